Context: an optimization exercise on an open-source flow, tuned for small area, a short achievable clock period and few clock cycles per item. The choices shown serve that exercise and are no tape-out recipe. Function was checked by simulation only, so behaviour that the tests miss may differ from the original. Order is by start time. A run may have started before the one above it ended, and the first run may already hold edits. The series may have gaps, and a smaller design here may also do less where the tests do not look.

$ cat design.v
module RSA #(
    parameter WIDTH = 16,
    parameter K = 4
)(
    input clk,
    input reset,
    input [WIDTH-1:0] Data,
    input [5:0] Key,
    input [WIDTH-1:0] N,
    output [WIDTH-1:0] Result,
    output Done
);
    localparam G = 16 / K;            
    localparam CW = (G > 8) ? 4 : (G > 4) ? 3 : (G > 2) ? 2 : 1;
    reg [15:0] Dr, Nr;
    reg [5:0]  Kr;
    always @(posedge clk) begin
        Dr <= Data;
        Nr <= N;
        Kr <= Key;
    end
    reg [15:0] R;           
    reg [16:0] P;           
    reg [CW-1:0] cnt;       
    reg [2:0] j;            
    reg mul;                
    reg first;              
    reg done;
    wire last = (G == 1) ? 1'b1 : (cnt == G - 1);
    wire [15:0] A = mul ? ((Kr == 6'd0) ? 16'd1 : Dr) : R;
    wire [15:0] Aw = A << (cnt * K);      
    wire [16:0] Nx  = {1'b0, Nr};
    wire [16:0] BmN = {1'b0, R} - Nx;
    wire [16:0] Ps [0:K];
    assign Ps[0] = P;
    genvar i;
    generate
        for (i = 0; i < K; i = i + 1) begin : st
            wire s  = Ps[i][16];
            wire [16:0] T = {Ps[i][15:0], 1'b0} + (s ? Nx : ~Nx) + {16'd0, ~s};
            wire [16:0] c2 = Aw[15 - i] ? (T[16] ? {1'b0, R} : BmN) : 17'd0;
            assign Ps[i+1] = T + c2;
        end
    endgenerate
    wire [16:0] Pk = Ps[K];
    wire [15:0] Rn = Pk[16] ? (Pk[15:0] + Nr) : Pk[15:0];
    wire [2:0] msb = Kr[5] ? 3'd5 : Kr[4] ? 3'd4 : Kr[3] ? 3'd3 :
                     Kr[2] ? 3'd2 : Kr[1] ? 3'd1 : 3'd0;
    wire [2:0] je = first ? msb : j;
    always @(posedge clk) begin
        if (reset) begin
            P <= 17'd0;
            cnt <= 0;
            R <= 16'd1;
            mul <= 1'b1;
            first <= 1'b1;
            done <= 1'b0;
            j <= 3'd0;
        end else begin
            P <= last ? 17'd0 : Pk;
            cnt <= last ? 0 : cnt + 1'b1;
            if (last && !done) begin
                R <= Rn;
                first <= 1'b0;
                if (mul) begin
                    if (je == 3'd0) done <= 1'b1;
                    else begin
                        j <= je - 3'd1;
                        mul <= 1'b0;
                    end
                end else begin
                    if (Kr[j]) mul <= 1'b1;
                    else if (j == 3'd0) done <= 1'b1;
                    else j <= j - 3'd1;
                end
            end
        end
    end
    assign Result = R;
    assign Done = done;
endmodule
$ cat run.sh
#!/bin/bash
# synth_recipe.tcl (not shown) runs the flow's synth.tcl, then flattens the netlist and writes it again
# the make line also repeats each setting of config.mk as NAME=value (left out here)
make -C /OpenROAD-flow-scripts/flow DESIGN_CONFIG=/design/flow/config.mk WORK_HOME=/design/flow/orfs CLKGATE_MAP_FILE= SYNTH_SCRIPT=/design/flow/synth_recipe.tcl finish
$ cat config.mk
export PLATFORM = sky130hd
export DESIGN_NAME = RSA
export DESIGN_NICKNAME = RSA
export VERILOG_FILES = /design/flow/design.v
export SDC_FILE = /design/flow/constraint.sdc
export NUM_CORES = 4
export LEC_CHECK = 0
export ABC_CLOCK_PERIOD_IN_PS = 25000
export CAP_MARGIN = 20
export CORE_MARGIN = 2
export CORE_UTILIZATION = 40
export PLACE_DENSITY = 0.6
export SLEW_MARGIN = 20
$ cat constraint.sdc
create_clock -name core_clock -period 145.0 [get_ports {clk}]
set_input_delay 29.0000 -clock core_clock [delete_from_list [all_inputs] [get_ports {clk}]]
set_output_delay 29.0000 -clock core_clock [all_outputs]
set_load 0.01 [all_outputs]
==> results of run 1 <==
[per-stage QoR]
step	area [um^2]	worst slack, ns	cells	hold WS (ns)
finish	12600	114.39	1879	0.531
detailed placement	12200	114.61	1864	0.520
CTS	12600	114.41	1879	0.537
floorplan	11300	115.16	1473	0.493
global route	12600	114.37	1879	0.578
global placement	12200	114.62	1864	0.519
[per-layer routing]
| layer | share of wire [%] | global-route usage, % | vias up |
|---|---|---|---|
| met4 | 2.9 | 8.73 | 2 |
| met5 | 0.035 | 0 | - |
| li1 | - | - | 5299 |
| met1 | 46 | 34.4 | 5058 |
| met2 | 46 | 41.6 | 353 |
| met3 | 5.5 | 2.27 | 61 |
[cells in the final DEF, fill, tap and decap left out, drive strengths merged, types with 12 or more instances in the layout]
cell	instances
o21a	29
o21bai	27
a311oi	12
a21o	40
nand2b	17
nor2	142
xnor2	148
a31oi	13
nand3	23
dfxtp	79
a21oi	139
buf	12
inv	88
nor2b	24
o21ai	79
mux2i	35
ha	162
nand2	117
xor2	34
and3	13
nor3	28
a211oi	18
clkdlybuf4s50	56
[layout make-up]
type,instances,area [um^2]
fillers,2823,15300
repair buffers,68,651
well taps,378,473
inverters,87,327
clock inverters,5,81.3
clock buffers,10,239
multi-input cells,1252,9210
flip-flops and latches,79,1580
[state kept, by name, indices dropped and copies added (netlist names)]
| signal | count |
|---|---|
| first | 1 |
| Dr | 16 |
| done | 1 |
| Kr | 6 |
| P | 17 |
| R | 16 |
| mul | 1 |
| Nr | 16 |
| cnt | 2 |
| j | 3 |
[cells by family after synthesis]
group,share of synthesized area [%]
AOI/OAI and AO/OA,24.4
and+or+nand+nor,17.8
xor gates and xnor gates,14.6
adders and majority gates,19.6
buffers and inverters,4.90
DFF,13.9
muxes,4.68
[worst paths after layout]
path,start,endpoint,slack [ns],cells after the start
worst min-delay path,done$_SDFFE_PP0P_,done$_SDFFE_PP0P_,0.53,2
worst max-delay path,R[12]$_SDFFE_PP0P_,Result[12],114.39,1
worst min register to register,done$_SDFFE_PP0P_,done$_SDFFE_PP0P_,0.53,2
worst max register to register,P[16]$_SDFF_PP0_,R[15]$_SDFFE_PP0P_,117.49,102
==> results.toml, run 1 <==
[placement]
numPortBuffers = 56
gp_congestion = 0.941
post-dp-hpwl_mm = 30.0

[run_status]
status = "timing/DRC/antenna clean"

[sta]
hold_viol = 0
finalClockSkew_ns = 0.0117
setup_tns_ns = 0
slew_viol_final = 0
setup_violations = 0
finalCritPeriodShare_pct = 21.1
rsz0062_at_grt = "no"
timing.fmax_mhz = 32.7
finalCriticalPeriod_ns = 30.61
worst_slew_margin_rel_pct = 28.0
worstMarginPinSlew_ns = 1.08

[critical_path]
crit_slowest_cell = "dfxtp_1"
worstSetupEndpointType = "output port"
cp-start-kind = "flip-flop"
critical-path-top-delay-family = "flip-flops"
crit_type = "flip-flop to output port"
path_cells = "clkdlybuf4s50_1"
worstPathRequired_ns = 116.00
cp_num_buf_inv = 1
critPathMaxStageDelay_ns = 0.63
cp_max_fo = 8
cp.arrival_ns = 1.61

[cts]
root_buffer = "clkbuf_16"
clk_pin_slew_ns = 0.06
hold_buffers = 0
cts_max_level = 3
clk_latency_ns = 0.35
cts_tree = "done"
cts.sinks = 79
postCtsSetupBuffers = 0
cts_resized = 0
cts_buffer_depth = 2
numCtsBuffers = 9

[floorplanning]
die_area_um2 = 29700
fp.dieW_um = 172
die_h_um = 172
initial_core_util_pct = 40.7
rows = 61
pin_count = 57
core_area_um2 = 27900

[grt]
grt_max_degree = 28
grt_remaining_overflow = 0
grt_usage_pct = 25.2
grt_pass1_wl_mm = 57.0
grt_pass1_vias = 10100
antenna_found_initial = 1

[final_layout]
nNetsFinal = 1709
antenna_cells = 0
fin_util_pct = 45.1
layout-drive-gt1-share_pct = 4.20
area_delta_synth_final_pct = 10.8

[worst_hold_path]
hold_path_class = "flip-flop to flip-flop"

[yosys]
synth.most_common_cell = "ha_1"
synth_top_area_share_pct = 17.9
yosysUniqueCellTypes = 79
async_flop_share_pct = 0
synth_seq_cells = 79
avgSynthCellArea_um2 = 7.70
synth_edf_count = 0
yosysWarningCount = 1
ys_seq_area_share_pct = 13.9
ys_top_cells_by_count = "162 x ha_1, 148 x xnor2_1, 142 x nor2_1"
yosys.area.top_type = "ha_1"
synth.cell_area_um2 = 11300
synthFlopType = "dfxtp_1"
synthCells = 1473
synthTopCellsByArea = "ha_1 18%, dfxtp_1 14%, xnor2_1 11%"

[route]
routed_via_density = 5.73
wl_per_cell_um = 19.7
route.detailed.drc = 0
via_count = 10800
drt_wl_total_mm = 37.0
first_iter_violations = 969
ant_nets = 0
firstDrtPassIters = 6

[run]
maxCapViolations = 0
Testbench counts, summed over its fixed seeds: cycles 34,968, ops 1,200.
Power of run 1 is left out: the tool's default activity adds up to more than one toggle a clock period on the data nets, which glitch-free logic cannot reach.
==> inputs of run 2 (changes only) <==
==> design.v (replaced) <==
module RSA #(
    parameter WIDTH = 16
)(
    input clk,
    input reset,
    input [WIDTH-1:0] Data,
    input [5:0] Key,
    input [WIDTH-1:0] N,
    output [WIDTH-1:0] Result,
    output Done
);
    reg [15:0] Dr, Nr;
    reg [5:0]  Kr;
    always @(posedge clk) begin
        Dr <= Data;
        Nr <= N;
        Kr <= Key;
    end
    reg [15:0] R;           
    reg [2:0] j;            
    reg mul;                
    reg first;              
    reg done;
    wire [3:0] s = Nr[15] ? 4'd0 : Nr[14] ? 4'd1 : Nr[13] ? 4'd2 : Nr[12] ? 4'd3 :
                   Nr[11] ? 4'd4 : Nr[10] ? 4'd5 : Nr[9]  ? 4'd6 : Nr[8]  ? 4'd7 :
                   Nr[7]  ? 4'd8 : Nr[6]  ? 4'd9 : Nr[5]  ? 4'd10 : Nr[4] ? 4'd11 :
                   Nr[3]  ? 4'd12 : Nr[2] ? 4'd13 : Nr[1]  ? 4'd14 : 4'd15;
    wire [15:0] Nn = Nr << s;       
    wire [15:0] Bn = R << s;        
    wire [15:0] A = mul ? ((Kr == 6'd0) ? 16'd1 : Dr) : R;
    wire [33:0] pp0 = {34{A[0]}} & ({18'd0, Bn} << 0);
    wire [33:0] pp1 = {34{A[1]}} & ({18'd0, Bn} << 1);
    wire [33:0] pp2 = {34{A[2]}} & ({18'd0, Bn} << 2);
    wire [33:0] pp3 = {34{A[3]}} & ({18'd0, Bn} << 3);
    wire [33:0] pp4 = {34{A[4]}} & ({18'd0, Bn} << 4);
    wire [33:0] pp5 = {34{A[5]}} & ({18'd0, Bn} << 5);
    wire [33:0] pp6 = {34{A[6]}} & ({18'd0, Bn} << 6);
    wire [33:0] pp7 = {34{A[7]}} & ({18'd0, Bn} << 7);
    wire [33:0] pp8 = {34{A[8]}} & ({18'd0, Bn} << 8);
    wire [33:0] pp9 = {34{A[9]}} & ({18'd0, Bn} << 9);
    wire [33:0] pp10 = {34{A[10]}} & ({18'd0, Bn} << 10);
    wire [33:0] pp11 = {34{A[11]}} & ({18'd0, Bn} << 11);
    wire [33:0] pp12 = {34{A[12]}} & ({18'd0, Bn} << 12);
    wire [33:0] pp13 = {34{A[13]}} & ({18'd0, Bn} << 13);
    wire [33:0] pp14 = {34{A[14]}} & ({18'd0, Bn} << 14);
    wire [33:0] pp15 = {34{A[15]}} & ({18'd0, Bn} << 15);
    wire [33:0] ms0 = pp0 ^ pp1 ^ pp2;
    wire [33:0] mc0m = (pp0 & pp1) | (pp0 & pp2) | (pp1 & pp2);
    wire [33:0] mc0 = {mc0m[32:0], 1'b0};
    wire [33:0] ms1 = pp3 ^ pp4 ^ pp5;
    wire [33:0] mc1m = (pp3 & pp4) | (pp3 & pp5) | (pp4 & pp5);
    wire [33:0] mc1 = {mc1m[32:0], 1'b0};
    wire [33:0] ms2 = pp6 ^ pp7 ^ pp8;
    wire [33:0] mc2m = (pp6 & pp7) | (pp6 & pp8) | (pp7 & pp8);
    wire [33:0] mc2 = {mc2m[32:0], 1'b0};
    wire [33:0] ms3 = pp9 ^ pp10 ^ pp11;
    wire [33:0] mc3m = (pp9 & pp10) | (pp9 & pp11) | (pp10 & pp11);
    wire [33:0] mc3 = {mc3m[32:0], 1'b0};
    wire [33:0] ms4 = pp12 ^ pp13 ^ pp14;
    wire [33:0] mc4m = (pp12 & pp13) | (pp12 & pp14) | (pp13 & pp14);
    wire [33:0] mc4 = {mc4m[32:0], 1'b0};
    wire [33:0] ms5 = ms0 ^ mc0 ^ ms1;
    wire [33:0] mc5m = (ms0 & mc0) | (ms0 & ms1) | (mc0 & ms1);
    wire [33:0] mc5 = {mc5m[32:0], 1'b0};
    wire [33:0] ms6 = mc1 ^ ms2 ^ mc2;
    wire [33:0] mc6m = (mc1 & ms2) | (mc1 & mc2) | (ms2 & mc2);
    wire [33:0] mc6 = {mc6m[32:0], 1'b0};
    wire [33:0] ms7 = ms3 ^ mc3 ^ ms4;
    wire [33:0] mc7m = (ms3 & mc3) | (ms3 & ms4) | (mc3 & ms4);
    wire [33:0] mc7 = {mc7m[32:0], 1'b0};
    wire [33:0] ms8 = ms5 ^ mc5 ^ ms6;
    wire [33:0] mc8m = (ms5 & mc5) | (ms5 & ms6) | (mc5 & ms6);
    wire [33:0] mc8 = {mc8m[32:0], 1'b0};
    wire [33:0] ms9 = mc6 ^ ms7 ^ mc7;
    wire [33:0] mc9m = (mc6 & ms7) | (mc6 & mc7) | (ms7 & mc7);
    wire [33:0] mc9 = {mc9m[32:0], 1'b0};
    wire [33:0] ms10 = ms8 ^ mc8 ^ ms9;
    wire [33:0] mc10m = (ms8 & mc8) | (ms8 & ms9) | (mc8 & ms9);
    wire [33:0] mc10 = {mc10m[32:0], 1'b0};
    wire [33:0] ms11 = mc9 ^ mc4 ^ pp15;
    wire [33:0] mc11m = (mc9 & mc4) | (mc9 & pp15) | (mc4 & pp15);
    wire [33:0] mc11 = {mc11m[32:0], 1'b0};
    wire [33:0] ms12 = ms10 ^ mc10 ^ ms11;
    wire [33:0] mc12m = (ms10 & mc10) | (ms10 & ms11) | (mc10 & ms11);
    wire [33:0] mc12 = {mc12m[32:0], 1'b0};
    wire [33:0] ms13 = ms12 ^ mc12 ^ mc11;
    wire [33:0] mc13m = (ms12 & mc12) | (ms12 & mc11) | (mc12 & mc11);
    wire [33:0] mc13 = {mc13m[32:0], 1'b0};
    wire [33:0] S16 = ms13;
    wire [33:0] C16 = mc13;
    wire [4:0] tH = S16[33:29] + C16[33:29];
    wire [4:0] H16 = tH;
    wire [28:0] SL16 = S16[28:0];
    wire [28:0] CL16 = C16[28:0];
    wire n14 = Nn[14];
    wire qp15 = ~H16[4];                                
    wire qm15 = H16[4] & ~(H16[3] & H16[2] & H16[1]);   
    wire [13:0] d15 = qp15 ? ~Nn[13:0] : qm15 ? Nn[13:0] : 14'd0;
    wire [13:0] a15 = SL16[28:15];
    wire [13:0] b15 = CL16[28:15];
    wire [13:0] fs15 = a15 ^ b15 ^ d15;
    wire [13:0] fc15 = (a15 & b15) | (a15 & d15) | (b15 & d15);
    wire [4:0] dh15 = qp15 ? (n14 ? 5'b11000 : 5'b11010) : qm15 ? (n14 ? 5'b00110 : 5'b00100) : 5'd0;
    wire s13p15 = a15[13] ^ b15[13] ^ ~Nn[13];
    wire c13p15 = (a15[13] & b15[13]) | (a15[13] & ~Nn[13]) | (b15[13] & ~Nn[13]);
    wire c12p15 = (a15[12] & b15[12]) | (a15[12] & ~Nn[12]) | (b15[12] & ~Nn[12]);
    wire [4:0] Hp15 = {H16[3:0], 1'b0} + (n14 ? 5'b11000 : 5'b11010) + {4'd0, s13p15} + {4'd0, c12p15} + {3'd0, c13p15, 1'b0};
    wire s13m15 = a15[13] ^ b15[13] ^ Nn[13];
    wire c13m15 = (a15[13] & b15[13]) | (a15[13] & Nn[13]) | (b15[13] & Nn[13]);
    wire c12m15 = (a15[12] & b15[12]) | (a15[12] & Nn[12]) | (b15[12] & Nn[12]);
    wire [4:0] Hm15 = {H16[3:0], 1'b0} + (n14 ? 5'b00110 : 5'b00100) + {4'd0, s13m15} + {4'd0, c12m15} + {3'd0, c13m15, 1'b0};
    wire s13z15 = a15[13] ^ b15[13] ^ 1'b0;
    wire c13z15 = (a15[13] & b15[13]) | (a15[13] & 1'b0) | (b15[13] & 1'b0);
    wire c12z15 = (a15[12] & b15[12]) | (a15[12] & 1'b0) | (b15[12] & 1'b0);
    wire [4:0] Hz15 = {H16[3:0], 1'b0} + 5'd0 + {4'd0, s13z15} + {4'd0, c12z15} + {3'd0, c13z15, 1'b0};
    wire [4:0] H15 = qp15 ? Hp15 : qm15 ? Hm15 : Hz15;
    wire [27:0] SL15 = {fs15[12:0], SL16[14:0]};
    wire [27:0] CL15 = {fc15[11:0], qp15, CL16[14:0]};
    wire qp14 = ~H15[4];                                
    wire qm14 = H15[4] & ~(H15[3] & H15[2] & H15[1]);   
    wire [13:0] d14 = qp14 ? ~Nn[13:0] : qm14 ? Nn[13:0] : 14'd0;
    wire [13:0] a14 = SL15[27:14];
    wire [13:0] b14 = CL15[27:14];
    wire [13:0] fs14 = a14 ^ b14 ^ d14;
    wire [13:0] fc14 = (a14 & b14) | (a14 & d14) | (b14 & d14);
    wire [4:0] dh14 = qp14 ? (n14 ? 5'b11000 : 5'b11010) : qm14 ? (n14 ? 5'b00110 : 5'b00100) : 5'd0;
    wire s13p14 = a14[13] ^ b14[13] ^ ~Nn[13];
    wire c13p14 = (a14[13] & b14[13]) | (a14[13] & ~Nn[13]) | (b14[13] & ~Nn[13]);
    wire c12p14 = (a14[12] & b14[12]) | (a14[12] & ~Nn[12]) | (b14[12] & ~Nn[12]);
    wire [4:0] Hp14 = {H15[3:0], 1'b0} + (n14 ? 5'b11000 : 5'b11010) + {4'd0, s13p14} + {4'd0, c12p14} + {3'd0, c13p14, 1'b0};
    wire s13m14 = a14[13] ^ b14[13] ^ Nn[13];
    wire c13m14 = (a14[13] & b14[13]) | (a14[13] & Nn[13]) | (b14[13] & Nn[13]);
    wire c12m14 = (a14[12] & b14[12]) | (a14[12] & Nn[12]) | (b14[12] & Nn[12]);
    wire [4:0] Hm14 = {H15[3:0], 1'b0} + (n14 ? 5'b00110 : 5'b00100) + {4'd0, s13m14} + {4'd0, c12m14} + {3'd0, c13m14, 1'b0};
    wire s13z14 = a14[13] ^ b14[13] ^ 1'b0;
    wire c13z14 = (a14[13] & b14[13]) | (a14[13] & 1'b0) | (b14[13] & 1'b0);
    wire c12z14 = (a14[12] & b14[12]) | (a14[12] & 1'b0) | (b14[12] & 1'b0);
    wire [4:0] Hz14 = {H15[3:0], 1'b0} + 5'd0 + {4'd0, s13z14} + {4'd0, c12z14} + {3'd0, c13z14, 1'b0};
    wire [4:0] H14 = qp14 ? Hp14 : qm14 ? Hm14 : Hz14;
    wire [26:0] SL14 = {fs14[12:0], SL15[13:0]};
    wire [26:0] CL14 = {fc14[11:0], qp14, CL15[13:0]};
    wire qp13 = ~H14[4];                                
    wire qm13 = H14[4] & ~(H14[3] & H14[2] & H14[1]);   
    wire [13:0] d13 = qp13 ? ~Nn[13:0] : qm13 ? Nn[13:0] : 14'd0;
    wire [13:0] a13 = SL14[26:13];
    wire [13:0] b13 = CL14[26:13];
    wire [13:0] fs13 = a13 ^ b13 ^ d13;
    wire [13:0] fc13 = (a13 & b13) | (a13 & d13) | (b13 & d13);
    wire [4:0] dh13 = qp13 ? (n14 ? 5'b11000 : 5'b11010) : qm13 ? (n14 ? 5'b00110 : 5'b00100) : 5'd0;
    wire s13p13 = a13[13] ^ b13[13] ^ ~Nn[13];
    wire c13p13 = (a13[13] & b13[13]) | (a13[13] & ~Nn[13]) | (b13[13] & ~Nn[13]);
    wire c12p13 = (a13[12] & b13[12]) | (a13[12] & ~Nn[12]) | (b13[12] & ~Nn[12]);
    wire [4:0] Hp13 = {H14[3:0], 1'b0} + (n14 ? 5'b11000 : 5'b11010) + {4'd0, s13p13} + {4'd0, c12p13} + {3'd0, c13p13, 1'b0};
    wire s13m13 = a13[13] ^ b13[13] ^ Nn[13];
    wire c13m13 = (a13[13] & b13[13]) | (a13[13] & Nn[13]) | (b13[13] & Nn[13]);
    wire c12m13 = (a13[12] & b13[12]) | (a13[12] & Nn[12]) | (b13[12] & Nn[12]);
    wire [4:0] Hm13 = {H14[3:0], 1'b0} + (n14 ? 5'b00110 : 5'b00100) + {4'd0, s13m13} + {4'd0, c12m13} + {3'd0, c13m13, 1'b0};
    wire s13z13 = a13[13] ^ b13[13] ^ 1'b0;
    wire c13z13 = (a13[13] & b13[13]) | (a13[13] & 1'b0) | (b13[13] & 1'b0);
    wire c12z13 = (a13[12] & b13[12]) | (a13[12] & 1'b0) | (b13[12] & 1'b0);
    wire [4:0] Hz13 = {H14[3:0], 1'b0} + 5'd0 + {4'd0, s13z13} + {4'd0, c12z13} + {3'd0, c13z13, 1'b0};
    wire [4:0] H13 = qp13 ? Hp13 : qm13 ? Hm13 : Hz13;
    wire [25:0] SL13 = {fs13[12:0], SL14[12:0]};
    wire [25:0] CL13 = {fc13[11:0], qp13, CL14[12:0]};
    wire qp12 = ~H13[4];                                
    wire qm12 = H13[4] & ~(H13[3] & H13[2] & H13[1]);   
    wire [13:0] d12 = qp12 ? ~Nn[13:0] : qm12 ? Nn[13:0] : 14'd0;
    wire [13:0] a12 = SL13[25:12];
    wire [13:0] b12 = CL13[25:12];
    wire [13:0] fs12 = a12 ^ b12 ^ d12;
    wire [13:0] fc12 = (a12 & b12) | (a12 & d12) | (b12 & d12);
    wire [4:0] dh12 = qp12 ? (n14 ? 5'b11000 : 5'b11010) : qm12 ? (n14 ? 5'b00110 : 5'b00100) : 5'd0;
    wire s13p12 = a12[13] ^ b12[13] ^ ~Nn[13];
    wire c13p12 = (a12[13] & b12[13]) | (a12[13] & ~Nn[13]) | (b12[13] & ~Nn[13]);
    wire c12p12 = (a12[12] & b12[12]) | (a12[12] & ~Nn[12]) | (b12[12] & ~Nn[12]);
    wire [4:0] Hp12 = {H13[3:0], 1'b0} + (n14 ? 5'b11000 : 5'b11010) + {4'd0, s13p12} + {4'd0, c12p12} + {3'd0, c13p12, 1'b0};
    wire s13m12 = a12[13] ^ b12[13] ^ Nn[13];
    wire c13m12 = (a12[13] & b12[13]) | (a12[13] & Nn[13]) | (b12[13] & Nn[13]);
    wire c12m12 = (a12[12] & b12[12]) | (a12[12] & Nn[12]) | (b12[12] & Nn[12]);
    wire [4:0] Hm12 = {H13[3:0], 1'b0} + (n14 ? 5'b00110 : 5'b00100) + {4'd0, s13m12} + {4'd0, c12m12} + {3'd0, c13m12, 1'b0};
    wire s13z12 = a12[13] ^ b12[13] ^ 1'b0;
    wire c13z12 = (a12[13] & b12[13]) | (a12[13] & 1'b0) | (b12[13] & 1'b0);
    wire c12z12 = (a12[12] & b12[12]) | (a12[12] & 1'b0) | (b12[12] & 1'b0);
    wire [4:0] Hz12 = {H13[3:0], 1'b0} + 5'd0 + {4'd0, s13z12} + {4'd0, c12z12} + {3'd0, c13z12, 1'b0};
    wire [4:0] H12 = qp12 ? Hp12 : qm12 ? Hm12 : Hz12;
    wire [24:0] SL12 = {fs12[12:0], SL13[11:0]};
    wire [24:0] CL12 = {fc12[11:0], qp12, CL13[11:0]};
    wire qp11 = ~H12[4];                                
    wire qm11 = H12[4] & ~(H12[3] & H12[2] & H12[1]);   
    wire [13:0] d11 = qp11 ? ~Nn[13:0] : qm11 ? Nn[13:0] : 14'd0;
    wire [13:0] a11 = SL12[24:11];
    wire [13:0] b11 = CL12[24:11];
    wire [13:0] fs11 = a11 ^ b11 ^ d11;
    wire [13:0] fc11 = (a11 & b11) | (a11 & d11) | (b11 & d11);
    wire [4:0] dh11 = qp11 ? (n14 ? 5'b11000 : 5'b11010) : qm11 ? (n14 ? 5'b00110 : 5'b00100) : 5'd0;
    wire s13p11 = a11[13] ^ b11[13] ^ ~Nn[13];
    wire c13p11 = (a11[13] & b11[13]) | (a11[13] & ~Nn[13]) | (b11[13] & ~Nn[13]);
    wire c12p11 = (a11[12] & b11[12]) | (a11[12] & ~Nn[12]) | (b11[12] & ~Nn[12]);
    wire [4:0] Hp11 = {H12[3:0], 1'b0} + (n14 ? 5'b11000 : 5'b11010) + {4'd0, s13p11} + {4'd0, c12p11} + {3'd0, c13p11, 1'b0};
    wire s13m11 = a11[13] ^ b11[13] ^ Nn[13];
    wire c13m11 = (a11[13] & b11[13]) | (a11[13] & Nn[13]) | (b11[13] & Nn[13]);
    wire c12m11 = (a11[12] & b11[12]) | (a11[12] & Nn[12]) | (b11[12] & Nn[12]);
    wire [4:0] Hm11 = {H12[3:0], 1'b0} + (n14 ? 5'b00110 : 5'b00100) + {4'd0, s13m11} + {4'd0, c12m11} + {3'd0, c13m11, 1'b0};
    wire s13z11 = a11[13] ^ b11[13] ^ 1'b0;
    wire c13z11 = (a11[13] & b11[13]) | (a11[13] & 1'b0) | (b11[13] & 1'b0);
    wire c12z11 = (a11[12] & b11[12]) | (a11[12] & 1'b0) | (b11[12] & 1'b0);
    wire [4:0] Hz11 = {H12[3:0], 1'b0} + 5'd0 + {4'd0, s13z11} + {4'd0, c12z11} + {3'd0, c13z11, 1'b0};
    wire [4:0] H11 = qp11 ? Hp11 : qm11 ? Hm11 : Hz11;
    wire [23:0] SL11 = {fs11[12:0], SL12[10:0]};
    wire [23:0] CL11 = {fc11[11:0], qp11, CL12[10:0]};
    wire qp10 = ~H11[4];                                
    wire qm10 = H11[4] & ~(H11[3] & H11[2] & H11[1]);   
    wire [13:0] d10 = qp10 ? ~Nn[13:0] : qm10 ? Nn[13:0] : 14'd0;
    wire [13:0] a10 = SL11[23:10];
    wire [13:0] b10 = CL11[23:10];
    wire [13:0] fs10 = a10 ^ b10 ^ d10;
    wire [13:0] fc10 = (a10 & b10) | (a10 & d10) | (b10 & d10);
    wire [4:0] dh10 = qp10 ? (n14 ? 5'b11000 : 5'b11010) : qm10 ? (n14 ? 5'b00110 : 5'b00100) : 5'd0;
    wire s13p10 = a10[13] ^ b10[13] ^ ~Nn[13];
    wire c13p10 = (a10[13] & b10[13]) | (a10[13] & ~Nn[13]) | (b10[13] & ~Nn[13]);
    wire c12p10 = (a10[12] & b10[12]) | (a10[12] & ~Nn[12]) | (b10[12] & ~Nn[12]);
    wire [4:0] Hp10 = {H11[3:0], 1'b0} + (n14 ? 5'b11000 : 5'b11010) + {4'd0, s13p10} + {4'd0, c12p10} + {3'd0, c13p10, 1'b0};
    wire s13m10 = a10[13] ^ b10[13] ^ Nn[13];
    wire c13m10 = (a10[13] & b10[13]) | (a10[13] & Nn[13]) | (b10[13] & Nn[13]);
    wire c12m10 = (a10[12] & b10[12]) | (a10[12] & Nn[12]) | (b10[12] & Nn[12]);
    wire [4:0] Hm10 = {H11[3:0], 1'b0} + (n14 ? 5'b00110 : 5'b00100) + {4'd0, s13m10} + {4'd0, c12m10} + {3'd0, c13m10, 1'b0};
    wire s13z10 = a10[13] ^ b10[13] ^ 1'b0;
    wire c13z10 = (a10[13] & b10[13]) | (a10[13] & 1'b0) | (b10[13] & 1'b0);
    wire c12z10 = (a10[12] & b10[12]) | (a10[12] & 1'b0) | (b10[12] & 1'b0);
    wire [4:0] Hz10 = {H11[3:0], 1'b0} + 5'd0 + {4'd0, s13z10} + {4'd0, c12z10} + {3'd0, c13z10, 1'b0};
    wire [4:0] H10 = qp10 ? Hp10 : qm10 ? Hm10 : Hz10;
    wire [22:0] SL10 = {fs10[12:0], SL11[9:0]};
    wire [22:0] CL10 = {fc10[11:0], qp10, CL11[9:0]};
    wire qp9 = ~H10[4];                                
    wire qm9 = H10[4] & ~(H10[3] & H10[2] & H10[1]);   
    wire [13:0] d9 = qp9 ? ~Nn[13:0] : qm9 ? Nn[13:0] : 14'd0;
    wire [13:0] a9 = SL10[22:9];
    wire [13:0] b9 = CL10[22:9];
    wire [13:0] fs9 = a9 ^ b9 ^ d9;
    wire [13:0] fc9 = (a9 & b9) | (a9 & d9) | (b9 & d9);
    wire [4:0] dh9 = qp9 ? (n14 ? 5'b11000 : 5'b11010) : qm9 ? (n14 ? 5'b00110 : 5'b00100) : 5'd0;
    wire s13p9 = a9[13] ^ b9[13] ^ ~Nn[13];
    wire c13p9 = (a9[13] & b9[13]) | (a9[13] & ~Nn[13]) | (b9[13] & ~Nn[13]);
    wire c12p9 = (a9[12] & b9[12]) | (a9[12] & ~Nn[12]) | (b9[12] & ~Nn[12]);
    wire [4:0] Hp9 = {H10[3:0], 1'b0} + (n14 ? 5'b11000 : 5'b11010) + {4'd0, s13p9} + {4'd0, c12p9} + {3'd0, c13p9, 1'b0};
    wire s13m9 = a9[13] ^ b9[13] ^ Nn[13];
    wire c13m9 = (a9[13] & b9[13]) | (a9[13] & Nn[13]) | (b9[13] & Nn[13]);
    wire c12m9 = (a9[12] & b9[12]) | (a9[12] & Nn[12]) | (b9[12] & Nn[12]);
    wire [4:0] Hm9 = {H10[3:0], 1'b0} + (n14 ? 5'b00110 : 5'b00100) + {4'd0, s13m9} + {4'd0, c12m9} + {3'd0, c13m9, 1'b0};
    wire s13z9 = a9[13] ^ b9[13] ^ 1'b0;
    wire c13z9 = (a9[13] & b9[13]) | (a9[13] & 1'b0) | (b9[13] & 1'b0);
    wire c12z9 = (a9[12] & b9[12]) | (a9[12] & 1'b0) | (b9[12] & 1'b0);
    wire [4:0] Hz9 = {H10[3:0], 1'b0} + 5'd0 + {4'd0, s13z9} + {4'd0, c12z9} + {3'd0, c13z9, 1'b0};
    wire [4:0] H9 = qp9 ? Hp9 : qm9 ? Hm9 : Hz9;
    wire [21:0] SL9 = {fs9[12:0], SL10[8:0]};
    wire [21:0] CL9 = {fc9[11:0], qp9, CL10[8:0]};
    wire qp8 = ~H9[4];                                
    wire qm8 = H9[4] & ~(H9[3] & H9[2] & H9[1]);   
    wire [13:0] d8 = qp8 ? ~Nn[13:0] : qm8 ? Nn[13:0] : 14'd0;
    wire [13:0] a8 = SL9[21:8];
    wire [13:0] b8 = CL9[21:8];
    wire [13:0] fs8 = a8 ^ b8 ^ d8;
    wire [13:0] fc8 = (a8 & b8) | (a8 & d8) | (b8 & d8);
    wire [4:0] dh8 = qp8 ? (n14 ? 5'b11000 : 5'b11010) : qm8 ? (n14 ? 5'b00110 : 5'b00100) : 5'd0;
    wire s13p8 = a8[13] ^ b8[13] ^ ~Nn[13];
    wire c13p8 = (a8[13] & b8[13]) | (a8[13] & ~Nn[13]) | (b8[13] & ~Nn[13]);
    wire c12p8 = (a8[12] & b8[12]) | (a8[12] & ~Nn[12]) | (b8[12] & ~Nn[12]);
    wire [4:0] Hp8 = {H9[3:0], 1'b0} + (n14 ? 5'b11000 : 5'b11010) + {4'd0, s13p8} + {4'd0, c12p8} + {3'd0, c13p8, 1'b0};
    wire s13m8 = a8[13] ^ b8[13] ^ Nn[13];
    wire c13m8 = (a8[13] & b8[13]) | (a8[13] & Nn[13]) | (b8[13] & Nn[13]);
    wire c12m8 = (a8[12] & b8[12]) | (a8[12] & Nn[12]) | (b8[12] & Nn[12]);
    wire [4:0] Hm8 = {H9[3:0], 1'b0} + (n14 ? 5'b00110 : 5'b00100) + {4'd0, s13m8} + {4'd0, c12m8} + {3'd0, c13m8, 1'b0};
    wire s13z8 = a8[13] ^ b8[13] ^ 1'b0;
    wire c13z8 = (a8[13] & b8[13]) | (a8[13] & 1'b0) | (b8[13] & 1'b0);
    wire c12z8 = (a8[12] & b8[12]) | (a8[12] & 1'b0) | (b8[12] & 1'b0);
    wire [4:0] Hz8 = {H9[3:0], 1'b0} + 5'd0 + {4'd0, s13z8} + {4'd0, c12z8} + {3'd0, c13z8, 1'b0};
    wire [4:0] H8 = qp8 ? Hp8 : qm8 ? Hm8 : Hz8;
    wire [20:0] SL8 = {fs8[12:0], SL9[7:0]};
    wire [20:0] CL8 = {fc8[11:0], qp8, CL9[7:0]};
    wire qp7 = ~H8[4];                                
    wire qm7 = H8[4] & ~(H8[3] & H8[2] & H8[1]);   
    wire [13:0] d7 = qp7 ? ~Nn[13:0] : qm7 ? Nn[13:0] : 14'd0;
    wire [13:0] a7 = SL8[20:7];
    wire [13:0] b7 = CL8[20:7];
    wire [13:0] fs7 = a7 ^ b7 ^ d7;
    wire [13:0] fc7 = (a7 & b7) | (a7 & d7) | (b7 & d7);
    wire [4:0] dh7 = qp7 ? (n14 ? 5'b11000 : 5'b11010) : qm7 ? (n14 ? 5'b00110 : 5'b00100) : 5'd0;
    wire s13p7 = a7[13] ^ b7[13] ^ ~Nn[13];
    wire c13p7 = (a7[13] & b7[13]) | (a7[13] & ~Nn[13]) | (b7[13] & ~Nn[13]);
    wire c12p7 = (a7[12] & b7[12]) | (a7[12] & ~Nn[12]) | (b7[12] & ~Nn[12]);
    wire [4:0] Hp7 = {H8[3:0], 1'b0} + (n14 ? 5'b11000 : 5'b11010) + {4'd0, s13p7} + {4'd0, c12p7} + {3'd0, c13p7, 1'b0};
    wire s13m7 = a7[13] ^ b7[13] ^ Nn[13];
    wire c13m7 = (a7[13] & b7[13]) | (a7[13] & Nn[13]) | (b7[13] & Nn[13]);
    wire c12m7 = (a7[12] & b7[12]) | (a7[12] & Nn[12]) | (b7[12] & Nn[12]);
    wire [4:0] Hm7 = {H8[3:0], 1'b0} + (n14 ? 5'b00110 : 5'b00100) + {4'd0, s13m7} + {4'd0, c12m7} + {3'd0, c13m7, 1'b0};
    wire s13z7 = a7[13] ^ b7[13] ^ 1'b0;
    wire c13z7 = (a7[13] & b7[13]) | (a7[13] & 1'b0) | (b7[13] & 1'b0);
    wire c12z7 = (a7[12] & b7[12]) | (a7[12] & 1'b0) | (b7[12] & 1'b0);
    wire [4:0] Hz7 = {H8[3:0], 1'b0} + 5'd0 + {4'd0, s13z7} + {4'd0, c12z7} + {3'd0, c13z7, 1'b0};
    wire [4:0] H7 = qp7 ? Hp7 : qm7 ? Hm7 : Hz7;
    wire [19:0] SL7 = {fs7[12:0], SL8[6:0]};
    wire [19:0] CL7 = {fc7[11:0], qp7, CL8[6:0]};
    wire qp6 = ~H7[4];                                
    wire qm6 = H7[4] & ~(H7[3] & H7[2] & H7[1]);   
    wire [13:0] d6 = qp6 ? ~Nn[13:0] : qm6 ? Nn[13:0] : 14'd0;
    wire [13:0] a6 = SL7[19:6];
    wire [13:0] b6 = CL7[19:6];
    wire [13:0] fs6 = a6 ^ b6 ^ d6;
    wire [13:0] fc6 = (a6 & b6) | (a6 & d6) | (b6 & d6);
    wire [4:0] dh6 = qp6 ? (n14 ? 5'b11000 : 5'b11010) : qm6 ? (n14 ? 5'b00110 : 5'b00100) : 5'd0;
    wire s13p6 = a6[13] ^ b6[13] ^ ~Nn[13];
    wire c13p6 = (a6[13] & b6[13]) | (a6[13] & ~Nn[13]) | (b6[13] & ~Nn[13]);
    wire c12p6 = (a6[12] & b6[12]) | (a6[12] & ~Nn[12]) | (b6[12] & ~Nn[12]);
    wire [4:0] Hp6 = {H7[3:0], 1'b0} + (n14 ? 5'b11000 : 5'b11010) + {4'd0, s13p6} + {4'd0, c12p6} + {3'd0, c13p6, 1'b0};
    wire s13m6 = a6[13] ^ b6[13] ^ Nn[13];
    wire c13m6 = (a6[13] & b6[13]) | (a6[13] & Nn[13]) | (b6[13] & Nn[13]);
    wire c12m6 = (a6[12] & b6[12]) | (a6[12] & Nn[12]) | (b6[12] & Nn[12]);
    wire [4:0] Hm6 = {H7[3:0], 1'b0} + (n14 ? 5'b00110 : 5'b00100) + {4'd0, s13m6} + {4'd0, c12m6} + {3'd0, c13m6, 1'b0};
    wire s13z6 = a6[13] ^ b6[13] ^ 1'b0;
    wire c13z6 = (a6[13] & b6[13]) | (a6[13] & 1'b0) | (b6[13] & 1'b0);
    wire c12z6 = (a6[12] & b6[12]) | (a6[12] & 1'b0) | (b6[12] & 1'b0);
    wire [4:0] Hz6 = {H7[3:0], 1'b0} + 5'd0 + {4'd0, s13z6} + {4'd0, c12z6} + {3'd0, c13z6, 1'b0};
    wire [4:0] H6 = qp6 ? Hp6 : qm6 ? Hm6 : Hz6;
    wire [18:0] SL6 = {fs6[12:0], SL7[5:0]};
    wire [18:0] CL6 = {fc6[11:0], qp6, CL7[5:0]};
    wire qp5 = ~H6[4];                                
    wire qm5 = H6[4] & ~(H6[3] & H6[2] & H6[1]);   
    wire [13:0] d5 = qp5 ? ~Nn[13:0] : qm5 ? Nn[13:0] : 14'd0;
    wire [13:0] a5 = SL6[18:5];
    wire [13:0] b5 = CL6[18:5];
    wire [13:0] fs5 = a5 ^ b5 ^ d5;
    wire [13:0] fc5 = (a5 & b5) | (a5 & d5) | (b5 & d5);
    wire [4:0] dh5 = qp5 ? (n14 ? 5'b11000 : 5'b11010) : qm5 ? (n14 ? 5'b00110 : 5'b00100) : 5'd0;
    wire s13p5 = a5[13] ^ b5[13] ^ ~Nn[13];
    wire c13p5 = (a5[13] & b5[13]) | (a5[13] & ~Nn[13]) | (b5[13] & ~Nn[13]);
    wire c12p5 = (a5[12] & b5[12]) | (a5[12] & ~Nn[12]) | (b5[12] & ~Nn[12]);
    wire [4:0] Hp5 = {H6[3:0], 1'b0} + (n14 ? 5'b11000 : 5'b11010) + {4'd0, s13p5} + {4'd0, c12p5} + {3'd0, c13p5, 1'b0};
    wire s13m5 = a5[13] ^ b5[13] ^ Nn[13];
    wire c13m5 = (a5[13] & b5[13]) | (a5[13] & Nn[13]) | (b5[13] & Nn[13]);
    wire c12m5 = (a5[12] & b5[12]) | (a5[12] & Nn[12]) | (b5[12] & Nn[12]);
    wire [4:0] Hm5 = {H6[3:0], 1'b0} + (n14 ? 5'b00110 : 5'b00100) + {4'd0, s13m5} + {4'd0, c12m5} + {3'd0, c13m5, 1'b0};
    wire s13z5 = a5[13] ^ b5[13] ^ 1'b0;
    wire c13z5 = (a5[13] & b5[13]) | (a5[13] & 1'b0) | (b5[13] & 1'b0);
    wire c12z5 = (a5[12] & b5[12]) | (a5[12] & 1'b0) | (b5[12] & 1'b0);
    wire [4:0] Hz5 = {H6[3:0], 1'b0} + 5'd0 + {4'd0, s13z5} + {4'd0, c12z5} + {3'd0, c13z5, 1'b0};
    wire [4:0] H5 = qp5 ? Hp5 : qm5 ? Hm5 : Hz5;
    wire [17:0] SL5 = {fs5[12:0], SL6[4:0]};
    wire [17:0] CL5 = {fc5[11:0], qp5, CL6[4:0]};
    wire qp4 = ~H5[4];                                
    wire qm4 = H5[4] & ~(H5[3] & H5[2] & H5[1]);   
    wire [13:0] d4 = qp4 ? ~Nn[13:0] : qm4 ? Nn[13:0] : 14'd0;
    wire [13:0] a4 = SL5[17:4];
    wire [13:0] b4 = CL5[17:4];
    wire [13:0] fs4 = a4 ^ b4 ^ d4;
    wire [13:0] fc4 = (a4 & b4) | (a4 & d4) | (b4 & d4);
    wire [4:0] dh4 = qp4 ? (n14 ? 5'b11000 : 5'b11010) : qm4 ? (n14 ? 5'b00110 : 5'b00100) : 5'd0;
    wire s13p4 = a4[13] ^ b4[13] ^ ~Nn[13];
    wire c13p4 = (a4[13] & b4[13]) | (a4[13] & ~Nn[13]) | (b4[13] & ~Nn[13]);
    wire c12p4 = (a4[12] & b4[12]) | (a4[12] & ~Nn[12]) | (b4[12] & ~Nn[12]);
    wire [4:0] Hp4 = {H5[3:0], 1'b0} + (n14 ? 5'b11000 : 5'b11010) + {4'd0, s13p4} + {4'd0, c12p4} + {3'd0, c13p4, 1'b0};
    wire s13m4 = a4[13] ^ b4[13] ^ Nn[13];
    wire c13m4 = (a4[13] & b4[13]) | (a4[13] & Nn[13]) | (b4[13] & Nn[13]);
    wire c12m4 = (a4[12] & b4[12]) | (a4[12] & Nn[12]) | (b4[12] & Nn[12]);
    wire [4:0] Hm4 = {H5[3:0], 1'b0} + (n14 ? 5'b00110 : 5'b00100) + {4'd0, s13m4} + {4'd0, c12m4} + {3'd0, c13m4, 1'b0};
    wire s13z4 = a4[13] ^ b4[13] ^ 1'b0;
    wire c13z4 = (a4[13] & b4[13]) | (a4[13] & 1'b0) | (b4[13] & 1'b0);
    wire c12z4 = (a4[12] & b4[12]) | (a4[12] & 1'b0) | (b4[12] & 1'b0);
    wire [4:0] Hz4 = {H5[3:0], 1'b0} + 5'd0 + {4'd0, s13z4} + {4'd0, c12z4} + {3'd0, c13z4, 1'b0};
    wire [4:0] H4 = qp4 ? Hp4 : qm4 ? Hm4 : Hz4;
    wire [16:0] SL4 = {fs4[12:0], SL5[3:0]};
    wire [16:0] CL4 = {fc4[11:0], qp4, CL5[3:0]};
    wire qp3 = ~H4[4];                                
    wire qm3 = H4[4] & ~(H4[3] & H4[2] & H4[1]);   
    wire [13:0] d3 = qp3 ? ~Nn[13:0] : qm3 ? Nn[13:0] : 14'd0;
    wire [13:0] a3 = SL4[16:3];
    wire [13:0] b3 = CL4[16:3];
    wire [13:0] fs3 = a3 ^ b3 ^ d3;
    wire [13:0] fc3 = (a3 & b3) | (a3 & d3) | (b3 & d3);
    wire [4:0] dh3 = qp3 ? (n14 ? 5'b11000 : 5'b11010) : qm3 ? (n14 ? 5'b00110 : 5'b00100) : 5'd0;
    wire s13p3 = a3[13] ^ b3[13] ^ ~Nn[13];
    wire c13p3 = (a3[13] & b3[13]) | (a3[13] & ~Nn[13]) | (b3[13] & ~Nn[13]);
    wire c12p3 = (a3[12] & b3[12]) | (a3[12] & ~Nn[12]) | (b3[12] & ~Nn[12]);
    wire [4:0] Hp3 = {H4[3:0], 1'b0} + (n14 ? 5'b11000 : 5'b11010) + {4'd0, s13p3} + {4'd0, c12p3} + {3'd0, c13p3, 1'b0};
    wire s13m3 = a3[13] ^ b3[13] ^ Nn[13];
    wire c13m3 = (a3[13] & b3[13]) | (a3[13] & Nn[13]) | (b3[13] & Nn[13]);
    wire c12m3 = (a3[12] & b3[12]) | (a3[12] & Nn[12]) | (b3[12] & Nn[12]);
    wire [4:0] Hm3 = {H4[3:0], 1'b0} + (n14 ? 5'b00110 : 5'b00100) + {4'd0, s13m3} + {4'd0, c12m3} + {3'd0, c13m3, 1'b0};
    wire s13z3 = a3[13] ^ b3[13] ^ 1'b0;
    wire c13z3 = (a3[13] & b3[13]) | (a3[13] & 1'b0) | (b3[13] & 1'b0);
    wire c12z3 = (a3[12] & b3[12]) | (a3[12] & 1'b0) | (b3[12] & 1'b0);
    wire [4:0] Hz3 = {H4[3:0], 1'b0} + 5'd0 + {4'd0, s13z3} + {4'd0, c12z3} + {3'd0, c13z3, 1'b0};
    wire [4:0] H3 = qp3 ? Hp3 : qm3 ? Hm3 : Hz3;
    wire [15:0] SL3 = {fs3[12:0], SL4[2:0]};
    wire [15:0] CL3 = {fc3[11:0], qp3, CL4[2:0]};
    wire qp2 = ~H3[4];                                
    wire qm2 = H3[4] & ~(H3[3] & H3[2] & H3[1]);   
    wire [13:0] d2 = qp2 ? ~Nn[13:0] : qm2 ? Nn[13:0] : 14'd0;
    wire [13:0] a2 = SL3[15:2];
    wire [13:0] b2 = CL3[15:2];
    wire [13:0] fs2 = a2 ^ b2 ^ d2;
    wire [13:0] fc2 = (a2 & b2) | (a2 & d2) | (b2 & d2);
    wire [4:0] dh2 = qp2 ? (n14 ? 5'b11000 : 5'b11010) : qm2 ? (n14 ? 5'b00110 : 5'b00100) : 5'd0;
    wire s13p2 = a2[13] ^ b2[13] ^ ~Nn[13];
    wire c13p2 = (a2[13] & b2[13]) | (a2[13] & ~Nn[13]) | (b2[13] & ~Nn[13]);
    wire c12p2 = (a2[12] & b2[12]) | (a2[12] & ~Nn[12]) | (b2[12] & ~Nn[12]);
    wire [4:0] Hp2 = {H3[3:0], 1'b0} + (n14 ? 5'b11000 : 5'b11010) + {4'd0, s13p2} + {4'd0, c12p2} + {3'd0, c13p2, 1'b0};
    wire s13m2 = a2[13] ^ b2[13] ^ Nn[13];
    wire c13m2 = (a2[13] & b2[13]) | (a2[13] & Nn[13]) | (b2[13] & Nn[13]);
    wire c12m2 = (a2[12] & b2[12]) | (a2[12] & Nn[12]) | (b2[12] & Nn[12]);
    wire [4:0] Hm2 = {H3[3:0], 1'b0} + (n14 ? 5'b00110 : 5'b00100) + {4'd0, s13m2} + {4'd0, c12m2} + {3'd0, c13m2, 1'b0};
    wire s13z2 = a2[13] ^ b2[13] ^ 1'b0;
    wire c13z2 = (a2[13] & b2[13]) | (a2[13] & 1'b0) | (b2[13] & 1'b0);
    wire c12z2 = (a2[12] & b2[12]) | (a2[12] & 1'b0) | (b2[12] & 1'b0);
    wire [4:0] Hz2 = {H3[3:0], 1'b0} + 5'd0 + {4'd0, s13z2} + {4'd0, c12z2} + {3'd0, c13z2, 1'b0};
    wire [4:0] H2 = qp2 ? Hp2 : qm2 ? Hm2 : Hz2;
    wire [14:0] SL2 = {fs2[12:0], SL3[1:0]};
    wire [14:0] CL2 = {fc2[11:0], qp2, CL3[1:0]};
    wire qp1 = ~H2[4];                                
    wire qm1 = H2[4] & ~(H2[3] & H2[2] & H2[1]);   
    wire [13:0] d1 = qp1 ? ~Nn[13:0] : qm1 ? Nn[13:0] : 14'd0;
    wire [13:0] a1 = SL2[14:1];
    wire [13:0] b1 = CL2[14:1];
    wire [13:0] fs1 = a1 ^ b1 ^ d1;
    wire [13:0] fc1 = (a1 & b1) | (a1 & d1) | (b1 & d1);
    wire [4:0] dh1 = qp1 ? (n14 ? 5'b11000 : 5'b11010) : qm1 ? (n14 ? 5'b00110 : 5'b00100) : 5'd0;
    wire s13p1 = a1[13] ^ b1[13] ^ ~Nn[13];
    wire c13p1 = (a1[13] & b1[13]) | (a1[13] & ~Nn[13]) | (b1[13] & ~Nn[13]);
    wire c12p1 = (a1[12] & b1[12]) | (a1[12] & ~Nn[12]) | (b1[12] & ~Nn[12]);
    wire [4:0] Hp1 = {H2[3:0], 1'b0} + (n14 ? 5'b11000 : 5'b11010) + {4'd0, s13p1} + {4'd0, c12p1} + {3'd0, c13p1, 1'b0};
    wire s13m1 = a1[13] ^ b1[13] ^ Nn[13];
    wire c13m1 = (a1[13] & b1[13]) | (a1[13] & Nn[13]) | (b1[13] & Nn[13]);
    wire c12m1 = (a1[12] & b1[12]) | (a1[12] & Nn[12]) | (b1[12] & Nn[12]);
    wire [4:0] Hm1 = {H2[3:0], 1'b0} + (n14 ? 5'b00110 : 5'b00100) + {4'd0, s13m1} + {4'd0, c12m1} + {3'd0, c13m1, 1'b0};
    wire s13z1 = a1[13] ^ b1[13] ^ 1'b0;
    wire c13z1 = (a1[13] & b1[13]) | (a1[13] & 1'b0) | (b1[13] & 1'b0);
    wire c12z1 = (a1[12] & b1[12]) | (a1[12] & 1'b0) | (b1[12] & 1'b0);
    wire [4:0] Hz1 = {H2[3:0], 1'b0} + 5'd0 + {4'd0, s13z1} + {4'd0, c12z1} + {3'd0, c13z1, 1'b0};
    wire [4:0] H1 = qp1 ? Hp1 : qm1 ? Hm1 : Hz1;
    wire [13:0] SL1 = {fs1[12:0], SL2[0:0]};
    wire [13:0] CL1 = {fc1[11:0], qp1, CL2[0:0]};
    wire qp0 = ~H1[4];                                
    wire qm0 = H1[4] & ~(H1[3] & H1[2] & H1[1]);   
    wire [13:0] d0 = qp0 ? ~Nn[13:0] : qm0 ? Nn[13:0] : 14'd0;
    wire [13:0] a0 = SL1[13:0];
    wire [13:0] b0 = CL1[13:0];
    wire [13:0] fs0 = a0 ^ b0 ^ d0;
    wire [13:0] fc0 = (a0 & b0) | (a0 & d0) | (b0 & d0);
    wire [4:0] dh0 = qp0 ? (n14 ? 5'b11000 : 5'b11010) : qm0 ? (n14 ? 5'b00110 : 5'b00100) : 5'd0;
    wire s13p0 = a0[13] ^ b0[13] ^ ~Nn[13];
    wire c13p0 = (a0[13] & b0[13]) | (a0[13] & ~Nn[13]) | (b0[13] & ~Nn[13]);
    wire c12p0 = (a0[12] & b0[12]) | (a0[12] & ~Nn[12]) | (b0[12] & ~Nn[12]);
    wire [4:0] Hp0 = {H1[3:0], 1'b0} + (n14 ? 5'b11000 : 5'b11010) + {4'd0, s13p0} + {4'd0, c12p0} + {3'd0, c13p0, 1'b0};
    wire s13m0 = a0[13] ^ b0[13] ^ Nn[13];
    wire c13m0 = (a0[13] & b0[13]) | (a0[13] & Nn[13]) | (b0[13] & Nn[13]);
    wire c12m0 = (a0[12] & b0[12]) | (a0[12] & Nn[12]) | (b0[12] & Nn[12]);
    wire [4:0] Hm0 = {H1[3:0], 1'b0} + (n14 ? 5'b00110 : 5'b00100) + {4'd0, s13m0} + {4'd0, c12m0} + {3'd0, c13m0, 1'b0};
    wire s13z0 = a0[13] ^ b0[13] ^ 1'b0;
    wire c13z0 = (a0[13] & b0[13]) | (a0[13] & 1'b0) | (b0[13] & 1'b0);
    wire c12z0 = (a0[12] & b0[12]) | (a0[12] & 1'b0) | (b0[12] & 1'b0);
    wire [4:0] Hz0 = {H1[3:0], 1'b0} + 5'd0 + {4'd0, s13z0} + {4'd0, c12z0} + {3'd0, c13z0, 1'b0};
    wire [4:0] H0 = qp0 ? Hp0 : qm0 ? Hm0 : Hz0;
    wire [12:0] SL0 = {fs0[12:0]};
    wire [12:0] CL0 = {fc0[11:0], qp0};
    wire [18:0] r1 = {H0[4], H0, 13'd0} + {6'd0, SL0} + {6'd0, CL0};
    wire [18:0] r2 = {H0[4], H0, 13'd0} + {6'd0, SL0} + {6'd0, CL0} + {3'b000, Nn};
    wire [15:0] rc = r1[18] ? r2[15:0] : r1[15:0];
    wire [15:0] Rn = rc >> s;
    wire [2:0] msb = Kr[5] ? 3'd5 : Kr[4] ? 3'd4 : Kr[3] ? 3'd3 :
                     Kr[2] ? 3'd2 : Kr[1] ? 3'd1 : 3'd0;
    wire [2:0] je = first ? msb : j;
    always @(posedge clk) begin
        if (reset) begin
            R <= 16'd1;
            mul <= 1'b1;
            first <= 1'b1;
            done <= 1'b0;
            j <= 3'd0;
        end else if (!done) begin
            R <= Rn;
            first <= 1'b0;
            if (mul) begin
                if (je == 3'd0) done <= 1'b1;
                else begin
                    j <= je - 3'd1;
                    mul <= 1'b0;
                end
            end else begin
                if (Kr[j]) mul <= 1'b1;
                else if (j == 3'd0) done <= 1'b1;
                else j <= j - 3'd1;
            end
        end
    end
    assign Result = R;
    assign Done = done;
endmodule
--- a/config.mk
+++ b/config.mk
@@ -7,3 +7,2 @@
 export LEC_CHECK = 0
-export ABC_CLOCK_PERIOD_IN_PS = 25000
 export CAP_MARGIN = 20
==> run 2 against run 1 <==
Area after synthesis increased by 150%. Sequential share of layout area decreased by 8.6 points. Global-route usage decreased by 4.2 points. Still clean.
==> results.toml, run 2 <==
[final_layout]
top_regs = "Dr x16, Nr x16, R x16"
area_delta_synth_final_pct = 6.67
fill_cells = 7039
layout_common_cells = "547 x inv_1, 496 x fa_1, 449 x nor2_1, 275 x ha_1, 269 x a21oi_1"
nNetsFinal = 4209
antenna_cells = 0
mostFrequentLayoutCell = "inv_1"
layout-drive-gt1-share_pct = 6.14

[sta]
finalCritPeriodShare_pct = 28.7
finalClockSkew_ns = 0.0133
worstMarginPinSlew_ns = 1.01
setup_tns_ns = 0
finalCriticalPeriod_ns = 41.60
setup_violations = 0
worst_slew_margin_rel_pct = 32.1
slew_viol_final = 0
hold_viol = 0
timing.fmax_mhz = 24.0
rsz0062_at_grt = "no"

[yosys]
yosysWarningCount = 1
synth-simple-area-share_pct = 14.8
synth.area.mux_share_pct = 4.13
synth_seq_cells = 60
synth-compound-area-share_pct = 16.3
synthTopCellsByArea = "fa_1 35%, ha_1 12%, inv_1 7.2%"
synth.cell_area_um2 = 28300
synthCells = 3439
async_flop_share_pct = 0
yosysUniqueCellTypes = 117
synthFlopType = "dfxtp_1"
synthAdderAreaFrac_pct = 47.2
synth_edf_count = 0
synth_top_area_share_pct = 35.0
synth.most_common_cell = "inv_1"
synth_xor_area_share_pct = 3.50
ys_top_cells_by_count = "547 x inv_1, 496 x fa_1, 452 x nor2_1"
ys_seq_area_share_pct = 4.24
avgSynthCellArea_um2 = 8.24
synth_top_family_by_area = "adder cells"
yosys.area.top_type = "fa_1"

[cts]
root_buffer = "clkbuf_16"
postCtsSetupBuffers = 0
cts_buffer_depth = 2
numCtsBuffers = 9
cts_max_level = 3
hold_buffers = 0
clk_pin_slew_ns = 0.06
cts_tree = "done"
cts_resized = 0
cts.sinks = 60
clk_latency_ns = 0.33

[route]
wl_per_cell_um = 17.2
first_iter_violations = 1674
routed_via_density = 5.26
via_count = 22800
drt_wl_total_mm = 74.8
ant_nets = 0
route.detailed.drc = 0
firstDrtPassIters = 5

[critical_path]
crit_slowest_cell = "fa_1"
critPathMaxStageDelay_ns = 0.58
crit_type = "flip-flop to flip-flop"
worstSetupEndpointType = "flip-flop"
cp.arrival_ns = 41.77
startpoint = "Nr[2]$_DFF_P_"
cp-start-kind = "flip-flop"
cp_max_fo = 51
reg2reg_from = "Nr[2]$_DFF_P_"
worstPathRequired_ns = 145.16
reg2reg_slack_ns = 103.40
r2r_cells = 173
cpMostUsedCell = "fa_1"
r2r_end = "R[0]$_SDFFE_PP1N_"

[placement]
post-dp-hpwl_mm = 61.8
gp_congestion = 0.901
numPortBuffers = 56

[grt]
grt_pass1_wl_mm = 126
grt_pass1_vias = 23300
antenna_found_initial = 0
grt_usage_pct = 21.0
grt_max_degree = 52
grt_remaining_overflow = 0

[floorplanning]
core_area_um2 = 70000
die_area_um2 = 73000
pin_count = 57
fp.dieW_um = 270
initial_core_util_pct = 40.5
rows = 97
die_h_um = 270

[worst_hold_path]
min-delay-start = "j[0]$_SDFFE_PP0P_"
holdPathStages = 2
hold_path_class = "flip-flop to flip-flop"
hold_end = "j[0]$_SDFFE_PP0P_"

[run]
maxCapViolations = 0

[run_status]
status = "timing/DRC/antenna clean"
## run 2: area by class of cell
cell class	instances	area, um^2	share of cell area (%)
Clock buffer	9	225	0.745
Clock inverter	7	98.8	0.327
Inverter	563	2120	7.00
Multi-Input combinational cell	2652	24400	80.8
Sequential cell	60	1200	3.97
Tap cell	940	1180	3.89
Timing Repair Buffer	112	981	3.25
## run 2: worst max-delay path by stage
stage          cells after the start  slack, ns                 to
6_report                         173     103.40  R[0]$_SDFFE_PP1N_
5_1_grt                          173     100.13  R[0]$_SDFFE_PP1N_
4_1_cts                          173     103.51  R[0]$_SDFFE_PP1N_
3_5_place_dp                     174     103.58  R[0]$_SDFFE_PP1N_
3_3_place_gp                     173     103.98  R[0]$_SDFFE_PP1N_
2_1_floorplan                    168     107.64  R[6]$_SDFFE_PP0N_
## run 2: critical path: cells and delay by family (launching register included)
family	cells	cell delay, ns
muxes	4	1.18
buffers and inverters	23	2.56
adders and majority gates	50	19.24
AOI/OAI and AO/OA	55	10.10
xor gates and xnor gates	6	1.95
DFF	1	0.39
and+or+nand+nor	35	5.97
## run 2: per-stage QoR
step,setup slack [ns],util [%],std cells,hold WS (ns),instance area [um^2]
after floorplan,107.64,-,3439,0.504,28300
after global placement,103.98,42.7,4327,0.553,29900
after detailed placement,103.58,42.7,4327,0.565,29900
after CTS,103.51,43.2,4343,0.569,30200
after global routing,100.13,43.2,4343,0.597,30200
final,103.40,43.2,4343,0.568,30200
## run 2: cell families after synthesis
| kind of cell | after synthesis |
|---|---|
| AOI/OAI and AO/OA | 723 |
| DFF | 60 |
| muxes | 101 |
| adders and majority gates | 771 |
| and+or+nand+nor | 948 |
| buffers and inverters | 727 |
| xor gates and xnor gates | 109 |
## run 2: per-layer routing
layer  wire length (um)  global-route usage [%]  vias to the layer above
met3               2780                    1.08                       60
li1                   -                       -                    11100
met5                  0                       0                        -
met4               1820                    4.81                        0
met1              35500                    30.3                    11200
met2              34700                    34.7                      514
Testbench counts for the RTL of run 2, summed over its fixed seeds: cycles 9,642, ops 1,200.
Power of run 2 is left out for the same reason.
==> inputs of run 3 (changes only) <==
==> design.v (replaced) <==
module RSA #(
    parameter WIDTH = 16
)(
    input clk,
    input reset,
    input [WIDTH-1:0] Data,
    input [5:0] Key,
    input [WIDTH-1:0] N,
    output [WIDTH-1:0] Result,
    output Done
);
    reg [15:0] Dr, Nr;
    reg [5:0]  Kr;
    always @(posedge clk) begin
        Dr <= Data;
        Nr <= N;
        Kr <= Key;
    end
    reg [15:0] R;           
    reg [2:0] j;            
    reg mul;                
    reg first;              
    reg done;
    wire [3:0] s = Nr[15] ? 4'd0 : Nr[14] ? 4'd1 : Nr[13] ? 4'd2 : Nr[12] ? 4'd3 :
                   Nr[11] ? 4'd4 : Nr[10] ? 4'd5 : Nr[9]  ? 4'd6 : Nr[8]  ? 4'd7 :
                   Nr[7]  ? 4'd8 : Nr[6]  ? 4'd9 : Nr[5]  ? 4'd10 : Nr[4] ? 4'd11 :
                   Nr[3]  ? 4'd12 : Nr[2] ? 4'd13 : Nr[1]  ? 4'd14 : 4'd15;
    wire [15:0] Nn = Nr << s;       
    wire [15:0] Bn = R << s;        
    wire [15:0] A = mul ? ((Kr == 6'd0) ? 16'd1 : Dr) : R;
    wire [33:0] pp0 = {34{A[0]}} & ({18'd0, Bn} << 0);
    wire [33:0] pp1 = {34{A[1]}} & ({18'd0, Bn} << 1);
    wire [33:0] pp2 = {34{A[2]}} & ({18'd0, Bn} << 2);
    wire [33:0] pp3 = {34{A[3]}} & ({18'd0, Bn} << 3);
    wire [33:0] pp4 = {34{A[4]}} & ({18'd0, Bn} << 4);
    wire [33:0] pp5 = {34{A[5]}} & ({18'd0, Bn} << 5);
    wire [33:0] pp6 = {34{A[6]}} & ({18'd0, Bn} << 6);
    wire [33:0] pp7 = {34{A[7]}} & ({18'd0, Bn} << 7);
    wire [33:0] pp8 = {34{A[8]}} & ({18'd0, Bn} << 8);
    wire [33:0] pp9 = {34{A[9]}} & ({18'd0, Bn} << 9);
    wire [33:0] pp10 = {34{A[10]}} & ({18'd0, Bn} << 10);
    wire [33:0] pp11 = {34{A[11]}} & ({18'd0, Bn} << 11);
    wire [33:0] pp12 = {34{A[12]}} & ({18'd0, Bn} << 12);
    wire [33:0] pp13 = {34{A[13]}} & ({18'd0, Bn} << 13);
    wire [33:0] pp14 = {34{A[14]}} & ({18'd0, Bn} << 14);
    wire [33:0] pp15 = {34{A[15]}} & ({18'd0, Bn} << 15);
    wire [33:0] ms0 = pp0 ^ pp1 ^ pp2;
    wire [33:0] mc0m = (pp0 & pp1) | (pp0 & pp2) | (pp1 & pp2);
    wire [33:0] mc0 = {mc0m[32:0], 1'b0};
    wire [33:0] ms1 = pp3 ^ pp4 ^ pp5;
    wire [33:0] mc1m = (pp3 & pp4) | (pp3 & pp5) | (pp4 & pp5);
    wire [33:0] mc1 = {mc1m[32:0], 1'b0};
    wire [33:0] ms2 = pp6 ^ pp7 ^ pp8;
    wire [33:0] mc2m = (pp6 & pp7) | (pp6 & pp8) | (pp7 & pp8);
    wire [33:0] mc2 = {mc2m[32:0], 1'b0};
    wire [33:0] ms3 = pp9 ^ pp10 ^ pp11;
    wire [33:0] mc3m = (pp9 & pp10) | (pp9 & pp11) | (pp10 & pp11);
    wire [33:0] mc3 = {mc3m[32:0], 1'b0};
    wire [33:0] ms4 = pp12 ^ pp13 ^ pp14;
    wire [33:0] mc4m = (pp12 & pp13) | (pp12 & pp14) | (pp13 & pp14);
    wire [33:0] mc4 = {mc4m[32:0], 1'b0};
    wire [33:0] ms5 = ms0 ^ mc0 ^ ms1;
    wire [33:0] mc5m = (ms0 & mc0) | (ms0 & ms1) | (mc0 & ms1);
    wire [33:0] mc5 = {mc5m[32:0], 1'b0};
    wire [33:0] ms6 = mc1 ^ ms2 ^ mc2;
    wire [33:0] mc6m = (mc1 & ms2) | (mc1 & mc2) | (ms2 & mc2);
    wire [33:0] mc6 = {mc6m[32:0], 1'b0};
    wire [33:0] ms7 = ms3 ^ mc3 ^ ms4;
    wire [33:0] mc7m = (ms3 & mc3) | (ms3 & ms4) | (mc3 & ms4);
    wire [33:0] mc7 = {mc7m[32:0], 1'b0};
    wire [33:0] ms8 = ms5 ^ mc5 ^ ms6;
    wire [33:0] mc8m = (ms5 & mc5) | (ms5 & ms6) | (mc5 & ms6);
    wire [33:0] mc8 = {mc8m[32:0], 1'b0};
    wire [33:0] ms9 = mc6 ^ ms7 ^ mc7;
    wire [33:0] mc9m = (mc6 & ms7) | (mc6 & mc7) | (ms7 & mc7);
    wire [33:0] mc9 = {mc9m[32:0], 1'b0};
    wire [33:0] ms10 = ms8 ^ mc8 ^ ms9;
    wire [33:0] mc10m = (ms8 & mc8) | (ms8 & ms9) | (mc8 & ms9);
    wire [33:0] mc10 = {mc10m[32:0], 1'b0};
    wire [33:0] ms11 = mc9 ^ mc4 ^ pp15;
    wire [33:0] mc11m = (mc9 & mc4) | (mc9 & pp15) | (mc4 & pp15);
    wire [33:0] mc11 = {mc11m[32:0], 1'b0};
    wire [33:0] ms12 = ms10 ^ mc10 ^ ms11;
    wire [33:0] mc12m = (ms10 & mc10) | (ms10 & ms11) | (mc10 & ms11);
    wire [33:0] mc12 = {mc12m[32:0], 1'b0};
    wire [33:0] ms13 = ms12 ^ mc12 ^ mc11;
    wire [33:0] mc13m = (ms12 & mc12) | (ms12 & mc11) | (mc12 & mc11);
    wire [33:0] mc13 = {mc13m[32:0], 1'b0};
    wire [33:0] S16 = ms13;
    wire [33:0] C16 = mc13;
    wire [4:0] tH = S16[33:29] + C16[33:29];
    wire [4:0] H16 = tH;
    wire [28:0] SL16 = S16[28:0];
    wire [28:0] CL16 = C16[28:0];
    wire n14 = Nn[14];
    wire qp15 = ~H16[4];                                
    wire qm15 = H16[4] & ~(H16[3] & H16[2] & H16[1]);   
    wire [13:0] d15 = qp15 ? ~Nn[13:0] : qm15 ? Nn[13:0] : 14'd0;
    wire [13:0] a15 = SL16[28:15];
    wire [13:0] b15 = CL16[28:15];
    wire [13:0] fs15 = a15 ^ b15 ^ d15;
    wire [13:0] fc15 = (a15 & b15) | (a15 & d15) | (b15 & d15);
    wire [4:0] dh15 = qp15 ? (n14 ? 5'b11000 : 5'b11010) : qm15 ? (n14 ? 5'b00110 : 5'b00100) : 5'd0;
    wire [4:0] H15 = {H16[3:0], 1'b0} + dh15 + {4'd0, fs15[13]} + {4'd0, fc15[12]} + {3'd0, fc15[13], 1'b0};
    wire [27:0] SL15 = {fs15[12:0], SL16[14:0]};
    wire [27:0] CL15 = {fc15[11:0], qp15, CL16[14:0]};
    wire qp14 = ~H15[4];                                
    wire qm14 = H15[4] & ~(H15[3] & H15[2] & H15[1]);   
    wire [13:0] d14 = qp14 ? ~Nn[13:0] : qm14 ? Nn[13:0] : 14'd0;
    wire [13:0] a14 = SL15[27:14];
    wire [13:0] b14 = CL15[27:14];
    wire [13:0] fs14 = a14 ^ b14 ^ d14;
    wire [13:0] fc14 = (a14 & b14) | (a14 & d14) | (b14 & d14);
    wire [4:0] dh14 = qp14 ? (n14 ? 5'b11000 : 5'b11010) : qm14 ? (n14 ? 5'b00110 : 5'b00100) : 5'd0;
    wire [4:0] H14 = {H15[3:0], 1'b0} + dh14 + {4'd0, fs14[13]} + {4'd0, fc14[12]} + {3'd0, fc14[13], 1'b0};
    wire [26:0] SL14 = {fs14[12:0], SL15[13:0]};
    wire [26:0] CL14 = {fc14[11:0], qp14, CL15[13:0]};
    wire qp13 = ~H14[4];                                
    wire qm13 = H14[4] & ~(H14[3] & H14[2] & H14[1]);   
    wire [13:0] d13 = qp13 ? ~Nn[13:0] : qm13 ? Nn[13:0] : 14'd0;
    wire [13:0] a13 = SL14[26:13];
    wire [13:0] b13 = CL14[26:13];
    wire [13:0] fs13 = a13 ^ b13 ^ d13;
    wire [13:0] fc13 = (a13 & b13) | (a13 & d13) | (b13 & d13);
    wire [4:0] dh13 = qp13 ? (n14 ? 5'b11000 : 5'b11010) : qm13 ? (n14 ? 5'b00110 : 5'b00100) : 5'd0;
    wire [4:0] H13 = {H14[3:0], 1'b0} + dh13 + {4'd0, fs13[13]} + {4'd0, fc13[12]} + {3'd0, fc13[13], 1'b0};
    wire [25:0] SL13 = {fs13[12:0], SL14[12:0]};
    wire [25:0] CL13 = {fc13[11:0], qp13, CL14[12:0]};
    wire qp12 = ~H13[4];                                
    wire qm12 = H13[4] & ~(H13[3] & H13[2] & H13[1]);   
    wire [13:0] d12 = qp12 ? ~Nn[13:0] : qm12 ? Nn[13:0] : 14'd0;
    wire [13:0] a12 = SL13[25:12];
    wire [13:0] b12 = CL13[25:12];
    wire [13:0] fs12 = a12 ^ b12 ^ d12;
    wire [13:0] fc12 = (a12 & b12) | (a12 & d12) | (b12 & d12);
    wire [4:0] dh12 = qp12 ? (n14 ? 5'b11000 : 5'b11010) : qm12 ? (n14 ? 5'b00110 : 5'b00100) : 5'd0;
    wire [4:0] H12 = {H13[3:0], 1'b0} + dh12 + {4'd0, fs12[13]} + {4'd0, fc12[12]} + {3'd0, fc12[13], 1'b0};
    wire [24:0] SL12 = {fs12[12:0], SL13[11:0]};
    wire [24:0] CL12 = {fc12[11:0], qp12, CL13[11:0]};
    wire qp11 = ~H12[4];                                
    wire qm11 = H12[4] & ~(H12[3] & H12[2] & H12[1]);   
    wire [13:0] d11 = qp11 ? ~Nn[13:0] : qm11 ? Nn[13:0] : 14'd0;
    wire [13:0] a11 = SL12[24:11];
    wire [13:0] b11 = CL12[24:11];
    wire [13:0] fs11 = a11 ^ b11 ^ d11;
    wire [13:0] fc11 = (a11 & b11) | (a11 & d11) | (b11 & d11);
    wire [4:0] dh11 = qp11 ? (n14 ? 5'b11000 : 5'b11010) : qm11 ? (n14 ? 5'b00110 : 5'b00100) : 5'd0;
    wire [4:0] H11 = {H12[3:0], 1'b0} + dh11 + {4'd0, fs11[13]} + {4'd0, fc11[12]} + {3'd0, fc11[13], 1'b0};
    wire [23:0] SL11 = {fs11[12:0], SL12[10:0]};
    wire [23:0] CL11 = {fc11[11:0], qp11, CL12[10:0]};
    wire qp10 = ~H11[4];                                
    wire qm10 = H11[4] & ~(H11[3] & H11[2] & H11[1]);   
    wire [13:0] d10 = qp10 ? ~Nn[13:0] : qm10 ? Nn[13:0] : 14'd0;
    wire [13:0] a10 = SL11[23:10];
    wire [13:0] b10 = CL11[23:10];
    wire [13:0] fs10 = a10 ^ b10 ^ d10;
    wire [13:0] fc10 = (a10 & b10) | (a10 & d10) | (b10 & d10);
    wire [4:0] dh10 = qp10 ? (n14 ? 5'b11000 : 5'b11010) : qm10 ? (n14 ? 5'b00110 : 5'b00100) : 5'd0;
    wire [4:0] H10 = {H11[3:0], 1'b0} + dh10 + {4'd0, fs10[13]} + {4'd0, fc10[12]} + {3'd0, fc10[13], 1'b0};
    wire [22:0] SL10 = {fs10[12:0], SL11[9:0]};
    wire [22:0] CL10 = {fc10[11:0], qp10, CL11[9:0]};
    wire qp9 = ~H10[4];                                
    wire qm9 = H10[4] & ~(H10[3] & H10[2] & H10[1]);   
    wire [13:0] d9 = qp9 ? ~Nn[13:0] : qm9 ? Nn[13:0] : 14'd0;
    wire [13:0] a9 = SL10[22:9];
    wire [13:0] b9 = CL10[22:9];
    wire [13:0] fs9 = a9 ^ b9 ^ d9;
    wire [13:0] fc9 = (a9 & b9) | (a9 & d9) | (b9 & d9);
    wire [4:0] dh9 = qp9 ? (n14 ? 5'b11000 : 5'b11010) : qm9 ? (n14 ? 5'b00110 : 5'b00100) : 5'd0;
    wire [4:0] H9 = {H10[3:0], 1'b0} + dh9 + {4'd0, fs9[13]} + {4'd0, fc9[12]} + {3'd0, fc9[13], 1'b0};
    wire [21:0] SL9 = {fs9[12:0], SL10[8:0]};
    wire [21:0] CL9 = {fc9[11:0], qp9, CL10[8:0]};
    wire qp8 = ~H9[4];                                
    wire qm8 = H9[4] & ~(H9[3] & H9[2] & H9[1]);   
    wire [13:0] d8 = qp8 ? ~Nn[13:0] : qm8 ? Nn[13:0] : 14'd0;
    wire [13:0] a8 = SL9[21:8];
    wire [13:0] b8 = CL9[21:8];
    wire [13:0] fs8 = a8 ^ b8 ^ d8;
    wire [13:0] fc8 = (a8 & b8) | (a8 & d8) | (b8 & d8);
    wire [4:0] dh8 = qp8 ? (n14 ? 5'b11000 : 5'b11010) : qm8 ? (n14 ? 5'b00110 : 5'b00100) : 5'd0;
    wire [4:0] H8 = {H9[3:0], 1'b0} + dh8 + {4'd0, fs8[13]} + {4'd0, fc8[12]} + {3'd0, fc8[13], 1'b0};
    wire [20:0] SL8 = {fs8[12:0], SL9[7:0]};
    wire [20:0] CL8 = {fc8[11:0], qp8, CL9[7:0]};
    wire qp7 = ~H8[4];                                
    wire qm7 = H8[4] & ~(H8[3] & H8[2] & H8[1]);   
    wire [13:0] d7 = qp7 ? ~Nn[13:0] : qm7 ? Nn[13:0] : 14'd0;
    wire [13:0] a7 = SL8[20:7];
    wire [13:0] b7 = CL8[20:7];
    wire [13:0] fs7 = a7 ^ b7 ^ d7;
    wire [13:0] fc7 = (a7 & b7) | (a7 & d7) | (b7 & d7);
    wire [4:0] dh7 = qp7 ? (n14 ? 5'b11000 : 5'b11010) : qm7 ? (n14 ? 5'b00110 : 5'b00100) : 5'd0;
    wire [4:0] H7 = {H8[3:0], 1'b0} + dh7 + {4'd0, fs7[13]} + {4'd0, fc7[12]} + {3'd0, fc7[13], 1'b0};
    wire [19:0] SL7 = {fs7[12:0], SL8[6:0]};
    wire [19:0] CL7 = {fc7[11:0], qp7, CL8[6:0]};
    wire qp6 = ~H7[4];                                
    wire qm6 = H7[4] & ~(H7[3] & H7[2] & H7[1]);   
    wire [13:0] d6 = qp6 ? ~Nn[13:0] : qm6 ? Nn[13:0] : 14'd0;
    wire [13:0] a6 = SL7[19:6];
    wire [13:0] b6 = CL7[19:6];
    wire [13:0] fs6 = a6 ^ b6 ^ d6;
    wire [13:0] fc6 = (a6 & b6) | (a6 & d6) | (b6 & d6);
    wire [4:0] dh6 = qp6 ? (n14 ? 5'b11000 : 5'b11010) : qm6 ? (n14 ? 5'b00110 : 5'b00100) : 5'd0;
    wire [4:0] H6 = {H7[3:0], 1'b0} + dh6 + {4'd0, fs6[13]} + {4'd0, fc6[12]} + {3'd0, fc6[13], 1'b0};
    wire [18:0] SL6 = {fs6[12:0], SL7[5:0]};
    wire [18:0] CL6 = {fc6[11:0], qp6, CL7[5:0]};
    wire qp5 = ~H6[4];                                
    wire qm5 = H6[4] & ~(H6[3] & H6[2] & H6[1]);   
    wire [13:0] d5 = qp5 ? ~Nn[13:0] : qm5 ? Nn[13:0] : 14'd0;
    wire [13:0] a5 = SL6[18:5];
    wire [13:0] b5 = CL6[18:5];
    wire [13:0] fs5 = a5 ^ b5 ^ d5;
    wire [13:0] fc5 = (a5 & b5) | (a5 & d5) | (b5 & d5);
    wire [4:0] dh5 = qp5 ? (n14 ? 5'b11000 : 5'b11010) : qm5 ? (n14 ? 5'b00110 : 5'b00100) : 5'd0;
    wire [4:0] H5 = {H6[3:0], 1'b0} + dh5 + {4'd0, fs5[13]} + {4'd0, fc5[12]} + {3'd0, fc5[13], 1'b0};
    wire [17:0] SL5 = {fs5[12:0], SL6[4:0]};
    wire [17:0] CL5 = {fc5[11:0], qp5, CL6[4:0]};
    wire qp4 = ~H5[4];                                
    wire qm4 = H5[4] & ~(H5[3] & H5[2] & H5[1]);   
    wire [13:0] d4 = qp4 ? ~Nn[13:0] : qm4 ? Nn[13:0] : 14'd0;
    wire [13:0] a4 = SL5[17:4];
    wire [13:0] b4 = CL5[17:4];
    wire [13:0] fs4 = a4 ^ b4 ^ d4;
    wire [13:0] fc4 = (a4 & b4) | (a4 & d4) | (b4 & d4);
    wire [4:0] dh4 = qp4 ? (n14 ? 5'b11000 : 5'b11010) : qm4 ? (n14 ? 5'b00110 : 5'b00100) : 5'd0;
    wire [4:0] H4 = {H5[3:0], 1'b0} + dh4 + {4'd0, fs4[13]} + {4'd0, fc4[12]} + {3'd0, fc4[13], 1'b0};
    wire [16:0] SL4 = {fs4[12:0], SL5[3:0]};
    wire [16:0] CL4 = {fc4[11:0], qp4, CL5[3:0]};
    wire qp3 = ~H4[4];                                
    wire qm3 = H4[4] & ~(H4[3] & H4[2] & H4[1]);   
    wire [13:0] d3 = qp3 ? ~Nn[13:0] : qm3 ? Nn[13:0] : 14'd0;
    wire [13:0] a3 = SL4[16:3];
    wire [13:0] b3 = CL4[16:3];
    wire [13:0] fs3 = a3 ^ b3 ^ d3;
    wire [13:0] fc3 = (a3 & b3) | (a3 & d3) | (b3 & d3);
    wire [4:0] dh3 = qp3 ? (n14 ? 5'b11000 : 5'b11010) : qm3 ? (n14 ? 5'b00110 : 5'b00100) : 5'd0;
    wire [4:0] H3 = {H4[3:0], 1'b0} + dh3 + {4'd0, fs3[13]} + {4'd0, fc3[12]} + {3'd0, fc3[13], 1'b0};
    wire [15:0] SL3 = {fs3[12:0], SL4[2:0]};
    wire [15:0] CL3 = {fc3[11:0], qp3, CL4[2:0]};
    wire qp2 = ~H3[4];                                
    wire qm2 = H3[4] & ~(H3[3] & H3[2] & H3[1]);   
    wire [13:0] d2 = qp2 ? ~Nn[13:0] : qm2 ? Nn[13:0] : 14'd0;
    wire [13:0] a2 = SL3[15:2];
    wire [13:0] b2 = CL3[15:2];
    wire [13:0] fs2 = a2 ^ b2 ^ d2;
    wire [13:0] fc2 = (a2 & b2) | (a2 & d2) | (b2 & d2);
    wire [4:0] dh2 = qp2 ? (n14 ? 5'b11000 : 5'b11010) : qm2 ? (n14 ? 5'b00110 : 5'b00100) : 5'd0;
    wire [4:0] H2 = {H3[3:0], 1'b0} + dh2 + {4'd0, fs2[13]} + {4'd0, fc2[12]} + {3'd0, fc2[13], 1'b0};
    wire [14:0] SL2 = {fs2[12:0], SL3[1:0]};
    wire [14:0] CL2 = {fc2[11:0], qp2, CL3[1:0]};
    wire qp1 = ~H2[4];                                
    wire qm1 = H2[4] & ~(H2[3] & H2[2] & H2[1]);   
    wire [13:0] d1 = qp1 ? ~Nn[13:0] : qm1 ? Nn[13:0] : 14'd0;
    wire [13:0] a1 = SL2[14:1];
    wire [13:0] b1 = CL2[14:1];
    wire [13:0] fs1 = a1 ^ b1 ^ d1;
    wire [13:0] fc1 = (a1 & b1) | (a1 & d1) | (b1 & d1);
    wire [4:0] dh1 = qp1 ? (n14 ? 5'b11000 : 5'b11010) : qm1 ? (n14 ? 5'b00110 : 5'b00100) : 5'd0;
    wire [4:0] H1 = {H2[3:0], 1'b0} + dh1 + {4'd0, fs1[13]} + {4'd0, fc1[12]} + {3'd0, fc1[13], 1'b0};
    wire [13:0] SL1 = {fs1[12:0], SL2[0:0]};
    wire [13:0] CL1 = {fc1[11:0], qp1, CL2[0:0]};
    wire qp0 = ~H1[4];                                
    wire qm0 = H1[4] & ~(H1[3] & H1[2] & H1[1]);   
    wire [13:0] d0 = qp0 ? ~Nn[13:0] : qm0 ? Nn[13:0] : 14'd0;
    wire [13:0] a0 = SL1[13:0];
    wire [13:0] b0 = CL1[13:0];
    wire [13:0] fs0 = a0 ^ b0 ^ d0;
    wire [13:0] fc0 = (a0 & b0) | (a0 & d0) | (b0 & d0);
    wire [4:0] dh0 = qp0 ? (n14 ? 5'b11000 : 5'b11010) : qm0 ? (n14 ? 5'b00110 : 5'b00100) : 5'd0;
    wire [4:0] H0 = {H1[3:0], 1'b0} + dh0 + {4'd0, fs0[13]} + {4'd0, fc0[12]} + {3'd0, fc0[13], 1'b0};
    wire [12:0] SL0 = {fs0[12:0]};
    wire [12:0] CL0 = {fc0[11:0], qp0};
    wire [18:0] r1 = {H0[4], H0, 13'd0} + {6'd0, SL0} + {6'd0, CL0};
    wire [18:0] r2 = {H0[4], H0, 13'd0} + {6'd0, SL0} + {6'd0, CL0} + {3'b000, Nn};
    wire [15:0] rc = r1[18] ? r2[15:0] : r1[15:0];
    wire [15:0] Rn = rc >> s;
    wire [2:0] msb = Kr[5] ? 3'd5 : Kr[4] ? 3'd4 : Kr[3] ? 3'd3 :
                     Kr[2] ? 3'd2 : Kr[1] ? 3'd1 : 3'd0;
    wire [2:0] je = first ? msb : j;
    always @(posedge clk) begin
        if (reset) begin
            R <= 16'd1;
            mul <= 1'b1;
            first <= 1'b1;
            done <= 1'b0;
            j <= 3'd0;
        end else if (!done) begin
            R <= Rn;
            first <= 1'b0;
            if (mul) begin
                if (je == 3'd0) done <= 1'b1;
                else begin
                    j <= je - 3'd1;
                    mul <= 1'b0;
                end
            end else begin
                if (Kr[j]) mul <= 1'b1;
                else if (j == 3'd0) done <= 1'b1;
                else j <= j - 3'd1;
            end
        end
    end
    assign Result = R;
    assign Done = done;
endmodule
==> flow/run.sh (new file) <==
#!/bin/bash
# The standard layout, except that synthesis leaves adders to ABC instead of
# extracting full/half adder cells first (ADDER_MAP_FILE empty): ABC then sees
# whole paths and maps them much faster.  Registers are unchanged.
set -euo pipefail
bash standard.sh ADDER_MAP_FILE= finish > flow_make.log 2>&1
==> standard.sh (new file) <==
#!/bin/bash
# synth_recipe.tcl (not shown) runs the flow's synth.tcl, then flattens the netlist and writes it again
# the make line also repeats each setting of config.mk as NAME=value (left out here)
make -C /OpenROAD-flow-scripts/flow DESIGN_CONFIG=/design/flow/config.mk WORK_HOME=/design/flow/orfs CLKGATE_MAP_FILE= SYNTH_SCRIPT=/design/flow/synth_recipe.tcl "${@:-finish}"
--- a/config.mk
+++ b/config.mk
@@ -7,2 +7,3 @@
 export LEC_CHECK = 0
+export ABC_AREA = 1
 export CAP_MARGIN = 20
removed: run.sh
==> run 3 against run 2 <==
Critical path depth is 171 lower. Clock skew down 0.0061 ns. Fmax increased by 37%. First-iteration DRC count increased by 22%. Area after synthesis is 3.6% higher. Worst setup slack gained 11 ns. Highest routed layer unchanged. Worst hold slack worse by 0.063 ns. Global-route usage increased by 1.0 points. Utilization fell by 1.4 points.
==> results.toml, run 3 <==
[critical_path]
critPathMaxStageDelay_ns = 0.58
critical-path-top-delay-family = "buffers and inverters"
path_cells = "buf_4, clkdlybuf4s50_1"
cp_num_buf_inv = 2
cp.arrival_ns = 1.48
cp-start-kind = "flip-flop"
worstSetupEndpointType = "output port"
crit_slowest_cell = "clkdlybuf4s50_1"
crit_type = "flip-flop to output port"
cp_max_fo = 20
worstPathRequired_ns = 116.00

[yosys]
synth.cell_area_um2 = 29400
synth.area.mux_share_pct = 0.136
synth-compound-area-share_pct = 14.6
synthFlopType = "dfxtp_1"
synth_top_area_share_pct = 23.8
async_flop_share_pct = 0
synth-simple-area-share_pct = 51.8
synthCells = 5710
synth_top_family_by_area = "simple AND/OR/NAND/NOR gates"
avgSynthCellArea_um2 = 5.14
synthTopCellsByArea = "nand2_1 24%, inv_1 11%, nor2_1 8.0%"
ys_top_cells_by_count = "1858 x nand2_1, 863 x inv_1, 628 x nor2_1"
synth_xor_area_share_pct = 12.8
synth.most_common_cell = "nand2_1"
yosysUniqueCellTypes = 81
synth_edf_count = 0
yosysWarningCount = 1
ys_seq_area_share_pct = 4.09
synthAdderAreaFrac_pct = 0.0682
synth_seq_cells = 60
yosys.area.top_type = "nand2_1"

[sta]
setup_ws_ns = 114.52
finalCritPeriodShare_pct = 21.0
worst_slew_margin_rel_pct = 23.8
rsz0062_at_grt = "no"
timing.fmax_mhz = 32.8
setup_violations = 0
worstMarginPinSlew_ns = 1.13
slew_viol_final = 0
finalCriticalPeriod_ns = 30.48
finalClockSkew_ns = 0.00719
hold_viol = 0
setup_tns_ns = 0

[route]
firstDrtPassIters = 6
via_count = 31900
ant_nets = 0
wl_per_cell_um = 12.7
routed_via_density = 4.81
drt_wl_total_mm = 84.4
first_iter_violations = 2050
route.detailed.drc = 0

[final_layout]
register_area_um2 = 1200
area_delta_synth_final_pct = 3.47
postLayoutCellArea_um2 = 30400
layout_common_cells = "1858 x nand2_1, 863 x inv_1, 628 x nor2_1, 384 x o21ai_0, 330 x nand3_1"
layout-drive-gt1-share_pct = 11.8
fill_cells = 8177
nNetsFinal = 5711
antenna_cells = 0
multi_input_area_um2 = 23300
top_regs = "Dr x16, Nr x16, R x16"
fin_util_pct = 41.7
mostFrequentLayoutCell = "nand2_1"

[grt]
grt_pass1_wl_mm = 138
grt_max_degree = 58
grt_remaining_overflow = 0
antenna_found_initial = 0
grt_pass1_vias = 27900
grt_usage_pct = 22.0

[floorplanning]
die_area_um2 = 75600
die_h_um = 275
pin_count = 57
core_area_um2 = 72800
initial_core_util_pct = 40.3
rows = 99
fp.dieW_um = 275

[cts]
clk_latency_ns = 0.34
root_buffer = "clkbuf_16"
cts_tree = "done"
clk_pin_slew_ns = 0.06
postCtsSetupBuffers = 0
hold_buffers = 0
cts_max_level = 3
cts_buffer_depth = 2
numCtsBuffers = 9
cts_resized = 0
cts.sinks = 60

[placement]
post-dp-hpwl_mm = 68.8
place_area_um2 = 30100
numPortBuffers = 56
gp_congestion = 0.902
place_ws_ns = 114.50

[run]
maxCapViolations = 0

[worst_hold_path]
hold_path_class = "flip-flop to flip-flop"

[run_status]
status = "timing/DRC/antenna clean"
## run 3: metrics by stage
| stage | hold WS (ns) | std cells |
|---|---|---|
| CTS | 0.501 | 6635 |
| global route | 0.524 | 6635 |
| finish | 0.505 | 6635 |
| global placement | 0.497 | 6619 |
| detailed placement | 0.490 | 6619 |
| floorplan | 0.469 | 5710 |
## run 3: final timing paths
check | startpoint | end | slack [ns] | cells past startpoint
worst max-delay path | done$_SDFF_PP0_ | Done | 114.52 | 2
worst min-delay path | j[1]$_SDFFE_PP0P_ | j[1]$_SDFFE_PP0P_ | 0.51 | 2
worst max register to register | Nr[2]$_DFF_P_ | R[2]$_SDFFE_PP0N_ | 117.69 | 211
worst min register to register | j[1]$_SDFFE_PP0P_ | j[1]$_SDFFE_PP0P_ | 0.51 | 2
## run 3: layer usage
metal | vias to the layer above | GRT usage, % | routed length (um)
li1 | 17500 | - | -
met1 | 13700 | 30.6 | 41300
met2 | 618 | 37.3 | 37600
met3 | 105 | 1.18 | 3540
met4 | 0 | 4.95 | 1970
met5 | - | 0 | 0
## run 3: worst reg2reg max path, delay by kind of cell (launching register included)
| kind | cells | cell delay [ns] |
|---|---|---|
| DFF | 1 | 0.34 |
| and+or+nand+nor | 157 | 18.43 |
| buffers and inverters | 22 | 3.40 |
| xor gates and xnor gates | 2 | 0.58 |
| AOI/OAI and AO/OA | 30 | 4.41 |
## run 3: final cells by class
| type | count | share of cell area [%] |
|---|---|---|
| flip-flops and latches | 60 | 3.95 |
| multi-input cells | 4574 | 76.8 |
| clock buffers | 11 | 0.766 |
| well taps | 959 | 3.95 |
| clock inverters | 5 | 0.128 |
| inverters | 934 | 11.7 |
| repair buffers | 92 | 2.73 |
## run 3: cells by family (layout without fill, tap and decap cells)
group           count (synthesis)  in the layout
compound gates                768            768
xor+xnor                      416            416
fa+ha+maj                       2              2
buf+inv                      1076           1042
flops                          60             60
mux                             4              4
simple gates                 3384           3384
Testbench counts for the RTL of run 3, summed over its fixed seeds: cycles 9,642, ops 1,200.
Power of run 3 is left out for the same reason.
==> inputs of run 4 (changes only) <==
--- a/design.v
+++ b/design.v
@@ -28,4 +28,10 @@
     wire [15:0] Nn = Nr << s;       
-    wire [15:0] Bn = R << s;        
-    wire [15:0] A = mul ? ((Kr == 6'd0) ? 16'd1 : Dr) : R;
+    wire [2:0] msb = Kr[5] ? 3'd5 : Kr[4] ? 3'd4 : Kr[3] ? 3'd3 :
+                     Kr[2] ? 3'd2 : Kr[1] ? 3'd1 : 3'd0;
+    wire skip = first & (Dr < Nr) & (Kr[5:1] != 5'd0);
+    wire me = first ? ~skip : mul;
+    wire [2:0] je = first ? (skip ? msb - 3'd1 : msb) : j;
+    wire [15:0] A = (me | first) ? ((Kr == 6'd0) ? 16'd1 : Dr) : R;
+    wire [15:0] Bsrc = first ? (skip ? Dr : 16'd1) : R;
+    wire [15:0] Bn = Bsrc << s;     
     wire [33:0] pp0 = {34{A[0]}} & ({18'd0, Bn} << 0);
@@ -275,8 +281,4 @@
     wire [15:0] Rn = rc >> s;
-    wire [2:0] msb = Kr[5] ? 3'd5 : Kr[4] ? 3'd4 : Kr[3] ? 3'd3 :
-                     Kr[2] ? 3'd2 : Kr[1] ? 3'd1 : 3'd0;
-    wire [2:0] je = first ? msb : j;
     always @(posedge clk) begin
         if (reset) begin
-            R <= 16'd1;
             mul <= 1'b1;
@@ -286,5 +288,4 @@
         end else if (!done) begin
-            R <= Rn;
             first <= 1'b0;
-            if (mul) begin
+            if (me) begin
                 if (je == 3'd0) done <= 1'b1;
@@ -295,5 +296,10 @@
             end else begin
-                if (Kr[j]) mul <= 1'b1;
-                else if (j == 3'd0) done <= 1'b1;
-                else j <= j - 3'd1;
+                if (Kr[je]) begin
+                    mul <= 1'b1;
+                    j <= je;
+                end else if (je == 3'd0) done <= 1'b1;
+                else begin
+                    j <= je - 3'd1;
+                    mul <= 1'b0;
+                end
             end
@@ -301,2 +307,5 @@
     end
+    always @(posedge clk) begin
+        if (!done) R <= Rn;
+    end
     assign Result = R;
==> flow/run.sh (replaced) <==
#!/bin/bash
# The standard layout with two synthesis changes, registers unchanged:
#  - adders are left to ABC instead of being extracted into full/half adder
#    cells first (ADDER_MAP_FILE empty), so ABC sees and maps whole paths;
#  - ABC's area script (flow/abc_area.script) buffers and downsizes but does
#    not upsize.
# ORFS's scripts are copied here so that only that one script differs.
set -euo pipefail
rm -rf scripts_abc
cp -r "$FLOW_HOME/scripts" scripts_abc
cp flow/abc_area.script scripts_abc/abc_area.script
bash standard.sh ADDER_MAP_FILE= SCRIPTS_DIR="$PWD/scripts_abc" finish > flow_make.log 2>&1
==> flow/abc_area.script (new file) <==
strash
dch
map -B 0.9
topo
stime -c
buffer -c
dnsize -c
==> run 4 against run 3 <==
Still clean on timing, DRC and antenna. Synthesized cell count up 1.5%. Worst setup slack worse by 3.3 ns. Area after synthesis down 7.3%. Critical endpoint is now R[5]$_DFFE_PN_.
==> results.toml, run 4 <==
[run_status]
status = "timing/DRC/antenna clean"

[cts]
clk_pin_slew_ns = 0.05
cts.sinks = 60
cts_max_level = 3
cts_buffer_depth = 2
hold_buffers = 0
numCtsBuffers = 9
cts_resized = 0
clk_latency_ns = 0.32
root_buffer = "clkbuf_16"
cts_tree = "done"
postCtsSetupBuffers = 0

[final_layout]
postLayoutCellArea_um2 = 29100
layout-drive-gt1-share_pct = 3.53
nNetsFinal = 5815
layout_common_cells = "2170 x nand2_1, 922 x inv_1, 685 x nor2_1, 512 x o21ai_0, 417 x nand3_1"
stdcell_count = 6654
mostFrequentLayoutCell = "nand2_1"
area_delta_synth_final_pct = 6.74
top_regs = "Dr x16, Nr x16, R x16"

[critical_path]
critical-path-top-delay-family = "simple AND/OR/NAND/NOR gates"
r2r_cells = 220
cpMostUsedCell = "nand2_1"
cp_num_buf_inv = 24
cp.arrival_ns = 33.83
worstSetupEndpointType = "flip-flop"
cp_max_fo = 51
crit_slowest_cell = "and2_0"
critPathMaxStageDelay_ns = 0.62
crit_type = "flip-flop to flip-flop"
r2r_end = "R[5]$_DFFE_PN_"
reg2reg_from = "Nr[2]$_DFF_P_"
worstPathRequired_ns = 145.06
cp-start-kind = "flip-flop"
reg2reg_slack_ns = 111.23

[route]
ant_nets = 0
via_count = 33000
first_iter_violations = 2502
route.detailed.drc = 0
wl_per_cell_um = 13.6
routed_via_density = 4.96
firstDrtPassIters = 6
drt_wl_total_mm = 90.7

[grt]
grt_remaining_overflow = 0
grt_max_degree = 60
grt_usage_pct = 25.3
grt_pass1_wl_mm = 147
grt_pass1_vias = 29300
antenna_found_initial = 1

[floorplanning]
die_h_um = 265
initial_core_util_pct = 40.5
core_area_um2 = 67300
rows = 95
die_area_um2 = 70200
pin_count = 57
fp.dieW_um = 265

[worst_hold_path]
hold_end = "mul$_SDFFE_PP1N_"
holdPathStages = 2
hold_path_class = "flip-flop to flip-flop"
min-delay-start = "mul$_SDFFE_PP1N_"

[yosys]
ys_top_cells_by_count = "2170 x nand2_1, 922 x inv_1, 686 x nor2_1"
synth_edf_count = 16
yosysUniqueCellTypes = 45
synth.most_common_cell = "nand2_1"
synthCells = 5796
avgSynthCellArea_um2 = 4.70
synth.cell_area_um2 = 27200
synth_top_area_share_pct = 29.9
synthFlopType = "dfxtp_1"
synth_seq_cells = 60
ys_seq_area_share_pct = 5.00
yosysWarningCount = 1
async_flop_share_pct = 0
yosys.area.top_type = "nand2_1"
synthTopCellsByArea = "nand2_1 30%, inv_1 13%, o21ai_0 9.6%"

[sta]
slew_viol_final = 0
setup_violations = 0
rsz0062_at_grt = "no"
setup_tns_ns = 0
worst_slew_margin_rel_pct = 36.7
timing.fmax_mhz = 29.6
finalCritPeriodShare_pct = 23.3
hold_viol = 0
setup_ws_ns = 111.23
finalCriticalPeriod_ns = 33.77
worstMarginPinSlew_ns = 0.948
finalClockSkew_ns = 0.00714

[placement]
dp_cells = 6637
post-dp-hpwl_mm = 72.7
place_ws_ns = 111.60
place_area_um2 = 28800
gp_congestion = 0.955
numPortBuffers = 56

[run]
maxCapViolations = 0
-- run 4: cell types whose count changed after synthesis, moves of 59 or more --
cell / previous run / this run
nand3_2: 90 / 0
nand3_1: 330 / 417
inv_1: 863 / 922
nand2_2: 195 / 1
nand2_1: 1858 / 2170
clkbuf_1: 44 / 109
o21ai_0: 387 / 520
-- run 4: cell type report --
| cell class | count | area [um^2] |
|---|---|---|
| fillers | 7767 | 38200 |
| multi-input cells | 4665 | 21900 |
| inverters | 927 | 3480 |
| flip-flops and latches | 60 | 1360 |
| well taps | 873 | 1090 |
| repair buffers | 112 | 981 |
| clock buffers | 9 | 225 |
| clock inverters | 7 | 57.6 |
| diodes | 1 | 2.50 |
-- run 4: per-stage QoR --
stage,hold slack [ns],utilization [%]
finish,0.494,43.2
global route,0.508,43.2
global placement,0.504,42.8
CTS,0.503,43.2
floorplan,0.447,-
detailed placement,0.496,42.8
-- run 4: layer usage --
| metal | GRT usage [%] | share of wire [%] |
|---|---|---|
| met3 | 2.25 | 5.7 |
| met4 | 10.1 | 4.2 |
| met5 | 0 | 0 |
| met1 | 33.5 | 47 |
| met2 | 42.3 | 43 |
-- run 4: logic make-up (layout without fill, tap and decap cells) --
kind of cell / Yosys count / after routing / synth area share [%]
flip-flops: 60 / 60 / 5.00
buffers and inverters: 1071 / 1055 / 14.8
AO/OA/AOI/OAI: 786 / 786 / 15.3
XOR/XNOR: 422 / 422 / 13.6
adder cells (fa/ha/maj): 1 / 1 / 0.0368
other: 0 / 1 / 0
AND/OR/NAND/NOR: 3456 / 3456 / 51.2
-- run 4: worst max-delay path by stage --
stage / from / endpoint / slack, ns / depth (start not counted)
after floorplan: R[11]$_SDFFCE_PP0N_ / Result[11] / 115.58 / 0
after global placement: Nr[15]$_DFF_P_ / R[5]$_DFFE_PN_ / 112.89 / 220
after detailed placement: Nr[15]$_DFF_P_ / R[5]$_DFFE_PN_ / 111.60 / 218
after CTS: Nr[15]$_DFF_P_ / R[5]$_DFFE_PN_ / 111.52 / 220
after global routing: Nr[2]$_DFF_P_ / R[5]$_DFFE_PN_ / 106.08 / 222
final: Nr[2]$_DFF_P_ / R[5]$_DFFE_PN_ / 111.23 / 220
-- run 4: tightest hold or removal path: cells and delay by family (launching register included) --
kind                   cells  cell delay, ns
DFF                        1            0.29
AOI/OAI and AO/OA          1            0.08
buffers and inverters      1            0.07
Testbench counts for the RTL of run 4, summed over its fixed seeds: cycles 9,070, ops 1,200.
Power of run 4 is left out for the same reason.
==> inputs of run 5 (changes only) <==
--- a/design.v
+++ b/design.v
@@ -19,2 +19,3 @@
     reg [15:0] R;           
+    reg [15:0] Rs;          
     reg [2:0] j;            
@@ -28,2 +29,15 @@
     wire [15:0] Nn = Nr << s;       
+    wire [15:0] lead;
+    genvar g;
+    generate
+        for (g = 0; g < 16; g = g + 1) begin : ld
+            if (g == 15) begin : t
+                assign lead[g] = Nr[g];
+            end else begin : o
+                assign lead[g] = Nr[g] & ~(|Nr[15:g+1]);
+            end
+        end
+    endgenerate
+    wire [15:0] p2s = {lead[0], lead[1], lead[2], lead[3], lead[4], lead[5], lead[6], lead[7],
+                       lead[8], lead[9], lead[10], lead[11], lead[12], lead[13], lead[14], lead[15]};
     wire [2:0] msb = Kr[5] ? 3'd5 : Kr[4] ? 3'd4 : Kr[3] ? 3'd3 :
@@ -33,5 +47,5 @@
     wire [2:0] je = first ? (skip ? msb - 3'd1 : msb) : j;
+    wire [15:0] Ds = Dr << s;
+    wire [15:0] Bn = first ? (skip ? Ds : p2s) : Rs;
     wire [15:0] A = (me | first) ? ((Kr == 6'd0) ? 16'd1 : Dr) : R;
-    wire [15:0] Bsrc = first ? (skip ? Dr : 16'd1) : R;
-    wire [15:0] Bn = Bsrc << s;     
     wire [33:0] pp0 = {34{A[0]}} & ({18'd0, Bn} << 0);
@@ -109,3 +123,15 @@
     wire [4:0] dh15 = qp15 ? (n14 ? 5'b11000 : 5'b11010) : qm15 ? (n14 ? 5'b00110 : 5'b00100) : 5'd0;
-    wire [4:0] H15 = {H16[3:0], 1'b0} + dh15 + {4'd0, fs15[13]} + {4'd0, fc15[12]} + {3'd0, fc15[13], 1'b0};
+    wire s13p15 = a15[13] ^ b15[13] ^ ~Nn[13];
+    wire c13p15 = (a15[13] & b15[13]) | (a15[13] & ~Nn[13]) | (b15[13] & ~Nn[13]);
+    wire c12p15 = (a15[12] & b15[12]) | (a15[12] & ~Nn[12]) | (b15[12] & ~Nn[12]);
+    wire [4:0] Hp15 = {H16[3:0], 1'b0} + (n14 ? 5'b11000 : 5'b11010) + {4'd0, s13p15} + {4'd0, c12p15} + {3'd0, c13p15, 1'b0};
+    wire s13m15 = a15[13] ^ b15[13] ^ Nn[13];
+    wire c13m15 = (a15[13] & b15[13]) | (a15[13] & Nn[13]) | (b15[13] & Nn[13]);
+    wire c12m15 = (a15[12] & b15[12]) | (a15[12] & Nn[12]) | (b15[12] & Nn[12]);
+    wire [4:0] Hm15 = {H16[3:0], 1'b0} + (n14 ? 5'b00110 : 5'b00100) + {4'd0, s13m15} + {4'd0, c12m15} + {3'd0, c13m15, 1'b0};
+    wire s13z15 = a15[13] ^ b15[13] ^ 1'b0;
+    wire c13z15 = (a15[13] & b15[13]) | (a15[13] & 1'b0) | (b15[13] & 1'b0);
+    wire c12z15 = (a15[12] & b15[12]) | (a15[12] & 1'b0) | (b15[12] & 1'b0);
+    wire [4:0] Hz15 = {H16[3:0], 1'b0} + 5'd0 + {4'd0, s13z15} + {4'd0, c12z15} + {3'd0, c13z15, 1'b0};
+    wire [4:0] H15 = qp15 ? Hp15 : qm15 ? Hm15 : Hz15;
     wire [27:0] SL15 = {fs15[12:0], SL16[14:0]};
@@ -120,3 +146,15 @@
     wire [4:0] dh14 = qp14 ? (n14 ? 5'b11000 : 5'b11010) : qm14 ? (n14 ? 5'b00110 : 5'b00100) : 5'd0;
-    wire [4:0] H14 = {H15[3:0], 1'b0} + dh14 + {4'd0, fs14[13]} + {4'd0, fc14[12]} + {3'd0, fc14[13], 1'b0};
+    wire s13p14 = a14[13] ^ b14[13] ^ ~Nn[13];
+    wire c13p14 = (a14[13] & b14[13]) | (a14[13] & ~Nn[13]) | (b14[13] & ~Nn[13]);
+    wire c12p14 = (a14[12] & b14[12]) | (a14[12] & ~Nn[12]) | (b14[12] & ~Nn[12]);
+    wire [4:0] Hp14 = {H15[3:0], 1'b0} + (n14 ? 5'b11000 : 5'b11010) + {4'd0, s13p14} + {4'd0, c12p14} + {3'd0, c13p14, 1'b0};
+    wire s13m14 = a14[13] ^ b14[13] ^ Nn[13];
+    wire c13m14 = (a14[13] & b14[13]) | (a14[13] & Nn[13]) | (b14[13] & Nn[13]);
+    wire c12m14 = (a14[12] & b14[12]) | (a14[12] & Nn[12]) | (b14[12] & Nn[12]);
+    wire [4:0] Hm14 = {H15[3:0], 1'b0} + (n14 ? 5'b00110 : 5'b00100) + {4'd0, s13m14} + {4'd0, c12m14} + {3'd0, c13m14, 1'b0};
+    wire s13z14 = a14[13] ^ b14[13] ^ 1'b0;
+    wire c13z14 = (a14[13] & b14[13]) | (a14[13] & 1'b0) | (b14[13] & 1'b0);
+    wire c12z14 = (a14[12] & b14[12]) | (a14[12] & 1'b0) | (b14[12] & 1'b0);
+    wire [4:0] Hz14 = {H15[3:0], 1'b0} + 5'd0 + {4'd0, s13z14} + {4'd0, c12z14} + {3'd0, c13z14, 1'b0};
+    wire [4:0] H14 = qp14 ? Hp14 : qm14 ? Hm14 : Hz14;
     wire [26:0] SL14 = {fs14[12:0], SL15[13:0]};
@@ -131,3 +169,15 @@
     wire [4:0] dh13 = qp13 ? (n14 ? 5'b11000 : 5'b11010) : qm13 ? (n14 ? 5'b00110 : 5'b00100) : 5'd0;
-    wire [4:0] H13 = {H14[3:0], 1'b0} + dh13 + {4'd0, fs13[13]} + {4'd0, fc13[12]} + {3'd0, fc13[13], 1'b0};
+    wire s13p13 = a13[13] ^ b13[13] ^ ~Nn[13];
+    wire c13p13 = (a13[13] & b13[13]) | (a13[13] & ~Nn[13]) | (b13[13] & ~Nn[13]);
+    wire c12p13 = (a13[12] & b13[12]) | (a13[12] & ~Nn[12]) | (b13[12] & ~Nn[12]);
+    wire [4:0] Hp13 = {H14[3:0], 1'b0} + (n14 ? 5'b11000 : 5'b11010) + {4'd0, s13p13} + {4'd0, c12p13} + {3'd0, c13p13, 1'b0};
+    wire s13m13 = a13[13] ^ b13[13] ^ Nn[13];
+    wire c13m13 = (a13[13] & b13[13]) | (a13[13] & Nn[13]) | (b13[13] & Nn[13]);
+    wire c12m13 = (a13[12] & b13[12]) | (a13[12] & Nn[12]) | (b13[12] & Nn[12]);
+    wire [4:0] Hm13 = {H14[3:0], 1'b0} + (n14 ? 5'b00110 : 5'b00100) + {4'd0, s13m13} + {4'd0, c12m13} + {3'd0, c13m13, 1'b0};
+    wire s13z13 = a13[13] ^ b13[13] ^ 1'b0;
+    wire c13z13 = (a13[13] & b13[13]) | (a13[13] & 1'b0) | (b13[13] & 1'b0);
+    wire c12z13 = (a13[12] & b13[12]) | (a13[12] & 1'b0) | (b13[12] & 1'b0);
+    wire [4:0] Hz13 = {H14[3:0], 1'b0} + 5'd0 + {4'd0, s13z13} + {4'd0, c12z13} + {3'd0, c13z13, 1'b0};
+    wire [4:0] H13 = qp13 ? Hp13 : qm13 ? Hm13 : Hz13;
     wire [25:0] SL13 = {fs13[12:0], SL14[12:0]};
@@ -142,3 +192,15 @@
     wire [4:0] dh12 = qp12 ? (n14 ? 5'b11000 : 5'b11010) : qm12 ? (n14 ? 5'b00110 : 5'b00100) : 5'd0;
-    wire [4:0] H12 = {H13[3:0], 1'b0} + dh12 + {4'd0, fs12[13]} + {4'd0, fc12[12]} + {3'd0, fc12[13], 1'b0};
+    wire s13p12 = a12[13] ^ b12[13] ^ ~Nn[13];
+    wire c13p12 = (a12[13] & b12[13]) | (a12[13] & ~Nn[13]) | (b12[13] & ~Nn[13]);
+    wire c12p12 = (a12[12] & b12[12]) | (a12[12] & ~Nn[12]) | (b12[12] & ~Nn[12]);
+    wire [4:0] Hp12 = {H13[3:0], 1'b0} + (n14 ? 5'b11000 : 5'b11010) + {4'd0, s13p12} + {4'd0, c12p12} + {3'd0, c13p12, 1'b0};
+    wire s13m12 = a12[13] ^ b12[13] ^ Nn[13];
+    wire c13m12 = (a12[13] & b12[13]) | (a12[13] & Nn[13]) | (b12[13] & Nn[13]);
+    wire c12m12 = (a12[12] & b12[12]) | (a12[12] & Nn[12]) | (b12[12] & Nn[12]);
+    wire [4:0] Hm12 = {H13[3:0], 1'b0} + (n14 ? 5'b00110 : 5'b00100) + {4'd0, s13m12} + {4'd0, c12m12} + {3'd0, c13m12, 1'b0};
+    wire s13z12 = a12[13] ^ b12[13] ^ 1'b0;
+    wire c13z12 = (a12[13] & b12[13]) | (a12[13] & 1'b0) | (b12[13] & 1'b0);
+    wire c12z12 = (a12[12] & b12[12]) | (a12[12] & 1'b0) | (b12[12] & 1'b0);
+    wire [4:0] Hz12 = {H13[3:0], 1'b0} + 5'd0 + {4'd0, s13z12} + {4'd0, c12z12} + {3'd0, c13z12, 1'b0};
+    wire [4:0] H12 = qp12 ? Hp12 : qm12 ? Hm12 : Hz12;
     wire [24:0] SL12 = {fs12[12:0], SL13[11:0]};
@@ -153,3 +215,15 @@
     wire [4:0] dh11 = qp11 ? (n14 ? 5'b11000 : 5'b11010) : qm11 ? (n14 ? 5'b00110 : 5'b00100) : 5'd0;
-    wire [4:0] H11 = {H12[3:0], 1'b0} + dh11 + {4'd0, fs11[13]} + {4'd0, fc11[12]} + {3'd0, fc11[13], 1'b0};
+    wire s13p11 = a11[13] ^ b11[13] ^ ~Nn[13];
+    wire c13p11 = (a11[13] & b11[13]) | (a11[13] & ~Nn[13]) | (b11[13] & ~Nn[13]);
+    wire c12p11 = (a11[12] & b11[12]) | (a11[12] & ~Nn[12]) | (b11[12] & ~Nn[12]);
+    wire [4:0] Hp11 = {H12[3:0], 1'b0} + (n14 ? 5'b11000 : 5'b11010) + {4'd0, s13p11} + {4'd0, c12p11} + {3'd0, c13p11, 1'b0};
+    wire s13m11 = a11[13] ^ b11[13] ^ Nn[13];
+    wire c13m11 = (a11[13] & b11[13]) | (a11[13] & Nn[13]) | (b11[13] & Nn[13]);
+    wire c12m11 = (a11[12] & b11[12]) | (a11[12] & Nn[12]) | (b11[12] & Nn[12]);
+    wire [4:0] Hm11 = {H12[3:0], 1'b0} + (n14 ? 5'b00110 : 5'b00100) + {4'd0, s13m11} + {4'd0, c12m11} + {3'd0, c13m11, 1'b0};
+    wire s13z11 = a11[13] ^ b11[13] ^ 1'b0;
+    wire c13z11 = (a11[13] & b11[13]) | (a11[13] & 1'b0) | (b11[13] & 1'b0);
+    wire c12z11 = (a11[12] & b11[12]) | (a11[12] & 1'b0) | (b11[12] & 1'b0);
+    wire [4:0] Hz11 = {H12[3:0], 1'b0} + 5'd0 + {4'd0, s13z11} + {4'd0, c12z11} + {3'd0, c13z11, 1'b0};
+    wire [4:0] H11 = qp11 ? Hp11 : qm11 ? Hm11 : Hz11;
     wire [23:0] SL11 = {fs11[12:0], SL12[10:0]};
@@ -164,3 +238,15 @@
     wire [4:0] dh10 = qp10 ? (n14 ? 5'b11000 : 5'b11010) : qm10 ? (n14 ? 5'b00110 : 5'b00100) : 5'd0;
-    wire [4:0] H10 = {H11[3:0], 1'b0} + dh10 + {4'd0, fs10[13]} + {4'd0, fc10[12]} + {3'd0, fc10[13], 1'b0};
+    wire s13p10 = a10[13] ^ b10[13] ^ ~Nn[13];
+    wire c13p10 = (a10[13] & b10[13]) | (a10[13] & ~Nn[13]) | (b10[13] & ~Nn[13]);
+    wire c12p10 = (a10[12] & b10[12]) | (a10[12] & ~Nn[12]) | (b10[12] & ~Nn[12]);
+    wire [4:0] Hp10 = {H11[3:0], 1'b0} + (n14 ? 5'b11000 : 5'b11010) + {4'd0, s13p10} + {4'd0, c12p10} + {3'd0, c13p10, 1'b0};
+    wire s13m10 = a10[13] ^ b10[13] ^ Nn[13];
+    wire c13m10 = (a10[13] & b10[13]) | (a10[13] & Nn[13]) | (b10[13] & Nn[13]);
+    wire c12m10 = (a10[12] & b10[12]) | (a10[12] & Nn[12]) | (b10[12] & Nn[12]);
+    wire [4:0] Hm10 = {H11[3:0], 1'b0} + (n14 ? 5'b00110 : 5'b00100) + {4'd0, s13m10} + {4'd0, c12m10} + {3'd0, c13m10, 1'b0};
+    wire s13z10 = a10[13] ^ b10[13] ^ 1'b0;
+    wire c13z10 = (a10[13] & b10[13]) | (a10[13] & 1'b0) | (b10[13] & 1'b0);
+    wire c12z10 = (a10[12] & b10[12]) | (a10[12] & 1'b0) | (b10[12] & 1'b0);
+    wire [4:0] Hz10 = {H11[3:0], 1'b0} + 5'd0 + {4'd0, s13z10} + {4'd0, c12z10} + {3'd0, c13z10, 1'b0};
+    wire [4:0] H10 = qp10 ? Hp10 : qm10 ? Hm10 : Hz10;
     wire [22:0] SL10 = {fs10[12:0], SL11[9:0]};
@@ -175,3 +261,15 @@
     wire [4:0] dh9 = qp9 ? (n14 ? 5'b11000 : 5'b11010) : qm9 ? (n14 ? 5'b00110 : 5'b00100) : 5'd0;
-    wire [4:0] H9 = {H10[3:0], 1'b0} + dh9 + {4'd0, fs9[13]} + {4'd0, fc9[12]} + {3'd0, fc9[13], 1'b0};
+    wire s13p9 = a9[13] ^ b9[13] ^ ~Nn[13];
+    wire c13p9 = (a9[13] & b9[13]) | (a9[13] & ~Nn[13]) | (b9[13] & ~Nn[13]);
+    wire c12p9 = (a9[12] & b9[12]) | (a9[12] & ~Nn[12]) | (b9[12] & ~Nn[12]);
+    wire [4:0] Hp9 = {H10[3:0], 1'b0} + (n14 ? 5'b11000 : 5'b11010) + {4'd0, s13p9} + {4'd0, c12p9} + {3'd0, c13p9, 1'b0};
+    wire s13m9 = a9[13] ^ b9[13] ^ Nn[13];
+    wire c13m9 = (a9[13] & b9[13]) | (a9[13] & Nn[13]) | (b9[13] & Nn[13]);
+    wire c12m9 = (a9[12] & b9[12]) | (a9[12] & Nn[12]) | (b9[12] & Nn[12]);
+    wire [4:0] Hm9 = {H10[3:0], 1'b0} + (n14 ? 5'b00110 : 5'b00100) + {4'd0, s13m9} + {4'd0, c12m9} + {3'd0, c13m9, 1'b0};
+    wire s13z9 = a9[13] ^ b9[13] ^ 1'b0;
+    wire c13z9 = (a9[13] & b9[13]) | (a9[13] & 1'b0) | (b9[13] & 1'b0);
+    wire c12z9 = (a9[12] & b9[12]) | (a9[12] & 1'b0) | (b9[12] & 1'b0);
+    wire [4:0] Hz9 = {H10[3:0], 1'b0} + 5'd0 + {4'd0, s13z9} + {4'd0, c12z9} + {3'd0, c13z9, 1'b0};
+    wire [4:0] H9 = qp9 ? Hp9 : qm9 ? Hm9 : Hz9;
     wire [21:0] SL9 = {fs9[12:0], SL10[8:0]};
@@ -186,3 +284,15 @@
     wire [4:0] dh8 = qp8 ? (n14 ? 5'b11000 : 5'b11010) : qm8 ? (n14 ? 5'b00110 : 5'b00100) : 5'd0;
-    wire [4:0] H8 = {H9[3:0], 1'b0} + dh8 + {4'd0, fs8[13]} + {4'd0, fc8[12]} + {3'd0, fc8[13], 1'b0};
+    wire s13p8 = a8[13] ^ b8[13] ^ ~Nn[13];
+    wire c13p8 = (a8[13] & b8[13]) | (a8[13] & ~Nn[13]) | (b8[13] & ~Nn[13]);
+    wire c12p8 = (a8[12] & b8[12]) | (a8[12] & ~Nn[12]) | (b8[12] & ~Nn[12]);
+    wire [4:0] Hp8 = {H9[3:0], 1'b0} + (n14 ? 5'b11000 : 5'b11010) + {4'd0, s13p8} + {4'd0, c12p8} + {3'd0, c13p8, 1'b0};
+    wire s13m8 = a8[13] ^ b8[13] ^ Nn[13];
+    wire c13m8 = (a8[13] & b8[13]) | (a8[13] & Nn[13]) | (b8[13] & Nn[13]);
+    wire c12m8 = (a8[12] & b8[12]) | (a8[12] & Nn[12]) | (b8[12] & Nn[12]);
+    wire [4:0] Hm8 = {H9[3:0], 1'b0} + (n14 ? 5'b00110 : 5'b00100) + {4'd0, s13m8} + {4'd0, c12m8} + {3'd0, c13m8, 1'b0};
+    wire s13z8 = a8[13] ^ b8[13] ^ 1'b0;
+    wire c13z8 = (a8[13] & b8[13]) | (a8[13] & 1'b0) | (b8[13] & 1'b0);
+    wire c12z8 = (a8[12] & b8[12]) | (a8[12] & 1'b0) | (b8[12] & 1'b0);
+    wire [4:0] Hz8 = {H9[3:0], 1'b0} + 5'd0 + {4'd0, s13z8} + {4'd0, c12z8} + {3'd0, c13z8, 1'b0};
+    wire [4:0] H8 = qp8 ? Hp8 : qm8 ? Hm8 : Hz8;
     wire [20:0] SL8 = {fs8[12:0], SL9[7:0]};
@@ -197,3 +307,15 @@
     wire [4:0] dh7 = qp7 ? (n14 ? 5'b11000 : 5'b11010) : qm7 ? (n14 ? 5'b00110 : 5'b00100) : 5'd0;
-    wire [4:0] H7 = {H8[3:0], 1'b0} + dh7 + {4'd0, fs7[13]} + {4'd0, fc7[12]} + {3'd0, fc7[13], 1'b0};
+    wire s13p7 = a7[13] ^ b7[13] ^ ~Nn[13];
+    wire c13p7 = (a7[13] & b7[13]) | (a7[13] & ~Nn[13]) | (b7[13] & ~Nn[13]);
+    wire c12p7 = (a7[12] & b7[12]) | (a7[12] & ~Nn[12]) | (b7[12] & ~Nn[12]);
+    wire [4:0] Hp7 = {H8[3:0], 1'b0} + (n14 ? 5'b11000 : 5'b11010) + {4'd0, s13p7} + {4'd0, c12p7} + {3'd0, c13p7, 1'b0};
+    wire s13m7 = a7[13] ^ b7[13] ^ Nn[13];
+    wire c13m7 = (a7[13] & b7[13]) | (a7[13] & Nn[13]) | (b7[13] & Nn[13]);
+    wire c12m7 = (a7[12] & b7[12]) | (a7[12] & Nn[12]) | (b7[12] & Nn[12]);
+    wire [4:0] Hm7 = {H8[3:0], 1'b0} + (n14 ? 5'b00110 : 5'b00100) + {4'd0, s13m7} + {4'd0, c12m7} + {3'd0, c13m7, 1'b0};
+    wire s13z7 = a7[13] ^ b7[13] ^ 1'b0;
+    wire c13z7 = (a7[13] & b7[13]) | (a7[13] & 1'b0) | (b7[13] & 1'b0);
+    wire c12z7 = (a7[12] & b7[12]) | (a7[12] & 1'b0) | (b7[12] & 1'b0);
+    wire [4:0] Hz7 = {H8[3:0], 1'b0} + 5'd0 + {4'd0, s13z7} + {4'd0, c12z7} + {3'd0, c13z7, 1'b0};
+    wire [4:0] H7 = qp7 ? Hp7 : qm7 ? Hm7 : Hz7;
     wire [19:0] SL7 = {fs7[12:0], SL8[6:0]};
@@ -208,3 +330,15 @@
     wire [4:0] dh6 = qp6 ? (n14 ? 5'b11000 : 5'b11010) : qm6 ? (n14 ? 5'b00110 : 5'b00100) : 5'd0;
-    wire [4:0] H6 = {H7[3:0], 1'b0} + dh6 + {4'd0, fs6[13]} + {4'd0, fc6[12]} + {3'd0, fc6[13], 1'b0};
+    wire s13p6 = a6[13] ^ b6[13] ^ ~Nn[13];
+    wire c13p6 = (a6[13] & b6[13]) | (a6[13] & ~Nn[13]) | (b6[13] & ~Nn[13]);
+    wire c12p6 = (a6[12] & b6[12]) | (a6[12] & ~Nn[12]) | (b6[12] & ~Nn[12]);
+    wire [4:0] Hp6 = {H7[3:0], 1'b0} + (n14 ? 5'b11000 : 5'b11010) + {4'd0, s13p6} + {4'd0, c12p6} + {3'd0, c13p6, 1'b0};
+    wire s13m6 = a6[13] ^ b6[13] ^ Nn[13];
+    wire c13m6 = (a6[13] & b6[13]) | (a6[13] & Nn[13]) | (b6[13] & Nn[13]);
+    wire c12m6 = (a6[12] & b6[12]) | (a6[12] & Nn[12]) | (b6[12] & Nn[12]);
+    wire [4:0] Hm6 = {H7[3:0], 1'b0} + (n14 ? 5'b00110 : 5'b00100) + {4'd0, s13m6} + {4'd0, c12m6} + {3'd0, c13m6, 1'b0};
+    wire s13z6 = a6[13] ^ b6[13] ^ 1'b0;
+    wire c13z6 = (a6[13] & b6[13]) | (a6[13] & 1'b0) | (b6[13] & 1'b0);
+    wire c12z6 = (a6[12] & b6[12]) | (a6[12] & 1'b0) | (b6[12] & 1'b0);
+    wire [4:0] Hz6 = {H7[3:0], 1'b0} + 5'd0 + {4'd0, s13z6} + {4'd0, c12z6} + {3'd0, c13z6, 1'b0};
+    wire [4:0] H6 = qp6 ? Hp6 : qm6 ? Hm6 : Hz6;
     wire [18:0] SL6 = {fs6[12:0], SL7[5:0]};
@@ -219,3 +353,15 @@
     wire [4:0] dh5 = qp5 ? (n14 ? 5'b11000 : 5'b11010) : qm5 ? (n14 ? 5'b00110 : 5'b00100) : 5'd0;
-    wire [4:0] H5 = {H6[3:0], 1'b0} + dh5 + {4'd0, fs5[13]} + {4'd0, fc5[12]} + {3'd0, fc5[13], 1'b0};
+    wire s13p5 = a5[13] ^ b5[13] ^ ~Nn[13];
+    wire c13p5 = (a5[13] & b5[13]) | (a5[13] & ~Nn[13]) | (b5[13] & ~Nn[13]);
+    wire c12p5 = (a5[12] & b5[12]) | (a5[12] & ~Nn[12]) | (b5[12] & ~Nn[12]);
+    wire [4:0] Hp5 = {H6[3:0], 1'b0} + (n14 ? 5'b11000 : 5'b11010) + {4'd0, s13p5} + {4'd0, c12p5} + {3'd0, c13p5, 1'b0};
+    wire s13m5 = a5[13] ^ b5[13] ^ Nn[13];
+    wire c13m5 = (a5[13] & b5[13]) | (a5[13] & Nn[13]) | (b5[13] & Nn[13]);
+    wire c12m5 = (a5[12] & b5[12]) | (a5[12] & Nn[12]) | (b5[12] & Nn[12]);
+    wire [4:0] Hm5 = {H6[3:0], 1'b0} + (n14 ? 5'b00110 : 5'b00100) + {4'd0, s13m5} + {4'd0, c12m5} + {3'd0, c13m5, 1'b0};
+    wire s13z5 = a5[13] ^ b5[13] ^ 1'b0;
+    wire c13z5 = (a5[13] & b5[13]) | (a5[13] & 1'b0) | (b5[13] & 1'b0);
+    wire c12z5 = (a5[12] & b5[12]) | (a5[12] & 1'b0) | (b5[12] & 1'b0);
+    wire [4:0] Hz5 = {H6[3:0], 1'b0} + 5'd0 + {4'd0, s13z5} + {4'd0, c12z5} + {3'd0, c13z5, 1'b0};
+    wire [4:0] H5 = qp5 ? Hp5 : qm5 ? Hm5 : Hz5;
     wire [17:0] SL5 = {fs5[12:0], SL6[4:0]};
@@ -230,3 +376,15 @@
     wire [4:0] dh4 = qp4 ? (n14 ? 5'b11000 : 5'b11010) : qm4 ? (n14 ? 5'b00110 : 5'b00100) : 5'd0;
-    wire [4:0] H4 = {H5[3:0], 1'b0} + dh4 + {4'd0, fs4[13]} + {4'd0, fc4[12]} + {3'd0, fc4[13], 1'b0};
+    wire s13p4 = a4[13] ^ b4[13] ^ ~Nn[13];
+    wire c13p4 = (a4[13] & b4[13]) | (a4[13] & ~Nn[13]) | (b4[13] & ~Nn[13]);
+    wire c12p4 = (a4[12] & b4[12]) | (a4[12] & ~Nn[12]) | (b4[12] & ~Nn[12]);
+    wire [4:0] Hp4 = {H5[3:0], 1'b0} + (n14 ? 5'b11000 : 5'b11010) + {4'd0, s13p4} + {4'd0, c12p4} + {3'd0, c13p4, 1'b0};
+    wire s13m4 = a4[13] ^ b4[13] ^ Nn[13];
+    wire c13m4 = (a4[13] & b4[13]) | (a4[13] & Nn[13]) | (b4[13] & Nn[13]);
+    wire c12m4 = (a4[12] & b4[12]) | (a4[12] & Nn[12]) | (b4[12] & Nn[12]);
+    wire [4:0] Hm4 = {H5[3:0], 1'b0} + (n14 ? 5'b00110 : 5'b00100) + {4'd0, s13m4} + {4'd0, c12m4} + {3'd0, c13m4, 1'b0};
+    wire s13z4 = a4[13] ^ b4[13] ^ 1'b0;
+    wire c13z4 = (a4[13] & b4[13]) | (a4[13] & 1'b0) | (b4[13] & 1'b0);
+    wire c12z4 = (a4[12] & b4[12]) | (a4[12] & 1'b0) | (b4[12] & 1'b0);
+    wire [4:0] Hz4 = {H5[3:0], 1'b0} + 5'd0 + {4'd0, s13z4} + {4'd0, c12z4} + {3'd0, c13z4, 1'b0};
+    wire [4:0] H4 = qp4 ? Hp4 : qm4 ? Hm4 : Hz4;
     wire [16:0] SL4 = {fs4[12:0], SL5[3:0]};
@@ -241,3 +399,15 @@
     wire [4:0] dh3 = qp3 ? (n14 ? 5'b11000 : 5'b11010) : qm3 ? (n14 ? 5'b00110 : 5'b00100) : 5'd0;
-    wire [4:0] H3 = {H4[3:0], 1'b0} + dh3 + {4'd0, fs3[13]} + {4'd0, fc3[12]} + {3'd0, fc3[13], 1'b0};
+    wire s13p3 = a3[13] ^ b3[13] ^ ~Nn[13];
+    wire c13p3 = (a3[13] & b3[13]) | (a3[13] & ~Nn[13]) | (b3[13] & ~Nn[13]);
+    wire c12p3 = (a3[12] & b3[12]) | (a3[12] & ~Nn[12]) | (b3[12] & ~Nn[12]);
+    wire [4:0] Hp3 = {H4[3:0], 1'b0} + (n14 ? 5'b11000 : 5'b11010) + {4'd0, s13p3} + {4'd0, c12p3} + {3'd0, c13p3, 1'b0};
+    wire s13m3 = a3[13] ^ b3[13] ^ Nn[13];
+    wire c13m3 = (a3[13] & b3[13]) | (a3[13] & Nn[13]) | (b3[13] & Nn[13]);
+    wire c12m3 = (a3[12] & b3[12]) | (a3[12] & Nn[12]) | (b3[12] & Nn[12]);
+    wire [4:0] Hm3 = {H4[3:0], 1'b0} + (n14 ? 5'b00110 : 5'b00100) + {4'd0, s13m3} + {4'd0, c12m3} + {3'd0, c13m3, 1'b0};
+    wire s13z3 = a3[13] ^ b3[13] ^ 1'b0;
+    wire c13z3 = (a3[13] & b3[13]) | (a3[13] & 1'b0) | (b3[13] & 1'b0);
+    wire c12z3 = (a3[12] & b3[12]) | (a3[12] & 1'b0) | (b3[12] & 1'b0);
+    wire [4:0] Hz3 = {H4[3:0], 1'b0} + 5'd0 + {4'd0, s13z3} + {4'd0, c12z3} + {3'd0, c13z3, 1'b0};
+    wire [4:0] H3 = qp3 ? Hp3 : qm3 ? Hm3 : Hz3;
     wire [15:0] SL3 = {fs3[12:0], SL4[2:0]};
@@ -252,3 +422,15 @@
     wire [4:0] dh2 = qp2 ? (n14 ? 5'b11000 : 5'b11010) : qm2 ? (n14 ? 5'b00110 : 5'b00100) : 5'd0;
-    wire [4:0] H2 = {H3[3:0], 1'b0} + dh2 + {4'd0, fs2[13]} + {4'd0, fc2[12]} + {3'd0, fc2[13], 1'b0};
+    wire s13p2 = a2[13] ^ b2[13] ^ ~Nn[13];
+    wire c13p2 = (a2[13] & b2[13]) | (a2[13] & ~Nn[13]) | (b2[13] & ~Nn[13]);
+    wire c12p2 = (a2[12] & b2[12]) | (a2[12] & ~Nn[12]) | (b2[12] & ~Nn[12]);
+    wire [4:0] Hp2 = {H3[3:0], 1'b0} + (n14 ? 5'b11000 : 5'b11010) + {4'd0, s13p2} + {4'd0, c12p2} + {3'd0, c13p2, 1'b0};
+    wire s13m2 = a2[13] ^ b2[13] ^ Nn[13];
+    wire c13m2 = (a2[13] & b2[13]) | (a2[13] & Nn[13]) | (b2[13] & Nn[13]);
+    wire c12m2 = (a2[12] & b2[12]) | (a2[12] & Nn[12]) | (b2[12] & Nn[12]);
+    wire [4:0] Hm2 = {H3[3:0], 1'b0} + (n14 ? 5'b00110 : 5'b00100) + {4'd0, s13m2} + {4'd0, c12m2} + {3'd0, c13m2, 1'b0};
+    wire s13z2 = a2[13] ^ b2[13] ^ 1'b0;
+    wire c13z2 = (a2[13] & b2[13]) | (a2[13] & 1'b0) | (b2[13] & 1'b0);
+    wire c12z2 = (a2[12] & b2[12]) | (a2[12] & 1'b0) | (b2[12] & 1'b0);
+    wire [4:0] Hz2 = {H3[3:0], 1'b0} + 5'd0 + {4'd0, s13z2} + {4'd0, c12z2} + {3'd0, c13z2, 1'b0};
+    wire [4:0] H2 = qp2 ? Hp2 : qm2 ? Hm2 : Hz2;
     wire [14:0] SL2 = {fs2[12:0], SL3[1:0]};
@@ -263,3 +445,15 @@
     wire [4:0] dh1 = qp1 ? (n14 ? 5'b11000 : 5'b11010) : qm1 ? (n14 ? 5'b00110 : 5'b00100) : 5'd0;
-    wire [4:0] H1 = {H2[3:0], 1'b0} + dh1 + {4'd0, fs1[13]} + {4'd0, fc1[12]} + {3'd0, fc1[13], 1'b0};
+    wire s13p1 = a1[13] ^ b1[13] ^ ~Nn[13];
+    wire c13p1 = (a1[13] & b1[13]) | (a1[13] & ~Nn[13]) | (b1[13] & ~Nn[13]);
+    wire c12p1 = (a1[12] & b1[12]) | (a1[12] & ~Nn[12]) | (b1[12] & ~Nn[12]);
+    wire [4:0] Hp1 = {H2[3:0], 1'b0} + (n14 ? 5'b11000 : 5'b11010) + {4'd0, s13p1} + {4'd0, c12p1} + {3'd0, c13p1, 1'b0};
+    wire s13m1 = a1[13] ^ b1[13] ^ Nn[13];
+    wire c13m1 = (a1[13] & b1[13]) | (a1[13] & Nn[13]) | (b1[13] & Nn[13]);
+    wire c12m1 = (a1[12] & b1[12]) | (a1[12] & Nn[12]) | (b1[12] & Nn[12]);
+    wire [4:0] Hm1 = {H2[3:0], 1'b0} + (n14 ? 5'b00110 : 5'b00100) + {4'd0, s13m1} + {4'd0, c12m1} + {3'd0, c13m1, 1'b0};
+    wire s13z1 = a1[13] ^ b1[13] ^ 1'b0;
+    wire c13z1 = (a1[13] & b1[13]) | (a1[13] & 1'b0) | (b1[13] & 1'b0);
+    wire c12z1 = (a1[12] & b1[12]) | (a1[12] & 1'b0) | (b1[12] & 1'b0);
+    wire [4:0] Hz1 = {H2[3:0], 1'b0} + 5'd0 + {4'd0, s13z1} + {4'd0, c12z1} + {3'd0, c13z1, 1'b0};
+    wire [4:0] H1 = qp1 ? Hp1 : qm1 ? Hm1 : Hz1;
     wire [13:0] SL1 = {fs1[12:0], SL2[0:0]};
@@ -274,3 +468,15 @@
     wire [4:0] dh0 = qp0 ? (n14 ? 5'b11000 : 5'b11010) : qm0 ? (n14 ? 5'b00110 : 5'b00100) : 5'd0;
-    wire [4:0] H0 = {H1[3:0], 1'b0} + dh0 + {4'd0, fs0[13]} + {4'd0, fc0[12]} + {3'd0, fc0[13], 1'b0};
+    wire s13p0 = a0[13] ^ b0[13] ^ ~Nn[13];
+    wire c13p0 = (a0[13] & b0[13]) | (a0[13] & ~Nn[13]) | (b0[13] & ~Nn[13]);
+    wire c12p0 = (a0[12] & b0[12]) | (a0[12] & ~Nn[12]) | (b0[12] & ~Nn[12]);
+    wire [4:0] Hp0 = {H1[3:0], 1'b0} + (n14 ? 5'b11000 : 5'b11010) + {4'd0, s13p0} + {4'd0, c12p0} + {3'd0, c13p0, 1'b0};
+    wire s13m0 = a0[13] ^ b0[13] ^ Nn[13];
+    wire c13m0 = (a0[13] & b0[13]) | (a0[13] & Nn[13]) | (b0[13] & Nn[13]);
+    wire c12m0 = (a0[12] & b0[12]) | (a0[12] & Nn[12]) | (b0[12] & Nn[12]);
+    wire [4:0] Hm0 = {H1[3:0], 1'b0} + (n14 ? 5'b00110 : 5'b00100) + {4'd0, s13m0} + {4'd0, c12m0} + {3'd0, c13m0, 1'b0};
+    wire s13z0 = a0[13] ^ b0[13] ^ 1'b0;
+    wire c13z0 = (a0[13] & b0[13]) | (a0[13] & 1'b0) | (b0[13] & 1'b0);
+    wire c12z0 = (a0[12] & b0[12]) | (a0[12] & 1'b0) | (b0[12] & 1'b0);
+    wire [4:0] Hz0 = {H1[3:0], 1'b0} + 5'd0 + {4'd0, s13z0} + {4'd0, c12z0} + {3'd0, c13z0, 1'b0};
+    wire [4:0] H0 = qp0 ? Hp0 : qm0 ? Hm0 : Hz0;
     wire [12:0] SL0 = {fs0[12:0]};
@@ -308,3 +514,6 @@
     always @(posedge clk) begin
-        if (!done) R <= Rn;
+        if (!done) begin
+            R <= Rn;
+            Rs <= rc;
+        end
     end
==> run.sh (new file) <==
#!/bin/bash
# synth_recipe.tcl (not shown) runs the flow's synth.tcl, then flattens the netlist and writes it again
# the make line also repeats each setting of config.mk as NAME=value (left out here)
make -C /OpenROAD-flow-scripts/flow DESIGN_CONFIG=/design/flow/config.mk WORK_HOME=/design/flow/orfs CLKGATE_MAP_FILE= SYNTH_SCRIPT=/design/flow/synth_recipe.tcl finish
removed: flow/run.sh
removed: flow/abc_area.script
removed: standard.sh
==> run 5 against run 4 <==
Non-clock buffer count decreased by 7. Final cell count down 27%. Fmax shrank 10%. Die area up 7.6%. Area after synthesis rose by 7.8%. Critical path depth decreased by 43. Clock skew about the same. Count of clock-buffer cells in the layout grew 3. Synthesized cell count shrank 32%. Critical path type unchanged.
==> results.toml, run 5 <==
[yosys]
synth.cell_area_um2 = 29300
ys_top_cells_by_count = "884 x nand2_1, 736 x inv_1, 496 x fa_1"
synthTopCellsByArea = "fa_1 34%, ha_1 12%, nand2_1 11%"
synth_seq_cells = 76
synth.most_common_cell = "nand2_1"
yosysUniqueCellTypes = 54
synth_edf_count = 32
synth_top_area_share_pct = 33.8
avgSynthCellArea_um2 = 7.47
yosys.area.top_type = "fa_1"
synthFlopType = "dfxtp_1"
yosysWarningCount = 1
async_flop_share_pct = 0
synthCells = 3927
ys_seq_area_share_pct = 6.28

[critical_path]
startpoint = "Nr[4]$_DFF_P_"
cp.arrival_ns = 37.82
reg2reg_from = "Nr[4]$_DFF_P_"
cp_max_fo = 51
cpMostUsedCell = "fa_1"
cp-start-kind = "flip-flop"
crit_slowest_cell = "fa_1"
worstSetupEndpointType = "flip-flop"
critPathMaxStageDelay_ns = 0.56
crit_path_end = "R[2]$_DFFE_PN_"
reg2reg_slack_ns = 107.29
r2r_end = "R[2]$_DFFE_PN_"
worstPathRequired_ns = 145.10
crit_type = "flip-flop to flip-flop"
r2r_cells = 177

[final_layout]
mostFrequentLayoutCell = "nand2_1"
layout_common_cells = "883 x nand2_1, 736 x inv_1, 496 x fa_1, 333 x o21ai_0, 292 x ha_1"
nNetsFinal = 4743
layout-drive-gt1-share_pct = 5.44
area_delta_synth_final_pct = 6.33

[grt]
grt_pass1_wl_mm = 134
antenna_found_initial = 0
grt_max_degree = 52
grt_pass1_vias = 25100
grt_usage_pct = 22.1
grt_remaining_overflow = 0

[route]
wl_per_cell_um = 16.5
routed_via_density = 5.09
first_iter_violations = 1639
drt_wl_total_mm = 80.7
route.detailed.drc = 0
firstDrtPassIters = 5
via_count = 24900
ant_nets = 0

[floorplanning]
rows = 99
core_area_um2 = 72800
fp.dieW_um = 275
die_area_um2 = 75600
die_h_um = 275
pin_count = 57
initial_core_util_pct = 40.3

[cts]
cts_buffer_depth = 2
cts_max_level = 3
cts_tree = "done"
clk_latency_ns = 0.35
cts_resized = 0
root_buffer = "clkbuf_16"
postCtsSetupBuffers = 0
clk_pin_slew_ns = 0.06
cts.sinks = 76
hold_buffers = 0
numCtsBuffers = 9

[sta]
worst_slew_margin_rel_pct = 28.4
finalCriticalPeriod_ns = 37.72
slew_viol_final = 0
hold_viol = 0
setup_violations = 0
finalCritPeriodShare_pct = 26.0
rsz0062_at_grt = "no"
finalClockSkew_ns = 0.00758
setup_tns_ns = 0
worstMarginPinSlew_ns = 1.06
timing.fmax_mhz = 26.5

[placement]
numPortBuffers = 56
post-dp-hpwl_mm = 68.2
gp_congestion = 0.932

[worst_hold_path]
min-delay-start = "mul$_SDFFE_PP1N_"
hold_path_class = "flip-flop to flip-flop"

[run]
maxCapViolations = 0

[run_status]
status = "timing/DRC/antenna clean"
[run 5: cell type report]
| type | count | area, um^2 |
|---|---|---|
| inverter | 779 | 2920 |
| multi-input combinational | 2944 | 24100 |
| clock inverter | 3 | 15.0 |
| antenna | 1 | 2.50 |
| tap | 959 | 1200 |
| timing repair buffer | 105 | 928 |
| clock buffer | 12 | 236 |
| sequential | 76 | 1840 |
| fill | 7539 | 41600 |
[run 5: per-layer routing]
| layer | GRT usage (%) | up-vias | share of wire [%] |
|---|---|---|---|
| met5 | 0 | - | 0 |
| met4 | 5.69 | 0 | 2.7 |
| met2 | 36.7 | 666 | 46 |
| li1 | - | 12200 | - |
| met3 | 2.31 | 111 | 5.5 |
| met1 | 30.8 | 11900 | 46 |
[run 5: worst max-delay path: cells and delay by family, from the launching register on]
kind	cells	cell delay, ns
compound gates	26	3.89
flops	1	0.35
simple gates	63	8.18
fa+ha+maj	56	21.25
buf+inv	27	2.94
xor+xnor	5	0.80
[run 5: worst min-delay path by stage]
stage / depth (start not counted) / slack, ns / to
finish: 2 / 0.49 / mul$_SDFFE_PP1N_
floorplan: 2 / 0.45 / mul$_SDFFE_PP1N_
global placement: 2 / 0.47 / mul$_SDFFE_PP1N_
detailed placement: 2 / 0.48 / mul$_SDFFE_PP1N_
CTS: 2 / 0.49 / mul$_SDFFE_PP1N_
global route: 2 / 0.53 / mul$_SDFFE_PP1N_
[run 5: cells by family (layout without fill, tap and decap cells)]
| family | after synthesis | count (layout) | synth area share, % |
|---|---|---|---|
| fa+ha+maj | 788 | 788 | 46.3 |
| simple gates | 1566 | 1566 | 23.7 |
| buf+inv | 907 | 899 | 11.9 |
| flops | 76 | 76 | 6.28 |
| other cells | 0 | 1 | 0 |
| mux | 8 | 8 | 0.273 |
| xor+xnor | 66 | 66 | 1.97 |
| compound gates | 516 | 516 | 9.67 |
[run 5: per-stage QoR]
stage,hold slack (ns),util (%),area [um^2],worst slack (ns),cells
detailed placement,0.475,42.5,31000,107.23,4863
finish,0.492,42.8,31200,107.29,4879
CTS,0.487,42.8,31200,107.16,4878
floorplan,0.449,-,29300,110.90,3927
global route,0.532,42.8,31200,103.91,4878
global placement,0.474,42.5,31000,107.58,4863
Testbench counts for the RTL of run 5, summed over its fixed seeds: cycles 9,070, ops 1,200.
Power of run 5 is left out for the same reason.
==> inputs of run 6 (changes only) <==
==> flow/run.sh (new file) <==
#!/bin/bash
# The standard layout (standard synthesis, same constraints), with one change:
# ORFS's repair_timing steps aim for a setup slack of 113 ns instead of 0, so
# that gate sizing and buffering shorten the internal register-to-register
# paths, which the 145 ns clock alone never asks for.  Logic is unchanged.
set -euo pipefail
bash standard.sh SETUP_SLACK_MARGIN=113 finish > flow_make.log 2>&1
==> standard.sh (new file) <==
#!/bin/bash
# synth_recipe.tcl (not shown) runs the flow's synth.tcl, then flattens the netlist and writes it again
# the make line also repeats each setting of config.mk as NAME=value (left out here)
make -C /OpenROAD-flow-scripts/flow DESIGN_CONFIG=/design/flow/config.mk WORK_HOME=/design/flow/orfs CLKGATE_MAP_FILE= SYNTH_SCRIPT=/design/flow/synth_recipe.tcl "${@:-finish}"
removed: run.sh
==> run 6 against run 5 <==
Largest cell class unchanged. Cell area grew 12%. Die area stayed put. Critical endpoint unchanged. Count of clock-buffer cells in the layout shrank 2. Highest routed layer unchanged. Register-to-register slack better by 6.4 ns. Fmax grew 20%. Critical path depth unchanged. Synthesized cell count is the same. Clock skew barely moved. Global-route usage up 0.82 points. Area after synthesis did not move. Flip-flop and latch count did not move.
==> results.toml, run 6 <==
[route]
firstDrtPassIters = 5
drt_wl_total_mm = 85.9
wl_per_cell_um = 16.8
first_iter_violations = 1812
route.detailed.drc = 0
ant_nets = 0
via_count = 26100
routed_via_density = 5.12

[floorplanning]
fp.dieW_um = 275
rows = 99
core_area_um2 = 72800
die_area_um2 = 75600
die_h_um = 275
pin_count = 57
initial_core_util_pct = 40.3

[yosys]
yosys.area.top_type = "fa_1"
synth.cell_area_um2 = 29300
avgSynthCellArea_um2 = 7.47
synth_seq_cells = 76
ys_seq_area_share_pct = 6.28
ys_top_cells_by_count = "884 x nand2_1, 736 x inv_1, 496 x fa_1"
synth.most_common_cell = "nand2_1"
synth_edf_count = 32
yosysWarningCount = 1
synthTopCellsByArea = "fa_1 34%, ha_1 12%, nand2_1 11%"
yosysUniqueCellTypes = 54
synth_top_area_share_pct = 33.8
synthFlopType = "dfxtp_1"
synthCells = 3927
async_flop_share_pct = 0

[worst_hold_path]
hold_path_class = "flip-flop to flip-flop"
holdPathStages = 2
hold_end = "mul$_SDFFE_PP1N_"
min-delay-start = "mul$_SDFFE_PP1N_"

[grt]
grt_pass1_wl_mm = 139
grt_pass1_vias = 26000
grt_max_degree = 51
grt_remaining_overflow = 0
antenna_found_initial = 0
grt_usage_pct = 22.9

[critical_path]
critical-path-top-delay-family = "adder cells"
cp-start-kind = "flip-flop"
cpMostUsedCell = "fa_2"
worstPathRequired_ns = 145.10
worstSetupEndpointType = "flip-flop"
reg2reg_slack_ns = 113.66
reg2reg_from = "Nr[2]$_DFF_P_"
r2r_end = "R[2]$_DFFE_PN_"
crit_type = "flip-flop to flip-flop"
cp_num_buf_inv = 26
crit_slowest_cell = "fa_1"
r2r_cells = 177
cp_max_fo = 6
cp.arrival_ns = 31.44
critPathMaxStageDelay_ns = 0.54

[sta]
setup_violations = 0
hold_viol = 0
rsz0062_at_grt = "yes"
worstMarginPinSlew_ns = 1.05
finalCriticalPeriod_ns = 31.34
finalCritPeriodShare_pct = 21.6
slew_viol_final = 0
finalClockSkew_ns = 0.00734
timing.fmax_mhz = 31.9
setup_tns_ns = 0
worst_slew_margin_rel_pct = 28.9

[final_layout]
mostFrequentLayoutCell = "nand2_1"
fill_cells = 7135
layout-drive-gt1-share_pct = 20.0
postLayoutCellArea_um2 = 35100
antenna_cells = 0
area_delta_synth_final_pct = 19.6
layout_common_cells = "818 x nand2_1, 680 x inv_1, 432 x fa_1, 266 x o21ai_0, 254 x buf_4"
nNetsFinal = 4964
stdcell_count = 5100

[cts]
numCtsBuffers = 9
cts.sinks = 76
cts_buffer_depth = 2
clk_latency_ns = 0.35
cts_max_level = 3
root_buffer = "clkbuf_16"
clk_pin_slew_ns = 0.06
cts_tree = "done"

[placement]
post-dp-hpwl_mm = 67.5
gp_congestion = 0.955
dp_cells = 4861
place_area_um2 = 31100
numPortBuffers = 56

[run_status]
status = "timing/DRC/antenna clean"

[run]
maxCapViolations = 0
-- run 6: cell counts after synthesis --
Identical to the previous run, type by type.
-- run 6: final cells by class --
class,count,area [um^2],share of cell area (%)
Timing Repair Buffer,324,2760,7.85
Inverter,779,2980,8.48
Multi-Input combinational cell,2946,26000,74.0
Clock inverter,6,103,0.292
Tap cell,959,1200,3.42
Sequential cell,76,1860,5.29
Clock buffer,10,229,0.652
-- run 6: worst register-to-register path: cells and delay by family (launching register included) --
family / cells / cell delay (ns)
buf+inv: 26 / 1.91
xor+xnor: 7 / 1.13
compound gates: 26 / 3.05
flops: 1 / 0.36
fa+ha+maj: 55 / 18.91
simple gates: 63 / 5.81
-- run 6: layer usage --
| metal | GRT usage (%) | wire [um] |
|---|---|---|
| met1 | 32.2 | 38700 |
| met2 | 38.6 | 40600 |
| met3 | 1.32 | 4230 |
| met4 | 5.87 | 2340 |
| met5 | 0 | 0 |
-- run 6: worst max-delay path by stage --
stage          slack (ns)     startpoint        endpoint  cells after the start
2_1_floorplan      113.03  Nr[4]$_DFF_P_  R[2]$_DFFE_PN_                    184
3_3_place_gp       108.59  Nr[1]$_DFF_P_  R[2]$_DFFE_PN_                    179
3_5_place_dp       108.49  Nr[1]$_DFF_P_  R[2]$_DFFE_PN_                    178
4_1_cts            113.00  Nr[2]$_DFF_P_  R[7]$_DFFE_PN_                    184
5_1_grt            112.31  Nr[2]$_DFF_P_  R[2]$_DFFE_PN_                    177
6_report           113.66  Nr[2]$_DFF_P_  R[2]$_DFFE_PN_                    177
-- run 6: what timing repair did --
action	4_1_cts	5_1_grt
pin swaps	113	222
resized for setup	263	276
endpoints found under the setup margin	32	32
cloned	4	3
buffers inserted	128	88
hold buffers	0	0
-- run 6: logic make-up (layout without fill, tap and decap cells) --
family	Yosys count	count (layout)	share of synthesized area [%]
flops	76	76	6.28
simple gates	1566	1568	23.7
fa+ha+maj	788	788	46.3
buf+inv	907	1119	11.9
mux	8	8	0.273
xor+xnor	66	66	1.97
compound gates	516	516	9.67
-- run 6: per-stage QoR --
step / utilization (%) / hold slack, ns / setup slack, ns
4_1_cts: 45.9 / 0.492 / 113.00
6_report: 48.2 / 0.485 / 113.66
3_5_place_dp: 42.6 / 0.480 / 108.49
2_1_floorplan: - / 0.449 / 113.03
5_1_grt: 48.2 / 0.535 / 112.31
3_3_place_gp: 42.6 / 0.473 / 108.59
Power of run 6 is left out for the same reason.
==> inputs of run 7 (changes only) <==
==> design.v: back to that of run 4 <==
==> flow/run.sh (replaced) <==
#!/bin/bash
# The standard layout, except that synthesis leaves adders to ABC instead of
# extracting full/half adder cells first (ADDER_MAP_FILE empty): ABC then sees
# whole paths and maps them much faster.  Registers are unchanged.
set -euo pipefail
bash standard.sh ADDER_MAP_FILE= finish > flow_make.log 2>&1
==> run 7 against run 6 <==
Utilization down 6.4 points. Highest routed layer unchanged. Fmax rose by 3.3%. Flip-flop and latch count is 16 lower. Still clean on timing, DRC and antenna.
==> results.toml, run 7 <==
[grt]
grt_remaining_overflow = 0
antenna_found_initial = 0
grt_usage_pct = 22.3
grt_pass1_wl_mm = 145
grt_max_degree = 60
grt_pass1_vias = 29900

[yosys]
synthCells = 5796
synth.most_common_cell = "nand2_1"
yosys.area.top_type = "nand2_1"
avgSynthCellArea_um2 = 5.21
yosysUniqueCellTypes = 78
synth.cell_area_um2 = 30200
synthTopCellsByArea = "nand2_1 24%, inv_1 10%, nor2_1 7.9%"
ys_seq_area_share_pct = 4.50
synth_seq_cells = 60
synth_top_area_share_pct = 24.1
async_flop_share_pct = 0
synth_edf_count = 16
synthFlopType = "dfxtp_1"
yosysWarningCount = 1
ys_top_cells_by_count = "1939 x nand2_1, 838 x inv_1, 634 x nor2_1"

[cts]
postCtsSetupBuffers = 0
cts_tree = "done"
cts_buffer_depth = 2
cts.sinks = 60
clk_latency_ns = 0.33
numCtsBuffers = 9
cts_resized = 0
hold_buffers = 0
root_buffer = "clkbuf_16"
cts_max_level = 3
clk_pin_slew_ns = 0.05

[route]
drt_wl_total_mm = 87.5
firstDrtPassIters = 5
via_count = 32700
wl_per_cell_um = 13.0
ant_nets = 0
first_iter_violations = 2109
routed_via_density = 4.86
route.detailed.drc = 0

[worst_hold_path]
hold_end = "mul$_SDFFE_PP1N_"
holdPathStages = 2
hold_path_class = "flip-flop to flip-flop"
min-delay-start = "mul$_SDFFE_PP1N_"

[critical_path]
cp-start-kind = "flip-flop"
reg2reg_slack_ns = 116.91
r2r_end = "R[5]$_DFFE_PN_"
critical-path-top-delay-family = "buffers and inverters"
cp.arrival_ns = 1.33
worstPathRequired_ns = 116.00
reg2reg_from = "Nr[15]$_DFF_P_"
r2r_cells = 214
cp_num_buf_inv = 1
worstSetupEndpointType = "output port"
crit_type = "flip-flop to output port"
path_depth = 1
critPathMaxStageDelay_ns = 0.59
crit_slowest_cell = "clkdlybuf4s50_1"
path_cells = "clkdlybuf4s50_1"
cp_max_fo = 3

[floorplanning]
pin_count = 57
die_h_um = 279
rows = 100
die_area_um2 = 77800
core_area_um2 = 74600
fp.dieW_um = 279
initial_core_util_pct = 40.5

[sta]
slew_viol_final = 0
finalClockSkew_ns = 0.00585
timing.fmax_mhz = 33.0
setup_tns_ns = 0
worstMarginPinSlew_ns = 1.04
hold_viol = 0
finalCritPeriodShare_pct = 20.9
rsz0062_at_grt = "no"
setup_violations = 0
worst_slew_margin_rel_pct = 30.5
finalCriticalPeriod_ns = 30.33

[final_layout]
mostFrequentLayoutCell = "nand2_1"
top_regs = "Dr x16, Nr x16, R x16"
layout_common_cells = "1939 x nand2_1, 838 x inv_1, 633 x nor2_1, 423 x o21ai_0, 311 x nand3_1"
fin_util_pct = 41.8
area_delta_synth_final_pct = 3.10
layout-drive-gt1-share_pct = 12.3
nNetsFinal = 5796

[placement]
gp_congestion = 0.964
numPortBuffers = 56
post-dp-hpwl_mm = 70.9

[run_status]
status = "timing/DRC/antenna clean"

[run]
maxCapViolations = 0
## run 7: worst max-delay path by stage
stage	slack, ns	endpoint	start
after global placement	115.02	Result[12]	R[12]$_SDFFCE_PP0N_
final	114.67	Result[12]	R[12]$_SDFFCE_PP0N_
after floorplan	115.55	Result[12]	R[12]$_SDFFCE_PP0N_
after detailed placement	115.01	Result[12]	R[12]$_SDFFCE_PP0N_
after global routing	113.17	R[9]$_SDFFCE_PP0N_	Nr[15]$_DFF_P_
after CTS	114.66	Result[12]	R[12]$_SDFFCE_PP0N_
## run 7: layout make-up
| class | count | area, um^2 |
|---|---|---|
| timing repair buffer | 93 | 846 |
| fill | 8328 | 43400 |
| multi-input combinational | 4665 | 23900 |
| clock buffer | 12 | 268 |
| tap | 969 | 1210 |
| clock inverter | 4 | 45.0 |
| sequential | 60 | 1360 |
| inverter | 927 | 3570 |
| antenna | 1 | 2.50 |
## run 7: metal layers
layer | global-route usage, % | vias to the layer above | wire length (um)
li1 | - | 17800 | -
met1 | 29.7 | 14200 | 42200
met3 | 1.09 | 103 | 3250
met2 | 39.3 | 613 | 39900
met5 | 0 | - | 0
met4 | 5.67 | 0 | 2170
## run 7: logic make-up (layout without fill, tap and decap cells)
kind of cell	Yosys count	in the layout	synth area share, %
and+or+nand+nor	3456	3456	51.6
buffers and inverters	1071	1036	16.7
AOI/OAI and AO/OA	786	786	14.7
xor gates and xnor gates	422	422	12.5
DFF	60	60	4.50
adders and majority gates	1	1	0.0331
other	0	1	0
## run 7: metrics by stage
step           cells  area (um^2)  hold slack (ns)  setup WS, ns
2_1_floorplan   5796        30200            0.502        115.55
6_report        6731        31200            0.535        114.67
3_5_place_dp    6713        30800            0.528        115.01
3_3_place_gp    6713        30800            0.532        115.02
4_1_cts         6729        31100            0.535        114.66
5_1_grt         6730        31200            0.577        113.17
Testbench counts for the RTL of run 7, summed over its fixed seeds: cycles 9,070, ops 1,200.
Power of run 7 is left out for the same reason.
==> inputs of run 8 (changes only) <==
==> design.v (replaced) <==
module HSTEP (
    input [4:0] H,
    input a12,
    input b12,
    input a13,
    input b13,
    input [2:0] Nt,
    output [4:0] Hn,
    output qp,
    output qm,
    output s12
);
    assign qp = ~H[4];                           
    assign qm = H[4] & ~(H[3] & H[2] & H[1]);    
    wire d12 = qp ? ~Nt[0] : qm ? Nt[0] : 1'b0;
    wire d13 = qp ? ~Nt[1] : qm ? Nt[1] : 1'b0;
    assign s12 = a12 ^ b12 ^ d12;
    wire c12 = (a12 & b12) | (a12 & d12) | (b12 & d12);
    wire s13 = a13 ^ b13 ^ d13;
    wire c13 = (a13 & b13) | (a13 & d13) | (b13 & d13);
    wire [4:0] dh = qp ? (Nt[2] ? 5'b11000 : 5'b11010) : qm ? (Nt[2] ? 5'b00110 : 5'b00100) : 5'd0;
    assign Hn = {H[3:0], 1'b0} + dh + {4'd0, s13} + {4'd0, c12} + {3'd0, c13, 1'b0};
endmodule
module FIXUP (
    input [4:0] H,
    input [12:0] S,
    input [12:0] C,
    input [15:0] Nn,
    output [15:0] rc
);
    wire [18:0] r1 = {H[4], H, 13'd0} + {6'd0, S} + {6'd0, C};
    wire [18:0] r2 = {H[4], H, 13'd0} + {6'd0, S} + {6'd0, C} + {3'b000, Nn};
    assign rc = r1[18] ? r2[15:0] : r1[15:0];
endmodule
module RSA #(
    parameter WIDTH = 16
)(
    input clk,
    input reset,
    input [WIDTH-1:0] Data,
    input [5:0] Key,
    input [WIDTH-1:0] N,
    output [WIDTH-1:0] Result,
    output Done
);
    reg [15:0] Dr, Nr;
    reg [5:0]  Kr;
    always @(posedge clk) begin
        Dr <= Data;
        Nr <= N;
        Kr <= Key;
    end
    reg [15:0] R;           
    reg [2:0] j;            
    reg mul;                
    reg first;              
    reg done;
    wire [3:0] s = Nr[15] ? 4'd0 : Nr[14] ? 4'd1 : Nr[13] ? 4'd2 : Nr[12] ? 4'd3 :
                   Nr[11] ? 4'd4 : Nr[10] ? 4'd5 : Nr[9]  ? 4'd6 : Nr[8]  ? 4'd7 :
                   Nr[7]  ? 4'd8 : Nr[6]  ? 4'd9 : Nr[5]  ? 4'd10 : Nr[4] ? 4'd11 :
                   Nr[3]  ? 4'd12 : Nr[2] ? 4'd13 : Nr[1]  ? 4'd14 : 4'd15;
    wire [15:0] Nn = Nr << s;       
    wire [2:0] msb = Kr[5] ? 3'd5 : Kr[4] ? 3'd4 : Kr[3] ? 3'd3 :
                     Kr[2] ? 3'd2 : Kr[1] ? 3'd1 : 3'd0;
    wire skip = first & (Dr < Nr) & (Kr[5:1] != 5'd0);
    wire me = first ? ~skip : mul;
    wire [2:0] je = first ? (skip ? msb - 3'd1 : msb) : j;
    wire [15:0] A = (me | first) ? ((Kr == 6'd0) ? 16'd1 : Dr) : R;
    wire [15:0] Bsrc = first ? (skip ? Dr : 16'd1) : R;
    wire [15:0] Bn = Bsrc << s;     
    wire [33:0] pp0 = {34{A[0]}} & ({18'd0, Bn} << 0);
    wire [33:0] pp1 = {34{A[1]}} & ({18'd0, Bn} << 1);
    wire [33:0] pp2 = {34{A[2]}} & ({18'd0, Bn} << 2);
    wire [33:0] pp3 = {34{A[3]}} & ({18'd0, Bn} << 3);
    wire [33:0] pp4 = {34{A[4]}} & ({18'd0, Bn} << 4);
    wire [33:0] pp5 = {34{A[5]}} & ({18'd0, Bn} << 5);
    wire [33:0] pp6 = {34{A[6]}} & ({18'd0, Bn} << 6);
    wire [33:0] pp7 = {34{A[7]}} & ({18'd0, Bn} << 7);
    wire [33:0] pp8 = {34{A[8]}} & ({18'd0, Bn} << 8);
    wire [33:0] pp9 = {34{A[9]}} & ({18'd0, Bn} << 9);
    wire [33:0] pp10 = {34{A[10]}} & ({18'd0, Bn} << 10);
    wire [33:0] pp11 = {34{A[11]}} & ({18'd0, Bn} << 11);
    wire [33:0] pp12 = {34{A[12]}} & ({18'd0, Bn} << 12);
    wire [33:0] pp13 = {34{A[13]}} & ({18'd0, Bn} << 13);
    wire [33:0] pp14 = {34{A[14]}} & ({18'd0, Bn} << 14);
    wire [33:0] pp15 = {34{A[15]}} & ({18'd0, Bn} << 15);
    wire [33:0] ms0 = pp0 ^ pp1 ^ pp2;
    wire [33:0] mc0m = (pp0 & pp1) | (pp0 & pp2) | (pp1 & pp2);
    wire [33:0] mc0 = {mc0m[32:0], 1'b0};
    wire [33:0] ms1 = pp3 ^ pp4 ^ pp5;
    wire [33:0] mc1m = (pp3 & pp4) | (pp3 & pp5) | (pp4 & pp5);
    wire [33:0] mc1 = {mc1m[32:0], 1'b0};
    wire [33:0] ms2 = pp6 ^ pp7 ^ pp8;
    wire [33:0] mc2m = (pp6 & pp7) | (pp6 & pp8) | (pp7 & pp8);
    wire [33:0] mc2 = {mc2m[32:0], 1'b0};
    wire [33:0] ms3 = pp9 ^ pp10 ^ pp11;
    wire [33:0] mc3m = (pp9 & pp10) | (pp9 & pp11) | (pp10 & pp11);
    wire [33:0] mc3 = {mc3m[32:0], 1'b0};
    wire [33:0] ms4 = pp12 ^ pp13 ^ pp14;
    wire [33:0] mc4m = (pp12 & pp13) | (pp12 & pp14) | (pp13 & pp14);
    wire [33:0] mc4 = {mc4m[32:0], 1'b0};
    wire [33:0] ms5 = ms0 ^ mc0 ^ ms1;
    wire [33:0] mc5m = (ms0 & mc0) | (ms0 & ms1) | (mc0 & ms1);
    wire [33:0] mc5 = {mc5m[32:0], 1'b0};
    wire [33:0] ms6 = mc1 ^ ms2 ^ mc2;
    wire [33:0] mc6m = (mc1 & ms2) | (mc1 & mc2) | (ms2 & mc2);
    wire [33:0] mc6 = {mc6m[32:0], 1'b0};
    wire [33:0] ms7 = ms3 ^ mc3 ^ ms4;
    wire [33:0] mc7m = (ms3 & mc3) | (ms3 & ms4) | (mc3 & ms4);
    wire [33:0] mc7 = {mc7m[32:0], 1'b0};
    wire [33:0] ms8 = ms5 ^ mc5 ^ ms6;
    wire [33:0] mc8m = (ms5 & mc5) | (ms5 & ms6) | (mc5 & ms6);
    wire [33:0] mc8 = {mc8m[32:0], 1'b0};
    wire [33:0] ms9 = mc6 ^ ms7 ^ mc7;
    wire [33:0] mc9m = (mc6 & ms7) | (mc6 & mc7) | (ms7 & mc7);
    wire [33:0] mc9 = {mc9m[32:0], 1'b0};
    wire [33:0] ms10 = ms8 ^ mc8 ^ ms9;
    wire [33:0] mc10m = (ms8 & mc8) | (ms8 & ms9) | (mc8 & ms9);
    wire [33:0] mc10 = {mc10m[32:0], 1'b0};
    wire [33:0] ms11 = mc9 ^ mc4 ^ pp15;
    wire [33:0] mc11m = (mc9 & mc4) | (mc9 & pp15) | (mc4 & pp15);
    wire [33:0] mc11 = {mc11m[32:0], 1'b0};
    wire [33:0] ms12 = ms10 ^ mc10 ^ ms11;
    wire [33:0] mc12m = (ms10 & mc10) | (ms10 & ms11) | (mc10 & ms11);
    wire [33:0] mc12 = {mc12m[32:0], 1'b0};
    wire [33:0] ms13 = ms12 ^ mc12 ^ mc11;
    wire [33:0] mc13m = (ms12 & mc12) | (ms12 & mc11) | (mc12 & mc11);
    wire [33:0] mc13 = {mc13m[32:0], 1'b0};
    wire [33:0] S16 = ms13;
    wire [33:0] C16 = mc13;
    wire [4:0] tH = S16[33:29] + C16[33:29];
    wire [4:0] H16 = tH;
    wire [28:0] SL16 = S16[28:0];
    wire [28:0] CL16 = C16[28:0];
    wire qp15, qm15, ts15;
    wire [4:0] H15;
    HSTEP h15 (.H(H16), .a12(SL16[27]), .b12(CL16[27]), .a13(SL16[28]), .b13(CL16[28]),
               .Nt(Nn[14:12]), .Hn(H15), .qp(qp15), .qm(qm15), .s12(ts15));
    wire [11:0] d15 = qp15 ? ~Nn[11:0] : qm15 ? Nn[11:0] : 12'd0;
    wire [11:0] a15 = SL16[26:15];
    wire [11:0] b15 = CL16[26:15];
    wire [11:0] fs15 = a15 ^ b15 ^ d15;
    wire [11:0] fc15 = (a15 & b15) | (a15 & d15) | (b15 & d15);
    wire [27:0] SL15 = {ts15, fs15, SL16[14:0]};
    wire [27:0] CL15 = {fc15, qp15, CL16[14:0]};
    wire qp14, qm14, ts14;
    wire [4:0] H14;
    HSTEP h14 (.H(H15), .a12(SL15[26]), .b12(CL15[26]), .a13(SL15[27]), .b13(CL15[27]),
               .Nt(Nn[14:12]), .Hn(H14), .qp(qp14), .qm(qm14), .s12(ts14));
    wire [11:0] d14 = qp14 ? ~Nn[11:0] : qm14 ? Nn[11:0] : 12'd0;
    wire [11:0] a14 = SL15[25:14];
    wire [11:0] b14 = CL15[25:14];
    wire [11:0] fs14 = a14 ^ b14 ^ d14;
    wire [11:0] fc14 = (a14 & b14) | (a14 & d14) | (b14 & d14);
    wire [26:0] SL14 = {ts14, fs14, SL15[13:0]};
    wire [26:0] CL14 = {fc14, qp14, CL15[13:0]};
    wire qp13, qm13, ts13;
    wire [4:0] H13;
    HSTEP h13 (.H(H14), .a12(SL14[25]), .b12(CL14[25]), .a13(SL14[26]), .b13(CL14[26]),
               .Nt(Nn[14:12]), .Hn(H13), .qp(qp13), .qm(qm13), .s12(ts13));
    wire [11:0] d13 = qp13 ? ~Nn[11:0] : qm13 ? Nn[11:0] : 12'd0;
    wire [11:0] a13 = SL14[24:13];
    wire [11:0] b13 = CL14[24:13];
    wire [11:0] fs13 = a13 ^ b13 ^ d13;
    wire [11:0] fc13 = (a13 & b13) | (a13 & d13) | (b13 & d13);
    wire [25:0] SL13 = {ts13, fs13, SL14[12:0]};
    wire [25:0] CL13 = {fc13, qp13, CL14[12:0]};
    wire qp12, qm12, ts12;
    wire [4:0] H12;
    HSTEP h12 (.H(H13), .a12(SL13[24]), .b12(CL13[24]), .a13(SL13[25]), .b13(CL13[25]),
               .Nt(Nn[14:12]), .Hn(H12), .qp(qp12), .qm(qm12), .s12(ts12));
    wire [11:0] d12 = qp12 ? ~Nn[11:0] : qm12 ? Nn[11:0] : 12'd0;
    wire [11:0] a12 = SL13[23:12];
    wire [11:0] b12 = CL13[23:12];
    wire [11:0] fs12 = a12 ^ b12 ^ d12;
    wire [11:0] fc12 = (a12 & b12) | (a12 & d12) | (b12 & d12);
    wire [24:0] SL12 = {ts12, fs12, SL13[11:0]};
    wire [24:0] CL12 = {fc12, qp12, CL13[11:0]};
    wire qp11, qm11, ts11;
    wire [4:0] H11;
    HSTEP h11 (.H(H12), .a12(SL12[23]), .b12(CL12[23]), .a13(SL12[24]), .b13(CL12[24]),
               .Nt(Nn[14:12]), .Hn(H11), .qp(qp11), .qm(qm11), .s12(ts11));
    wire [11:0] d11 = qp11 ? ~Nn[11:0] : qm11 ? Nn[11:0] : 12'd0;
    wire [11:0] a11 = SL12[22:11];
    wire [11:0] b11 = CL12[22:11];
    wire [11:0] fs11 = a11 ^ b11 ^ d11;
    wire [11:0] fc11 = (a11 & b11) | (a11 & d11) | (b11 & d11);
    wire [23:0] SL11 = {ts11, fs11, SL12[10:0]};
    wire [23:0] CL11 = {fc11, qp11, CL12[10:0]};
    wire qp10, qm10, ts10;
    wire [4:0] H10;
    HSTEP h10 (.H(H11), .a12(SL11[22]), .b12(CL11[22]), .a13(SL11[23]), .b13(CL11[23]),
               .Nt(Nn[14:12]), .Hn(H10), .qp(qp10), .qm(qm10), .s12(ts10));
    wire [11:0] d10 = qp10 ? ~Nn[11:0] : qm10 ? Nn[11:0] : 12'd0;
    wire [11:0] a10 = SL11[21:10];
    wire [11:0] b10 = CL11[21:10];
    wire [11:0] fs10 = a10 ^ b10 ^ d10;
    wire [11:0] fc10 = (a10 & b10) | (a10 & d10) | (b10 & d10);
    wire [22:0] SL10 = {ts10, fs10, SL11[9:0]};
    wire [22:0] CL10 = {fc10, qp10, CL11[9:0]};
    wire qp9, qm9, ts9;
    wire [4:0] H9;
    HSTEP h9 (.H(H10), .a12(SL10[21]), .b12(CL10[21]), .a13(SL10[22]), .b13(CL10[22]),
               .Nt(Nn[14:12]), .Hn(H9), .qp(qp9), .qm(qm9), .s12(ts9));
    wire [11:0] d9 = qp9 ? ~Nn[11:0] : qm9 ? Nn[11:0] : 12'd0;
    wire [11:0] a9 = SL10[20:9];
    wire [11:0] b9 = CL10[20:9];
    wire [11:0] fs9 = a9 ^ b9 ^ d9;
    wire [11:0] fc9 = (a9 & b9) | (a9 & d9) | (b9 & d9);
    wire [21:0] SL9 = {ts9, fs9, SL10[8:0]};
    wire [21:0] CL9 = {fc9, qp9, CL10[8:0]};
    wire qp8, qm8, ts8;
    wire [4:0] H8;
    HSTEP h8 (.H(H9), .a12(SL9[20]), .b12(CL9[20]), .a13(SL9[21]), .b13(CL9[21]),
               .Nt(Nn[14:12]), .Hn(H8), .qp(qp8), .qm(qm8), .s12(ts8));
    wire [11:0] d8 = qp8 ? ~Nn[11:0] : qm8 ? Nn[11:0] : 12'd0;
    wire [11:0] a8 = SL9[19:8];
    wire [11:0] b8 = CL9[19:8];
    wire [11:0] fs8 = a8 ^ b8 ^ d8;
    wire [11:0] fc8 = (a8 & b8) | (a8 & d8) | (b8 & d8);
    wire [20:0] SL8 = {ts8, fs8, SL9[7:0]};
    wire [20:0] CL8 = {fc8, qp8, CL9[7:0]};
    wire qp7, qm7, ts7;
    wire [4:0] H7;
    HSTEP h7 (.H(H8), .a12(SL8[19]), .b12(CL8[19]), .a13(SL8[20]), .b13(CL8[20]),
               .Nt(Nn[14:12]), .Hn(H7), .qp(qp7), .qm(qm7), .s12(ts7));
    wire [11:0] d7 = qp7 ? ~Nn[11:0] : qm7 ? Nn[11:0] : 12'd0;
    wire [11:0] a7 = SL8[18:7];
    wire [11:0] b7 = CL8[18:7];
    wire [11:0] fs7 = a7 ^ b7 ^ d7;
    wire [11:0] fc7 = (a7 & b7) | (a7 & d7) | (b7 & d7);
    wire [19:0] SL7 = {ts7, fs7, SL8[6:0]};
    wire [19:0] CL7 = {fc7, qp7, CL8[6:0]};
    wire qp6, qm6, ts6;
    wire [4:0] H6;
    HSTEP h6 (.H(H7), .a12(SL7[18]), .b12(CL7[18]), .a13(SL7[19]), .b13(CL7[19]),
               .Nt(Nn[14:12]), .Hn(H6), .qp(qp6), .qm(qm6), .s12(ts6));
    wire [11:0] d6 = qp6 ? ~Nn[11:0] : qm6 ? Nn[11:0] : 12'd0;
    wire [11:0] a6 = SL7[17:6];
    wire [11:0] b6 = CL7[17:6];
    wire [11:0] fs6 = a6 ^ b6 ^ d6;
    wire [11:0] fc6 = (a6 & b6) | (a6 & d6) | (b6 & d6);
    wire [18:0] SL6 = {ts6, fs6, SL7[5:0]};
    wire [18:0] CL6 = {fc6, qp6, CL7[5:0]};
    wire qp5, qm5, ts5;
    wire [4:0] H5;
    HSTEP h5 (.H(H6), .a12(SL6[17]), .b12(CL6[17]), .a13(SL6[18]), .b13(CL6[18]),
               .Nt(Nn[14:12]), .Hn(H5), .qp(qp5), .qm(qm5), .s12(ts5));
    wire [11:0] d5 = qp5 ? ~Nn[11:0] : qm5 ? Nn[11:0] : 12'd0;
    wire [11:0] a5 = SL6[16:5];
    wire [11:0] b5 = CL6[16:5];
    wire [11:0] fs5 = a5 ^ b5 ^ d5;
    wire [11:0] fc5 = (a5 & b5) | (a5 & d5) | (b5 & d5);
    wire [17:0] SL5 = {ts5, fs5, SL6[4:0]};
    wire [17:0] CL5 = {fc5, qp5, CL6[4:0]};
    wire qp4, qm4, ts4;
    wire [4:0] H4;
    HSTEP h4 (.H(H5), .a12(SL5[16]), .b12(CL5[16]), .a13(SL5[17]), .b13(CL5[17]),
               .Nt(Nn[14:12]), .Hn(H4), .qp(qp4), .qm(qm4), .s12(ts4));
    wire [11:0] d4 = qp4 ? ~Nn[11:0] : qm4 ? Nn[11:0] : 12'd0;
    wire [11:0] a4 = SL5[15:4];
    wire [11:0] b4 = CL5[15:4];
    wire [11:0] fs4 = a4 ^ b4 ^ d4;
    wire [11:0] fc4 = (a4 & b4) | (a4 & d4) | (b4 & d4);
    wire [16:0] SL4 = {ts4, fs4, SL5[3:0]};
    wire [16:0] CL4 = {fc4, qp4, CL5[3:0]};
    wire qp3, qm3, ts3;
    wire [4:0] H3;
    HSTEP h3 (.H(H4), .a12(SL4[15]), .b12(CL4[15]), .a13(SL4[16]), .b13(CL4[16]),
               .Nt(Nn[14:12]), .Hn(H3), .qp(qp3), .qm(qm3), .s12(ts3));
    wire [11:0] d3 = qp3 ? ~Nn[11:0] : qm3 ? Nn[11:0] : 12'd0;
    wire [11:0] a3 = SL4[14:3];
    wire [11:0] b3 = CL4[14:3];
    wire [11:0] fs3 = a3 ^ b3 ^ d3;
    wire [11:0] fc3 = (a3 & b3) | (a3 & d3) | (b3 & d3);
    wire [15:0] SL3 = {ts3, fs3, SL4[2:0]};
    wire [15:0] CL3 = {fc3, qp3, CL4[2:0]};
    wire qp2, qm2, ts2;
    wire [4:0] H2;
    HSTEP h2 (.H(H3), .a12(SL3[14]), .b12(CL3[14]), .a13(SL3[15]), .b13(CL3[15]),
               .Nt(Nn[14:12]), .Hn(H2), .qp(qp2), .qm(qm2), .s12(ts2));
    wire [11:0] d2 = qp2 ? ~Nn[11:0] : qm2 ? Nn[11:0] : 12'd0;
    wire [11:0] a2 = SL3[13:2];
    wire [11:0] b2 = CL3[13:2];
    wire [11:0] fs2 = a2 ^ b2 ^ d2;
    wire [11:0] fc2 = (a2 & b2) | (a2 & d2) | (b2 & d2);
    wire [14:0] SL2 = {ts2, fs2, SL3[1:0]};
    wire [14:0] CL2 = {fc2, qp2, CL3[1:0]};
    wire qp1, qm1, ts1;
    wire [4:0] H1;
    HSTEP h1 (.H(H2), .a12(SL2[13]), .b12(CL2[13]), .a13(SL2[14]), .b13(CL2[14]),
               .Nt(Nn[14:12]), .Hn(H1), .qp(qp1), .qm(qm1), .s12(ts1));
    wire [11:0] d1 = qp1 ? ~Nn[11:0] : qm1 ? Nn[11:0] : 12'd0;
    wire [11:0] a1 = SL2[12:1];
    wire [11:0] b1 = CL2[12:1];
    wire [11:0] fs1 = a1 ^ b1 ^ d1;
    wire [11:0] fc1 = (a1 & b1) | (a1 & d1) | (b1 & d1);
    wire [13:0] SL1 = {ts1, fs1, SL2[0:0]};
    wire [13:0] CL1 = {fc1, qp1, CL2[0:0]};
    wire qp0, qm0, ts0;
    wire [4:0] H0;
    HSTEP h0 (.H(H1), .a12(SL1[12]), .b12(CL1[12]), .a13(SL1[13]), .b13(CL1[13]),
               .Nt(Nn[14:12]), .Hn(H0), .qp(qp0), .qm(qm0), .s12(ts0));
    wire [11:0] d0 = qp0 ? ~Nn[11:0] : qm0 ? Nn[11:0] : 12'd0;
    wire [11:0] a0 = SL1[11:0];
    wire [11:0] b0 = CL1[11:0];
    wire [11:0] fs0 = a0 ^ b0 ^ d0;
    wire [11:0] fc0 = (a0 & b0) | (a0 & d0) | (b0 & d0);
    wire [12:0] SL0 = {ts0, fs0};
    wire [12:0] CL0 = {fc0, qp0};
    wire [15:0] rc;
    FIXUP fx (.H(H0), .S(SL0), .C(CL0), .Nn(Nn), .rc(rc));
    wire [15:0] Rn = rc >> s;
    always @(posedge clk) begin
        if (reset) begin
            mul <= 1'b1;
            first <= 1'b1;
            done <= 1'b0;
            j <= 3'd0;
        end else if (!done) begin
            first <= 1'b0;
            if (me) begin
                if (je == 3'd0) done <= 1'b1;
                else begin
                    j <= je - 3'd1;
                    mul <= 1'b0;
                end
            end else begin
                if (Kr[je]) begin
                    mul <= 1'b1;
                    j <= je;
                end else if (je == 3'd0) done <= 1'b1;
                else begin
                    j <= je - 3'd1;
                    mul <= 1'b0;
                end
            end
        end
    end
    always @(posedge clk) begin
        if (!done) R <= Rn;
    end
    assign Result = R;
    assign Done = done;
endmodule
==> flow/run.sh (replaced) <==
#!/bin/bash
# The standard layout with two changes; registers and constraints unchanged.
#  - Synthesis (hierarchical, as config.mk sets) extracts full/half adder cells
#    only in the top module RSA.  The small SRT-step and fix-up modules
#    (HSTEP, FIXUP in BRam.v) are left to ABC, which maps their short loop
#    much faster than a chain of adder cells.
#  - ORFS's repair_timing steps aim for a setup slack of 115 ns instead of 0,
#    so that sizing and buffering also work on the paths inside the design.
# ORFS's scripts are copied here so that only that one synthesis line differs.
set -euo pipefail
rm -rf scripts_sel
cp -r "$FLOW_HOME/scripts" scripts_sel
sed -i 's/^  extract_fa {\*}\[dont_use_extract_fa_args\]$/  extract_fa {*}[dont_use_extract_fa_args] RSA/' scripts_sel/synth.tcl
grep -q '^  extract_fa {\*}\[dont_use_extract_fa_args\] RSA$' scripts_sel/synth.tcl
bash standard.sh SCRIPTS_DIR="$PWD/scripts_sel" SETUP_SLACK_MARGIN=115 finish > flow_make.log 2>&1
--- a/config.mk
+++ b/config.mk
@@ -13 +13,2 @@
 export SLEW_MARGIN = 20
+export SYNTH_HIERARCHICAL = 1
==> run 8 against run 7 <==
Still clean. Die area fell by 12%. Global-route usage rose by 1.3 points. Critical path depth did not move. Via count fell by 26%. First-iteration DRC count fell by 15%. Count of clock-buffer cells in the layout fell by 3. Worst setup slack improved by 0.31 ns. Non-clock buffer count rose by 33. Register-to-register slack improved by 0.66 ns. Area after synthesis fell by 12%. Worst hold slack improved by 0.013 ns. Routed wire length fell by 8.2%.
==> results.toml, run 8 <==
[critical_path]
cp_num_buf_inv = 1
crit_type = "flip-flop to output port"
worstSetupEndpointType = "output port"
cp_max_fo = 3
path_cells = "buf_2"
worstPathRequired_ns = 116.00
cp-start-kind = "flip-flop"
critPathMaxStageDelay_ns = 0.50
cp.arrival_ns = 1.02
critical-path-top-delay-family = "flip-flops"
crit_slowest_cell = "edfxtp_1"

[cts]
clk_latency_ns = 0.34
cts_max_level = 3
cts.sinks = 60
cts_buffer_depth = 2
numCtsBuffers = 9
hold_buffers = 0
root_buffer = "clkbuf_16"
clk_pin_slew_ns = 0.06
cts_tree = "done"

[grt]
grt_remaining_overflow = 0
grt_pass1_wl_mm = 128
antenna_found_initial = 1
grt_max_degree = 64
grt_usage_pct = 23.6
grt_pass1_vias = 23400

[run]
maxCapViolations = 0

[floorplanning]
initial_core_util_pct = 40.4
fp.dieW_um = 261
core_area_um2 = 65600
rows = 94
pin_count = 57
die_h_um = 261
die_area_um2 = 68300

[final_layout]
mostFrequentLayoutCell = "nand2_1"
nNetsFinal = 4407
postLayoutCellArea_um2 = 28800
area_delta_synth_final_pct = 8.60
fill_cells = 6947
layout-drive-gt1-share_pct = 16.3
top_regs = "Dr x16, Nr x16, R x16"
fin_util_pct = 43.9
antenna_cells = 0
layout_common_cells = "959 x nand2_1, 590 x inv_1, 385 x fa_1, 363 x nand3_1, 284 x nor2_1"

[yosys]
synthCells = 3879
synth.cell_area_um2 = 26500
yosys.area.top_type = "fa_1"
synth_top_area_share_pct = 29.2
synthFlopType = "dfxtp_1"
synth.most_common_cell = "nand2_1"
yosysUniqueCellTypes = 53
synth_seq_cells = 60
async_flop_share_pct = 0
synth_edf_count = 16
avgSynthCellArea_um2 = 6.83
ys_top_cells_by_count = "1008 x nand2_1, 605 x inv_1, 386 x fa_1"
synthTopCellsByArea = "fa_1 29%, nand2_1 14%, inv_1 8.6%"
ys_seq_area_share_pct = 5.14
yosysWarningCount = 7

[placement]
place_area_um2 = 27700
numPortBuffers = 56
gp_congestion = 0.960
post-dp-hpwl_mm = 64.3

[route]
wl_per_cell_um = 16.9
drt_wl_total_mm = 80.4
via_count = 24400
first_iter_violations = 1799
route.detailed.drc = 0
firstDrtPassIters = 6
ant_nets = 0
routed_via_density = 5.11

[sta]
worstMarginPinSlew_ns = 1.04
worst_slew_margin_rel_pct = 30.3
rsz0062_at_grt = "yes"
slew_viol_final = 0
hold_viol = 0
setup_tns_ns = 0
finalCritPeriodShare_pct = 20.7
finalClockSkew_ns = 0.00682
finalCriticalPeriod_ns = 30.02
setup_violations = 0
timing.fmax_mhz = 33.3

[worst_hold_path]
hold_path_class = "flip-flop to flip-flop"

[run_status]
status = "timing/DRC/antenna clean"
==> run 8: cell count changes after synthesis, moves of 77 or more <==
| cell | previous run | this run |
|---|---|---|
| nand2_1 | 1939 | 1008 |
| fa_1 | 0 | 386 |
| nor2_1 | 634 | 290 |
| inv_1 | 838 | 605 |
| o21ai_0 | 431 | 230 |
| xor2_1 | 259 | 71 |
| a21oi_1 | 151 | 36 |
| xnor2_1 | 154 | 39 |
| ha_1 | 0 | 80 |
| or2_2 | 101 | 24 |
==> run 8: modules after synthesis (local to each module, per instance) <==
module  flops+latches  cells inside  area (um^2)
HSTEP               0            66          387
FIXUP               0           487         2250
RSA                60          2336        18100
==> run 8: logic make-up (layout without fill, tap and decap cells) <==
logic type      Yosys count  count (layout)  share of synthesized area, %
buf+inv                 778             802                          12.1
mux                       1               1                        0.0378
flops                    60              60                          5.14
fa+ha+maj               466             466                          32.9
compound gates          389             390                          8.00
other cells               1               1                        0.0141
simple gates           2074            2076                          38.1
xor+xnor                110             110                          3.63
==> run 8: final timing paths <==
kind / end / slack, ns / start / depth (start not counted)
worst min-delay path: done$_SDFF_PP0_ / 0.55 / done$_SDFF_PP0_ / 2
worst min register to register: done$_SDFF_PP0_ / 0.55 / done$_SDFF_PP0_ / 2
worst max register to register: R[3]$_DFFE_PN_ / 117.57 / first$_SDFFE_PP1N_ / 186
worst max-delay path: Result[10] / 114.98 / R[10]$_SDFFCE_PP0N_ / 1
==> run 8: metal layers <==
metal | share of wire (%) | vias to the layer above | routed length (um) | GRT usage, %
li1 | - | 12000 | - | -
met1 | 43 | 11400 | 34600 | 31.6
met2 | 48 | 788 | 38800 | 41.0
met3 | 6.1 | 127 | 4900 | 2.28
met4 | 2.6 | 0 | 2130 | 5.49
met5 | 0 | - | 0 | 0
==> run 8: what timing repair did <==
item / in CTS / in global routing
setup buffers: 17 / 19
gates resized for setup: 91 / 157
pin swaps: 2 / 13
cloned: 1 / 2
setup endpoints to repair: 33 / 22
==> run 8: area by class of cell <==
cell class	count	area (um^2)	area share, %
well taps	864	1080	3.76
multi-input cells	3044	22500	78.2
inverters	660	2520	8.77
repair buffers	126	1020	3.55
flip-flops and latches	60	1370	4.76
clock inverters	7	60.1	0.209
clock buffers	9	225	0.782
==> run 8: stage by stage <==
step | std cells | hold slack (ns) | setup slack (ns)
after floorplan | 3879 | 0.471 | 115.58
after global placement | 4715 | 0.496 | 112.56
after detailed placement | 4715 | 0.507 | 112.43
after CTS | 4749 | 0.536 | 114.98
after global routing | 4770 | 0.576 | 114.83
final | 4770 | 0.548 | 114.98
Testbench counts for the RTL of run 8, summed over its fixed seeds: cycles 9,070, ops 1,200.
Power of run 8 is left out for the same reason.
==> inputs of run 9 (changes only) <==
==> flow/run.sh (replaced) <==
#!/bin/bash
# The standard layout (standard synthesis, hierarchical as config.mk sets, same
# constraints), with one change: ORFS's repair_timing steps aim for a setup
# slack of 115 ns instead of 0, so that gate sizing and buffering also shorten
# the paths inside the design, which the 145 ns clock alone never asks for.
set -euo pipefail
bash standard.sh SETUP_SLACK_MARGIN=115 finish > flow_make.log 2>&1
==> run 9 against run 8 <==
Count of clock-buffer cells in the layout did not move. Largest cell class unchanged. Highest routed layer unchanged. First-iteration DRC count down 19%. Register-to-register slack worse by 8.7 ns. Via count decreased by 6.9%. Flip-flop and latch count unchanged.
==> results.toml, run 9 <==
[yosys]
synth.area.mux_share_pct = 0.0403
synthTopCellsByArea = "fa_1 36%, nand2_1 12%, ha_1 10%"
synth_edf_count = 16
synthFlopType = "dfxtp_1"
synth_top_family_by_area = "adder cells"
synth_top_area_share_pct = 36.5
yosysUniqueCellTypes = 52
synth-compound-area-share_pct = 7.53
yosysWarningCount = 7
async_flop_share_pct = 0
synthAdderAreaFrac_pct = 46.9
synth_seq_cells = 60
synth.most_common_cell = "nand2_1"
ys_seq_area_share_pct = 5.49
synth.cell_area_um2 = 24800
synth_xor_area_share_pct = 1.27
ys_top_cells_by_count = "812 x nand2_1, 624 x inv_1, 452 x fa_1"
synth-simple-area-share_pct = 26.4
avgSynthCellArea_um2 = 7.31
synthCells = 3396
yosys.area.top_type = "fa_1"

[route]
ant_nets = 0
wl_per_cell_um = 17.5
first_iter_violations = 1449
route.detailed.drc = 0
drt_wl_total_mm = 76.3
firstDrtPassIters = 6
routed_via_density = 5.19
via_count = 22700

[grt]
grt_use_met2_pct = 41.6
grt_max_degree = 49
grt_pass1_vias = 23100
top_usage_layer = "met2"
grt_pass1_wl_mm = 124
grt_usage_pct = 24.4
met3_usage_pct = 3.41
antenna_found_initial = 0
grt_remaining_overflow = 0
use_met1_pct = 32.4

[floorplanning]
core_area_um2 = 61500
pin_count = 57
fp.dieW_um = 253
rows = 91
die_h_um = 253
die_area_um2 = 64000
initial_core_util_pct = 40.4

[final_layout]
fill_cells = 5995
mostFrequentLayoutCell = "nand2_1"
layout-drive-gt1-share_pct = 21.8
top_regs = "Dr x16, Nr x16, R x16"
antenna_cells = 0
nNetsFinal = 4268
area_delta_synth_final_pct = 20.6
stdcell_count = 4364
layout_common_cells = "702 x nand2_1, 576 x inv_1, 409 x fa_1, 269 x nor2_1, 254 x nand3_1"

[sta]
finalCritPeriodShare_pct = 24.9
slew_viol_final = 0
rsz0062_at_grt = "yes"
timing.fmax_mhz = 27.7
finalClockSkew_ns = 0.00842
finalCriticalPeriod_ns = 36.15
setup_violations = 0
worstMarginPinSlew_ns = 1.16
setup_tns_ns = 0
hold_viol = 0
worst_slew_margin_rel_pct = 22.6

[critical_path]
cp.arrival_ns = 36.22
worstPathRequired_ns = 145.07
path_depth = 210
r2r_end = "R[5]$_DFFE_PN_"
cpMostUsedCell = "fa_2"
critPathMaxStageDelay_ns = 0.47
cp_max_fo = 7
crit_type = "flip-flop to flip-flop"
reg2reg_slack_ns = 108.85
critical-path-top-delay-family = "adder cells"
crit_slowest_cell = "fa_1"
cp_num_buf_inv = 30
crit_path_end = "R[5]$_DFFE_PN_"
startpoint = "Nr[5]$_DFF_P_"
reg2reg_from = "Nr[5]$_DFF_P_"
worstSetupEndpointType = "flip-flop"
r2r_cells = 210
cp-start-kind = "flip-flop"

[cts]
cts_max_level = 3
cts_tree = "done"
clk_latency_ns = 0.34
clk_pin_slew_ns = 0.06
numCtsBuffers = 9
cts.sinks = 60
hold_buffers = 0
root_buffer = "clkbuf_16"
cts_buffer_depth = 2

[placement]
dp_cells = 4177
post-dp-hpwl_mm = 58.2
gp_congestion = 0.898
numPortBuffers = 56

[run]
maxCapViolations = 0

[worst_hold_path]
holdPathStages = 2
hold_path_class = "flip-flop to flip-flop"

[run_status]
status = "timing/DRC/antenna clean"
run 9: cell count changes after synthesis, moves of 32 or more:
cell	delta
o21ai_1	-40
fa_1	+66
nand2_1	-196
nand2_4	-32
nand3_1	-76
nand3_2	-51
xor2_1	-44
ha_1	+127
nand2_2	-109
run 9: routing by layer:
layer  vias up  routed length (um)
met1     10900               31900
met5         -                   0
li1      10800                   -
met2       783               37000
met4         0                2240
met3       145                5230
run 9: worst min path at each step:
stage | from | to | slack, ns
after floorplan | mul$_SDFFE_PP1N_ | mul$_SDFFE_PP1N_ | 0.47
after global placement | mul$_SDFFE_PP1N_ | mul$_SDFFE_PP1N_ | 0.50
after detailed placement | mul$_SDFFE_PP1N_ | mul$_SDFFE_PP1N_ | 0.51
after CTS | mul$_SDFFE_PP1N_ | mul$_SDFFE_PP1N_ | 0.56
after global routing | mul$_SDFFE_PP1N_ | mul$_SDFFE_PP1N_ | 0.57
final | mul$_SDFFE_PP1N_ | mul$_SDFFE_PP1N_ | 0.55
run 9: cell families after synthesis:
group / after synthesis
buffers and inverters: 769
xor gates and xnor gates: 36
other: 1
AOI/OAI and AO/OA: 342
and+or+nand+nor: 1528
adders and majority gates: 659
muxes: 1
DFF: 60
run 9: timing repair:
item | in CTS | in global routing
setup buffers | 130 | 35
pin swaps | 122 | 128
gates cloned | 5 | 1
endpoints found under the setup margin | 33 | 33
gates resized for setup | 321 | 193
run 9: per-stage QoR:
step / hold slack, ns / cell area [um^2] / worst slack [ns] / util [%]
after floorplan: 0.471 / 25400 / 109.22 / -
final: 0.551 / 29900 / 108.85 / 48.7
after CTS: 0.563 / 28900 / 108.95 / 47.1
after global routing: 0.569 / 29900 / 107.21 / 48.7
after detailed placement: 0.511 / 26600 / 106.37 / 43.3
after global placement: 0.504 / 26600 / 106.89 / 43.3
run 9: cell type report:
cell class	instances	area, um^2	share of cell area (%)
repair buffers	259	2290	7.64
clock buffers	9	225	0.753
inverters	666	2570	8.57
well taps	790	988	3.30
multi-input cells	2573	22400	74.8
clock inverters	7	81.3	0.272
flip-flops and latches	60	1410	4.71
run 9: worst min-delay path, stage by stage, from the launching register on:
cell,delay (ns)
dfxtp_1,0.30
inv_1,0.08
o211ai_1,0.11
run 9: Yosys stat by module, one instance, submodules excluded:
module  area (um^2)  flip-flops and latches  cells
RSA           18100                      60   2336
FIXUP          1880                       0    340
HSTEP           304                       0     45
Power of run 9 is left out for the same reason.
==> inputs of run 10 (changes only) <==
==> design.v (replaced) <==
module HSTEP (
    input [4:0] H,
    input s,
    input c,
    input c2,
    input [1:0] Nt,
    output [4:0] Hn,
    output qp,
    output qm
);
    assign qp = ~H[4];                           
    assign qm = H[4] & ~(H[3] & H[2] & H[1]);    
    wire [4:0] k = qp ? {3'b110, ~Nt} : qm ? {3'b001, Nt} : 5'd0;
    assign Hn = {H[3:0], 1'b0} + k + {4'd0, s} + {4'd0, c} + {3'd0, c2, 1'b0};
endmodule
module FIXUP (
    input [4:0] H,
    input [12:0] S,
    input [13:0] C,
    input [15:0] Nn,
    output [15:0] rc
);
    wire [18:0] r1 = {H[4], H, 13'd0} + {6'd0, S} + {5'd0, C};
    wire [18:0] r2 = {H[4], H, 13'd0} + {6'd0, S} + {5'd0, C} + {3'b000, Nn};
    assign rc = r1[18] ? r2[15:0] : r1[15:0];
endmodule
module RSA #(
    parameter WIDTH = 16
)(
    input clk,
    input reset,
    input [WIDTH-1:0] Data,
    input [5:0] Key,
    input [WIDTH-1:0] N,
    output [WIDTH-1:0] Result,
    output Done
);
    reg [15:0] Dr, Nr;
    reg [5:0]  Kr;
    always @(posedge clk) begin
        Dr <= Data;
        Nr <= N;
        Kr <= Key;
    end
    reg [15:0] R;           
    reg [2:0] j;            
    reg mul;                
    reg first;              
    reg done;
    wire [3:0] s = Nr[15] ? 4'd0 : Nr[14] ? 4'd1 : Nr[13] ? 4'd2 : Nr[12] ? 4'd3 :
                   Nr[11] ? 4'd4 : Nr[10] ? 4'd5 : Nr[9]  ? 4'd6 : Nr[8]  ? 4'd7 :
                   Nr[7]  ? 4'd8 : Nr[6]  ? 4'd9 : Nr[5]  ? 4'd10 : Nr[4] ? 4'd11 :
                   Nr[3]  ? 4'd12 : Nr[2] ? 4'd13 : Nr[1]  ? 4'd14 : 4'd15;
    wire [15:0] Nn = Nr << s;       
    wire [2:0] msb = Kr[5] ? 3'd5 : Kr[4] ? 3'd4 : Kr[3] ? 3'd3 :
                     Kr[2] ? 3'd2 : Kr[1] ? 3'd1 : 3'd0;
    wire skip = first & (Dr < Nr) & (Kr[5:1] != 5'd0);
    wire me = first ? ~skip : mul;
    wire [2:0] je = first ? (skip ? msb - 3'd1 : msb) : j;
    wire [15:0] A = (me | first) ? ((Kr == 6'd0) ? 16'd1 : Dr) : R;
    wire [15:0] Bsrc = first ? (skip ? Dr : 16'd1) : R;
    wire [15:0] Bn = Bsrc << s;     
    wire [33:0] pp0 = {34{A[0]}} & ({18'd0, Bn} << 0);
    wire [33:0] pp1 = {34{A[1]}} & ({18'd0, Bn} << 1);
    wire [33:0] pp2 = {34{A[2]}} & ({18'd0, Bn} << 2);
    wire [33:0] pp3 = {34{A[3]}} & ({18'd0, Bn} << 3);
    wire [33:0] pp4 = {34{A[4]}} & ({18'd0, Bn} << 4);
    wire [33:0] pp5 = {34{A[5]}} & ({18'd0, Bn} << 5);
    wire [33:0] pp6 = {34{A[6]}} & ({18'd0, Bn} << 6);
    wire [33:0] pp7 = {34{A[7]}} & ({18'd0, Bn} << 7);
    wire [33:0] pp8 = {34{A[8]}} & ({18'd0, Bn} << 8);
    wire [33:0] pp9 = {34{A[9]}} & ({18'd0, Bn} << 9);
    wire [33:0] pp10 = {34{A[10]}} & ({18'd0, Bn} << 10);
    wire [33:0] pp11 = {34{A[11]}} & ({18'd0, Bn} << 11);
    wire [33:0] pp12 = {34{A[12]}} & ({18'd0, Bn} << 12);
    wire [33:0] pp13 = {34{A[13]}} & ({18'd0, Bn} << 13);
    wire [33:0] pp14 = {34{A[14]}} & ({18'd0, Bn} << 14);
    wire [33:0] pp15 = {34{A[15]}} & ({18'd0, Bn} << 15);
    wire [33:0] ms0 = pp0 ^ pp1 ^ pp2;
    wire [33:0] mc0m = (pp0 & pp1) | (pp0 & pp2) | (pp1 & pp2);
    wire [33:0] mc0 = {mc0m[32:0], 1'b0};
    wire [33:0] ms1 = pp3 ^ pp4 ^ pp5;
    wire [33:0] mc1m = (pp3 & pp4) | (pp3 & pp5) | (pp4 & pp5);
    wire [33:0] mc1 = {mc1m[32:0], 1'b0};
    wire [33:0] ms2 = pp6 ^ pp7 ^ pp8;
    wire [33:0] mc2m = (pp6 & pp7) | (pp6 & pp8) | (pp7 & pp8);
    wire [33:0] mc2 = {mc2m[32:0], 1'b0};
    wire [33:0] ms3 = pp9 ^ pp10 ^ pp11;
    wire [33:0] mc3m = (pp9 & pp10) | (pp9 & pp11) | (pp10 & pp11);
    wire [33:0] mc3 = {mc3m[32:0], 1'b0};
    wire [33:0] ms4 = pp12 ^ pp13 ^ pp14;
    wire [33:0] mc4m = (pp12 & pp13) | (pp12 & pp14) | (pp13 & pp14);
    wire [33:0] mc4 = {mc4m[32:0], 1'b0};
    wire [33:0] ms5 = ms0 ^ mc0 ^ ms1;
    wire [33:0] mc5m = (ms0 & mc0) | (ms0 & ms1) | (mc0 & ms1);
    wire [33:0] mc5 = {mc5m[32:0], 1'b0};
    wire [33:0] ms6 = mc1 ^ ms2 ^ mc2;
    wire [33:0] mc6m = (mc1 & ms2) | (mc1 & mc2) | (ms2 & mc2);
    wire [33:0] mc6 = {mc6m[32:0], 1'b0};
    wire [33:0] ms7 = ms3 ^ mc3 ^ ms4;
    wire [33:0] mc7m = (ms3 & mc3) | (ms3 & ms4) | (mc3 & ms4);
    wire [33:0] mc7 = {mc7m[32:0], 1'b0};
    wire [33:0] ms8 = ms5 ^ mc5 ^ ms6;
    wire [33:0] mc8m = (ms5 & mc5) | (ms5 & ms6) | (mc5 & ms6);
    wire [33:0] mc8 = {mc8m[32:0], 1'b0};
    wire [33:0] ms9 = mc6 ^ ms7 ^ mc7;
    wire [33:0] mc9m = (mc6 & ms7) | (mc6 & mc7) | (ms7 & mc7);
    wire [33:0] mc9 = {mc9m[32:0], 1'b0};
    wire [33:0] ms10 = ms8 ^ mc8 ^ ms9;
    wire [33:0] mc10m = (ms8 & mc8) | (ms8 & ms9) | (mc8 & ms9);
    wire [33:0] mc10 = {mc10m[32:0], 1'b0};
    wire [33:0] ms11 = mc9 ^ mc4 ^ pp15;
    wire [33:0] mc11m = (mc9 & mc4) | (mc9 & pp15) | (mc4 & pp15);
    wire [33:0] mc11 = {mc11m[32:0], 1'b0};
    wire [33:0] ms12 = ms10 ^ mc10 ^ ms11;
    wire [33:0] mc12m = (ms10 & mc10) | (ms10 & ms11) | (mc10 & ms11);
    wire [33:0] mc12 = {mc12m[32:0], 1'b0};
    wire [33:0] ms13 = ms12 ^ mc12 ^ mc11;
    wire [33:0] mc13m = (ms12 & mc12) | (ms12 & mc11) | (mc12 & mc11);
    wire [33:0] mc13 = {mc13m[32:0], 1'b0};
    wire [33:0] S16 = ms13;
    wire [33:0] C16 = mc13;
    wire [4:0] tH = S16[33:29] + C16[33:29];
    wire [4:0] H16 = tH;
    wire [28:0] SL16 = S16[28:0];
    wire [29:0] CL16 = {1'b0, C16[28:0]};
    wire qp15, qm15;
    wire [4:0] H15;
    HSTEP h15 (.H(H16), .s(SL16[28]), .c(CL16[28]), .c2(CL16[29]),
               .Nt(Nn[14:13]), .Hn(H15), .qp(qp15), .qm(qm15));
    wire [12:0] d15 = qp15 ? ~Nn[12:0] : qm15 ? Nn[12:0] : 13'd0;
    wire [12:0] a15 = SL16[27:15];
    wire [12:0] b15 = CL16[27:15];
    wire [12:0] fs15 = a15 ^ b15 ^ d15;
    wire [12:0] fc15 = (a15 & b15) | (a15 & d15) | (b15 & d15);
    wire [27:0] SL15 = {fs15, SL16[14:0]};
    wire [28:0] CL15 = {fc15, qp15, CL16[14:0]};
    wire qp14, qm14;
    wire [4:0] H14;
    HSTEP h14 (.H(H15), .s(SL15[27]), .c(CL15[27]), .c2(CL15[28]),
               .Nt(Nn[14:13]), .Hn(H14), .qp(qp14), .qm(qm14));
    wire [12:0] d14 = qp14 ? ~Nn[12:0] : qm14 ? Nn[12:0] : 13'd0;
    wire [12:0] a14 = SL15[26:14];
    wire [12:0] b14 = CL15[26:14];
    wire [12:0] fs14 = a14 ^ b14 ^ d14;
    wire [12:0] fc14 = (a14 & b14) | (a14 & d14) | (b14 & d14);
    wire [26:0] SL14 = {fs14, SL15[13:0]};
    wire [27:0] CL14 = {fc14, qp14, CL15[13:0]};
    wire qp13, qm13;
    wire [4:0] H13;
    HSTEP h13 (.H(H14), .s(SL14[26]), .c(CL14[26]), .c2(CL14[27]),
               .Nt(Nn[14:13]), .Hn(H13), .qp(qp13), .qm(qm13));
    wire [12:0] d13 = qp13 ? ~Nn[12:0] : qm13 ? Nn[12:0] : 13'd0;
    wire [12:0] a13 = SL14[25:13];
    wire [12:0] b13 = CL14[25:13];
    wire [12:0] fs13 = a13 ^ b13 ^ d13;
    wire [12:0] fc13 = (a13 & b13) | (a13 & d13) | (b13 & d13);
    wire [25:0] SL13 = {fs13, SL14[12:0]};
    wire [26:0] CL13 = {fc13, qp13, CL14[12:0]};
    wire qp12, qm12;
    wire [4:0] H12;
    HSTEP h12 (.H(H13), .s(SL13[25]), .c(CL13[25]), .c2(CL13[26]),
               .Nt(Nn[14:13]), .Hn(H12), .qp(qp12), .qm(qm12));
    wire [12:0] d12 = qp12 ? ~Nn[12:0] : qm12 ? Nn[12:0] : 13'd0;
    wire [12:0] a12 = SL13[24:12];
    wire [12:0] b12 = CL13[24:12];
    wire [12:0] fs12 = a12 ^ b12 ^ d12;
    wire [12:0] fc12 = (a12 & b12) | (a12 & d12) | (b12 & d12);
    wire [24:0] SL12 = {fs12, SL13[11:0]};
    wire [25:0] CL12 = {fc12, qp12, CL13[11:0]};
    wire qp11, qm11;
    wire [4:0] H11;
    HSTEP h11 (.H(H12), .s(SL12[24]), .c(CL12[24]), .c2(CL12[25]),
               .Nt(Nn[14:13]), .Hn(H11), .qp(qp11), .qm(qm11));
    wire [12:0] d11 = qp11 ? ~Nn[12:0] : qm11 ? Nn[12:0] : 13'd0;
    wire [12:0] a11 = SL12[23:11];
    wire [12:0] b11 = CL12[23:11];
    wire [12:0] fs11 = a11 ^ b11 ^ d11;
    wire [12:0] fc11 = (a11 & b11) | (a11 & d11) | (b11 & d11);
    wire [23:0] SL11 = {fs11, SL12[10:0]};
    wire [24:0] CL11 = {fc11, qp11, CL12[10:0]};
    wire qp10, qm10;
    wire [4:0] H10;
    HSTEP h10 (.H(H11), .s(SL11[23]), .c(CL11[23]), .c2(CL11[24]),
               .Nt(Nn[14:13]), .Hn(H10), .qp(qp10), .qm(qm10));
    wire [12:0] d10 = qp10 ? ~Nn[12:0] : qm10 ? Nn[12:0] : 13'd0;
    wire [12:0] a10 = SL11[22:10];
    wire [12:0] b10 = CL11[22:10];
    wire [12:0] fs10 = a10 ^ b10 ^ d10;
    wire [12:0] fc10 = (a10 & b10) | (a10 & d10) | (b10 & d10);
    wire [22:0] SL10 = {fs10, SL11[9:0]};
    wire [23:0] CL10 = {fc10, qp10, CL11[9:0]};
    wire qp9, qm9;
    wire [4:0] H9;
    HSTEP h9 (.H(H10), .s(SL10[22]), .c(CL10[22]), .c2(CL10[23]),
               .Nt(Nn[14:13]), .Hn(H9), .qp(qp9), .qm(qm9));
    wire [12:0] d9 = qp9 ? ~Nn[12:0] : qm9 ? Nn[12:0] : 13'd0;
    wire [12:0] a9 = SL10[21:9];
    wire [12:0] b9 = CL10[21:9];
    wire [12:0] fs9 = a9 ^ b9 ^ d9;
    wire [12:0] fc9 = (a9 & b9) | (a9 & d9) | (b9 & d9);
    wire [21:0] SL9 = {fs9, SL10[8:0]};
    wire [22:0] CL9 = {fc9, qp9, CL10[8:0]};
    wire qp8, qm8;
    wire [4:0] H8;
    HSTEP h8 (.H(H9), .s(SL9[21]), .c(CL9[21]), .c2(CL9[22]),
               .Nt(Nn[14:13]), .Hn(H8), .qp(qp8), .qm(qm8));
    wire [12:0] d8 = qp8 ? ~Nn[12:0] : qm8 ? Nn[12:0] : 13'd0;
    wire [12:0] a8 = SL9[20:8];
    wire [12:0] b8 = CL9[20:8];
    wire [12:0] fs8 = a8 ^ b8 ^ d8;
    wire [12:0] fc8 = (a8 & b8) | (a8 & d8) | (b8 & d8);
    wire [20:0] SL8 = {fs8, SL9[7:0]};
    wire [21:0] CL8 = {fc8, qp8, CL9[7:0]};
    wire qp7, qm7;
    wire [4:0] H7;
    HSTEP h7 (.H(H8), .s(SL8[20]), .c(CL8[20]), .c2(CL8[21]),
               .Nt(Nn[14:13]), .Hn(H7), .qp(qp7), .qm(qm7));
    wire [12:0] d7 = qp7 ? ~Nn[12:0] : qm7 ? Nn[12:0] : 13'd0;
    wire [12:0] a7 = SL8[19:7];
    wire [12:0] b7 = CL8[19:7];
    wire [12:0] fs7 = a7 ^ b7 ^ d7;
    wire [12:0] fc7 = (a7 & b7) | (a7 & d7) | (b7 & d7);
    wire [19:0] SL7 = {fs7, SL8[6:0]};
    wire [20:0] CL7 = {fc7, qp7, CL8[6:0]};
    wire qp6, qm6;
    wire [4:0] H6;
    HSTEP h6 (.H(H7), .s(SL7[19]), .c(CL7[19]), .c2(CL7[20]),
               .Nt(Nn[14:13]), .Hn(H6), .qp(qp6), .qm(qm6));
    wire [12:0] d6 = qp6 ? ~Nn[12:0] : qm6 ? Nn[12:0] : 13'd0;
    wire [12:0] a6 = SL7[18:6];
    wire [12:0] b6 = CL7[18:6];
    wire [12:0] fs6 = a6 ^ b6 ^ d6;
    wire [12:0] fc6 = (a6 & b6) | (a6 & d6) | (b6 & d6);
    wire [18:0] SL6 = {fs6, SL7[5:0]};
    wire [19:0] CL6 = {fc6, qp6, CL7[5:0]};
    wire qp5, qm5;
    wire [4:0] H5;
    HSTEP h5 (.H(H6), .s(SL6[18]), .c(CL6[18]), .c2(CL6[19]),
               .Nt(Nn[14:13]), .Hn(H5), .qp(qp5), .qm(qm5));
    wire [12:0] d5 = qp5 ? ~Nn[12:0] : qm5 ? Nn[12:0] : 13'd0;
    wire [12:0] a5 = SL6[17:5];
    wire [12:0] b5 = CL6[17:5];
    wire [12:0] fs5 = a5 ^ b5 ^ d5;
    wire [12:0] fc5 = (a5 & b5) | (a5 & d5) | (b5 & d5);
    wire [17:0] SL5 = {fs5, SL6[4:0]};
    wire [18:0] CL5 = {fc5, qp5, CL6[4:0]};
    wire qp4, qm4;
    wire [4:0] H4;
    HSTEP h4 (.H(H5), .s(SL5[17]), .c(CL5[17]), .c2(CL5[18]),
               .Nt(Nn[14:13]), .Hn(H4), .qp(qp4), .qm(qm4));
    wire [12:0] d4 = qp4 ? ~Nn[12:0] : qm4 ? Nn[12:0] : 13'd0;
    wire [12:0] a4 = SL5[16:4];
    wire [12:0] b4 = CL5[16:4];
    wire [12:0] fs4 = a4 ^ b4 ^ d4;
    wire [12:0] fc4 = (a4 & b4) | (a4 & d4) | (b4 & d4);
    wire [16:0] SL4 = {fs4, SL5[3:0]};
    wire [17:0] CL4 = {fc4, qp4, CL5[3:0]};
    wire qp3, qm3;
    wire [4:0] H3;
    HSTEP h3 (.H(H4), .s(SL4[16]), .c(CL4[16]), .c2(CL4[17]),
               .Nt(Nn[14:13]), .Hn(H3), .qp(qp3), .qm(qm3));
    wire [12:0] d3 = qp3 ? ~Nn[12:0] : qm3 ? Nn[12:0] : 13'd0;
    wire [12:0] a3 = SL4[15:3];
    wire [12:0] b3 = CL4[15:3];
    wire [12:0] fs3 = a3 ^ b3 ^ d3;
    wire [12:0] fc3 = (a3 & b3) | (a3 & d3) | (b3 & d3);
    wire [15:0] SL3 = {fs3, SL4[2:0]};
    wire [16:0] CL3 = {fc3, qp3, CL4[2:0]};
    wire qp2, qm2;
    wire [4:0] H2;
    HSTEP h2 (.H(H3), .s(SL3[15]), .c(CL3[15]), .c2(CL3[16]),
               .Nt(Nn[14:13]), .Hn(H2), .qp(qp2), .qm(qm2));
    wire [12:0] d2 = qp2 ? ~Nn[12:0] : qm2 ? Nn[12:0] : 13'd0;
    wire [12:0] a2 = SL3[14:2];
    wire [12:0] b2 = CL3[14:2];
    wire [12:0] fs2 = a2 ^ b2 ^ d2;
    wire [12:0] fc2 = (a2 & b2) | (a2 & d2) | (b2 & d2);
    wire [14:0] SL2 = {fs2, SL3[1:0]};
    wire [15:0] CL2 = {fc2, qp2, CL3[1:0]};
    wire qp1, qm1;
    wire [4:0] H1;
    HSTEP h1 (.H(H2), .s(SL2[14]), .c(CL2[14]), .c2(CL2[15]),
               .Nt(Nn[14:13]), .Hn(H1), .qp(qp1), .qm(qm1));
    wire [12:0] d1 = qp1 ? ~Nn[12:0] : qm1 ? Nn[12:0] : 13'd0;
    wire [12:0] a1 = SL2[13:1];
    wire [12:0] b1 = CL2[13:1];
    wire [12:0] fs1 = a1 ^ b1 ^ d1;
    wire [12:0] fc1 = (a1 & b1) | (a1 & d1) | (b1 & d1);
    wire [13:0] SL1 = {fs1, SL2[0:0]};
    wire [14:0] CL1 = {fc1, qp1, CL2[0:0]};
    wire qp0, qm0;
    wire [4:0] H0;
    HSTEP h0 (.H(H1), .s(SL1[13]), .c(CL1[13]), .c2(CL1[14]),
               .Nt(Nn[14:13]), .Hn(H0), .qp(qp0), .qm(qm0));
    wire [12:0] d0 = qp0 ? ~Nn[12:0] : qm0 ? Nn[12:0] : 13'd0;
    wire [12:0] a0 = SL1[12:0];
    wire [12:0] b0 = CL1[12:0];
    wire [12:0] fs0 = a0 ^ b0 ^ d0;
    wire [12:0] fc0 = (a0 & b0) | (a0 & d0) | (b0 & d0);
    wire [12:0] SL0 = {fs0};
    wire [13:0] CL0 = {fc0, qp0};
    wire [15:0] rc;
    FIXUP fx (.H(H0), .S(SL0), .C(CL0), .Nn(Nn), .rc(rc));
    wire [15:0] Rn = rc >> s;
    always @(posedge clk) begin
        if (reset) begin
            mul <= 1'b1;
            first <= 1'b1;
            done <= 1'b0;
            j <= 3'd0;
        end else if (!done) begin
            first <= 1'b0;
            if (me) begin
                if (je == 3'd0) done <= 1'b1;
                else begin
                    j <= je - 3'd1;
                    mul <= 1'b0;
                end
            end else begin
                if (Kr[je]) begin
                    mul <= 1'b1;
                    j <= je;
                end else if (je == 3'd0) done <= 1'b1;
                else begin
                    j <= je - 3'd1;
                    mul <= 1'b0;
                end
            end
        end
    end
    always @(posedge clk) begin
        if (!done) R <= Rn;
    end
    assign Result = R;
    assign Done = done;
endmodule
==> flow/run.sh (replaced) <==
#!/bin/bash
# The standard layout with two changes; registers and constraints unchanged.
#  - Synthesis (hierarchical, as config.mk sets) extracts full/half adder cells
#    only in the top module RSA.  The small SRT-step and fix-up modules
#    (HSTEP, FIXUP in BRam.v) are left to ABC, which maps their short loop
#    much faster than a chain of adder cells.
#  - ORFS's repair_timing steps aim for a setup slack of 115 ns instead of 0,
#    so that sizing and buffering also work on the paths inside the design.
# ORFS's scripts are copied here so that only that one synthesis line differs.
set -euo pipefail
rm -rf scripts_sel
cp -r "$FLOW_HOME/scripts" scripts_sel
sed -i 's/^  extract_fa {\*}\[dont_use_extract_fa_args\]$/  extract_fa {*}[dont_use_extract_fa_args] RSA/' scripts_sel/synth.tcl
grep -q '^  extract_fa {\*}\[dont_use_extract_fa_args\] RSA$' scripts_sel/synth.tcl
bash standard.sh SCRIPTS_DIR="$PWD/scripts_sel" SETUP_SLACK_MARGIN=115 finish > flow_make.log 2>&1
==> run 10 against run 9 <==
Fmax increased by 21%. First-iteration DRC count increased by 25%. Final cell count increased by 8.0%. Highest routed layer unchanged. Critical path depth decreased by 209. Via count increased by 5.8%. Cell area decreased by 5.4%.
==> results.toml, run 10 <==
[sta]
hold_viol = 0
slew_viol_final = 0
worst_slew_margin_rel_pct = 24.8
timing.fmax_mhz = 33.3
finalCriticalPeriod_ns = 29.99
setup_violations = 0
finalClockSkew_ns = 0.00740
rsz0062_at_grt = "no"
finalCritPeriodShare_pct = 20.7
setup_tns_ns = 0
worstMarginPinSlew_ns = 1.12

[final_layout]
register_area_um2 = 1360
mostFrequentLayoutCell = "nand2_1"
area_delta_synth_final_pct = 6.13
layout-drive-gt1-share_pct = 14.2
antenna_cells = 0
fin_util_pct = 43.0
nNetsFinal = 4367
multi_input_area_um2 = 22100
fill_cells = 6951
layout_common_cells = "919 x nand2_1, 570 x inv_1, 476 x nand3_1, 402 x fa_1, 295 x nor2_1"
top_regs = "Dr x16, Nr x16, R x16"

[critical_path]
cp.arrival_ns = 0.99
crit_slowest_cell = "edfxtp_1"
crit_type = "flip-flop to output port"
cp_max_fo = 2
cp-start-kind = "flip-flop"
cp_num_buf_inv = 1
critPathMaxStageDelay_ns = 0.41
critical-path-top-delay-family = "flip-flops"
worstPathRequired_ns = 116.00
worstSetupEndpointType = "output port"
path_cells = "clkdlybuf4s15_2"

[cts]
numCtsBuffers = 9
clk_pin_slew_ns = 0.06
cts_buffer_depth = 2
hold_buffers = 0
cts_tree = "done"
cts.sinks = 60
root_buffer = "clkbuf_16"
clk_latency_ns = 0.34
cts_max_level = 3

[route]
via_count = 24000
wl_per_cell_um = 16.3
drt_wl_total_mm = 77.1
routed_via_density = 5.09
route.detailed.drc = 0
first_iter_violations = 1808
firstDrtPassIters = 5
ant_nets = 0

[yosys]
synth_top_area_share_pct = 30.2
synthFlopType = "dfxtp_1"
avgSynthCellArea_um2 = 6.91
synth_edf_count = 16
ys_top_cells_by_count = "943 x nand2_1, 586 x inv_1, 478 x nand3_1"
yosysUniqueCellTypes = 56
async_flop_share_pct = 0
synth_seq_cells = 60
ys_seq_area_share_pct = 5.10
synthTopCellsByArea = "fa_1 30%, nand2_1 13%, nand3_1 9.0%"
synth.cell_area_um2 = 26700
synthCells = 3857
yosys.area.top_type = "fa_1"
yosysWarningCount = 7
synth.most_common_cell = "nand2_1"

[grt]
use_met1_pct = 31.7
grt_pass1_wl_mm = 127
grt_use_met2_pct = 36.5
met3_usage_pct = 2.46
grt_max_degree = 68
antenna_found_initial = 0
top_usage_layer = "met2"
grt_pass1_vias = 23500
grt_remaining_overflow = 0
grt_usage_pct = 22.5

[floorplanning]
die_h_um = 262
pin_count = 57
rows = 94
die_area_um2 = 68800
initial_core_util_pct = 40.5
fp.dieW_um = 262
core_area_um2 = 65900

[run]
maxCapViolations = 0

[run_status]
status = "timing/DRC/antenna clean"

[worst_hold_path]
hold_path_class = "flip-flop to flip-flop"

[placement]
gp_congestion = 0.904
post-dp-hpwl_mm = 61.7
numPortBuffers = 56
## run 10: kinds of logic (layout without fill, tap and decap cells)
logic type	after synthesis	count (layout)	share of synthesized area, %
AND/OR/NAND/NOR	2084	2085	37.8
buffers and inverters	801	791	12.7
adder cells (fa/ha/maj)	482	482	33.9
AO/OA/AOI/OAI	335	335	6.91
XOR/XNOR	94	94	3.54
flip-flops	60	60	5.10
other	1	3	0.0141
## run 10: timing repair
item / 4_1_cts / 5_1_grt
resized for setup: 37 / 84
gates cloned: 0 / 1
endpoints found under the hold margin: 0 / 0
setup buffers: 6 / 24
pin swaps: 0 / 2
setup endpoints to repair: 17 / 30
## run 10: path summary, 6_finish.rpt
check	startpoint	to	slack, ns	depth (start not counted)
setup / recovery	R[14]$_SDFFCE_PP0N_	Result[14]	115.01	1
hold / removal	mul$_SDFFE_PP1N_	mul$_SDFFE_PP1N_	0.50	2
setup reg to reg	Nr[2]$_DFF_P_	R[0]$_DFFE_PN_	117.95	161
hold reg to reg	mul$_SDFFE_PP1N_	mul$_SDFFE_PP1N_	0.50	2
## run 10: worst min-delay path: stages, from the launching register on
cell     delay, ns
dfxtp_1       0.31
o21ai_0       0.07
nand3_1       0.07
## run 10: modules after synthesis (local to each module, per instance)
module | copies in the design | cells
RSA | 1 | 2469
FIXUP | 1 | 492
HSTEP | 16 | 56
## run 10: area by class of cell
| type | instances | share of cell area, % |
|---|---|---|
| Sequential cell | 60 | 4.81 |
| Timing Repair Buffer | 114 | 3.30 |
| Tap cell | 864 | 3.82 |
| Clock inverter | 7 | 0.203 |
| Inverter | 661 | 8.99 |
| Multi-Input combinational cell | 2999 | 78.1 |
| Clock buffer | 9 | 0.796 |
## run 10: metrics by stage
step                      instances  cell area (um^2)  worst slack (ns)  hold slack [ns]
after global placement         4667             27700            115.01            0.498
after floorplan                3859             26700            115.58            0.467
after detailed placement       4667             27700            115.02            0.499
after global routing           4714             28300            114.99            0.553
final                          4714             28300            115.01            0.504
after CTS                      4689             28000            114.89            0.510
## run 10: layer usage
layer,share of wire [%],routed length (um)
met1,45,34900
met2,46,35400
met4,3.0,2290
met5,0,0
met3,5.8,4460
Testbench counts for the RTL of run 10, summed over its fixed seeds: cycles 9,070, ops 1,200.
Power of run 10 is left out for the same reason.
==> inputs of run 11 (changes only) <==
==> flow/run.sh (replaced) <==
#!/bin/bash
# The standard layout (standard synthesis, hierarchical as config.mk sets, same
# constraints), with one change: ORFS's repair_timing steps aim for a setup
# slack of 115 ns instead of 0, so that gate sizing and buffering also shorten
# the paths inside the design, which the 145 ns clock alone never asks for.
set -euo pipefail
bash standard.sh SETUP_SLACK_MARGIN=115 finish > flow_make.log 2>&1
==> run 11 against run 10 <==
Still clean on timing, DRC and antenna. Final cell count fell by 3.5%. Synthesized cell count fell by 8.9%. Clock skew about the same. Worst hold slack improved by 0.0099 ns. Non-clock buffer count grew 172. Fmax is 8.7% lower. Count of clock-buffer cells in the layout is the same. Sequential share of layout area is 0.15 points lower. Worst setup slack got worse by 2.9 ns. Register-to-register slack got worse by 5.8 ns. Area after synthesis shrank 5.3%.
==> results.toml, run 11 <==
[placement]
gp_congestion = 0.953
dp_cells = 4323
numPortBuffers = 56
post-dp-hpwl_mm = 58.6

[critical_path]
critPathMaxStageDelay_ns = 0.56
worstSetupEndpointType = "flip-flop"
reg2reg_slack_ns = 112.15
cpMostUsedCell = "nand2_2"
cp.arrival_ns = 32.94
critical-path-top-delay-family = "adder cells"
reg2reg_from = "Nr[11]$_DFF_P_"
worstPathRequired_ns = 145.09
cp_num_buf_inv = 46
r2r_cells = 210
r2r_end = "R[2]$_DFFE_PN_"
crit_type = "flip-flop to flip-flop"
cp_max_fo = 8
crit_slowest_cell = "fa_1"
cp-start-kind = "flip-flop"

[yosys]
synthCells = 3515
synth.cell_area_um2 = 25300
yosysWarningCount = 7
synth_seq_cells = 60
avgSynthCellArea_um2 = 7.19
synth_edf_count = 16
synthTopCellsByArea = "fa_1 36%, nand2_1 14%, inv_1 9.8%"
synth.most_common_cell = "nand2_1"
yosysUniqueCellTypes = 54
yosys.area.top_type = "fa_1"
synth_top_area_share_pct = 35.8
ys_top_cells_by_count = "945 x nand2_1, 660 x inv_1, 452 x fa_1"
synthFlopType = "dfxtp_1"
async_flop_share_pct = 0
ys_seq_area_share_pct = 5.39

[route]
first_iter_violations = 1684
routed_via_density = 5.12
ant_nets = 0
wl_per_cell_um = 17.0
wl_met1_mm = 33.9
dr_wl_met2_mm = 36.0
drt_wl_total_mm = 77.5
via_count = 23300
dr_wl_met3_mm = 4.34
route.detailed.drc = 0
routed.top_layer = "met4"
firstDrtPassIters = 8

[cts]
cts_buffer_depth = 2
cts_max_level = 3
numCtsBuffers = 9
cts_tree = "done"
root_buffer = "clkbuf_16"
hold_buffers = 0
clk_latency_ns = 0.33
cts.sinks = 60
clk_pin_slew_ns = 0.06

[worst_hold_path]
hold_end = "mul$_SDFFE_PP1N_"
holdPathStages = 2
hold_path_class = "flip-flop to flip-flop"
min-delay-start = "mul$_SDFFE_PP1N_"

[final_layout]
layout-drive-gt1-share_pct = 22.4
nNetsFinal = 4381
top_regs = "Dr x16, Nr x16, R x16"
stdcell_count = 4548
area_delta_synth_final_pct = 19.5
fill_cells = 6237
antenna_cells = 0
layout_common_cells = "808 x nand2_1, 598 x inv_1, 429 x fa_1, 322 x nand3_1, 228 x nor2_1"
mostFrequentLayoutCell = "nand2_1"

[sta]
finalClockSkew_ns = 0.00780
timing.fmax_mhz = 30.4
setup_tns_ns = 0
finalCritPeriodShare_pct = 22.7
slew_viol_final = 0
rsz0062_at_grt = "yes"
hold_viol = 0
worstMarginPinSlew_ns = 1.12
setup_violations = 0
worst_slew_margin_rel_pct = 24.4
finalCriticalPeriod_ns = 32.85

[floorplanning]
die_area_um2 = 65200
fp.dieW_um = 255
initial_core_util_pct = 40.3
rows = 92
die_h_um = 255
pin_count = 57
core_area_um2 = 62700

[grt]
grt_max_degree = 57
grt_remaining_overflow = 0
grt_usage_pct = 24.3
grt_pass1_wl_mm = 125
grt_pass1_vias = 23400
antenna_found_initial = 0

[run_status]
status = "timing/DRC/antenna clean"

[run]
maxCapViolations = 0
run 11: cell families (layout without fill, tap and decap cells):
kind of cell    Yosys count  after routing  share of synthesized area (%)
simple gates           1676           1678                           28.8
buf+inv                 809            989                           13.1
fa+ha+maj               644            644                           45.3
compound gates          287            287                           6.10
flops                    60             60                           5.39
xor+xnor                 38             38                           1.32
other cells               1              6                         0.0148
run 11: area by class of cell:
class / instances / area (um^2) / area share [%]
multi-input combinational: 2653 / 22500 / 74.4
inverter: 686 / 2610 / 8.66
timing repair buffer: 286 / 2320 / 7.68
sequential: 60 / 1410 / 4.66
tap: 846 / 1060 / 3.51
clock buffer: 9 / 225 / 0.746
clock inverter: 7 / 98.8 / 0.327
timing repair inverter: 1 / 7.51 / 0.0249
run 11: per-module statistics from Yosys (local to each module, per instance):
module,times used,flops+latches,cells inside
HSTEP,16,0,44
RSA,1,60,2469
FIXUP,1,0,342
run 11: worst max path at each step:
stage,start,endpoint,slack (ns),depth (start not counted)
after floorplan,Nr[11]$_DFF_P_,R[0]$_DFFE_PN_,113.39,211
after global placement,Nr[4]$_DFF_P_,R[0]$_DFFE_PN_,111.26,214
after detailed placement,Nr[12]$_DFF_P_,R[4]$_DFFE_PN_,110.66,209
after CTS,Nr[11]$_DFF_P_,R[4]$_DFFE_PN_,112.29,211
after global routing,Nr[15]$_DFF_P_,R[9]$_SDFFCE_PP0N_,110.27,214
final,Nr[11]$_DFF_P_,R[2]$_DFFE_PN_,112.15,210
run 11: metrics by stage:
step	util, %	hold slack (ns)	setup WS [ns]	instance area (um^2)
after floorplan	-	0.467	113.39	25700
after CTS	46.6	0.519	112.29	29200
final	48.1	0.514	112.15	30200
after global placement	42.7	0.495	111.26	26800
after global routing	48.1	0.529	110.27	30200
after detailed placement	42.7	0.511	110.66	26800
run 11: timing repair:
item	in CTS	in global routing
cloned	3	0
endpoints found under the setup margin	33	31
resized for setup	293	194
pin swaps	156	114
buffers inserted	165	41
run 11: routing by layer:
| metal | global-route usage, % | vias up |
|---|---|---|
| met5 | 0 | - |
| met4 | 8.27 | 0 |
| met3 | 2.02 | 150 |
| met2 | 39.9 | 769 |
| met1 | 33.7 | 11300 |
| li1 | - | 11100 |
run 11: worst min-delay path, cell delays in order (launching register included):
cell and delay, ns:
dfxtp_1 0.31, o21ai_0 0.07, nand3_1 0.08
Power of run 11 is left out for the same reason.
==> inputs of run 12 (changes only) <==
==> design.v: back to that of run 8 <==
==> flow/run.sh (replaced) <==
#!/bin/bash
# The standard layout with three changes; registers and constraints unchanged.
#  - Synthesis (hierarchical, as config.mk sets) extracts full/half adder cells
#    only in the top module RSA.  The small SRT-step and fix-up modules
#    (HSTEP, FIXUP in BRam.v) are left to ABC, which maps their short loop
#    much faster than a chain of adder cells.
#  - ABC's area script (flow/abc_area.script) buffers and downsizes but does
#    not upsize; the layout's timing repair sizes up only where needed.
#  - ORFS's repair_timing steps aim for a setup slack of 115 ns instead of 0,
#    so that sizing and buffering also work on the paths inside the design.
# ORFS's scripts are copied here so that only those two synthesis files differ.
set -euo pipefail
rm -rf scripts_sel
cp -r "$FLOW_HOME/scripts" scripts_sel
sed -i 's/^  extract_fa {\*}\[dont_use_extract_fa_args\]$/  extract_fa {*}[dont_use_extract_fa_args] RSA/' scripts_sel/synth.tcl
grep -q '^  extract_fa {\*}\[dont_use_extract_fa_args\] RSA$' scripts_sel/synth.tcl
cp flow/abc_area.script scripts_sel/abc_area.script
bash standard.sh SCRIPTS_DIR="$PWD/scripts_sel" SETUP_SLACK_MARGIN=115 finish > flow_make.log 2>&1
==> flow/abc_area.script (new file) <==
strash
dch
map -B 0.9
topo
stime -c
buffer -c
dnsize -c
==> run 12 against run 11 <==
First-iteration DRC count is 21% higher. Fmax grew 9.5%. Register-to-register slack improved by 4.7 ns. Synthesized cell count increased by 10%. Largest cell class unchanged.
==> results.toml, run 12 <==
[yosys]
synth.most_common_cell = "nand2_1"
ys_top_cells_by_count = "1206 x nand2_1, 637 x inv_1, 442 x nand3_1"
synth_top_area_share_pct = 31.4
yosys.area.top_type = "fa_1"
yosysUniqueCellTypes = 34
avgSynthCellArea_um2 = 6.35
synthCells = 3879
ys_seq_area_share_pct = 5.53
yosysWarningCount = 7
synthFlopType = "dfxtp_1"
async_flop_share_pct = 0
synth_seq_cells = 60
synthTopCellsByArea = "fa_1 31%, nand2_1 18%, inv_1 9.7%"
synth_edf_count = 16
synth.cell_area_um2 = 24600

[floorplanning]
core_area_um2 = 60600
rows = 90
die_area_um2 = 63600
fp.dieW_um = 252
pin_count = 57
initial_core_util_pct = 40.6
die_h_um = 252

[critical_path]
worstSetupEndpointType = "output port"
crit_slowest_cell = "edfxtp_1"
critPathMaxStageDelay_ns = 0.48
cp-start-kind = "flip-flop"
crit_type = "flip-flop to output port"
cp.arrival_ns = 1.00
cp_max_fo = 2
worstPathRequired_ns = 116.00
cp_num_buf_inv = 1
path_cells = "buf_2"
critical-path-top-delay-family = "flip-flops"

[grt]
grt_max_degree = 67
grt_pass1_vias = 23200
antenna_found_initial = 0
grt_pass1_wl_mm = 123
grt_usage_pct = 24.0
grt_remaining_overflow = 0

[route]
firstDrtPassIters = 8
routed_via_density = 5.18
wl_per_cell_um = 16.4
first_iter_violations = 2044
route.detailed.drc = 0
via_count = 24600
drt_wl_total_mm = 77.7
ant_nets = 0

[cts]
clk_latency_ns = 0.33
cts_max_level = 3
clk_pin_slew_ns = 0.05
cts.sinks = 60
numCtsBuffers = 9
root_buffer = "clkbuf_16"
cts_tree = "done"
cts_buffer_depth = 2

[sta]
finalClockSkew_ns = 0.00348
worstMarginPinSlew_ns = 1.20
setup_tns_ns = 0
setup_violations = 0
finalCriticalPeriod_ns = 30.00
slew_viol_final = 0
timing.fmax_mhz = 33.3
finalCritPeriodShare_pct = 20.7
hold_viol = 0
rsz0062_at_grt = "yes"
worst_slew_margin_rel_pct = 19.5
hold_slack_ns = 0.549

[run]
maxCapViolations = 0

[final_layout]
fin_util_pct = 47.9
layout_common_cells = "1024 x nand2_1, 610 x inv_1, 379 x fa_1, 362 x nand3_1, 274 x nor2_1"
antenna_cells = 0
mostFrequentLayoutCell = "nand2_1"
top_regs = "Dr x16, Nr x16, R x16"
layout-drive-gt1-share_pct = 16.8
area_delta_synth_final_pct = 17.9
nNetsFinal = 4470

[worst_hold_path]
hold_path_class = "flip-flop to flip-flop"

[run_status]
status = "timing/DRC/antenna clean"

[placement]
numPortBuffers = 56
post-dp-hpwl_mm = 59.6
gp_congestion = 0.935
==> run 12: cell types whose count changed after synthesis, moves of 21 or more <==
cell and delta:
or2_2 +33, nand2_2 -29, nand3_1 +87, buf_2 -37
fa_1 -66, ha_1 -112, nand2_1 +261, a21oi_1 -21
inv_1 -23, o21ai_0 +138, clkbuf_1 +66, nor2_1 +82
nand4_1 +22, xor2_1 +59
==> run 12: stage by stage <==
step	cells	worst slack (ns)	cell area (um^2)
4_1_cts	4684	114.99	26700
6_report	4751	115.00	29000
3_5_place_dp	4642	112.26	26100
3_3_place_gp	4642	112.47	26100
2_1_floorplan	3879	115.58	24600
5_1_grt	4751	114.48	29000
==> run 12: timing repair <==
| item | in CTS | in global routing |
|---|---|---|
| gates resized for setup | 140 | 540 |
| hold buffers | 0 | 0 |
| setup buffers | 25 | 63 |
| setup endpoints to repair | 33 | 22 |
| pin swaps | 6 | 120 |
| cloned | 1 | 4 |
==> run 12: area by class of cell <==
type,instances,area (um^2)
fill,6174,31600
multi-input combinational,3043,22300
inverter,660,2540
timing repair buffer,190,1560
sequential,60,1390
tap,782,978
clock buffer,11,254
clock inverter,5,57.6
==> run 12: final timing paths <==
| path | from | end | slack [ns] | depth (start not counted) |
|---|---|---|---|---|
| worst max-delay path | R[8]$_SDFFCE_PP0N_ | Result[8] | 115.00 | 1 |
| worst max register to register | Nr[3]$_DFF_P_ | R[9]$_SDFFCE_PP0N_ | 116.90 | 243 |
| worst min register to register | done$_SDFF_PP0_ | done$_SDFF_PP0_ | 0.55 | 2 |
| worst min-delay path | done$_SDFF_PP0_ | done$_SDFF_PP0_ | 0.55 | 2 |
==> run 12: kinds of logic (layout without fill, tap and decap cells) <==
group / after synthesis / after routing / share of synthesized area [%]
flops: 60 / 60 / 5.53
xor+xnor: 110 / 110 / 3.91
compound gates: 389 / 389 / 8.23
fa+ha+maj: 466 / 466 / 35.4
other cells: 1 / 1 / 0.0152
mux: 1 / 1 / 0.0407
simple gates: 2074 / 2076 / 34.9
buf+inv: 778 / 866 / 11.9
==> run 12: per-module statistics from Yosys (local to each module, per instance) <==
| module | flops+latches | area [um^2] | cells inside | times used |
|---|---|---|---|---|
| RSA | 60 | 17700 | 2336 | 1 |
| FIXUP | 0 | 2070 | 487 | 1 |
| HSTEP | 0 | 303 | 66 | 16 |
==> run 12: per-layer routing <==
metal / global-route usage [%] / routed length [um] / share of wire [%]
met3: 2.85 / 5370 / 6.9
met2: 39.9 / 36600 / 47
met4: 5.82 / 2040 / 2.6
met1: 33.2 / 33700 / 43
met5: 0 / 0 / 0
Testbench counts for the RTL of run 12, summed over its fixed seeds: cycles 9,070, ops 1,200.
Power of run 12 is left out for the same reason.
==> inputs of run 13 (changes only) <==
==> design.v: back to that of run 10 <==
==> flow/run.sh (replaced) <==
#!/bin/bash
# The standard layout with two changes; registers and constraints unchanged.
#  - Synthesis (hierarchical, as config.mk sets) extracts full/half adder cells
#    only in the top module RSA.  The small SRT-step and fix-up modules
#    (HSTEP, FIXUP in BRam.v) are left to ABC, which maps their short loop
#    much faster than a chain of adder cells.
#  - ORFS's repair_timing steps aim for a setup slack of 115 ns instead of 0,
#    so that sizing and buffering also work on the paths inside the design.
# ORFS's scripts are copied here so that only that one synthesis line differs.
set -euo pipefail
rm -rf scripts_sel
cp -r "$FLOW_HOME/scripts" scripts_sel
sed -i 's/^  extract_fa {\*}\[dont_use_extract_fa_args\]$/  extract_fa {*}[dont_use_extract_fa_args] RSA/' scripts_sel/synth.tcl
grep -q '^  extract_fa {\*}\[dont_use_extract_fa_args\] RSA$' scripts_sel/synth.tcl
bash standard.sh SCRIPTS_DIR="$PWD/scripts_sel" SETUP_SLACK_MARGIN=115 finish > flow_make.log 2>&1
--- a/config.mk
+++ b/config.mk
@@ -10,4 +10,4 @@
 export CORE_MARGIN = 2
-export CORE_UTILIZATION = 40
-export PLACE_DENSITY = 0.6
+export CORE_UTILIZATION = 60
+export PLACE_DENSITY = 0.75
 export SLEW_MARGIN = 20
removed: flow/abc_area.script
==> run 13 against run 12 <==
Still clean. Worst hold slack got worse by 0.032 ns. Critical path depth unchanged. Flip-flop and latch count unchanged. Register-to-register slack improved by 0.53 ns. Die area decreased by 27%. Non-clock buffer count decreased by 82. Synthesized cell count decreased by 0.57%. Cell area decreased by 3.7%. Routed wire length decreased by 8.1%. Clock skew increased by 0.0057 ns. Final cell count decreased by 6.6%. Critical endpoint is now Result[0]. Highest routed layer unchanged.
==> results.toml, run 13 <==
[yosys]
yosysUniqueCellTypes = 56
synth_top_area_share_pct = 30.2
synth_seq_cells = 60
synth_edf_count = 16
async_flop_share_pct = 0
synthTopCellsByArea = "fa_1 30%, nand2_1 13%, nand3_1 9.0%"
avgSynthCellArea_um2 = 6.91
synthCells = 3857
synth.cell_area_um2 = 26700
ys_top_cells_by_count = "943 x nand2_1, 586 x inv_1, 478 x nand3_1"
synthFlopType = "dfxtp_1"
synth.most_common_cell = "nand2_1"
yosysWarningCount = 7
yosys.area.top_type = "fa_1"
ys_seq_area_share_pct = 5.10

[critical_path]
cp.arrival_ns = 1.00
r2r_end = "R[8]$_SDFFCE_PP0N_"
path_cells = "clkdlybuf4s15_1"
crit_slowest_cell = "edfxtp_1"
critPathMaxStageDelay_ns = 0.39
startpoint = "R[0]$_DFFE_PN_"
r2r_cells = 162
critical-path-top-delay-family = "flip-flops"
path_depth = 1
reg2reg_slack_ns = 117.43
cp_num_buf_inv = 1
worstPathRequired_ns = 116.00
reg2reg_from = "first$_SDFFE_PP1N_"
worstSetupEndpointType = "output port"
cp-start-kind = "flip-flop"
crit_type = "flip-flop to output port"
cp_max_fo = 2
crit_path_end = "Result[0]"

[sta]
finalClockSkew_ns = 0.00918
worstMarginPinSlew_ns = 1.08
timing.fmax_mhz = 33.3
worst_slew_margin_rel_pct = 27.8
finalCriticalPeriod_ns = 30.00
hold_viol = 0
rsz0062_at_grt = "yes"
slew_viol_final = 0
setup_tns_ns = 0
finalCritPeriodShare_pct = 20.7
setup_violations = 0

[final_layout]
nNetsFinal = 4361
antenna_cells = 0
fill_cells = 4152
top_regs = "Dr x16, Nr x16, R x16"
area_delta_synth_final_pct = 4.81
layout-drive-gt1-share_pct = 13.9
layout_common_cells = "918 x nand2_1, 570 x inv_1, 476 x nand3_1, 402 x fa_1, 294 x nor2_1"
mostFrequentLayoutCell = "nand2_1"

[grt]
grt_usage_pct = 31.5
grt_pass1_wl_mm = 119
grt_remaining_overflow = 0
grt_max_degree = 70
antenna_found_initial = 0
grt_pass1_vias = 23500

[cts]
cts_max_level = 3
root_buffer = "clkbuf_16"
clk_pin_slew_ns = 0.06
cts_tree = "done"
hold_buffers = 0
cts.sinks = 60
cts_buffer_depth = 2
clk_latency_ns = 0.35
numCtsBuffers = 9

[route]
first_iter_violations = 2077
ant_nets = 0
routed_via_density = 5.52
wl_per_cell_um = 16.1
firstDrtPassIters = 9
route.detailed.drc = 0
via_count = 24500
drt_wl_total_mm = 71.5

[placement]
post-dp-hpwl_mm = 56.9
numPortBuffers = 56
gp_congestion = 0.942

[worst_hold_path]
hold_path_class = "flip-flop to flip-flop"

[floorplanning]
initial_core_util_pct = 60.6
pin_count = 57
rows = 77
fp.dieW_um = 215
die_area_um2 = 46200
core_area_um2 = 44000
die_h_um = 215

[run_status]
status = "timing/DRC/antenna clean"

[run]
maxCapViolations = 0
==> run 13: cell types whose count changed after synthesis, sizes merged, moves of 19 or more <==
cell / before / now
a21oi: 41 / 60
buf: 14 / 101
clkbuf: 104 / 39
inv: 638 / 657
nand2: 1206 / 1116
nand3: 442 / 535
o21ai: 312 / 241
xnor2: 39 / 6
==> run 13: worst register-to-register path: cells and delay by family, from the launching register on <==
| kind | cells | cell delay (ns) |
|---|---|---|
| simple gates | 89 | 9.33 |
| fa+ha+maj | 16 | 7.19 |
| buf+inv | 41 | 5.76 |
| compound gates | 8 | 2.61 |
| xor+xnor | 8 | 1.76 |
| flops | 1 | 0.58 |
==> run 13: logic make-up (layout without fill, tap and decap cells) <==
kind of cell,Yosys count,after routing,share of synthesized area [%]
buffers and inverters,801,785,12.7
AND/OR/NAND/NOR,2084,2085,37.8
XOR/XNOR,94,94,3.54
AO/OA/AOI/OAI,335,335,6.91
other,1,3,0.0141
flip-flops,60,60,5.10
adder cells (fa/ha/maj),482,482,33.9
==> run 13: modules after synthesis, one instance, submodules excluded <==
| module | cells inside | copies in the design |
|---|---|---|
| RSA | 2469 | 1 |
| HSTEP | 56 | 16 |
| FIXUP | 492 | 1 |
==> run 13: worst min-delay path by stage <==
stage / start / endpoint / cells past startpoint
5_1_grt: mul$_SDFFE_PP1N_ / mul$_SDFFE_PP1N_ / 2
2_1_floorplan: mul$_SDFFE_PP1N_ / mul$_SDFFE_PP1N_ / 2
3_5_place_dp: mul$_SDFFE_PP1N_ / mul$_SDFFE_PP1N_ / 2
4_1_cts: mul$_SDFFE_PP1N_ / mul$_SDFFE_PP1N_ / 2
3_3_place_gp: mul$_SDFFE_PP1N_ / mul$_SDFFE_PP1N_ / 2
6_report: mul$_SDFFE_PP1N_ / mul$_SDFFE_PP1N_ / 2
==> run 13: layer usage <==
layer | GRT usage (%) | wire, um
met5 | 0 | 0
met2 | 50.7 | 32300
met4 | 11.7 | 2910
met3 | 3.72 | 5380
met1 | 43.7 | 30900
==> run 13: repair_timing <==
action,CTS,global route
gates resized for setup,34,77
pin swaps,0,2
setup buffers,0,27
setup endpoints to repair,17,25
cloned,0,1
==> run 13: stage by stage <==
| stage | cell area (um^2) | worst slack, ns | util (%) | hold slack (ns) | std cells |
|---|---|---|---|---|---|
| floorplan | 26700 | 115.58 | - | 0.467 | 3859 |
| global placement | 27300 | 115.10 | 62.0 | 0.491 | 4392 |
| detailed placement | 27300 | 115.09 | 62.0 | 0.512 | 4392 |
| CTS | 27600 | 114.94 | 62.7 | 0.517 | 4408 |
| global route | 28000 | 114.88 | 63.5 | 0.547 | 4436 |
| finish | 28000 | 115.00 | 63.5 | 0.517 | 4436 |
==> run 13: area by class of cell <==
cell class	instances	area (um^2)	area share, %
inverters	661	2550	9.11
multi-input cells	2999	22100	79.0
well taps	592	741	2.65
repair buffers	108	911	3.26
clock inverters	7	75.1	0.269
flip-flops and latches	60	1360	4.87
clock buffers	9	225	0.806
Testbench counts for the RTL of run 13, summed over its fixed seeds: cycles 9,070, ops 1,200.
Power of run 13 is left out for the same reason.
==> inputs of run 14 (changes only) <==
--- a/design.v
+++ b/design.v
@@ -22,4 +22,5 @@
 );
-    wire [18:0] r1 = {H[4], H, 13'd0} + {6'd0, S} + {5'd0, C};
-    wire [18:0] r2 = {H[4], H, 13'd0} + {6'd0, S} + {5'd0, C} + {3'b000, Nn};
+    wire [14:0] t = {2'd0, S} + {1'd0, C};
+    wire [18:0] r1 = {H[4], H, 13'd0} + {4'd0, t};
+    wire [18:0] r2 = r1 + {3'b000, Nn};
     assign rc = r1[18] ? r2[15:0] : r1[15:0];
--- a/flow/run.sh
+++ b/flow/run.sh
@@ -6,3 +6,3 @@
 #    much faster than a chain of adder cells.
-#  - ORFS's repair_timing steps aim for a setup slack of 115 ns instead of 0,
+#  - ORFS's repair_timing steps aim for a setup slack of 115.4 ns instead of 0,
 #    so that sizing and buffering also work on the paths inside the design.
@@ -14,2 +14,2 @@
 grep -q '^  extract_fa {\*}\[dont_use_extract_fa_args\] RSA$' scripts_sel/synth.tcl
-bash standard.sh SCRIPTS_DIR="$PWD/scripts_sel" SETUP_SLACK_MARGIN=115 finish > flow_make.log 2>&1
+bash standard.sh SCRIPTS_DIR="$PWD/scripts_sel" SETUP_SLACK_MARGIN=115.4 finish > flow_make.log 2>&1
--- a/config.mk
+++ b/config.mk
@@ -10,4 +10,4 @@
 export CORE_MARGIN = 2
-export CORE_UTILIZATION = 60
-export PLACE_DENSITY = 0.75
+export CORE_UTILIZATION = 40
+export PLACE_DENSITY = 0.6
 export SLEW_MARGIN = 20
==> run 14 against run 13 <==
Critical path type unchanged. Largest cell class unchanged. Fmax rose by 0.31%. Register-to-register slack gained 0.58 ns. Routed wire length is 7.3% higher. Sequential share of layout area is essentially flat. Cell area up 1.1%. Flip-flop and latch count is the same. Utilization fell by 20 points. Synthesized cell count shrank 1.8%.
==> results.toml, run 14 <==
[cts]
cts_buffer_depth = 2
cts.sinks = 60
root_buffer = "clkbuf_16"
clk_latency_ns = 0.32
numCtsBuffers = 9
cts_tree = "done"
cts_max_level = 3
clk_pin_slew_ns = 0.05

[final_layout]
layout-drive-gt1-share_pct = 14.3
mostFrequentLayoutCell = "nand2_1"
antenna_cells = 0
nNetsFinal = 4345
fill_cells = 6785
layout_common_cells = "872 x nand2_1, 535 x inv_1, 463 x nand3_1, 401 x fa_1, 336 x nor2_1"
top_regs = "Dr x16, Nr x16, R x16"
register_area_um2 = 1360
area_delta_synth_final_pct = 8.17
multi_input_area_um2 = 21800

[yosys]
async_flop_share_pct = 0
avgSynthCellArea_um2 = 6.90
yosysWarningCount = 7
synthCells = 3786
synth_edf_count = 16
synthTopCellsByArea = "fa_1 31%, nand2_1 13%, nand3_1 8.9%"
ys_seq_area_share_pct = 5.21
synth.cell_area_um2 = 26100
ys_top_cells_by_count = "899 x nand2_1, 556 x inv_1, 464 x nand3_1"
synth.most_common_cell = "nand2_1"
synthFlopType = "dfxtp_1"
synth_seq_cells = 60
synth_top_area_share_pct = 30.8
yosysUniqueCellTypes = 48
yosys.area.top_type = "fa_1"

[critical_path]
path_cells = "buf_2"
cp_num_buf_inv = 1
reg2reg_slack_ns = 118.01
cp.arrival_ns = 0.90
critical-path-top-delay-family = "flip-flops"
crit_type = "flip-flop to output port"
r2r_cells = 187
cp-start-kind = "flip-flop"
startpoint = "R[11]$_SDFFCE_PP0N_"
critPathMaxStageDelay_ns = 0.41
cp_max_fo = 2
crit_slowest_cell = "edfxtp_1"
worstPathRequired_ns = 116.00
r2r_end = "R[3]$_DFFE_PN_"
reg2reg_from = "Nr[5]$_DFF_P_"
worstSetupEndpointType = "output port"
path_depth = 1
crit_path_end = "Result[11]"

[floorplanning]
die_h_um = 260
pin_count = 57
initial_core_util_pct = 40.5
rows = 93
fp.dieW_um = 260
die_area_um2 = 67400
core_area_um2 = 64500

[worst_hold_path]
min-delay-start = "mul$_SDFFE_PP1N_"
hold_path_class = "flip-flop to flip-flop"

[placement]
numPortBuffers = 56
gp_congestion = 0.906
post-dp-hpwl_mm = 61.1

[route]
via_count = 24000
firstDrtPassIters = 6
routed_via_density = 5.12
drt_wl_total_mm = 76.7
wl_per_cell_um = 16.4
ant_nets = 0
first_iter_violations = 1956
route.detailed.drc = 0

[grt]
grt_usage_pct = 22.9
grt_pass1_vias = 23400
grt_pass1_wl_mm = 125
antenna_found_initial = 0
grt_remaining_overflow = 0
grt_max_degree = 72

[sta]
setup_violations = 0
finalClockSkew_ns = 0.00365
finalCriticalPeriod_ns = 29.90
worstMarginPinSlew_ns = 1.01
rsz0062_at_grt = "yes"
finalCritPeriodShare_pct = 20.6
setup_tns_ns = 0
timing.fmax_mhz = 33.4
worst_slew_margin_rel_pct = 32.3
slew_viol_final = 0
hold_viol = 0

[run_status]
status = "timing/DRC/antenna clean"

[run]
maxCapViolations = 0
## run 14: cell count changes in the layout (fill, tap and decap cells not counted), sizes merged, moves of 13 or more
cell    previous run  this run
inv              641       603
nor2             333       361
a21oi             60        46
nand3            535       510
nand2           1117      1049
o21ai            241       273
o211ai             5        18
buf               54       122
## run 14: layout make-up
| type | instances | share of cell area (%) |
|---|---|---|
| clock buffer | 14 | 0.974 |
| sequential | 60 | 4.83 |
| tap | 855 | 3.79 |
| multi-input combinational | 2966 | 77.3 |
| clock inverter | 1 | 0.0177 |
| timing repair buffer | 161 | 4.54 |
| timing repair inverter | 2 | 0.0531 |
| inverter | 623 | 8.53 |
## run 14: repair_timing
action / in CTS / in global routing
cloned: 1 / 2
endpoints found under the setup margin: 33 / 35
pin swaps: 0 / 8
hold buffers: 0 / 0
gates resized for setup: 93 / 85
setup buffers: 21 / 36
## run 14: routing by layer
layer / GRT usage [%] / wire (um) / vias up
met4: 6.53 / 2400 / 0
met3: 1.86 / 4490 / 116
met5: 0 / 0 / -
met1: 32.2 / 34700 / 11300
met2: 37.9 / 35100 / 735
li1: - / - / 11800
## run 14: worst min-delay path by stage
stage,to,depth (start not counted)
floorplan,mul$_SDFFE_PP1N_,2
global route,mul$_SDFFE_PP1N_,2
CTS,mul$_SDFFE_PP1N_,2
global placement,mul$_SDFFE_PP1N_,2
finish,mul$_SDFFE_PP1N_,2
detailed placement,mul$_SDFFE_PP1N_,2
## run 14: logic make-up (layout without fill, tap and decap cells)
logic type | count (synthesis) | count (layout) | share of synthesized area (%)
DFF | 60 | 60 | 5.21
adders and majority gates | 482 | 482 | 34.6
buffers and inverters | 763 | 801 | 12.2
AOI/OAI and AO/OA | 360 | 360 | 7.46
other | 1 | 3 | 0.0144
xor gates and xnor gates | 94 | 94 | 3.67
and+or+nand+nor | 2025 | 2026 | 36.8
muxes | 1 | 1 | 0.0383
## run 14: stage by stage
step	instances	worst slack, ns	hold slack, ns	instance area (um^2)	util, %
after detailed placement	4607	114.33	0.504	27300	42.3
after CTS	4644	115.09	0.514	27700	43.0
after global placement	4607	114.61	0.495	27300	42.3
after global routing	4682	115.08	0.535	28300	43.8
after floorplan	3788	115.58	0.471	26100	-
final	4682	115.10	0.509	28300	43.8
## run 14: per-module statistics from Yosys (local to each module, per instance)
module	cells	flops+latches	area (um^2)
HSTEP	56	0	328
RSA	2422	60	18700
FIXUP	468	0	2200
Testbench counts for the RTL of run 14, summed over its fixed seeds: cycles 9,070, ops 1,200.
Power of run 14 is left out for the same reason.
==> inputs of run 15 (changes only) <==
--- a/flow/run.sh
+++ b/flow/run.sh
@@ -6,3 +6,3 @@
 #    much faster than a chain of adder cells.
-#  - ORFS's repair_timing steps aim for a setup slack of 115.4 ns instead of 0,
+#  - ORFS's repair_timing steps aim for a setup slack of 115 ns instead of 0,
 #    so that sizing and buffering also work on the paths inside the design.
@@ -14,2 +14,2 @@
 grep -q '^  extract_fa {\*}\[dont_use_extract_fa_args\] RSA$' scripts_sel/synth.tcl
-bash standard.sh SCRIPTS_DIR="$PWD/scripts_sel" SETUP_SLACK_MARGIN=115.4 finish > flow_make.log 2>&1
+bash standard.sh SCRIPTS_DIR="$PWD/scripts_sel" SETUP_SLACK_MARGIN=115 finish > flow_make.log 2>&1
==> run 15 against run 14 <==
Worst hold slack barely moved. Global-route usage is essentially flat. Critical path depth unchanged. Area after synthesis is the same. Non-clock buffer count fell by 14. Still clean. Final cell count decreased by 0.32%.
==> results.toml, run 15 <==
[critical_path]
cp.arrival_ns = 0.99
cp-start-kind = "flip-flop"
crit_type = "flip-flop to output port"
path_cells = "clkdlybuf4s15_2"
cp_max_fo = 3
critPathMaxStageDelay_ns = 0.41
cp_num_buf_inv = 1
critical-path-top-delay-family = "flip-flops"
worstPathRequired_ns = 116.00
crit_slowest_cell = "edfxtp_1"
worstSetupEndpointType = "output port"

[sta]
setup_tns_ns = 0
worst_slew_margin_rel_pct = 32.5
finalCritPeriodShare_pct = 20.7
finalCriticalPeriod_ns = 29.99
finalClockSkew_ns = 0.00446
rsz0062_at_grt = "no"
worstMarginPinSlew_ns = 1.01
setup_violations = 0
slew_viol_final = 0
hold_viol = 0
timing.fmax_mhz = 33.3

[cts]
cts_buffer_depth = 2
cts.sinks = 60
cts_max_level = 3
root_buffer = "clkbuf_16"
numCtsBuffers = 9
clk_latency_ns = 0.32
hold_buffers = 0
cts_tree = "done"
clk_pin_slew_ns = 0.05

[final_layout]
mostFrequentLayoutCell = "nand2_1"
layout-drive-gt1-share_pct = 13.4
area_delta_synth_final_pct = 7.58
top_regs = "Dr x16, Nr x16, R x16"
antenna_cells = 0
nNetsFinal = 4330
layout_common_cells = "875 x nand2_1, 538 x inv_1, 463 x nand3_1, 402 x fa_1, 337 x nor2_1"

[yosys]
synth_seq_cells = 60
synth_xor_area_share_pct = 3.67
ys_top_cells_by_count = "899 x nand2_1, 556 x inv_1, 464 x nand3_1"
synthAdderAreaFrac_pct = 34.6
synth.cell_area_um2 = 26100
synth_edf_count = 16
yosysUniqueCellTypes = 48
synth-simple-area-share_pct = 36.8
synth_top_family_by_area = "simple AND/OR/NAND/NOR gates"
avgSynthCellArea_um2 = 6.90
synthTopCellsByArea = "fa_1 31%, nand2_1 13%, nand3_1 8.9%"
synth.most_common_cell = "nand2_1"
synth_top_area_share_pct = 30.8
synthCells = 3786
synthFlopType = "dfxtp_1"
ys_seq_area_share_pct = 5.21
yosys.area.top_type = "fa_1"
synth-compound-area-share_pct = 7.46
synth.area.mux_share_pct = 0.0383
async_flop_share_pct = 0
yosysWarningCount = 7

[placement]
gp_congestion = 0.906
post-dp-hpwl_mm = 61.1
numPortBuffers = 56

[route]
ant_nets = 0
routed_via_density = 5.11
first_iter_violations = 1824
route.detailed.drc = 0
drt_wl_total_mm = 76.4
firstDrtPassIters = 5
via_count = 23900
wl_per_cell_um = 16.4

[floorplanning]
die_h_um = 260
initial_core_util_pct = 40.5
core_area_um2 = 64500
die_area_um2 = 67400
pin_count = 57
rows = 93
fp.dieW_um = 260

[run]
maxCapViolations = 0

[worst_hold_path]
hold_path_class = "flip-flop to flip-flop"

[grt]
grt_usage_pct = 23.0
grt_pass1_vias = 23400
grt_remaining_overflow = 0
antenna_found_initial = 0
grt_max_degree = 72
grt_pass1_wl_mm = 125

[run_status]
status = "timing/DRC/antenna clean"
run 15: path summary, 6_finish.rpt:
kind / from / endpoint / slack (ns) / depth (start not counted)
setup / recovery: R[11]$_SDFFCE_PP0N_ / Result[11] / 115.01 / 1
hold / removal: mul$_SDFFE_PP1N_ / mul$_SDFFE_PP1N_ / 0.51 / 2
setup reg to reg: Nr[5]$_DFF_P_ / R[3]$_DFFE_PN_ / 117.68 / 183
hold reg to reg: mul$_SDFFE_PP1N_ / mul$_SDFFE_PP1N_ / 0.51 / 2
run 15: timing repair:
action                     4_1_cts  5_1_grt
setup endpoints to repair       33       26
buffers inserted                16       27
cloned                           1        1
resized for setup               56       73
pin swaps                        0        3
hold endpoints to repair         0        0
run 15: cells by family after synthesis:
logic type	Yosys count
other	1
flip-flops	60
AND/OR/NAND/NOR	2025
AO/OA/AOI/OAI	360
XOR/XNOR	94
buffers and inverters	763
multiplexers	1
adder cells (fa/ha/maj)	482
run 15: tightest hold or removal path, cell delays in order, from the launching register on:
cell      delay [ns]
dfxtp_1         0.29
inv_1           0.07
o211ai_1        0.09
run 15: layout make-up:
| class | count | area (um^2) |
|---|---|---|
| repair buffers | 147 | 1210 |
| repair inverters | 2 | 12.5 |
| clock inverters | 1 | 5.00 |
| multi-input cells | 2965 | 21800 |
| fillers | 6800 | 36400 |
| inverters | 623 | 2400 |
| flip-flops and latches | 60 | 1360 |
| well taps | 855 | 1070 |
| clock buffers | 14 | 275 |
run 15: metrics by stage:
| step | setup WS, ns | instance area (um^2) | util [%] | hold WS, ns | cells |
|---|---|---|---|---|---|
| 4_1_cts | 115.00 | 27800 | 43.1 | 0.514 | 4639 |
| 3_5_place_dp | 114.33 | 27300 | 42.3 | 0.504 | 4607 |
| 5_1_grt | 114.91 | 28100 | 43.6 | 0.535 | 4667 |
| 2_1_floorplan | 115.58 | 26100 | - | 0.471 | 3788 |
| 6_report | 115.01 | 28100 | 43.6 | 0.508 | 4667 |
| 3_3_place_gp | 114.61 | 27300 | 42.3 | 0.495 | 4607 |
run 15: per-module statistics from Yosys, one instance, submodules excluded:
module  times used  cells
RSA              1   2422
FIXUP            1    468
HSTEP           16     56
run 15: metal layers:
metal  GRT usage, %  wire, um  vias to the layer above
li1               -         -                    11800
met1           32.2     34800                    11300
met2           37.6     35000                      702
met5              0         0                        -
met3           2.08      4290                      108
met4           6.96      2410                        0
Power of run 15 is left out for the same reason.
==> inputs of run 16 (changes only) <==
--- a/design.v
+++ b/design.v
@@ -60,4 +60,4 @@
     wire [2:0] je = first ? (skip ? msb - 3'd1 : msb) : j;
-    wire [15:0] A = (me | first) ? ((Kr == 6'd0) ? 16'd1 : Dr) : R;
-    wire [15:0] Bsrc = first ? (skip ? Dr : 16'd1) : R;
+    wire [15:0] A = (~done & (me | first)) ? ((Kr == 6'd0) ? 16'd1 : Dr) : R;
+    wire [15:0] Bsrc = first ? (skip ? Dr : 16'd1) : (done ? 16'd1 : R);
     wire [15:0] Bn = Bsrc << s;     
@@ -333,3 +333,3 @@
     always @(posedge clk) begin
-        if (!done) R <= Rn;
+        R <= Rn;
     end
==> run 16 against run 15 <==
Final cell count is 1.2% lower. Register-to-register slack better by 0.12 ns. Worst setup slack lost 0.0070 ns. Largest cell class unchanged. Routed wire length decreased by 5.0%. Sequential share of layout area down 0.46 points. Utilization down 0.49 points. Global-route usage down 0.95 points. Via count fell by 2.1%. Count of clock-buffer cells in the layout down 3. Worst hold slack gained 0.056 ns. Area after synthesis down 1.1%. Critical endpoint is now Result[0]. Flip-flop and latch count did not move. Critical path type unchanged.
==> results.toml, run 16 <==
[run_status]
status = "timing/DRC/antenna clean"

[floorplanning]
die_h_um = 258
initial_core_util_pct = 40.3
fp.dieW_um = 258
core_area_um2 = 64100
die_area_um2 = 66700
rows = 93
pin_count = 57

[cts]
cts_tree = "done"
clk_latency_ns = 0.34
cts.sinks = 60
cts_max_level = 3
hold_buffers = 0
clk_pin_slew_ns = 0.06
numCtsBuffers = 9
root_buffer = "clkbuf_16"
cts_buffer_depth = 2

[grt]
grt_pass1_vias = 22600
grt_pass1_wl_mm = 120
grt_max_degree = 58
antenna_found_initial = 0
grt_remaining_overflow = 0
grt_usage_pct = 22.0

[yosys]
avgSynthCellArea_um2 = 6.88
synth_top_area_share_pct = 31.1
synthCells = 3756
yosys.area.top_type = "fa_1"
synthTopCellsByArea = "fa_1 31%, nand2_1 13%, inv_1 8.4%"
synth.most_common_cell = "nand2_1"
synth_seq_cells = 60
synth_edf_count = 0
async_flop_share_pct = 0
ys_seq_area_share_pct = 4.65
yosysUniqueCellTypes = 51
synthFlopType = "dfxtp_1"
yosysWarningCount = 7
synth.cell_area_um2 = 25800
ys_top_cells_by_count = "913 x nand2_1, 576 x inv_1, 402 x fa_1"

[critical_path]
crit_type = "flip-flop to output port"
cp.arrival_ns = 1.00
cp-start-kind = "flip-flop"
critical-path-top-delay-family = "flip-flops"
cp_num_buf_inv = 1
path_cells = "clkdlybuf4s15_2"
worstSetupEndpointType = "output port"
worstPathRequired_ns = 116.00
crit_slowest_cell = "dfxtp_1"
critPathMaxStageDelay_ns = 0.41
cp_max_fo = 3

[sta]
setup_ws_ns = 115.00
hold_viol = 0
worst_slew_margin_rel_pct = 34.0
finalCriticalPeriod_ns = 30.00
finalCritPeriodShare_pct = 20.7
slew_viol_final = 0
finalClockSkew_ns = 0.00850
worstMarginPinSlew_ns = 0.986
setup_violations = 0
rsz0062_at_grt = "yes"
timing.fmax_mhz = 33.3
setup_tns_ns = 0

[route]
wl_per_cell_um = 15.8
route.detailed.drc = 0
routed_via_density = 5.07
drt_wl_total_mm = 72.6
firstDrtPassIters = 5
ant_nets = 0
first_iter_violations = 1698
via_count = 23400

[final_layout]
mostFrequentLayoutCell = "nand2_1"
antenna_cells = 0
layout_common_cells = "890 x nand2_1, 567 x inv_1, 402 x fa_1, 398 x nand3_1, 333 x nor2_1"
layout-drive-gt1-share_pct = 12.6
area_delta_synth_final_pct = 6.92
postLayoutCellArea_um2 = 27600
nNetsFinal = 4272
stdcell_count = 4609
top_regs = "Dr x16, Nr x16, R x16"

[placement]
place_ws_ns = 114.96
dp_cells = 4568
place_area_um2 = 26900
numPortBuffers = 56
gp_congestion = 0.915
post-dp-hpwl_mm = 59.0

[run]
maxCapViolations = 0

[worst_hold_path]
hold_path_class = "flip-flop to flip-flop"
run 16: changes by cell type after synthesis, moves of 13 or more:
cell	previous run	this run
a21oi_1	45	58
dfxtp_1	44	60
edfxtp_1	16	0
inv_1	556	576
nand2_1	899	913
nand3_1	464	400
nand4_1	41	27
o21ai_1	74	57
run 16: kinds of logic (layout without fill, tap and decap cells):
kind of cell,count (synthesis),after routing,share of synthesized area (%)
AND/OR/NAND/NOR,1950,1950,35.6
other,1,3,0.0145
buffers and inverters,783,779,12.6
XOR/XNOR,94,94,3.71
AO/OA/AOI/OAI,386,386,8.47
flip-flops,60,60,4.65
adder cells (fa/ha/maj),482,482,35.0
run 16: layout make-up:
class	instances	area (um^2)
timing repair inverter	2	12.5
inverter	648	2500
clock inverter	4	25.0
multi-input combinational	2915	21600
fill	6697	36500
timing repair buffer	114	985
tap	855	1070
sequential	60	1210
clock buffer	11	253
run 16: per-layer routing:
layer  vias up  routed length (um)  track usage [%]
met1     11000               34200             31.8
met3        98                3500             1.44
met5         -                   0                0
met2       662               33000             36.0
li1      11600                   -                -
met4         0                1870             5.39
run 16: worst paths after layout:
check	cells after the start	endpoint	slack (ns)	from
hold reg to reg	2	mul$_SDFFE_PP1N_	0.56	mul$_SDFFE_PP1N_
setup reg to reg	174	R[0]$_DFF_P_	117.80	Nr[13]$_DFF_P_
setup / recovery	1	Result[0]	115.00	R[0]$_DFF_P_
hold / removal	2	mul$_SDFFE_PP1N_	0.56	mul$_SDFFE_PP1N_
run 16: per-module statistics from Yosys (local to each module, per instance):
module  cells inside  times used  flops+latches
FIXUP            468           1              0
HSTEP             56          16              0
RSA             2392           1             60
run 16: metrics by stage:
stage | hold WS [ns] | util, %
final | 0.564 | 43.1
after global routing | 0.594 | 43.1
after CTS | 0.560 | 42.5
after detailed placement | 0.551 | 42.0
after global placement | 0.548 | 42.0
after floorplan | 0.490 | -
run 16: timing repair:
item,in CTS,in global routing
gates resized for setup,29,72
gates cloned,0,2
endpoints found under the hold margin,0,0
setup buffers,0,24
setup endpoints to repair,17,20
Testbench counts for the RTL of run 16, summed over its fixed seeds: cycles 9,070, ops 1,200.
Power of run 16 is left out for the same reason.
==> inputs of run 17 (changes only) <==
--- a/design.v
+++ b/design.v
@@ -63,62 +63,441 @@
     wire [15:0] Bn = Bsrc << s;     
-    wire [33:0] pp0 = {34{A[0]}} & ({18'd0, Bn} << 0);
-    wire [33:0] pp1 = {34{A[1]}} & ({18'd0, Bn} << 1);
-    wire [33:0] pp2 = {34{A[2]}} & ({18'd0, Bn} << 2);
-    wire [33:0] pp3 = {34{A[3]}} & ({18'd0, Bn} << 3);
-    wire [33:0] pp4 = {34{A[4]}} & ({18'd0, Bn} << 4);
-    wire [33:0] pp5 = {34{A[5]}} & ({18'd0, Bn} << 5);
-    wire [33:0] pp6 = {34{A[6]}} & ({18'd0, Bn} << 6);
-    wire [33:0] pp7 = {34{A[7]}} & ({18'd0, Bn} << 7);
-    wire [33:0] pp8 = {34{A[8]}} & ({18'd0, Bn} << 8);
-    wire [33:0] pp9 = {34{A[9]}} & ({18'd0, Bn} << 9);
-    wire [33:0] pp10 = {34{A[10]}} & ({18'd0, Bn} << 10);
-    wire [33:0] pp11 = {34{A[11]}} & ({18'd0, Bn} << 11);
-    wire [33:0] pp12 = {34{A[12]}} & ({18'd0, Bn} << 12);
-    wire [33:0] pp13 = {34{A[13]}} & ({18'd0, Bn} << 13);
-    wire [33:0] pp14 = {34{A[14]}} & ({18'd0, Bn} << 14);
-    wire [33:0] pp15 = {34{A[15]}} & ({18'd0, Bn} << 15);
-    wire [33:0] ms0 = pp0 ^ pp1 ^ pp2;
-    wire [33:0] mc0m = (pp0 & pp1) | (pp0 & pp2) | (pp1 & pp2);
-    wire [33:0] mc0 = {mc0m[32:0], 1'b0};
-    wire [33:0] ms1 = pp3 ^ pp4 ^ pp5;
-    wire [33:0] mc1m = (pp3 & pp4) | (pp3 & pp5) | (pp4 & pp5);
-    wire [33:0] mc1 = {mc1m[32:0], 1'b0};
-    wire [33:0] ms2 = pp6 ^ pp7 ^ pp8;
-    wire [33:0] mc2m = (pp6 & pp7) | (pp6 & pp8) | (pp7 & pp8);
-    wire [33:0] mc2 = {mc2m[32:0], 1'b0};
-    wire [33:0] ms3 = pp9 ^ pp10 ^ pp11;
-    wire [33:0] mc3m = (pp9 & pp10) | (pp9 & pp11) | (pp10 & pp11);
-    wire [33:0] mc3 = {mc3m[32:0], 1'b0};
-    wire [33:0] ms4 = pp12 ^ pp13 ^ pp14;
-    wire [33:0] mc4m = (pp12 & pp13) | (pp12 & pp14) | (pp13 & pp14);
-    wire [33:0] mc4 = {mc4m[32:0], 1'b0};
-    wire [33:0] ms5 = ms0 ^ mc0 ^ ms1;
-    wire [33:0] mc5m = (ms0 & mc0) | (ms0 & ms1) | (mc0 & ms1);
-    wire [33:0] mc5 = {mc5m[32:0], 1'b0};
-    wire [33:0] ms6 = mc1 ^ ms2 ^ mc2;
-    wire [33:0] mc6m = (mc1 & ms2) | (mc1 & mc2) | (ms2 & mc2);
-    wire [33:0] mc6 = {mc6m[32:0], 1'b0};
-    wire [33:0] ms7 = ms3 ^ mc3 ^ ms4;
-    wire [33:0] mc7m = (ms3 & mc3) | (ms3 & ms4) | (mc3 & ms4);
-    wire [33:0] mc7 = {mc7m[32:0], 1'b0};
-    wire [33:0] ms8 = ms5 ^ mc5 ^ ms6;
-    wire [33:0] mc8m = (ms5 & mc5) | (ms5 & ms6) | (mc5 & ms6);
-    wire [33:0] mc8 = {mc8m[32:0], 1'b0};
-    wire [33:0] ms9 = mc6 ^ ms7 ^ mc7;
-    wire [33:0] mc9m = (mc6 & ms7) | (mc6 & mc7) | (ms7 & mc7);
-    wire [33:0] mc9 = {mc9m[32:0], 1'b0};
-    wire [33:0] ms10 = ms8 ^ mc8 ^ ms9;
-    wire [33:0] mc10m = (ms8 & mc8) | (ms8 & ms9) | (mc8 & ms9);
-    wire [33:0] mc10 = {mc10m[32:0], 1'b0};
-    wire [33:0] ms11 = mc9 ^ mc4 ^ pp15;
-    wire [33:0] mc11m = (mc9 & mc4) | (mc9 & pp15) | (mc4 & pp15);
-    wire [33:0] mc11 = {mc11m[32:0], 1'b0};
-    wire [33:0] ms12 = ms10 ^ mc10 ^ ms11;
-    wire [33:0] mc12m = (ms10 & mc10) | (ms10 & ms11) | (mc10 & ms11);
-    wire [33:0] mc12 = {mc12m[32:0], 1'b0};
-    wire [33:0] ms13 = ms12 ^ mc12 ^ mc11;
-    wire [33:0] mc13m = (ms12 & mc12) | (ms12 & mc11) | (mc12 & mc11);
-    wire [33:0] mc13 = {mc13m[32:0], 1'b0};
-    wire [33:0] S16 = ms13;
-    wire [33:0] C16 = mc13;
+    wire [15:0] pa [0:15];
+    assign pa[0] = {16{A[0]}} & Bn;
+    assign pa[1] = {16{A[1]}} & Bn;
+    assign pa[2] = {16{A[2]}} & Bn;
+    assign pa[3] = {16{A[3]}} & Bn;
+    assign pa[4] = {16{A[4]}} & Bn;
+    assign pa[5] = {16{A[5]}} & Bn;
+    assign pa[6] = {16{A[6]}} & Bn;
+    assign pa[7] = {16{A[7]}} & Bn;
+    assign pa[8] = {16{A[8]}} & Bn;
+    assign pa[9] = {16{A[9]}} & Bn;
+    assign pa[10] = {16{A[10]}} & Bn;
+    assign pa[11] = {16{A[11]}} & Bn;
+    assign pa[12] = {16{A[12]}} & Bn;
+    assign pa[13] = {16{A[13]}} & Bn;
+    assign pa[14] = {16{A[14]}} & Bn;
+    assign pa[15] = {16{A[15]}} & Bn;
+    wire fs0_m = pa[0][13] ^ pa[1][12];
+    wire fc0_m = pa[0][13] & pa[1][12];
+    wire fs1_m = pa[0][14] ^ pa[1][13] ^ pa[2][12];
+    wire fc1_m = (pa[0][14] & pa[1][13]) | (pa[0][14] & pa[2][12]) | (pa[1][13] & pa[2][12]);
+    wire fs2_m = pa[3][11] ^ pa[4][10];
+    wire fc2_m = pa[3][11] & pa[4][10];
+    wire fs3_m = pa[0][15] ^ pa[1][14] ^ pa[2][13];
+    wire fc3_m = (pa[0][15] & pa[1][14]) | (pa[0][15] & pa[2][13]) | (pa[1][14] & pa[2][13]);
+    wire fs4_m = pa[3][12] ^ pa[4][11] ^ pa[5][10];
+    wire fc4_m = (pa[3][12] & pa[4][11]) | (pa[3][12] & pa[5][10]) | (pa[4][11] & pa[5][10]);
+    wire fs5_m = pa[6][9] ^ pa[7][8];
+    wire fc5_m = pa[6][9] & pa[7][8];
+    wire fs6_m = pa[1][15] ^ pa[2][14] ^ pa[3][13];
+    wire fc6_m = (pa[1][15] & pa[2][14]) | (pa[1][15] & pa[3][13]) | (pa[2][14] & pa[3][13]);
+    wire fs7_m = pa[4][12] ^ pa[5][11] ^ pa[6][10];
+    wire fc7_m = (pa[4][12] & pa[5][11]) | (pa[4][12] & pa[6][10]) | (pa[5][11] & pa[6][10]);
+    wire fs8_m = pa[7][9] ^ pa[8][8];
+    wire fc8_m = pa[7][9] & pa[8][8];
+    wire fs9_m = pa[2][15] ^ pa[3][14] ^ pa[4][13];
+    wire fc9_m = (pa[2][15] & pa[3][14]) | (pa[2][15] & pa[4][13]) | (pa[3][14] & pa[4][13]);
+    wire fs10_m = pa[5][12] ^ pa[6][11] ^ pa[7][10];
+    wire fc10_m = (pa[5][12] & pa[6][11]) | (pa[5][12] & pa[7][10]) | (pa[6][11] & pa[7][10]);
+    wire fs11_m = pa[3][15] ^ pa[4][14] ^ pa[5][13];
+    wire fc11_m = (pa[3][15] & pa[4][14]) | (pa[3][15] & pa[5][13]) | (pa[4][14] & pa[5][13]);
+    wire fs12_m = pa[0][9] ^ pa[1][8];
+    wire fc12_m = pa[0][9] & pa[1][8];
+    wire fs13_m = pa[0][10] ^ pa[1][9] ^ pa[2][8];
+    wire fc13_m = (pa[0][10] & pa[1][9]) | (pa[0][10] & pa[2][8]) | (pa[1][9] & pa[2][8]);
+    wire fs14_m = pa[3][7] ^ pa[4][6];
+    wire fc14_m = pa[3][7] & pa[4][6];
+    wire fs15_m = pa[0][11] ^ pa[1][10] ^ pa[2][9];
+    wire fc15_m = (pa[0][11] & pa[1][10]) | (pa[0][11] & pa[2][9]) | (pa[1][10] & pa[2][9]);
+    wire fs16_m = pa[3][8] ^ pa[4][7] ^ pa[5][6];
+    wire fc16_m = (pa[3][8] & pa[4][7]) | (pa[3][8] & pa[5][6]) | (pa[4][7] & pa[5][6]);
+    wire fs17_m = pa[6][5] ^ pa[7][4];
+    wire fc17_m = pa[6][5] & pa[7][4];
+    wire fs18_m = pa[0][12] ^ pa[1][11] ^ pa[2][10];
+    wire fc18_m = (pa[0][12] & pa[1][11]) | (pa[0][12] & pa[2][10]) | (pa[1][11] & pa[2][10]);
+    wire fs19_m = pa[3][9] ^ pa[4][8] ^ pa[5][7];
+    wire fc19_m = (pa[3][9] & pa[4][8]) | (pa[3][9] & pa[5][7]) | (pa[4][8] & pa[5][7]);
+    wire fs20_m = pa[6][6] ^ pa[7][5] ^ pa[8][4];
+    wire fc20_m = (pa[6][6] & pa[7][5]) | (pa[6][6] & pa[8][4]) | (pa[7][5] & pa[8][4]);
+    wire fs21_m = pa[9][3] ^ pa[10][2];
+    wire fc21_m = pa[9][3] & pa[10][2];
+    wire fs22_m = pa[2][11] ^ pa[3][10] ^ pa[4][9];
+    wire fc22_m = (pa[2][11] & pa[3][10]) | (pa[2][11] & pa[4][9]) | (pa[3][10] & pa[4][9]);
+    wire fs23_m = pa[5][8] ^ pa[6][7] ^ pa[7][6];
+    wire fc23_m = (pa[5][8] & pa[6][7]) | (pa[5][8] & pa[7][6]) | (pa[6][7] & pa[7][6]);
+    wire fs24_m = pa[8][5] ^ pa[9][4] ^ pa[10][3];
+    wire fc24_m = (pa[8][5] & pa[9][4]) | (pa[8][5] & pa[10][3]) | (pa[9][4] & pa[10][3]);
+    wire fs25_m = pa[11][2] ^ pa[12][1] ^ pa[13][0];
+    wire fc25_m = (pa[11][2] & pa[12][1]) | (pa[11][2] & pa[13][0]) | (pa[12][1] & pa[13][0]);
+    wire fs26_m = pa[5][9] ^ pa[6][8] ^ pa[7][7];
+    wire fc26_m = (pa[5][9] & pa[6][8]) | (pa[5][9] & pa[7][7]) | (pa[6][8] & pa[7][7]);
+    wire fs27_m = pa[8][6] ^ pa[9][5] ^ pa[10][4];
+    wire fc27_m = (pa[8][6] & pa[9][5]) | (pa[8][6] & pa[10][4]) | (pa[9][5] & pa[10][4]);
+    wire fs28_m = pa[11][3] ^ pa[12][2] ^ pa[13][1];
+    wire fc28_m = (pa[11][3] & pa[12][2]) | (pa[11][3] & pa[13][1]) | (pa[12][2] & pa[13][1]);
+    wire fs29_m = pa[14][0] ^ fc0_m ^ fs1_m;
+    wire fc29_m = (pa[14][0] & fc0_m) | (pa[14][0] & fs1_m) | (fc0_m & fs1_m);
+    wire fs30_m = pa[8][7] ^ pa[9][6] ^ pa[10][5];
+    wire fc30_m = (pa[8][7] & pa[9][6]) | (pa[8][7] & pa[10][5]) | (pa[9][6] & pa[10][5]);
+    wire fs31_m = pa[11][4] ^ pa[12][3] ^ pa[13][2];
+    wire fc31_m = (pa[11][4] & pa[12][3]) | (pa[11][4] & pa[13][2]) | (pa[12][3] & pa[13][2]);
+    wire fs32_m = pa[14][1] ^ pa[15][0] ^ fc1_m;
+    wire fc32_m = (pa[14][1] & pa[15][0]) | (pa[14][1] & fc1_m) | (pa[15][0] & fc1_m);
+    wire fs33_m = fc2_m ^ fs3_m ^ fs4_m;
+    wire fc33_m = (fc2_m & fs3_m) | (fc2_m & fs4_m) | (fs3_m & fs4_m);
+    wire fs34_m = pa[9][7] ^ pa[10][6] ^ pa[11][5];
+    wire fc34_m = (pa[9][7] & pa[10][6]) | (pa[9][7] & pa[11][5]) | (pa[10][6] & pa[11][5]);
+    wire fs35_m = pa[12][4] ^ pa[13][3] ^ pa[14][2];
+    wire fc35_m = (pa[12][4] & pa[13][3]) | (pa[12][4] & pa[14][2]) | (pa[13][3] & pa[14][2]);
+    wire fs36_m = pa[15][1] ^ fc3_m ^ fc4_m;
+    wire fc36_m = (pa[15][1] & fc3_m) | (pa[15][1] & fc4_m) | (fc3_m & fc4_m);
+    wire fs37_m = fc5_m ^ fs6_m ^ fs7_m;
+    wire fc37_m = (fc5_m & fs6_m) | (fc5_m & fs7_m) | (fs6_m & fs7_m);
+    wire fs38_m = pa[8][9] ^ pa[9][8] ^ pa[10][7];
+    wire fc38_m = (pa[8][9] & pa[9][8]) | (pa[8][9] & pa[10][7]) | (pa[9][8] & pa[10][7]);
+    wire fs39_m = pa[11][6] ^ pa[12][5] ^ pa[13][4];
+    wire fc39_m = (pa[11][6] & pa[12][5]) | (pa[11][6] & pa[13][4]) | (pa[12][5] & pa[13][4]);
+    wire fs40_m = pa[14][3] ^ pa[15][2] ^ fc6_m;
+    wire fc40_m = (pa[14][3] & pa[15][2]) | (pa[14][3] & fc6_m) | (pa[15][2] & fc6_m);
+    wire fs41_m = fc7_m ^ fc8_m ^ fs9_m;
+    wire fc41_m = (fc7_m & fc8_m) | (fc7_m & fs9_m) | (fc8_m & fs9_m);
+    wire fs42_m = pa[6][12] ^ pa[7][11] ^ pa[8][10];
+    wire fc42_m = (pa[6][12] & pa[7][11]) | (pa[6][12] & pa[8][10]) | (pa[7][11] & pa[8][10]);
+    wire fs43_m = pa[9][9] ^ pa[10][8] ^ pa[11][7];
+    wire fc43_m = (pa[9][9] & pa[10][8]) | (pa[9][9] & pa[11][7]) | (pa[10][8] & pa[11][7]);
+    wire fs44_m = pa[12][6] ^ pa[13][5] ^ pa[14][4];
+    wire fc44_m = (pa[12][6] & pa[13][5]) | (pa[12][6] & pa[14][4]) | (pa[13][5] & pa[14][4]);
+    wire fs45_m = pa[15][3] ^ fc9_m ^ fc10_m;
+    wire fc45_m = (pa[15][3] & fc9_m) | (pa[15][3] & fc10_m) | (fc9_m & fc10_m);
+    wire fs46_m = pa[4][15] ^ pa[5][14] ^ pa[6][13];
+    wire fc46_m = (pa[4][15] & pa[5][14]) | (pa[4][15] & pa[6][13]) | (pa[5][14] & pa[6][13]);
+    wire fs47_m = pa[7][12] ^ pa[8][11] ^ pa[9][10];
+    wire fc47_m = (pa[7][12] & pa[8][11]) | (pa[7][12] & pa[9][10]) | (pa[8][11] & pa[9][10]);
+    wire fs48_m = pa[10][9] ^ pa[11][8] ^ pa[12][7];
+    wire fc48_m = (pa[10][9] & pa[11][8]) | (pa[10][9] & pa[12][7]) | (pa[11][8] & pa[12][7]);
+    wire fs49_m = pa[13][6] ^ pa[14][5] ^ pa[15][4];
+    wire fc49_m = (pa[13][6] & pa[14][5]) | (pa[13][6] & pa[15][4]) | (pa[14][5] & pa[15][4]);
+    wire fs50_m = pa[5][15] ^ pa[6][14] ^ pa[7][13];
+    wire fc50_m = (pa[5][15] & pa[6][14]) | (pa[5][15] & pa[7][13]) | (pa[6][14] & pa[7][13]);
+    wire fs51_m = pa[8][12] ^ pa[9][11] ^ pa[10][10];
+    wire fc51_m = (pa[8][12] & pa[9][11]) | (pa[8][12] & pa[10][10]) | (pa[9][11] & pa[10][10]);
+    wire fs52_m = pa[11][9] ^ pa[12][8] ^ pa[13][7];
+    wire fc52_m = (pa[11][9] & pa[12][8]) | (pa[11][9] & pa[13][7]) | (pa[12][8] & pa[13][7]);
+    wire fs53_m = pa[6][15] ^ pa[7][14] ^ pa[8][13];
+    wire fc53_m = (pa[6][15] & pa[7][14]) | (pa[6][15] & pa[8][13]) | (pa[7][14] & pa[8][13]);
+    wire fs54_m = pa[9][12] ^ pa[10][11] ^ pa[11][10];
+    wire fc54_m = (pa[9][12] & pa[10][11]) | (pa[9][12] & pa[11][10]) | (pa[10][11] & pa[11][10]);
+    wire fs55_m = pa[7][15] ^ pa[8][14] ^ pa[9][13];
+    wire fc55_m = (pa[7][15] & pa[8][14]) | (pa[7][15] & pa[9][13]) | (pa[8][14] & pa[9][13]);
+    wire fs56_m = pa[0][6] ^ pa[1][5];
+    wire fc56_m = pa[0][6] & pa[1][5];
+    wire fs57_m = pa[0][7] ^ pa[1][6] ^ pa[2][5];
+    wire fc57_m = (pa[0][7] & pa[1][6]) | (pa[0][7] & pa[2][5]) | (pa[1][6] & pa[2][5]);
+    wire fs58_m = pa[3][4] ^ pa[4][3];
+    wire fc58_m = pa[3][4] & pa[4][3];
+    wire fs59_m = pa[0][8] ^ pa[1][7] ^ pa[2][6];
+    wire fc59_m = (pa[0][8] & pa[1][7]) | (pa[0][8] & pa[2][6]) | (pa[1][7] & pa[2][6]);
+    wire fs60_m = pa[3][5] ^ pa[4][4] ^ pa[5][3];
+    wire fc60_m = (pa[3][5] & pa[4][4]) | (pa[3][5] & pa[5][3]) | (pa[4][4] & pa[5][3]);
+    wire fs61_m = pa[6][2] ^ pa[7][1];
+    wire fc61_m = pa[6][2] & pa[7][1];
+    wire fs62_m = pa[2][7] ^ pa[3][6] ^ pa[4][5];
+    wire fc62_m = (pa[2][7] & pa[3][6]) | (pa[2][7] & pa[4][5]) | (pa[3][6] & pa[4][5]);
+    wire fs63_m = pa[5][4] ^ pa[6][3] ^ pa[7][2];
+    wire fc63_m = (pa[5][4] & pa[6][3]) | (pa[5][4] & pa[7][2]) | (pa[6][3] & pa[7][2]);
+    wire fs64_m = pa[8][1] ^ pa[9][0] ^ fs12_m;
+    wire fc64_m = (pa[8][1] & pa[9][0]) | (pa[8][1] & fs12_m) | (pa[9][0] & fs12_m);
+    wire fs65_m = pa[5][5] ^ pa[6][4] ^ pa[7][3];
+    wire fc65_m = (pa[5][5] & pa[6][4]) | (pa[5][5] & pa[7][3]) | (pa[6][4] & pa[7][3]);
+    wire fs66_m = pa[8][2] ^ pa[9][1] ^ pa[10][0];
+    wire fc66_m = (pa[8][2] & pa[9][1]) | (pa[8][2] & pa[10][0]) | (pa[9][1] & pa[10][0]);
+    wire fs67_m = fc12_m ^ fs13_m ^ fs14_m;
+    wire fc67_m = (fc12_m & fs13_m) | (fc12_m & fs14_m) | (fs13_m & fs14_m);
+    wire fs68_m = pa[8][3] ^ pa[9][2] ^ pa[10][1];
+    wire fc68_m = (pa[8][3] & pa[9][2]) | (pa[8][3] & pa[10][1]) | (pa[9][2] & pa[10][1]);
+    wire fs69_m = pa[11][0] ^ fc13_m ^ fc14_m;
+    wire fc69_m = (pa[11][0] & fc13_m) | (pa[11][0] & fc14_m) | (fc13_m & fc14_m);
+    wire fs70_m = fs15_m ^ fs16_m ^ fs17_m;
+    wire fc70_m = (fs15_m & fs16_m) | (fs15_m & fs17_m) | (fs16_m & fs17_m);
+    wire fs71_m = pa[11][1] ^ pa[12][0] ^ fc15_m;
+    wire fc71_m = (pa[11][1] & pa[12][0]) | (pa[11][1] & fc15_m) | (pa[12][0] & fc15_m);
+    wire fs72_m = fc16_m ^ fc17_m ^ fs18_m;
+    wire fc72_m = (fc16_m & fc17_m) | (fc16_m & fs18_m) | (fc17_m & fs18_m);
+    wire fs73_m = fs19_m ^ fs20_m ^ fs21_m;
+    wire fc73_m = (fs19_m & fs20_m) | (fs19_m & fs21_m) | (fs20_m & fs21_m);
+    wire fs74_m = fs0_m ^ fc18_m ^ fc19_m;
+    wire fc74_m = (fs0_m & fc18_m) | (fs0_m & fc19_m) | (fc18_m & fc19_m);
+    wire fs75_m = fc20_m ^ fc21_m ^ fs22_m;
+    wire fc75_m = (fc20_m & fc21_m) | (fc20_m & fs22_m) | (fc21_m & fs22_m);
+    wire fs76_m = fs23_m ^ fs24_m ^ fs25_m;
+    wire fc76_m = (fs23_m & fs24_m) | (fs23_m & fs25_m) | (fs24_m & fs25_m);
+    wire fs77_m = fs2_m ^ fc22_m ^ fc23_m;
+    wire fc77_m = (fs2_m & fc22_m) | (fs2_m & fc23_m) | (fc22_m & fc23_m);
+    wire fs78_m = fc24_m ^ fc25_m ^ fs26_m;
+    wire fc78_m = (fc24_m & fc25_m) | (fc24_m & fs26_m) | (fc25_m & fs26_m);
+    wire fs79_m = fs27_m ^ fs28_m ^ fs29_m;
+    wire fc79_m = (fs27_m & fs28_m) | (fs27_m & fs29_m) | (fs28_m & fs29_m);
+    wire fs80_m = fs5_m ^ fc26_m ^ fc27_m;
+    wire fc80_m = (fs5_m & fc26_m) | (fs5_m & fc27_m) | (fc26_m & fc27_m);
+    wire fs81_m = fc28_m ^ fc29_m ^ fs30_m;
+    wire fc81_m = (fc28_m & fc29_m) | (fc28_m & fs30_m) | (fc29_m & fs30_m);
+    wire fs82_m = fs31_m ^ fs32_m ^ fs33_m;
+    wire fc82_m = (fs31_m & fs32_m) | (fs31_m & fs33_m) | (fs32_m & fs33_m);
+    wire fs83_m = fs8_m ^ fc30_m ^ fc31_m;
+    wire fc83_m = (fs8_m & fc30_m) | (fs8_m & fc31_m) | (fc30_m & fc31_m);
+    wire fs84_m = fc32_m ^ fc33_m ^ fs34_m;
+    wire fc84_m = (fc32_m & fc33_m) | (fc32_m & fs34_m) | (fc33_m & fs34_m);
+    wire fs85_m = fs35_m ^ fs36_m ^ fs37_m;
+    wire fc85_m = (fs35_m & fs36_m) | (fs35_m & fs37_m) | (fs36_m & fs37_m);
+    wire fs86_m = fs10_m ^ fc34_m ^ fc35_m;
+    wire fc86_m = (fs10_m & fc34_m) | (fs10_m & fc35_m) | (fc34_m & fc35_m);
+    wire fs87_m = fc36_m ^ fc37_m ^ fs38_m;
+    wire fc87_m = (fc36_m & fc37_m) | (fc36_m & fs38_m) | (fc37_m & fs38_m);
+    wire fs88_m = fs39_m ^ fs40_m ^ fs41_m;
+    wire fc88_m = (fs39_m & fs40_m) | (fs39_m & fs41_m) | (fs40_m & fs41_m);
+    wire fs89_m = fs11_m ^ fc38_m ^ fc39_m;
+    wire fc89_m = (fs11_m & fc38_m) | (fs11_m & fc39_m) | (fc38_m & fc39_m);
+    wire fs90_m = fc40_m ^ fc41_m ^ fs42_m;
+    wire fc90_m = (fc40_m & fc41_m) | (fc40_m & fs42_m) | (fc41_m & fs42_m);
+    wire fs91_m = fs43_m ^ fs44_m ^ fs45_m;
+    wire fc91_m = (fs43_m & fs44_m) | (fs43_m & fs45_m) | (fs44_m & fs45_m);
+    wire fs92_m = fc11_m ^ fc42_m ^ fc43_m;
+    wire fc92_m = (fc11_m & fc42_m) | (fc11_m & fc43_m) | (fc42_m & fc43_m);
+    wire fs93_m = fc44_m ^ fc45_m ^ fs46_m;
+    wire fc93_m = (fc44_m & fc45_m) | (fc44_m & fs46_m) | (fc45_m & fs46_m);
+    wire fs94_m = fs47_m ^ fs48_m ^ fs49_m;
+    wire fc94_m = (fs47_m & fs48_m) | (fs47_m & fs49_m) | (fs48_m & fs49_m);
+    wire fs95_m = pa[14][6] ^ pa[15][5] ^ fc46_m;
+    wire fc95_m = (pa[14][6] & pa[15][5]) | (pa[14][6] & fc46_m) | (pa[15][5] & fc46_m);
+    wire fs96_m = fc47_m ^ fc48_m ^ fc49_m;
+    wire fc96_m = (fc47_m & fc48_m) | (fc47_m & fc49_m) | (fc48_m & fc49_m);
+    wire fs97_m = fs50_m ^ fs51_m ^ fs52_m;
+    wire fc97_m = (fs50_m & fs51_m) | (fs50_m & fs52_m) | (fs51_m & fs52_m);
+    wire fs98_m = pa[12][9] ^ pa[13][8] ^ pa[14][7];
+    wire fc98_m = (pa[12][9] & pa[13][8]) | (pa[12][9] & pa[14][7]) | (pa[13][8] & pa[14][7]);
+    wire fs99_m = pa[15][6] ^ fc50_m ^ fc51_m;
+    wire fc99_m = (pa[15][6] & fc50_m) | (pa[15][6] & fc51_m) | (fc50_m & fc51_m);
+    wire fs100_m = fc52_m ^ fs53_m ^ fs54_m;
+    wire fc100_m = (fc52_m & fs53_m) | (fc52_m & fs54_m) | (fs53_m & fs54_m);
+    wire fs101_m = pa[10][12] ^ pa[11][11] ^ pa[12][10];
+    wire fc101_m = (pa[10][12] & pa[11][11]) | (pa[10][12] & pa[12][10]) | (pa[11][11] & pa[12][10]);
+    wire fs102_m = pa[13][9] ^ pa[14][8] ^ pa[15][7];
+    wire fc102_m = (pa[13][9] & pa[14][8]) | (pa[13][9] & pa[15][7]) | (pa[14][8] & pa[15][7]);
+    wire fs103_m = fc53_m ^ fc54_m ^ fs55_m;
+    wire fc103_m = (fc53_m & fc54_m) | (fc53_m & fs55_m) | (fc54_m & fs55_m);
+    wire fs104_m = pa[8][15] ^ pa[9][14] ^ pa[10][13];
+    wire fc104_m = (pa[8][15] & pa[9][14]) | (pa[8][15] & pa[10][13]) | (pa[9][14] & pa[10][13]);
+    wire fs105_m = pa[11][12] ^ pa[12][11] ^ pa[13][10];
+    wire fc105_m = (pa[11][12] & pa[12][11]) | (pa[11][12] & pa[13][10]) | (pa[12][11] & pa[13][10]);
+    wire fs106_m = pa[14][9] ^ pa[15][8] ^ fc55_m;
+    wire fc106_m = (pa[14][9] & pa[15][8]) | (pa[14][9] & fc55_m) | (pa[15][8] & fc55_m);
+    wire fs107_m = pa[9][15] ^ pa[10][14] ^ pa[11][13];
+    wire fc107_m = (pa[9][15] & pa[10][14]) | (pa[9][15] & pa[11][13]) | (pa[10][14] & pa[11][13]);
+    wire fs108_m = pa[12][12] ^ pa[13][11] ^ pa[14][10];
+    wire fc108_m = (pa[12][12] & pa[13][11]) | (pa[12][12] & pa[14][10]) | (pa[13][11] & pa[14][10]);
+    wire fs109_m = pa[10][15] ^ pa[11][14] ^ pa[12][13];
+    wire fc109_m = (pa[10][15] & pa[11][14]) | (pa[10][15] & pa[12][13]) | (pa[11][14] & pa[12][13]);
+    wire fs110_m = pa[0][4] ^ pa[1][3];
+    wire fc110_m = pa[0][4] & pa[1][3];
+    wire fs111_m = pa[0][5] ^ pa[1][4] ^ pa[2][3];
+    wire fc111_m = (pa[0][5] & pa[1][4]) | (pa[0][5] & pa[2][3]) | (pa[1][4] & pa[2][3]);
+    wire fs112_m = pa[3][2] ^ pa[4][1];
+    wire fc112_m = pa[3][2] & pa[4][1];
+    wire fs113_m = pa[2][4] ^ pa[3][3] ^ pa[4][2];
+    wire fc113_m = (pa[2][4] & pa[3][3]) | (pa[2][4] & pa[4][2]) | (pa[3][3] & pa[4][2]);
+    wire fs114_m = pa[5][1] ^ pa[6][0] ^ fs56_m;
+    wire fc114_m = (pa[5][1] & pa[6][0]) | (pa[5][1] & fs56_m) | (pa[6][0] & fs56_m);
+    wire fs115_m = pa[5][2] ^ pa[6][1] ^ pa[7][0];
+    wire fc115_m = (pa[5][2] & pa[6][1]) | (pa[5][2] & pa[7][0]) | (pa[6][1] & pa[7][0]);
+    wire fs116_m = fc56_m ^ fs57_m ^ fs58_m;
+    wire fc116_m = (fc56_m & fs57_m) | (fc56_m & fs58_m) | (fs57_m & fs58_m);
+    wire fs117_m = pa[8][0] ^ fc57_m ^ fc58_m;
+    wire fc117_m = (pa[8][0] & fc57_m) | (pa[8][0] & fc58_m) | (fc57_m & fc58_m);
+    wire fs118_m = fs59_m ^ fs60_m ^ fs61_m;
+    wire fc118_m = (fs59_m & fs60_m) | (fs59_m & fs61_m) | (fs60_m & fs61_m);
+    wire fs119_m = fc59_m ^ fc60_m ^ fc61_m;
+    wire fc119_m = (fc59_m & fc60_m) | (fc59_m & fc61_m) | (fc60_m & fc61_m);
+    wire fs120_m = fs62_m ^ fs63_m ^ fs64_m;
+    wire fc120_m = (fs62_m & fs63_m) | (fs62_m & fs64_m) | (fs63_m & fs64_m);
+    wire fs121_m = fc62_m ^ fc63_m ^ fc64_m;
+    wire fc121_m = (fc62_m & fc63_m) | (fc62_m & fc64_m) | (fc63_m & fc64_m);
+    wire fs122_m = fs65_m ^ fs66_m ^ fs67_m;
+    wire fc122_m = (fs65_m & fs66_m) | (fs65_m & fs67_m) | (fs66_m & fs67_m);
+    wire fs123_m = fc65_m ^ fc66_m ^ fc67_m;
+    wire fc123_m = (fc65_m & fc66_m) | (fc65_m & fc67_m) | (fc66_m & fc67_m);
+    wire fs124_m = fs68_m ^ fs69_m ^ fs70_m;
+    wire fc124_m = (fs68_m & fs69_m) | (fs68_m & fs70_m) | (fs69_m & fs70_m);
+    wire fs125_m = fc68_m ^ fc69_m ^ fc70_m;
+    wire fc125_m = (fc68_m & fc69_m) | (fc68_m & fc70_m) | (fc69_m & fc70_m);
+    wire fs126_m = fs71_m ^ fs72_m ^ fs73_m;
+    wire fc126_m = (fs71_m & fs72_m) | (fs71_m & fs73_m) | (fs72_m & fs73_m);
+    wire fs127_m = fc71_m ^ fc72_m ^ fc73_m;
+    wire fc127_m = (fc71_m & fc72_m) | (fc71_m & fc73_m) | (fc72_m & fc73_m);
+    wire fs128_m = fs74_m ^ fs75_m ^ fs76_m;
+    wire fc128_m = (fs74_m & fs75_m) | (fs74_m & fs76_m) | (fs75_m & fs76_m);
+    wire fs129_m = fc74_m ^ fc75_m ^ fc76_m;
+    wire fc129_m = (fc74_m & fc75_m) | (fc74_m & fc76_m) | (fc75_m & fc76_m);
+    wire fs130_m = fs77_m ^ fs78_m ^ fs79_m;
+    wire fc130_m = (fs77_m & fs78_m) | (fs77_m & fs79_m) | (fs78_m & fs79_m);
+    wire fs131_m = fc77_m ^ fc78_m ^ fc79_m;
+    wire fc131_m = (fc77_m & fc78_m) | (fc77_m & fc79_m) | (fc78_m & fc79_m);
+    wire fs132_m = fs80_m ^ fs81_m ^ fs82_m;
+    wire fc132_m = (fs80_m & fs81_m) | (fs80_m & fs82_m) | (fs81_m & fs82_m);
+    wire fs133_m = fc80_m ^ fc81_m ^ fc82_m;
+    wire fc133_m = (fc80_m & fc81_m) | (fc80_m & fc82_m) | (fc81_m & fc82_m);
+    wire fs134_m = fs83_m ^ fs84_m ^ fs85_m;
+    wire fc134_m = (fs83_m & fs84_m) | (fs83_m & fs85_m) | (fs84_m & fs85_m);
+    wire fs135_m = fc83_m ^ fc84_m ^ fc85_m;
+    wire fc135_m = (fc83_m & fc84_m) | (fc83_m & fc85_m) | (fc84_m & fc85_m);
+    wire fs136_m = fs86_m ^ fs87_m ^ fs88_m;
+    wire fc136_m = (fs86_m & fs87_m) | (fs86_m & fs88_m) | (fs87_m & fs88_m);
+    wire fs137_m = fc86_m ^ fc87_m ^ fc88_m;
+    wire fc137_m = (fc86_m & fc87_m) | (fc86_m & fc88_m) | (fc87_m & fc88_m);
+    wire fs138_m = fs89_m ^ fs90_m ^ fs91_m;
+    wire fc138_m = (fs89_m & fs90_m) | (fs89_m & fs91_m) | (fs90_m & fs91_m);
+    wire fs139_m = fc89_m ^ fc90_m ^ fc91_m;
+    wire fc139_m = (fc89_m & fc90_m) | (fc89_m & fc91_m) | (fc90_m & fc91_m);
+    wire fs140_m = fs92_m ^ fs93_m ^ fs94_m;
+    wire fc140_m = (fs92_m & fs93_m) | (fs92_m & fs94_m) | (fs93_m & fs94_m);
+    wire fs141_m = fc92_m ^ fc93_m ^ fc94_m;
+    wire fc141_m = (fc92_m & fc93_m) | (fc92_m & fc94_m) | (fc93_m & fc94_m);
+    wire fs142_m = fs95_m ^ fs96_m ^ fs97_m;
+    wire fc142_m = (fs95_m & fs96_m) | (fs95_m & fs97_m) | (fs96_m & fs97_m);
+    wire fs143_m = fc95_m ^ fc96_m ^ fc97_m;
+    wire fc143_m = (fc95_m & fc96_m) | (fc95_m & fc97_m) | (fc96_m & fc97_m);
+    wire fs144_m = fs98_m ^ fs99_m ^ fs100_m;
+    wire fc144_m = (fs98_m & fs99_m) | (fs98_m & fs100_m) | (fs99_m & fs100_m);
+    wire fs145_m = fc98_m ^ fc99_m ^ fc100_m;
+    wire fc145_m = (fc98_m & fc99_m) | (fc98_m & fc100_m) | (fc99_m & fc100_m);
+    wire fs146_m = fs101_m ^ fs102_m ^ fs103_m;
+    wire fc146_m = (fs101_m & fs102_m) | (fs101_m & fs103_m) | (fs102_m & fs103_m);
+    wire fs147_m = fc101_m ^ fc102_m ^ fc103_m;
+    wire fc147_m = (fc101_m & fc102_m) | (fc101_m & fc103_m) | (fc102_m & fc103_m);
+    wire fs148_m = fs104_m ^ fs105_m ^ fs106_m;
+    wire fc148_m = (fs104_m & fs105_m) | (fs104_m & fs106_m) | (fs105_m & fs106_m);
+    wire fs149_m = pa[15][9] ^ fc104_m ^ fc105_m;
+    wire fc149_m = (pa[15][9] & fc104_m) | (pa[15][9] & fc105_m) | (fc104_m & fc105_m);
+    wire fs150_m = fc106_m ^ fs107_m ^ fs108_m;
+    wire fc150_m = (fc106_m & fs107_m) | (fc106_m & fs108_m) | (fs107_m & fs108_m);
+    wire fs151_m = pa[13][12] ^ pa[14][11] ^ pa[15][10];
+    wire fc151_m = (pa[13][12] & pa[14][11]) | (pa[13][12] & pa[15][10]) | (pa[14][11] & pa[15][10]);
+    wire fs152_m = fc107_m ^ fc108_m ^ fs109_m;
+    wire fc152_m = (fc107_m & fc108_m) | (fc107_m & fs109_m) | (fc108_m & fs109_m);
+    wire fs153_m = pa[11][15] ^ pa[12][14] ^ pa[13][13];
+    wire fc153_m = (pa[11][15] & pa[12][14]) | (pa[11][15] & pa[13][13]) | (pa[12][14] & pa[13][13]);
+    wire fs154_m = pa[14][12] ^ pa[15][11] ^ fc109_m;
+    wire fc154_m = (pa[14][12] & pa[15][11]) | (pa[14][12] & fc109_m) | (pa[15][11] & fc109_m);
+    wire fs155_m = pa[12][15] ^ pa[13][14] ^ pa[14][13];
+    wire fc155_m = (pa[12][15] & pa[13][14]) | (pa[12][15] & pa[14][13]) | (pa[13][14] & pa[14][13]);
+    wire fs156_m = pa[0][3] ^ pa[1][2];
+    wire fc156_m = pa[0][3] & pa[1][2];
+    wire fs157_m = pa[2][2] ^ pa[3][1] ^ pa[4][0];
+    wire fc157_m = (pa[2][2] & pa[3][1]) | (pa[2][2] & pa[4][0]) | (pa[3][1] & pa[4][0]);
+    wire fs158_m = pa[5][0] ^ fc110_m ^ fs111_m;
+    wire fc158_m = (pa[5][0] & fc110_m) | (pa[5][0] & fs111_m) | (fc110_m & fs111_m);
+    wire fs159_m = fc111_m ^ fc112_m ^ fs113_m;
+    wire fc159_m = (fc111_m & fc112_m) | (fc111_m & fs113_m) | (fc112_m & fs113_m);
+    wire fs160_m = fc113_m ^ fc114_m ^ fs115_m;
+    wire fc160_m = (fc113_m & fc114_m) | (fc113_m & fs115_m) | (fc114_m & fs115_m);
+    wire fs161_m = fc115_m ^ fc116_m ^ fs117_m;
+    wire fc161_m = (fc115_m & fc116_m) | (fc115_m & fs117_m) | (fc116_m & fs117_m);
+    wire fs162_m = fc117_m ^ fc118_m ^ fs119_m;
+    wire fc162_m = (fc117_m & fc118_m) | (fc117_m & fs119_m) | (fc118_m & fs119_m);
+    wire fs163_m = fc119_m ^ fc120_m ^ fs121_m;
+    wire fc163_m = (fc119_m & fc120_m) | (fc119_m & fs121_m) | (fc120_m & fs121_m);
+    wire fs164_m = fc121_m ^ fc122_m ^ fs123_m;
+    wire fc164_m = (fc121_m & fc122_m) | (fc121_m & fs123_m) | (fc122_m & fs123_m);
+    wire fs165_m = fc123_m ^ fc124_m ^ fs125_m;
+    wire fc165_m = (fc123_m & fc124_m) | (fc123_m & fs125_m) | (fc124_m & fs125_m);
+    wire fs166_m = fc125_m ^ fc126_m ^ fs127_m;
+    wire fc166_m = (fc125_m & fc126_m) | (fc125_m & fs127_m) | (fc126_m & fs127_m);
+    wire fs167_m = fc127_m ^ fc128_m ^ fs129_m;
+    wire fc167_m = (fc127_m & fc128_m) | (fc127_m & fs129_m) | (fc128_m & fs129_m);
+    wire fs168_m = fc129_m ^ fc130_m ^ fs131_m;
+    wire fc168_m = (fc129_m & fc130_m) | (fc129_m & fs131_m) | (fc130_m & fs131_m);
+    wire fs169_m = fc131_m ^ fc132_m ^ fs133_m;
+    wire fc169_m = (fc131_m & fc132_m) | (fc131_m & fs133_m) | (fc132_m & fs133_m);
+    wire fs170_m = fc133_m ^ fc134_m ^ fs135_m;
+    wire fc170_m = (fc133_m & fc134_m) | (fc133_m & fs135_m) | (fc134_m & fs135_m);
+    wire fs171_m = fc135_m ^ fc136_m ^ fs137_m;
+    wire fc171_m = (fc135_m & fc136_m) | (fc135_m & fs137_m) | (fc136_m & fs137_m);
+    wire fs172_m = fc137_m ^ fc138_m ^ fs139_m;
+    wire fc172_m = (fc137_m & fc138_m) | (fc137_m & fs139_m) | (fc138_m & fs139_m);
+    wire fs173_m = fc139_m ^ fc140_m ^ fs141_m;
+    wire fc173_m = (fc139_m & fc140_m) | (fc139_m & fs141_m) | (fc140_m & fs141_m);
+    wire fs174_m = fc141_m ^ fc142_m ^ fs143_m;
+    wire fc174_m = (fc141_m & fc142_m) | (fc141_m & fs143_m) | (fc142_m & fs143_m);
+    wire fs175_m = fc143_m ^ fc144_m ^ fs145_m;
+    wire fc175_m = (fc143_m & fc144_m) | (fc143_m & fs145_m) | (fc144_m & fs145_m);
+    wire fs176_m = fc145_m ^ fc146_m ^ fs147_m;
+    wire fc176_m = (fc145_m & fc146_m) | (fc145_m & fs147_m) | (fc146_m & fs147_m);
+    wire fs177_m = fc147_m ^ fc148_m ^ fs149_m;
+    wire fc177_m = (fc147_m & fc148_m) | (fc147_m & fs149_m) | (fc148_m & fs149_m);
+    wire fs178_m = fc149_m ^ fc150_m ^ fs151_m;
+    wire fc178_m = (fc149_m & fc150_m) | (fc149_m & fs151_m) | (fc150_m & fs151_m);
+    wire fs179_m = fc151_m ^ fc152_m ^ fs153_m;
+    wire fc179_m = (fc151_m & fc152_m) | (fc151_m & fs153_m) | (fc152_m & fs153_m);
+    wire fs180_m = pa[15][12] ^ fc153_m ^ fc154_m;
+    wire fc180_m = (pa[15][12] & fc153_m) | (pa[15][12] & fc154_m) | (fc153_m & fc154_m);
+    wire fs181_m = pa[13][15] ^ pa[14][14] ^ pa[15][13];
+    wire fc181_m = (pa[13][15] & pa[14][14]) | (pa[13][15] & pa[15][13]) | (pa[14][14] & pa[15][13]);
+    wire fs182_m = pa[0][2] ^ pa[1][1];
+    wire fc182_m = pa[0][2] & pa[1][1];
+    wire fs183_m = pa[2][1] ^ pa[3][0] ^ fs156_m;
+    wire fc183_m = (pa[2][1] & pa[3][0]) | (pa[2][1] & fs156_m) | (pa[3][0] & fs156_m);
+    wire fs184_m = fs110_m ^ fc156_m ^ fs157_m;
+    wire fc184_m = (fs110_m & fc156_m) | (fs110_m & fs157_m) | (fc156_m & fs157_m);
+    wire fs185_m = fs112_m ^ fc157_m ^ fs158_m;
+    wire fc185_m = (fs112_m & fc157_m) | (fs112_m & fs158_m) | (fc157_m & fs158_m);
+    wire fs186_m = fs114_m ^ fc158_m ^ fs159_m;
+    wire fc186_m = (fs114_m & fc158_m) | (fs114_m & fs159_m) | (fc158_m & fs159_m);
+    wire fs187_m = fs116_m ^ fc159_m ^ fs160_m;
+    wire fc187_m = (fs116_m & fc159_m) | (fs116_m & fs160_m) | (fc159_m & fs160_m);
+    wire fs188_m = fs118_m ^ fc160_m ^ fs161_m;
+    wire fc188_m = (fs118_m & fc160_m) | (fs118_m & fs161_m) | (fc160_m & fs161_m);
+    wire fs189_m = fs120_m ^ fc161_m ^ fs162_m;
+    wire fc189_m = (fs120_m & fc161_m) | (fs120_m & fs162_m) | (fc161_m & fs162_m);
+    wire fs190_m = fs122_m ^ fc162_m ^ fs163_m;
+    wire fc190_m = (fs122_m & fc162_m) | (fs122_m & fs163_m) | (fc162_m & fs163_m);
+    wire fs191_m = fs124_m ^ fc163_m ^ fs164_m;
+    wire fc191_m = (fs124_m & fc163_m) | (fs124_m & fs164_m) | (fc163_m & fs164_m);
+    wire fs192_m = fs126_m ^ fc164_m ^ fs165_m;
+    wire fc192_m = (fs126_m & fc164_m) | (fs126_m & fs165_m) | (fc164_m & fs165_m);
+    wire fs193_m = fs128_m ^ fc165_m ^ fs166_m;
+    wire fc193_m = (fs128_m & fc165_m) | (fs128_m & fs166_m) | (fc165_m & fs166_m);
+    wire fs194_m = fs130_m ^ fc166_m ^ fs167_m;
+    wire fc194_m = (fs130_m & fc166_m) | (fs130_m & fs167_m) | (fc166_m & fs167_m);
+    wire fs195_m = fs132_m ^ fc167_m ^ fs168_m;
+    wire fc195_m = (fs132_m & fc167_m) | (fs132_m & fs168_m) | (fc167_m & fs168_m);
+    wire fs196_m = fs134_m ^ fc168_m ^ fs169_m;
+    wire fc196_m = (fs134_m & fc168_m) | (fs134_m & fs169_m) | (fc168_m & fs169_m);
+    wire fs197_m = fs136_m ^ fc169_m ^ fs170_m;
+    wire fc197_m = (fs136_m & fc169_m) | (fs136_m & fs170_m) | (fc169_m & fs170_m);
+    wire fs198_m = fs138_m ^ fc170_m ^ fs171_m;
+    wire fc198_m = (fs138_m & fc170_m) | (fs138_m & fs171_m) | (fc170_m & fs171_m);
+    wire fs199_m = fs140_m ^ fc171_m ^ fs172_m;
+    wire fc199_m = (fs140_m & fc171_m) | (fs140_m & fs172_m) | (fc171_m & fs172_m);
+    wire fs200_m = fs142_m ^ fc172_m ^ fs173_m;
+    wire fc200_m = (fs142_m & fc172_m) | (fs142_m & fs173_m) | (fc172_m & fs173_m);
+    wire fs201_m = fs144_m ^ fc173_m ^ fs174_m;
+    wire fc201_m = (fs144_m & fc173_m) | (fs144_m & fs174_m) | (fc173_m & fs174_m);
+    wire fs202_m = fs146_m ^ fc174_m ^ fs175_m;
+    wire fc202_m = (fs146_m & fc174_m) | (fs146_m & fs175_m) | (fc174_m & fs175_m);
+    wire fs203_m = fs148_m ^ fc175_m ^ fs176_m;
+    wire fc203_m = (fs148_m & fc175_m) | (fs148_m & fs176_m) | (fc175_m & fs176_m);
+    wire fs204_m = fs150_m ^ fc176_m ^ fs177_m;
+    wire fc204_m = (fs150_m & fc176_m) | (fs150_m & fs177_m) | (fc176_m & fs177_m);
+    wire fs205_m = fs152_m ^ fc177_m ^ fs178_m;
+    wire fc205_m = (fs152_m & fc177_m) | (fs152_m & fs178_m) | (fc177_m & fs178_m);
+    wire fs206_m = fs154_m ^ fc178_m ^ fs179_m;
+    wire fc206_m = (fs154_m & fc178_m) | (fs154_m & fs179_m) | (fc178_m & fs179_m);
+    wire fs207_m = fs155_m ^ fc179_m ^ fs180_m;
+    wire fc207_m = (fs155_m & fc179_m) | (fs155_m & fs180_m) | (fc179_m & fs180_m);
+    wire fs208_m = fc155_m ^ fc180_m ^ fs181_m;
+    wire fc208_m = (fc155_m & fc180_m) | (fc155_m & fs181_m) | (fc180_m & fs181_m);
+    wire fs209_m = pa[14][15] ^ pa[15][14] ^ fc181_m;
+    wire fc209_m = (pa[14][15] & pa[15][14]) | (pa[14][15] & fc181_m) | (pa[15][14] & fc181_m);
+    wire [33:0] S16 = {1'b0, 1'b0, 1'b0, pa[15][15], fc208_m, fc207_m, fc206_m, fc205_m, fc204_m, fc203_m, fc202_m, fc201_m, fc200_m, fc199_m, fc198_m, fc197_m, fc196_m, fc195_m, fc194_m, fc193_m, fc192_m, fc191_m, fc190_m, fc189_m, fc188_m, fc187_m, fc186_m, fc185_m, fc184_m, fc183_m, fc182_m, pa[2][0], pa[0][1], pa[0][0]};
+    wire [33:0] C16 = {1'b0, 1'b0, 1'b0, fc209_m, fs209_m, fs208_m, fs207_m, fs206_m, fs205_m, fs204_m, fs203_m, fs202_m, fs201_m, fs200_m, fs199_m, fs198_m, fs197_m, fs196_m, fs195_m, fs194_m, fs193_m, fs192_m, fs191_m, fs190_m, fs189_m, fs188_m, fs187_m, fs186_m, fs185_m, fs184_m, fs183_m, fs182_m, pa[1][0], 1'b0};
     wire [4:0] tH = S16[33:29] + C16[33:29];
==> run 17 against run 16 <==
Still clean. Cell area down 1.9%. Worst setup slack better by 0.030 ns. Die area is 1.1% lower. Clock skew decreased by 0.0036 ns. Fmax is 0.10% higher. Critical path depth stayed put. Utilization fell by 0.12 points. Register-to-register slack improved by 0.15 ns. Non-clock buffer count shrank 17. First-iteration DRC count fell by 0.41%. Via count down 1.1%.
==> results.toml, run 17 <==
[cts]
cts_buffer_depth = 2
clk_latency_ns = 0.33
cts.sinks = 60
clk_pin_slew_ns = 0.05
root_buffer = "clkbuf_16"
cts_max_level = 3
cts_tree = "done"
numCtsBuffers = 9

[grt]
grt_remaining_overflow = 0
grt_usage_pct = 22.1
antenna_found_initial = 0
grt_pass1_wl_mm = 120
grt_pass1_vias = 22900
grt_max_degree = 66

[critical_path]
cp_max_fo = 6
r2r_cells = 167
crit_path_end = "Done"
r2r_end = "R[0]$_DFF_P_"
reg2reg_from = "Nr[13]$_DFF_P_"
crit_type = "flip-flop to output port"
worstPathRequired_ns = 116.00
critPathMaxStageDelay_ns = 0.36
crit_slowest_cell = "dfxtp_4"
startpoint = "done$_SDFF_PP0_"
path_depth = 1
worstSetupEndpointType = "output port"
cp-start-kind = "flip-flop"
cp.arrival_ns = 0.97
cp_num_buf_inv = 1
critical-path-top-delay-family = "flip-flops"
path_cells = "dlygate4sd2_1"
reg2reg_slack_ns = 117.95

[run]
maxCapViolations = 0

[route]
firstDrtPassIters = 6
drt_wl_total_mm = 71.7
via_count = 23100
ant_nets = 0
wl_per_cell_um = 15.7
route.detailed.drc = 0
first_iter_violations = 1691
routed_via_density = 5.07

[final_layout]
layout-drive-gt1-share_pct = 12.7
mostFrequentLayoutCell = "nand2_1"
fill_cells = 6669
area_delta_synth_final_pct = 6.03
antenna_cells = 0
fin_util_pct = 43.0
nNetsFinal = 4180
top_regs = "Dr x16, Nr x16, R x16"
layout_common_cells = "912 x nand2_1, 539 x inv_1, 404 x nand3_1, 403 x fa_1, 330 x nor2_1"

[sta]
setup_tns_ns = 0
slew_viol_final = 0
finalCritPeriodShare_pct = 20.7
worst_slew_margin_rel_pct = 28.0
rsz0062_at_grt = "yes"
finalCriticalPeriod_ns = 29.97
worstMarginPinSlew_ns = 1.08
finalClockSkew_ns = 0.00485
setup_violations = 0
timing.fmax_mhz = 33.4
hold_viol = 0

[yosys]
synth-compound-area-share_pct = 8.23
yosysWarningCount = 7
synth_edf_count = 0
synthCells = 3724
synth.cell_area_um2 = 25600
yosys.area.top_type = "fa_1"
synth_xor_area_share_pct = 3.71
yosysUniqueCellTypes = 52
avgSynthCellArea_um2 = 6.87
synth_seq_cells = 60
ys_top_cells_by_count = "931 x nand2_1, 545 x inv_1, 405 x nand3_1"
ys_seq_area_share_pct = 4.70
synth.area.mux_share_pct = 0
synth-simple-area-share_pct = 37.5
async_flop_share_pct = 0
synthFlopType = "dfxtp_1"
synth.most_common_cell = "nand2_1"
synth_top_area_share_pct = 31.6
synth_top_family_by_area = "simple AND/OR/NAND/NOR gates"
synthTopCellsByArea = "fa_1 32%, nand2_1 14%, inv_1 8.0%"
synthAdderAreaFrac_pct = 33.3

[floorplanning]
rows = 92
die_h_um = 257
fp.dieW_um = 257
pin_count = 57
core_area_um2 = 63100
initial_core_util_pct = 40.5
die_area_um2 = 66000

[placement]
gp_congestion = 0.948
numPortBuffers = 56
post-dp-hpwl_mm = 59.4

[run_status]
status = "timing/DRC/antenna clean"

[worst_hold_path]
hold_path_class = "flip-flop to flip-flop"
-- run 17: cell types whose count changed after synthesis, sizes merged, moves of 16 or more --
cell,delta
ha,-45
nand2,+35
inv,-28
o21ai,-21
buf,+16
nand3,+16
-- run 17: repair_timing --
| item | 4_1_cts | 5_1_grt |
|---|---|---|
| pin swaps | 0 | 0 |
| cloned | 0 | 1 |
| hold buffers | 0 | 0 |
| setup endpoints to repair | 17 | 19 |
| gates resized for setup | 18 | 61 |
| setup buffers | 0 | 9 |
-- run 17: final cells by class --
type / instances / area (um^2) / area share [%]
well taps: 846 / 1060 / 3.90
multi-input cells: 2907 / 21300 / 78.4
repair buffers: 97 / 850 / 3.13
flip-flops and latches: 60 / 1200 / 4.44
clock inverters: 6 / 63.8 / 0.235
inverters: 626 / 2430 / 8.96
repair inverters: 1 / 7.51 / 0.0277
clock buffers: 10 / 229 / 0.845
-- run 17: kinds of logic after synthesis --
group                    count (synthesis)
AO/OA/AOI/OAI                          368
XOR/XNOR                                93
adder cells (fa/ha/maj)                438
buffers and inverters                  762
flip-flops                              60
other                                    1
AND/OR/NAND/NOR                       2002
-- run 17: stage by stage --
stage,cells,setup slack [ns],hold slack [ns],cell area [um^2]
floorplan,3729,115.59,0.485,25600
global placement,4527,115.02,0.542,26600
detailed placement,4527,115.01,0.539,26600
CTS,4543,115.00,0.551,26900
global route,4553,114.99,0.592,27100
finish,4553,115.03,0.554,27100
-- run 17: layer usage --
metal  GRT usage [%]  part of all wire, %
met5               0                    0
met4            5.78                  2.6
met3            2.08                  4.8
met2            36.9                   46
met1            30.7                   46
-- run 17: worst min path at each step --
stage | startpoint | depth (start not counted) | slack [ns] | end
3_5_place_dp | j[2]$_SDFFE_PP0N_ | 2 | 0.54 | j[2]$_SDFFE_PP0N_
4_1_cts | j[2]$_SDFFE_PP0N_ | 2 | 0.55 | j[2]$_SDFFE_PP0N_
5_1_grt | done$_SDFF_PP0_ | 2 | 0.59 | done$_SDFF_PP0_
2_1_floorplan | mul$_SDFFE_PP1N_ | 2 | 0.49 | mul$_SDFFE_PP1N_
6_report | j[2]$_SDFFE_PP0N_ | 2 | 0.55 | j[2]$_SDFFE_PP0N_
3_3_place_gp | mul$_SDFFE_PP1N_ | 2 | 0.54 | mul$_SDFFE_PP1N_
-- run 17: modules after synthesis (local to each module, per instance) --
| module | times used | area (um^2) | cells | flops+latches |
|---|---|---|---|---|
| RSA | 1 | 18100 | 2360 | 60 |
| FIXUP | 1 | 2200 | 468 | 0 |
| HSTEP | 16 | 328 | 56 | 0 |
Testbench counts for the RTL of run 17, summed over its fixed seeds: cycles 9,070, ops 1,200.
Power of run 17 is left out for the same reason.

==> separate check: timing with driven ports <==
No port has a modelled driver above. Below, the same layouts with a new extraction and two added sets of constraints.
Step 1 (the two cells are an assumption about what drives the block):
set clk [get_ports {clk}]
set_driving_cell -lib_cell sky130_fd_sc_hd__clkbuf_16 $clk
set_driving_cell -lib_cell sky130_fd_sc_hd__buf_2 [delete_from_list [all_inputs] $clk]
Step 2 times the ports against the registers' clock, not the clock port: input delays grow and output delays shrink by t, the midpoint of the rising clock arrivals with the driver on.
Three values: no drivers, after step 1, after step 2; two values: the first two.
run	shift t [ns]	slack for setup (ns)	pins driven straight from the clock port
run 1	0.389	114.389 / 114.347 / 114.566	1
run 2	0.354	103.397 / 103.397 / 103.397	1
run 3	0.376	114.523 / 114.483 / 114.402	1
run 4	0.360	111.229 / 111.229 / 111.229	1
run 5	0.391	107.285 / 107.285 / 107.285	1
run 6	0.386	113.664 / 113.664 / 113.664	1
run 7	0.361	114.669 / 114.633 / 114.994	1
run 8	0.364	114.976 / 114.944 / 114.942	1
run 9	0.368	108.854 / 108.854 / 108.854	1
run 10	0.366	115.011 / 114.976 / 115.104	1
run 11	0.362	112.152 / 112.152 / 112.152	1
run 12	0.363	114.998 / 114.964 / 115.054	1
run 13	0.380	115.003 / 114.968 / 115.073	1
run 14	0.362	115.097 / 115.058 / 115.130	1
run 15	0.359	115.006 / 114.968 / 115.086	1
run 16	0.367	114.999 / 114.964 / 115.085	1
run 17	0.361	115.029 / 114.994 / 115.119	1
After both steps every run listed still meets setup and hold. The setup slack of run 3, which loses most, moves by -0.040 ns with the drivers and by -0.121 ns with both steps.
